From an optimization exercise on the open Yosys and OpenROAD flow, aimed at small area and a short achievable clock period; shortcuts taken in it are not production practice.
Where RTL was checked, it was by simulation tests only, not by an equivalence proof against the original.
Order is by start time. A run may have started before the one above it ended, and the first run may already hold edits.
Some runs may be left out. An edit can pass the tests and still lose a function that they never use.
The RTL of runs 2, 10, 11, 13 to 15, 18, 27 to 29, 32 and 40 was laid out without a check of its function.

==> design.v <==
`timescale 1ns / 1ps
module FIR_Filter_16tap #(parameter N = 16)(
    input clk, reset, enable,
    input [N-1:0] data_in,
    output reg [31:0] data_out   
);
  wire [15:0] b0  = 16'h0003; 
  wire [15:0] b1  = 16'h0007; 
  wire [15:0] b2  = 16'h000C; 
  wire [15:0] b3  = 16'h0012;
  wire [15:0] b4  = 16'h0019;
  wire [15:0] b5  = 16'h0020;
  wire [15:0] b6  = 16'h0026;
  wire [15:0] b7  = 16'h002A;
  wire [15:0] b8  = 16'h002A;
  wire [15:0] b9  = 16'h0026;
  wire [15:0] b10 = 16'h0020;
  wire [15:0] b11 = 16'h0019;
  wire [15:0] b12 = 16'h0012;
  wire [15:0] b13 = 16'h000C;
  wire [15:0] b14 = 16'h0007;
  wire [15:0] b15 = 16'h0003;
  wire [N-1:0] x1, x2, x3, x4, x5, x6, x7, x8, x9, x10, x11, x12, x13, x14, x15;
    DFF DFF0  (.clk(clk), .reset(reset), .enable(enable), .data_in(data_in), .data_delayed(x1));    
    DFF DFF1  (.clk(clk), .reset(reset), .enable(enable), .data_in(x1),     .data_delayed(x2));    
    DFF DFF2  (.clk(clk), .reset(reset), .enable(enable), .data_in(x2),     .data_delayed(x3));    
    DFF DFF3  (.clk(clk), .reset(reset), .enable(enable), .data_in(x3),     .data_delayed(x4));    
    DFF DFF4  (.clk(clk), .reset(reset), .enable(enable), .data_in(x4),     .data_delayed(x5));    
    DFF DFF5  (.clk(clk), .reset(reset), .enable(enable), .data_in(x5),     .data_delayed(x6));    
    DFF DFF6  (.clk(clk), .reset(reset), .enable(enable), .data_in(x6),     .data_delayed(x7));    
    DFF DFF7  (.clk(clk), .reset(reset), .enable(enable), .data_in(x7),     .data_delayed(x8));    
    DFF DFF8  (.clk(clk), .reset(reset), .enable(enable), .data_in(x8),     .data_delayed(x9));    
    DFF DFF9  (.clk(clk), .reset(reset), .enable(enable), .data_in(x9),     .data_delayed(x10));   
    DFF DFF10 (.clk(clk), .reset(reset), .enable(enable), .data_in(x10),    .data_delayed(x11));   
    DFF DFF11 (.clk(clk), .reset(reset), .enable(enable), .data_in(x11),    .data_delayed(x12));   
    DFF DFF12 (.clk(clk), .reset(reset), .enable(enable), .data_in(x12),    .data_delayed(x13));   
    DFF DFF13 (.clk(clk), .reset(reset), .enable(enable), .data_in(x13),    .data_delayed(x14));   
    DFF DFF14 (.clk(clk), .reset(reset), .enable(enable), .data_in(x14),    .data_delayed(x15));   
  wire [31:0] Mul0, Mul1, Mul2, Mul3, Mul4, Mul5, Mul6,
              Mul7, Mul8, Mul9, Mul10, Mul11, Mul12, Mul13, Mul14, Mul15;
  hyd_mul16_4chain m0(
    .A(data_in),
    .B(b0),
    .en(enable),
    .Product(Mul0)
  );
  hyd_mul16_4chain m1(
    .A(x1),
    .B(b1),
    .en(enable),
    .Product(Mul1)
  );
  hyd_mul16_4chain m2(
    .A(x2),
    .B(b2),
    .en(enable),
    .Product(Mul2)
  );
  hyd_mul16_4chain m3(
    .A(x3),
    .B(b3),
    .en(enable),
    .Product(Mul3)
  );
  hyd_mul16_4chain m4(
    .A(x4),
    .B(b4),
    .en(enable),
    .Product(Mul4)
  );
  hyd_mul16_4chain m5(
    .A(x5),
    .B(b5),
    .en(enable),
    .Product(Mul5)
  );
  hyd_mul16_4chain m6(
    .A(x6),
    .B(b6),
    .en(enable),
    .Product(Mul6)
  );
  hyd_mul16_4chain m7(
    .A(x7),
    .B(b7),
    .en(enable),
    .Product(Mul7)
  );
  hyd_mul16_4chain m8(
    .A(x8),
    .B(b8),
    .en(enable),
    .Product(Mul8)
  );
  hyd_mul16_4chain m9(
    .A(x9),
    .B(b9),
    .en(enable),
    .Product(Mul9)
  );
  hyd_mul16_4chain m10(
    .A(x10),
    .B(b10),
    .en(enable),
    .Product(Mul10)
  );
  hyd_mul16_4chain m11(
    .A(x11),
    .B(b11),
    .en(enable),
    .Product(Mul11)
  );
  hyd_mul16_4chain m12(
    .A(x12),
    .B(b12),
    .en(enable),
    .Product(Mul12)
  );
  hyd_mul16_4chain m13(
    .A(x13),
    .B(b13),
    .en(enable),
    .Product(Mul13)
  );
  hyd_mul16_4chain m14(
    .A(x14),
    .B(b14),
    .en(enable),
    .Product(Mul14)
  );
  hyd_mul16_4chain m15(
    .A(x15),
    .B(b15),
    .en(enable),
    .Product(Mul15)
  );
  wire [31:0] chain1_0, chain1_1, chain1_final;
  wire [2:0]  chain1_cout;
  hyd_adr32 chain1_adder0 (
      .A(Mul0),
      .B(Mul1),
      .Cin(1'b0),
      .enable(enable),
      .Sum(chain1_0),
      .Cout(chain1_cout[0])
  );
  hyd_adr32 chain1_adder1 (
      .A(chain1_0),
      .B(Mul2),
      .Cin(chain1_cout[0]),
      .enable(enable),
      .Sum(chain1_1),
      .Cout(chain1_cout[1])
  );
  hyd_adr32 chain1_adder2 (
      .A(chain1_1),
      .B(Mul3),
      .Cin(chain1_cout[1]),
      .enable(enable),
      .Sum(chain1_final),
      .Cout(chain1_cout[2])
  );
  wire [31:0] chain2_0, chain2_1, chain2_final;
  wire [2:0]  chain2_cout;
  hyd_adr32 chain2_adder0 (
      .A(Mul4),
      .B(Mul5),
      .Cin(1'b0),
      .enable(enable),
      .Sum(chain2_0),
      .Cout(chain2_cout[0])
  );
  hyd_adr32 chain2_adder1 (
      .A(chain2_0),
      .B(Mul6),
      .Cin(chain2_cout[0]),
      .enable(enable),
      .Sum(chain2_1),
      .Cout(chain2_cout[1])
  );
  hyd_adr32 chain2_adder2 (
      .A(chain2_1),
      .B(Mul7),
      .Cin(chain2_cout[1]),
      .enable(enable),
      .Sum(chain2_final),
      .Cout(chain2_cout[2])
  );
  wire [31:0] chain3_0, chain3_1, chain3_final;
  wire [2:0]  chain3_cout;
  hyd_adr32 chain3_adder0 (
      .A(Mul8),
      .B(Mul9),
      .Cin(1'b0),
      .enable(enable),
      .Sum(chain3_0),
      .Cout(chain3_cout[0])
  );
  hyd_adr32 chain3_adder1 (
      .A(chain3_0),
      .B(Mul10),
      .Cin(chain3_cout[0]),
      .enable(enable),
      .Sum(chain3_1),
      .Cout(chain3_cout[1])
  );
  hyd_adr32 chain3_adder2 (
      .A(chain3_1),
      .B(Mul11),
      .Cin(chain3_cout[1]),
      .enable(enable),
      .Sum(chain3_final),
      .Cout(chain3_cout[2])
  );
  wire [31:0] chain4_0, chain4_1, chain4_final;
  wire [2:0]  chain4_cout;
  hyd_adr32 chain4_adder0 (
      .A(Mul12),
      .B(Mul13),
      .Cin(1'b0),
      .enable(enable),
      .Sum(chain4_0),
      .Cout(chain4_cout[0])
  );
  hyd_adr32 chain4_adder1 (
      .A(chain4_0),
      .B(Mul14),
      .Cin(chain4_cout[0]),
      .enable(enable),
      .Sum(chain4_1),
      .Cout(chain4_cout[1])
  );
  hyd_adr32 chain4_adder2 (
      .A(chain4_1),
      .B(Mul15),
      .Cin(chain4_cout[1]),
      .enable(enable),
      .Sum(chain4_final),
      .Cout(chain4_cout[2])
  );
  wire [31:0] group1, group2;
  hyd_adr32 group_adder0 (
      .A(chain1_final),
      .B(chain2_final),
      .Cin(1'b0),
      .enable(enable),
      .Sum(group1),
      .Cout()   
  );
  hyd_adr32 group_adder1 (
      .A(chain3_final),
      .B(chain4_final),
      .Cin(1'b0),
      .enable(enable),
      .Sum(group2),
      .Cout()   
  );
  wire [31:0] final_sum;
  hyd_adr32 final_adder (
      .A(group1),
      .B(group2),
      .Cin(1'b0),
      .enable(enable),
      .Sum(final_sum),
      .Cout()   
  );
  always @(posedge clk) begin
      if (reset || !enable)
          data_out <= 32'd0;
      else
          data_out <= final_sum;
  end
endmodule
module DFF #(parameter N = 16)(    
    input clk, reset, enable,
    input [N-1:0] data_in,
    output [N-1:0] data_delayed
);
    reg [N-1:0] Q_reg;
    always @(posedge clk) begin
        if (reset || !enable)
            Q_reg <= {N{1'b0}};  
        else
            Q_reg <= data_in;
    end
    assign data_delayed = Q_reg;
endmodule
module hyd_mul16_4chain(
    input  [15:0] A,       
    input  [15:0] B,       
    input         en,      
    output [31:0] Product  
);
    reg [31:0] PP0, PP1, PP2, PP3, PP4, PP5, PP6, PP7;
    reg [31:0] PP8, PP9, PP10, PP11, PP12, PP13, PP14, PP15;
    always @(*) begin
        if (en) begin
            PP0  = {16'b0, (A & {16{B[0]}})}  << 0;
            PP1  = {16'b0, (A & {16{B[1]}})}  << 1;
            PP2  = {16'b0, (A & {16{B[2]}})}  << 2;
            PP3  = {16'b0, (A & {16{B[3]}})}  << 3;
            PP4  = {16'b0, (A & {16{B[4]}})}  << 4;
            PP5  = {16'b0, (A & {16{B[5]}})}  << 5;
            PP6  = {16'b0, (A & {16{B[6]}})}  << 6;
            PP7  = {16'b0, (A & {16{B[7]}})}  << 7;
            PP8  = {16'b0, (A & {16{B[8]}})}  << 8;
            PP9  = {16'b0, (A & {16{B[9]}})}  << 9;
            PP10 = {16'b0, (A & {16{B[10]}})} << 10;
            PP11 = {16'b0, (A & {16{B[11]}})} << 11;
            PP12 = {16'b0, (A & {16{B[12]}})} << 12;
            PP13 = {16'b0, (A & {16{B[13]}})} << 13;
            PP14 = {16'b0, (A & {16{B[14]}})} << 14;
            PP15 = {16'b0, (A & {16{B[15]}})} << 15;
        end else begin
            PP0  = 32'b0; PP1  = 32'b0; PP2  = 32'b0; PP3  = 32'b0;
            PP4  = 32'b0; PP5  = 32'b0; PP6  = 32'b0; PP7  = 32'b0;
            PP8  = 32'b0; PP9  = 32'b0; PP10 = 32'b0; PP11 = 32'b0;
            PP12 = 32'b0; PP13 = 32'b0; PP14 = 32'b0; PP15 = 32'b0;
        end
    end
    wire [31:0] chain1_0, chain1_1, chain1_final;
    wire [2:0]  chain1_cout;
    hyd_adr32 chain1_adder0 (
        .A(PP0),
        .B(PP1),
        .Cin(1'b0),
        .enable(en),
        .Sum(chain1_0),
        .Cout(chain1_cout[0])
    );
    hyd_adr32 chain1_adder1 (
        .A(chain1_0),
        .B(PP2),
        .Cin(chain1_cout[0]),
        .enable(en),
        .Sum(chain1_1),
        .Cout(chain1_cout[1])
    );
    hyd_adr32 chain1_adder2 (
        .A(chain1_1),
        .B(PP3),
        .Cin(chain1_cout[1]),
        .enable(en),
        .Sum(chain1_final),
        .Cout(chain1_cout[2])
    );
    wire [31:0] chain2_0, chain2_1, chain2_final;
    wire [2:0]  chain2_cout;
    hyd_adr32 chain2_adder0 (
        .A(PP4),
        .B(PP5),
        .Cin(1'b0),
        .enable(en),
        .Sum(chain2_0),
        .Cout(chain2_cout[0])
    );
    hyd_adr32 chain2_adder1 (
        .A(chain2_0),
        .B(PP6),
        .Cin(chain2_cout[0]),
        .enable(en),
        .Sum(chain2_1),
        .Cout(chain2_cout[1])
    );
    hyd_adr32 chain2_adder2 (
        .A(chain2_1),
        .B(PP7),
        .Cin(chain2_cout[1]),
        .enable(en),
        .Sum(chain2_final),
        .Cout(chain2_cout[2])
    );
    wire [31:0] chain3_0, chain3_1, chain3_final;
    wire [2:0]  chain3_cout;
    hyd_adr32 chain3_adder0 (
        .A(PP8),
        .B(PP9),
        .Cin(1'b0),
        .enable(en),
        .Sum(chain3_0),
        .Cout(chain3_cout[0])
    );
    hyd_adr32 chain3_adder1 (
        .A(chain3_0),
        .B(PP10),
        .Cin(chain3_cout[0]),
        .enable(en),
        .Sum(chain3_1),
        .Cout(chain3_cout[1])
    );
    hyd_adr32 chain3_adder2 (
        .A(chain3_1),
        .B(PP11),
        .Cin(chain3_cout[1]),
        .enable(en),
        .Sum(chain3_final),
        .Cout(chain3_cout[2])
    );
    wire [31:0] chain4_0, chain4_1, chain4_final;
    wire [2:0]  chain4_cout;
    hyd_adr32 chain4_adder0 (
        .A(PP12),
        .B(PP13),
        .Cin(1'b0),
        .enable(en),
        .Sum(chain4_0),
        .Cout(chain4_cout[0])
    );
    hyd_adr32 chain4_adder1 (
        .A(chain4_0),
        .B(PP14),
        .Cin(chain4_cout[0]),
        .enable(en),
        .Sum(chain4_1),
        .Cout(chain4_cout[1])
    );
    hyd_adr32 chain4_adder2 (
        .A(chain4_1),
        .B(PP15),
        .Cin(chain4_cout[1]),
        .enable(en),
        .Sum(chain4_final),
        .Cout(chain4_cout[2])
    );
    wire [31:0] group1, group2;
    hyd_adr32 group_adder0 (
        .A(chain1_final),
        .B(chain2_final),
        .Cin(1'b0),
        .enable(en),
        .Sum(group1),
        .Cout()
    );
    hyd_adr32 group_adder1 (
        .A(chain3_final),
        .B(chain4_final),
        .Cin(1'b0),
        .enable(en),
        .Sum(group2),
        .Cout()
    );
    wire [31:0] final_sum;
    hyd_adr32 final_adder (
        .A(group1),
        .B(group2),
        .Cin(1'b0),
        .enable(en),
        .Sum(final_sum),
        .Cout()
    );
    assign Product = (en ? final_sum : 32'b0);
endmodule
module hyd_adr32 (
    input  [31:0] A,          
    input  [31:0] B,          
    input         Cin,        
    input         enable,     
    output [31:0] Sum,        
    output        Cout        
);
    wire [15:0] A_low, A_high;
    wire [15:0] B_low, B_high;
    assign A_low  = A[15:0];
    assign A_high = A[31:16];
    assign B_low  = B[15:0];
    assign B_high = B[31:16];
    wire [15:0] Sum_low, Sum_high;
    wire        Cout_low, Cout_high;
     ling_adder16_en lower_adder (
        .A(A_low),
        .B(B_low),
        .Cin(Cin),
        .enable(enable),
        .Sum(Sum_low),
        .CarryOut(Cout_low)
    );
    sparse_kogge_stone_adder_16_en upper_adder (
        .a(A_high),
        .b(B_high),
        .cin(Cout_low),
        .enable(enable),
        .sum(Sum_high),
        .cout(Cout_high)
    );
    wire [31:0] combined_sum;
    wire        combined_cout;
    assign combined_sum  = {Sum_high, Sum_low};
    assign combined_cout = Cout_high;
    reg [31:0] out_Sum;
    reg        out_Cout;
    always @(*) begin
        if (enable) begin
            out_Sum  = combined_sum;
            out_Cout = combined_cout;
        end else begin
            out_Sum  = 32'd0;
            out_Cout = 1'b0;
        end
    end
    assign Sum  = out_Sum;
    assign Cout = out_Cout;
endmodule
module  ling_adder16_en (
    input  [15:0] A,        
    input  [15:0] B,        
    input         Cin,      
    input         enable,   
    output [15:0] Sum,      
    output        CarryOut  
);
    wire [15:0] P;   
    wire [15:0] G;   
    wire [15:0] H;   
    assign P = A ^ B;
    assign G = A & B;
    assign H[0]  = G[0]  | (P[0]  & Cin);
    assign H[1]  = G[1]  | (P[1]  & H[0]);
    assign H[2]  = G[2]  | (P[2]  & H[1]);
    assign H[3]  = G[3]  | (P[3]  & H[2]);
    assign H[4]  = G[4]  | (P[4]  & H[3]);
    assign H[5]  = G[5]  | (P[5]  & H[4]);
    assign H[6]  = G[6]  | (P[6]  & H[5]);
    assign H[7]  = G[7]  | (P[7]  & H[6]);
    assign H[8]  = G[8]  | (P[8]  & H[7]);
    assign H[9]  = G[9]  | (P[9]  & H[8]);
    assign H[10] = G[10] | (P[10] & H[9]);
    assign H[11] = G[11] | (P[11] & H[10]);
    assign H[12] = G[12] | (P[12] & H[11]);
    assign H[13] = G[13] | (P[13] & H[12]);
    assign H[14] = G[14] | (P[14] & H[13]);
    assign H[15] = G[15] | (P[15] & H[14]);
    wire [15:0] computed_sum;
    assign computed_sum[0]  = P[0]  ^ Cin;
    assign computed_sum[1]  = P[1]  ^ H[0];
    assign computed_sum[2]  = P[2]  ^ H[1];
    assign computed_sum[3]  = P[3]  ^ H[2];
    assign computed_sum[4]  = P[4]  ^ H[3];
    assign computed_sum[5]  = P[5]  ^ H[4];
    assign computed_sum[6]  = P[6]  ^ H[5];
    assign computed_sum[7]  = P[7]  ^ H[6];
    assign computed_sum[8]  = P[8]  ^ H[7];
    assign computed_sum[9]  = P[9]  ^ H[8];
    assign computed_sum[10] = P[10] ^ H[9];
    assign computed_sum[11] = P[11] ^ H[10];
    assign computed_sum[12] = P[12] ^ H[11];
    assign computed_sum[13] = P[13] ^ H[12];
    assign computed_sum[14] = P[14] ^ H[13];
    assign computed_sum[15] = P[15] ^ H[14];
    wire computed_carry;
    assign computed_carry = H[15];
    reg [15:0] out_sum;
    reg        out_carry;
    always @(*) begin
        if (enable) begin
            out_sum  = computed_sum;
            out_carry = computed_carry;
        end
        else begin
            out_sum  = 16'd0;
            out_carry = 1'b0;
        end
    end
    assign Sum      = out_sum;
    assign CarryOut = out_carry;
endmodule
module sparse_kogge_stone_adder_16_en (
    input  [15:0] a,
    input  [15:0] b,
    input         cin,
    input         enable,
    output [15:0] sum,
    output        cout
);
  wire [15:0] g0, p0;
  assign g0 = a & b;
  assign p0 = a ^ b;
  wire [15:0] g1, p1;
  assign g1[0] = g0[0] | (p0[0] & cin);
  assign p1[0] = p0[0];
  assign g1[1] = g0[1] | (p0[1] & g1[0]);
  assign p1[1] = p0[1] & p1[0];
  assign g1[2] = g0[2] | (p0[2] & g1[1]);
  assign p1[2] = p0[2] & p1[1];
  assign g1[3] = g0[3] | (p0[3] & g1[2]);
  assign p1[3] = p0[3] & p1[2];
  assign g1[4] = g0[4] | (p0[4] & g1[3]);
  assign p1[4] = p0[4] & p1[3];
  assign g1[5] = g0[5] | (p0[5] & g1[4]);
  assign p1[5] = p0[5] & p1[4];
  assign g1[6] = g0[6] | (p0[6] & g1[5]);
  assign p1[6] = p0[6] & p1[5];
  assign g1[7] = g0[7] | (p0[7] & g1[6]);
  assign p1[7] = p0[7] & p1[6];
  assign g1[8] = g0[8] | (p0[8] & g1[7]);
  assign p1[8] = p0[8] & p1[7];
  assign g1[9] = g0[9] | (p0[9] & g1[8]);
  assign p1[9] = p0[9] & p1[8];
  assign g1[10] = g0[10] | (p0[10] & g1[9]);
  assign p1[10] = p0[10] & p1[9];
  assign g1[11] = g0[11] | (p0[11] & g1[10]);
  assign p1[11] = p0[11] & p1[10];
  assign g1[12] = g0[12] | (p0[12] & g1[11]);
  assign p1[12] = p0[12] & p1[11];
  assign g1[13] = g0[13] | (p0[13] & g1[12]);
  assign p1[13] = p0[13] & p1[12];
  assign g1[14] = g0[14] | (p0[14] & g1[13]);
  assign p1[14] = p0[14] & p1[13];
  assign g1[15] = g0[15] | (p0[15] & g1[14]);
  assign p1[15] = p0[15] & p1[14];
  wire [15:0] g2, p2;
  assign g2[0]  = g1[0];  assign p2[0]  = p1[0];
  assign g2[1]  = g1[1];  assign p2[1]  = p1[1];
  assign g2[2]  = g1[2]  | (p1[2]  & g1[0]);
  assign p2[2]  = p1[2]  & p1[0];
  assign g2[3]  = g1[3]  | (p1[3]  & g1[1]);
  assign p2[3]  = p1[3]  & p1[1];
  assign g2[4]  = g1[4]  | (p1[4]  & g1[2]);
  assign p2[4]  = p1[4]  & p1[2];
  assign g2[5]  = g1[5]  | (p1[5]  & g1[3]);
  assign p2[5]  = p1[5]  & p1[3];
  assign g2[6]  = g1[6]  | (p1[6]  & g1[4]);
  assign p2[6]  = p1[6]  & p1[4];
  assign g2[7]  = g1[7]  | (p1[7]  & g1[5]);
  assign p2[7]  = p1[7]  & p1[5];
  assign g2[8]  = g1[8]  | (p1[8]  & g1[6]);
  assign p2[8]  = p1[8]  & p1[6];
  assign g2[9]  = g1[9]  | (p1[9]  & g1[7]);
  assign p2[9]  = p1[9]  & p1[7];
  assign g2[10] = g1[10] | (p1[10] & g1[8]);
  assign p2[10] = p1[10] & p1[8];
  assign g2[11] = g1[11] | (p1[11] & g1[9]);
  assign p2[11] = p1[11] & p1[9];
  assign g2[12] = g1[12] | (p1[12] & g1[10]);
  assign p2[12] = p1[12] & p1[10];
  assign g2[13] = g1[13] | (p1[13] & g1[11]);
  assign p2[13] = p1[13] & p1[11];
  assign g2[14] = g1[14] | (p1[14] & g1[12]);
  assign p2[14] = p1[14] & p1[12];
  assign g2[15] = g1[15] | (p1[15] & g1[13]);
  assign p2[15] = p1[15] & p1[13];
  wire [15:0] g3, p3;
  assign g3[0]  = g2[0];  assign p3[0]  = p2[0];
  assign g3[1]  = g2[1];  assign p3[1]  = p2[1];
  assign g3[2]  = g2[2];  assign p3[2]  = p2[2];
  assign g3[3]  = g2[3];  assign p3[3]  = p2[3];
  assign g3[4]  = g2[4]  | (p2[4]  & g2[0]);
  assign p3[4]  = p2[4]  & p2[0];
  assign g3[5]  = g2[5]  | (p2[5]  & g2[1]);
  assign p3[5]  = p2[5]  & p2[1];
  assign g3[6]  = g2[6]  | (p2[6]  & g2[2]);
  assign p3[6]  = p2[6]  & p2[2];
  assign g3[7]  = g2[7]  | (p2[7]  & g2[3]);
  assign p3[7]  = p2[7]  & p2[3];
  assign g3[8]  = g2[8]  | (p2[8]  & g2[4]);
  assign p3[8]  = p2[8]  & p2[4];
  assign g3[9]  = g2[9]  | (p2[9]  & g2[5]);
  assign p3[9]  = p2[9]  & p2[5];
  assign g3[10] = g2[10] | (p2[10] & g2[6]);
  assign p3[10] = p2[10] & p2[6];
  assign g3[11] = g2[11] | (p2[11] & g2[7]);
  assign p3[11] = p2[11] & p2[7];
  assign g3[12] = g2[12] | (p2[12] & g2[8]);
  assign p3[12] = p2[12] & p2[8];
  assign g3[13] = g2[13] | (p2[13] & g2[9]);
  assign p3[13] = p2[13] & p2[9];
  assign g3[14] = g2[14] | (p2[14] & g2[10]);
  assign p3[14] = p2[14] & p2[10];
  assign g3[15] = g2[15] | (p2[15] & g2[11]);
  assign p3[15] = p2[15] & p2[11];
  wire [15:0] g4, p4;
  assign g4[0]  = g3[0];  assign p4[0]  = p3[0];
  assign g4[1]  = g3[1];  assign p4[1]  = p3[1];
  assign g4[2]  = g3[2];  assign p4[2]  = p3[2];
  assign g4[3]  = g3[3];  assign p4[3]  = p3[3];
  assign g4[4]  = g3[4];  assign p4[4]  = p3[4];
  assign g4[5]  = g3[5];  assign p4[5]  = p3[5];
  assign g4[6]  = g3[6];  assign p4[6]  = p3[6];
  assign g4[7]  = g3[7];  assign p4[7]  = p3[7];
  assign g4[8]  = g3[8]  | (p3[8]  & g3[0]);
  assign p4[8]  = p3[8]  & p3[0];
  assign g4[9]  = g3[9]  | (p3[9]  & g3[1]);
  assign p4[9]  = p3[9]  & p3[1];
  assign g4[10] = g3[10] | (p3[10] & g3[2]);
  assign p4[10] = p3[10] & p3[2];
  assign g4[11] = g3[11] | (p3[11] & g3[3]);
  assign p4[11] = p3[11] & p3[3];
  assign g4[12] = g3[12] | (p3[12] & g3[4]);
  assign p4[12] = p3[12] & p3[4];
  assign g4[13] = g3[13] | (p3[13] & g3[5]);
  assign p4[13] = p3[13] & p3[5];
  assign g4[14] = g3[14] | (p3[14] & g3[6]);
  assign p4[14] = p3[14] & p3[6];
  assign g4[15] = g3[15] | (p3[15] & g3[7]);
  assign p4[15] = p3[15] & p3[7];
  wire [15:0] computed_sum;
  wire computed_out;
  wire computed_cout;
  assign computed_sum[0]  = p0[0] ^ cin;
  assign computed_sum[1]  = p0[1] ^ g4[0];
  assign computed_sum[2]  = p0[2] ^ g4[1];
  assign computed_sum[3]  = p0[3] ^ g4[2];
  assign computed_sum[4]  = p0[4] ^ g4[3];
  assign computed_sum[5]  = p0[5] ^ g4[4];
  assign computed_sum[6]  = p0[6] ^ g4[5];
  assign computed_sum[7]  = p0[7] ^ g4[6];
  assign computed_sum[8]  = p0[8] ^ g4[7];
  assign computed_sum[9]  = p0[9] ^ g4[8];
  assign computed_sum[10] = p0[10] ^ g4[9];
  assign computed_sum[11] = p0[11] ^ g4[10];
  assign computed_sum[12] = p0[12] ^ g4[11];
  assign computed_sum[13] = p0[13] ^ g4[12];
  assign computed_sum[14] = p0[14] ^ g4[13];
  assign computed_sum[15] = p0[15] ^ g4[14];
  assign computed_cout    = g4[15];
  reg [15:0] out_sum;
  reg        out_cout;
  always @(*) begin
    if (enable) begin
      out_sum  = computed_sum;
      out_cout = computed_cout;
    end
    else begin
      out_sum  = 16'd0;
      out_cout = 1'b0;
    end
  end
  assign sum  = out_sum;
  assign cout = out_cout;
endmodule
==> run.sh <==
#!/bin/bash
# synth_recipe.tcl (not shown) runs the flow's synth.tcl, then flattens the netlist and writes it again
# the make line also repeats each setting of config.mk as NAME=value (left out here)
make -C /OpenROAD-flow-scripts/flow DESIGN_CONFIG=/design/flow/config.mk WORK_HOME=/design/flow/orfs CLKGATE_MAP_FILE= SYNTH_SCRIPT=/design/flow/synth_recipe.tcl finish
==> config.mk <==
export PLATFORM = sky130hd
export DESIGN_NAME = FIR_Filter_16tap
export DESIGN_NICKNAME = FIR_Filter_16tap
export VERILOG_FILES = /design/flow/design.v
export SDC_FILE = /design/flow/constraint.sdc
export NUM_CORES = 4
export LEC_CHECK = 0
export CAP_MARGIN = 20
export CORE_MARGIN = 2
export CORE_UTILIZATION = 40
export SLEW_MARGIN = 20
==> constraint.sdc <==
create_clock -name core_clock -period 16.0 [get_ports {clk}]
set_input_delay 3.2000 -clock core_clock [delete_from_list [all_inputs] [get_ports {clk}]]
set_output_delay 3.2000 -clock core_clock [all_outputs]
set_load 0.01 [all_outputs]
==> results of run 1 <==
## per-stage QoR
stage,instances,TNS (ns)
2_1_floorplan,2851,0
3_5_place_dp,3708,-0.572
6_report,3771,0
3_3_place_gp,3708,0
5_1_grt,3771,-0.0192
4_1_cts,3768,0
## worst min-delay path: cells and delay by family (launching register included)
kind,cells,cell delay (ns)
and+or+nand+nor,2,0.14
DFF,1,0.29
## worst min-delay path by stage
| stage | from | endpoint | slack, ns | depth (start not counted) |
|---|---|---|---|---|
| after floorplan | DFF9.Q_reg[10] | DFF10.Q_reg[10] | 0.46 | 2 |
| after global placement | DFF9.Q_reg[3] | DFF10.Q_reg[3] | 0.47 | 2 |
| after detailed placement | DFF9.Q_reg[5] | DFF10.Q_reg[5] | 0.47 | 2 |
| after CTS | DFF9.Q_reg[8] | DFF10.Q_reg[8] | 0.47 | 2 |
| after global routing | DFF9.Q_reg[8] | DFF10.Q_reg[8] | 0.50 | 2 |
| final | DFF9.Q_reg[8] | DFF10.Q_reg[8] | 0.46 | 2 |
## synthesized netlist by cell type, drive strengths merged, types with 7 or more instances
library cell,instances,area (µm²)
a21o,8,60.1
a21oi,29,145
a41oi,10,87.6
and2,92,578
buf,44,223
clkbuf,96,360
dfxtp,267,5350
fa,543,10900
ha,168,2100
inv,227,852
nand2,321,1200
nand2b,455,2850
nand3,19,95.1
nor2,365,1370
nor2b,35,219
nor3,7,35.0
o21ai,34,170
xnor2,29,254
xor2,20,175
## kinds of logic after synthesis
| family | count (synthesis) |
|---|---|
| and+or+nand+nor | 1324 |
| adders and majority gates | 711 |
| buffers and inverters | 367 |
| DFF | 267 |
| AOI/OAI and AO/OA | 122 |
| xor gates and xnor gates | 51 |
| muxes | 2 |
| other | 1 |
## layer usage
layer / routed length (µm) / global-route usage, %
met1: 25300 / 21.5
met3: 1340 / 2.12
met5: 0 / 0
met4: 1210 / 3.93
met2: 25700 / 27.8
## cell type report
cell class	instances	area, µm²
Tap cell	882	1100
Fill cell	6609	37900
Sequential cell	267	5350
Inverter	227	855
Multi-Input combinational cell	2217	20900
Timing Repair Buffer	118	1110
Clock inverter	12	150
Clock buffer	48	1020
==> results.sh, run 1 <==
export IMPL_status="no timing/DRC/antenna violations"
export IMPL_yosys_area_share_simple_pct=23.8
export IMPL_die_w_um=267
export IMPL_dp_slack_ns=-0.279
export IMPL_timing_rr_start="DFF0.Q_reg[0]"
export IMPL_maxSlewHeadroom_pct=24.5
export IMPL_cts_max_level=2
export IMPL_dp_hpwl_um=41800
export IMPL_wire_per_inst_um=14.2
export IMPL_worst_path_buf_inv=5
export IMPL_crit_path_max_fanout=4
export IMPL_finClkSkew_ns=0.0155
export IMPL_crit_cells=47
export IMPL_clock_path_buffers=3
export IMPL_grt_pass1_vias=19900
export IMPL_hold_viol_final=0
export IMPL_synth_fa_ha_area_share_pct=46.9
export IMPL_cts_resized=0
export IMPL_drt_total_wl_um=53600
export IMPL_dr_pass1_iters=4
export IMPL_overflow=0
export IMPL_clkTransAtPathRegs_ns=0.06
export IMPL_setup_viol=0
export IMPL_r2r_setup_slack_ns=2.97
export IMPL_fin_crit_sh_pct=96.5
export IMPL_numCtsBuffers=37
export IMPL_synth_flop_cell="dfxtp_1"
export IMPL_syn_cell_area_um2=27600
export IMPL_cts_tree="built"
export IMPL_layout_min_cycle_time_ns=15.44
export IMPL_rr_endpoint="data_out[24]"
export IMPL_io_pins=51
export IMPL_cts_hold_buf=0
export IMPL_synthDistinctLibCells=63
export IMPL_synth_edf_count=0
export IMPL_initial_core_util_pct=40.4
export IMPL_start_kind="primary input"
export IMPL_die_area_um2=71200
export IMPL_placementRows=96
export IMPL_cp_slowest_stage_delay_ns=0.49
export IMPL_worst_slack_ns=0.560
export IMPL_synth_top_family_by_area="adder cells"
export IMPL_ys_seq_area_share_pct=19.3
export IMPL_synth_yosys_warnings=6
export IMPL_place_gp_congestion=0.861
export IMPL_synth_xor_area_share_pct=1.72
export IMPL_drive_gt1_share_pct=5.43
export IMPL_async_flop_share_pct=0
export IMPL_clk_latency_ns=0.56
export IMPL_startpoint="enable"
export IMPL_area_growth_pct=10.4
export IMPL_coreArea_um2=68500
export IMPL_grt_total_usage_pct=16.1
export IMPL_fin_area_um2=30500
export IMPL_utilization_pct=44.6
export IMPL_avgSynthCellArea_um2=9.71
export IMPL_fin_nets=3598
export IMPL_critPathMostFrequentCell="fa_1"
export IMPL_synthMuxAreaShare_pct=0.0724
export IMPL_cts_root_buf="clkbuf_16"
export IMPL_tightest_slew_ns=1.13
export IMPL_endpoint="data_out[24]"
export IMPL_cp_arrival_ns=15.83
export IMPL_layout_commonest_cell="fa_1"
export IMPL_largest_reg_flops=27
export IMPL_drt_iter0_markers=882
export IMPL_grt_max_degree=123
export IMPL_drv_slew=0
export IMPL_mostFrequentLayoutCells="537 x fa_1, 454 x nand2b_1, 361 x nor2_1"
export IMPL_crit_family="adder cells"
export IMPL_path_class="in2reg"
export IMPL_top_register="data_out"
export IMPL_holdWs_ns=0.465
export IMPL_synth_compound_area_share_pct=2.93
export IMPL_synth_seq_cells=267
export IMPL_vias_per_cell=4.68
export IMPL_die_h_um=267
export IMPL_postSynthCellCount=2845
export IMPL_hp_class="reg2reg"
export IMPL_cts_sinks=267
export IMPL_maxCapViolations=0
export IMPL_antenna_cells=0
export IMPL_drcViolationCount=0
export IMPL_end_kind="register"
export IMPL_vias=17700
export IMPL_rr_worst_depth=46
export IMPL_antenna_found_initial=0
export IMPL_cts_setup_buffers=0
export IMPL_slowest_stage="fa_1"
export IMPL_dpl_cell_area_um2=29200
export IMPL_grt_pass1_wl_um=94700
export IMPL_io_buffers=45
export IMPL_antenna_left=0
export IMPL_critPathRequiredTime_ns=16.39
export IMPL_max_clock_freq_ghz=0.0648
Power of run 1 is not shown: the default activity estimate is doubtful for this run.
--- run 2: outline of the changes from run 1 ---
design.v: 729 -> 1268 lines; modules unchanged: 0
  FIR_Filter_16tap: edited, 272 -> 1268 lines, shown in part
  removed: DFF, hyd_mul16_4chain, hyd_adr32, ling_adder16_en, sparse_kogge_stone_adder_16_en
  code outside the modules changed too, not shown
==> module FIR_Filter_16tap as of run 2, first 131 of 1268 lines <==
module FIR_Filter_16tap #(parameter N = 16)(
    input clk, reset, enable,
    input [N-1:0] data_in,
    output [31:0] data_out
);
  wire clr = reset | ~enable;
  wire clrn = ~clr;
  reg [15:0] x1;
  reg [15:0] x2;
  reg [15:0] x3;
  reg [15:0] x4;
  reg [15:0] xn5;
  reg [15:0] xn6;
  reg [15:0] xn7;
  reg [15:0] xn8;
  reg [15:0] xn9;
  reg [15:0] xn10;
  reg [15:0] xn11;
  reg [15:0] x12;
  reg [15:0] x13;
  reg [15:0] x14;
  reg [15:0] x15;
  reg [15:0] x16;
  reg [15:0] x17;
  reg [24:0] y1, y2n;
  wire [24:0] ra, rb, sum;
  wire t1;
  wire t2;
  wire t3;
  wire t4;
  wire t5;
  wire t6;
  wire t7;
  wire t8;
  wire t9;
  wire t10;
  wire t11;
  wire t12;
  wire t13;
  wire t14;
  wire t15;
  wire t16;
  wire t17;
  wire t18;
  wire t19;
  wire t20;
  wire t21;
  wire t22;
  wire t23;
  wire t24;
  wire t25;
  wire t26;
  wire t27;
  wire t28;
  wire t29;
  wire t30;
  wire t31;
  wire t32;
  wire t33;
  wire t34;
  wire t35;
  wire t36;
  wire t37;
  wire t38;
  wire t39;
  wire t40;
  wire t41;
  wire t42;
  wire t43;
  wire t44;
  wire t45;
  wire t46;
  wire t47;
  wire t48;
  wire t49;
  wire t50;
  wire t51;
  wire t52;
  wire t53;
  wire t54;
  wire t55;
  wire t56;
  wire t57;
  wire t58;
  wire t59;
  wire t60;
  wire t61;
  wire t62;
  wire t63;
  wire t64;
  wire t65;
  wire t66;
  wire t67;
  wire t68;
  wire t69;
  wire t70;
  wire t71;
  wire t72;
  wire t73;
  wire t74;
  wire t75;
  wire t76;
  wire t77;
  wire t78;
  wire t79;
  wire t80;
  wire t81;
  wire t82;
  wire t83;
  wire t84;
  wire t85;
  wire t86;
  wire t87;
  wire t88;
  wire t89;
  wire t90;
  wire t91;
  wire t92;
  wire t93;
  wire t94;
  wire t95;
  wire t96;
  wire t97;
  wire t98;
  wire t99;
  wire t100;
  wire t101;
  wire t102;
  wire t103;
  wire t104;
  wire t105;
==> results.sh, run 2 <==
export IMPL_maxSlewHeadroom_pct=25.6
export IMPL_worstHoldStart="x4[15]"
export IMPL_antenna_cells=0
export IMPL_hp_class="reg2reg"
export IMPL_ys_seq_area_share_pct=38.3
export IMPL_clock_path_buffers=3
export IMPL_vias_per_cell=4.26
export IMPL_clk_latency_ns=0.53
export IMPL_io_buffers=43
export IMPL_postSynthCellCount=1521
export IMPL_mostFrequentLayoutCells="379 x inv_1, 322 x dfxtp_1, 293 x fa_1"
export IMPL_antenna_found_initial=0
export IMPL_drv_slew=0
export IMPL_synth_edf_count=0
export IMPL_die_area_um2=43700
export IMPL_dp_hpwl_um=22100
export IMPL_antenna_left=0
export IMPL_numCtsBuffers=36
export IMPL_r2r_setup_slack_ns=9.47
export IMPL_place_gp_congestion=0.811
export IMPL_async_flop_share_pct=0
export IMPL_worst_slack_ns=9.47
export IMPL_synth_yosys_warnings=1
export IMPL_rr_worst_depth=17
export IMPL_cts_sinks=322
export IMPL_finalSetupTns_ns=0
export IMPL_hold_viol_final=0
export IMPL_final_seq_area_um2=6450
export IMPL_maxCapViolations=0
export IMPL_avgSynthCellArea_um2=11.1
export IMPL_reg_top3="y1: 25 flops, y2n: 25 flops"
export IMPL_fill_cells=3822
export IMPL_io_pins=51
export IMPL_max_clock_freq_ghz=0.153
export IMPL_crit_path_max_fanout=6
export IMPL_grt_pass1_vias=10200
export IMPL_clkTransAtPathRegs_ns=0.06
export IMPL_cts_root_buf="clkbuf_16"
export IMPL_cp_arrival_ns=6.98
export IMPL_critPathRequiredTime_ns=16.46
export IMPL_die_w_um=209
export IMPL_setup_viol=0
export IMPL_drt_iter0_markers=405
export IMPL_area_growth_pct=12.8
export IMPL_vias=9062
export IMPL_layout_min_cycle_time_ns=6.53
export IMPL_dr_pass1_iters=4
export IMPL_synth_seq_cells=322
export IMPL_dp_slack_ns=9.08
export IMPL_drive_gt1_share_pct=4.29
export IMPL_fin_nets=1898
export IMPL_synth_area_leaders="dfxtp_1 38%, fa_1 35%, inv_1 8.5%"
export IMPL_status="no timing/DRC/antenna violations"
export IMPL_end_kind="register"
export IMPL_initial_core_util_pct=40.3
export IMPL_layout_commonest_cell="inv_1"
export IMPL_startpoint="y1[12]"
export IMPL_overflow=0
export IMPL_path_class="reg2reg"
export IMPL_endpoint="y1[24]"
export IMPL_fin_cells=2125
export IMPL_yosysMostFrequentCell="inv_1"
export IMPL_synth_common_cells="379 x inv_1, 322 x dfxtp_1, 293 x fa_1"
export IMPL_syn_cell_area_um2=16800
export IMPL_wire_per_inst_um=13.8
export IMPL_cts_max_level=2
export IMPL_start_kind="register"
export IMPL_timing_rr_start="y1[12]"
export IMPL_yosys_area_top_type="dfxtp_1"
export IMPL_drcViolationCount=0
export IMPL_multiInputGateArea_um2=8760
export IMPL_netlist_area_leader_share_pct=38.3
export IMPL_cts_hold_buf=0
export IMPL_tightest_slew_ns=1.12
export IMPL_cts_resized=0
export IMPL_utilization_pct=45.4
export IMPL_grt_pass1_wl_um=51100
export IMPL_coreArea_um2=41800
export IMPL_die_h_um=209
export IMPL_grt_total_usage_pct=14.7
export IMPL_rsz0062_at_grt="no"
export IMPL_grt_max_degree=261
export IMPL_fin_crit_sh_pct=40.8
export IMPL_rr_endpoint="y1[24]"
export IMPL_placementRows=75
export IMPL_finClkSkew_ns=0.0184
export IMPL_drt_total_wl_um=29200
export IMPL_synth_flop_cell="dfxtp_1"
export IMPL_cts_tree="built"
export IMPL_numPlacedInstances=2061
export IMPL_synthDistinctLibCells=51
export IMPL_cts_setup_buffers=0
[run 2: changes by cell type in the layout (fill, tap and decap cells not counted), moves of 35 or more]
cell	previous run	this run
buf_4	65	0
nand2_1	321	92
nand2b_1	454	64
nor2b_1	35	0
dfxtp_1	267	322
nor2_1	361	64
ha_1	167	26
inv_1	226	379
fa_1	537	293
[run 2: per-stage QoR]
step	hold WS [ns]	area, µm²
2_1_floorplan	0.358	16800
3_3_place_gp	0.364	17700
3_5_place_dp	0.367	17700
4_1_cts	0.381	19000
5_1_grt	0.401	19000
6_report	0.378	19000
[run 2: kinds of logic (layout without fill, tap and decap cells)]
family	after synthesis	count (layout)	share of synthesized area, %
buffers and inverters	428	487	9.85
AND/OR/NAND/NOR	371	371	11.5
flip-flops	322	322	38.3
adder cells (fa/ha/maj)	319	319	36.8
AO/OA/AOI/OAI	62	62	2.52
XOR/XNOR	14	14	0.729
multiplexers	4	4	0.238
other	1	7	0.0223
[run 2: worst max-delay path, stage by stage, from the launching register on]
cell,delay (ns)
dfxtp_1,0.35
fa_1,0.46
fa_1,0.54
inv_1,0.05
fa_1,0.50
fa_1,0.47
fa_1,0.54
inv_1,0.05
fa_1,0.44
fa_1,0.50
fa_1,0.41
fa_1,0.43
ha_1,0.37
and3_1,0.19
and2_0,0.17
or4b_4,0.51
a211oi_2,0.26
mux2i_1,0.19
[run 2: how the worst min path moves through the flow]
stage | cells after the start | slack (ns) | to
global route | 1 | 0.40 | xn5[8]
CTS | 1 | 0.38 | xn5[15]
detailed placement | 1 | 0.37 | xn5[15]
floorplan | 1 | 0.36 | xn5[0]
finish | 1 | 0.38 | xn5[15]
global placement | 1 | 0.36 | xn5[6]
[run 2: routing by layer]
| metal | track usage, % | routed length [µm] |
|---|---|---|
| met4 | 3.82 | 636 |
| met2 | 24.7 | 14200 |
| met3 | 2.93 | 981 |
| met5 | 0 | 0 |
| met1 | 19.6 | 13400 |
[run 2: layout make-up]
cell class | instances | share of cell area [%]
inverters | 379 | 7.50
well taps | 539 | 3.55
multi-input cells | 777 | 46.1
clock buffers | 52 | 5.44
flip-flops and latches | 322 | 34.0
clock inverters | 12 | 1.02
repair buffers | 44 | 2.37
Power of run 2 is left out: the tool's default activity adds up to more than one toggle a clock period on the data nets, which glitch-free logic cannot reach.
## Run 3: large edit since run 2, in outline
design.v: 1268 -> 1144 lines; modules unchanged: 0
  FIR_Filter_16tap: edited, 1268 -> 1144 lines, shown in part
==> module FIR_Filter_16tap, changes in run 3, first 100 of 1288 lines <==
@@ -8,22 +8,21 @@
   reg [15:0] x1;
   reg [15:0] x2;
   reg [15:0] x3;
-  reg [15:0] x4;
+  reg [15:0] xn4;
   reg [15:0] xn5;
   reg [15:0] xn6;
   reg [15:0] xn7;
   reg [15:0] xn8;
   reg [15:0] xn9;
   reg [15:0] xn10;
-  reg [15:0] xn11;
+  reg [15:0] x11;
   reg [15:0] x12;
   reg [15:0] x13;
   reg [15:0] x14;
   reg [15:0] x15;
   reg [15:0] x16;
-  reg [15:0] x17;
-  reg [24:0] y1, y2n;
-  wire [24:0] ra, rb, sum;
+  reg [24:0] y1, C;
+  wire [24:0] y1n = ~y1;
   wire t1;
   wire t2;
   wire t3;
@@ -568,701 +567,578 @@
   wire t542;
   wire t543;
   wire t544;
-  wire t545;
-  wire t546;
-  wire t547;
-  wire t548;
-  wire t549;
-  wire t550;
-  wire t551;
-  wire t552;
-  wire t553;
-  wire t554;
-  wire t555;
-  wire t556;
-  wire t557;
-  wire t558;
-  wire t559;
-  wire t560;
-  wire t561;
-  wire t562;
-  wire t563;
-  wire t564;
-  wire t565;
-  wire t566;
-  wire t567;
-  wire t568;
-  wire t569;
-  wire t570;
-  wire t571;
-  wire t572;
-  wire t573;
-  wire t574;
-  wire t575;
-  wire t576;
-  wire t577;
-  wire t578;
-  wire t579;
-  wire t580;
-  wire t581;
-  wire t582;
-  wire t583;
-  wire t584;
-  wire t585;
-  wire t586;
-  wire t587;
-  wire t588;
-  wire t589;
-  wire t590;
-  wire t591;
-  wire t592;
-  wire t593;
-  wire t594;
-  wire t595;
-  wire t596;
-  wire t597;
-  wire t598;
-  wire t599;
-  wire t600;
-  wire t601;
-  wire t602;
-  wire t603;
-  wire t604;
-  wire t605;
-  wire t606;
-  wire t607;
-  wire t608;
-  assign t1 = 1'b1 ^ x1[0] ^ x2[0];
-  assign t2 = (1'b1 & x1[0]) | (1'b1 & x2[0]) | (x1[0] & x2[0]);
-  assign t3 = x3[0] ^ x4[0] ^ xn6[0];
-  assign t4 = (x3[0] & x4[0]) | (x3[0] & xn6[0]) | (x4[0] & xn6[0]);
-  assign t5 = xn11[0] ^ x13[0] ^ x14[0];
==> results.sh, run 3 <==
export IMPL_antenna_cells=0
export IMPL_crit_path_max_fanout=6
export IMPL_io_buffers=43
export IMPL_synth_compound_area_share_pct=5.18
export IMPL_synth_fa_ha_area_share_pct=34.8
export IMPL_drv_slew=0
export IMPL_endpoint="y1[23]"
export IMPL_antenna_left=0
export IMPL_maxCapViolations=0
export IMPL_synth_yosys_warnings=1
export IMPL_cts_sinks=306
export IMPL_maxSlewHeadroom_pct=38.6
export IMPL_synth_area_leaders="dfxtp_1 36%, fa_1 30%, inv_1 8.5%"
export IMPL_crit_cells=14
export IMPL_placementRows=76
export IMPL_synth_xor_area_share_pct=3.00
export IMPL_synth_seq_cells=306
export IMPL_fin_crit_sh_pct=40.2
export IMPL_fin_cells=2275
export IMPL_fin_area_um2=19200
export IMPL_cts_root_buf="clkbuf_16"
export IMPL_antenna_found_initial=0
export IMPL_worst_path_buf_inv=3
export IMPL_numCtsBuffers=31
export IMPL_drt_iter0_markers=354
export IMPL_hp_class="reg2reg"
export IMPL_timing_rr_start="x1[14]"
export IMPL_fin_nets=2046
export IMPL_cts_tree="built"
export IMPL_finClkSkew_ns=0.00953
export IMPL_crit_chain="clkdlybuf4s50_1 -> inv_1 -> fa_1 -> inv_1 -> ha_1 -> a21oi_1 -> o21ai_0 -> o31ai_1 -> o21ai_0 -> a21oi_1 -> nor2_1 -> o21ai_0 -> or4_1 -> a21oi_1"
export IMPL_initial_core_util_pct=40.2
export IMPL_worst_slack_ns=9.58
export IMPL_dpl_cell_area_um2=18200
export IMPL_netlist_area_leader_share_pct=35.6
export IMPL_mostFrequentLayoutCells="390 x inv_1, 306 x dfxtp_1, 262 x fa_1"
export IMPL_finalSetupTns_ns=0
export IMPL_crit_family="compound AO/OA/AOI/OAI gates"
export IMPL_path_class="in2reg"
export IMPL_yosysMostFrequentCell="inv_1"
export IMPL_hold_viol_final=0
export IMPL_critPathRequiredTime_ns=16.41
export IMPL_drcViolationCount=0
export IMPL_io_pins=51
export IMPL_grt_pass1_vias=11100
export IMPL_rsz0062_at_grt="no"
export IMPL_postSynthCellCount=1663
export IMPL_tightest_slew_ns=0.921
export IMPL_cts_hold_buf=0
export IMPL_max_clock_freq_ghz=0.156
export IMPL_startpoint="data_in[5]"
export IMPL_cp_arrival_ns=6.84
export IMPL_yosys_area_share_simple_pct=11.7
export IMPL_layout_commonest_cell="inv_1"
export IMPL_cts_max_level=1
export IMPL_layout_min_cycle_time_ns=6.42
export IMPL_end_kind="register"
export IMPL_status="no timing/DRC/antenna violations"
export IMPL_grt_pass1_wl_um=54600
export IMPL_setup_viol=0
export IMPL_yosys_area_top_type="dfxtp_1"
export IMPL_die_area_um2=44700
export IMPL_grt_total_usage_pct=15.4
export IMPL_rr_worst_depth=19
export IMPL_synth_flop_cell="dfxtp_1"
export IMPL_clock_path_buffers=3
export IMPL_synth_common_cells="390 x inv_1, 306 x dfxtp_1, 262 x fa_1"
export IMPL_die_w_um=211
export IMPL_syn_cell_area_um2=17200
export IMPL_dp_slack_ns=9.08
export IMPL_avgSynthCellArea_um2=10.4
export IMPL_clk_latency_ns=0.57
export IMPL_numPlacedInstances=2219
export IMPL_worstHoldStart="x3[2]"
export IMPL_place_gp_congestion=0.817
export IMPL_rr_endpoint="C[23]"
export IMPL_synth_top_family_by_area="adder cells"
export IMPL_drt_total_wl_um=32000
export IMPL_r2r_setup_slack_ns=10.01
export IMPL_synthDistinctLibCells=58
export IMPL_synthMuxAreaShare_pct=0.0581
export IMPL_dr_pass1_iters=5
export IMPL_vias_per_cell=4.47
export IMPL_area_growth_pct=11.8
export IMPL_cts_setup_buffers=0
export IMPL_cts_resized=0
export IMPL_start_kind="primary input"
export IMPL_ys_seq_area_share_pct=35.6
export IMPL_grt_max_degree=101
export IMPL_wire_per_inst_um=14.1
export IMPL_overflow=0
export IMPL_reg_top3="C: 25 flops, y1: 25 flops"
export IMPL_async_flop_share_pct=0
export IMPL_cp_slowest_stage_delay_ns=0.54
export IMPL_clkTransAtPathRegs_ns=0.06
export IMPL_dp_hpwl_um=25300
export IMPL_coreArea_um2=42800
export IMPL_die_h_um=211
export IMPL_slowest_stage="fa_1"
export IMPL_vias=10200
export IMPL_drive_gt1_share_pct=3.93
export IMPL_synth_edf_count=0
-- run 3: layout make-up --
type,instances,area [µm²]
fill,4077,23500
multi-input combinational,931,9460
clock buffer,40,860
clock inverter,16,200
timing repair buffer,46,453
sequential,306,6130
tap,546,683
inverter,390,1460
-- run 3: how the worst min path moves through the flow --
stage	end	slack, ns	depth (start not counted)
final	xn4[2]	0.39	1
after global routing	xn4[2]	0.41	1
after CTS	xn4[2]	0.38	1
after detailed placement	xn4[2]	0.37	1
after global placement	xn4[2]	0.37	1
after floorplan	xn4[1]	0.36	1
-- run 3: kinds of logic (layout without fill, tap and decap cells) --
kind of cell	Yosys count	after routing
other	1	7
and+or+nand+nor	409	409
xor gates and xnor gates	59	59
muxes	1	1
DFF	306	306
adders and majority gates	321	321
AOI/OAI and AO/OA	134	134
buffers and inverters	432	492
-- run 3: stage by stage --
stage,utilization [%],hold WS (ns)
global route,45.0,0.409
CTS,45.0,0.383
floorplan,-,0.358
finish,45.0,0.387
detailed placement,42.5,0.372
global placement,42.5,0.370
-- run 3: per-layer routing --
layer / share of wire, % / track usage, % / vias to the layer above
met5: 0 / 0 / -
met4: 2.6 / 4.08 / 0
met2: 51 / 27.1 / 105
met1: 43 / 19.6 / 5005
met3: 3.2 / 2.52 / 47
li1: - / - / 5005
Power of run 3 is not shown: the default activity estimate is doubtful for this run.
==> run 4, diff against run 3 <==
==> flow/run.sh (new file) <==
#!/bin/bash
set -e
cp standard.sh synth_recipe.tcl config.mk flow/ 2>/dev/null || true
bash standard.sh > standard.log 2>&1
==> flow/synth_recipe.tcl (new file) <==
proc synth {args} { yosys synth -nofsm -noshare {*}$args }
source $::env(SCRIPTS_DIR)/synth.tcl
# left out here: clear keep_hierarchy, flatten, clean up, hide names made inside functions, write 1_2_yosys.v
==> flow/config.mk (new file) <==
export PLATFORM = sky130hd
export DESIGN_NAME = FIR_Filter_16tap
export DESIGN_NICKNAME = bench
export VERILOG_FILES = /design/flow/design.v
export SDC_FILE = /design/flow/constraint.sdc
export NUM_CORES = 4
export LEC_CHECK = 0
export CAP_MARGIN = 20
export CORE_MARGIN = 2
export CORE_UTILIZATION = 40
export SLEW_MARGIN = 20
==> flow/standard.sh (new file) <==
#!/bin/bash
# The standard flow's own layout of this design, on the ORFS make targets given (by default finish). After
# finish it leaves the final layout's DEF at /design/flow/out/final.def.
set -euo pipefail
make -C /OpenROAD-flow-scripts/flow DESIGN_CONFIG=/design/flow/config.mk WORK_HOME=/design/flow/orfs CLKGATE_MAP_FILE= SYNTH_SCRIPT=/design/flow/synth_recipe.tcl CAP_MARGIN=20 CORE_MARGIN=2 CORE_UTILIZATION=40 SLEW_MARGIN=20 "${@:-finish}"
if [[ -f /design/flow/orfs/results/sky130hd/FIR_Filter_16tap/base/6_final.odb ]]; then
  : # left out here: write the final layout as DEF
fi
==> standard.sh (new file) <==
#!/bin/bash
# synth_recipe.tcl (not shown) runs the flow's synth.tcl, then flattens the netlist and writes it again
# the make line also repeats each setting of config.mk as NAME=value (left out here)
make -C /OpenROAD-flow-scripts/flow DESIGN_CONFIG=/design/flow/config.mk WORK_HOME=/design/flow/orfs CLKGATE_MAP_FILE= SYNTH_SCRIPT=/design/flow/synth_recipe.tcl "${@:-finish}"
removed: run.sh
==> results.sh, run 4 <==
export IMPL_status="no timing/DRC/antenna violations"
export IMPL_path_class="in2reg"
export IMPL_layout_commonest_cell="inv_1"
export IMPL_wl_met2_um=16200
export IMPL_grt_max_degree=101
export IMPL_vias=10200
export IMPL_fill_cells=4077
export IMPL_drcViolationCount=0
export IMPL_mostFrequentLayoutCells="390 x inv_1, 306 x dfxtp_1, 262 x fa_1"
export IMPL_async_flop_share_pct=0
export IMPL_synthDistinctLibCells=58
export IMPL_numCtsBuffers=31
export IMPL_grt_pass1_vias=11100
export IMPL_layout_min_cycle_time_ns=6.42
export IMPL_io_buffers=43
export IMPL_rr_worst_depth=19
export IMPL_antenna_cells=0
export IMPL_area_growth_pct=11.8
export IMPL_hold_viol_final=0
export IMPL_clkTransAtPathRegs_ns=0.06
export IMPL_antenna_left=0
export IMPL_overflow=0
export IMPL_setup_viol=0
export IMPL_drt_iter0_markers=354
export IMPL_ys_seq_area_share_pct=35.6
export IMPL_placementRows=76
export IMPL_cts_resized=0
export IMPL_cts_setup_buffers=0
export IMPL_routed_top_layer="met4"
export IMPL_start_kind="primary input"
export IMPL_utilization_pct=45.0
export IMPL_tightest_slew_ns=0.921
export IMPL_fin_nets=2046
export IMPL_drv_slew=0
export IMPL_cp_arrival_ns=6.84
export IMPL_synth_common_cells="390 x inv_1, 306 x dfxtp_1, 262 x fa_1"
export IMPL_die_h_um=211
export IMPL_cts_sinks=306
export IMPL_initial_core_util_pct=40.2
export IMPL_coreArea_um2=42800
export IMPL_finClkSkew_ns=0.00953
export IMPL_dr_pass1_iters=5
export IMPL_vias_per_cell=4.47
export IMPL_wl_met1_um=13900
export IMPL_synth_seq_cells=306
export IMPL_maxSlewHeadroom_pct=38.6
export IMPL_fin_cells=2275
export IMPL_cts_max_level=1
export IMPL_cts_hold_buf=0
export IMPL_critPathRequiredTime_ns=16.41
export IMPL_route_met3_wl_um=1030
export IMPL_final_seq_area_um2=6130
export IMPL_synth_edf_count=0
export IMPL_yosysMostFrequentCell="inv_1"
export IMPL_synth_flop_cell="dfxtp_1"
export IMPL_maxCapViolations=0
export IMPL_clk_latency_ns=0.57
export IMPL_numPlacedInstances=2219
export IMPL_antenna_found_initial=0
export IMPL_netlist_area_leader_share_pct=35.6
export IMPL_dp_hpwl_um=25300
export IMPL_clock_path_buffers=3
export IMPL_end_kind="register"
export IMPL_die_area_um2=44700
export IMPL_cts_root_buf="clkbuf_16"
export IMPL_yosys_area_top_type="dfxtp_1"
export IMPL_synth_yosys_warnings=1
export IMPL_drive_gt1_share_pct=3.93
export IMPL_cts_tree="built"
export IMPL_hp_class="reg2reg"
export IMPL_multiInputGateArea_um2=9460
export IMPL_synth_area_leaders="dfxtp_1 36%, fa_1 30%, inv_1 8.5%"
export IMPL_drt_total_wl_um=32000
export IMPL_max_clock_freq_ghz=0.156
export IMPL_wire_per_inst_um=14.1
export IMPL_grt_pass1_wl_um=54600
export IMPL_grt_total_usage_pct=15.4
export IMPL_reg_top3="C: 25 flops, y1: 25 flops"
export IMPL_die_w_um=211
export IMPL_postSynthCellCount=1663
export IMPL_fin_crit_sh_pct=40.2
export IMPL_finalSetupTns_ns=0
export IMPL_crit_path_max_fanout=6
export IMPL_place_gp_congestion=0.817
export IMPL_rsz0062_at_grt="no"
export IMPL_syn_cell_area_um2=17200
export IMPL_io_pins=51
export IMPL_avgSynthCellArea_um2=10.4
export IMPL_holdWs_ns=0.387
export IMPL_hold_path_depth=1
==> run 4: cell counts after synthesis <==
Identical to the previous run, type by type.
==> run 4: cell families (layout without fill, tap and decap cells) <==
family	Yosys count	count (layout)	share of synthesized area (%)
adders and majority gates	321	321	34.8
muxes	1	1	0.0581
DFF	306	306	35.6
buffers and inverters	432	492	9.67
and+or+nand+nor	409	409	11.7
AOI/OAI and AO/OA	134	134	5.18
xor gates and xnor gates	59	59	3.00
other	1	7	0.0218
==> run 4: per-stage QoR <==
| step | setup slack [ns] | cell area (µm²) |
|---|---|---|
| 6_report | 9.58 | 19200 |
| 5_1_grt | 9.28 | 19200 |
| 4_1_cts | 9.66 | 19200 |
| 3_5_place_dp | 9.08 | 18200 |
| 3_3_place_gp | 9.15 | 18200 |
| 2_1_floorplan | 10.01 | 17200 |
==> run 4: final cells by class <==
class,instances,share of cell area (%)
Multi-Input combinational cell,931,49.2
Inverter,390,7.60
Tap cell,546,3.55
Timing Repair Buffer,46,2.35
Clock buffer,40,4.47
Sequential cell,306,31.8
Clock inverter,16,1.04
==> run 4: worst max-delay path, cell delays in order <==
cell and delay, ns:
clkdlybuf4s50_1 0.45, inv_1 0.08, fa_1 0.54, inv_1 0.04
ha_1 0.36, a21oi_1 0.27, o21ai_0 0.17, o31ai_1 0.51
o21ai_0 0.26, a21oi_1 0.24, nor2_1 0.06, o21ai_0 0.41
or4_1 0.19, a21oi_1 0.06
==> run 4: path summary, 6_finish.rpt <==
path / startpoint / end / slack [ns]
worst min register to register: x3[2] / xn4[2] / 0.39
worst max register to register: x1[14] / C[23] / 10.01
worst max-delay path: data_in[5] / y1[23] / 9.58
worst min-delay path: x3[2] / xn4[2] / 0.39
==> run 4: metal layers <==
metal  up-vias  global-route usage, %
li1       5005                      -
met1      5005                   19.6
met2       105                   27.1
met3        47                   2.52
met4         0                   4.08
met5         -                      0
Power of run 4 is not shown: the default activity estimate is doubtful for this run.
==> run 5, diff against run 4 <==
==> flow/run.sh (replaced) <==
#!/bin/bash
# Layout flow: the standard flow, plus
#  - after synthesis, flow/fixpol.py removes the inverters Yosys leaves
#    between full adders (a full adder is self-dual, so each fa cell can work
#    on complemented signals); the logic function is unchanged;
#  - timing repair aims at a tighter setup margin than the 16 ns clock needs,
#    and ports are buffered with buf_2 cells.
set -euo pipefail
MARGIN=${MARGIN:-11}
R=orfs/results/sky130hd/FIR_Filter_16tap/base
bash standard.sh synth > make_synth.log 2>&1
python3 flow/fixpol.py $R/1_2_yosys.v > fixpol.log 2>&1
touch $R/1_2_yosys.v
bash standard.sh finish SETUP_SLACK_MARGIN=$MARGIN "BUFFER_PORTS_ARGS=-buffer_cell sky130_fd_sc_hd__buf_2" > make_finish.log 2>&1
==> flow/fixpol.py (new file) <==
#!/usr/bin/env python3
"""Remove inverters around full adders in a mapped sky130hd netlist.

A full adder is self-dual: FA(~a,~b,~c) = (~cout, ~sum).  Yosys' extract_fa
often leaves inverters between adders; this picks, for every fa cell, whether
it works on true or complemented signals so that as few inverters as
possible remain.  The logic function of the netlist is unchanged.
usage: fixpol.py netlist.v  (rewritten in place)
"""
import re, sys, collections, random

path = sys.argv[1]
text = open(path).read()
m = re.search(r'^module\s.*?^endmodule', text, re.S | re.M)
body = m.group(0)

cell_re = re.compile(r'^\s*(sky130_fd_sc_hd__\w+)\s+(\S+)\s*\((.*?)\);\s*$', re.S | re.M)
pin_re = re.compile(r'\.(\w+)\(\s*(.*?)\s*\)\s*(?:,|$)', re.S)
OUTPINS = {'X', 'Y', 'Q', 'Q_N', 'SUM', 'COUT', 'HI', 'LO'}

cells = []
for cm in cell_re.finditer(body):
    typ, name, pins = cm.group(1), cm.group(2), cm.group(3)
    pl = [(p, n.strip()) for p, n in pin_re.findall(pins.strip())]
    cells.append([typ, name, pl, cm.start(), cm.end()])

assigns = [(a.start(), a.end(), a.group(1).strip(), a.group(2).strip())
           for a in re.finditer(r'^\s*assign\s+(.*?)\s*=\s*(.*?)\s*;\s*$', body, re.M)]
ports = set()
for pm in re.finditer(r'^\s*(?:input|output|inout)\s+(?:\[[^\]]*\]\s*)?(.*?);', body, re.M):
    for n in pm.group(1).split(','):
        ports.add(n.strip())
def is_port(net):
    base = net.split('[')[0].strip()
    return base in ports or net in ports

inv_of = {}                      # inverter output net -> input net
inv_cells = set()
for i, c in enumerate(cells):
    if re.match(r'sky130_fd_sc_hd__inv_\d+$', c[0]):
        d = dict(c[2])
        if is_port(d['Y']):
            continue             # keep: drives a port
        inv_of[d['Y']] = d['A']
        inv_cells.add(i)

def resolve(n):
    pol = 0
    while n in inv_of:
        n = inv_of[n]; pol ^= 1
    return n, pol

driver_fa = {}                   # root net -> fa cell index
fas = [i for i, c in enumerate(cells) if re.match(r'sky130_fd_sc_hd__fa_\d+$', c[0])]
for i in fas:
    for p, n in cells[i][2]:
        if p in ('SUM', 'COUT'):
            driver_fa[n] = i

# consumers: (cell index or None, pin index or assign idx, root, pol, is_fa)
cons = []
for i, c in enumerate(cells):
    if i in inv_cells: continue
    isfa = i in driver_fa.values() or c[0].startswith('sky130_fd_sc_hd__fa_')
    for k, (p, n) in enumerate(c[2]):
        if p in OUTPINS: continue
        if not n or n.startswith("1'") or n.startswith("'"): continue
        r, pol = resolve(n)
        cons.append(('c', i, k, r, pol, isfa))
for k, (s, e, lhs, rhs) in enumerate(assigns):
    if rhs.startswith("1'") or rhs.startswith('{'): continue
    r, pol = resolve(rhs)
    cons.append(('a', k, None, r, pol, False))

flip = collections.defaultdict(int)
by_root = collections.defaultdict(list)
by_cell = collections.defaultdict(list)
for ci, cn in enumerate(cons):
    by_root[cn[3]].append(ci)
    if cn[0] == 'c' and cn[5]: by_cell[cn[1]].append(ci)

def parity(ci):
    kind, i, k, r, pol, isfa = cons[ci]
    p = pol ^ (flip[driver_fa[r]] if r in driver_fa else 0)
    if isfa: p ^= flip[i]
    return p
def root_cost(r):
    return 1 if any(parity(ci) for ci in by_root[r]) else 0
def fa_roots(i):
    rs = set(cons[ci][3] for ci in by_cell[i])
    for p, n in cells[i][2]:
        if p in ('SUM', 'COUT'): rs.add(n)
    return rs
def total():
    return sum(root_cost(r) for r in by_root)

before = total()
random.seed(1)
improved = True
while improved:
    improved = False
    for i in fas:
        rs = fa_roots(i)
        c0 = sum(root_cost(r) for r in rs)
        flip[i] ^= 1
        c1 = sum(root_cost(r) for r in rs)
        if c1 < c0: improved = True
        else: flip[i] ^= 1
after = total()

# rewrite
invnet = {}
newcells = []
def comp(r):
    if r not in invnet:
        invnet[r] = '_fixpol_%d_' % len(invnet)
    return invnet[r]
pinrep = {}
for ci, cn in enumerate(cons):
    kind, i, k, r, pol, isfa = cn
    net = comp(r) if parity(ci) else r
    pinrep[(kind, i, k)] = net

out = []
pos = 0
edits = []
for i, c in enumerate(cells):
    if i in inv_cells:
        edits.append((c[3], c[4], ''))
        continue
    pl = []
    for k, (p, n) in enumerate(c[2]):
        pl.append((p, pinrep.get(('c', i, k), n)))
    s = '  %s %s (\n%s\n  );' % (c[0], c[1], ',\n'.join('    .%s(%s)' % (p, n if not n.startswith('\\') else n + ' ') for p, n in pl))
    edits.append((c[3], c[4], s))
for k, (s, e, lhs, rhs) in enumerate(assigns):
    if ('a', k, None) in pinrep:
        n = pinrep[('a', k, None)]
        edits.append((s, e, '  assign %s = %s;' % (lhs, n if not n.startswith('\\') else n + ' ')))
edits.sort()
nb = []
for s, e, rep in edits:
    nb.append(body[pos:s]); nb.append(rep); pos = e
nb.append(body[pos:])
nb = ''.join(nb)
decl = ''.join('  wire %s;\n' % w for w in invnet.values())
invs = ''.join('  sky130_fd_sc_hd__inv_1 _fixpol_inv_%d_ (\n    .A(%s),\n    .Y(%s)\n  );\n' % (j, r if not r.startswith('\\') else r + ' ', w) for j, (r, w) in enumerate(invnet.items()))
nb = nb.replace('endmodule', decl + invs + 'endmodule')
# declarations must come before use for some readers: insert after the port list
hdr_end = nb.index(');') + 2
nb = nb[:hdr_end] + '\n' + decl + nb[hdr_end:].replace(decl + invs + 'endmodule', invs + 'endmodule')
open(path, 'w').write(text[:m.start()] + nb + text[m.end():])
print('fixpol: fa %d, inverters %d -> %d' % (len(fas), len(inv_cells), len(invnet)), file=sys.stderr)
removed: flow/synth_recipe.tcl
removed: flow/config.mk
removed: flow/standard.sh
==> results.sh, run 5 <==
export IMPL_critPathMostFrequentCell="o21ai_2"
export IMPL_drt_total_wl_um=32500
export IMPL_initial_core_util_pct=40.7
export IMPL_die_area_um2=43400
export IMPL_reg_top3="C: 25 flops, y1: 25 flops"
export IMPL_place_gp_congestion=0.842
export IMPL_rsz0062_at_grt="yes"
export IMPL_hp_class="reg2reg"
export IMPL_mostFrequentLayoutCells="271 x dfxtp_1, 241 x inv_1, 185 x fa_1"
export IMPL_crit_family="adder cells"
export IMPL_cts_sinks=306
export IMPL_die_h_um=208
export IMPL_io_buffers=43
export IMPL_vias_per_cell=4.61
export IMPL_fin_nets=1948
export IMPL_clkTransAtPathRegs_ns=0.06
export IMPL_dr_pass1_iters=4
export IMPL_clock_path_buffers=3
export IMPL_crit_chain="buf_8 -> fa_1 -> ha_4 -> buf_6 -> o21ai_2 -> nor2_2 -> o21ai_2 -> o21ai_2 -> a41o_1 -> a41oi_2 -> buf_4 -> nor3b_2 -> xnor2_1 -> nor2_1"
export IMPL_antenna_found_initial=0
export IMPL_drv_slew=0
export IMPL_vias=9971
export IMPL_cts_root_buf="clkbuf_16"
export IMPL_hold_viol_final=0
export IMPL_setup_viol=0
export IMPL_finalSetupTns_ns=0
export IMPL_area_growth_pct=18.8
export IMPL_cp_slowest_stage_delay_ns=0.50
export IMPL_drcViolationCount=0
export IMPL_placementRows=74
export IMPL_io_pins=51
export IMPL_synth_yosys_warnings=1
export IMPL_grt_pass1_vias=10900
export IMPL_cts_max_level=2
export IMPL_status="no timing/DRC/antenna violations"
export IMPL_slowest_stage="fa_1"
export IMPL_finClkSkew_ns=0.0277
export IMPL_numCtsBuffers=35
export IMPL_antenna_left=0
export IMPL_clk_latency_ns=0.54
export IMPL_maxCapViolations=0
export IMPL_die_w_um=208
export IMPL_cp_arrival_ns=5.63
export IMPL_coreArea_um2=41000
export IMPL_fill_cells=3706
export IMPL_grt_max_degree=102
export IMPL_tightest_slew_ns=0.942
export IMPL_max_clock_freq_ghz=0.191
export IMPL_multiInputGateArea_um2=10400
export IMPL_start_kind="primary input"
export IMPL_antenna_cells=0
export IMPL_final_seq_area_um2=6180
export IMPL_layout_min_cycle_time_ns=5.24
export IMPL_avgSynthCellArea_um2=10.9
export IMPL_worst_path_buf_inv=3
export IMPL_drive_gt1_share_pct=22.1
export IMPL_crit_path_max_fanout=3
export IMPL_overflow=0
export IMPL_layout_commonest_cell="dfxtp_1"
export IMPL_dp_hpwl_um=24100
export IMPL_wire_per_inst_um=15.0
export IMPL_path_class="in2reg"
export IMPL_syn_cell_area_um2=16700
export IMPL_grt_pass1_wl_um=54200
export IMPL_cts_tree="built"
export IMPL_critPathRequiredTime_ns=16.38
export IMPL_grt_total_usage_pct=15.6
export IMPL_maxSlewHeadroom_pct=37.2
export IMPL_end_kind="register"
export IMPL_drt_iter0_markers=342
export IMPL_fin_crit_sh_pct=32.8
export IMPL_postSynthCellCount=1526
-- run 5: what timing repair did --
item	in CTS	in global routing
pin swaps	90	100
setup endpoints to repair	22	24
buffers inserted	24	11
hold buffers	0	0
resized for setup	112	101
-- run 5: metrics by stage --
stage	hold WS, ns	instance area, µm²	setup slack, ns	util, %	std cells
2_1_floorplan	0.380	17000	10.45	-	1532
3_3_place_gp	0.387	17700	10.07	43.1	2068
3_5_place_dp	0.389	17700	10.04	43.1	2068
4_1_cts	0.402	19400	10.69	47.3	2153
5_1_grt	0.412	19800	10.67	48.4	2164
6_report	0.397	19800	10.76	48.4	2164
-- run 5: final cells by class --
type,instances,share of cell area [%]
multi-input combinational,931,52.2
sequential,306,31.1
clock buffer,46,4.87
inverter,253,4.79
tap,532,3.35
timing repair buffer,81,2.75
clock inverter,15,0.883
-- run 5: routing by layer --
layer | global-route usage (%) | wire [µm] | share of wire, % | vias up
met5 | 0 | 0 | 0 | -
met4 | 4.52 | 741 | 2.3 | 0
met3 | 2.58 | 927 | 2.9 | 54
met2 | 27.8 | 16800 | 52 | 107
met1 | 19.4 | 14100 | 43 | 5002
li1 | - | - | - | 4808
-- run 5: final timing paths --
path,cells after the start,end,from,slack [ns]
setup / recovery,14,y1[20],data_in[2],10.76
hold / removal,1,xn4[10],x3[10],0.40
setup reg to reg,16,C[23],x3[13],10.95
hold reg to reg,1,xn4[10],x3[10],0.40
Power of run 5 is not shown: the default activity estimate is doubtful for this run.
==> run 6, diff against run 5 <==
--- a/flow/fixpol.py
+++ b/flow/fixpol.py
@@ -7,7 +7,7 @@
 possible remain.  The logic function of the netlist is unchanged.
 usage: fixpol.py netlist.v  (rewritten in place)
 """
-import re, sys, collections, random
+import re, sys, os, collections, random
 
 path = sys.argv[1]
 text = open(path).read()
@@ -95,17 +95,37 @@
     return sum(root_cost(r) for r in by_root)
 
 before = total()
-random.seed(1)
-improved = True
-while improved:
-    improved = False
-    for i in fas:
-        rs = fa_roots(i)
-        c0 = sum(root_cost(r) for r in rs)
-        flip[i] ^= 1
-        c1 = sum(root_cost(r) for r in rs)
-        if c1 < c0: improved = True
-        else: flip[i] ^= 1
+rng = random.Random(1)
+roots_of = {i: fa_roots(i) for i in fas}
+def delta(i):
+    rs = roots_of[i]
+    c0 = sum(root_cost(r) for r in rs)
+    flip[i] ^= 1
+    c1 = sum(root_cost(r) for r in rs)
+    flip[i] ^= 1
+    return c1 - c0
+def greedy():
+    improved = True
+    while improved:
+        improved = False
+        for i in fas:
+            if delta(i) < 0:
+                flip[i] ^= 1; improved = True
+greedy()
+cur = total(); best = cur; bestflip = dict(flip)
+if fas:
+    T = 2.0
+    steps = int(os.environ.get("FIXPOL_STEPS", "1000")) * len(fas)
+    for step in range(steps):
+        T = 2.0 * (1 - step / steps) + 0.05
+        i = rng.choice(fas)
+        d = delta(i)
+        if d <= 0 or rng.random() < pow(2.718, -d / T):
+            flip[i] ^= 1; cur += d
+            if cur < best:
+                best = cur; bestflip = dict(flip)
+    flip.clear(); flip.update(bestflip)
+    greedy()
 after = total()
 
 # rewrite
--- a/config.mk
+++ b/config.mk
@@ -7,5 +7,5 @@
 export LEC_CHECK = 0
 export CAP_MARGIN = 20
 export CORE_MARGIN = 2
-export CORE_UTILIZATION = 40
+export CORE_UTILIZATION = 60
 export SLEW_MARGIN = 20
==> results.sh, run 6 <==
export IMPL_status="no timing/DRC/antenna violations"
export IMPL_vias=9674
export IMPL_grt_pass1_vias=10800
export IMPL_die_h_um=169
export IMPL_syn_cell_area_um2=16400
export IMPL_numPlacedInstances=1787
export IMPL_grt_pass1_wl_um=54000
export IMPL_hold_path_depth=1
export IMPL_antenna_left=0
export IMPL_timing_rr_start="x2[3]"
export IMPL_routed_top_layer="met4"
export IMPL_fin_cells=1880
export IMPL_worstHoldStart="xn4[11]"
export IMPL_dr_pass1_iters=4
export IMPL_cts_max_level=2
export IMPL_drv_slew=0
export IMPL_grt_max_degree=107
export IMPL_start_kind="primary input"
export IMPL_reg_top3="C: 25 flops, y1: 25 flops"
export IMPL_wl_met1_um=12600
export IMPL_placementRows=60
export IMPL_mostFrequentLayoutCells="268 x dfxtp_1, 185 x fa_1, 159 x inv_1"
export IMPL_postSynthCellCount=1436
export IMPL_drive_gt1_share_pct=23.3
export IMPL_r2r_setup_slack_ns=10.96
export IMPL_synth_yosys_warnings=1
export IMPL_finalSetupTns_ns=0
export IMPL_dp_slack_ns=10.07
export IMPL_coreArea_um2=26900
export IMPL_io_buffers=43
export IMPL_end_kind="register"
export IMPL_drt_total_wl_um=32200
export IMPL_path_class="in2reg"
export IMPL_setup_viol=0
export IMPL_die_area_um2=28600
export IMPL_cts_root_buf="clkbuf_16"
export IMPL_cts_sinks=306
export IMPL_grt_total_usage_pct=24.0
export IMPL_crit_path_max_fanout=4
export IMPL_cp_arrival_ns=5.70
export IMPL_maxSlewHeadroom_pct=34.7
export IMPL_layout_min_cycle_time_ns=5.27
export IMPL_numCtsBuffers=35
export IMPL_vias_per_cell=5.15
export IMPL_cts_tree="built"
export IMPL_route_met3_wl_um=857
export IMPL_clkTransAtPathRegs_ns=0.06
export IMPL_rr_worst_depth=15
export IMPL_antenna_cells=0
export IMPL_io_pins=51
export IMPL_max_clock_freq_ghz=0.190
export IMPL_maxCapViolations=0
export IMPL_worst_slack_ns=10.73
export IMPL_holdPathEnd="xn5[11]"
export IMPL_wire_per_inst_um=17.1
export IMPL_cts_hold_buf=0
export IMPL_clk_latency_ns=0.51
export IMPL_wl_met2_um=17900
export IMPL_overflow=0
export IMPL_dp_hpwl_um=23900
export IMPL_area_growth_pct=18.2
export IMPL_antenna_found_initial=0
export IMPL_place_gp_congestion=0.834
export IMPL_finClkSkew_ns=0.0112
export IMPL_rsz0062_at_grt="yes"
export IMPL_rr_endpoint="C[23]"
export IMPL_avgSynthCellArea_um2=11.4
export IMPL_tightest_slew_ns=0.980
export IMPL_drcViolationCount=0
export IMPL_layout_commonest_cell="dfxtp_1"
export IMPL_clock_path_buffers=3
export IMPL_initial_core_util_pct=60.9
export IMPL_critPathRequiredTime_ns=16.43
export IMPL_fin_crit_sh_pct=32.9
export IMPL_hold_viol_final=0
export IMPL_holdWs_ns=0.405
export IMPL_fin_nets=1860
export IMPL_die_w_um=169
export IMPL_hp_class="reg2reg"
export IMPL_drt_iter0_markers=282
==> run 6: timing repair <==
action / CTS / global route
setup buffers: 22 / 15
endpoints found under the setup margin: 23 / 82
resized for setup: 124 / 89
pin swaps: 78 / 99
hold endpoints to repair: 0 / 0
cloned: 0 / 0
==> run 6: critical path: stages <==
cell	delay (ns)
buf_8	0.10
fa_1	0.50
ha_4	0.31
nand4b_1	0.15
a21oi_2	0.27
o31ai_4	0.10
o21ai_2	0.16
a21oi_2	0.09
nor2_2	0.10
o21ai_2	0.09
buf_4	0.17
or3_4	0.35
a21oi_2	0.12
==> run 6: final cells by class <==
type / count / area (µm²)
inverter: 163 / 612
timing repair buffer: 83 / 572
multi-input combinational: 931 / 10300
tap: 341 / 427
clock inverter: 14 / 238
clock buffer: 42 / 963
sequential: 306 / 6200
fill: 1911 / 7530
==> run 6: metrics by stage <==
| stage | utilization, % | area, µm² |
|---|---|---|
| 2_1_floorplan | - | 16600 |
| 3_3_place_gp | 63.6 | 17100 |
| 3_5_place_dp | 63.6 | 17100 |
| 4_1_cts | 70.4 | 18900 |
| 5_1_grt | 72.0 | 19300 |
| 6_report | 72.0 | 19300 |
==> run 6: routing by layer <==
metal	GRT usage (%)	vias up
met4	5.65	0
met1	28.7	4879
met5	0	-
met3	3.06	56
li1	-	4627
met2	45.9	112
==> run 6: worst max path at each step <==
stage          startpoint  endpoint  slack [ns]  cells after the start
2_1_floorplan  data_in[2]    y1[23]       10.45                     11
3_3_place_gp   data_in[2]    y1[23]       10.10                     12
3_5_place_dp   data_in[2]    y1[23]       10.07                     12
4_1_cts        data_in[3]    y1[23]       10.71                     12
5_1_grt        data_in[2]    y1[21]       10.63                     13
6_report       data_in[2]    y1[21]       10.73                     13
Power of run 6 is not shown: the default activity estimate is doubtful for this run.
==> run 7, diff against run 6 <==
--- a/flow/run.sh
+++ b/flow/run.sh
@@ -6,7 +6,7 @@
 #  - timing repair aims at a tighter setup margin than the 16 ns clock needs,
 #    and ports are buffered with buf_2 cells.
 set -euo pipefail
-MARGIN=${MARGIN:-11}
+MARGIN=${MARGIN:-11.5}
 R=orfs/results/sky130hd/FIR_Filter_16tap/base
 bash standard.sh synth > make_synth.log 2>&1
 python3 flow/fixpol.py $R/1_2_yosys.v > fixpol.log 2>&1
==> results.sh, run 7 <==
export IMPL_status="no timing/DRC/antenna violations"
export IMPL_die_h_um=169
export IMPL_crit_path_max_fanout=3
export IMPL_die_area_um2=28600
export IMPL_layout_min_cycle_time_ns=5.33
export IMPL_hold_viol_final=0
export IMPL_io_pins=51
export IMPL_dp_hpwl_um=24000
export IMPL_utilization_pct=72.0
export IMPL_drt_total_wl_um=31900
export IMPL_antenna_cells=0
export IMPL_rsz0062_at_grt="yes"
export IMPL_antenna_found_initial=0
export IMPL_reg_top3="C: 25 flops, y1: 25 flops"
export IMPL_drt_iter0_markers=348
export IMPL_area_growth_pct=18.2
export IMPL_antenna_left=0
export IMPL_grt_max_degree=104
export IMPL_place_gp_congestion=0.851
export IMPL_maxCapViolations=0
export IMPL_avgSynthCellArea_um2=11.4
export IMPL_tightest_slew_ns=0.963
export IMPL_end_kind="register"
export IMPL_critPathRequiredTime_ns=16.43
export IMPL_numCtsBuffers=36
export IMPL_numPlacedInstances=1787
export IMPL_coreArea_um2=26900
export IMPL_fin_cells=1889
export IMPL_fill_cells=2001
export IMPL_cts_sinks=306
export IMPL_hp_class="reg2reg"
export IMPL_grt_total_usage_pct=23.6
export IMPL_clkTransAtPathRegs_ns=0.06
export IMPL_layout_commonest_cell="dfxtp_1"
export IMPL_start_kind="primary input"
export IMPL_postSynthCellCount=1436
export IMPL_grt_pass1_wl_um=53200
export IMPL_fin_crit_sh_pct=33.3
export IMPL_synth_yosys_warnings=1
export IMPL_dr_pass1_iters=4
export IMPL_drive_gt1_share_pct=22.9
export IMPL_r2r_setup_slack_ns=10.99
export IMPL_clock_path_buffers=3
export IMPL_wire_per_inst_um=16.9
export IMPL_initial_core_util_pct=60.9
export IMPL_syn_cell_area_um2=16400
export IMPL_die_w_um=169
export IMPL_worst_slack_ns=10.67
export IMPL_cts_tree="built"
export IMPL_max_clock_freq_ghz=0.187
export IMPL_drv_slew=0
export IMPL_grt_pass1_vias=10700
export IMPL_path_class="in2reg"
export IMPL_maxSlewHeadroom_pct=35.8
export IMPL_dp_slack_ns=10.07
export IMPL_cp_arrival_ns=5.76
export IMPL_vias_per_cell=5.15
export IMPL_cts_max_level=2
export IMPL_cts_root_buf="clkbuf_16"
export IMPL_mostFrequentLayoutCells="281 x dfxtp_1, 177 x fa_1, 159 x inv_1"
export IMPL_overflow=0
export IMPL_io_buffers=43
export IMPL_placementRows=60
export IMPL_setup_viol=0
export IMPL_finalSetupTns_ns=0
export IMPL_drcViolationCount=0
export IMPL_clk_latency_ns=0.51
export IMPL_finClkSkew_ns=0.0226
export IMPL_vias=9721
export IMPL_fin_nets=1864
==> run 7: worst paths after layout <==
check	start	to	depth (start not counted)
min	xn4[7]	xn5[7]	1
min reg2reg	xn4[7]	xn5[7]	1
max reg2reg	y1[1]	y1[20]	21
max	data_in[2]	y1[23]	12
==> run 7: critical path: stages <==
cell and delay (ns):
buf_8 0.10, fa_1 0.49, ha_4 0.30, nand4b_1 0.19
a21oi_4 0.24, o31ai_4 0.11, o21ai_2 0.17, a21oi_2 0.08
nor2_1 0.12, o21ai_2 0.08, or4_4 0.52, a21oi_2 0.14
==> run 7: repair_timing <==
action                     4_1_cts  5_1_grt
setup endpoints to repair      134      136
gates resized for setup         79       42
setup buffers                   28       12
hold buffers                     0        0
pin swaps                       70       47
==> run 7: metrics by stage <==
stage | cell area, µm² | hold slack [ns]
floorplan | 16900 | 0.380
global placement | 17400 | 0.390
detailed placement | 17400 | 0.394
CTS | 19100 | 0.402
global route | 19300 | 0.418
finish | 19300 | 0.404
==> run 7: area by class of cell <==
cell class	count	area, µm²	share of cell area (%)
clock buffers	52	1030	5.34
clock inverters	10	92.6	0.479
inverters	163	614	3.18
multi-input cells	931	10400	53.6
flip-flops and latches	306	6180	32.0
well taps	341	427	2.21
repair buffers	86	632	3.27
==> run 7: routing by layer <==
metal / global-route usage, % / vias to the layer above / wire length, µm
met3: 2.92 / 77 / 801
met4: 8.14 / 0 / 1060
met2: 43.6 / 122 / 17300
met5: 0 / - / 0
met1: 28.7 / 4887 / 12700
li1: - / 4635 / -
Power of run 7 is not shown: the default activity estimate is doubtful for this run.
==> run 8, diff against run 7 <==
--- a/flow/run.sh
+++ b/flow/run.sh
@@ -6,7 +6,7 @@
 #  - timing repair aims at a tighter setup margin than the 16 ns clock needs,
 #    and ports are buffered with buf_2 cells.
 set -euo pipefail
-MARGIN=${MARGIN:-11.5}
+MARGIN=${MARGIN:-11}
 R=orfs/results/sky130hd/FIR_Filter_16tap/base
 bash standard.sh synth > make_synth.log 2>&1
 python3 flow/fixpol.py $R/1_2_yosys.v > fixpol.log 2>&1
--- a/config.mk
+++ b/config.mk
@@ -8,4 +8,6 @@
 export CAP_MARGIN = 20
 export CORE_MARGIN = 2
 export CORE_UTILIZATION = 60
+export CTS_BUF_LIST = sky130_fd_sc_hd__clkbuf_8
+export CTS_CLUSTER_SIZE = 30
 export SLEW_MARGIN = 20
==> results.sh, run 8 <==
export IMPL_finalSetupTns_ns=0
export IMPL_place_gp_congestion=0.834
export IMPL_drive_gt1_share_pct=21.5
export IMPL_tightest_slew_ns=0.967
export IMPL_vias=9758
export IMPL_crit_family="compound AO/OA/AOI/OAI gates"
export IMPL_drt_total_wl_um=31800
export IMPL_layout_min_cycle_time_ns=5.24
export IMPL_cts_max_level=2
export IMPL_clk_latency_ns=0.58
export IMPL_hp_class="reg2reg"
export IMPL_grt_pass1_wl_um=53600
export IMPL_cp_slowest_stage_delay_ns=0.50
export IMPL_die_h_um=169
export IMPL_rsz0062_at_grt="yes"
export IMPL_maxSlewHeadroom_pct=35.5
export IMPL_crit_chain="buf_8 -> fa_1 -> ha_4 -> nand4b_1 -> a21oi_2 -> o31ai_4 -> o21ai_2 -> a21oi_2 -> nor2_2 -> o21ai_2 -> buf_4 -> or3_4 -> a21oi_2"
export IMPL_die_w_um=169
export IMPL_start_kind="primary input"
export IMPL_cts_tree="built"
export IMPL_clkTransAtPathRegs_ns=0.06
export IMPL_dp_hpwl_um=23900
export IMPL_drt_iter0_markers=308
export IMPL_crit_cells=13
export IMPL_hold_path_depth=1
export IMPL_reg_top3="C: 25 flops, y1: 25 flops"
export IMPL_io_buffers=43
export IMPL_maxCapViolations=0
export IMPL_dr_pass1_iters=4
export IMPL_end_kind="register"
export IMPL_area_growth_pct=15.8
export IMPL_crit_path_max_fanout=4
export IMPL_cts_root_buf="clkbuf_8"
export IMPL_layout_commonest_cell="dfxtp_1"
export IMPL_initial_core_util_pct=60.9
export IMPL_coreArea_um2=26900
export IMPL_avgSynthCellArea_um2=11.4
export IMPL_drv_slew=0
export IMPL_hold_viol_final=0
export IMPL_critPathRequiredTime_ns=16.48
export IMPL_fin_area_um2=19000
export IMPL_slowest_stage="fa_1"
export IMPL_antenna_found_initial=0
export IMPL_drcViolationCount=0
export IMPL_die_area_um2=28600
export IMPL_grt_total_usage_pct=24.0
export IMPL_cp_arrival_ns=5.72
export IMPL_placementRows=60
export IMPL_worst_path_buf_inv=2
export IMPL_status="no timing/DRC/antenna violations"
export IMPL_synth_yosys_warnings=1
export IMPL_antenna_cells=0
export IMPL_fin_crit_sh_pct=32.7
export IMPL_rr_worst_depth=16
export IMPL_syn_cell_area_um2=16400
export IMPL_path_class="in2reg"
export IMPL_antenna_left=0
export IMPL_max_clock_freq_ghz=0.191
export IMPL_overflow=0
export IMPL_wire_per_inst_um=16.7
export IMPL_vias_per_cell=5.12
export IMPL_fin_nets=1874
export IMPL_clock_path_buffers=3
export IMPL_mostFrequentLayoutCells="277 x dfxtp_1, 203 x fa_1, 176 x inv_1"
export IMPL_numCtsBuffers=50
export IMPL_grt_pass1_vias=10900
export IMPL_critPathMostFrequentCell="a21oi_2"
export IMPL_cts_sinks=306
export IMPL_postSynthCellCount=1436
export IMPL_finClkSkew_ns=0.0378
export IMPL_io_pins=51
export IMPL_grt_max_degree=107
export IMPL_dpl_cell_area_um2=17100
export IMPL_setup_viol=0
[run 8: area by class of cell]
class                           instances  area (µm²)
Clock buffer                           63         867
Clock inverter                         19        86.3
Fill cell                            2004        7920
Inverter                              163         612
Multi-Input combinational cell        931       10200
Sequential cell                       306        6190
Tap cell                              341         427
Timing Repair Buffer                   82         538
[run 8: final timing paths]
check / start / slack, ns / endpoint
setup / recovery: data_in[2] / 10.76 / y1[21]
hold / removal: xn4[3] / 0.41 / xn5[3]
setup reg to reg: y1[13] / 10.97 / C[23]
hold reg to reg: xn4[3] / 0.41 / xn5[3]
[run 8: routing by layer]
metal,vias up,routed length (µm),GRT usage (%)
li1,4653,-,-
met1,4910,12600,28.5
met2,144,17600,45.2
met3,51,928,3.43
met4,0,643,6.50
met5,-,0,0
[run 8: stage by stage]
step / std cells / utilization [%] / hold slack, ns / worst slack (ns)
after floorplan: 1442 / - / 0.380 / 10.45
after global placement: 1787 / 63.6 / 0.388 / 10.10
after detailed placement: 1787 / 63.6 / 0.393 / 10.07
after CTS: 1893 / 69.4 / 0.401 / 10.77
after global routing: 1905 / 70.5 / 0.414 / 10.68
final: 1905 / 70.5 / 0.405 / 10.76
[run 8: worst register-to-register path: cells and delay by family, from the launching register on]
| kind | cells | cell delay (ns) |
|---|---|---|
| simple gates | 4 | 0.69 |
| buf+inv | 1 | 0.07 |
| compound gates | 2 | 0.24 |
| fa+ha+maj | 9 | 3.50 |
| flops | 1 | 0.38 |
[run 8: repair_timing]
item / CTS / global route
endpoints found under the setup margin: 22 / 23
resized for setup: 113 / 55
pin swaps: 79 / 58
setup buffers: 24 / 12
hold buffers: 0 / 0
Power of run 8 is not shown: the default activity estimate is doubtful for this run.
==> run 9, diff against run 8 <==
--- a/config.mk
+++ b/config.mk
@@ -8,6 +8,5 @@
 export CAP_MARGIN = 20
 export CORE_MARGIN = 2
 export CORE_UTILIZATION = 60
-export CTS_BUF_LIST = sky130_fd_sc_hd__clkbuf_8
-export CTS_CLUSTER_SIZE = 30
+export CTS_BUF_LIST = sky130_fd_sc_hd__clkbuf_4
 export SLEW_MARGIN = 20
==> results.sh, run 9 <==
export IMPL_status="no timing/DRC/antenna violations"
export IMPL_slowest_stage="or4_1"
export IMPL_dr_pass1_iters=6
export IMPL_max_clock_freq_ghz=0.193
export IMPL_rsz0062_at_grt="yes"
export IMPL_maxSlewHeadroom_pct=36.2
export IMPL_vias=9950
export IMPL_die_w_um=169
export IMPL_tightest_slew_ns=0.957
export IMPL_finClkSkew_ns=0.0816
export IMPL_io_buffers=43
export IMPL_timing_rr_start="y1[13]"
export IMPL_drcViolationCount=0
export IMPL_fin_crit_sh_pct=32.4
export IMPL_die_h_um=169
export IMPL_layout_min_cycle_time_ns=5.18
export IMPL_path_class="in2reg"
export IMPL_start_kind="primary input"
export IMPL_initial_core_util_pct=60.9
export IMPL_maxCapViolations=0
export IMPL_cts_tree="built"
export IMPL_reg_top3="C: 25 flops, y1: 25 flops"
export IMPL_drive_gt1_share_pct=24.7
export IMPL_grt_pass1_vias=11100
export IMPL_grt_pass1_wl_um=54100
export IMPL_postSynthCellCount=1436
export IMPL_syn_cell_area_um2=16400
export IMPL_coreArea_um2=26900
export IMPL_synth_yosys_warnings=1
export IMPL_grt_total_usage_pct=24.2
export IMPL_placementRows=60
export IMPL_clk_latency_ns=0.71
export IMPL_fin_nets=1902
export IMPL_r2r_setup_slack_ns=10.96
export IMPL_clock_path_buffers=3
export IMPL_io_pins=51
export IMPL_die_area_um2=28600
export IMPL_grt_max_degree=107
export IMPL_hold_viol_final=0
export IMPL_overflow=0
export IMPL_cts_root_buf="clkbuf_4"
export IMPL_drt_iter0_markers=327
export IMPL_setup_viol=0
export IMPL_wire_per_inst_um=16.3
export IMPL_antenna_found_initial=1
export IMPL_clkTransAtPathRegs_ns=0.08
export IMPL_mostFrequentLayoutCells="281 x dfxtp_1, 195 x fa_1, 160 x inv_1"
export IMPL_drv_slew=0
export IMPL_cts_sinks=306
export IMPL_area_growth_pct=16.2
export IMPL_crit_path_max_fanout=5
export IMPL_cts_hold_buf=0
export IMPL_worstHoldStart="x3[4]"
export IMPL_hp_class="reg2reg"
export IMPL_numCtsBuffers=82
export IMPL_drt_total_wl_um=31900
export IMPL_dp_hpwl_um=23900
export IMPL_hold_path_depth=1
export IMPL_crit_chain="buf_8 -> fa_1 -> ha_4 -> nand4b_1 -> a21oi_2 -> o31ai_4 -> o21ai_2 -> a21oi_2 -> nor2_2 -> o21ai_4 -> or4_1 -> a21oi_2"
export IMPL_cp_slowest_stage_delay_ns=0.54
export IMPL_finalSetupTns_ns=0
export IMPL_cp_arrival_ns=5.82
export IMPL_holdPathEnd="xn4[4]"
export IMPL_layout_commonest_cell="dfxtp_1"
export IMPL_avgSynthCellArea_um2=11.4
export IMPL_critPathMostFrequentCell="a21oi_2"
export IMPL_rr_endpoint="C[23]"
export IMPL_vias_per_cell=5.08
export IMPL_cts_max_level=3
export IMPL_critPathRequiredTime_ns=16.64
export IMPL_place_gp_congestion=0.834
export IMPL_rr_worst_depth=16
export IMPL_antenna_left=0
export IMPL_end_kind="register"
run 9: layout make-up:
| class | instances | area, µm² |
|---|---|---|
| inverter | 163 | 612 |
| antenna | 1 | 2.50 |
| clock inverter | 20 | 105 |
| tap | 341 | 427 |
| timing repair buffer | 78 | 515 |
| multi-input combinational | 931 | 10300 |
| sequential | 306 | 6180 |
| fill | 2013 | 7850 |
| clock buffer | 120 | 901 |
run 9: worst max path at each step:
stage / start / to / slack (ns) / cells past startpoint
3_3_place_gp: data_in[2] / y1[23] / 10.10 / 12
2_1_floorplan: data_in[2] / y1[23] / 10.45 / 11
6_report: data_in[2] / y1[23] / 10.82 / 12
3_5_place_dp: data_in[2] / y1[23] / 10.07 / 12
4_1_cts: data_in[3] / y1[23] / 10.94 / 12
5_1_grt: data_in[2] / y1[23] / 10.78 / 12
run 9: through the flow:
| step | util, % | instances | instance area (µm²) | setup slack [ns] | hold slack [ns] |
|---|---|---|---|---|---|
| CTS | 69.4 | 1943 | 18600 | 10.94 | 0.384 |
| global route | 70.8 | 1960 | 19000 | 10.78 | 0.401 |
| global placement | 63.6 | 1787 | 17100 | 10.10 | 0.388 |
| finish | 70.8 | 1960 | 19000 | 10.82 | 0.394 |
| detailed placement | 63.6 | 1787 | 17100 | 10.07 | 0.393 |
| floorplan | - | 1442 | 16600 | 10.45 | 0.380 |
run 9: worst max-delay path: cells and delay by family:
kind	cells	cell delay, ns
and+or+nand+nor	3	0.86
buffers and inverters	1	0.10
AOI/OAI and AO/OA	6	0.84
adders and majority gates	2	0.81
run 9: timing repair:
action	CTS	global route
endpoints found under the setup margin	22	23
buffers inserted	16	16
pin swaps	73	67
gates cloned	0	0
gates resized for setup	109	70
run 9: per-layer routing:
| layer | vias to the layer above | global-route usage [%] | wire [µm] |
|---|---|---|---|
| li1 | 4761 | - | - |
| met1 | 4996 | 28.6 | 12600 |
| met2 | 141 | 44.9 | 17800 |
| met3 | 52 | 4.52 | 878 |
| met5 | - | 0 | 0 |
| met4 | 0 | 7.17 | 585 |
Power of run 9 is not shown: the default activity estimate is doubtful for this run.
## Run 10: large edit since run 9, in outline
design.v: 1144 -> 1364 lines; modules unchanged: 0
  FIR_Filter_16tap: edited, 1144 -> 1364 lines, shown in part
==> module FIR_Filter_16tap, changes in run 10, first 53 of 1223 lines <==
@@ -6,21 +6,21 @@
   wire clr = reset | ~enable;
   wire clrn = ~clr;
   reg [15:0] x1;
-  reg [15:0] x2;
+  reg [15:0] xn2;
   reg [15:0] x3;
   reg [15:0] xn4;
-  reg [15:0] xn5;
+  reg [15:0] x5;
   reg [15:0] xn6;
-  reg [15:0] xn7;
+  reg [15:0] x7;
   reg [15:0] xn8;
-  reg [15:0] xn9;
+  reg [15:0] x9;
   reg [15:0] xn10;
   reg [15:0] x11;
-  reg [15:0] x12;
+  reg [15:0] xn12;
   reg [15:0] x13;
-  reg [15:0] x14;
+  reg [15:0] xn14;
   reg [15:0] x15;
-  reg [15:0] x16;
+  reg [15:0] xn16;
   reg [24:0] y1, C;
   wire [24:0] y1n = ~y1;
   wire t1;
@@ -617,7 +617,117 @@
   assign t48 = (y1[23] & C[24]) | (y1[23] & t46) | (C[24] & t46);
   wire [24:0] sA_a = {t47, t45, t43, t41, t39, t37, t35, t33, t31, t28, t26, t24, t22, t20, t18, t16, t14, t12, t10, t8, t6, t4, t2, t1, x1[0]};
   wire [24:0] sA_b = {1'b0, 1'b0, 1'b0, 1'b0, 1'b0, 1'b0, 1'b0, 1'b0, 1'b0, t29, t27, t25, t23, t21, t19, t17, t15, t13, t11, t9, t7, t5, t3, 1'b0, C[0]};
-  wire [24:0] sA = sA_a + sA_b;
+  wire [24:0] sA_p = sA_a ^ sA_b;
+  wire [24:0] sA_g = sA_a & sA_b;
+  wire sA_G1 = sA_g[1] | (sA_p[1] & sA_g[0]);
+  wire sA_P1 = sA_p[1] & sA_p[0];
+  wire sA_G2 = sA_g[3] | (sA_p[3] & sA_g[2]);
+  wire sA_P2 = sA_p[3] & sA_p[2];
+  wire sA_G3 = sA_g[5] | (sA_p[5] & sA_g[4]);
+  wire sA_P3 = sA_p[5] & sA_p[4];
+  wire sA_G4 = sA_g[7] | (sA_p[7] & sA_g[6]);
+  wire sA_P4 = sA_p[7] & sA_p[6];
+  wire sA_G5 = sA_g[9] | (sA_p[9] & sA_g[8]);
+  wire sA_P5 = sA_p[9] & sA_p[8];
+  wire sA_G6 = sA_g[11] | (sA_p[11] & sA_g[10]);
+  wire sA_P6 = sA_p[11] & sA_p[10];
+  wire sA_G7 = sA_g[13] | (sA_p[13] & sA_g[12]);
+  wire sA_P7 = sA_p[13] & sA_p[12];
+  wire sA_G8 = sA_g[15] | (sA_p[15] & sA_g[14]);
+  wire sA_P8 = sA_p[15] & sA_p[14];
+  wire sA_G9 = sA_g[17] | (sA_p[17] & sA_g[16]);
==> results.sh, run 10 <==
export IMPL_grtUsageMet3_pct=4.27
export IMPL_fin_nets=1816
export IMPL_antenna_left=0
export IMPL_drcViolationCount=0
export IMPL_finClkSkew_ns=0.0555
export IMPL_io_buffers=43
export IMPL_drive_gt1_share_pct=23.6
export IMPL_fin_crit_sh_pct=34.0
export IMPL_hp_class="reg2reg"
export IMPL_overflow=0
export IMPL_layout_commonest_cell="dfxtp_1"
export IMPL_numCtsBuffers=81
export IMPL_wire_per_inst_um=16.5
export IMPL_status="no timing/DRC/antenna violations"
export IMPL_grt_max_degree=90
export IMPL_grt_pass1_wl_um=50500
export IMPL_syn_cell_area_um2=15600
export IMPL_clk_latency_ns=0.70
export IMPL_layout_min_cycle_time_ns=5.44
export IMPL_postSynthCellCount=1338
export IMPL_die_area_um2=27300
export IMPL_maxSlewHeadroom_pct=34.1
export IMPL_grt_total_usage_pct=24.4
export IMPL_vias_per_cell=5.01
export IMPL_drt_iter0_markers=317
export IMPL_reg_top3="C: 25 flops, y1: 25 flops"
export IMPL_cts_max_level=3
export IMPL_placementRows=59
export IMPL_dr_pass1_iters=4
export IMPL_vias=9301
export IMPL_initial_core_util_pct=60.4
export IMPL_cts_sinks=306
export IMPL_cts_tree="built"
export IMPL_coreArea_um2=25800
export IMPL_dp_slack_ns=9.94
export IMPL_drt_total_wl_um=30600
export IMPL_clkTransAtPathRegs_ns=0.07
export IMPL_die_h_um=165
export IMPL_grt_pass1_vias=10300
export IMPL_place_gp_congestion=0.839
export IMPL_clock_path_buffers=3
export IMPL_dp_hpwl_um=23200
export IMPL_worst_slack_ns=10.56
export IMPL_antenna_found_initial=1
export IMPL_grt_met2_usage_pct=45.3
export IMPL_maxCapViolations=0
export IMPL_path_class="reg2reg"
export IMPL_end_kind="register"
export IMPL_drv_slew=0
export IMPL_critPathRequiredTime_ns=16.51
export IMPL_synth_yosys_warnings=1
export IMPL_avgSynthCellArea_um2=11.7
export IMPL_max_clock_freq_ghz=0.184
export IMPL_crit_path_max_fanout=3
export IMPL_busiest_layer="met2"
export IMPL_cp_arrival_ns=5.95
export IMPL_area_growth_pct=16.0
export IMPL_mostFrequentLayoutCells="284 x dfxtp_1, 223 x fa_1, 172 x nor2_1"
export IMPL_start_kind="register"
export IMPL_rsz0062_at_grt="yes"
export IMPL_cts_root_buf="clkbuf_4"
export IMPL_io_pins=51
export IMPL_fill_cells=2027
export IMPL_grt_util_met1_pct=28.3
export IMPL_finalSetupTns_ns=0
export IMPL_die_w_um=165
export IMPL_hold_viol_final=0
export IMPL_setup_viol=0
export IMPL_tightest_slew_ns=0.988
## run 10: metal layers
layer	wire length (µm)	vias to the layer above	part of all wire (%)
met5	0	-	0
met4	977	0	3.2
met3	962	75	3.1
met2	16900	149	55
met1	11800	4662	38
li1	-	4415	-
## run 10: repair_timing
item                       in CTS  in global routing
pin swaps                      39                 69
setup buffers                  17                 21
hold buffers                    0                  0
setup endpoints to repair      22                 26
cloned                          0                  0
resized for setup              63                 64
## run 10: per-stage QoR
stage	area, µm²	hold WS, ns	std cells	utilization (%)
2_1_floorplan	15800	0.343	1344	-
3_3_place_gp	16300	0.344	1683	63.2
3_5_place_dp	16300	0.351	1683	63.2
4_1_cts	17700	0.334	1832	68.5
5_1_grt	18100	0.365	1855	70.1
6_report	18100	0.336	1855	70.1
## run 10: critical path, cell delays in order, from the launching register on
cell and delay (ns):
dfxtp_4 0.37, fa_1 0.43, inv_1 0.08, fa_2 0.44, fa_2 0.38, fa_2 0.60
fa_2 0.44, fa_2 0.57, ha_4 0.21, o21a_1 0.17, o22a_2 0.23, and3_4 0.19
a221oi_4 0.33, and2b_2 0.28, o21a_1 0.19, nor2_2 0.12, xor2_1 0.16, nor2_1 0.06
## run 10: final cells by class
class / instances / area, µm² / share of cell area, %
Tap cell: 335 / 419 / 2.31
Timing Repair Buffer: 84 / 611 / 3.37
Multi-Input combinational cell: 855 / 9390 / 51.9
Antenna cell: 2 / 5.00 / 0.0276
Clock inverter: 14 / 98.8 / 0.546
Clock buffer: 118 / 886 / 4.89
Inverter: 141 / 529 / 2.92
Sequential cell: 306 / 6170 / 34.1
## run 10: worst paths after layout
check                             from  cells after the start  slack, ns    end
worst max register to register   y1[4]                     17      10.56  C[14]
worst min register to register  xn4[1]                      1       0.34  x5[1]
worst min-delay path            xn4[1]                      1       0.34  x5[1]
worst max-delay path             y1[4]                     17      10.56  C[14]
Power of run 10 is not shown: the default activity estimate is doubtful for this run.
==> run 11, diff against run 10 <==
--- a/config.mk
+++ b/config.mk
@@ -7,6 +7,6 @@
 export LEC_CHECK = 0
 export CAP_MARGIN = 20
 export CORE_MARGIN = 2
-export CORE_UTILIZATION = 60
+export CORE_UTILIZATION = 70
 export CTS_BUF_LIST = sky130_fd_sc_hd__clkbuf_4
 export SLEW_MARGIN = 20
==> results.sh, run 11 <==
export IMPL_r2r_setup_slack_ns=10.64
export IMPL_numPlacedInstances=1628
export IMPL_io_pins=51
export IMPL_rsz0062_at_grt="yes"
export IMPL_avgSynthCellArea_um2=11.7
export IMPL_timing_rr_start="x5[5]"
export IMPL_cts_tree="built"
export IMPL_syn_cell_area_um2=15600
export IMPL_drt_iter0_markers=318
export IMPL_start_kind="register"
export IMPL_maxCapViolations=0
export IMPL_fin_crit_sh_pct=33.5
export IMPL_numCtsBuffers=79
export IMPL_fin_cells=1784
export IMPL_layout_min_cycle_time_ns=5.36
export IMPL_grt_total_usage_pct=27.9
export IMPL_overflow=0
export IMPL_drt_total_wl_um=30900
export IMPL_layout_commonest_cell="dfxtp_1"
export IMPL_fin_nets=1803
export IMPL_holdWs_ns=0.347
export IMPL_crit_path_max_fanout=3
export IMPL_max_clock_freq_ghz=0.186
export IMPL_coreArea_um2=21900
export IMPL_wire_per_inst_um=17.3
export IMPL_io_buffers=43
export IMPL_grt_max_degree=97
export IMPL_tightest_slew_ns=1.05
export IMPL_cts_root_buf="clkbuf_4"
export IMPL_grt_pass1_vias=10700
export IMPL_drcViolationCount=0
export IMPL_grt_pass1_wl_um=51100
export IMPL_clk_latency_ns=0.69
export IMPL_placementRows=54
export IMPL_reg_top3="C: 25 flops, y1: 25 flops"
export IMPL_dr_pass1_iters=6
export IMPL_area_growth_pct=15.2
export IMPL_postSynthCellCount=1338
export IMPL_clkTransAtPathRegs_ns=0.07
export IMPL_die_h_um=153
export IMPL_dp_hpwl_um=22800
export IMPL_maxSlewHeadroom_pct=30.1
export IMPL_vias=9491
export IMPL_hp_class="reg2reg"
export IMPL_place_gp_congestion=0.878
export IMPL_cp_arrival_ns=5.90
export IMPL_drive_gt1_share_pct=22.7
export IMPL_hold_viol_final=0
export IMPL_initial_core_util_pct=71.3
export IMPL_fill_cells=1324
export IMPL_worstHoldStart="xn4[5]"
export IMPL_critPathRequiredTime_ns=16.53
export IMPL_status="no timing/DRC/antenna violations"
export IMPL_end_kind="register"
export IMPL_die_w_um=153
export IMPL_die_area_um2=23500
export IMPL_multiInputGateArea_um2=9480
export IMPL_antenna_left=0
export IMPL_setup_viol=0
export IMPL_cts_max_level=3
export IMPL_antenna_found_initial=1
export IMPL_finalSetupTns_ns=0
export IMPL_cts_sinks=306
export IMPL_holdPathEnd="x5[5]"
export IMPL_finClkSkew_ns=0.0480
export IMPL_drv_slew=0
export IMPL_final_seq_area_um2=6170
export IMPL_hold_path_depth=1
export IMPL_mostFrequentLayoutCells="284 x dfxtp_1, 222 x fa_1, 172 x nor2_1"
export IMPL_rr_worst_depth=17
export IMPL_rr_endpoint="C[14]"
export IMPL_path_class="reg2reg"
export IMPL_synth_yosys_warnings=1
export IMPL_clock_path_buffers=3
export IMPL_vias_per_cell=5.32
run 11: through the flow:
stage	instance area, µm²	setup slack, ns	utilization (%)
floorplan	15800	10.45	-
global placement	16300	10.03	74.3
detailed placement	16300	9.95	74.3
CTS	17700	10.62	80.7
global route	18000	10.45	82.2
finish	18000	10.64	82.2
run 11: layer usage:
| layer | vias up | part of all wire, % | global-route usage [%] |
|---|---|---|---|
| met5 | - | 0 | 0 |
| met4 | 0 | 3.8 | 11.8 |
| met3 | 92 | 2.8 | 4.62 |
| met2 | 207 | 55 | 50.6 |
| met1 | 4791 | 38 | 33.0 |
| li1 | 4401 | - | - |
run 11: how the worst max path moves through the flow:
| stage | from | endpoint | slack [ns] |
|---|---|---|---|
| floorplan | data_in[2] | y1[21] | 10.45 |
| finish | x5[5] | C[14] | 10.64 |
| CTS | x5[5] | C[14] | 10.62 |
| global placement | data_in[1] | y1[21] | 10.03 |
| detailed placement | data_in[1] | y1[21] | 9.95 |
| global route | x5[5] | C[14] | 10.45 |
run 11: area by class of cell:
type	instances	area share, %
multi-input combinational	855	52.7
sequential	306	34.3
clock buffer	106	4.42
inverter	141	2.94
timing repair buffer	73	2.80
tap	280	1.95
clock inverter	22	0.876
antenna	1	0.0139
run 11: critical path, cell delays in order (launching register included):
cell,delay [ns]
dfxtp_2,0.34
fa_1,0.51
fa_2,0.40
inv_2,0.07
fa_2,0.43
fa_2,0.55
fa_2,0.44
fa_2,0.57
ha_4,0.20
o21a_1,0.17
o22a_2,0.23
and3_4,0.18
a221oi_4,0.33
and2b_2,0.28
o21a_1,0.19
nor2_1,0.11
xor2_1,0.16
nor2_1,0.05
run 11: repair_timing:
action	CTS	global route
setup buffers	19	8
gates cloned	0	0
endpoints found under the setup margin	21	26
hold buffers	0	0
pin swaps	51	49
gates resized for setup	77	55
Power of run 11 is not shown: the default activity estimate is doubtful for this run.
--- run 12: outline of the changes from run 11 ---
design.v: 1364 -> 3236 lines; modules unchanged: 0
  FIR_Filter_16tap: edited, 1364 -> 3236 lines, shown in part
==> module FIR_Filter_16tap as of run 12, first 65 of 3236 lines <==
module FIR_Filter_16tap #(parameter N = 16)(
    input clk, reset, enable,
    input [N-1:0] data_in,
    output [31:0] data_out
);
  reg [15:0] x1;
  reg [15:0] xn2;
  reg [15:0] x3;
  reg [15:0] xn4;
  reg [15:0] x5;
  reg [15:0] xn6;
  reg [15:0] x7;
  reg [15:0] xn8;
  reg [15:0] x9;
  reg [15:0] xn10;
  reg [15:0] x11;
  reg [15:0] xn12;
  reg [15:0] x13;
  reg [15:0] xn14;
  reg [15:0] x15;
  reg [15:0] xn16;
  reg [24:0] y1, C;
  wire _h1_;
  wire _h3_;
  wire _h5_;
  wire _h7_;
  wire _h9_;
  wire _h11_;
  wire _h13_;
  wire _h15_;
  wire _h17_;
  wire _h19_;
  wire _h21_;
  wire _h23_;
  wire _h25_;
  wire _h27_;
  wire _h29_;
  wire _h31_;
  wire _h33_;
  wire _h35_;
  wire _h37_;
  wire _h39_;
  wire _h41_;
  wire _h43_;
  wire _h45_;
  wire _h47_;
  wire _h49_;
  wire _h51_;
  wire _h53_;
  wire _h55_;
  wire _h57_;
  wire _h59_;
  wire _h61_;
  wire _h63_;
  wire _h65_;
  wire _h67_;
  wire _h69_;
  wire _h71_;
  wire _h73_;
  wire _h75_;
  wire _h77_;
  wire _h79_;
  wire _h81_;
  wire _h83_;
  wire _h85_;
new, not shown: flow/hand.py
==> flow/run.sh (replaced) <==
#!/bin/bash
# Layout flow: the standard flow with its synthesis netlist replaced by a
# hand-built gate netlist of the same design (flow/hand.py), then
#  - flow/fixpol.py removes inverters around full adders (a full adder is
#    self-dual); the logic function is unchanged;
#  - timing repair aims at a tighter setup margin than the 16 ns clock needs;
#  - ports are buffered with buf_2, and the clock tree uses clkbuf_4/8 with
#    larger sink clusters and no dummy loads.
# The standard synthesis still runs first; if its registers (names and cell
# types) differ from the hand netlist's, its own netlist is kept instead.
set -euo pipefail
MARGIN=${MARGIN:-11}
CTS="-sink_clustering_enable -repair_clock_nets -dont_use_dummy_load -buf_list {sky130_fd_sc_hd__clkbuf_8} -sink_clustering_size 15 -sink_clustering_max_diameter 60"
R=orfs/results/sky130hd/FIR_Filter_16tap/base
bash standard.sh synth > make_synth.log 2>&1
cp $R/1_2_yosys.v std_synth.v
python3 flow/hand.py --pol alt --khi 20 -o hand.v > hand.log 2>&1
regs() { grep -o 'dfxtp_1 [^ ]*' "$1" | sort; }
if [[ "$(regs std_synth.v)" == "$(regs hand.v)" ]] && [[ $(regs hand.v | wc -l) -gt 0 ]]; then
  echo "using hand netlist" >> hand.log
  cp hand.v $R/1_2_yosys.v
else
  echo "register mismatch: keeping the standard netlist" >> hand.log
fi
python3 flow/fixpol.py $R/1_2_yosys.v > fixpol.log 2>&1
touch $R/1_2_yosys.v
bash standard.sh finish SETUP_SLACK_MARGIN=$MARGIN "BUFFER_PORTS_ARGS=-buffer_cell sky130_fd_sc_hd__buf_2" "CTS_ARGS=$CTS" > make_finish.log 2>&1
--- a/config.mk
+++ b/config.mk
@@ -8,5 +8,4 @@
 export CAP_MARGIN = 20
 export CORE_MARGIN = 2
 export CORE_UTILIZATION = 70
-export CTS_BUF_LIST = sky130_fd_sc_hd__clkbuf_4
 export SLEW_MARGIN = 20
==> results.sh, run 12 <==
export IMPL_synth_yosys_warnings=1
export IMPL_maxCapViolations=0
export IMPL_start_kind="register"
export IMPL_clkTransAtPathRegs_ns=0.09
export IMPL_grt_max_degree=91
export IMPL_die_h_um=154
export IMPL_wire_per_inst_um=16.2
export IMPL_maxSlewHeadroom_pct=30.5
export IMPL_overflow=0
export IMPL_drv_slew=0
export IMPL_antenna_left=0
export IMPL_tightest_slew_ns=1.04
export IMPL_grt_pass1_vias=10200
export IMPL_rsz0062_at_grt="yes"
export IMPL_cts_sinks=306
export IMPL_postSynthCellCount=1464
export IMPL_vias_per_cell=5.23
export IMPL_setup_viol=0
export IMPL_clock_path_buffers=3
export IMPL_end_kind="register"
export IMPL_clk_latency_ns=0.58
export IMPL_avgSynthCellArea_um2=10.8
export IMPL_hp_class="reg2reg"
export IMPL_path_class="reg2reg"
export IMPL_vias=9573
export IMPL_cp_arrival_ns=5.32
export IMPL_dp_hpwl_um=22500
export IMPL_crit_path_max_fanout=8
export IMPL_placementRows=54
export IMPL_layout_min_cycle_time_ns=4.93
export IMPL_status="no timing/DRC/antenna violations"
export IMPL_io_pins=51
export IMPL_coreArea_um2=22000
export IMPL_layout_commonest_cell="dfxtp_1"
export IMPL_initial_core_util_pct=71.8
export IMPL_drt_total_wl_um=29600
export IMPL_syn_cell_area_um2=15800
export IMPL_reg_top3="C: 25 flops, y1: 25 flops"
export IMPL_fin_nets=1820
export IMPL_finClkSkew_ns=0.0347
export IMPL_fin_crit_sh_pct=30.8
export IMPL_max_clock_freq_ghz=0.203
export IMPL_io_buffers=43
export IMPL_dr_pass1_iters=4
export IMPL_grt_total_usage_pct=26.3
export IMPL_grt_pass1_wl_um=49600
export IMPL_drcViolationCount=0
export IMPL_cts_max_level=1
export IMPL_mostFrequentLayoutCells="283 x dfxtp_1, 221 x fa_1, 197 x nor2_1"
export IMPL_cts_hold_buf=0
export IMPL_drive_gt1_share_pct=10.6
export IMPL_die_w_um=154
export IMPL_critPathRequiredTime_ns=16.39
export IMPL_cts_root_buf="clkbuf_8"
export IMPL_hold_viol_final=0
export IMPL_place_gp_congestion=0.837
export IMPL_antenna_found_initial=3
export IMPL_finalSetupTns_ns=0
export IMPL_numCtsBuffers=26
export IMPL_cts_tree="built"
export IMPL_drt_iter0_markers=390
export IMPL_area_growth_pct=8.54
export IMPL_die_area_um2=23700
[run 12: through the flow]
stage	hold slack, ns	utilization (%)	cells	area (µm²)	setup slack, ns
3_3_place_gp	0.345	74.5	1790	16400	9.95
6_report	0.370	77.9	1830	17100	11.07
2_1_floorplan	0.343	-	1464	15800	8.64
4_1_cts	0.372	76.5	1819	16800	10.98
5_1_grt	0.376	77.9	1828	17100	10.82
3_5_place_dp	0.349	74.5	1790	16400	9.87
[run 12: worst max-delay path, stage by stage (launching register included)]
cell     delay (ns)
dfxtp_4        0.37
fa_2           0.47
fa_2           0.36
fa_1           0.56
fa_1           0.45
fa_1           0.52
fa_2           0.42
xnor2_2        0.26
inv_1          0.09
nor2b_1        0.15
inv_1          0.11
o21ai_2        0.08
a21oi_4        0.14
buf_12         0.15
o21ai_4        0.09
buf_4          0.16
a21oi_2        0.13
xor2_1         0.15
nor2_1         0.06
[run 12: layout make-up]
class / instances / area [µm²]
Antenna cell: 2 / 5.00
Tap cell: 280 / 350
Multi-Input combinational cell: 1038 / 9430
Timing Repair Buffer: 58 / 340
Clock buffer: 26 / 358
Inverter: 120 / 453
Fill cell: 1478 / 4860
Sequential cell: 306 / 6160
[run 12: worst paths after layout]
check / from / endpoint / slack (ns) / cells past startpoint
min reg2reg: x11[3] / xn12[3] / 0.37 / 1
max reg2reg: y1[5] / C[17] / 11.07 / 18
min: x11[3] / xn12[3] / 0.37 / 1
max: y1[5] / C[17] / 11.07 / 18
[run 12: what timing repair did]
item | CTS | global route
resized for setup | 18 | 78
pin swaps | 2 | 23
hold endpoints to repair | 0 | 0
gates cloned | 0 | 0
setup endpoints to repair | 28 | 25
buffers inserted | 3 | 9
[run 12: layer usage]
| layer | part of all wire (%) | up-vias | GRT usage (%) |
|---|---|---|---|
| met5 | 0.027 | - | 0 |
| met3 | 2.7 | 59 | 3.27 |
| met1 | 45 | 4771 | 36.3 |
| met4 | 2.8 | 2 | 6.72 |
| li1 | - | 4629 | - |
| met2 | 50 | 112 | 44.9 |
Power of run 12 is not shown: the default activity estimate is doubtful for this run.
--- run 13: outline of the changes from run 12 ---
design.v: 3236 -> 3066 lines; modules unchanged: 0
  FIR_Filter_16tap: edited, 3236 -> 3066 lines, shown in part
==> module FIR_Filter_16tap, changes in run 13, first 110 of 3743 lines <==
@@ -19,7 +19,9 @@
   reg [15:0] xn14;
   reg [15:0] x15;
   reg [15:0] xn16;
-  reg [24:0] y1, C;
+  reg [20:0] Cc;
+  reg [24:0] Cs;
+  reg [24:0] y1;
   wire _h1_;
   wire _h3_;
   wire _h5_;
@@ -305,38 +307,37 @@
   wire _h554_;
   wire _h555_;
   wire _h557_;
-  wire _h559_;
+  wire _h558_;
   wire _h560_;
   wire _h562_;
-  wire _h563_;
+  wire _h564_;
   wire _h565_;
-  wire _h566_;
+  wire _h567_;
   wire _h568_;
-  wire _h569_;
+  wire _h570_;
   wire _h571_;
-  wire _h572_;
+  wire _h573_;
   wire _h574_;
-  wire _h575_;
+  wire _h576_;
   wire _h577_;
-  wire _h578_;
+  wire _h579_;
   wire _h580_;
   wire _h582_;
-  wire _h583_;
+  wire _h584_;
   wire _h585_;
-  wire _h586_;
+  wire _h587_;
   wire _h588_;
-  wire _h589_;
+  wire _h590_;
   wire _h591_;
-  wire _h592_;
-  wire _h594_;
+  wire _h593_;
+  wire _h595_;
   wire _h596_;
-  wire _h597_;
-  wire _h599_;
+  wire _h598_;
   wire _h600_;
-  wire _h602_;
+  wire _h601_;
+  wire _h603_;
   wire _h604_;
-  wire _h605_;
-  wire _h607_;
+  wire _h606_;
   wire _h608_;
   wire _h610_;
   wire _h611_;
@@ -347,19 +348,19 @@
   wire _h619_;
   wire _h620_;
   wire _h622_;
-  wire _h624_;
+  wire _h623_;
   wire _h625_;
-  wire _h627_;
+  wire _h626_;
   wire _h628_;
   wire _h630_;
   wire _h631_;
   wire _h633_;
   wire _h634_;
   wire _h636_;
-  wire _h638_;
+  wire _h637_;
   wire _h639_;
   wire _h641_;
-  wire _h643_;
+  wire _h642_;
   wire _h644_;
   wire _h646_;
   wire _h647_;
@@ -370,40 +371,39 @@
   wire _h656_;
   wire _h657_;
   wire _h659_;
-  wire _h660_;
+  wire _h661_;
   wire _h662_;
-  wire _h663_;
+  wire _h664_;
   wire _h665_;
-  wire _h666_;
+  wire _h667_;
   wire _h668_;
-  wire _h669_;
+  wire _h670_;
   wire _h671_;
-  wire _h672_;
+  wire _h673_;
   wire _h674_;
   wire _h676_;
changed, not shown: flow/hand.py
--- a/flow/run.sh
+++ b/flow/run.sh
@@ -14,7 +14,7 @@
 R=orfs/results/sky130hd/FIR_Filter_16tap/base
 bash standard.sh synth > make_synth.log 2>&1
 cp $R/1_2_yosys.v std_synth.v
-python3 flow/hand.py --pol alt --khi 20 -o hand.v > hand.log 2>&1
+python3 flow/hand.py --pol alt --csC -o hand.v > hand.log 2>&1
 regs() { grep -o 'dfxtp_1 [^ ]*' "$1" | sort; }
 if [[ "$(regs std_synth.v)" == "$(regs hand.v)" ]] && [[ $(regs hand.v | wc -l) -gt 0 ]]; then
   echo "using hand netlist" >> hand.log
==> results.sh, run 13 <==
export IMPL_drive_gt1_share_pct=7.43
export IMPL_layout_min_cycle_time_ns=4.88
export IMPL_r2r_setup_slack_ns=11.18
export IMPL_max_clock_freq_ghz=0.205
export IMPL_grt_pass1_vias=9721
export IMPL_busiest_layer="met2"
export IMPL_cts_tree="built"
export IMPL_grt_max_degree=96
export IMPL_critPathRequiredTime_ns=16.44
export IMPL_placementRows=54
export IMPL_holdPathEnd="xn16[15]"
export IMPL_maxSlewHeadroom_pct=30.1
export IMPL_place_gp_congestion=0.841
export IMPL_reg_top3="Cs: 25 flops, y1: 25 flops, Cc: 20 flops"
export IMPL_cp_arrival_ns=5.32
export IMPL_end_kind="register"
export IMPL_antenna_left=0
export IMPL_drcViolationCount=0
export IMPL_timing_rr_start="y1[1]"
export IMPL_fin_nets=1739
export IMPL_coreArea_um2=21900
export IMPL_numCtsBuffers=29
export IMPL_grt_pass1_wl_um=48100
export IMPL_overflow=0
export IMPL_avgSynthCellArea_um2=11.4
export IMPL_io_pins=51
export IMPL_hp_class="reg2reg"
export IMPL_final_seq_area_um2=6530
export IMPL_drv_slew=0
export IMPL_die_w_um=154
export IMPL_grt_util_met1_pct=35.2
export IMPL_finalSetupTns_ns=0
export IMPL_path_class="in2reg"
export IMPL_clock_path_buffers=3
export IMPL_clkTransAtPathRegs_ns=0.08
export IMPL_cts_sinks=326
export IMPL_synth_yosys_warnings=1
export IMPL_io_buffers=43
export IMPL_status="no timing/DRC/antenna violations"
export IMPL_grt_total_usage_pct=25.6
export IMPL_fin_crit_sh_pct=30.5
export IMPL_rr_worst_depth=20
export IMPL_drt_iter0_markers=389
export IMPL_hold_viol_final=0
export IMPL_cts_max_level=1
export IMPL_multiInputGateArea_um2=8920
export IMPL_dp_hpwl_um=21700
export IMPL_drt_total_wl_um=28400
export IMPL_die_h_um=154
export IMPL_vias=9034
export IMPL_fill_cells=1466
export IMPL_die_area_um2=23600
export IMPL_vias_per_cell=5.21
export IMPL_dr_pass1_iters=7
export IMPL_rsz0062_at_grt="no"
export IMPL_grt_met2_usage_pct=43.7
export IMPL_layout_commonest_cell="dfxtp_1"
export IMPL_worstHoldStart="x15[15]"
export IMPL_tightest_slew_ns=1.05
export IMPL_setup_viol=0
export IMPL_wire_per_inst_um=16.4
export IMPL_area_growth_pct=7.58
export IMPL_postSynthCellCount=1371
export IMPL_maxCapViolations=0
export IMPL_start_kind="primary input"
export IMPL_syn_cell_area_um2=15700
export IMPL_clk_latency_ns=0.60
export IMPL_finClkSkew_ns=0.0722
export IMPL_hold_path_depth=1
export IMPL_grtUsageMet3_pct=3.41
export IMPL_crit_path_max_fanout=8
export IMPL_initial_core_util_pct=71.7
export IMPL_utilization_pct=77.1
export IMPL_antenna_found_initial=1
export IMPL_mostFrequentLayoutCells="326 x dfxtp_1, 256 x fa_1, 202 x nand2_1"
export IMPL_rr_endpoint="y1[21]"
export IMPL_cts_root_buf="clkbuf_8"
-- run 13: changes by cell type in the layout (fill, tap and decap cells not counted), sizes merged, moves of 15 or more --
cell,delta
a21oi,-29
dfxtp,+20
fa,+19
inv,-17
nor2b,-30
o21ai,-20
xnor2,-19
xor2,-15
-- run 13: how the worst max path moves through the flow --
stage,startpoint,endpoint,cells past startpoint
floorplan,enable,Cc[10],3
global placement,data_in[2],y1[20],11
detailed placement,data_in[2],y1[20],11
CTS,y1[1],y1[20],21
global route,y1[1],y1[24],20
finish,data_in[2],y1[20],11
-- run 13: cell type report --
type	instances	share of cell area [%]
diodes	1	0.0148
clock buffers	29	2.36
inverters	103	2.31
multi-input cells	942	52.9
flip-flops and latches	326	38.7
well taps	280	2.08
repair buffers	53	1.72
-- run 13: stage by stage --
stage          setup WS [ns]  hold WS (ns)  cell area [µm²]  cells
3_5_place_dp            9.80         0.357            16300   1697
6_report               11.12         0.358            16900   1734
5_1_grt                10.94         0.368            16900   1733
2_1_floorplan           8.33         0.352            15700   1371
3_3_place_gp            9.91         0.353            16300   1697
4_1_cts                11.02         0.357            16700   1727
-- run 13: layer usage --
| metal | vias up | part of all wire [%] |
|---|---|---|
| met2 | 133 | 51 |
| met3 | 56 | 3.6 |
| li1 | 4300 | - |
| met1 | 4545 | 43 |
| met4 | 0 | 2.6 |
| met5 | - | 0 |
-- run 13: what timing repair did --
action,in CTS,in global routing
setup endpoints to repair,15,13
buffers inserted,1,6
hold buffers,0,0
pin swaps,2,9
gates resized for setup,12,27
-- run 13: worst max-delay path, stage by stage --
cell and delay [ns]:
buf_2 0.13, maj3_1 0.38, xnor2_1 0.28, o21ai_0 0.19, a21oi_2 0.28, o21ai_4 0.13, a21oi_2 0.19, inv_1 0.09
a21oi_1 0.21, xor2_1 0.17, nor2_1 0.06
Power of run 13 is not shown: default switching activity piles up to over one toggle a cycle in this logic, so the estimate is an artifact.
==> run 14, diff against run 13 <==
--- a/flow/run.sh
+++ b/flow/run.sh
@@ -9,7 +9,7 @@
 # The standard synthesis still runs first; if its registers (names and cell
 # types) differ from the hand netlist's, its own netlist is kept instead.
 set -euo pipefail
-MARGIN=${MARGIN:-11}
+MARGIN=${MARGIN:-10.8}
 CTS="-sink_clustering_enable -repair_clock_nets -dont_use_dummy_load -buf_list {sky130_fd_sc_hd__clkbuf_8} -sink_clustering_size 15 -sink_clustering_max_diameter 60"
 R=orfs/results/sky130hd/FIR_Filter_16tap/base
 bash standard.sh synth > make_synth.log 2>&1
==> results.sh, run 14 <==
export IMPL_finalSetupTns_ns=0
export IMPL_busiest_layer="met2"
export IMPL_antenna_found_initial=0
export IMPL_grt_util_met1_pct=34.2
export IMPL_antenna_left=0
export IMPL_syn_cell_area_um2=15700
export IMPL_timing_rr_start="y1[1]"
export IMPL_placementRows=54
export IMPL_grt_pass1_wl_um=47800
export IMPL_rsz0062_at_grt="no"
export IMPL_grt_max_degree=91
export IMPL_die_w_um=154
export IMPL_antenna_cells=0
export IMPL_io_pins=51
export IMPL_reg_top3="Cs: 25 flops, y1: 25 flops, Cc: 20 flops"
export IMPL_wire_per_inst_um=16.2
export IMPL_start_kind="primary input"
export IMPL_cts_tree="built"
export IMPL_max_clock_freq_ghz=0.199
export IMPL_vias=8972
export IMPL_hold_viol_final=0
export IMPL_critPathRequiredTime_ns=16.43
export IMPL_synth_yosys_warnings=1
export IMPL_layout_min_cycle_time_ns=5.02
export IMPL_worstHoldStart="x11[15]"
export IMPL_coreArea_um2=21900
export IMPL_dr_pass1_iters=5
export IMPL_postSynthCellCount=1371
export IMPL_end_kind="register"
export IMPL_tightest_slew_ns=1.04
export IMPL_vias_per_cell=5.18
export IMPL_cts_hold_buf=0
export IMPL_maxSlewHeadroom_pct=30.5
export IMPL_clkTransAtPathRegs_ns=0.09
export IMPL_setup_viol=0
export IMPL_place_gp_congestion=0.843
export IMPL_mostFrequentLayoutCells="326 x dfxtp_1, 257 x fa_1, 202 x nand2_1"
export IMPL_drcViolationCount=0
export IMPL_cp_arrival_ns=5.45
export IMPL_fill_cells=1474
export IMPL_clk_latency_ns=0.59
export IMPL_layout_commonest_cell="dfxtp_1"
export IMPL_drt_total_wl_um=28100
export IMPL_finClkSkew_ns=0.0404
export IMPL_initial_core_util_pct=71.7
export IMPL_drt_iter0_markers=256
export IMPL_cts_root_buf="clkbuf_8"
export IMPL_startpoint="enable"
export IMPL_hp_class="reg2reg"
export IMPL_drive_gt1_share_pct=6.81
export IMPL_numCtsBuffers=28
export IMPL_fin_crit_sh_pct=31.4
export IMPL_overflow=0
export IMPL_grt_pass1_vias=9811
export IMPL_cts_sinks=326
export IMPL_grt_total_usage_pct=25.3
export IMPL_cts_max_level=1
export IMPL_die_h_um=154
export IMPL_dp_hpwl_um=21700
export IMPL_die_area_um2=23600
export IMPL_io_buffers=43
export IMPL_status="no timing/DRC/antenna violations"
export IMPL_grt_met2_usage_pct=44.9
export IMPL_area_growth_pct=7.29
export IMPL_crit_path_max_fanout=90
export IMPL_avgSynthCellArea_um2=11.4
export IMPL_grtUsageMet3_pct=2.85
export IMPL_path_class="in2reg"
export IMPL_fin_nets=1739
export IMPL_drv_slew=0
export IMPL_clock_path_buffers=3
export IMPL_maxCapViolations=0
run 14: timing repair:
item | 4_1_cts | 5_1_grt
pin swaps | 1 | 2
buffers inserted | 1 | 6
hold endpoints to repair | 0 | 0
endpoints found under the setup margin | 13 | 16
resized for setup | 6 | 17
run 14: cell type report:
cell class / count / area [µm²] / area share [%]
clock buffers: 28 / 385 / 2.29
well taps: 280 / 350 / 2.08
repair buffers: 54 / 298 / 1.77
multi-input cells: 942 / 8880 / 52.8
flip-flops and latches: 326 / 6530 / 38.8
inverters: 103 / 389 / 2.31
run 14: stage by stage:
stage | setup slack [ns] | instances | utilization [%] | area (µm²) | hold slack [ns]
floorplan | 8.28 | 1371 | - | 15700 | 0.343
global placement | 9.91 | 1698 | 74.4 | 16300 | 0.345
detailed placement | 9.85 | 1698 | 74.4 | 16300 | 0.348
global route | 10.73 | 1733 | 76.9 | 16800 | 0.338
CTS | 10.86 | 1727 | 76.3 | 16700 | 0.338
finish | 10.98 | 1733 | 76.9 | 16800 | 0.339
run 14: worst paths after layout:
path                                  to  slack, ns  cells after the start
worst max-delay path               x7[9]      10.98                      6
worst min-delay path            xn12[15]       0.34                      1
worst max register to register    y1[20]      11.14                     20
worst min register to register  xn12[15]       0.34                      1
run 14: worst max-delay path: stages:
cell	delay, ns
buf_2	0.09
nor2b_4	0.11
buf_4	0.28
inv_4	0.61
buf_4	0.90
nor2_1	0.11
run 14: per-layer routing:
layer / up-vias / routed length, µm
li1: 4301 / -
met1: 4526 / 12300
met2: 101 / 14500
met3: 44 / 676
met4: 0 / 638
met5: - / 0
Power of run 14 is not shown: the default activity estimate is doubtful for this run.
## Run 15: large edit since run 14, in outline
design.v: 3066 -> 3169 lines; modules unchanged: 0
  FIR_Filter_16tap: edited, 3066 -> 3169 lines, shown in part
==> module FIR_Filter_16tap, changes in run 15, first 103 of 3460 lines <==
@@ -307,7 +307,7 @@
   wire _h554_;
   wire _h555_;
   wire _h557_;
-  wire _h558_;
+  wire _h559_;
   wire _h560_;
   wire _h562_;
   wire _h564_;
@@ -336,7 +336,7 @@
   wire _h600_;
   wire _h601_;
   wire _h603_;
-  wire _h604_;
+  wire _h605_;
   wire _h606_;
   wire _h608_;
   wire _h610_;
@@ -374,22 +374,22 @@
   wire _h661_;
   wire _h662_;
   wire _h664_;
-  wire _h665_;
+  wire _h666_;
   wire _h667_;
-  wire _h668_;
+  wire _h669_;
   wire _h670_;
-  wire _h671_;
+  wire _h672_;
   wire _h673_;
-  wire _h674_;
+  wire _h675_;
   wire _h676_;
-  wire _h677_;
+  wire _h678_;
   wire _h679_;
   wire _h681_;
   wire _h682_;
   wire _h684_;
-  wire _h685_;
+  wire _h686_;
   wire _h687_;
-  wire _h688_;
+  wire _h689_;
   wire _h690_;
   wire _h692_;
   wire _h693_;
@@ -403,30 +403,30 @@
   wire _h707_;
   wire _h708_;
   wire _h710_;
-  wire _h711_;
+  wire _h712_;
   wire _h713_;
   wire _h715_;
   wire _h716_;
   wire _h718_;
-  wire _h719_;
+  wire _h720_;
   wire _h721_;
-  wire _h722_;
-  wire _h724_;
+  wire _h723_;
   wire _h725_;
-  wire _h727_;
+  wire _h726_;
   wire _h728_;
-  wire _h730_;
+  wire _h729_;
   wire _h731_;
-  wire _h733_;
+  wire _h732_;
+  wire _h734_;
   wire _h735_;
-  wire _h736_;
+  wire _h737_;
   wire _h738_;
-  wire _h739_;
+  wire _h740_;
   wire _h741_;
-  wire _h742_;
-  wire _h744_;
+  wire _h743_;
+  wire _h745_;
   wire _h746_;
-  wire _h747_;
+  wire _h748_;
   wire _h749_;
   wire _h751_;
   wire _h752_;
@@ -443,28 +443,28 @@
   wire _h771_;
   wire _h772_;
   wire _h774_;
-  wire _h775_;
+  wire _h776_;
   wire _h777_;
-  wire _h778_;
-  wire _h780_;
+  wire _h779_;
   wire _h781_;
-  wire _h783_;
changed, not shown: flow/hand.py
--- a/flow/run.sh
+++ b/flow/run.sh
@@ -9,12 +9,12 @@
 # The standard synthesis still runs first; if its registers (names and cell
 # types) differ from the hand netlist's, its own netlist is kept instead.
 set -euo pipefail
-MARGIN=${MARGIN:-10.8}
+MARGIN=${MARGIN:-11}
 CTS="-sink_clustering_enable -repair_clock_nets -dont_use_dummy_load -buf_list {sky130_fd_sc_hd__clkbuf_8} -sink_clustering_size 15 -sink_clustering_max_diameter 60"
 R=orfs/results/sky130hd/FIR_Filter_16tap/base
 bash standard.sh synth > make_synth.log 2>&1
 cp $R/1_2_yosys.v std_synth.v
-python3 flow/hand.py --pol alt --csC -o hand.v > hand.log 2>&1
+python3 flow/hand.py --pol alt --csC --x1c --cpaA bk --cpaY ks -o hand.v > hand.log 2>&1
 regs() { grep -o 'dfxtp_1 [^ ]*' "$1" | sort; }
 if [[ "$(regs std_synth.v)" == "$(regs hand.v)" ]] && [[ $(regs hand.v | wc -l) -gt 0 ]]; then
   echo "using hand netlist" >> hand.log
==> results.sh, run 15 <==
export IMPL_synth_yosys_warnings=1
export IMPL_cp_slowest_stage_delay_ns=0.40
export IMPL_crit_chain="buf_2 -> maj3_1 -> maj3_1 -> xnor2_2 -> nor2b_2 -> nor2b_1 -> nor2b_1 -> nand2_1 -> o21ai_0 -> xnor2_1 -> nor2_1"
export IMPL_vias=9318
export IMPL_wire_per_inst_um=16.6
export IMPL_fin_nets=1793
export IMPL_drv_slew=0
export IMPL_initial_core_util_pct=70.8
export IMPL_die_w_um=155
export IMPL_end_kind="register"
export IMPL_cp_arrival_ns=5.31
export IMPL_cts_tree="built"
export IMPL_critPathRequiredTime_ns=16.43
export IMPL_crit_path_max_fanout=6
export IMPL_grt_pass1_wl_um=49300
export IMPL_cts_max_level=1
export IMPL_place_gp_congestion=0.874
export IMPL_path_class="in2reg"
export IMPL_status="no timing/DRC/antenna violations"
export IMPL_clock_path_buffers=3
export IMPL_layout_commonest_cell="dfxtp_1"
export IMPL_grt_total_usage_pct=26.2
export IMPL_antenna_left=0
export IMPL_die_h_um=155
export IMPL_rsz0062_at_grt="yes"
export IMPL_antenna_cells=0
export IMPL_dr_pass1_iters=4
export IMPL_antenna_found_initial=0
export IMPL_coreArea_um2=22400
export IMPL_finClkSkew_ns=0.0371
export IMPL_tightest_slew_ns=1.07
export IMPL_numCtsBuffers=28
export IMPL_grt_max_degree=94
export IMPL_die_area_um2=23900
export IMPL_drcViolationCount=0
export IMPL_avgSynthCellArea_um2=11.2
export IMPL_io_pins=51
export IMPL_dp_hpwl_um=22800
export IMPL_clk_latency_ns=0.59
export IMPL_cts_sinks=325
export IMPL_placementRows=55
export IMPL_drt_total_wl_um=29600
export IMPL_io_buffers=43
export IMPL_cts_hold_buf=0
export IMPL_overflow=0
export IMPL_finalSetupTns_ns=0
export IMPL_layout_min_cycle_time_ns=4.87
export IMPL_maxCapViolations=0
export IMPL_mostFrequentLayoutCells="325 x dfxtp_1, 259 x fa_1, 216 x nand2_1"
export IMPL_grt_pass1_vias=10100
export IMPL_slowest_stage="maj3_1"
export IMPL_vias_per_cell=5.21
export IMPL_maxSlewHeadroom_pct=28.6
export IMPL_cts_root_buf="clkbuf_8"
export IMPL_drive_gt1_share_pct=6.78
export IMPL_drt_iter0_markers=355
export IMPL_fin_crit_sh_pct=30.5
export IMPL_start_kind="primary input"
export IMPL_area_growth_pct=7.27
export IMPL_hold_viol_final=0
export IMPL_max_clock_freq_ghz=0.205
export IMPL_hp_class="reg2reg"
export IMPL_clkTransAtPathRegs_ns=0.09
export IMPL_fill_cells=1531
export IMPL_setup_viol=0
export IMPL_postSynthCellCount=1425
export IMPL_reg_top3="Cs: 25 flops, y1: 25 flops, Cc: 19 flops"
export IMPL_syn_cell_area_um2=15900
==> run 15: final cells by class <==
cell class | instances | area [µm²] | area share (%)
repair buffers | 51 | 275 | 1.61
flip-flops and latches | 325 | 6510 | 38.2
multi-input cells | 981 | 9070 | 53.2
clock buffers | 28 | 385 | 2.26
well taps | 285 | 357 | 2.09
inverters | 120 | 453 | 2.66
==> run 15: routing by layer <==
layer / up-vias / global-route usage, % / part of all wire (%)
met5: - / 0 / 0
met4: 0 / 6.83 / 2.7
met3: 56 / 3.19 / 3.1
met2: 143 / 46.8 / 52
met1: 4650 / 34.5 / 42
li1: 4469 / - / -
==> run 15: path summary, 6_finish.rpt <==
path / start / end / slack [ns] / depth (start not counted)
setup / recovery: data_in[15] / y1[21] / 11.13 / 11
hold / removal: x15[13] / xn16[13] / 0.36 / 1
setup reg to reg: y1[0] / y1[21] / 11.35 / 22
hold reg to reg: x15[13] / xn16[13] / 0.36 / 1
==> run 15: worst max-delay path: cells and delay by family <==
kind	cells	cell delay [ns]
buffers and inverters	1	0.14
AO/OA/AOI/OAI	1	0.22
AND/OR/NAND/NOR	5	0.63
adder cells (fa/ha/maj)	2	0.78
XOR/XNOR	2	0.34
==> run 15: through the flow <==
step	util [%]	instances	area, µm²	hold slack, ns	worst slack, ns
CTS	75.4	1785	16900	0.362	11.02
floorplan	-	1425	15900	0.352	8.35
global route	76.0	1790	17000	0.381	10.94
global placement	73.5	1756	16500	0.353	10.36
finish	76.0	1790	17000	0.364	11.13
detailed placement	73.5	1756	16500	0.355	10.33
==> run 15: timing repair <==
| item | CTS | global route |
|---|---|---|
| pin swaps | 1 | 3 |
| setup buffers | 1 | 4 |
| gates cloned | 0 | 1 |
| setup endpoints to repair | 10 | 92 |
| gates resized for setup | 8 | 31 |
Power of run 15 is not shown: default switching activity piles up to over one toggle a cycle in this logic, so the estimate is an artifact.
==> run 16: too many edits to list; what changed since run 15 <==
design.v: 3169 -> 3027 lines; modules unchanged: 0
  FIR_Filter_16tap: edited, 3169 -> 3027 lines, shown in part
==> module FIR_Filter_16tap, changes in run 16, first 104 of 588 lines <==
@@ -1241,9 +1241,7 @@
   wire _h2222_;
   wire _h2224_;
   wire _h2226_;
-  wire _h2228_;
   wire _h2230_;
-  wire _h2232_;
   wire _h2234_;
   wire _h2236_;
   wire _h2238_;
@@ -1258,20 +1256,19 @@
   wire _h2256_;
   wire _h2258_;
   wire _h2260_;
+  wire _h2262_;
   wire _h2264_;
   wire _h2266_;
+  wire _h2268_;
   wire _h2270_;
+  wire _h2272_;
   wire _h2274_;
   wire _h2276_;
-  wire _h2278_;
   wire _h2280_;
   wire _h2282_;
-  wire _h2284_;
   wire _h2286_;
   wire _h2288_;
-  wire _h2290_;
   wire _h2292_;
-  wire _h2294_;
   wire _h2296_;
   wire _h2298_;
   wire _h2300_;
@@ -1292,41 +1289,25 @@
   wire _h2330_;
   wire _h2332_;
   wire _h2334_;
-  wire _h2336_;
   wire _h2338_;
-  wire _h2340_;
   wire _h2342_;
-  wire _h2344_;
   wire _h2346_;
   wire _h2348_;
   wire _h2352_;
   wire _h2356_;
-  wire _h2358_;
-  wire _h2362_;
+  wire _h2360_;
   wire _h2364_;
-  wire _h2368_;
   wire _h2372_;
-  wire _h2374_;
   wire _h2376_;
   wire _h2378_;
-  wire _h2380_;
   wire _h2382_;
-  wire _h2384_;
   wire _h2386_;
   wire _h2388_;
-  wire _h2390_;
   wire _h2392_;
-  wire _h2394_;
   wire _h2396_;
   wire _h2398_;
-  wire _h2400_;
   wire _h2402_;
-  wire _h2404_;
   wire _h2406_;
-  wire _h2408_;
-  wire _h2410_;
-  wire _h2412_;
-  wire _h2414_;
   wire _h2416_;
   wire _h2418_;
   wire _h2420_;
@@ -1339,16 +1320,26 @@
   wire _h2434_;
   wire _h2436_;
   wire _h2438_;
+  wire _h2440_;
+  wire _h2442_;
   wire _h2444_;
   wire _h2446_;
+  wire _h2448_;
   wire _h2450_;
+  wire _h2452_;
   wire _h2454_;
+  wire _h2456_;
   wire _h2458_;
   wire _h2460_;
+  wire _h2462_;
   wire _h2464_;
+  wire _h2466_;
   wire _h2468_;
+  wire _h2470_;
   wire _h2472_;
+  wire _h2474_;
   wire _h2476_;
+  wire _h2478_;
   wire _h2480_;
   wire _h2482_;
   wire _h2484_;
--- a/flow/run.sh
+++ b/flow/run.sh
@@ -14,7 +14,7 @@
 R=orfs/results/sky130hd/FIR_Filter_16tap/base
 bash standard.sh synth > make_synth.log 2>&1
 cp $R/1_2_yosys.v std_synth.v
-python3 flow/hand.py --pol alt --csC --x1c --cpaA bk --cpaY ks -o hand.v > hand.log 2>&1
+python3 flow/hand.py --pol alt --csC --x1c --cpaA bk -o hand.v > hand.log 2>&1
 regs() { grep -o 'dfxtp_1 [^ ]*' "$1" | sort; }
 if [[ "$(regs std_synth.v)" == "$(regs hand.v)" ]] && [[ $(regs hand.v | wc -l) -gt 0 ]]; then
   echo "using hand netlist" >> hand.log
==> results.sh, run 16 <==
export IMPL_status="no timing/DRC/antenna violations"
export IMPL_crit_path_max_fanout=6
export IMPL_maxSlewHeadroom_pct=30.2
export IMPL_wire_per_inst_um=16.3
export IMPL_io_pins=51
export IMPL_cts_tree="built"
export IMPL_die_w_um=153
export IMPL_wl_met2_um=14400
export IMPL_wl_met1_um=12300
export IMPL_place_gp_congestion=0.824
export IMPL_cts_max_level=1
export IMPL_max_clock_freq_ghz=0.207
export IMPL_syn_cell_area_um2=15600
export IMPL_vias=8859
export IMPL_worstHoldStart="x11[2]"
export IMPL_fill_cells=1435
export IMPL_cp_slowest_stage_delay_ns=0.29
export IMPL_overflow=0
export IMPL_grt_max_degree=100
export IMPL_dpl_cell_area_um2=16200
export IMPL_cp_arrival_ns=5.27
export IMPL_coreArea_um2=21800
export IMPL_clkTransAtPathRegs_ns=0.07
export IMPL_fin_nets=1722
export IMPL_area_growth_pct=7.39
export IMPL_crit_chain="buf_2 -> xor2_1 -> xor2_1 -> xnor2_2 -> o21ai_0 -> a21oi_2 -> o21ai_4 -> a21oi_4 -> inv_1 -> a21oi_1 -> xor2_1 -> nor2_1"
export IMPL_hold_viol_final=0
export IMPL_cts_hold_buf=0
export IMPL_drive_gt1_share_pct=7.04
export IMPL_holdPathEnd="xn12[2]"
export IMPL_layout_min_cycle_time_ns=4.84
export IMPL_fin_area_um2=16700
export IMPL_maxCapViolations=0
export IMPL_r2r_setup_slack_ns=11.38
export IMPL_reg_top3="Cs: 25 flops, y1: 25 flops, Cc: 19 flops"
export IMPL_timing_rr_start="y1[2]"
export IMPL_mostFrequentLayoutCells="325 x dfxtp_1, 259 x fa_1, 200 x nand2_1"
export IMPL_rsz0062_at_grt="no"
export IMPL_drt_total_wl_um=28000
export IMPL_avgSynthCellArea_um2=11.5
export IMPL_numCtsBuffers=28
export IMPL_critPathMostFrequentCell="xor2_1"
export IMPL_rr_endpoint="y1[18]"
export IMPL_crit_family="compound AO/OA/AOI/OAI gates"
export IMPL_rr_worst_depth=21
export IMPL_routed_top_layer="met4"
export IMPL_hold_path_depth=1
export IMPL_grt_pass1_vias=9754
export IMPL_die_h_um=153
export IMPL_path_class="in2reg"
export IMPL_postSynthCellCount=1352
export IMPL_finClkSkew_ns=0.0582
export IMPL_drt_iter0_markers=374
export IMPL_cts_root_buf="clkbuf_8"
export IMPL_startpoint="data_in[4]"
export IMPL_vias_per_cell=5.17
export IMPL_antenna_cells=0
export IMPL_cts_sinks=325
export IMPL_drv_slew=0
export IMPL_worst_path_buf_inv=2
export IMPL_slowest_stage="xor2_1"
export IMPL_io_buffers=43
export IMPL_clk_latency_ns=0.59
export IMPL_clock_path_buffers=3
export IMPL_setup_viol=0
export IMPL_layout_commonest_cell="dfxtp_1"
export IMPL_antenna_left=0
export IMPL_placementRows=54
export IMPL_drcViolationCount=0
export IMPL_fin_crit_sh_pct=30.2
export IMPL_critPathRequiredTime_ns=16.43
export IMPL_synth_yosys_warnings=1
export IMPL_end_kind="register"
export IMPL_dp_hpwl_um=21500
export IMPL_start_kind="primary input"
export IMPL_antenna_found_initial=0
export IMPL_initial_core_util_pct=71.3
export IMPL_dr_pass1_iters=4
export IMPL_hp_class="reg2reg"
export IMPL_tightest_slew_ns=1.05
export IMPL_die_area_um2=23400
export IMPL_route_met3_wl_um=855
export IMPL_finalSetupTns_ns=0
export IMPL_grt_pass1_wl_um=48400
export IMPL_grt_total_usage_pct=25.7
## run 16: worst max-delay path by stage
stage	to	cells past startpoint	slack, ns
after floorplan	Cc[10]	3	8.35
after global placement	y1[22]	12	9.88
after detailed placement	y1[20]	12	9.76
after CTS	y1[20]	12	11.00
after global routing	y1[22]	12	10.99
final	y1[20]	12	11.16
## run 16: metal layers
metal | vias up | track usage [%]
li1 | 4204 | -
met1 | 4499 | 36.1
met2 | 115 | 44.2
met3 | 41 | 3.15
met4 | 0 | 5.25
met5 | - | 0
## run 16: cell type report
cell class / count / area, µm² / share of cell area [%]
Clock buffer: 28 / 385 / 2.31
Inverter: 117 / 442 / 2.64
Multi-Input combinational cell: 910 / 8740 / 52.3
Sequential cell: 325 / 6510 / 38.9
Tap cell: 280 / 350 / 2.10
Timing Repair Buffer: 54 / 298 / 1.78
## run 16: what timing repair did
| action | 4_1_cts | 5_1_grt |
|---|---|---|
| endpoints found under the setup margin | 15 | 9 |
| gates cloned | 0 | 0 |
| pin swaps | 2 | 5 |
| setup buffers | 3 | 5 |
| gates resized for setup | 7 | 19 |
## run 16: per-stage QoR
step | setup slack, ns | hold slack [ns] | std cells | util (%)
2_1_floorplan | 8.35 | 0.352 | 1352 | -
3_3_place_gp | 9.88 | 0.353 | 1678 | 74.1
3_5_place_dp | 9.76 | 0.355 | 1678 | 74.1
4_1_cts | 11.00 | 0.365 | 1709 | 76.0
5_1_grt | 10.99 | 0.391 | 1714 | 76.6
6_report | 11.16 | 0.363 | 1714 | 76.6
Power of run 16 is not shown: the default activity estimate is doubtful for this run.
==> run 17, diff against run 16 <==
--- a/flow/run.sh
+++ b/flow/run.sh
@@ -9,7 +9,7 @@
 # The standard synthesis still runs first; if its registers (names and cell
 # types) differ from the hand netlist's, its own netlist is kept instead.
 set -euo pipefail
-MARGIN=${MARGIN:-11}
+MARGIN=${MARGIN:-11.3}
 CTS="-sink_clustering_enable -repair_clock_nets -dont_use_dummy_load -buf_list {sky130_fd_sc_hd__clkbuf_8} -sink_clustering_size 15 -sink_clustering_max_diameter 60"
 R=orfs/results/sky130hd/FIR_Filter_16tap/base
 bash standard.sh synth > make_synth.log 2>&1
==> results.sh, run 17 <==
export IMPL_syn_cell_area_um2=15600
export IMPL_finalSetupTns_ns=0
export IMPL_worst_slack_ns=11.31
export IMPL_rsz0062_at_grt="yes"
export IMPL_finClkSkew_ns=0.0629
export IMPL_postSynthCellCount=1352
export IMPL_avgSynthCellArea_um2=11.5
export IMPL_mostFrequentLayoutCells="325 x dfxtp_1, 259 x fa_1, 200 x nand2_1"
export IMPL_grt_pass1_wl_um=48600
export IMPL_wl_met1_um=12300
export IMPL_grt_max_degree=100
export IMPL_fin_crit_sh_pct=29.3
export IMPL_initial_core_util_pct=71.3
export IMPL_io_pins=51
export IMPL_drive_gt1_share_pct=11.5
export IMPL_coreArea_um2=21800
export IMPL_reg_top3="Cs: 25 flops, y1: 25 flops, Cc: 19 flops"
export IMPL_path_class="in2reg"
export IMPL_cts_tree="built"
export IMPL_final_seq_area_um2=6510
export IMPL_vias_per_cell=5.21
export IMPL_io_buffers=43
export IMPL_place_gp_congestion=0.824
export IMPL_cts_root_buf="clkbuf_8"
export IMPL_holdWs_ns=0.364
export IMPL_synth_yosys_warnings=1
export IMPL_maxCapViolations=0
export IMPL_area_growth_pct=10.7
export IMPL_max_clock_freq_ghz=0.213
export IMPL_status="no timing/DRC/antenna violations"
export IMPL_antenna_cells=0
export IMPL_drcViolationCount=0
export IMPL_layout_min_cycle_time_ns=4.69
export IMPL_dp_slack_ns=9.76
export IMPL_placementRows=54
export IMPL_tightest_slew_ns=1.05
export IMPL_maxSlewHeadroom_pct=29.8
export IMPL_die_w_um=153
export IMPL_routed_top_layer="met4"
export IMPL_numCtsBuffers=28
export IMPL_wl_met2_um=15000
export IMPL_overflow=0
export IMPL_die_h_um=153
export IMPL_route_met3_wl_um=1030
export IMPL_dr_pass1_iters=4
export IMPL_cp_arrival_ns=5.12
export IMPL_setup_viol=0
export IMPL_grt_pass1_vias=9814
export IMPL_hp_class="reg2reg"
export IMPL_start_kind="primary input"
export IMPL_cts_sinks=325
export IMPL_vias=8996
export IMPL_drt_total_wl_um=28900
export IMPL_clkTransAtPathRegs_ns=0.07
export IMPL_hold_viol_final=0
export IMPL_critPathRequiredTime_ns=16.43
export IMPL_clk_latency_ns=0.60
export IMPL_cts_hold_buf=0
export IMPL_wire_per_inst_um=16.7
export IMPL_layout_commonest_cell="dfxtp_1"
export IMPL_fill_cells=1360
export IMPL_grt_total_usage_pct=25.9
export IMPL_dp_hpwl_um=21500
export IMPL_antenna_found_initial=0
export IMPL_drt_iter0_markers=338
export IMPL_antenna_left=0
export IMPL_clock_path_buffers=3
export IMPL_drv_slew=0
export IMPL_crit_path_max_fanout=6
export IMPL_end_kind="register"
export IMPL_fin_nets=1736
export IMPL_multiInputGateArea_um2=9070
export IMPL_cts_max_level=1
export IMPL_die_area_um2=23400
-- run 17: worst paths after layout --
kind	cells past startpoint	start	slack, ns	end
setup / recovery	12	data_in[11]	11.31	y1[20]
hold reg to reg	1	x11[2]	0.36	xn12[2]
setup reg to reg	20	y1[2]	11.59	y1[24]
hold / removal	1	x11[2]	0.36	xn12[2]
-- run 17: final cells by class --
| cell class | count | share of cell area, % |
|---|---|---|
| well taps | 280 | 2.03 |
| multi-input cells | 910 | 52.7 |
| flip-flops and latches | 325 | 37.8 |
| clock buffers | 28 | 2.24 |
| inverters | 117 | 2.56 |
| repair buffers | 68 | 2.76 |
-- run 17: timing repair --
| action | in CTS | in global routing |
|---|---|---|
| endpoints found under the setup margin | 20 | 16 |
| buffers inserted | 7 | 15 |
| pin swaps | 7 | 35 |
| gates resized for setup | 32 | 93 |
-- run 17: through the flow --
stage	instance area (µm²)	cells	utilization (%)
after floorplan	15600	1352	-
after global placement	16200	1678	74.1
after detailed placement	16200	1678	74.1
after CTS	16700	1713	76.7
after global routing	17200	1728	79.0
final	17200	1728	79.0
-- run 17: per-layer routing --
metal / vias up / track usage, %
li1: 4236 / -
met1: 4572 / 36.2
met2: 137 / 44.6
met3: 51 / 3.18
met4: 0 / 5.56
met5: - / 0
-- run 17: critical path, stage by stage --
cell and delay [ns]:
buf_2 0.17, xor2_2 0.20, xor2_2 0.21, xnor2_2 0.26, o21ai_1 0.14, a21oi_2 0.19, o21ai_2 0.09, a21oi_4 0.20
inv_2 0.08, a21oi_2 0.15, xor2_1 0.16, nor2_1 0.06
Power of run 17 is left out: the tool's default activity adds up to more than one toggle a clock period on the data nets, which glitch-free logic cannot reach.
==> run 18, diff against run 17 <==
==> design.v: back to that of run 15 <==
--- a/flow/run.sh
+++ b/flow/run.sh
@@ -14,7 +14,7 @@
 R=orfs/results/sky130hd/FIR_Filter_16tap/base
 bash standard.sh synth > make_synth.log 2>&1
 cp $R/1_2_yosys.v std_synth.v
-python3 flow/hand.py --pol alt --csC --x1c --cpaA bk -o hand.v > hand.log 2>&1
+python3 flow/hand.py --pol alt --csC --x1c --cpaA bk --cpaY ks -o hand.v > hand.log 2>&1
 regs() { grep -o 'dfxtp_1 [^ ]*' "$1" | sort; }
 if [[ "$(regs std_synth.v)" == "$(regs hand.v)" ]] && [[ $(regs hand.v | wc -l) -gt 0 ]]; then
   echo "using hand netlist" >> hand.log
==> results.sh, run 18 <==
export IMPL_die_h_um=155
export IMPL_drcViolationCount=0
export IMPL_grt_pass1_wl_um=49900
export IMPL_crit_chain="buf_12 -> maj3_2 -> maj3_2 -> xnor2_4 -> nor2b_4 -> nand2_1 -> o21ai_0 -> a21oi_1 -> o21ai_2 -> xnor2_1 -> nor2_1"
export IMPL_drt_iter0_markers=348
export IMPL_hp_class="reg2reg"
export IMPL_multiInputGateArea_um2=9440
export IMPL_path_class="in2reg"
export IMPL_drv_slew=0
export IMPL_cp_arrival_ns=5.17
export IMPL_place_gp_congestion=0.874
export IMPL_clk_latency_ns=0.59
export IMPL_cts_tree="built"
export IMPL_setup_viol=0
export IMPL_maxCapViolations=0
export IMPL_slowest_stage="maj3_2"
export IMPL_hold_path_depth=1
export IMPL_cp_slowest_stage_delay_ns=0.37
export IMPL_dp_hpwl_um=22800
export IMPL_dr_pass1_iters=5
export IMPL_vias=9457
export IMPL_drive_gt1_share_pct=12.4
export IMPL_fin_nets=1805
export IMPL_clkTransAtPathRegs_ns=0.09
export IMPL_fin_crit_sh_pct=29.5
export IMPL_cts_root_buf="clkbuf_8"
export IMPL_crit_path_max_fanout=6
export IMPL_grt_pass1_vias=10100
export IMPL_drt_total_wl_um=30400
export IMPL_initial_core_util_pct=70.8
export IMPL_finalSetupTns_ns=0
export IMPL_rr_worst_depth=23
export IMPL_antenna_left=0
export IMPL_finClkSkew_ns=0.0362
export IMPL_syn_cell_area_um2=15900
export IMPL_final_seq_area_um2=6510
export IMPL_die_area_um2=23900
export IMPL_io_pins=51
export IMPL_area_growth_pct=10.3
export IMPL_die_w_um=155
export IMPL_io_buffers=43
export IMPL_cts_sinks=325
export IMPL_max_clock_freq_ghz=0.212
export IMPL_start_kind="primary input"
export IMPL_grt_max_degree=94
export IMPL_clock_path_buffers=3
export IMPL_vias_per_cell=5.25
export IMPL_mostFrequentLayoutCells="325 x dfxtp_1, 258 x fa_1, 211 x nand2_1"
export IMPL_synth_yosys_warnings=1
export IMPL_status="no timing/DRC/antenna violations"
export IMPL_postSynthCellCount=1425
export IMPL_numCtsBuffers=28
export IMPL_tightest_slew_ns=0.910
export IMPL_critPathMostFrequentCell="maj3_2"
export IMPL_fill_cells=1451
export IMPL_reg_top3="Cs: 25 flops, y1: 25 flops, Cc: 19 flops"
export IMPL_antenna_cells=0
export IMPL_wire_per_inst_um=16.9
export IMPL_rsz0062_at_grt="yes"
export IMPL_hold_viol_final=0
export IMPL_layout_min_cycle_time_ns=4.72
export IMPL_coreArea_um2=22400
export IMPL_layout_commonest_cell="dfxtp_1"
export IMPL_critPathRequiredTime_ns=16.45
export IMPL_maxSlewHeadroom_pct=39.1
export IMPL_overflow=0
export IMPL_placementRows=55
export IMPL_cts_max_level=1
export IMPL_grt_total_usage_pct=26.7
export IMPL_end_kind="register"
export IMPL_antenna_found_initial=1
export IMPL_avgSynthCellArea_um2=11.2
[run 18: final cells by class]
cell class	count	area share, %
Multi-Input combinational cell	981	53.8
Timing Repair Buffer	63	2.23
Inverter	120	2.58
Clock buffer	28	2.20
Tap cell	285	2.03
Sequential cell	325	37.1
[run 18: critical path: cells and delay by family]
family	cells	cell delay, ns
adder cells (fa/ha/maj)	2	0.71
XOR/XNOR	2	0.33
AO/OA/AOI/OAI	3	0.47
AND/OR/NAND/NOR	3	0.33
buffers and inverters	1	0.11
[run 18: timing repair]
action	4_1_cts	5_1_grt
cloned	1	0
setup endpoints to repair	93	18
pin swaps	4	27
hold buffers	0	0
setup buffers	3	14
resized for setup	41	115
[run 18: worst paths after layout]
kind	start	to	slack (ns)
worst min-delay path	x15[13]	xn16[13]	0.36
worst max-delay path	data_in[15]	y1[18]	11.28
worst min register to register	x15[13]	xn16[13]	0.36
worst max register to register	y1[0]	y1[18]	11.44
[run 18: metal layers]
| metal | routed length, µm | track usage, % | up-vias |
|---|---|---|---|
| met1 | 12700 | 35.4 | 4758 |
| met5 | 0 | 0 | - |
| met2 | 15900 | 47.2 | 157 |
| li1 | - | - | 4486 |
| met3 | 963 | 3.22 | 56 |
| met4 | 775 | 6.92 | 0 |
[run 18: metrics by stage]
stage / utilization [%] / hold WS, ns / area (µm²) / setup slack (ns) / std cells
5_1_grt: 78.1 / 0.381 / 17500 / 11.15 / 1802
3_5_place_dp: 73.5 / 0.355 / 16500 / 10.33 / 1756
2_1_floorplan: - / 0.352 / 15900 / 8.35 / 1425
3_3_place_gp: 73.5 / 0.353 / 16500 / 10.36 / 1756
4_1_cts: 76.0 / 0.362 / 17100 / 11.31 / 1788
6_report: 78.1 / 0.365 / 17500 / 11.28 / 1802
Power of run 18 is left out for the same reason.
==> run 19, diff against run 18 <==
==> design.v: back to that of run 16 <==
--- a/flow/run.sh
+++ b/flow/run.sh
@@ -9,12 +9,12 @@
 # The standard synthesis still runs first; if its registers (names and cell
 # types) differ from the hand netlist's, its own netlist is kept instead.
 set -euo pipefail
-MARGIN=${MARGIN:-11.3}
+MARGIN=${MARGIN:-11}
 CTS="-sink_clustering_enable -repair_clock_nets -dont_use_dummy_load -buf_list {sky130_fd_sc_hd__clkbuf_8} -sink_clustering_size 15 -sink_clustering_max_diameter 60"
 R=orfs/results/sky130hd/FIR_Filter_16tap/base
 bash standard.sh synth > make_synth.log 2>&1
 cp $R/1_2_yosys.v std_synth.v
-python3 flow/hand.py --pol alt --csC --x1c --cpaA bk --cpaY ks -o hand.v > hand.log 2>&1
+python3 flow/hand.py --pol alt --csC --x1c --cpaA bk -o hand.v > hand.log 2>&1
 regs() { grep -o 'dfxtp_1 [^ ]*' "$1" | sort; }
 if [[ "$(regs std_synth.v)" == "$(regs hand.v)" ]] && [[ $(regs hand.v | wc -l) -gt 0 ]]; then
   echo "using hand netlist" >> hand.log
--- a/flow/hand.py
+++ b/flow/hand.py
@@ -520,7 +520,10 @@
         r.append('// Logic: A = 2*y1 + x1 + C;  y[n] = 3*data_in + A + KHI;')
         r.append('//        C_next = -y1 + sum_j P[j+1]*x_j - KHI  (KHI = %d).' % KHI)
     r.append('// Each sum is a full-adder tree and a parallel-prefix adder written out')
-    r.append('// gate by gate; reset or enable low clears every register (C to -KHI).')
+    if args.csC:
+        r.append('// gate by gate; reset or enable low clears every register (Cs to -K).')
+    else:
+        r.append('// gate by gate; reset or enable low clears every register (C to -KHI).')
     r.append('module FIR_Filter_16tap #(parameter N = 16)(')
     r.append('    input clk, reset, enable,')
     r.append('    input [N-1:0] data_in,')
==> results.sh, run 19 <==
export IMPL_status="no timing/DRC/antenna violations"
export IMPL_tightest_slew_ns=1.05
export IMPL_antenna_cells=0
export IMPL_finalSetupTns_ns=0
export IMPL_antenna_found_initial=0
export IMPL_cts_tree="built"
export IMPL_drv_slew=0
export IMPL_layout_min_cycle_time_ns=4.84
export IMPL_clock_path_buffers=3
export IMPL_path_class="in2reg"
export IMPL_vias_per_cell=5.17
export IMPL_die_area_um2=23400
export IMPL_crit_path_max_fanout=6
export IMPL_io_buffers=43
export IMPL_drt_iter0_markers=374
export IMPL_dpl_cell_area_um2=16200
export IMPL_max_clock_freq_ghz=0.207
export IMPL_clk_latency_ns=0.59
export IMPL_hp_class="reg2reg"
export IMPL_cts_hold_buf=0
export IMPL_drive_gt1_share_pct=7.04
export IMPL_setup_viol=0
export IMPL_drcViolationCount=0
export IMPL_grt_max_degree=100
export IMPL_start_kind="primary input"
export IMPL_grt_pass1_vias=9754
export IMPL_vias=8859
export IMPL_end_kind="register"
export IMPL_cts_max_level=1
export IMPL_finClkSkew_ns=0.0582
export IMPL_wire_per_inst_um=16.3
export IMPL_drt_total_wl_um=28000
export IMPL_mostFrequentLayoutCells="325 x dfxtp_1, 259 x fa_1, 200 x nand2_1"
export IMPL_clkTransAtPathRegs_ns=0.07
export IMPL_synth_yosys_warnings=1
export IMPL_place_gp_congestion=0.824
export IMPL_reg_top3="Cs: 25 flops, y1: 25 flops, Cc: 19 flops"
export IMPL_cp_arrival_ns=5.27
export IMPL_final_seq_area_um2=6510
export IMPL_coreArea_um2=21800
export IMPL_io_pins=51
export IMPL_antenna_left=0
export IMPL_overflow=0
export IMPL_maxSlewHeadroom_pct=30.2
export IMPL_placementRows=54
export IMPL_worst_slack_ns=11.16
export IMPL_critPathRequiredTime_ns=16.43
export IMPL_postSynthCellCount=1352
export IMPL_fin_area_um2=16700
export IMPL_cts_sinks=325
export IMPL_cts_root_buf="clkbuf_8"
export IMPL_maxCapViolations=0
export IMPL_dp_slack_ns=9.76
export IMPL_die_h_um=153
export IMPL_grt_total_usage_pct=25.7
export IMPL_numCtsBuffers=28
export IMPL_avgSynthCellArea_um2=11.5
export IMPL_fin_nets=1722
export IMPL_dr_pass1_iters=4
export IMPL_multiInputGateArea_um2=8740
export IMPL_hold_viol_final=0
export IMPL_fin_crit_sh_pct=30.2
export IMPL_area_growth_pct=7.39
export IMPL_syn_cell_area_um2=15600
export IMPL_layout_commonest_cell="dfxtp_1"
export IMPL_die_w_um=153
export IMPL_rsz0062_at_grt="no"
export IMPL_fill_cells=1435
export IMPL_grt_pass1_wl_um=48400
export IMPL_dp_hpwl_um=21500
export IMPL_initial_core_util_pct=71.3
-- run 19: metrics by stage --
stage	hold WS [ns]	std cells	utilization [%]
global route	0.391	1714	76.6
CTS	0.365	1709	76.0
finish	0.363	1714	76.6
global placement	0.353	1678	74.1
floorplan	0.352	1352	-
detailed placement	0.355	1678	74.1
-- run 19: per-layer routing --
metal  GRT usage (%)  routed length (µm)  up-vias
li1                -                   -     4204
met1            36.1               12300     4499
met2            44.2               14400      115
met3            3.15                 855       41
met4            5.25                 514        0
met5               0                   0        -
-- run 19: worst max-delay path, cell delays in order --
cell	delay (ns)
buf_2	0.18
xor2_1	0.19
xor2_1	0.29
xnor2_2	0.18
o21ai_0	0.21
a21oi_2	0.24
o21ai_4	0.10
a21oi_4	0.21
inv_1	0.08
a21oi_1	0.18
xor2_1	0.16
nor2_1	0.06
-- run 19: what timing repair did --
action / 4_1_cts / 5_1_grt
setup buffers: 3 / 5
setup endpoints to repair: 15 / 9
resized for setup: 7 / 19
pin swaps: 2 / 5
-- run 19: final cells by class --
class,instances,share of cell area (%)
clock buffers,28,2.31
well taps,280,2.10
flip-flops and latches,325,38.9
repair buffers,54,1.78
multi-input cells,910,52.3
inverters,117,2.64
-- run 19: worst paths after layout --
check | start | slack, ns | endpoint | cells past startpoint
max | data_in[4] | 11.16 | y1[20] | 12
min | x11[2] | 0.36 | xn12[2] | 1
max reg2reg | y1[2] | 11.38 | y1[18] | 21
min reg2reg | x11[2] | 0.36 | xn12[2] | 1
Power of run 19 is not shown: the default activity estimate is doubtful for this run.
==> run 20, diff against run 19 <==
--- a/flow/run.sh
+++ b/flow/run.sh
@@ -9,7 +9,7 @@
 # The standard synthesis still runs first; if its registers (names and cell
 # types) differ from the hand netlist's, its own netlist is kept instead.
 set -euo pipefail
-MARGIN=${MARGIN:-11}
+MARGIN=${MARGIN:-11.5}
 CTS="-sink_clustering_enable -repair_clock_nets -dont_use_dummy_load -buf_list {sky130_fd_sc_hd__clkbuf_8} -sink_clustering_size 15 -sink_clustering_max_diameter 60"
 R=orfs/results/sky130hd/FIR_Filter_16tap/base
 bash standard.sh synth > make_synth.log 2>&1
--- a/flow/hand.py
+++ b/flow/hand.py
@@ -520,10 +520,7 @@
         r.append('// Logic: A = 2*y1 + x1 + C;  y[n] = 3*data_in + A + KHI;')
         r.append('//        C_next = -y1 + sum_j P[j+1]*x_j - KHI  (KHI = %d).' % KHI)
     r.append('// Each sum is a full-adder tree and a parallel-prefix adder written out')
-    if args.csC:
-        r.append('// gate by gate; reset or enable low clears every register (Cs to -K).')
-    else:
-        r.append('// gate by gate; reset or enable low clears every register (C to -KHI).')
+    r.append('// gate by gate; reset or enable low clears every register (C to -KHI).')
     r.append('module FIR_Filter_16tap #(parameter N = 16)(')
     r.append('    input clk, reset, enable,')
     r.append('    input [N-1:0] data_in,')
==> results.sh, run 20 <==
export IMPL_fin_area_um2=17600
export IMPL_fin_crit_sh_pct=29.5
export IMPL_vias=9133
export IMPL_io_buffers=43
export IMPL_area_growth_pct=12.8
export IMPL_finClkSkew_ns=0.0611
export IMPL_die_area_um2=23400
export IMPL_die_h_um=153
export IMPL_hold_path_depth=1
export IMPL_place_gp_congestion=0.824
export IMPL_hold_viol_final=0
export IMPL_cts_max_level=1
export IMPL_drcViolationCount=0
export IMPL_drive_gt1_share_pct=14.8
export IMPL_cts_hold_buf=0
export IMPL_dr_pass1_iters=6
export IMPL_cp_slowest_stage_delay_ns=0.31
export IMPL_clkTransAtPathRegs_ns=0.10
export IMPL_die_w_um=153
export IMPL_reg_top3="Cs: 25 flops, y1: 25 flops, Cc: 19 flops"
export IMPL_worst_slack_ns=11.28
export IMPL_critPathMostFrequentCell="a21oi_2"
export IMPL_numCtsBuffers=28
export IMPL_antenna_cells=0
export IMPL_crit_path_max_fanout=6
export IMPL_initial_core_util_pct=71.3
export IMPL_route_met3_wl_um=975
export IMPL_maxSlewHeadroom_pct=29.6
export IMPL_slowest_stage="xnor2_2"
export IMPL_grt_pass1_vias=9938
export IMPL_placementRows=54
export IMPL_dp_hpwl_um=21500
export IMPL_routed_top_layer="met4"
export IMPL_io_pins=51
export IMPL_grt_max_degree=100
export IMPL_path_class="in2reg"
export IMPL_drt_iter0_markers=384
export IMPL_worstHoldStart="x11[2]"
export IMPL_rr_worst_depth=21
export IMPL_syn_cell_area_um2=15600
export IMPL_cts_tree="built"
export IMPL_antenna_found_initial=0
export IMPL_end_kind="register"
export IMPL_vias_per_cell=5.22
export IMPL_tightest_slew_ns=1.06
export IMPL_rsz0062_at_grt="yes"
export IMPL_layout_commonest_cell="dfxtp_1"
export IMPL_clock_path_buffers=3
export IMPL_postSynthCellCount=1352
export IMPL_overflow=0
export IMPL_dpl_cell_area_um2=16200
export IMPL_layout_min_cycle_time_ns=4.72
export IMPL_clk_latency_ns=0.60
export IMPL_mostFrequentLayoutCells="313 x dfxtp_1, 259 x fa_1, 198 x nand2_1"
export IMPL_cp_arrival_ns=5.15
export IMPL_multiInputGateArea_um2=9140
export IMPL_rr_endpoint="y1[22]"
export IMPL_status="no timing/DRC/antenna violations"
export IMPL_timing_rr_start="y1[2]"
export IMPL_synth_yosys_warnings=1
export IMPL_holdPathEnd="xn12[2]"
export IMPL_dp_slack_ns=9.76
export IMPL_max_clock_freq_ghz=0.212
export IMPL_wl_met1_um=12700
export IMPL_drt_total_wl_um=30000
export IMPL_r2r_setup_slack_ns=11.51
export IMPL_grt_total_usage_pct=26.3
export IMPL_grt_pass1_wl_um=49300
export IMPL_critPathRequiredTime_ns=16.44
export IMPL_holdWs_ns=0.363
export IMPL_setup_viol=0
export IMPL_hp_class="reg2reg"
export IMPL_fill_cells=1297
export IMPL_wire_per_inst_um=17.1
export IMPL_fin_nets=1757
export IMPL_antenna_left=0
export IMPL_wl_met2_um=15700
export IMPL_cts_sinks=325
export IMPL_maxCapViolations=0
export IMPL_crit_chain="buf_12 -> xor2_4 -> xor2_2 -> xnor2_2 -> nor2_2 -> a21oi_2 -> o21ai_4 -> a21oi_4 -> inv_2 -> a21oi_2 -> xor2_1 -> nor2_1"
export IMPL_cts_root_buf="clkbuf_8"
export IMPL_start_kind="primary input"
export IMPL_final_seq_area_um2=6520
export IMPL_coreArea_um2=21800
export IMPL_avgSynthCellArea_um2=11.5
export IMPL_drv_slew=0
export IMPL_finalSetupTns_ns=0
## run 20: through the flow
stage                     instances  util (%)
final                          1749      80.5
after global placement         1678      74.1
after detailed placement       1678      74.1
after global routing           1749      80.5
after floorplan                1352         -
after CTS                      1723      77.9
## run 20: layer usage
metal,GRT usage (%),vias up
met5,0,-
met4,5.20,0
met3,3.29,50
met2,45.7,144
met1,36.5,4671
li1,-,4268
## run 20: worst max path at each step
stage	slack, ns	endpoint	startpoint
floorplan	8.35	Cc[10]	enable
global placement	9.88	y1[22]	data_in[3]
detailed placement	9.76	y1[20]	data_in[3]
CTS	11.40	y1[19]	data_in[8]
global route	11.19	y1[22]	data_in[5]
finish	11.28	y1[22]	data_in[5]
## run 20: layout make-up
class | instances | area share, %
clock buffer | 28 | 2.19
inverter | 117 | 2.53
multi-input combinational | 910 | 52.1
sequential | 325 | 37.1
tap | 280 | 1.99
timing repair buffer | 89 | 4.10
## run 20: what timing repair did
item                       in CTS  in global routing
cloned                          0                  0
pin swaps                      28                 57
buffers inserted               17                 26
setup endpoints to repair      99                 88
resized for setup              93                 89
## run 20: worst max-delay path: cells and delay by family
kind | cells | cell delay, ns
buffers and inverters | 2 | 0.21
xor gates and xnor gates | 4 | 0.87
AOI/OAI and AO/OA | 4 | 0.72
and+or+nand+nor | 2 | 0.16
Power of run 20 is left out: the tool's default activity adds up to more than one toggle a clock period on the data nets, which glitch-free logic cannot reach.
==> run 21, diff against run 20 <==
--- a/flow/run.sh
+++ b/flow/run.sh
@@ -9,7 +9,7 @@
 # The standard synthesis still runs first; if its registers (names and cell
 # types) differ from the hand netlist's, its own netlist is kept instead.
 set -euo pipefail
-MARGIN=${MARGIN:-11.5}
+MARGIN=${MARGIN:-11.3}
 CTS="-sink_clustering_enable -repair_clock_nets -dont_use_dummy_load -buf_list {sky130_fd_sc_hd__clkbuf_8} -sink_clustering_size 15 -sink_clustering_max_diameter 60"
 R=orfs/results/sky130hd/FIR_Filter_16tap/base
 bash standard.sh synth > make_synth.log 2>&1
--- a/config.mk
+++ b/config.mk
@@ -7,5 +7,5 @@
 export LEC_CHECK = 0
 export CAP_MARGIN = 20
 export CORE_MARGIN = 2
-export CORE_UTILIZATION = 70
+export CORE_UTILIZATION = 80
 export SLEW_MARGIN = 20
==> results.sh, run 21 <==
export IMPL_status="no timing/DRC/antenna violations"
export IMPL_numCtsBuffers=26
export IMPL_synth_yosys_warnings=1
export IMPL_initial_core_util_pct=80.8
export IMPL_slowest_stage="xor2_1"
export IMPL_place_gp_congestion=0.825
export IMPL_crit_chain="clkbuf_4 -> xor2_1 -> xor2_1 -> xnor2_1 -> nor2_1 -> nand2_1 -> o21ai_4 -> a21oi_2 -> buf_6 -> buf_4 -> nor2b_1 -> xor2_1 -> nor2_1"
export IMPL_vias_per_cell=5.94
export IMPL_fin_nets=1737
export IMPL_mostFrequentLayoutCells="325 x dfxtp_1, 259 x fa_1, 199 x nand2_1"
export IMPL_finalSetupTns_ns=0
export IMPL_avgSynthCellArea_um2=11.5
export IMPL_maxCapViolations=0
export IMPL_setup_viol=0
export IMPL_crit_path_max_fanout=7
export IMPL_wire_per_inst_um=23.4
export IMPL_grt_max_degree=166
export IMPL_path_class="in2reg"
export IMPL_critPathMostFrequentCell="xor2_1"
export IMPL_cts_tree="built"
export IMPL_drive_gt1_share_pct=11.9
export IMPL_tightest_slew_ns=0.737
export IMPL_reg_top3="Cs: 25 flops, y1: 25 flops, Cc: 19 flops"
export IMPL_cts_sinks=325
export IMPL_finClkSkew_ns=0.0433
export IMPL_postSynthCellCount=1352
export IMPL_clock_path_buffers=3
export IMPL_coreArea_um2=19300
export IMPL_grt_pass1_vias=10600
export IMPL_area_growth_pct=10.5
export IMPL_die_area_um2=20600
export IMPL_end_kind="register"
export IMPL_cp_arrival_ns=5.31
export IMPL_placementRows=51
export IMPL_antenna_cells=0
export IMPL_drt_total_wl_um=40100
export IMPL_overflow=0
export IMPL_syn_cell_area_um2=15600
export IMPL_vias=10200
export IMPL_cts_hold_buf=0
export IMPL_layout_min_cycle_time_ns=4.81
export IMPL_final_seq_area_um2=6510
export IMPL_antenna_left=0
export IMPL_clk_latency_ns=0.61
export IMPL_drv_slew=0
export IMPL_drcViolationCount=0
export IMPL_antenna_found_initial=1
export IMPL_rsz0062_at_grt="no"
export IMPL_multiInputGateArea_um2=9060
export IMPL_critPathRequiredTime_ns=16.50
export IMPL_grt_total_usage_pct=34.0
export IMPL_die_w_um=143
export IMPL_cp_slowest_stage_delay_ns=0.25
export IMPL_crit_family="XOR/XNOR gates"
export IMPL_hold_viol_final=0
export IMPL_maxSlewHeadroom_pct=50.9
export IMPL_cts_root_buf="clkbuf_8"
export IMPL_hp_class="reg2reg"
export IMPL_fin_crit_sh_pct=30.1
export IMPL_dr_pass1_iters=5
export IMPL_clkTransAtPathRegs_ns=0.11
export IMPL_layout_commonest_cell="dfxtp_1"
export IMPL_dp_hpwl_um=23600
export IMPL_grt_pass1_wl_um=52900
export IMPL_worst_path_buf_inv=3
export IMPL_cts_max_level=1
export IMPL_io_pins=51
export IMPL_max_clock_freq_ghz=0.208
export IMPL_fill_cells=753
export IMPL_io_buffers=43
export IMPL_die_h_um=143
export IMPL_start_kind="primary input"
export IMPL_drt_iter0_markers=693
run 21: cell types whose count changed in the layout (fill, tap and decap cells not counted), sizes merged:
cell	before	now
buf	89	66
clkbuf	28	31
run 21: cell type report:
type                    instances  area share (%)
repair buffers                 71            2.94
flip-flops and latches        325            37.8
inverters                     117            2.57
well taps                     265            1.93
multi-input cells             910            52.7
clock buffers                  26            2.08
run 21: routing by layer:
metal / vias to the layer above / global-route usage (%) / part of all wire (%)
met3: 238 / 4.13 / 5.7
li1: 4226 / - / -
met1: 5203 / 41.8 / 34
met2: 518 / 61.4 / 53
met5: - / 0 / 0.042
met4: 2 / 14.3 / 7.5
run 21: final timing paths:
check	start	slack [ns]	endpoint	cells past startpoint
worst max register to register	y1[2]	11.20	y1[17]	21
worst min register to register	x11[9]	0.38	xn12[9]	1
worst min-delay path	x11[9]	0.38	xn12[9]	1
worst max-delay path	data_in[3]	11.19	y1[17]	13
run 21: what timing repair did:
action                                  in CTS  in global routing
resized for setup                           31                 90
pin swaps                                    6                 36
endpoints found under the setup margin      17                 15
buffers inserted                             8                 17
run 21: through the flow:
| step | hold slack (ns) | area (µm²) | utilization, % | worst slack (ns) | cells |
|---|---|---|---|---|---|
| finish | 0.384 | 17200 | 89.3 | 11.19 | 1714 |
| CTS | 0.373 | 16700 | 86.5 | 11.29 | 1696 |
| global route | 0.392 | 17200 | 89.3 | 11.05 | 1714 |
| detailed placement | 0.356 | 16200 | 83.8 | 9.87 | 1662 |
| floorplan | 0.352 | 15600 | - | 8.35 | 1352 |
| global placement | 0.353 | 16200 | 83.8 | 9.92 | 1662 |
run 21: worst register-to-register path, stage by stage, from the launching register on:
cell     delay (ns)
dfxtp_1        0.42
or2_1          0.29
fa_1           0.44
xnor2_1        0.31
o21ai_0        0.24
a21oi_1        0.23
o21ai_2        0.10
buf_4          0.17
a21oi_1        0.23
o21ai_0        0.15
xnor2_1        0.22
maj3_1         0.46
xnor2_2        0.22
nor2_1         0.16
nand2_1        0.12
nor2_2         0.16
a21oi_2        0.07
buf_6          0.14
buf_4          0.14
nor2b_1        0.16
xor2_1         0.20
nor2_1         0.07
Power of run 21 is left out for the same reason.
==> run 22, diff against run 21 <==
--- a/config.mk
+++ b/config.mk
@@ -7,5 +7,5 @@
 export LEC_CHECK = 0
 export CAP_MARGIN = 20
 export CORE_MARGIN = 2
-export CORE_UTILIZATION = 80
+export CORE_UTILIZATION = 62
 export SLEW_MARGIN = 20
==> results.sh, run 22 <==
export IMPL_placementRows=57
export IMPL_mostFrequentLayoutCells="325 x dfxtp_1, 259 x fa_1, 199 x nand2_1"
export IMPL_tightest_slew_ns=0.873
export IMPL_dpl_cell_area_um2=16200
export IMPL_rsz0062_at_grt="yes"
export IMPL_final_seq_area_um2=6510
export IMPL_synth_yosys_warnings=1
export IMPL_multiInputGateArea_um2=9130
export IMPL_clock_path_buffers=3
export IMPL_utilization_pct=70.9
export IMPL_numCtsBuffers=29
export IMPL_layout_commonest_cell="dfxtp_1"
export IMPL_fin_crit_sh_pct=29.1
export IMPL_clkTransAtPathRegs_ns=0.09
export IMPL_maxSlewHeadroom_pct=41.8
export IMPL_start_kind="primary input"
export IMPL_hp_class="reg2reg"
export IMPL_grt_pass1_vias=9655
export IMPL_die_area_um2=26400
export IMPL_coreArea_um2=24500
export IMPL_reg_top3="Cs: 25 flops, y1: 25 flops, Cc: 19 flops"
export IMPL_cp_slowest_stage_delay_ns=0.39
export IMPL_slowest_stage="maj3_1"
export IMPL_rr_worst_depth=20
export IMPL_overflow=0
export IMPL_vias_per_cell=5.02
export IMPL_cts_max_level=1
export IMPL_syn_cell_area_um2=15600
export IMPL_hold_path_depth=1
export IMPL_finClkSkew_ns=0.0522
export IMPL_cts_hold_buf=0
export IMPL_avgSynthCellArea_um2=11.5
export IMPL_crit_family="adder cells"
export IMPL_rr_endpoint="y1[22]"
export IMPL_setup_viol=0
export IMPL_crit_path_max_fanout=6
export IMPL_fill_cells=1828
export IMPL_place_gp_congestion=0.796
export IMPL_max_clock_freq_ghz=0.215
export IMPL_vias=8906
export IMPL_die_w_um=162
export IMPL_drive_gt1_share_pct=12.0
export IMPL_r2r_setup_slack_ns=11.58
export IMPL_layout_min_cycle_time_ns=4.66
export IMPL_drt_iter0_markers=445
export IMPL_path_class="in2reg"
export IMPL_initial_core_util_pct=63.6
export IMPL_cp_arrival_ns=5.07
export IMPL_end_kind="register"
export IMPL_holdPathEnd="x5[4]"
export IMPL_drcViolationCount=0
export IMPL_cts_sinks=325
export IMPL_clk_latency_ns=0.60
export IMPL_timing_rr_start="y1[2]"
export IMPL_finalSetupTns_ns=0
export IMPL_critPathRequiredTime_ns=16.41
export IMPL_status="no timing/DRC/antenna violations"
export IMPL_cts_tree="built"
export IMPL_grt_total_usage_pct=23.6
export IMPL_fin_nets=1737
export IMPL_dr_pass1_iters=4
export IMPL_fin_cells=1773
export IMPL_io_buffers=43
export IMPL_cts_root_buf="clkbuf_8"
export IMPL_die_h_um=162
export IMPL_antenna_cells=0
export IMPL_area_growth_pct=11.5
export IMPL_io_pins=51
export IMPL_drt_total_wl_um=29200
export IMPL_crit_chain="buf_2 -> maj3_1 -> maj3_2 -> xnor2_2 -> nor2b_2 -> nor2b_4 -> nor2b_2 -> a21oi_2 -> xor2_1 -> nor2_1"
export IMPL_dp_hpwl_um=21900
export IMPL_drv_slew=0
export IMPL_worstHoldStart="xn4[4]"
export IMPL_grt_pass1_wl_um=48500
export IMPL_critPathMostFrequentCell="nor2b_2"
export IMPL_numPlacedInstances=1723
export IMPL_antenna_found_initial=0
export IMPL_grt_max_degree=86
export IMPL_worst_path_buf_inv=1
export IMPL_hold_viol_final=0
export IMPL_maxCapViolations=0
export IMPL_fin_area_um2=17400
export IMPL_wire_per_inst_um=16.5
export IMPL_postSynthCellCount=1352
export IMPL_antenna_left=0
-- run 22: worst max-delay path by stage --
| stage | startpoint | endpoint | slack [ns] | depth (start not counted) |
|---|---|---|---|---|
| 2_1_floorplan | enable | Cc[10] | 8.35 | 3 |
| 3_3_place_gp | data_in[2] | y1[22] | 9.82 | 11 |
| 3_5_place_dp | data_in[2] | y1[20] | 9.76 | 11 |
| 4_1_cts | data_in[2] | y1[20] | 11.25 | 12 |
| 5_1_grt | data_in[1] | y1[22] | 11.23 | 12 |
| 6_report | data_in[15] | y1[22] | 11.34 | 10 |
-- run 22: final cells by class --
cell class,instances,area share (%)
Multi-Input combinational cell,910,52.6
Timing Repair Buffer,68,2.70
Clock buffer,29,2.30
Inverter,117,2.56
Sequential cell,325,37.5
Tap cell,324,2.34
-- run 22: per-stage QoR --
stage	worst slack [ns]	hold WS (ns)
finish	11.34	0.371
global placement	9.82	0.354
global route	11.23	0.388
CTS	11.25	0.374
floorplan	8.35	0.352
detailed placement	9.76	0.359
-- run 22: repair_timing --
item / in CTS / in global routing
pin swaps: 9 / 31
gates cloned: 0 / 0
gates resized for setup: 39 / 91
buffers inserted: 7 / 14
setup endpoints to repair: 94 / 93
-- run 22: metal layers --
layer	track usage (%)	vias up	routed length (µm)
li1	-	4228	-
met1	33.1	4541	13200
met2	40.1	91	14600
met3	2.90	46	698
met4	4.83	0	686
met5	0	-	0
Power of run 22 is left out for the same reason.
==> run 23, diff against run 22 <==
--- a/flow/run.sh
+++ b/flow/run.sh
@@ -24,4 +24,4 @@
 fi
 python3 flow/fixpol.py $R/1_2_yosys.v > fixpol.log 2>&1
 touch $R/1_2_yosys.v
-bash standard.sh finish SETUP_SLACK_MARGIN=$MARGIN "BUFFER_PORTS_ARGS=-buffer_cell sky130_fd_sc_hd__buf_2" "CTS_ARGS=$CTS" > make_finish.log 2>&1
+bash standard.sh finish SETUP_SLACK_MARGIN=$MARGIN "BUFFER_PORTS_ARGS=-buffer_cell sky130_fd_sc_hd__buf_4" "CTS_ARGS=$CTS" > make_finish.log 2>&1
--- a/config.mk
+++ b/config.mk
@@ -7,5 +7,5 @@
 export LEC_CHECK = 0
 export CAP_MARGIN = 20
 export CORE_MARGIN = 2
-export CORE_UTILIZATION = 62
+export CORE_UTILIZATION = 70
 export SLEW_MARGIN = 20
==> results.sh, run 23 <==
export IMPL_end_kind="register"
export IMPL_crit_chain="buf_4 -> xor2_2 -> xor2_2 -> xnor2_2 -> nor2_2 -> a21oi_2 -> o21ai_2 -> a21oi_4 -> buf_6 -> o21bai_2 -> xnor2_1 -> nor2_1"
export IMPL_syn_cell_area_um2=15600
export IMPL_cp_arrival_ns=5.10
export IMPL_numPlacedInstances=1678
export IMPL_drt_iter0_markers=365
export IMPL_drcViolationCount=0
export IMPL_grt_pass1_vias=9590
export IMPL_reg_top3="Cs: 25 flops, y1: 25 flops, Cc: 19 flops"
export IMPL_drive_gt1_share_pct=10.6
export IMPL_grtUsageMet3_pct=3.23
export IMPL_postSynthCellCount=1352
export IMPL_cts_root_buf="clkbuf_8"
export IMPL_max_clock_freq_ghz=0.214
export IMPL_path_class="in2reg"
export IMPL_grt_pass1_wl_um=47800
export IMPL_layout_commonest_cell="dfxtp_1"
export IMPL_critPathMostFrequentCell="xor2_2"
export IMPL_cp_slowest_stage_delay_ns=0.30
export IMPL_cts_sinks=325
export IMPL_drv_slew=0
export IMPL_vias_per_cell=5.12
export IMPL_critPathRequiredTime_ns=16.42
export IMPL_die_h_um=153
export IMPL_drt_total_wl_um=28300
export IMPL_rsz0062_at_grt="yes"
export IMPL_status="no timing/DRC/antenna violations"
export IMPL_coreArea_um2=21800
export IMPL_die_area_um2=23400
export IMPL_cts_hold_buf=0
export IMPL_fill_cells=1405
export IMPL_hp_class="reg2reg"
export IMPL_maxCapViolations=0
export IMPL_hold_viol_final=0
export IMPL_grt_total_usage_pct=25.6
export IMPL_overflow=0
export IMPL_clk_latency_ns=0.58
export IMPL_place_gp_congestion=0.825
export IMPL_fin_cells=1724
export IMPL_finalSetupTns_ns=0
export IMPL_cts_max_level=1
export IMPL_fin_nets=1732
export IMPL_layout_min_cycle_time_ns=4.68
export IMPL_setup_viol=0
export IMPL_clock_path_buffers=3
export IMPL_cts_tree="built"
export IMPL_io_buffers=43
export IMPL_numCtsBuffers=27
export IMPL_avgSynthCellArea_um2=11.5
export IMPL_area_growth_pct=10.4
export IMPL_vias=8835
export IMPL_clkTransAtPathRegs_ns=0.09
export IMPL_grt_util_met1_pct=36.5
export IMPL_finClkSkew_ns=0.0380
export IMPL_die_w_um=153
export IMPL_tightest_slew_ns=0.759
export IMPL_grt_max_degree=101
export IMPL_mostFrequentLayoutCells="325 x dfxtp_1, 259 x fa_1, 200 x nand2_1"
export IMPL_dr_pass1_iters=4
export IMPL_initial_core_util_pct=71.3
export IMPL_fin_crit_sh_pct=29.3
export IMPL_maxSlewHeadroom_pct=49.4
export IMPL_r2r_setup_slack_ns=11.49
export IMPL_io_pins=51
export IMPL_fin_area_um2=17200
export IMPL_grt_met2_usage_pct=43.5
export IMPL_dp_hpwl_um=21600
export IMPL_dpl_cell_area_um2=16300
export IMPL_holdWs_ns=0.370
export IMPL_synth_yosys_warnings=1
export IMPL_slowest_stage="xnor2_2"
export IMPL_antenna_left=0
export IMPL_antenna_found_initial=0
export IMPL_start_kind="primary input"
export IMPL_antenna_cells=0
export IMPL_wire_per_inst_um=16.4
export IMPL_placementRows=54
export IMPL_crit_path_max_fanout=6
export IMPL_busiest_layer="met2"
## run 23: cell count changes in the layout (fill, tap and decap cells not counted), moves of 3 or more
cell	delta
a21oi_1	+3
buf_2	-30
buf_4	+31
clkbuf_4	-3
nor2_1	+4
nor2_2	-4
xor2_1	+5
xor2_2	-3
## run 23: critical path, delay by kind of cell
family,cells,cell delay (ns)
xor+xnor,4,0.85
buf+inv,2,0.30
simple gates,2,0.15
compound gates,4,0.60
## run 23: per-stage QoR
step	setup WS [ns]	util [%]
4_1_cts	11.29	77.0
3_3_place_gp	9.88	74.6
5_1_grt	11.22	78.7
2_1_floorplan	8.35	-
3_5_place_dp	9.85	74.6
6_report	11.32	78.7
## run 23: final timing paths
kind / depth (start not counted) / to / from
max reg2reg: 20 / y1[23] / y1[2]
min reg2reg: 1 / xn12[8] / x11[8]
max: 12 / y1[19] / data_in[11]
min: 1 / xn12[8] / x11[8]
## run 23: what timing repair did
item | in CTS | in global routing
resized for setup | 32 | 60
pin swaps | 6 | 24
buffers inserted | 5 | 14
setup endpoints to repair | 41 | 103
## run 23: metal layers
layer | wire length, µm | part of all wire, % | vias to the layer above
met2 | 14500 | 51 | 106
met4 | 463 | 1.6 | 0
li1 | - | - | 4218
met1 | 12500 | 44 | 4473
met5 | 0 | 0 | -
met3 | 852 | 3.0 | 38
## run 23: area by class of cell
cell class              count  area [µm²]  share of cell area [%]
multi-input cells         910        9000                    52.4
flip-flops and latches    325        6510                    37.9
repair buffers             65         518                    3.01
inverters                 117         442                    2.57
clock buffers              27         372                    2.16
well taps                 280         350                    2.04
Power of run 23 is left out for the same reason.
==> run 24, diff against run 23 <==
--- a/config.mk
+++ b/config.mk
@@ -7,5 +7,5 @@
 export LEC_CHECK = 0
 export CAP_MARGIN = 20
 export CORE_MARGIN = 2
-export CORE_UTILIZATION = 70
+export CORE_UTILIZATION = 62
 export SLEW_MARGIN = 20
==> results.sh, run 24 <==
export IMPL_clock_path_buffers=3
export IMPL_placementRows=57
export IMPL_postSynthCellCount=1352
export IMPL_coreArea_um2=24500
export IMPL_layout_min_cycle_time_ns=4.66
export IMPL_die_w_um=162
export IMPL_maxSlewHeadroom_pct=39.0
export IMPL_syn_cell_area_um2=15600
export IMPL_drcViolationCount=0
export IMPL_fill_cells=1866
export IMPL_dp_hpwl_um=21700
export IMPL_antenna_left=0
export IMPL_grt_max_degree=90
export IMPL_vias_per_cell=5.02
export IMPL_wire_per_inst_um=16.3
export IMPL_io_pins=51
export IMPL_status="no timing/DRC/antenna violations"
export IMPL_cts_root_buf="clkbuf_8"
export IMPL_finClkSkew_ns=0.0524
export IMPL_grt_total_usage_pct=23.3
export IMPL_numCtsBuffers=30
export IMPL_die_area_um2=26400
export IMPL_antenna_found_initial=0
export IMPL_drt_total_wl_um=28900
export IMPL_cts_hold_buf=0
export IMPL_reg_top3="Cs: 25 flops, y1: 25 flops, Cc: 19 flops"
export IMPL_dr_pass1_iters=4
export IMPL_grt_pass1_vias=9532
export IMPL_start_kind="primary input"
export IMPL_worstHoldStart="x9[15]"
export IMPL_initial_core_util_pct=63.6
export IMPL_synth_yosys_warnings=1
export IMPL_clkTransAtPathRegs_ns=0.10
export IMPL_timing_rr_start="y1[0]"
export IMPL_cts_max_level=1
export IMPL_layout_commonest_cell="dfxtp_1"
export IMPL_place_gp_congestion=0.790
export IMPL_r2r_setup_slack_ns=11.59
export IMPL_critPathRequiredTime_ns=16.46
export IMPL_clk_latency_ns=0.61
export IMPL_cts_tree="built"
export IMPL_finalSetupTns_ns=0
export IMPL_io_buffers=43
export IMPL_max_clock_freq_ghz=0.215
export IMPL_avgSynthCellArea_um2=11.5
export IMPL_startpoint="data_in[10]"
export IMPL_maxCapViolations=0
export IMPL_overflow=0
export IMPL_drt_iter0_markers=432
export IMPL_path_class="in2reg"
export IMPL_utilization_pct=70.4
export IMPL_fin_crit_sh_pct=29.1
export IMPL_crit_path_max_fanout=6
export IMPL_antenna_cells=0
export IMPL_rsz0062_at_grt="yes"
export IMPL_tightest_slew_ns=0.915
export IMPL_setup_viol=0
export IMPL_cp_arrival_ns=5.12
export IMPL_cts_sinks=325
export IMPL_fin_nets=1736
export IMPL_grt_pass1_wl_um=48200
export IMPL_hp_class="reg2reg"
export IMPL_area_growth_pct=10.6
export IMPL_vias=8890
export IMPL_hold_viol_final=0
export IMPL_drv_slew=0
export IMPL_die_h_um=162
export IMPL_mostFrequentLayoutCells="325 x dfxtp_1, 259 x fa_1, 199 x nand2_1"
export IMPL_drive_gt1_share_pct=10.4
export IMPL_end_kind="register"
-- run 24: metrics by stage --
step	area, µm²	hold WS [ns]	setup slack (ns)	instances
floorplan	15600	0.352	8.35	1352
global placement	16300	0.353	9.82	1723
detailed placement	16300	0.355	9.77	1723
CTS	16900	0.364	11.32	1758
global route	17200	0.378	11.22	1772
finish	17200	0.364	11.34	1772
-- run 24: final timing paths --
kind	endpoint	cells after the start
worst min-delay path	xn10[15]	1
worst min register to register	xn10[15]	1
worst max register to register	y1[21]	21
worst max-delay path	y1[14]	10
-- run 24: critical path, cell delays in order --
cell and delay (ns):
buf_4 0.15, maj3_1 0.41, xnor2_2 0.25, nor2_1 0.12
a21oi_2 0.23, inv_1 0.09, a21oi_1 0.16, a21boi_0 0.28
xnor2_1 0.16, nor2_1 0.06
-- run 24: cell type report --
| class | count | area [µm²] | area share (%) |
|---|---|---|---|
| Timing Repair Buffer | 66 | 503 | 2.92 |
| Sequential cell | 325 | 6510 | 37.8 |
| Multi-Input combinational cell | 910 | 8950 | 52.0 |
| Tap cell | 324 | 405 | 2.35 |
| Clock buffer | 30 | 413 | 2.40 |
| Inverter | 117 | 444 | 2.58 |
-- run 24: metal layers --
metal	share of wire, %	track usage [%]	vias to the layer above	wire length [µm]
met3	3.2	3.00	39	919
met2	50	38.8	111	14300
met5	0	0	-	0
met1	45	33.3	4499	13100
met4	2.0	4.79	0	591
li1	-	-	4241	-
-- run 24: timing repair --
item	in CTS	in global routing
pin swaps	5	20
endpoints found under the hold margin	0	0
resized for setup	27	54
buffers inserted	5	14
setup endpoints to repair	102	15
Power of run 24 is left out for the same reason.
==> run 25, diff against run 24 <==
--- a/config.mk
+++ b/config.mk
@@ -7,5 +7,5 @@
 export LEC_CHECK = 0
 export CAP_MARGIN = 20
 export CORE_MARGIN = 2
-export CORE_UTILIZATION = 62
+export CORE_UTILIZATION = 55
 export SLEW_MARGIN = 20
==> results.sh, run 25 <==
export IMPL_status="no timing/DRC/antenna violations"
export IMPL_cts_hold_buf=0
export IMPL_place_gp_congestion=0.795
export IMPL_clk_latency_ns=0.61
export IMPL_cts_root_buf="clkbuf_8"
export IMPL_drv_slew=0
export IMPL_path_class="in2reg"
export IMPL_io_pins=51
export IMPL_synth_yosys_warnings=1
export IMPL_finClkSkew_ns=0.0452
export IMPL_area_growth_pct=10.9
export IMPL_initial_core_util_pct=55.9
export IMPL_grt_total_usage_pct=20.5
export IMPL_drcViolationCount=0
export IMPL_cts_max_level=1
export IMPL_cp_arrival_ns=5.16
export IMPL_layout_commonest_cell="dfxtp_1"
export IMPL_overflow=0
export IMPL_antenna_found_initial=0
export IMPL_crit_chain="buf_4 -> xor2_1 -> xor2_1 -> xnor2_2 -> o21ai_2 -> a21oi_2 -> o21ai_2 -> a21oi_4 -> inv_2 -> a21oi_2 -> xor2_1 -> nor2_1"
export IMPL_postSynthCellCount=1352
export IMPL_finalSetupTns_ns=0
export IMPL_mostFrequentLayoutCells="325 x dfxtp_1, 259 x fa_1, 199 x nand2_1"
export IMPL_setup_viol=0
export IMPL_start_kind="primary input"
export IMPL_hold_viol_final=0
export IMPL_vias=8757
export IMPL_clkTransAtPathRegs_ns=0.09
export IMPL_syn_cell_area_um2=15600
export IMPL_slowest_stage="xor2_1"
export IMPL_clock_path_buffers=3
export IMPL_maxCapViolations=0
export IMPL_rsz0062_at_grt="yes"
export IMPL_die_h_um=172
export IMPL_drt_total_wl_um=28400
export IMPL_tightest_slew_ns=0.787
export IMPL_r2r_setup_slack_ns=11.62
export IMPL_utilization_pct=62.0
export IMPL_cp_slowest_stage_delay_ns=0.32
export IMPL_wire_per_inst_um=15.6
export IMPL_hp_class="reg2reg"
export IMPL_dp_hpwl_um=21200
export IMPL_fin_crit_sh_pct=29.5
export IMPL_avgSynthCellArea_um2=11.5
export IMPL_vias_per_cell=4.80
export IMPL_fin_nets=1733
export IMPL_cts_sinks=325
export IMPL_placementRows=61
export IMPL_drt_iter0_markers=354
export IMPL_io_buffers=43
export IMPL_crit_path_max_fanout=6
export IMPL_end_kind="register"
export IMPL_antenna_cells=0
export IMPL_die_area_um2=29700
export IMPL_critPathMostFrequentCell="xor2_1"
export IMPL_grt_max_degree=167
export IMPL_drive_gt1_share_pct=10.4
export IMPL_maxSlewHeadroom_pct=47.5
export IMPL_die_w_um=172
export IMPL_numCtsBuffers=29
export IMPL_cts_tree="built"
export IMPL_grt_pass1_wl_um=47200
export IMPL_antenna_left=0
export IMPL_max_clock_freq_ghz=0.212
export IMPL_critPathRequiredTime_ns=16.45
export IMPL_dr_pass1_iters=4
export IMPL_reg_top3="Cs: 25 flops, y1: 25 flops, Cc: 19 flops"
export IMPL_grt_pass1_vias=9358
export IMPL_coreArea_um2=27900
export IMPL_layout_min_cycle_time_ns=4.72
-- run 25: area by class of cell --
| type | count | area [µm²] |
|---|---|---|
| Timing Repair Buffer | 64 | 517 |
| Tap cell | 378 | 473 |
| Sequential cell | 325 | 6510 |
| Fill cell | 2374 | 10600 |
| Inverter | 117 | 447 |
| Clock buffer | 29 | 399 |
| Multi-Input combinational cell | 910 | 8930 |
-- run 25: final timing paths --
kind / start / end / cells past startpoint
setup / recovery: data_in[9] / y1[20] / 12
hold / removal: x11[15] / xn12[15] / 1
setup reg to reg: y1[0] / y1[22] / 21
hold reg to reg: x11[15] / xn12[15] / 1
-- run 25: critical path: cells and delay by family --
kind	cells	cell delay, ns
compound gates	5	0.81
xor+xnor	4	0.88
buf+inv	2	0.23
simple gates	1	0.05
-- run 25: through the flow --
step	hold slack [ns]	instance area [µm²]	std cells	worst slack (ns)
floorplan	0.352	15600	1352	8.35
detailed placement	0.355	16400	1775	9.79
CTS	0.374	17000	1810	11.25
global placement	0.353	16400	1775	9.85
finish	0.366	17300	1823	11.28
global route	0.387	17300	1823	11.17
-- run 25: metal layers --
metal	vias up	routed length [µm]	global-route usage, %
met5	-	0	0
met4	0	591	4.31
met3	42	668	2.47
met2	80	14100	35.0
met1	4408	13000	28.4
li1	4227	-	-
-- run 25: what timing repair did --
action | 4_1_cts | 5_1_grt
setup endpoints to repair | 71 | 70
pin swaps | 5 | 33
gates resized for setup | 26 | 58
setup buffers | 6 | 13
Power of run 25 is left out for the same reason.
==> run 26, diff against run 25 <==
--- a/flow/run.sh
+++ b/flow/run.sh
@@ -1,13 +1,18 @@
 #!/bin/bash
 # Layout flow: the standard flow with its synthesis netlist replaced by a
-# hand-built gate netlist of the same design (flow/hand.py), then
+# hand-built gate netlist of the same design (flow/hand.py, the script that
+# also wrote rtl/fir_filter_16tap.v, so registers and adder structure match
+# the RTL one for one), then
 #  - flow/fixpol.py removes inverters around full adders (a full adder is
 #    self-dual); the logic function is unchanged;
-#  - timing repair aims at a tighter setup margin than the 16 ns clock needs;
-#  - ports are buffered with buf_2, and the clock tree uses clkbuf_4/8 with
-#    larger sink clusters and no dummy loads.
+#  - timing repair aims at a setup margin of 11.3 ns (about a 4.7 ns period)
+#    instead of the bare 16 ns clock;
+#  - ports are buffered with buf_4 cells, and the clock tree uses clkbuf_8
+#    cells, sink clusters of 15 and no dummy loads.
 # The standard synthesis still runs first; if its registers (names and cell
 # types) differ from the hand netlist's, its own netlist is kept instead.
+# Logs: make_synth.log, hand.log, fixpol.log, make_finish.log here, and the
+# ORFS logs under orfs/logs.
 set -euo pipefail
 MARGIN=${MARGIN:-11.3}
 CTS="-sink_clustering_enable -repair_clock_nets -dont_use_dummy_load -buf_list {sky130_fd_sc_hd__clkbuf_8} -sink_clustering_size 15 -sink_clustering_max_diameter 60"
--- a/flow/hand.py
+++ b/flow/hand.py
@@ -520,7 +520,10 @@
         r.append('// Logic: A = 2*y1 + x1 + C;  y[n] = 3*data_in + A + KHI;')
         r.append('//        C_next = -y1 + sum_j P[j+1]*x_j - KHI  (KHI = %d).' % KHI)
     r.append('// Each sum is a full-adder tree and a parallel-prefix adder written out')
-    r.append('// gate by gate; reset or enable low clears every register (C to -KHI).')
+    if args.csC:
+        r.append('// gate by gate; reset or enable low clears every register (Cs to -K).')
+    else:
+        r.append('// gate by gate; reset or enable low clears every register (C to -KHI).')
     r.append('module FIR_Filter_16tap #(parameter N = 16)(')
     r.append('    input clk, reset, enable,')
     r.append('    input [N-1:0] data_in,')
--- a/config.mk
+++ b/config.mk
@@ -7,5 +7,5 @@
 export LEC_CHECK = 0
 export CAP_MARGIN = 20
 export CORE_MARGIN = 2
-export CORE_UTILIZATION = 55
+export CORE_UTILIZATION = 62
 export SLEW_MARGIN = 20
==> results.sh, run 26 <==
export IMPL_start_kind="primary input"
export IMPL_fin_crit_sh_pct=29.1
export IMPL_die_w_um=162
export IMPL_hold_path_depth=1
export IMPL_endpoint="y1[14]"
export IMPL_hold_viol_final=0
export IMPL_drt_iter0_markers=432
export IMPL_initial_core_util_pct=63.6
export IMPL_numCtsBuffers=30
export IMPL_finalSetupTns_ns=0
export IMPL_crit_path_max_fanout=6
export IMPL_reg_top3="Cs: 25 flops, y1: 25 flops, Cc: 19 flops"
export IMPL_place_gp_congestion=0.790
export IMPL_die_area_um2=26400
export IMPL_coreArea_um2=24500
export IMPL_fin_nets=1736
export IMPL_layout_commonest_cell="dfxtp_1"
export IMPL_vias_per_cell=5.02
export IMPL_clk_latency_ns=0.61
export IMPL_tightest_slew_ns=0.915
export IMPL_antenna_found_initial=0
export IMPL_synth_yosys_warnings=1
export IMPL_postSynthCellCount=1352
export IMPL_rsz0062_at_grt="yes"
export IMPL_hp_class="reg2reg"
export IMPL_end_kind="register"
export IMPL_dp_hpwl_um=21700
export IMPL_cts_hold_buf=0
export IMPL_overflow=0
export IMPL_grt_pass1_vias=9532
export IMPL_timing_rr_start="y1[0]"
export IMPL_path_class="in2reg"
export IMPL_startpoint="data_in[10]"
export IMPL_wire_per_inst_um=16.3
export IMPL_setup_viol=0
export IMPL_rr_worst_depth=21
export IMPL_cts_max_level=1
export IMPL_critPathRequiredTime_ns=16.46
export IMPL_clock_path_buffers=3
export IMPL_antenna_cells=0
export IMPL_cts_sinks=325
export IMPL_avgSynthCellArea_um2=11.5
export IMPL_numPlacedInstances=1723
export IMPL_maxSlewHeadroom_pct=39.0
export IMPL_drive_gt1_share_pct=10.4
export IMPL_die_h_um=162
export IMPL_grt_max_degree=90
export IMPL_cp_arrival_ns=5.12
export IMPL_placementRows=57
export IMPL_cts_tree="built"
export IMPL_drv_slew=0
export IMPL_cts_root_buf="clkbuf_8"
export IMPL_io_buffers=43
export IMPL_final_seq_area_um2=6510
export IMPL_r2r_setup_slack_ns=11.59
export IMPL_io_pins=51
export IMPL_clkTransAtPathRegs_ns=0.10
export IMPL_maxCapViolations=0
export IMPL_dr_pass1_iters=4
export IMPL_status="no timing/DRC/antenna violations"
export IMPL_grt_total_usage_pct=23.3
export IMPL_area_growth_pct=10.6
export IMPL_multiInputGateArea_um2=8950
export IMPL_drt_total_wl_um=28900
export IMPL_max_clock_freq_ghz=0.215
export IMPL_fill_cells=1866
export IMPL_vias=8890
export IMPL_layout_min_cycle_time_ns=4.66
export IMPL_grt_pass1_wl_um=48200
export IMPL_rr_endpoint="y1[21]"
export IMPL_finClkSkew_ns=0.0524
export IMPL_drcViolationCount=0
export IMPL_syn_cell_area_um2=15600
export IMPL_antenna_left=0
export IMPL_mostFrequentLayoutCells="325 x dfxtp_1, 259 x fa_1, 199 x nand2_1"
export IMPL_fin_cells=1772
[run 26: repair_timing]
item	CTS	global route
setup endpoints to repair	102	15
buffers inserted	5	14
pin swaps	5	20
resized for setup	27	54
[run 26: stage by stage]
stage               area, µm²  hold slack (ns)  utilization (%)  setup slack (ns)
CTS                     16900            0.364             69.0             11.32
finish                  17200            0.364             70.4             11.34
global route            17200            0.378             70.4             11.22
floorplan               15600            0.352                -              8.35
detailed placement      16300            0.355             66.8              9.77
global placement        16300            0.353             66.8              9.82
[run 26: per-layer routing]
layer	part of all wire, %	routed length (µm)	vias up	track usage [%]
li1	-	-	4241	-
met1	45	13100	4499	33.3
met2	50	14300	111	38.8
met3	3.2	919	39	3.00
met4	2.0	591	0	4.79
met5	0	0	-	0
[run 26: layout make-up]
cell class,count,share of cell area (%)
inverter,117,2.58
tap,324,2.35
timing repair buffer,66,2.92
sequential,325,37.8
multi-input combinational,910,52.0
clock buffer,30,2.40
[run 26: critical path: stages]
cell and delay (ns):
buf_4 0.15, maj3_1 0.41, xnor2_2 0.25, nor2_1 0.12
a21oi_2 0.23, inv_1 0.09, a21oi_1 0.16, a21boi_0 0.28
xnor2_1 0.16, nor2_1 0.06
[run 26: how the worst min path moves through the flow]
stage,start,end,slack [ns]
after global placement,x11[4],xn12[4],0.35
final,x9[15],xn10[15],0.36
after detailed placement,x11[11],xn12[11],0.36
after CTS,x9[15],xn10[15],0.36
after global routing,x9[15],xn10[15],0.38
after floorplan,x11[0],xn12[0],0.35
Power of run 26 is left out for the same reason.
## Run 27: large edit since run 26, in outline
design.v: 3027 -> 3091 lines; modules unchanged: 0
  FIR_Filter_16tap: edited, 3027 -> 3091 lines, shown in part
==> module FIR_Filter_16tap, changes in run 27, first 39 of 806 lines <==
@@ -1140,96 +1140,81 @@
   wire _h2018_;
   wire _h2020_;
   wire _h2022_;
-  wire _h2024_;
   wire _h2026_;
   wire _h2028_;
   wire _h2030_;
   wire _h2032_;
   wire _h2034_;
-  wire _h2036_;
   wire _h2038_;
   wire _h2040_;
   wire _h2042_;
   wire _h2044_;
   wire _h2046_;
-  wire _h2048_;
   wire _h2050_;
   wire _h2052_;
   wire _h2054_;
   wire _h2056_;
   wire _h2058_;
-  wire _h2060_;
   wire _h2062_;
   wire _h2064_;
   wire _h2066_;
   wire _h2068_;
   wire _h2070_;
-  wire _h2072_;
   wire _h2074_;
   wire _h2076_;
   wire _h2078_;
   wire _h2080_;
   wire _h2082_;
-  wire _h2084_;
   wire _h2086_;
   wire _h2088_;
   wire _h2090_;
   wire _h2092_;
--- a/flow/run.sh
+++ b/flow/run.sh
@@ -19,7 +19,7 @@
 R=orfs/results/sky130hd/FIR_Filter_16tap/base
 bash standard.sh synth > make_synth.log 2>&1
 cp $R/1_2_yosys.v std_synth.v
-python3 flow/hand.py --pol alt --csC --x1c --cpaA bk -o hand.v > hand.log 2>&1
+python3 flow/hand.py --pol alt --csC --x1c --cpaA bk --fast3 -o hand.v > hand.log 2>&1
 regs() { grep -o 'dfxtp_1 [^ ]*' "$1" | sort; }
 if [[ "$(regs std_synth.v)" == "$(regs hand.v)" ]] && [[ $(regs hand.v | wc -l) -gt 0 ]]; then
   echo "using hand netlist" >> hand.log
--- a/flow/hand.py
+++ b/flow/hand.py
@@ -20,6 +20,7 @@
 ap.add_argument('--cpaA', default='sk')
 ap.add_argument('--csC', action='store_true')
 ap.add_argument('--x1c', action='store_true')
+ap.add_argument('--fast3', action='store_true')
 ap.add_argument('--cpaC', default='sk')
 ap.add_argument('--cpaY', default='sk')
 args = ap.parse_args()
@@ -410,6 +411,12 @@
         if av[1] is None:
             s = (u, 0) if av[0] == '0' else (u, 1)
             c = (AND2(x0[0], x1[0]), 0) if av[0] == '0' else (OR2(x0[0], x1[0]), 0)
+        elif args.fast3:
+            # the late bits take the fast pins; a (= A_i, early) selects
+            # or/and of the late pair for the carry
+            s = (gate('xor3_1', 'X', A=av[0], B=x1[0], C=x0[0]), 0)
+            an = INV(av[0])
+            c = (O21AI(an, NOR2(x0[0], x1[0]), NAND2(x0[0], x1[0])), 0)
         else:
             s = (XOR2(u, av[0]), 0)
             c = (MAJ3(x0[0], x1[0], av[0]), 0)
@@ -485,6 +492,7 @@
     'and2_1': lambda p: ('X', '%s & %s' % (p['A'], p['B'])),
     'or2_1': lambda p: ('X', '%s | %s' % (p['A'], p['B'])),
     'xor2_1': lambda p: ('X', '%s ^ %s' % (p['A'], p['B'])),
+    'xor3_1': lambda p: ('X', '%s ^ %s ^ %s' % (p['A'], p['B'], p['C'])),
     'xnor2_1': lambda p: ('Y', '~(%s ^ %s)' % (p['A'], p['B'])),
     'maj3_1': lambda p: ('X', '(%s & %s) | (%s & %s) | (%s & %s)' % (p['A'], p['B'], p['A'], p['C'], p['B'], p['C'])),
     'a21oi_1': lambda p: ('Y', '~((%s & %s) | %s)' % (p['A1'], p['A2'], p['B1'])),
==> results.sh, run 27 <==
export IMPL_antenna_left=0
export IMPL_avgSynthCellArea_um2=11.4
export IMPL_utilization_pct=69.3
export IMPL_setup_viol=0
export IMPL_critPathRequiredTime_ns=16.41
export IMPL_layout_min_cycle_time_ns=4.65
export IMPL_cp_arrival_ns=5.06
export IMPL_fill_cells=1879
export IMPL_rsz0062_at_grt="yes"
export IMPL_holdWs_ns=0.374
export IMPL_r2r_setup_slack_ns=11.61
export IMPL_layout_commonest_cell="dfxtp_1"
export IMPL_dr_pass1_iters=4
export IMPL_crit_cells=11
export IMPL_synth_yosys_warnings=1
export IMPL_maxSlewHeadroom_pct=34.9
export IMPL_tightest_slew_ns=0.977
export IMPL_dp_hpwl_um=21600
export IMPL_place_gp_congestion=0.795
export IMPL_worstHoldStart="x3[15]"
export IMPL_max_clock_freq_ghz=0.215
export IMPL_finalSetupTns_ns=0
export IMPL_drv_slew=0
export IMPL_initial_core_util_pct=62.9
export IMPL_clkTransAtPathRegs_ns=0.09
export IMPL_status="no timing/DRC/antenna violations"
export IMPL_crit_chain="buf_4 -> xor3_1 -> xnor2_2 -> o21ai_2 -> a21oi_2 -> o21ai_2 -> a21oi_4 -> buf_6 -> o21bai_4 -> xnor2_1 -> nor2_1"
export IMPL_grt_util_met1_pct=32.5
export IMPL_path_class="in2reg"
export IMPL_drt_iter0_markers=404
export IMPL_grt_max_degree=96
export IMPL_fin_crit_sh_pct=29.1
export IMPL_holdPathEnd="xn4[15]"
export IMPL_syn_cell_area_um2=15800
export IMPL_clk_latency_ns=0.59
export IMPL_die_w_um=163
export IMPL_hp_class="reg2reg"
export IMPL_timing_rr_start="y1[0]"
export IMPL_finClkSkew_ns=0.0581
export IMPL_die_h_um=163
export IMPL_vias=8991
export IMPL_cp_slowest_stage_delay_ns=0.41
export IMPL_rr_worst_depth=20
export IMPL_cts_sinks=325
export IMPL_io_pins=51
export IMPL_critPathMostFrequentCell="o21ai_2"
export IMPL_hold_path_depth=1
export IMPL_worst_path_buf_inv=2
export IMPL_vias_per_cell=5.00
export IMPL_start_kind="primary input"
export IMPL_drt_total_wl_um=28700
export IMPL_reg_top3="Cs: 25 flops, y1: 25 flops, Cc: 19 flops"
export IMPL_coreArea_um2=25000
export IMPL_maxCapViolations=0
export IMPL_overflow=0
export IMPL_grt_pass1_vias=9708
export IMPL_die_area_um2=26700
export IMPL_fin_nets=1757
export IMPL_grtUsageMet3_pct=2.67
export IMPL_hold_viol_final=0
export IMPL_area_growth_pct=10.1
export IMPL_crit_path_max_fanout=8
export IMPL_cts_tree="built"
export IMPL_clock_path_buffers=3
export IMPL_io_buffers=43
export IMPL_antenna_found_initial=0
export IMPL_cts_max_level=1
export IMPL_grt_total_usage_pct=23.2
export IMPL_drcViolationCount=0
export IMPL_drive_gt1_share_pct=9.39
export IMPL_end_kind="register"
export IMPL_crit_family="XOR/XNOR gates"
export IMPL_mostFrequentLayoutCells="325 x dfxtp_1, 259 x fa_1, 215 x nand2_1"
export IMPL_busiest_layer="met2"
export IMPL_wire_per_inst_um=16.0
export IMPL_numCtsBuffers=30
export IMPL_antenna_cells=0
export IMPL_rr_endpoint="y1[12]"
export IMPL_grt_pass1_wl_um=48400
export IMPL_placementRows=58
export IMPL_grt_met2_usage_pct=39.2
export IMPL_slowest_stage="xor3_1"
export IMPL_postSynthCellCount=1382
export IMPL_cts_root_buf="clkbuf_8"
export IMPL_cts_hold_buf=0
## run 27: timing repair
action | in CTS | in global routing
gates resized for setup | 27 | 66
buffers inserted | 7 | 4
pin swaps | 5 | 29
endpoints found under the setup margin | 58 | 16
## run 27: area by class of cell
cell class	instances	area (µm²)	area share [%]
multi-input combinational	926	9070	52.3
clock buffer	30	413	2.38
inverter	131	494	2.85
sequential	325	6510	37.5
tap	330	413	2.38
timing repair buffer	57	459	2.65
## run 27: worst register-to-register path: cells and delay by family (launching register included)
kind            cells  cell delay, ns
xor+xnor            5            1.28
simple gates        5            0.69
flops               1            0.38
compound gates      5            0.96
buf+inv             4            0.33
fa+ha+maj           1            0.57
## run 27: layer usage
metal  vias to the layer above  wire, µm
li1                       4307         -
met1                      4539     12800
met2                       104     14400
met3                        41       791
met4                         0       690
met5                         -         0
## run 27: worst max-delay path by stage
stage                from      to  slack, ns
6_report       data_in[8]  y1[19]      11.35
5_1_grt        data_in[5]  y1[22]      11.25
4_1_cts             y1[0]  y1[20]      11.30
3_5_place_dp   data_in[2]  y1[20]       9.85
3_3_place_gp   data_in[2]  y1[22]       9.92
2_1_floorplan      enable  Cc[10]       8.35
## run 27: through the flow
stage,worst slack (ns),cells,instance area (µm²)
2_1_floorplan,8.35,1382,15800
3_3_place_gp,9.92,1758,16500
3_5_place_dp,9.85,1758,16500
4_1_cts,11.30,1795,17100
5_1_grt,11.25,1799,17400
6_report,11.35,1799,17400
Power of run 27 is left out for the same reason.
==> run 28, diff against run 27 <==
--- a/flow/run.sh
+++ b/flow/run.sh
@@ -14,7 +14,7 @@
 # Logs: make_synth.log, hand.log, fixpol.log, make_finish.log here, and the
 # ORFS logs under orfs/logs.
 set -euo pipefail
-MARGIN=${MARGIN:-11.3}
+MARGIN=${MARGIN:-11.5}
 CTS="-sink_clustering_enable -repair_clock_nets -dont_use_dummy_load -buf_list {sky130_fd_sc_hd__clkbuf_8} -sink_clustering_size 15 -sink_clustering_max_diameter 60"
 R=orfs/results/sky130hd/FIR_Filter_16tap/base
 bash standard.sh synth > make_synth.log 2>&1
==> results.sh, run 28 <==
export IMPL_status="no timing/DRC/antenna violations"
export IMPL_fin_crit_sh_pct=28.7
export IMPL_maxCapViolations=0
export IMPL_syn_cell_area_um2=15800
export IMPL_avgSynthCellArea_um2=11.4
export IMPL_path_class="in2reg"
export IMPL_start_kind="primary input"
export IMPL_hp_class="reg2reg"
export IMPL_place_gp_congestion=0.795
export IMPL_mostFrequentLayoutCells="316 x dfxtp_1, 258 x fa_1, 213 x nand2_1"
export IMPL_hold_viol_final=0
export IMPL_grt_total_usage_pct=23.4
export IMPL_finClkSkew_ns=0.0587
export IMPL_cp_slowest_stage_delay_ns=0.40
export IMPL_critPathRequiredTime_ns=16.45
export IMPL_initial_core_util_pct=62.9
export IMPL_io_pins=51
export IMPL_dr_pass1_iters=4
export IMPL_clk_latency_ns=0.59
export IMPL_drcViolationCount=0
export IMPL_antenna_cells=0
export IMPL_postSynthCellCount=1382
export IMPL_fin_nets=1779
export IMPL_antenna_found_initial=0
export IMPL_dp_slack_ns=9.85
export IMPL_end_kind="register"
export IMPL_layout_commonest_cell="dfxtp_1"
export IMPL_slowest_stage="xor3_1"
export IMPL_grt_max_degree=96
export IMPL_critPathMostFrequentCell="a21oi_2"
export IMPL_crit_path_max_fanout=7
export IMPL_cts_max_level=1
export IMPL_grt_pass1_vias=9839
export IMPL_drive_gt1_share_pct=12.6
export IMPL_setup_viol=0
export IMPL_drt_total_wl_um=29200
export IMPL_io_buffers=43
export IMPL_vias_per_cell=5.01
export IMPL_worst_slack_ns=11.41
export IMPL_worst_path_buf_inv=2
export IMPL_cts_tree="built"
export IMPL_overflow=0
export IMPL_max_clock_freq_ghz=0.218
export IMPL_vias=9118
export IMPL_maxSlewHeadroom_pct=34.6
export IMPL_cp_arrival_ns=5.04
export IMPL_area_growth_pct=12.6
export IMPL_cts_root_buf="clkbuf_8"
export IMPL_crit_family="XOR/XNOR gates"
export IMPL_placementRows=58
export IMPL_wire_per_inst_um=16.0
export IMPL_cts_sinks=325
export IMPL_drv_slew=0
export IMPL_layout_min_cycle_time_ns=4.59
export IMPL_die_area_um2=26700
export IMPL_grt_pass1_wl_um=48900
export IMPL_synth_yosys_warnings=1
export IMPL_numCtsBuffers=30
export IMPL_finalSetupTns_ns=0
export IMPL_tightest_slew_ns=0.982
export IMPL_rsz0062_at_grt="yes"
export IMPL_drt_iter0_markers=434
export IMPL_die_w_um=163
export IMPL_dp_hpwl_um=21600
export IMPL_clock_path_buffers=3
export IMPL_clkTransAtPathRegs_ns=0.10
export IMPL_crit_chain="buf_12 -> xor3_1 -> xnor2_2 -> nor2_4 -> a21oi_2 -> o21ai_4 -> a21oi_4 -> inv_2 -> a21oi_2 -> xor2_1 -> nor2_1"
export IMPL_reg_top3="Cs: 25 flops, y1: 25 flops, Cc: 19 flops"
export IMPL_antenna_left=0
export IMPL_coreArea_um2=25000
export IMPL_die_h_um=163
[run 28: changes by cell type in the layout (fill, tap and decap cells not counted), sizes merged]
cell  previous run  this run
buf             57        79
[run 28: layout make-up]
cell class / count / area, µm²
clock buffers: 30 / 413
fillers: 1817 / 7290
inverters: 131 / 497
multi-input cells: 926 / 9190
flip-flops and latches: 325 / 6520
well taps: 330 / 413
repair buffers: 79 / 716
[run 28: worst reg2reg max path, delay by kind of cell, from the launching register on]
kind / cells / cell delay (ns)
AO/OA/AOI/OAI: 9 / 1.34
XOR/XNOR: 5 / 1.18
adder cells (fa/ha/maj): 1 / 0.57
buffers and inverters: 3 / 0.29
flip-flops: 1 / 0.38
AND/OR/NAND/NOR: 3 / 0.38
[run 28: final timing paths]
| path | startpoint | to | slack [ns] | depth (start not counted) |
|---|---|---|---|---|
| max | data_in[5] | y1[22] | 11.41 | 11 |
| min | x3[15] | xn4[15] | 0.37 | 1 |
| max reg2reg | y1[0] | y1[22] | 11.71 | 21 |
| min reg2reg | x3[15] | xn4[15] | 0.37 | 1 |
[run 28: per-layer routing]
metal	vias up	track usage (%)	share of wire, %
li1	4360	-	-
met1	4604	32.5	45
met2	107	40.0	50
met3	47	2.69	2.7
met4	0	5.71	2.5
met5	-	0	0
[run 28: stage by stage]
step	cells	hold WS (ns)	utilization, %	cell area, µm²
floorplan	1382	0.352	-	15800
global placement	1758	0.353	66.0	16500
finish	1821	0.373	70.9	17700
global route	1821	0.384	70.9	17700
detailed placement	1758	0.356	66.0	16500
CTS	1809	0.373	69.2	17300
[run 28: timing repair]
item                                    in CTS  in global routing
pin swaps                                   20                 51
setup buffers                               21                 12
hold buffers                                 0                  0
endpoints found under the setup margin     103                 23
gates resized for setup                     65                 95
Power of run 28 is left out for the same reason.
==> run 29, diff against run 28 <==
--- a/flow/run.sh
+++ b/flow/run.sh
@@ -14,7 +14,7 @@
 # Logs: make_synth.log, hand.log, fixpol.log, make_finish.log here, and the
 # ORFS logs under orfs/logs.
 set -euo pipefail
-MARGIN=${MARGIN:-11.5}
+MARGIN=${MARGIN:-11.7}
 CTS="-sink_clustering_enable -repair_clock_nets -dont_use_dummy_load -buf_list {sky130_fd_sc_hd__clkbuf_8} -sink_clustering_size 15 -sink_clustering_max_diameter 60"
 R=orfs/results/sky130hd/FIR_Filter_16tap/base
 bash standard.sh synth > make_synth.log 2>&1
==> results.sh, run 29 <==
export IMPL_status="no timing/DRC/antenna violations"
export IMPL_layout_commonest_cell="dfxtp_1"
export IMPL_die_w_um=163
export IMPL_fin_crit_sh_pct=28.9
export IMPL_die_h_um=163
export IMPL_io_buffers=43
export IMPL_grt_pass1_vias=10000
export IMPL_hp_class="reg2reg"
export IMPL_finClkSkew_ns=0.0638
export IMPL_place_gp_congestion=0.795
export IMPL_io_pins=51
export IMPL_numCtsBuffers=30
export IMPL_drcViolationCount=0
export IMPL_rr_endpoint="y1[19]"
export IMPL_rsz0062_at_grt="yes"
export IMPL_initial_core_util_pct=62.9
export IMPL_die_area_um2=26700
export IMPL_holdPathEnd="x5[2]"
export IMPL_reg_top3="Cs: 25 flops, y1: 25 flops, Cc: 19 flops"
export IMPL_max_clock_freq_ghz=0.216
export IMPL_tightest_slew_ns=0.719
export IMPL_vias_per_cell=4.99
export IMPL_syn_cell_area_um2=15800
export IMPL_cp_arrival_ns=5.05
export IMPL_wire_per_inst_um=16.2
export IMPL_placementRows=58
export IMPL_end_kind="register"
export IMPL_drv_slew=0
export IMPL_avgSynthCellArea_um2=11.4
export IMPL_timing_rr_start="y1[0]"
export IMPL_cts_sinks=325
export IMPL_grt_total_usage_pct=24.0
export IMPL_vias=9182
export IMPL_synth_yosys_warnings=1
export IMPL_path_class="in2reg"
export IMPL_maxCapViolations=0
export IMPL_cts_max_level=1
export IMPL_dp_hpwl_um=21600
export IMPL_drt_iter0_markers=478
export IMPL_cts_root_buf="clkbuf_8"
export IMPL_coreArea_um2=25000
export IMPL_antenna_found_initial=0
export IMPL_area_growth_pct=13.7
export IMPL_antenna_left=0
export IMPL_cts_hold_buf=0
export IMPL_critPathRequiredTime_ns=16.42
export IMPL_crit_path_max_fanout=8
export IMPL_cts_tree="built"
export IMPL_finalSetupTns_ns=0
export IMPL_grt_pass1_wl_um=50000
export IMPL_antenna_cells=0
export IMPL_postSynthCellCount=1382
export IMPL_clk_latency_ns=0.60
export IMPL_worstHoldStart="xn4[2]"
export IMPL_hold_path_depth=1
export IMPL_drive_gt1_share_pct=14.2
export IMPL_hold_viol_final=0
export IMPL_fin_nets=1798
export IMPL_fill_cells=1800
export IMPL_numPlacedInstances=1758
export IMPL_layout_min_cycle_time_ns=4.63
export IMPL_mostFrequentLayoutCells="300 x dfxtp_1, 259 x fa_1, 214 x nand2_1"
export IMPL_grt_max_degree=96
export IMPL_start_kind="primary input"
export IMPL_drt_total_wl_um=29800
export IMPL_dr_pass1_iters=4
export IMPL_overflow=0
export IMPL_r2r_setup_slack_ns=11.62
export IMPL_rr_worst_depth=20
export IMPL_fin_cells=1840
export IMPL_clock_path_buffers=3
export IMPL_maxSlewHeadroom_pct=52.1
export IMPL_clkTransAtPathRegs_ns=0.07
export IMPL_setup_viol=0
==> run 29: cell count changes in the layout (fill, tap and decap cells not counted), moves of 3 or more <==
cell     delta
buf_12      -6
buf_6      +24
dfxtp_1    -16
dfxtp_2     -5
dfxtp_4    +21
nor2_2      +4
nor2_4      -4
o21ai_1     +4
o21ai_2     -4
xnor2_2     +3
==> run 29: per-layer routing <==
metal	global-route usage [%]	share of wire [%]	vias to the layer above
li1	-	-	4394
met1	33.5	45	4639
met2	41.2	50	110
met3	2.62	2.5	39
met4	5.03	2.0	0
met5	0	0	-
==> run 29: repair_timing <==
item / CTS / global route
gates resized for setup: 153 / 42
setup endpoints to repair: 123 / 141
buffers inserted: 42 / 10
pin swaps: 50 / 22
==> run 29: cell type report <==
| cell class | count | area (µm²) | area share, % |
|---|---|---|---|
| inverters | 131 | 497 | 2.77 |
| flip-flops and latches | 325 | 6590 | 36.8 |
| well taps | 330 | 413 | 2.30 |
| clock buffers | 30 | 413 | 2.30 |
| repair buffers | 98 | 887 | 4.95 |
| multi-input cells | 926 | 9130 | 50.9 |
==> run 29: worst max path at each step <==
stage	from	endpoint	slack (ns)	cells after the start
finish	data_in[10]	y1[19]	11.37	11
global route	data_in[3]	y1[19]	11.25	13
global placement	data_in[2]	y1[22]	9.92	11
CTS	data_in[9]	y1[19]	11.45	11
detailed placement	data_in[2]	y1[20]	9.85	11
floorplan	enable	Cc[10]	8.35	3
==> run 29: critical path, stage by stage <==
cell and delay, ns:
buf_6 0.11, xor3_2 0.50, xnor2_4 0.23, o21ai_2 0.10
a21oi_4 0.18, o21ai_2 0.10, a21oi_4 0.21, buf_6 0.14
o21bai_1 0.08, xnor2_1 0.16, nor2_1 0.05
==> run 29: stage by stage <==
stage | util [%] | hold slack [ns] | cell area, µm² | worst slack, ns
final | 71.6 | 0.373 | 17900 | 11.37
after global routing | 71.6 | 0.384 | 17900 | 11.25
after CTS | 70.7 | 0.373 | 17700 | 11.45
after detailed placement | 66.0 | 0.356 | 16500 | 9.85
after global placement | 66.0 | 0.353 | 16500 | 9.92
after floorplan | - | 0.352 | 15800 | 8.35
Power of run 29 is left out for the same reason.
==> run 30, diff against run 29 <==
==> design.v: back to that of run 16 <==
--- a/flow/run.sh
+++ b/flow/run.sh
@@ -14,12 +14,12 @@
 # Logs: make_synth.log, hand.log, fixpol.log, make_finish.log here, and the
 # ORFS logs under orfs/logs.
 set -euo pipefail
-MARGIN=${MARGIN:-11.7}
+MARGIN=${MARGIN:-11.3}
 CTS="-sink_clustering_enable -repair_clock_nets -dont_use_dummy_load -buf_list {sky130_fd_sc_hd__clkbuf_8} -sink_clustering_size 15 -sink_clustering_max_diameter 60"
 R=orfs/results/sky130hd/FIR_Filter_16tap/base
 bash standard.sh synth > make_synth.log 2>&1
 cp $R/1_2_yosys.v std_synth.v
-python3 flow/hand.py --pol alt --csC --x1c --cpaA bk --fast3 -o hand.v > hand.log 2>&1
+python3 flow/hand.py --pol alt --csC --x1c --cpaA bk -o hand.v > hand.log 2>&1
 regs() { grep -o 'dfxtp_1 [^ ]*' "$1" | sort; }
 if [[ "$(regs std_synth.v)" == "$(regs hand.v)" ]] && [[ $(regs hand.v | wc -l) -gt 0 ]]; then
   echo "using hand netlist" >> hand.log
--- a/flow/hand.py
+++ b/flow/hand.py
@@ -20,7 +20,6 @@
 ap.add_argument('--cpaA', default='sk')
 ap.add_argument('--csC', action='store_true')
 ap.add_argument('--x1c', action='store_true')
-ap.add_argument('--fast3', action='store_true')
 ap.add_argument('--cpaC', default='sk')
 ap.add_argument('--cpaY', default='sk')
 args = ap.parse_args()
@@ -411,12 +410,6 @@
         if av[1] is None:
             s = (u, 0) if av[0] == '0' else (u, 1)
             c = (AND2(x0[0], x1[0]), 0) if av[0] == '0' else (OR2(x0[0], x1[0]), 0)
-        elif args.fast3:
-            # the late bits take the fast pins; a (= A_i, early) selects
-            # or/and of the late pair for the carry
-            s = (gate('xor3_1', 'X', A=av[0], B=x1[0], C=x0[0]), 0)
-            an = INV(av[0])
-            c = (O21AI(an, NOR2(x0[0], x1[0]), NAND2(x0[0], x1[0])), 0)
         else:
             s = (XOR2(u, av[0]), 0)
             c = (MAJ3(x0[0], x1[0], av[0]), 0)
@@ -492,7 +485,6 @@
     'and2_1': lambda p: ('X', '%s & %s' % (p['A'], p['B'])),
     'or2_1': lambda p: ('X', '%s | %s' % (p['A'], p['B'])),
     'xor2_1': lambda p: ('X', '%s ^ %s' % (p['A'], p['B'])),
-    'xor3_1': lambda p: ('X', '%s ^ %s ^ %s' % (p['A'], p['B'], p['C'])),
     'xnor2_1': lambda p: ('Y', '~(%s ^ %s)' % (p['A'], p['B'])),
     'maj3_1': lambda p: ('X', '(%s & %s) | (%s & %s) | (%s & %s)' % (p['A'], p['B'], p['A'], p['C'], p['B'], p['C'])),
     'a21oi_1': lambda p: ('Y', '~((%s & %s) | %s)' % (p['A1'], p['A2'], p['B1'])),
--- a/config.mk
+++ b/config.mk
@@ -8,4 +8,5 @@
 export CAP_MARGIN = 20
 export CORE_MARGIN = 2
 export CORE_UTILIZATION = 62
+export PLACE_DENSITY = 0.75
 export SLEW_MARGIN = 20
==> results.sh, run 30 <==
export IMPL_utilization_pct=70.7
export IMPL_cts_max_level=1
export IMPL_start_kind="primary input"
export IMPL_grt_max_degree=99
export IMPL_avgSynthCellArea_um2=11.5
export IMPL_maxSlewHeadroom_pct=46.5
export IMPL_cp_slowest_stage_delay_ns=0.32
export IMPL_fin_nets=1740
export IMPL_io_buffers=43
export IMPL_dp_slack_ns=9.70
export IMPL_antenna_cells=0
export IMPL_setup_viol=0
export IMPL_die_h_um=162
export IMPL_synth_yosys_warnings=1
export IMPL_numCtsBuffers=29
export IMPL_drive_gt1_share_pct=10.5
export IMPL_worst_path_buf_inv=3
export IMPL_reg_top3="Cs: 25 flops, y1: 25 flops, Cc: 19 flops"
export IMPL_cts_sinks=325
export IMPL_die_area_um2=26400
export IMPL_clock_path_buffers=3
export IMPL_drcViolationCount=0
export IMPL_crit_family="XOR/XNOR gates"
export IMPL_end_kind="register"
export IMPL_crit_chain="buf_4 -> xor2_1 -> xor2_1 -> xnor2_2 -> o21ai_1 -> a21oi_2 -> o21ai_4 -> a21oi_4 -> buf_6 -> buf_6 -> nor2b_4 -> xor2_1 -> nor2_1"
export IMPL_critPathRequiredTime_ns=16.43
export IMPL_dr_pass1_iters=5
export IMPL_syn_cell_area_um2=15600
export IMPL_drv_slew=0
export IMPL_area_growth_pct=11.1
export IMPL_fill_cells=1741
export IMPL_maxCapViolations=0
export IMPL_cts_root_buf="clkbuf_8"
export IMPL_fin_crit_sh_pct=30.0
export IMPL_grt_pass1_wl_um=49000
export IMPL_max_clock_freq_ghz=0.208
export IMPL_fin_cells=1776
export IMPL_critPathMostFrequentCell="xor2_1"
export IMPL_antenna_found_initial=0
export IMPL_startpoint="data_in[7]"
export IMPL_vias=9054
export IMPL_timing_rr_start="y1[0]"
export IMPL_place_gp_congestion=0.837
export IMPL_wire_per_inst_um=16.5
export IMPL_status="no timing/DRC/antenna violations"
export IMPL_dp_hpwl_um=21700
export IMPL_placementRows=57
export IMPL_clk_latency_ns=0.60
export IMPL_slowest_stage="xor2_1"
export IMPL_drt_total_wl_um=29300
export IMPL_numPlacedInstances=1722
export IMPL_crit_path_max_fanout=6
export IMPL_hp_class="reg2reg"
export IMPL_clkTransAtPathRegs_ns=0.09
export IMPL_hold_viol_final=0
export IMPL_multiInputGateArea_um2=8970
export IMPL_layout_commonest_cell="dfxtp_1"
export IMPL_grt_pass1_vias=9851
export IMPL_worst_slack_ns=11.19
export IMPL_postSynthCellCount=1352
export IMPL_finalSetupTns_ns=0
export IMPL_cp_arrival_ns=5.24
export IMPL_worstHoldStart="x11[11]"
export IMPL_die_w_um=162
export IMPL_initial_core_util_pct=63.6
export IMPL_mostFrequentLayoutCells="325 x dfxtp_1, 259 x fa_1, 198 x nand2_1"
export IMPL_vias_per_cell=5.10
export IMPL_rsz0062_at_grt="yes"
export IMPL_final_seq_area_um2=6510
export IMPL_cts_hold_buf=0
export IMPL_cts_tree="built"
export IMPL_io_pins=51
export IMPL_tightest_slew_ns=0.803
export IMPL_coreArea_um2=24500
export IMPL_path_class="in2reg"
export IMPL_drt_iter0_markers=488
export IMPL_grt_total_usage_pct=23.6
export IMPL_layout_min_cycle_time_ns=4.81
export IMPL_finClkSkew_ns=0.0451
export IMPL_antenna_left=0
export IMPL_overflow=0
run 30: layer usage:
| layer | track usage (%) | wire (µm) | vias up |
|---|---|---|---|
| li1 | - | - | 4245 |
| met1 | 32.5 | 12700 | 4608 |
| met2 | 40.8 | 15000 | 156 |
| met3 | 3.06 | 993 | 45 |
| met4 | 4.99 | 617 | 0 |
| met5 | 0 | 0 | - |
run 30: final cells by class:
type / count / share of cell area, %
well taps: 324 / 2.34
repair buffers: 71 / 3.33
flip-flops and latches: 325 / 37.6
multi-input cells: 910 / 51.8
clock buffers: 29 / 2.31
inverters: 117 / 2.55
run 30: path summary, 6_finish.rpt:
check	endpoint	slack, ns	cells after the start
setup / recovery	y1[17]	11.19	13
hold / removal	xn12[11]	0.34	1
setup reg to reg	y1[22]	11.48	21
hold reg to reg	xn12[11]	0.34	1
run 30: what timing repair did:
action | in CTS | in global routing
gates cloned | 0 | 0
resized for setup | 35 | 54
pin swaps | 7 | 24
buffers inserted | 9 | 16
setup endpoints to repair | 32 | 109
run 30: worst register-to-register path, stage by stage, from the launching register on:
cell     delay (ns)
dfxtp_1        0.37
or2_1          0.27
xnor2_1        0.14
inv_1          0.07
fa_1           0.52
nor2_4         0.17
a21oi_4        0.10
o21ai_2        0.25
inv_1          0.12
o21ai_2        0.19
a21oi_1        0.13
o21ai_1        0.17
xnor2_1        0.12
maj3_1         0.40
maj3_1         0.38
xnor2_1        0.27
nor2b_2        0.08
nor2b_4        0.15
nor2b_1        0.14
a21oi_2        0.15
xor2_1         0.16
nor2_1         0.05
run 30: through the flow:
step	hold slack (ns)	cell area, µm²
2_1_floorplan	0.352	15600
3_3_place_gp	0.353	16300
3_5_place_dp	0.357	16300
4_1_cts	0.352	16900
5_1_grt	0.373	17300
6_report	0.345	17300
Power of run 30 is left out for the same reason.
==> run 31, diff against run 30 <==
--- a/flow/run.sh
+++ b/flow/run.sh
@@ -29,4 +29,4 @@
 fi
 python3 flow/fixpol.py $R/1_2_yosys.v > fixpol.log 2>&1
 touch $R/1_2_yosys.v
-bash standard.sh finish SETUP_SLACK_MARGIN=$MARGIN "BUFFER_PORTS_ARGS=-buffer_cell sky130_fd_sc_hd__buf_4" "CTS_ARGS=$CTS" > make_finish.log 2>&1
+bash standard.sh finish SETUP_SLACK_MARGIN=$MARGIN "BUFFER_PORTS_ARGS=-buffer_cell sky130_fd_sc_hd__buf_4" "CTS_ARGS=$CTS" RECOVER_POWER=100 > make_finish.log 2>&1
--- a/config.mk
+++ b/config.mk
@@ -8,5 +8,4 @@
 export CAP_MARGIN = 20
 export CORE_MARGIN = 2
 export CORE_UTILIZATION = 62
-export PLACE_DENSITY = 0.75
 export SLEW_MARGIN = 20
==> results.sh, run 31 <==
export IMPL_status="failed layout checks"
export IMPL_so_faults="max-capacitance violations, max-slew violations"
export IMPL_tightest_slew_ns=4.24
export IMPL_antenna_left=0
export IMPL_crit_chain="clkbuf_1 -> nor2b_4 -> clkbuf_1 -> clkinvlp_2 -> clkbuf_1 -> nor2_1"
export IMPL_fin_nets=1736
export IMPL_start_kind="primary input"
export IMPL_fin_crit_sh_pct=56.0
export IMPL_timing_rr_start="y1[2]"
export IMPL_antenna_cells=0
export IMPL_area_growth_pct=9.88
export IMPL_layout_min_cycle_time_ns=8.96
export IMPL_end_kind="register"
export IMPL_finClkSkew_ns=0.0521
export IMPL_setup_viol=0
export IMPL_finalSetupTns_ns=0
export IMPL_holdPathEnd="xn12[8]"
export IMPL_cp_arrival_ns=9.37
export IMPL_worstHoldStart="x11[8]"
export IMPL_busiest_layer="met2"
export IMPL_clk_latency_ns=0.61
export IMPL_grt_met2_usage_pct=38.8
export IMPL_initial_core_util_pct=63.6
export IMPL_fin_cells=1772
export IMPL_cts_sinks=325
export IMPL_placementRows=57
export IMPL_vias=8875
export IMPL_r2r_setup_slack_ns=11.53
export IMPL_numCtsBuffers=30
export IMPL_rr_worst_depth=20
export IMPL_grt_util_met1_pct=33.3
export IMPL_rr_endpoint="y1[21]"
export IMPL_layout_commonest_cell="dfxtp_1"
export IMPL_hp_class="reg2reg"
export IMPL_cts_hold_buf=0
export IMPL_grt_max_degree=90
export IMPL_cts_tree="built"
export IMPL_grt_total_usage_pct=23.3
export IMPL_avgSynthCellArea_um2=11.5
export IMPL_vias_per_cell=5.01
export IMPL_rsz0062_at_grt="yes"
export IMPL_maxCapViolations=4
export IMPL_antenna_found_initial=0
export IMPL_io_pins=51
export IMPL_drt_iter0_markers=425
export IMPL_coreArea_um2=24500
export IMPL_max_clock_freq_ghz=0.112
export IMPL_die_w_um=162
export IMPL_hold_path_depth=1
export IMPL_path_class="in2reg"
export IMPL_cts_max_level=1
export IMPL_grt_pass1_vias=9532
export IMPL_slowest_stage="clkinvlp_2"
export IMPL_critPathMostFrequentCell="clkbuf_1"
export IMPL_drive_gt1_share_pct=8.36
export IMPL_grt_pass1_wl_um=48200
export IMPL_hold_viol_final=0
export IMPL_wire_per_inst_um=16.3
export IMPL_die_area_um2=26400
export IMPL_dr_pass1_iters=4
export IMPL_dp_hpwl_um=21700
export IMPL_reg_top3="Cs: 25 flops, y1: 25 flops, Cc: 19 flops"
export IMPL_postSynthCellCount=1352
export IMPL_grtUsageMet3_pct=3.00
export IMPL_overflow=0
export IMPL_die_h_um=162
export IMPL_cts_root_buf="clkbuf_8"
export IMPL_place_gp_congestion=0.790
export IMPL_fill_cells=1882
export IMPL_syn_cell_area_um2=15600
export IMPL_worst_path_buf_inv=4
export IMPL_mostFrequentLayoutCells="325 x dfxtp_1, 259 x fa_1, 199 x nand2_1"
export IMPL_maxSlewHeadroom_pct=-182
export IMPL_drv_slew=307
export IMPL_drcViolationCount=0
export IMPL_cp_slowest_stage_delay_ns=2.40
export IMPL_clock_path_buffers=3
export IMPL_clkTransAtPathRegs_ns=0.10
export IMPL_crit_path_max_fanout=89
export IMPL_numPlacedInstances=1723
export IMPL_crit_family="buffers and inverters"
export IMPL_io_buffers=43
export IMPL_critPathRequiredTime_ns=16.42
export IMPL_synth_yosys_warnings=1
export IMPL_drt_total_wl_um=28900
-- run 31: cell types whose count changed in the layout (fill, tap and decap cells not counted), sizes merged --
cell      previous run  this run
buf                 71        36
clkbuf              29        60
clkinvlp             0         1
inv                117       116
-- run 31: worst max-delay path by stage --
stage,start,end,slack [ns],cells after the start
5_1_grt,reset,y1[3],6.32,6
4_1_cts,data_in[12],y1[22],11.32,11
3_5_place_dp,data_in[2],y1[22],9.77,11
2_1_floorplan,enable,Cc[10],8.35,3
3_3_place_gp,data_in[2],y1[20],9.82,11
6_report,reset,y1[3],7.04,6
-- run 31: through the flow --
step / instance area [µm²] / utilization, % / setup WS [ns] / hold slack [ns]
floorplan: 15600 / - / 8.35 / 0.352
global placement: 16300 / 66.8 / 9.82 / 0.353
detailed placement: 16300 / 66.8 / 9.77 / 0.355
CTS: 16900 / 69.0 / 11.32 / 0.364
global route: 17100 / 69.9 / 6.32 / 0.378
finish: 17100 / 69.9 / 7.04 / 0.368
-- run 31: what timing repair did --
item	4_1_cts	5_1_grt
pin swaps	5	20
setup buffers	5	14
setup endpoints to repair	102	15
resized for setup	27	54
-- run 31: per-layer routing --
metal	part of all wire, %	vias up
met1	46	4496
met4	2.0	0
li1	-	4235
met5	0	-
met3	2.8	40
met2	50	104
-- run 31: worst register-to-register path: stages, from the launching register on --
cell and delay (ns):
dfxtp_1 0.40, or2_1 0.27, fa_1 0.49, xnor2_1 0.20
nor2_1 0.17, nand2_1 0.12, o21ai_4 0.20, inv_1 0.12
o21ai_4 0.18, a21oi_2 0.10, o21ai_1 0.16, xnor2_1 0.12
maj3_1 0.40, maj3_2 0.33, xnor2_1 0.16, nor2b_1 0.18
nor2b_4 0.22, nand2_1 0.07, o21ai_1 0.19, xnor2_1 0.15
nor2_1 0.07
-- run 31: layout make-up --
type	count	area (µm²)	area share, %
multi-input cells	910	8950	52.3
inverters	117	440	2.57
well taps	324	405	2.37
clock buffers	30	413	2.41
flip-flops and latches	325	6510	38.0
repair buffers	66	387	2.26
Power of run 31 is left out for the same reason.
## Run 32: large edit since run 31, in outline
design.v: 3027 -> 3087 lines; modules unchanged: 0
  FIR_Filter_16tap: edited, 3027 -> 3087 lines, shown in part
==> module FIR_Filter_16tap, changes in run 32, first 88 of 802 lines <==
@@ -1140,96 +1140,81 @@
   wire _h2018_;
   wire _h2020_;
   wire _h2022_;
-  wire _h2024_;
   wire _h2026_;
   wire _h2028_;
   wire _h2030_;
   wire _h2032_;
   wire _h2034_;
-  wire _h2036_;
   wire _h2038_;
   wire _h2040_;
   wire _h2042_;
   wire _h2044_;
   wire _h2046_;
-  wire _h2048_;
   wire _h2050_;
   wire _h2052_;
   wire _h2054_;
   wire _h2056_;
   wire _h2058_;
-  wire _h2060_;
   wire _h2062_;
   wire _h2064_;
   wire _h2066_;
   wire _h2068_;
   wire _h2070_;
-  wire _h2072_;
   wire _h2074_;
   wire _h2076_;
   wire _h2078_;
   wire _h2080_;
   wire _h2082_;
-  wire _h2084_;
   wire _h2086_;
   wire _h2088_;
   wire _h2090_;
   wire _h2092_;
   wire _h2094_;
-  wire _h2096_;
   wire _h2098_;
   wire _h2100_;
   wire _h2102_;
   wire _h2104_;
   wire _h2106_;
-  wire _h2108_;
   wire _h2110_;
   wire _h2112_;
   wire _h2114_;
   wire _h2116_;
   wire _h2118_;
-  wire _h2120_;
   wire _h2122_;
   wire _h2124_;
   wire _h2126_;
   wire _h2128_;
   wire _h2130_;
-  wire _h2132_;
   wire _h2134_;
   wire _h2136_;
   wire _h2138_;
   wire _h2140_;
   wire _h2142_;
-  wire _h2144_;
   wire _h2146_;
   wire _h2148_;
   wire _h2150_;
   wire _h2152_;
   wire _h2154_;
-  wire _h2156_;
   wire _h2158_;
   wire _h2160_;
   wire _h2162_;
   wire _h2164_;
   wire _h2166_;
-  wire _h2168_;
   wire _h2170_;
   wire _h2172_;
   wire _h2174_;
   wire _h2176_;
   wire _h2178_;
-  wire _h2180_;
   wire _h2182_;
   wire _h2184_;
+  wire _h2186_;
   wire _h2188_;
   wire _h2190_;
changed, not shown: flow/hand.py
--- a/flow/run.sh
+++ b/flow/run.sh
@@ -19,7 +19,7 @@
 R=orfs/results/sky130hd/FIR_Filter_16tap/base
 bash standard.sh synth > make_synth.log 2>&1
 cp $R/1_2_yosys.v std_synth.v
-python3 flow/hand.py --pol alt --csC --x1c --cpaA bk -o hand.v > hand.log 2>&1
+python3 flow/hand.py --pol alt --csC --x1c --cpaA bk --gclr --fast3 -o hand.v > hand.log 2>&1
 regs() { grep -o 'dfxtp_1 [^ ]*' "$1" | sort; }
 if [[ "$(regs std_synth.v)" == "$(regs hand.v)" ]] && [[ $(regs hand.v | wc -l) -gt 0 ]]; then
   echo "using hand netlist" >> hand.log
@@ -29,4 +29,4 @@
 fi
 python3 flow/fixpol.py $R/1_2_yosys.v > fixpol.log 2>&1
 touch $R/1_2_yosys.v
-bash standard.sh finish SETUP_SLACK_MARGIN=$MARGIN "BUFFER_PORTS_ARGS=-buffer_cell sky130_fd_sc_hd__buf_4" "CTS_ARGS=$CTS" RECOVER_POWER=100 > make_finish.log 2>&1
+bash standard.sh finish SETUP_SLACK_MARGIN=$MARGIN "BUFFER_PORTS_ARGS=-buffer_cell sky130_fd_sc_hd__buf_4" "CTS_ARGS=$CTS" > make_finish.log 2>&1
==> results.sh, run 32 <==
export IMPL_status="no timing/DRC/antenna violations"
export IMPL_worst_path_buf_inv=2
export IMPL_critPathMostFrequentCell="buf_4"
export IMPL_clock_path_buffers=3
export IMPL_grt_met2_usage_pct=39.6
export IMPL_clkTransAtPathRegs_ns=0.09
export IMPL_numCtsBuffers=29
export IMPL_io_pins=51
export IMPL_drcViolationCount=0
export IMPL_antenna_left=0
export IMPL_cts_sinks=325
export IMPL_avgSynthCellArea_um2=11.4
export IMPL_hold_viol_final=0
export IMPL_initial_core_util_pct=62.8
export IMPL_tightest_slew_ns=0.932
export IMPL_dp_hpwl_um=22000
export IMPL_area_growth_pct=9.92
export IMPL_dr_pass1_iters=5
export IMPL_die_area_um2=26700
export IMPL_end_kind="register"
export IMPL_place_gp_congestion=0.796
export IMPL_layout_commonest_cell="dfxtp_1"
export IMPL_vias_per_cell=4.99
export IMPL_wire_per_inst_um=16.4
export IMPL_grt_max_degree=90
export IMPL_antenna_cells=0
export IMPL_overflow=0
export IMPL_cp_arrival_ns=5.13
export IMPL_maxSlewHeadroom_pct=37.9
export IMPL_crit_path_max_fanout=8
export IMPL_setup_viol=0
export IMPL_cts_root_buf="clkbuf_8"
export IMPL_grt_util_met1_pct=33.7
export IMPL_mostFrequentLayoutCells="325 x dfxtp_1, 259 x fa_1, 209 x nand2_1"
export IMPL_crit_chain="buf_4 -> xor3_1 -> xnor2_2 -> nor2_1 -> nand2_1 -> o21ai_4 -> a21oi_4 -> buf_4 -> o21ai_2 -> xnor2_1"
export IMPL_grt_pass1_wl_um=48500
export IMPL_die_h_um=164
export IMPL_slowest_stage="xor3_1"
export IMPL_start_kind="primary input"
export IMPL_fin_area_um2=17300
export IMPL_grt_pass1_vias=9590
export IMPL_finalSetupTns_ns=0
export IMPL_drv_slew=0
export IMPL_grt_total_usage_pct=23.6
export IMPL_vias=8979
export IMPL_antenna_found_initial=0
export IMPL_clk_latency_ns=0.60
export IMPL_rsz0062_at_grt="no"
export IMPL_maxCapViolations=0
export IMPL_drt_iter0_markers=405
export IMPL_reg_top3="Cs: 25 flops, y1: 25 flops, Cc: 19 flops"
export IMPL_placementRows=58
export IMPL_drt_total_wl_um=29600
export IMPL_synth_yosys_warnings=1
export IMPL_drive_gt1_share_pct=8.84
export IMPL_layout_min_cycle_time_ns=4.64
export IMPL_path_class="in2reg"
export IMPL_grtUsageMet3_pct=2.89
export IMPL_critPathRequiredTime_ns=16.50
export IMPL_finClkSkew_ns=0.0339
export IMPL_crit_family="XOR/XNOR gates"
export IMPL_io_buffers=43
export IMPL_hp_class="reg2reg"
export IMPL_fin_nets=1759
export IMPL_fin_crit_sh_pct=29.0
export IMPL_coreArea_um2=25100
export IMPL_utilization_pct=69.1
export IMPL_syn_cell_area_um2=15800
export IMPL_cts_max_level=1
export IMPL_die_w_um=164
export IMPL_cp_slowest_stage_delay_ns=0.42
export IMPL_cts_tree="built"
export IMPL_max_clock_freq_ghz=0.216
export IMPL_postSynthCellCount=1382
export IMPL_busiest_layer="met2"
export IMPL_dpl_cell_area_um2=16600
run 32: repair_timing:
item | 4_1_cts | 5_1_grt
buffers inserted | 7 | 3
pin swaps | 4 | 8
setup endpoints to repair | 62 | 14
hold endpoints to repair | 0 | 0
hold buffers | 0 | 0
gates resized for setup | 19 | 37
gates cloned | 2 | 1
run 32: through the flow:
step	setup slack (ns)	std cells	hold WS (ns)
4_1_cts	11.32	1797	0.351
3_5_place_dp	9.79	1759	0.355
6_report	11.36	1801	0.347
2_1_floorplan	7.77	1382	0.352
5_1_grt	11.28	1801	0.361
3_3_place_gp	9.83	1759	0.353
run 32: per-layer routing:
metal,part of all wire (%),wire length [µm]
met1,46,13500
met2,50,14800
met3,3.0,895
met4,1.4,413
met5,0,0
run 32: layout make-up:
type,instances,area (µm²)
Multi-Input combinational cell,927,9020
Clock buffer,29,399
Tap cell,330,413
Sequential cell,325,6510
Inverter,131,494
Timing Repair Buffer,59,509
Fill cell,1926,7760
run 32: final timing paths:
path,startpoint,endpoint,slack [ns],depth (start not counted)
worst min-delay path,x11[2],xn12[2],0.35,1
worst min register to register,x11[2],xn12[2],0.35,1
worst max-delay path,data_in[4],y1[18],11.36,10
worst max register to register,y1[0],y1[18],11.61,22
Power of run 32 is not shown: the default activity estimate is doubtful for this run.
## Run 33: large edit since run 32, in outline
design.v: 3087 -> 3023 lines; modules unchanged: 0
  FIR_Filter_16tap: edited, 3087 -> 3023 lines, shown in part
==> module FIR_Filter_16tap, changes in run 33, first 96 of 800 lines <==
@@ -1140,81 +1140,96 @@
   wire _h2018_;
   wire _h2020_;
   wire _h2022_;
+  wire _h2024_;
   wire _h2026_;
   wire _h2028_;
   wire _h2030_;
   wire _h2032_;
   wire _h2034_;
+  wire _h2036_;
   wire _h2038_;
   wire _h2040_;
   wire _h2042_;
   wire _h2044_;
   wire _h2046_;
+  wire _h2048_;
   wire _h2050_;
   wire _h2052_;
   wire _h2054_;
   wire _h2056_;
   wire _h2058_;
+  wire _h2060_;
   wire _h2062_;
   wire _h2064_;
   wire _h2066_;
   wire _h2068_;
   wire _h2070_;
+  wire _h2072_;
   wire _h2074_;
   wire _h2076_;
   wire _h2078_;
   wire _h2080_;
   wire _h2082_;
+  wire _h2084_;
   wire _h2086_;
   wire _h2088_;
   wire _h2090_;
   wire _h2092_;
   wire _h2094_;
+  wire _h2096_;
   wire _h2098_;
   wire _h2100_;
   wire _h2102_;
   wire _h2104_;
   wire _h2106_;
+  wire _h2108_;
   wire _h2110_;
   wire _h2112_;
   wire _h2114_;
   wire _h2116_;
   wire _h2118_;
+  wire _h2120_;
   wire _h2122_;
   wire _h2124_;
   wire _h2126_;
   wire _h2128_;
   wire _h2130_;
+  wire _h2132_;
   wire _h2134_;
   wire _h2136_;
   wire _h2138_;
   wire _h2140_;
   wire _h2142_;
+  wire _h2144_;
   wire _h2146_;
   wire _h2148_;
   wire _h2150_;
   wire _h2152_;
   wire _h2154_;
+  wire _h2156_;
   wire _h2158_;
   wire _h2160_;
   wire _h2162_;
   wire _h2164_;
   wire _h2166_;
+  wire _h2168_;
   wire _h2170_;
   wire _h2172_;
   wire _h2174_;
   wire _h2176_;
   wire _h2178_;
+  wire _h2180_;
   wire _h2182_;
   wire _h2184_;
-  wire _h2186_;
   wire _h2188_;
   wire _h2190_;
+  wire _h2192_;
   wire _h2194_;
   wire _h2196_;
   wire _h2198_;
   wire _h2200_;
   wire _h2202_;
+  wire _h2204_;
   wire _h2206_;
--- a/flow/run.sh
+++ b/flow/run.sh
@@ -14,12 +14,12 @@
 # Logs: make_synth.log, hand.log, fixpol.log, make_finish.log here, and the
 # ORFS logs under orfs/logs.
 set -euo pipefail
-MARGIN=${MARGIN:-11.3}
+MARGIN=${MARGIN:-11.5}
 CTS="-sink_clustering_enable -repair_clock_nets -dont_use_dummy_load -buf_list {sky130_fd_sc_hd__clkbuf_8} -sink_clustering_size 15 -sink_clustering_max_diameter 60"
 R=orfs/results/sky130hd/FIR_Filter_16tap/base
 bash standard.sh synth > make_synth.log 2>&1
 cp $R/1_2_yosys.v std_synth.v
-python3 flow/hand.py --pol alt --csC --x1c --cpaA bk --gclr --fast3 -o hand.v > hand.log 2>&1
+python3 flow/hand.py --pol alt --csC --x1c --cpaA bk --gclr -o hand.v > hand.log 2>&1
 regs() { grep -o 'dfxtp_1 [^ ]*' "$1" | sort; }
 if [[ "$(regs std_synth.v)" == "$(regs hand.v)" ]] && [[ $(regs hand.v | wc -l) -gt 0 ]]; then
   echo "using hand netlist" >> hand.log
==> results.sh, run 33 <==
export IMPL_status="no timing/DRC/antenna violations"
export IMPL_start_kind="primary input"
export IMPL_overflow=0
export IMPL_maxCapViolations=0
export IMPL_finClkSkew_ns=0.0570
export IMPL_grt_total_usage_pct=24.6
export IMPL_die_area_um2=26400
export IMPL_fill_cells=1879
export IMPL_final_seq_area_um2=6520
export IMPL_dr_pass1_iters=4
export IMPL_mostFrequentLayoutCells="311 x dfxtp_1, 259 x fa_1, 191 x nand2_1"
export IMPL_fin_area_um2=17800
export IMPL_finalSetupTns_ns=0
export IMPL_cts_root_buf="clkbuf_8"
export IMPL_max_clock_freq_ghz=0.218
export IMPL_layout_commonest_cell="dfxtp_1"
export IMPL_placementRows=58
export IMPL_io_buffers=43
export IMPL_tightest_slew_ns=0.627
export IMPL_vias_per_cell=5.07
export IMPL_io_pins=51
export IMPL_multiInputGateArea_um2=9110
export IMPL_critPathRequiredTime_ns=16.51
export IMPL_clkTransAtPathRegs_ns=0.09
export IMPL_avgSynthCellArea_um2=11.5
export IMPL_layout_min_cycle_time_ns=4.58
export IMPL_clk_latency_ns=0.59
export IMPL_drt_iter0_markers=440
export IMPL_cp_arrival_ns=5.09
export IMPL_cts_max_level=1
export IMPL_numCtsBuffers=28
export IMPL_antenna_found_initial=1
export IMPL_hold_viol_final=0
export IMPL_reg_top3="Cs: 25 flops, y1: 25 flops, Cc: 19 flops"
export IMPL_maxSlewHeadroom_pct=58.2
export IMPL_dp_hpwl_um=21700
export IMPL_drive_gt1_share_pct=13.9
export IMPL_syn_cell_area_um2=15600
export IMPL_fin_nets=1757
export IMPL_synth_yosys_warnings=1
export IMPL_drcViolationCount=0
export IMPL_crit_path_max_fanout=7
export IMPL_initial_core_util_pct=62.4
export IMPL_die_w_um=163
export IMPL_coreArea_um2=25000
export IMPL_postSynthCellCount=1352
export IMPL_end_kind="register"
export IMPL_wire_per_inst_um=17.3
export IMPL_fin_crit_sh_pct=28.6
export IMPL_path_class="in2reg"
export IMPL_die_h_um=163
export IMPL_clock_path_buffers=3
export IMPL_vias=9125
export IMPL_place_gp_congestion=0.830
export IMPL_grt_max_degree=93
export IMPL_area_growth_pct=14.4
export IMPL_cts_tree="built"
export IMPL_dpl_cell_area_um2=16400
export IMPL_drv_slew=0
export IMPL_rsz0062_at_grt="yes"
export IMPL_grt_pass1_wl_um=50000
export IMPL_antenna_left=0
export IMPL_grt_pass1_vias=9722
export IMPL_cts_sinks=325
export IMPL_holdWs_ns=0.373
export IMPL_hp_class="reg2reg"
export IMPL_drt_total_wl_um=31200
export IMPL_setup_viol=0
==> run 33: changes by cell type in the layout (fill, tap and decap cells not counted), moves of 10 or more <==
cell,previous run,this run
maj3_1,0,10
dfxtp_2,0,14
inv_1,129,115
o21ai_0,37,25
nor2_1,185,163
xor2_2,0,10
buf_4,54,66
xor3_1,13,0
xor2_1,20,40
nand2_1,209,191
dfxtp_1,325,311
==> run 33: critical path, cell delays in order <==
cell and delay [ns]:
buf_4 0.16, xor2_2 0.19, xor2_2 0.20, xnor2_2 0.26, o21ai_2 0.11, a21oi_2 0.25
o21ai_2 0.10, a21oi_4 0.14, buf_12 0.14, inv_2 0.05, a21oi_2 0.13, xor2_1 0.14
==> run 33: routing by layer <==
layer	vias to the layer above	part of all wire (%)	GRT usage [%]	routed length, µm
li1	4293	-	-	-
met2	130	50	41.3	15600
met5	-	0	0	0
met1	4652	44	34.1	13700
met3	50	3.9	3.90	1230
met4	0	2.1	5.95	642
==> run 33: worst paths after layout <==
kind                            endpoint  startpoint  slack, ns  depth (start not counted)
worst max-delay path              y1[20]  data_in[9]      11.42                         12
worst min-delay path             xn12[9]      x11[9]       0.37                          1
worst max register to register    y1[21]       y1[2]      11.65                         20
worst min register to register   xn12[9]      x11[9]       0.37                          1
==> run 33: timing repair <==
item / in CTS / in global routing
setup endpoints to repair: 110 / 21
hold buffers: 0 / 0
cloned: 5 / 2
setup buffers: 17 / 19
resized for setup: 58 / 70
pin swaps: 16 / 29
==> run 33: layout make-up <==
cell class | instances | area share (%)
Multi-Input combinational cell | 910 | 51.1
Inverter | 117 | 2.48
Timing Repair Buffer | 89 | 5.36
Antenna cell | 1 | 0.0140
Sequential cell | 325 | 36.6
Clock buffer | 28 | 2.16
Tap cell | 330 | 2.32
==> run 33: through the flow <==
step | utilization (%) | setup slack [ns] | instances
final | 71.4 | 11.42 | 1800
after global routing | 71.4 | 11.36 | 1799
after CTS | 69.4 | 11.45 | 1778
after detailed placement | 65.8 | 9.85 | 1728
after global placement | 65.8 | 9.90 | 1728
after floorplan | - | 7.77 | 1352
Power of run 33 is not shown: the default activity estimate is doubtful for this run.
==> run 34, diff against run 33 <==
--- a/flow/run.sh
+++ b/flow/run.sh
@@ -14,7 +14,7 @@
 # Logs: make_synth.log, hand.log, fixpol.log, make_finish.log here, and the
 # ORFS logs under orfs/logs.
 set -euo pipefail
-MARGIN=${MARGIN:-11.5}
+MARGIN=${MARGIN:-11.15}
 CTS="-sink_clustering_enable -repair_clock_nets -dont_use_dummy_load -buf_list {sky130_fd_sc_hd__clkbuf_8} -sink_clustering_size 15 -sink_clustering_max_diameter 60"
 R=orfs/results/sky130hd/FIR_Filter_16tap/base
 bash standard.sh synth > make_synth.log 2>&1
==> results.sh, run 34 <==
export IMPL_crit_path_max_fanout=8
export IMPL_rsz0062_at_grt="yes"
export IMPL_drt_iter0_markers=404
export IMPL_die_area_um2=26400
export IMPL_maxCapViolations=0
export IMPL_die_h_um=163
export IMPL_fin_nets=1732
export IMPL_clkTransAtPathRegs_ns=0.09
export IMPL_status="no timing/DRC/antenna violations"
export IMPL_layout_min_cycle_time_ns=4.73
export IMPL_setup_viol=0
export IMPL_fill_cells=1967
export IMPL_end_kind="register"
export IMPL_cp_arrival_ns=5.18
export IMPL_dr_pass1_iters=4
export IMPL_clk_latency_ns=0.59
export IMPL_drv_slew=0
export IMPL_hp_class="reg2reg"
export IMPL_layout_commonest_cell="dfxtp_1"
export IMPL_antenna_cells=0
export IMPL_antenna_found_initial=0
export IMPL_antenna_left=0
export IMPL_drive_gt1_share_pct=7.76
export IMPL_finalSetupTns_ns=0
export IMPL_grt_pass1_vias=9509
export IMPL_maxSlewHeadroom_pct=49.8
export IMPL_holdWs_ns=0.373
export IMPL_cts_tree="built"
export IMPL_syn_cell_area_um2=15600
export IMPL_mostFrequentLayoutCells="325 x dfxtp_1, 259 x fa_1, 193 x nand2_1"
export IMPL_grt_pass1_wl_um=49000
export IMPL_tightest_slew_ns=0.753
export IMPL_coreArea_um2=25000
export IMPL_initial_core_util_pct=62.4
export IMPL_io_pins=51
export IMPL_max_clock_freq_ghz=0.211
export IMPL_fin_crit_sh_pct=29.6
export IMPL_grt_max_degree=93
export IMPL_avgSynthCellArea_um2=11.5
export IMPL_cts_sinks=325
export IMPL_vias=8933
export IMPL_postSynthCellCount=1352
export IMPL_grt_total_usage_pct=24.0
export IMPL_busiest_layer="met2"
export IMPL_slowest_stage="maj3_1"
export IMPL_die_w_um=163
export IMPL_io_buffers=43
export IMPL_cp_slowest_stage_delay_ns=0.38
export IMPL_grtUsageMet3_pct=3.26
export IMPL_drt_total_wl_um=29600
export IMPL_crit_chain="buf_4 -> maj3_1 -> xnor2_1 -> o21ai_1 -> a21oi_2 -> o21ai_0 -> a21oi_4 -> buf_4 -> o21ai_2 -> xnor2_1"
export IMPL_critPathRequiredTime_ns=16.45
export IMPL_overflow=0
export IMPL_place_gp_congestion=0.830
export IMPL_grt_util_met1_pct=33.9
export IMPL_area_growth_pct=9.82
export IMPL_clock_path_buffers=3
export IMPL_grt_met2_usage_pct=40.3
export IMPL_cts_root_buf="clkbuf_8"
export IMPL_finClkSkew_ns=0.0627
export IMPL_dp_slack_ns=9.85
export IMPL_wire_per_inst_um=16.7
export IMPL_dp_hpwl_um=21700
export IMPL_placementRows=58
export IMPL_vias_per_cell=5.04
export IMPL_reg_top3="Cs: 25 flops, y1: 25 flops, Cc: 19 flops"
export IMPL_cts_max_level=1
export IMPL_path_class="in2reg"
export IMPL_numCtsBuffers=28
export IMPL_drcViolationCount=0
export IMPL_hold_viol_final=0
export IMPL_synth_yosys_warnings=1
export IMPL_worst_slack_ns=11.27
export IMPL_start_kind="primary input"
[run 34: final cells by class]
type,count,area [µm²],area share [%]
Sequential cell,325,6510,38.0
Multi-Input combinational cell,910,8760,51.2
Tap cell,330,413,2.41
Inverter,117,442,2.58
Timing Repair Buffer,64,613,3.58
Clock buffer,28,385,2.25
[run 34: layer usage]
metal  wire (µm)  part of all wire [%]  up-vias
met3        1130                   3.8       41
met1       13300                    45     4516
met2       14600                    49      116
met5           0                     0        -
met4         576                   1.9        0
li1            -                     -     4260
[run 34: critical path, delay by kind of cell]
kind / cells / cell delay [ns]
buffers and inverters: 2 / 0.31
adder cells (fa/ha/maj): 1 / 0.38
XOR/XNOR: 2 / 0.38
AO/OA/AOI/OAI: 5 / 0.90
[run 34: what timing repair did]
action,in CTS,in global routing
endpoints found under the setup margin,100,18
resized for setup,12,10
buffers inserted,4,10
hold buffers,0,0
cloned,3,1
pin swaps,2,2
[run 34: final timing paths]
check | from | to | slack (ns) | depth (start not counted)
min reg2reg | x11[9] | xn12[9] | 0.37 | 1
min | x11[9] | xn12[9] | 0.37 | 1
max reg2reg | y1[0] | y1[22] | 11.44 | 20
max | data_in[8] | y1[24] | 11.27 | 10
[run 34: metrics by stage]
step | cells | instance area (µm²) | utilization (%)
floorplan | 1352 | 15700 | -
global placement | 1728 | 16400 | 65.8
detailed placement | 1728 | 16400 | 65.8
CTS | 1763 | 17000 | 68.1
global route | 1774 | 17100 | 68.6
finish | 1774 | 17100 | 68.6
Power of run 34 is not shown: the default activity estimate is doubtful for this run.
==> run 35, diff against run 34 <==
--- a/flow/run.sh
+++ b/flow/run.sh
@@ -14,7 +14,7 @@
 # Logs: make_synth.log, hand.log, fixpol.log, make_finish.log here, and the
 # ORFS logs under orfs/logs.
 set -euo pipefail
-MARGIN=${MARGIN:-11.15}
+MARGIN=${MARGIN:-11.3}
 CTS="-sink_clustering_enable -repair_clock_nets -dont_use_dummy_load -buf_list {sky130_fd_sc_hd__clkbuf_8} -sink_clustering_size 15 -sink_clustering_max_diameter 60"
 R=orfs/results/sky130hd/FIR_Filter_16tap/base
 bash standard.sh synth > make_synth.log 2>&1
==> results.sh, run 35 <==
export IMPL_cts_sinks=325
export IMPL_cts_hold_buf=0
export IMPL_place_gp_congestion=0.830
export IMPL_avgSynthCellArea_um2=11.5
export IMPL_wl_met1_um=13300
export IMPL_hold_viol_final=0
export IMPL_cts_tree="built"
export IMPL_drv_slew=0
export IMPL_clock_path_buffers=3
export IMPL_end_kind="register"
export IMPL_maxCapViolations=0
export IMPL_grt_pass1_wl_um=49000
export IMPL_grt_max_degree=93
export IMPL_start_kind="primary input"
export IMPL_synth_yosys_warnings=1
export IMPL_wire_per_inst_um=16.8
export IMPL_mostFrequentLayoutCells="325 x dfxtp_1, 259 x fa_1, 193 x nand2_1"
export IMPL_area_growth_pct=10.7
export IMPL_dr_pass1_iters=4
export IMPL_drt_total_wl_um=29800
export IMPL_path_class="in2reg"
export IMPL_worst_path_buf_inv=1
export IMPL_slowest_stage="maj3_1"
export IMPL_die_w_um=163
export IMPL_io_pins=51
export IMPL_cts_max_level=1
export IMPL_numCtsBuffers=28
export IMPL_wl_met2_um=14800
export IMPL_critPathMostFrequentCell="maj3_1"
export IMPL_layout_commonest_cell="dfxtp_1"
export IMPL_startpoint="data_in[15]"
export IMPL_coreArea_um2=25000
export IMPL_crit_path_max_fanout=6
export IMPL_drt_iter0_markers=348
export IMPL_tightest_slew_ns=0.628
export IMPL_rsz0062_at_grt="yes"
export IMPL_cp_slowest_stage_delay_ns=0.38
export IMPL_worstHoldStart="x11[9]"
export IMPL_timing_rr_start="y1[2]"
export IMPL_placementRows=58
export IMPL_fin_crit_sh_pct=28.9
export IMPL_fin_nets=1735
export IMPL_status="no timing/DRC/antenna violations"
export IMPL_finClkSkew_ns=0.0540
export IMPL_clk_latency_ns=0.58
export IMPL_reg_top3="Cs: 25 flops, y1: 25 flops, Cc: 19 flops"
export IMPL_fill_cells=1944
export IMPL_max_clock_freq_ghz=0.216
export IMPL_vias=8921
export IMPL_initial_core_util_pct=62.4
export IMPL_die_h_um=163
export IMPL_hp_class="reg2reg"
export IMPL_io_buffers=43
export IMPL_drcViolationCount=0
export IMPL_crit_family="adder cells"
export IMPL_layout_min_cycle_time_ns=4.62
export IMPL_grt_total_usage_pct=24.0
export IMPL_antenna_cells=0
export IMPL_drive_gt1_share_pct=8.98
export IMPL_vias_per_cell=5.02
export IMPL_die_area_um2=26400
export IMPL_cp_arrival_ns=5.09
export IMPL_syn_cell_area_um2=15600
export IMPL_route_met3_wl_um=1130
export IMPL_crit_chain="buf_4 -> maj3_1 -> maj3_1 -> xnor2_1 -> nor2b_1 -> nor2b_4 -> nor2b_2 -> a21oi_2 -> xor2_1"
export IMPL_antenna_found_initial=0
export IMPL_overflow=0
export IMPL_antenna_left=0
export IMPL_grt_pass1_vias=9529
export IMPL_maxSlewHeadroom_pct=58.2
export IMPL_setup_viol=0
export IMPL_cts_root_buf="clkbuf_8"
export IMPL_routed_top_layer="met4"
export IMPL_critPathRequiredTime_ns=16.47
export IMPL_postSynthCellCount=1352
export IMPL_dp_hpwl_um=21700
export IMPL_clkTransAtPathRegs_ns=0.09
export IMPL_finalSetupTns_ns=0
[run 35: layer usage]
metal | vias to the layer above | global-route usage (%)
met5 | - | 0
met1 | 4495 | 33.9
met3 | 42 | 3.26
li1 | 4265 | -
met2 | 119 | 40.4
met4 | 0 | 4.99
[run 35: final cells by class]
cell class | count | area, µm² | share of cell area (%)
multi-input combinational | 910 | 8840 | 51.3
sequential | 325 | 6510 | 37.7
timing repair buffer | 67 | 657 | 3.81
inverter | 117 | 442 | 2.56
tap | 330 | 413 | 2.39
clock buffer | 28 | 385 | 2.23
[run 35: path summary, 6_finish.rpt]
check        slack (ns)  depth (start not counted)       to
max               11.38                          9   y1[22]
max reg2reg       11.50                         19   y1[22]
min reg2reg        0.37                          1  xn12[9]
min                0.37                          1  xn12[9]
[run 35: timing repair]
item | in CTS | in global routing
setup buffers | 9 | 7
endpoints found under the setup margin | 100 | 15
gates cloned | 3 | 2
resized for setup | 18 | 26
pin swaps | 2 | 10
[run 35: worst reg2reg max path, delay by kind of cell (launching register included)]
family,cells,cell delay (ns)
adder cells (fa/ha/maj),3,1.19
AO/OA/AOI/OAI,7,1.04
AND/OR/NAND/NOR,4,0.91
XOR/XNOR,4,0.75
flip-flops,1,0.39
buffers and inverters,1,0.12
[run 35: metrics by stage]
| step | utilization, % | hold slack [ns] | setup slack (ns) | cell area, µm² | cells |
|---|---|---|---|---|---|
| after global routing | 69.1 | 0.388 | 11.28 | 17200 | 1777 |
| after floorplan | - | 0.352 | 7.77 | 15700 | 1352 |
| after detailed placement | 65.8 | 0.356 | 9.85 | 16400 | 1728 |
| final | 69.1 | 0.375 | 11.38 | 17200 | 1777 |
| after CTS | 68.3 | 0.373 | 11.30 | 17100 | 1768 |
| after global placement | 65.8 | 0.353 | 9.90 | 16400 | 1728 |
Power of run 35 is not shown: the default activity estimate is doubtful for this run.
==> run 36, diff against run 35 <==
--- a/config.mk
+++ b/config.mk
@@ -7,5 +7,5 @@
 export LEC_CHECK = 0
 export CAP_MARGIN = 20
 export CORE_MARGIN = 2
-export CORE_UTILIZATION = 62
+export CORE_UTILIZATION = 66
 export SLEW_MARGIN = 20
==> results.sh, run 36 <==
export IMPL_cp_arrival_ns=5.13
export IMPL_start_kind="primary input"
export IMPL_io_buffers=43
export IMPL_hold_viol_final=0
export IMPL_io_pins=51
export IMPL_maxCapViolations=0
export IMPL_syn_cell_area_um2=15600
export IMPL_cts_tree="built"
export IMPL_die_area_um2=24900
export IMPL_busiest_layer="met2"
export IMPL_vias=8919
export IMPL_cts_hold_buf=0
export IMPL_grt_pass1_wl_um=47500
export IMPL_rr_worst_depth=20
export IMPL_hold_path_depth=1
export IMPL_hp_class="reg2reg"
export IMPL_finalSetupTns_ns=0
export IMPL_holdWs_ns=0.371
export IMPL_antenna_cells=0
export IMPL_grtUsageMet3_pct=3.01
export IMPL_fin_crit_sh_pct=29.4
export IMPL_place_gp_congestion=0.813
export IMPL_drv_slew=0
export IMPL_drive_gt1_share_pct=8.81
export IMPL_placementRows=56
export IMPL_wire_per_inst_um=16.6
export IMPL_clock_path_buffers=3
export IMPL_synth_yosys_warnings=1
export IMPL_cts_root_buf="clkbuf_8"
export IMPL_end_kind="register"
export IMPL_setup_viol=0
export IMPL_rsz0062_at_grt="no"
export IMPL_antenna_left=0
export IMPL_max_clock_freq_ghz=0.212
export IMPL_reg_top3="Cs: 25 flops, y1: 25 flops, Cc: 19 flops"
export IMPL_die_w_um=158
export IMPL_dr_pass1_iters=4
export IMPL_overflow=0
export IMPL_grt_pass1_vias=9585
export IMPL_dp_hpwl_um=21500
export IMPL_coreArea_um2=23300
export IMPL_critPathRequiredTime_ns=16.43
export IMPL_path_class="in2reg"
export IMPL_clkTransAtPathRegs_ns=0.10
export IMPL_finClkSkew_ns=0.0538
export IMPL_numCtsBuffers=29
export IMPL_fin_cells=1761
export IMPL_numPlacedInstances=1718
export IMPL_avgSynthCellArea_um2=11.5
export IMPL_cts_sinks=325
export IMPL_drt_total_wl_um=29100
export IMPL_fin_area_um2=17200
export IMPL_dpl_cell_area_um2=16400
export IMPL_maxSlewHeadroom_pct=58.2
export IMPL_layout_commonest_cell="dfxtp_1"
export IMPL_crit_path_max_fanout=6
export IMPL_grt_util_met1_pct=33.7
export IMPL_cts_max_level=1
export IMPL_drt_iter0_markers=356
export IMPL_grt_total_usage_pct=24.7
export IMPL_tightest_slew_ns=0.627
export IMPL_grt_met2_usage_pct=43.1
export IMPL_die_h_um=158
export IMPL_grt_max_degree=88
export IMPL_status="no timing/DRC/antenna violations"
export IMPL_postSynthCellCount=1352
export IMPL_clk_latency_ns=0.60
export IMPL_layout_min_cycle_time_ns=4.71
export IMPL_antenna_found_initial=0
export IMPL_drcViolationCount=0
export IMPL_vias_per_cell=5.06
export IMPL_mostFrequentLayoutCells="325 x dfxtp_1, 259 x fa_1, 193 x nand2_1"
export IMPL_area_growth_pct=10.1
export IMPL_initial_core_util_pct=66.8
export IMPL_fin_nets=1730
[run 36: changes by cell type in the layout (fill, tap and decap cells not counted), sizes merged]
cell    before  now
clkbuf      30   31
bufbuf       3    1
buf         62   58
[run 36: final cells by class]
cell class / instances / area (µm²)
clock buffers: 29 / 399
multi-input cells: 910 / 8840
fillers: 1646 / 6180
repair buffers: 61 / 562
well taps: 319 / 399
inverters: 117 / 444
flip-flops and latches: 325 / 6510
[run 36: critical path, cell delays in order]
cell and delay [ns]:
buf_4 0.15, xor2_1 0.19, xor2_1 0.36, xnor2_2 0.20
nor2_1 0.11, a21oi_2 0.23, o21ai_1 0.13, a21oi_4 0.23
buf_4 0.16, o21ai_2 0.05, xnor2_1 0.13
[run 36: what timing repair did]
| action | 4_1_cts | 5_1_grt |
|---|---|---|
| buffers inserted | 3 | 8 |
| endpoints found under the hold margin | 0 | 0 |
| endpoints found under the setup margin | 119 | 80 |
| cloned | 1 | 2 |
| resized for setup | 22 | 22 |
| pin swaps | 4 | 5 |
[run 36: path summary, 6_finish.rpt]
kind,from,endpoint,slack (ns)
max,data_in[10],y1[18],11.29
max reg2reg,y1[0],y1[22],11.54
min reg2reg,x11[9],xn12[9],0.37
min,x11[9],xn12[9],0.37
[run 36: per-layer routing]
metal	vias up	part of all wire, %	wire, µm
li1	4246	-	-
met1	4523	44	12800
met2	108	51	14900
met3	42	2.9	854
met4	0	2.0	571
met5	-	0	0
[run 36: per-stage QoR]
| stage | setup slack, ns | util [%] |
|---|---|---|
| after floorplan | 7.77 | - |
| after global placement | 9.78 | 70.3 |
| after detailed placement | 9.72 | 70.3 |
| after CTS | 11.32 | 72.6 |
| after global routing | 11.23 | 73.5 |
| final | 11.29 | 73.5 |
Power of run 36 is not shown: the default activity estimate is doubtful for this run.
==> run 37, diff against run 36 <==
--- a/config.mk
+++ b/config.mk
@@ -7,5 +7,5 @@
 export LEC_CHECK = 0
 export CAP_MARGIN = 20
 export CORE_MARGIN = 2
-export CORE_UTILIZATION = 66
+export CORE_UTILIZATION = 57
 export SLEW_MARGIN = 20
==> results.sh, run 37 <==
export IMPL_status="no timing/DRC/antenna violations"
export IMPL_reg_top3="Cs: 25 flops, y1: 25 flops, Cc: 19 flops"
export IMPL_slowest_stage="maj3_1"
export IMPL_syn_cell_area_um2=15600
export IMPL_cts_max_level=1
export IMPL_antenna_left=0
export IMPL_numCtsBuffers=30
export IMPL_coreArea_um2=26900
export IMPL_clkTransAtPathRegs_ns=0.09
export IMPL_utilization_pct=63.6
export IMPL_maxCapViolations=0
export IMPL_wire_per_inst_um=16.7
export IMPL_fin_nets=1726
export IMPL_io_pins=51
export IMPL_dr_pass1_iters=4
export IMPL_postSynthCellCount=1352
export IMPL_placementRows=60
export IMPL_cts_root_buf="clkbuf_8"
export IMPL_hold_viol_final=0
export IMPL_avgSynthCellArea_um2=11.5
export IMPL_die_area_um2=28700
export IMPL_synth_yosys_warnings=1
export IMPL_fin_crit_sh_pct=29.3
export IMPL_io_buffers=43
export IMPL_rr_worst_depth=20
export IMPL_layout_min_cycle_time_ns=4.69
export IMPL_fill_cells=2204
export IMPL_end_kind="register"
export IMPL_initial_core_util_pct=58.0
export IMPL_drt_iter0_markers=289
export IMPL_cts_hold_buf=0
export IMPL_dp_hpwl_um=21400
export IMPL_dp_slack_ns=10.12
export IMPL_fin_area_um2=17100
export IMPL_crit_chain="buf_4 -> maj3_1 -> xnor2_1 -> o21ai_0 -> a21oi_2 -> o21ai_4 -> a21oi_4 -> buf_12 -> inv_2 -> a21oi_2 -> xor2_1"
export IMPL_path_class="in2reg"
export IMPL_antenna_found_initial=0
export IMPL_layout_commonest_cell="dfxtp_1"
export IMPL_worst_slack_ns=11.31
export IMPL_die_h_um=169
export IMPL_mostFrequentLayoutCells="325 x dfxtp_1, 259 x fa_1, 193 x nand2_1"
export IMPL_maxSlewHeadroom_pct=54.7
export IMPL_cp_arrival_ns=5.23
export IMPL_critPathMostFrequentCell="a21oi_2"
export IMPL_max_clock_freq_ghz=0.213
export IMPL_critPathRequiredTime_ns=16.54
export IMPL_vias=8817
export IMPL_dpl_cell_area_um2=16400
export IMPL_area_growth_pct=9.74
export IMPL_grt_pass1_vias=9607
export IMPL_clock_path_buffers=3
export IMPL_hold_path_depth=1
export IMPL_finalSetupTns_ns=0
export IMPL_cts_tree="built"
export IMPL_clk_latency_ns=0.60
export IMPL_finClkSkew_ns=0.0372
export IMPL_cts_sinks=325
export IMPL_grt_pass1_wl_um=49700
export IMPL_start_kind="primary input"
export IMPL_die_w_um=169
export IMPL_antenna_cells=0
export IMPL_vias_per_cell=4.96
export IMPL_hp_class="reg2reg"
export IMPL_place_gp_congestion=0.802
export IMPL_drive_gt1_share_pct=7.86
export IMPL_rsz0062_at_grt="no"
export IMPL_grt_total_usage_pct=22.2
export IMPL_tightest_slew_ns=0.679
export IMPL_setup_viol=0
export IMPL_overflow=0
export IMPL_drt_total_wl_um=29700
export IMPL_cp_slowest_stage_delay_ns=0.38
export IMPL_grt_max_degree=96
export IMPL_drv_slew=0
export IMPL_drcViolationCount=0
export IMPL_crit_path_max_fanout=8
==> run 37: layout make-up <==
class	count	area [µm²]	area share (%)
flip-flops and latches	325	6510	38.0
well taps	341	427	2.49
clock buffers	30	413	2.41
multi-input cells	910	8780	51.4
repair buffers	56	532	3.11
inverters	117	444	2.60
==> run 37: critical path, delay by kind of cell <==
family,cells,cell delay (ns)
adders and majority gates,1,0.38
AOI/OAI and AO/OA,5,0.89
buffers and inverters,3,0.34
xor gates and xnor gates,2,0.40
==> run 37: routing by layer <==
metal  share of wire (%)  track usage, %  wire, µm
met1                  46            30.9     13600
met2                  50            38.1     14800
met3                 2.9            3.08       857
met4                 1.5            3.90       450
met5                   0               0         0
==> run 37: timing repair <==
action / CTS / global route
setup endpoints to repair: 92 / 12
gates resized for setup: 10 / 15
pin swaps: 1 / 3
gates cloned: 3 / 0
setup buffers: 2 / 6
==> run 37: final timing paths <==
| path | from | to | slack [ns] |
|---|---|---|---|
| worst max-delay path | data_in[4] | y1[20] | 11.31 |
| worst min-delay path | x15[7] | xn16[7] | 0.37 |
| worst min register to register | x15[7] | xn16[7] | 0.37 |
| worst max register to register | y1[0] | y1[22] | 11.60 |
==> run 37: stage by stage <==
step,instances,hold WS (ns)
2_1_floorplan,1352,0.352
3_3_place_gp,1738,0.353
3_5_place_dp,1738,0.355
4_1_cts,1773,0.368
5_1_grt,1779,0.382
6_report,1779,0.365
Power of run 37 is not shown: the default activity estimate is doubtful for this run.
==> run 38, diff against run 37 <==
--- a/design.v
+++ b/design.v
@@ -1221,7 +1221,7 @@
   wire _h2180_;
   wire _h2182_;
   wire _h2184_;
-  wire _h2188_;
+  wire _h2186_;
   wire _h2190_;
   wire _h2192_;
   wire _h2194_;
@@ -1241,9 +1241,9 @@
   wire _h2222_;
   wire _h2224_;
   wire _h2226_;
+  wire _h2228_;
   wire _h2230_;
   wire _h2234_;
-  wire _h2236_;
   wire _h2238_;
   wire _h2240_;
   wire _h2242_;
@@ -1264,13 +1264,13 @@
   wire _h2272_;
   wire _h2274_;
   wire _h2276_;
+  wire _h2278_;
   wire _h2280_;
-  wire _h2282_;
+  wire _h2284_;
   wire _h2286_;
-  wire _h2288_;
+  wire _h2290_;
   wire _h2292_;
   wire _h2296_;
-  wire _h2298_;
   wire _h2300_;
   wire _h2302_;
   wire _h2304_;
@@ -1289,27 +1289,27 @@
   wire _h2330_;
   wire _h2332_;
   wire _h2334_;
+  wire _h2336_;
   wire _h2338_;
   wire _h2342_;
   wire _h2346_;
-  wire _h2348_;
+  wire _h2350_;
   wire _h2352_;
   wire _h2356_;
   wire _h2360_;
   wire _h2364_;
-  wire _h2372_;
+  wire _h2368_;
   wire _h2376_;
-  wire _h2378_;
+  wire _h2380_;
   wire _h2382_;
   wire _h2386_;
-  wire _h2388_;
+  wire _h2390_;
   wire _h2392_;
   wire _h2396_;
-  wire _h2398_;
+  wire _h2400_;
   wire _h2402_;
   wire _h2406_;
-  wire _h2416_;
-  wire _h2418_;
+  wire _h2410_;
   wire _h2420_;
   wire _h2422_;
   wire _h2424_;
@@ -1357,6 +1357,8 @@
   wire _h2508_;
   wire _h2510_;
   wire _h2512_;
+  wire _h2514_;
+  wire _h2516_;
   assign _h1_ = ~(reset | ~enable);
   assign _h3_ = ~_h1_;
   assign _h5_ = data_in[0] & _h1_;
@@ -2520,178 +2522,180 @@
   assign _h2108_ = data_in[15] ^ data_in[14];
   assign _h2110_ = _h2108_ ^ _h2004_;
   assign _h2112_ = (data_in[15] & data_in[14]) | (data_in[15] & _h2004_) | (data_in[14] & _h2004_);
-  assign _h2114_ = data_in[15] ^ _h2112_;
-  assign _h2116_ = _h2114_ ^ _h2006_;
-  assign _h2118_ = (data_in[15] & _h2112_) | (data_in[15] & _h2006_) | (_h2112_ & _h2006_);
-  assign _h2120_ = ~(data_in[0] & _h1974_ & _h1_);
-  assign _h2122_ = ~(data_in[0] ^ _h1974_);
-  assign _h2124_ = ~(_h2028_ & _h2032_ & _h1_);
-  assign _h2126_ = ~(_h2028_ ^ _h2032_);
-  assign _h2128_ = ~(_h2034_ & _h2038_ & _h1_);
-  assign _h2130_ = ~(_h2034_ ^ _h2038_);
-  assign _h2132_ = ~(_h2040_ & _h2044_ & _h1_);
-  assign _h2134_ = ~(_h2040_ ^ _h2044_);
-  assign _h2136_ = ~(_h2046_ & _h2050_ & _h1_);
-  assign _h2138_ = ~(_h2046_ ^ _h2050_);
-  assign _h2140_ = ~(_h2052_ & _h2056_ & _h1_);
-  assign _h2142_ = ~(_h2052_ ^ _h2056_);
-  assign _h2144_ = ~(_h2058_ & _h2062_ & _h1_);
-  assign _h2146_ = ~(_h2058_ ^ _h2062_);
-  assign _h2148_ = ~(_h2064_ & _h2068_ & _h1_);
-  assign _h2150_ = ~(_h2064_ ^ _h2068_);
-  assign _h2152_ = ~(_h2070_ & _h2074_ & _h1_);
-  assign _h2154_ = ~(_h2070_ ^ _h2074_);
-  assign _h2156_ = ~(_h2076_ & _h2080_ & _h1_);
-  assign _h2158_ = ~(_h2076_ ^ _h2080_);
-  assign _h2160_ = ~(_h2082_ & _h2086_ & _h1_);
-  assign _h2162_ = ~(_h2082_ ^ _h2086_);
-  assign _h2164_ = ~(_h2088_ & _h2092_ & _h1_);
-  assign _h2166_ = ~(_h2088_ ^ _h2092_);
-  assign _h2168_ = ~(_h2094_ & _h2098_ & _h1_);
-  assign _h2170_ = ~(_h2094_ ^ _h2098_);
-  assign _h2172_ = ~(_h2100_ & _h2104_ & _h1_);
-  assign _h2174_ = ~(_h2100_ ^ _h2104_);
-  assign _h2176_ = ~(_h2106_ & _h2110_ & _h1_);
-  assign _h2178_ = ~(_h2106_ ^ _h2110_);
-  assign _h2180_ = ~(_h2118_ & _h2008_ & _h1_);
-  assign _h2182_ = ~(_h2118_ ^ _h2008_);
-  assign _h2184_ = ~(_h2120_ | ~_h2026_);
-  assign _h2188_ = ~((_h2130_ | _h2124_) & _h2128_);
-  assign _h2190_ = ~(_h2130_ | _h2126_);
-  assign _h2192_ = ~((_h2138_ | _h2132_) & _h2136_);
-  assign _h2194_ = ~(_h2138_ | _h2134_);
-  assign _h2196_ = ~((_h2146_ | _h2140_) & _h2144_);
-  assign _h2198_ = ~(_h2146_ | _h2142_);
-  assign _h2200_ = ~((_h2154_ | _h2148_) & _h2152_);
-  assign _h2202_ = ~(_h2154_ | _h2150_);
-  assign _h2204_ = ~((_h2162_ | _h2156_) & _h2160_);
-  assign _h2206_ = ~(_h2162_ | _h2158_);
-  assign _h2208_ = ~((_h2170_ | _h2164_) & _h2168_);
-  assign _h2210_ = ~(_h2170_ | _h2166_);
-  assign _h2212_ = ~((_h2178_ | _h2172_) & _h2176_);
-  assign _h2214_ = ~(_h2178_ | _h2174_);
-  assign _h2216_ = ~(_h2182_ | ~_h2116_);
-  assign _h2218_ = ~(_h2012_ & _h2010_);
-  assign _h2220_ = ~(_h2016_ & _h2014_);
-  assign _h2222_ = ~(_h2020_ & _h2018_);
-  assign _h2224_ = ~_h2184_;
-  assign _h2226_ = ~((_h2126_ | _h2224_) & _h2124_);
-  assign _h2230_ = ~((_h2190_ & _h2184_) | _h2188_);
-  assign _h2234_ = ~_h2192_;
-  assign _h2236_ = ~((_h2142_ | _h2234_) & _h2140_);
-  assign _h2238_ = ~(_h2142_ | ~_h2194_);
-  assign _h2240_ = ~((_h2198_ & _h2192_) | _h2196_);
-  assign _h2242_ = ~(_h2198_ & _h2194_);
-  assign _h2244_ = ~_h2200_;
-  assign _h2246_ = ~((_h2158_ | _h2244_) & _h2156_);
-  assign _h2248_ = ~(_h2158_ | ~_h2202_);
-  assign _h2250_ = ~((_h2206_ & _h2200_) | _h2204_);
-  assign _h2252_ = ~(_h2206_ & _h2202_);
-  assign _h2254_ = ~_h2208_;
-  assign _h2256_ = ~((_h2174_ | _h2254_) & _h2172_);
-  assign _h2258_ = ~(_h2174_ | ~_h2210_);
-  assign _h2260_ = ~((_h2214_ & _h2208_) | _h2212_);
-  assign _h2262_ = ~(_h2214_ & _h2210_);
-  assign _h2264_ = ~(_h2180_ | ~_h2010_);
-  assign _h2266_ = ~(_h2010_ & _h2216_);
-  assign _h2268_ = ~(_h2218_ | _h2180_);
-  assign _h2270_ = ~(_h2218_ | ~_h2216_);
-  assign _h2272_ = ~(_h2220_ | ~_h2018_);
-  assign _h2274_ = ~(_h2222_ | _h2220_);
-  assign _h2276_ = ~((_h2134_ | _h2230_) & _h2132_);
-  assign _h2280_ = ~_h2230_;
-  assign _h2282_ = ~((_h2194_ & _h2280_) | _h2192_);
-  assign _h2286_ = ~_h2230_;
-  assign _h2288_ = ~((_h2238_ & _h2286_) | _h2236_);
-  assign _h2292_ = ~((_h2242_ | _h2230_) & _h2240_);
-  assign _h2296_ = ~((_h2166_ | _h2250_) & _h2164_);
-  assign _h2298_ = ~(_h2166_ | _h2252_);
-  assign _h2300_ = ~_h2250_;
-  assign _h2302_ = ~((_h2210_ & _h2300_) | _h2208_);
-  assign _h2304_ = ~(_h2252_ | ~_h2210_);
-  assign _h2306_ = ~_h2250_;
-  assign _h2308_ = ~((_h2258_ & _h2306_) | _h2256_);
-  assign _h2310_ = ~(_h2252_ | ~_h2258_);
-  assign _h2312_ = ~((_h2262_ | _h2250_) & _h2260_);
-  assign _h2314_ = ~(_h2262_ | _h2252_);
-  assign _h2316_ = ~(_h2014_ & _h2268_);
-  assign _h2318_ = ~(_h2014_ & _h2270_);
-  assign _h2320_ = ~(_h2220_ | ~_h2268_);
-  assign _h2322_ = ~(_h2220_ | ~_h2270_);
-  assign _h2324_ = ~(_h2272_ & _h2268_);
-  assign _h2326_ = ~(_h2272_ & _h2270_);
-  assign _h2328_ = ~(_h2274_ & _h2268_);
-  assign _h2330_ = ~(_h2274_ & _h2270_);
-  assign _h2332_ = ~_h2292_;
-  assign _h2334_ = ~((_h2150_ | _h2332_) & _h2148_);
-  assign _h2338_ = ~((_h2202_ & _h2292_) | _h2200_);
-  assign _h2342_ = ~((_h2248_ & _h2292_) | _h2246_);
-  assign _h2346_ = ~_h2292_;
-  assign _h2348_ = ~((_h2252_ | _h2346_) & _h2250_);
-  assign _h2352_ = ~((_h2298_ & _h2292_) | _h2296_);
-  assign _h2356_ = ~((_h2304_ & _h2292_) | ~_h2302_);
-  assign _h2360_ = ~((_h2310_ & _h2292_) | ~_h2308_);
-  assign _h2364_ = ~((_h2314_ & _h2292_) | _h2312_);
-  assign _h2372_ = ~(_h2364_ | ~_h2116_);
-  assign _h2376_ = ~_h2216_;
-  assign _h2378_ = ~((_h2376_ | _h2364_) & _h2180_);
-  assign _h2382_ = ~((_h2266_ | _h2364_) & ~_h2264_);
-  assign _h2386_ = ~_h2364_;
-  assign _h2388_ = ~((_h2270_ & _h2386_) | _h2268_);
-  assign _h2392_ = ~((_h2318_ | _h2364_) & _h2316_);
-  assign _h2396_ = ~_h2364_;
-  assign _h2398_ = ~((_h2322_ & _h2396_) | _h2320_);
-  assign _h2402_ = ~((_h2326_ | _h2364_) & _h2324_);
-  assign _h2406_ = ~((_h2330_ | _h2364_) & _h2328_);
-  assign _h2416_ = ~(_h2122_ | _h3_);
-  assign _h2418_ = ~(_h2026_ & _h1_);
-  assign _h2420_ = ~(_h2126_ | _h3_);
-  assign _h2422_ = ~(_h2130_ | _h3_);
-  assign _h2424_ = ~(_h2134_ | _h3_);
-  assign _h2426_ = ~(_h2138_ | _h3_);
-  assign _h2428_ = ~(_h2142_ | _h3_);
-  assign _h2430_ = ~(_h2146_ | _h3_);
-  assign _h2432_ = ~(_h2150_ | _h3_);
-  assign _h2434_ = ~(_h2154_ | _h3_);
-  assign _h2436_ = ~(_h2158_ | _h3_);
-  assign _h2438_ = ~(_h2162_ | _h3_);
-  assign _h2440_ = ~(_h2166_ | _h3_);
-  assign _h2442_ = ~(_h2170_ | _h3_);
-  assign _h2444_ = ~(_h2174_ | _h3_);
-  assign _h2446_ = ~(_h2178_ | _h3_);
-  assign _h2448_ = ~(_h2116_ & _h1_);
-  assign _h2450_ = ~(_h2182_ | _h3_);
-  assign _h2452_ = ~(_h2010_ & _h1_);
-  assign _h2454_ = ~(_h2012_ & _h1_);
-  assign _h2456_ = ~(_h2014_ & _h1_);
-  assign _h2458_ = ~(_h2016_ & _h1_);
-  assign _h2460_ = ~(_h2018_ & _h1_);
-  assign _h2462_ = ~(_h2020_ & _h1_);
-  assign _h2464_ = ~(_h2022_ & _h1_);
-  assign _h2466_ = _h2418_ ^ _h2120_;
-  assign _h2468_ = _h2420_ ^ _h2184_;
-  assign _h2470_ = _h2422_ ^ _h2226_;
-  assign _h2472_ = ~(_h2424_ ^ _h2230_);
-  assign _h2474_ = _h2426_ ^ _h2276_;
-  assign _h2476_ = ~(_h2428_ ^ _h2282_);
-  assign _h2478_ = ~(_h2430_ ^ _h2288_);
-  assign _h2480_ = _h2432_ ^ _h2292_;
-  assign _h2482_ = _h2434_ ^ _h2334_;
-  assign _h2484_ = ~(_h2436_ ^ _h2338_);
-  assign _h2486_ = ~(_h2438_ ^ _h2342_);
-  assign _h2488_ = _h2440_ ^ _h2348_;
-  assign _h2490_ = ~(_h2442_ ^ _h2352_);
-  assign _h2492_ = ~(_h2444_ ^ _h2356_);
-  assign _h2494_ = ~(_h2446_ ^ _h2360_);
-  assign _h2496_ = _h2448_ ^ _h2364_;
-  assign _h2498_ = _h2450_ ^ _h2372_;
-  assign _h2500_ = ~(_h2452_ ^ _h2378_);
-  assign _h2502_ = ~(_h2454_ ^ _h2382_);
-  assign _h2504_ = _h2456_ ^ _h2388_;
-  assign _h2506_ = ~(_h2458_ ^ _h2392_);
-  assign _h2508_ = _h2460_ ^ _h2398_;
-  assign _h2510_ = ~(_h2462_ ^ _h2402_);
-  assign _h2512_ = ~(_h2464_ ^ _h2406_);
+  assign _h2114_ = data_in[15] ^ _h2006_;
+  assign _h2116_ = data_in[15] & _h2006_;
+  assign _h2118_ = ~(data_in[0] & _h1974_ & _h1_);
+  assign _h2120_ = ~(data_in[0] ^ _h1974_);
+  assign _h2122_ = ~(_h2028_ & _h2032_ & _h1_);
+  assign _h2124_ = ~(_h2028_ ^ _h2032_);
+  assign _h2126_ = ~(_h2034_ & _h2038_ & _h1_);
+  assign _h2128_ = ~(_h2034_ ^ _h2038_);
+  assign _h2130_ = ~(_h2040_ & _h2044_ & _h1_);
+  assign _h2132_ = ~(_h2040_ ^ _h2044_);
+  assign _h2134_ = ~(_h2046_ & _h2050_ & _h1_);
+  assign _h2136_ = ~(_h2046_ ^ _h2050_);
+  assign _h2138_ = ~(_h2052_ & _h2056_ & _h1_);
+  assign _h2140_ = ~(_h2052_ ^ _h2056_);
+  assign _h2142_ = ~(_h2058_ & _h2062_ & _h1_);
+  assign _h2144_ = ~(_h2058_ ^ _h2062_);
+  assign _h2146_ = ~(_h2064_ & _h2068_ & _h1_);
+  assign _h2148_ = ~(_h2064_ ^ _h2068_);
+  assign _h2150_ = ~(_h2070_ & _h2074_ & _h1_);
+  assign _h2152_ = ~(_h2070_ ^ _h2074_);
+  assign _h2154_ = ~(_h2076_ & _h2080_ & _h1_);
+  assign _h2156_ = ~(_h2076_ ^ _h2080_);
+  assign _h2158_ = ~(_h2082_ & _h2086_ & _h1_);
+  assign _h2160_ = ~(_h2082_ ^ _h2086_);
+  assign _h2162_ = ~(_h2088_ & _h2092_ & _h1_);
+  assign _h2164_ = ~(_h2088_ ^ _h2092_);
+  assign _h2166_ = ~(_h2094_ & _h2098_ & _h1_);
+  assign _h2168_ = ~(_h2094_ ^ _h2098_);
+  assign _h2170_ = ~(_h2100_ & _h2104_ & _h1_);
+  assign _h2172_ = ~(_h2100_ ^ _h2104_);
+  assign _h2174_ = ~(_h2106_ & _h2110_ & _h1_);
+  assign _h2176_ = ~(_h2106_ ^ _h2110_);
+  assign _h2178_ = ~(_h2112_ & _h2114_ & _h1_);
+  assign _h2180_ = ~(_h2112_ ^ _h2114_);
+  assign _h2182_ = ~(_h2116_ & _h2008_ & _h1_);
+  assign _h2184_ = ~(_h2116_ ^ _h2008_);
+  assign _h2186_ = ~(_h2118_ | ~_h2026_);
+  assign _h2190_ = ~((_h2128_ | _h2122_) & _h2126_);
+  assign _h2192_ = ~(_h2128_ | _h2124_);
+  assign _h2194_ = ~((_h2136_ | _h2130_) & _h2134_);
+  assign _h2196_ = ~(_h2136_ | _h2132_);
+  assign _h2198_ = ~((_h2144_ | _h2138_) & _h2142_);
+  assign _h2200_ = ~(_h2144_ | _h2140_);
+  assign _h2202_ = ~((_h2152_ | _h2146_) & _h2150_);
+  assign _h2204_ = ~(_h2152_ | _h2148_);
+  assign _h2206_ = ~((_h2160_ | _h2154_) & _h2158_);
+  assign _h2208_ = ~(_h2160_ | _h2156_);
+  assign _h2210_ = ~((_h2168_ | _h2162_) & _h2166_);
+  assign _h2212_ = ~(_h2168_ | _h2164_);
+  assign _h2214_ = ~((_h2176_ | _h2170_) & _h2174_);
+  assign _h2216_ = ~(_h2176_ | _h2172_);
+  assign _h2218_ = ~((_h2184_ | _h2178_) & _h2182_);
+  assign _h2220_ = ~(_h2184_ | _h2180_);
+  assign _h2222_ = ~(_h2012_ & _h2010_);
+  assign _h2224_ = ~(_h2016_ & _h2014_);
+  assign _h2226_ = ~(_h2020_ & _h2018_);
+  assign _h2228_ = ~_h2186_;
+  assign _h2230_ = ~((_h2124_ | _h2228_) & _h2122_);
+  assign _h2234_ = ~((_h2192_ & _h2186_) | _h2190_);
+  assign _h2238_ = ~_h2194_;
+  assign _h2240_ = ~((_h2140_ | _h2238_) & _h2138_);
+  assign _h2242_ = ~(_h2140_ | ~_h2196_);
+  assign _h2244_ = ~((_h2200_ & _h2194_) | _h2198_);
+  assign _h2246_ = ~(_h2200_ & _h2196_);
+  assign _h2248_ = ~_h2202_;
+  assign _h2250_ = ~((_h2156_ | _h2248_) & _h2154_);
+  assign _h2252_ = ~(_h2156_ | ~_h2204_);
+  assign _h2254_ = ~((_h2208_ & _h2202_) | _h2206_);
+  assign _h2256_ = ~(_h2208_ & _h2204_);
+  assign _h2258_ = ~_h2210_;
+  assign _h2260_ = ~((_h2172_ | _h2258_) & _h2170_);
+  assign _h2262_ = ~(_h2172_ | ~_h2212_);
+  assign _h2264_ = ~((_h2216_ & _h2210_) | _h2214_);
+  assign _h2266_ = ~(_h2216_ & _h2212_);
+  assign _h2268_ = ~(_h2010_ & _h2218_);
+  assign _h2270_ = ~(_h2010_ & _h2220_);
+  assign _h2272_ = ~(_h2222_ | ~_h2218_);
+  assign _h2274_ = ~(_h2222_ | ~_h2220_);
+  assign _h2276_ = ~(_h2224_ | ~_h2018_);
+  assign _h2278_ = ~(_h2226_ | _h2224_);
+  assign _h2280_ = ~((_h2132_ | _h2234_) & _h2130_);
+  assign _h2284_ = ~_h2234_;
+  assign _h2286_ = ~((_h2196_ & _h2284_) | _h2194_);
+  assign _h2290_ = ~_h2234_;
+  assign _h2292_ = ~((_h2242_ & _h2290_) | _h2240_);
+  assign _h2296_ = ~((_h2246_ | _h2234_) & _h2244_);
+  assign _h2300_ = ~((_h2164_ | _h2254_) & _h2162_);
+  assign _h2302_ = ~(_h2164_ | _h2256_);
+  assign _h2304_ = ~_h2254_;
+  assign _h2306_ = ~((_h2212_ & _h2304_) | _h2210_);
+  assign _h2308_ = ~(_h2256_ | ~_h2212_);
+  assign _h2310_ = ~_h2254_;
+  assign _h2312_ = ~((_h2262_ & _h2310_) | _h2260_);
+  assign _h2314_ = ~(_h2256_ | ~_h2262_);
+  assign _h2316_ = ~((_h2266_ | _h2254_) & _h2264_);
+  assign _h2318_ = ~(_h2266_ | _h2256_);
+  assign _h2320_ = ~(_h2014_ & _h2272_);
+  assign _h2322_ = ~(_h2014_ & _h2274_);
+  assign _h2324_ = ~(_h2224_ | ~_h2272_);
+  assign _h2326_ = ~(_h2224_ | ~_h2274_);
+  assign _h2328_ = ~(_h2276_ & _h2272_);
+  assign _h2330_ = ~(_h2276_ & _h2274_);
+  assign _h2332_ = ~(_h2278_ & _h2272_);
+  assign _h2334_ = ~(_h2278_ & _h2274_);
+  assign _h2336_ = ~_h2296_;
+  assign _h2338_ = ~((_h2148_ | _h2336_) & _h2146_);
+  assign _h2342_ = ~((_h2204_ & _h2296_) | _h2202_);
+  assign _h2346_ = ~((_h2252_ & _h2296_) | _h2250_);
+  assign _h2350_ = ~_h2296_;
+  assign _h2352_ = ~((_h2256_ | _h2350_) & _h2254_);
+  assign _h2356_ = ~((_h2302_ & _h2296_) | _h2300_);
+  assign _h2360_ = ~((_h2308_ & _h2296_) | ~_h2306_);
+  assign _h2364_ = ~((_h2314_ & _h2296_) | ~_h2312_);
+  assign _h2368_ = ~((_h2318_ & _h2296_) | _h2316_);
+  assign _h2376_ = ~((_h2180_ | _h2368_) & _h2178_);
+  assign _h2380_ = ~_h2368_;
+  assign _h2382_ = ~((_h2220_ & _h2380_) | _h2218_);
+  assign _h2386_ = ~((_h2270_ | _h2368_) & _h2268_);
+  assign _h2390_ = ~_h2368_;
+  assign _h2392_ = ~((_h2274_ & _h2390_) | _h2272_);
+  assign _h2396_ = ~((_h2322_ | _h2368_) & _h2320_);
+  assign _h2400_ = ~_h2368_;
+  assign _h2402_ = ~((_h2326_ & _h2400_) | _h2324_);
+  assign _h2406_ = ~((_h2330_ | _h2368_) & _h2328_);
+  assign _h2410_ = ~((_h2334_ | _h2368_) & _h2332_);
+  assign _h2420_ = ~(_h2120_ | _h3_);
+  assign _h2422_ = ~(_h2026_ & _h1_);
+  assign _h2424_ = ~(_h2124_ | _h3_);
+  assign _h2426_ = ~(_h2128_ | _h3_);
+  assign _h2428_ = ~(_h2132_ | _h3_);
+  assign _h2430_ = ~(_h2136_ | _h3_);
+  assign _h2432_ = ~(_h2140_ | _h3_);
+  assign _h2434_ = ~(_h2144_ | _h3_);
+  assign _h2436_ = ~(_h2148_ | _h3_);
+  assign _h2438_ = ~(_h2152_ | _h3_);
+  assign _h2440_ = ~(_h2156_ | _h3_);
+  assign _h2442_ = ~(_h2160_ | _h3_);
+  assign _h2444_ = ~(_h2164_ | _h3_);
+  assign _h2446_ = ~(_h2168_ | _h3_);
+  assign _h2448_ = ~(_h2172_ | _h3_);
+  assign _h2450_ = ~(_h2176_ | _h3_);
+  assign _h2452_ = ~(_h2180_ | _h3_);
+  assign _h2454_ = ~(_h2184_ | _h3_);
+  assign _h2456_ = ~(_h2010_ & _h1_);
+  assign _h2458_ = ~(_h2012_ & _h1_);
+  assign _h2460_ = ~(_h2014_ & _h1_);
+  assign _h2462_ = ~(_h2016_ & _h1_);
+  assign _h2464_ = ~(_h2018_ & _h1_);
+  assign _h2466_ = ~(_h2020_ & _h1_);
+  assign _h2468_ = ~(_h2022_ & _h1_);
+  assign _h2470_ = _h2422_ ^ _h2118_;
+  assign _h2472_ = _h2424_ ^ _h2186_;
+  assign _h2474_ = _h2426_ ^ _h2230_;
+  assign _h2476_ = ~(_h2428_ ^ _h2234_);
+  assign _h2478_ = _h2430_ ^ _h2280_;
+  assign _h2480_ = ~(_h2432_ ^ _h2286_);
+  assign _h2482_ = ~(_h2434_ ^ _h2292_);
+  assign _h2484_ = _h2436_ ^ _h2296_;
+  assign _h2486_ = _h2438_ ^ _h2338_;
+  assign _h2488_ = ~(_h2440_ ^ _h2342_);
+  assign _h2490_ = ~(_h2442_ ^ _h2346_);
+  assign _h2492_ = _h2444_ ^ _h2352_;
+  assign _h2494_ = ~(_h2446_ ^ _h2356_);
+  assign _h2496_ = ~(_h2448_ ^ _h2360_);
+  assign _h2498_ = ~(_h2450_ ^ _h2364_);
+  assign _h2500_ = ~(_h2452_ ^ _h2368_);
+  assign _h2502_ = _h2454_ ^ _h2376_;
+  assign _h2504_ = _h2456_ ^ _h2382_;
+  assign _h2506_ = ~(_h2458_ ^ _h2386_);
+  assign _h2508_ = _h2460_ ^ _h2392_;
+  assign _h2510_ = ~(_h2462_ ^ _h2396_);
+  assign _h2512_ = _h2464_ ^ _h2402_;
+  assign _h2514_ = ~(_h2466_ ^ _h2406_);
+  assign _h2516_ = ~(_h2468_ ^ _h2410_);
   always @(posedge clk) begin
     x1[0] <= _h5_;
     x1[1] <= _h7_;
@@ -2993,31 +2997,31 @@
     Cs[22] <= _h1575_;
     Cs[23] <= _h1577_;
     Cs[24] <= _h1579_;
-    y1[0] <= _h2416_;
-    y1[1] <= _h2466_;
-    y1[2] <= _h2468_;
-    y1[3] <= _h2470_;
-    y1[4] <= _h2472_;
-    y1[5] <= _h2474_;
-    y1[6] <= _h2476_;
-    y1[7] <= _h2478_;
-    y1[8] <= _h2480_;
-    y1[9] <= _h2482_;
-    y1[10] <= _h2484_;
-    y1[11] <= _h2486_;
-    y1[12] <= _h2488_;
-    y1[13] <= _h2490_;
-    y1[14] <= _h2492_;
-    y1[15] <= _h2494_;
-    y1[16] <= _h2496_;
-    y1[17] <= _h2498_;
-    y1[18] <= _h2500_;
-    y1[19] <= _h2502_;
-    y1[20] <= _h2504_;
-    y1[21] <= _h2506_;
-    y1[22] <= _h2508_;
-    y1[23] <= _h2510_;
-    y1[24] <= _h2512_;
+    y1[0] <= _h2420_;
+    y1[1] <= _h2470_;
+    y1[2] <= _h2472_;
+    y1[3] <= _h2474_;
+    y1[4] <= _h2476_;
+    y1[5] <= _h2478_;
+    y1[6] <= _h2480_;
+    y1[7] <= _h2482_;
+    y1[8] <= _h2484_;
+    y1[9] <= _h2486_;
+    y1[10] <= _h2488_;
+    y1[11] <= _h2490_;
+    y1[12] <= _h2492_;
+    y1[13] <= _h2494_;
+    y1[14] <= _h2496_;
+    y1[15] <= _h2498_;
+    y1[16] <= _h2500_;
+    y1[17] <= _h2502_;
+    y1[18] <= _h2504_;
+    y1[19] <= _h2506_;
+    y1[20] <= _h2508_;
+    y1[21] <= _h2510_;
+    y1[22] <= _h2512_;
+    y1[23] <= _h2514_;
+    y1[24] <= _h2516_;
   end
   assign data_out = {7'd0, y1};
 endmodule
--- a/flow/run.sh
+++ b/flow/run.sh
@@ -14,12 +14,12 @@
 # Logs: make_synth.log, hand.log, fixpol.log, make_finish.log here, and the
 # ORFS logs under orfs/logs.
 set -euo pipefail
-MARGIN=${MARGIN:-11.3}
+MARGIN=${MARGIN:-11.45}
 CTS="-sink_clustering_enable -repair_clock_nets -dont_use_dummy_load -buf_list {sky130_fd_sc_hd__clkbuf_8} -sink_clustering_size 15 -sink_clustering_max_diameter 60"
 R=orfs/results/sky130hd/FIR_Filter_16tap/base
 bash standard.sh synth > make_synth.log 2>&1
 cp $R/1_2_yosys.v std_synth.v
-python3 flow/hand.py --pol alt --csC --x1c --cpaA bk --gclr -o hand.v > hand.log 2>&1
+python3 flow/hand.py --pol alt --csC --x1c --cpaA bk --gclr --c16ha -o hand.v > hand.log 2>&1
 regs() { grep -o 'dfxtp_1 [^ ]*' "$1" | sort; }
 if [[ "$(regs std_synth.v)" == "$(regs hand.v)" ]] && [[ $(regs hand.v | wc -l) -gt 0 ]]; then
   echo "using hand netlist" >> hand.log
--- a/flow/hand.py
+++ b/flow/hand.py
@@ -22,6 +22,7 @@
 ap.add_argument('--x1c', action='store_true')
 ap.add_argument('--fast3', action='store_true')
 ap.add_argument('--gclr', action='store_true')
+ap.add_argument('--c16ha', action='store_true')
 ap.add_argument('--cpaC', default='sk')
 ap.add_argument('--cpaY', default='sk')
 args = ap.parse_args()
@@ -446,8 +447,14 @@
             c = (MAJ3(x0[0], x1[0], av[0]), 0)
         colsY[i].append((s, 1.0))
         if i+1 < W:
-            if i+1 == 16: carry = c       # joins column 16 (a single data_in bit)
+            if i+1 == 16 and not args.c16ha: carry = c       # joins column 16 (a single data_in bit)
             else: colsY[i+1].append((c, 1.0))
+    elif args.c16ha and len(xs) == 1 and i > 0 and lit(a, 0)[1] is not None:
+        # column 16: half adder of the lone data_in bit and A, so no carry
+        # passes through two adders in a row
+        x0, av = lit(xs[0], 0), lit(a, 0)
+        colsY[i].append(((XOR2(x0[0], av[0]), 0), 1.0))
+        if i+1 < W: colsY[i+1].append(((AND2(x0[0], av[0]), 0), 1.0))
     else:
         for x in xs: colsY[i].append((x, 1.0))
         colsY[i].append((a, 0.5))
--- a/config.mk
+++ b/config.mk
@@ -7,5 +7,5 @@
 export LEC_CHECK = 0
 export CAP_MARGIN = 20
 export CORE_MARGIN = 2
-export CORE_UTILIZATION = 57
+export CORE_UTILIZATION = 62
 export SLEW_MARGIN = 20
==> results.sh, run 38 <==
export IMPL_status="no timing/DRC/antenna violations"
export IMPL_tightest_slew_ns=1.07
export IMPL_antenna_found_initial=0
export IMPL_finClkSkew_ns=0.0566
export IMPL_path_class="in2reg"
export IMPL_start_kind="primary input"
export IMPL_grt_pass1_vias=9539
export IMPL_overflow=0
export IMPL_cts_root_buf="clkbuf_8"
export IMPL_end_kind="register"
export IMPL_vias=8922
export IMPL_initial_core_util_pct=62.4
export IMPL_drcViolationCount=0
export IMPL_io_pins=51
export IMPL_dp_hpwl_um=21800
export IMPL_critPathRequiredTime_ns=16.49
export IMPL_io_buffers=43
export IMPL_maxSlewHeadroom_pct=28.4
export IMPL_finalSetupTns_ns=0
export IMPL_drt_total_wl_um=29300
export IMPL_reg_top3="Cs: 25 flops, y1: 25 flops, Cc: 19 flops"
export IMPL_coreArea_um2=25000
export IMPL_drive_gt1_share_pct=11.7
export IMPL_wire_per_inst_um=16.4
export IMPL_cts_hold_buf=0
export IMPL_grt_max_degree=99
export IMPL_area_growth_pct=12.4
export IMPL_cts_sinks=325
export IMPL_fin_area_um2=17500
export IMPL_vias_per_cell=5.00
export IMPL_drv_slew=0
export IMPL_dpl_cell_area_um2=16400
export IMPL_crit_chain="buf_12 -> xor2_2 -> xor2_1 -> buf_4 -> xnor2_4 -> o21ai_2 -> a21oi_2 -> o21ai_2 -> a21oi_4 -> inv_2 -> a21oi_2 -> xor2_1"
export IMPL_placementRows=58
export IMPL_layout_min_cycle_time_ns=4.51
export IMPL_numCtsBuffers=29
export IMPL_synth_yosys_warnings=1
export IMPL_cp_slowest_stage_delay_ns=0.23
export IMPL_fill_cells=1883
export IMPL_rsz0062_at_grt="yes"
export IMPL_layout_commonest_cell="dfxtp_1"
export IMPL_fin_crit_sh_pct=28.2
export IMPL_clkTransAtPathRegs_ns=0.09
export IMPL_hold_viol_final=0
export IMPL_antenna_cells=0
export IMPL_drt_iter0_markers=430
export IMPL_fin_nets=1742
export IMPL_syn_cell_area_um2=15600
export IMPL_grt_pass1_wl_um=48300
export IMPL_maxCapViolations=0
export IMPL_cp_arrival_ns=5.00
export IMPL_clock_path_buffers=3
export IMPL_multiInputGateArea_um2=9070
export IMPL_die_w_um=163
export IMPL_dp_slack_ns=10.00
export IMPL_die_area_um2=26400
export IMPL_final_seq_area_um2=6510
export IMPL_place_gp_congestion=0.838
export IMPL_cts_max_level=1
export IMPL_slowest_stage="a21oi_2"
export IMPL_setup_viol=0
export IMPL_clk_latency_ns=0.59
export IMPL_antenna_left=0
export IMPL_cts_tree="built"
export IMPL_hp_class="reg2reg"
export IMPL_crit_path_max_fanout=6
export IMPL_max_clock_freq_ghz=0.222
export IMPL_dr_pass1_iters=5
export IMPL_grt_total_usage_pct=23.6
export IMPL_utilization_pct=70.2
export IMPL_mostFrequentLayoutCells="325 x dfxtp_1, 259 x fa_1, 193 x nand2_1"
export IMPL_worst_slack_ns=11.49
export IMPL_avgSynthCellArea_um2=11.5
export IMPL_die_h_um=163
export IMPL_postSynthCellCount=1353
## run 38: path summary, 6_finish.rpt
path	startpoint	end	slack [ns]	depth (start not counted)
max	data_in[8]	y1[20]	11.49	12
min	x11[11]	xn12[11]	0.37	1
max reg2reg	y1[0]	y1[20]	11.76	21
min reg2reg	x11[11]	xn12[11]	0.37	1
## run 38: layer usage
layer / share of wire (%) / vias to the layer above / global-route usage, %
li1: - / 4271 / -
met1: 45 / 4504 / 33.0
met2: 50 / 113 / 40.8
met3: 3.2 / 34 / 2.98
met4: 1.5 / 0 / 3.62
met5: 0 / - / 0
## run 38: critical path: cells and delay by family
| kind | cells | cell delay [ns] |
|---|---|---|
| compound gates | 5 | 0.78 |
| buf+inv | 3 | 0.37 |
| xor+xnor | 4 | 0.66 |
## run 38: repair_timing
item	CTS	global route
endpoints found under the setup margin	189	18
pin swaps	16	21
cloned	2	1
resized for setup	45	50
hold endpoints to repair	0	0
buffers inserted	9	13
## run 38: metrics by stage
| step | hold slack (ns) | instances |
|---|---|---|
| after global placement | 0.353 | 1730 |
| after global routing | 0.382 | 1784 |
| after detailed placement | 0.356 | 1730 |
| final | 0.371 | 1784 |
| after floorplan | 0.352 | 1353 |
| after CTS | 0.378 | 1770 |
## run 38: cell type report
class | count | share of cell area (%)
timing repair buffer | 72 | 3.95
sequential | 325 | 37.1
multi-input combinational | 912 | 51.8
clock buffer | 29 | 2.28
inverter | 116 | 2.51
tap | 330 | 2.36
Power of run 38 is not shown: the default activity estimate is doubtful for this run.
==> run 39, diff against run 38 <==
--- a/flow/run.sh
+++ b/flow/run.sh
@@ -14,7 +14,7 @@
 # Logs: make_synth.log, hand.log, fixpol.log, make_finish.log here, and the
 # ORFS logs under orfs/logs.
 set -euo pipefail
-MARGIN=${MARGIN:-11.45}
+MARGIN=${MARGIN:-11.3}
 CTS="-sink_clustering_enable -repair_clock_nets -dont_use_dummy_load -buf_list {sky130_fd_sc_hd__clkbuf_8} -sink_clustering_size 15 -sink_clustering_max_diameter 60"
 R=orfs/results/sky130hd/FIR_Filter_16tap/base
 bash standard.sh synth > make_synth.log 2>&1
==> results.sh, run 39 <==
export IMPL_status="no timing/DRC/antenna violations"
export IMPL_postSynthCellCount=1353
export IMPL_endpoint="y1[18]"
export IMPL_worst_slack_ns=11.39
export IMPL_wire_per_inst_um=16.1
export IMPL_die_h_um=163
export IMPL_io_pins=51
export IMPL_drv_slew=0
export IMPL_cts_tree="built"
export IMPL_numCtsBuffers=29
export IMPL_syn_cell_area_um2=15600
export IMPL_drive_gt1_share_pct=7.86
export IMPL_grt_pass1_wl_um=47600
export IMPL_cts_sinks=325
export IMPL_cts_root_buf="clkbuf_8"
export IMPL_end_kind="register"
export IMPL_reg_top3="Cs: 25 flops, y1: 25 flops, Cc: 19 flops"
export IMPL_dp_hpwl_um=21800
export IMPL_path_class="in2reg"
export IMPL_tightest_slew_ns=1.07
export IMPL_critPathMostFrequentCell="a21oi_4"
export IMPL_rr_endpoint="y1[18]"
export IMPL_hold_path_depth=1
export IMPL_antenna_cells=0
export IMPL_slowest_stage="maj3_1"
export IMPL_clkTransAtPathRegs_ns=0.09
export IMPL_drt_iter0_markers=406
export IMPL_clk_latency_ns=0.59
export IMPL_drt_total_wl_um=28400
export IMPL_hp_class="reg2reg"
export IMPL_dp_slack_ns=10.00
export IMPL_vias_per_cell=4.97
export IMPL_startpoint="data_in[2]"
export IMPL_place_gp_congestion=0.838
export IMPL_rsz0062_at_grt="yes"
export IMPL_hold_viol_final=0
export IMPL_grt_total_usage_pct=23.2
export IMPL_cp_arrival_ns=5.10
export IMPL_dr_pass1_iters=4
export IMPL_fin_crit_sh_pct=28.8
export IMPL_cp_slowest_stage_delay_ns=0.39
export IMPL_layout_commonest_cell="dfxtp_1"
export IMPL_clock_path_buffers=3
export IMPL_overflow=0
export IMPL_area_growth_pct=9.32
export IMPL_avgSynthCellArea_um2=11.5
export IMPL_drcViolationCount=0
export IMPL_die_area_um2=26400
export IMPL_rr_worst_depth=21
export IMPL_maxCapViolations=0
export IMPL_synth_yosys_warnings=1
export IMPL_start_kind="primary input"
export IMPL_grt_max_degree=99
export IMPL_placementRows=58
export IMPL_max_clock_freq_ghz=0.217
export IMPL_cts_max_level=1
export IMPL_initial_core_util_pct=62.4
export IMPL_crit_path_max_fanout=6
export IMPL_vias=8791
export IMPL_mostFrequentLayoutCells="325 x dfxtp_1, 259 x fa_1, 193 x nand2_1"
export IMPL_holdWs_ns=0.373
export IMPL_timing_rr_start="y1[0]"
export IMPL_r2r_setup_slack_ns=11.63
export IMPL_io_buffers=43
export IMPL_crit_chain="buf_4 -> maj3_1 -> xnor2_1 -> nor2_1 -> a21oi_4 -> o21ai_4 -> a21oi_4 -> inv_2 -> a21oi_2 -> xor2_1"
export IMPL_fin_nets=1726
export IMPL_maxSlewHeadroom_pct=28.6
export IMPL_die_w_um=163
export IMPL_coreArea_um2=25000
export IMPL_antenna_found_initial=0
export IMPL_grt_pass1_vias=9440
export IMPL_critPathRequiredTime_ns=16.49
export IMPL_finClkSkew_ns=0.0570
export IMPL_finalSetupTns_ns=0
export IMPL_setup_viol=0
export IMPL_antenna_left=0
export IMPL_layout_min_cycle_time_ns=4.61
run 39: cell count changes in the layout (fill, tap and decap cells not counted), sizes merged:
cell / change
buf: -14
bufbuf: -1
clkbuf: -1
run 39: repair_timing:
item,4_1_cts,5_1_grt
gates cloned,1,0
setup buffers,3,5
gates resized for setup,16,20
hold endpoints to repair,0,0
hold buffers,0,0
pin swaps,4,2
endpoints found under the setup margin,188,18
run 39: cell type report:
class                           count  area, µm²
Fill cell                        1947       7930
Tap cell                          330        413
Timing Repair Buffer               56        485
Clock buffer                       29        399
Sequential cell                   325       6510
Inverter                          116        440
Multi-Input combinational cell    912       8790
run 39: layer usage:
layer	vias to the layer above	track usage, %	routed length [µm]
li1	4247	-	-
met1	4421	32.6	13100
met2	96	40.0	14200
met3	27	2.95	742
met4	0	3.38	391
met5	-	0	0
run 39: through the flow:
stage          instances  util, %  instance area, µm²
4_1_cts             1763     67.8               16900
2_1_floorplan       1353        -               15700
6_report            1768     68.2               17000
3_5_place_dp        1730     65.8               16400
5_1_grt             1768     68.2               17000
3_3_place_gp        1730     65.8               16400
run 39: critical path, delay by kind of cell:
family	cells	cell delay, ns
compound gates	4	0.72
xor+xnor	2	0.41
fa+ha+maj	1	0.39
buf+inv	2	0.24
simple gates	1	0.12
run 39: worst min-delay path by stage:
stage,from,end,slack (ns)
after floorplan,x11[0],xn12[0],0.35
after global placement,x11[8],xn12[8],0.35
after detailed placement,x11[3],xn12[3],0.36
after CTS,x11[3],xn12[3],0.38
after global routing,x11[1],xn12[1],0.38
final,x11[11],xn12[11],0.37
Power of run 39 is not shown: the default activity estimate is doubtful for this run.
--- run 40: outline of the changes from run 39 ---
design.v: 3027 -> 3117 lines; modules unchanged: 0
  FIR_Filter_16tap: edited, 3027 -> 3117 lines, shown in part
==> module FIR_Filter_16tap, changes in run 40, first 71 of 725 lines <==
@@ -1222,6 +1222,7 @@
   wire _h2182_;
   wire _h2184_;
   wire _h2186_;
+  wire _h2188_;
   wire _h2190_;
   wire _h2192_;
   wire _h2194_;
@@ -1243,7 +1244,9 @@
   wire _h2226_;
   wire _h2228_;
   wire _h2230_;
+  wire _h2232_;
   wire _h2234_;
+  wire _h2236_;
   wire _h2238_;
   wire _h2240_;
   wire _h2242_;
@@ -1264,13 +1267,16 @@
   wire _h2272_;
   wire _h2274_;
   wire _h2276_;
-  wire _h2278_;
   wire _h2280_;
+  wire _h2282_;
   wire _h2284_;
   wire _h2286_;
+  wire _h2288_;
   wire _h2290_;
   wire _h2292_;
+  wire _h2294_;
   wire _h2296_;
+  wire _h2298_;
   wire _h2300_;
   wire _h2302_;
   wire _h2304_;
@@ -1282,83 +1288,122 @@
   wire _h2316_;
   wire _h2318_;
   wire _h2320_;
-  wire _h2322_;
   wire _h2324_;
-  wire _h2326_;
   wire _h2328_;
   wire _h2330_;
   wire _h2332_;
   wire _h2334_;
   wire _h2336_;
   wire _h2338_;
+  wire _h2340_;
   wire _h2342_;
+  wire _h2344_;
   wire _h2346_;
+  wire _h2348_;
   wire _h2350_;
   wire _h2352_;
+  wire _h2354_;
   wire _h2356_;
+  wire _h2358_;
   wire _h2360_;
+  wire _h2362_;
   wire _h2364_;
+  wire _h2366_;
   wire _h2368_;
+  wire _h2370_;
+  wire _h2374_;
   wire _h2376_;
   wire _h2380_;
   wire _h2382_;
   wire _h2386_;
   wire _h2390_;
--- a/flow/run.sh
+++ b/flow/run.sh
@@ -19,7 +19,7 @@
 R=orfs/results/sky130hd/FIR_Filter_16tap/base
 bash standard.sh synth > make_synth.log 2>&1
 cp $R/1_2_yosys.v std_synth.v
-python3 flow/hand.py --pol alt --csC --x1c --cpaA bk --gclr --c16ha -o hand.v > hand.log 2>&1
+python3 flow/hand.py --pol alt --csC --x1c --cpaA bk --gclr --c16ha --fastc -o hand.v > hand.log 2>&1
 regs() { grep -o 'dfxtp_1 [^ ]*' "$1" | sort; }
 if [[ "$(regs std_synth.v)" == "$(regs hand.v)" ]] && [[ $(regs hand.v | wc -l) -gt 0 ]]; then
   echo "using hand netlist" >> hand.log
--- a/flow/hand.py
+++ b/flow/hand.py
@@ -23,6 +23,7 @@
 ap.add_argument('--fast3', action='store_true')
 ap.add_argument('--gclr', action='store_true')
 ap.add_argument('--c16ha', action='store_true')
+ap.add_argument('--fastc', action='store_true')
 ap.add_argument('--cpaC', default='sk')
 ap.add_argument('--cpaY', default='sk')
 args = ap.parse_args()
@@ -442,6 +443,10 @@
             s = (gate('xor3_1', 'X', A=av[0], B=x1[0], C=x0[0]), 0)
             an = INV(av[0])
             c = (O21AI(an, NOR2(x0[0], x1[0]), NAND2(x0[0], x1[0])), 0)
+        elif args.fastc:
+            # carry: a (= A_i, early) selects or/and of the late pair
+            s = (XOR2(u, av[0]), 0)
+            c = (O21AI(INV(av[0]), NOR2(x0[0], x1[0]), NAND2(x0[0], x1[0])), 0)
         else:
             s = (XOR2(u, av[0]), 0)
             c = (MAJ3(x0[0], x1[0], av[0]), 0)
==> results.sh, run 40 <==
export IMPL_numCtsBuffers=27
export IMPL_utilization_pct=69.2
export IMPL_path_class="in2reg"
export IMPL_grt_total_usage_pct=23.4
export IMPL_antenna_found_initial=0
export IMPL_postSynthCellCount=1396
export IMPL_clock_path_buffers=3
export IMPL_drt_total_wl_um=29300
export IMPL_cts_root_buf="clkbuf_8"
export IMPL_dpl_cell_area_um2=16500
export IMPL_drive_gt1_share_pct=9.18
export IMPL_cts_sinks=325
export IMPL_cts_hold_buf=0
export IMPL_vias=9097
export IMPL_dr_pass1_iters=5
export IMPL_start_kind="primary input"
export IMPL_wire_per_inst_um=16.1
export IMPL_antenna_left=0
export IMPL_cp_arrival_ns=5.10
export IMPL_drt_iter0_markers=541
export IMPL_clk_latency_ns=0.57
export IMPL_rr_endpoint="y1[18]"
export IMPL_overflow=0
export IMPL_rr_worst_depth=22
export IMPL_crit_path_max_fanout=8
export IMPL_mostFrequentLayoutCells="325 x dfxtp_1, 259 x fa_1, 208 x nand2_1"
export IMPL_die_h_um=163
export IMPL_fin_crit_sh_pct=28.9
export IMPL_max_clock_freq_ghz=0.216
export IMPL_layout_min_cycle_time_ns=4.63
export IMPL_grt_pass1_wl_um=48100
export IMPL_syn_cell_area_um2=15700
export IMPL_setup_viol=0
export IMPL_grt_max_degree=81
export IMPL_finalSetupTns_ns=0
export IMPL_critPathRequiredTime_ns=16.47
export IMPL_placementRows=58
export IMPL_status="no timing/DRC/antenna violations"
export IMPL_die_w_um=163
export IMPL_maxSlewHeadroom_pct=55.6
export IMPL_tightest_slew_ns=0.663
export IMPL_cts_max_level=1
export IMPL_initial_core_util_pct=62.8
export IMPL_cts_tree="built"
export IMPL_vias_per_cell=4.99
export IMPL_maxCapViolations=0
export IMPL_hold_viol_final=0
export IMPL_end_kind="register"
export IMPL_drv_slew=0
export IMPL_reg_top3="Cs: 25 flops, y1: 25 flops, Cc: 19 flops"
export IMPL_dp_slack_ns=9.87
export IMPL_fin_nets=1781
export IMPL_avgSynthCellArea_um2=11.2
export IMPL_hp_class="reg2reg"
export IMPL_io_buffers=43
export IMPL_antenna_cells=0
export IMPL_grt_pass1_vias=9544
export IMPL_drcViolationCount=0
export IMPL_r2r_setup_slack_ns=11.68
export IMPL_place_gp_congestion=0.810
export IMPL_layout_commonest_cell="dfxtp_1"
export IMPL_timing_rr_start="y1[0]"
export IMPL_worst_slack_ns=11.37
export IMPL_synth_yosys_warnings=1
export IMPL_rsz0062_at_grt="no"
export IMPL_coreArea_um2=25000
export IMPL_die_area_um2=26600
export IMPL_clkTransAtPathRegs_ns=0.09
export IMPL_fin_area_um2=17300
export IMPL_finClkSkew_ns=0.0345
export IMPL_io_pins=51
export IMPL_holdPathEnd="xn12[3]"
export IMPL_dp_hpwl_um=22100
export IMPL_worstHoldStart="x11[3]"
export IMPL_area_growth_pct=10.2
export IMPL_hold_path_depth=1
==> run 40: worst max-delay path, cell delays in order <==
cell and delay [ns]:
buf_4 0.16, xor2_2 0.18, xor2_1 0.30, xnor2_1 0.20
nor2_1 0.11, a21oi_2 0.19, o21ai_4 0.12, a21oi_4 0.24
inv_2 0.09, a21oi_2 0.15, xor2_1 0.15
==> run 40: through the flow <==
stage | hold WS, ns | std cells
after floorplan | 0.352 | 1396
after global placement | 0.353 | 1773
after detailed placement | 0.356 | 1773
after CTS | 0.372 | 1812
after global routing | 0.386 | 1823
final | 0.371 | 1823
==> run 40: area by class of cell <==
| cell class | instances | area, µm² |
|---|---|---|
| timing repair buffer | 69 | 579 |
| clock buffer | 27 | 372 |
| sequential | 325 | 6510 |
| fill | 1910 | 7690 |
| inverter | 129 | 492 |
| tap | 330 | 413 |
| multi-input combinational | 943 | 8910 |
==> run 40: repair_timing <==
action / 4_1_cts / 5_1_grt
resized for setup: 15 / 32
pin swaps: 5 / 11
endpoints found under the setup margin: 132 / 12
buffers inserted: 10 / 11
gates cloned: 2 / 0
==> run 40: worst max path at each step <==
stage / startpoint / to / slack, ns
5_1_grt: data_in[7] / y1[18] / 11.26
3_3_place_gp: reset / y1[17] / 9.90
6_report: data_in[7] / y1[18] / 11.37
3_5_place_dp: reset / y1[17] / 9.87
2_1_floorplan: enable / y1[10] / 7.76
4_1_cts: data_in[9] / y1[18] / 11.31
==> run 40: per-layer routing <==
layer | wire (µm) | GRT usage [%] | up-vias
met2 | 14800 | 40.8 | 120
met3 | 977 | 3.21 | 36
li1 | - | - | 4389
met5 | 0 | 0 | -
met4 | 451 | 3.78 | 0
met1 | 13100 | 32.1 | 4552
Power of run 40 is not shown: the default activity estimate is doubtful for this run.
==> run 41, diff against run 40 <==
==> design.v: back to that of run 38 <==
--- a/flow/run.sh
+++ b/flow/run.sh
@@ -15,11 +15,11 @@
 # ORFS logs under orfs/logs.
 set -euo pipefail
 MARGIN=${MARGIN:-11.3}
-CTS="-sink_clustering_enable -repair_clock_nets -dont_use_dummy_load -buf_list {sky130_fd_sc_hd__clkbuf_8} -sink_clustering_size 15 -sink_clustering_max_diameter 60"
+CTS="-sink_clustering_enable -repair_clock_nets -dont_use_dummy_load -buf_list {sky130_fd_sc_hd__clkbuf_8} -sink_clustering_size 12 -sink_clustering_max_diameter 50"
 R=orfs/results/sky130hd/FIR_Filter_16tap/base
 bash standard.sh synth > make_synth.log 2>&1
 cp $R/1_2_yosys.v std_synth.v
-python3 flow/hand.py --pol alt --csC --x1c --cpaA bk --gclr --c16ha --fastc -o hand.v > hand.log 2>&1
+python3 flow/hand.py --pol alt --csC --x1c --cpaA bk --gclr --c16ha -o hand.v > hand.log 2>&1
 regs() { grep -o 'dfxtp_1 [^ ]*' "$1" | sort; }
 if [[ "$(regs std_synth.v)" == "$(regs hand.v)" ]] && [[ $(regs hand.v | wc -l) -gt 0 ]]; then
   echo "using hand netlist" >> hand.log
--- a/flow/hand.py
+++ b/flow/hand.py
@@ -23,7 +23,6 @@
 ap.add_argument('--fast3', action='store_true')
 ap.add_argument('--gclr', action='store_true')
 ap.add_argument('--c16ha', action='store_true')
-ap.add_argument('--fastc', action='store_true')
 ap.add_argument('--cpaC', default='sk')
 ap.add_argument('--cpaY', default='sk')
 args = ap.parse_args()
@@ -443,10 +442,6 @@
             s = (gate('xor3_1', 'X', A=av[0], B=x1[0], C=x0[0]), 0)
             an = INV(av[0])
             c = (O21AI(an, NOR2(x0[0], x1[0]), NAND2(x0[0], x1[0])), 0)
-        elif args.fastc:
-            # carry: a (= A_i, early) selects or/and of the late pair
-            s = (XOR2(u, av[0]), 0)
-            c = (O21AI(INV(av[0]), NOR2(x0[0], x1[0]), NAND2(x0[0], x1[0])), 0)
         else:
             s = (XOR2(u, av[0]), 0)
             c = (MAJ3(x0[0], x1[0], av[0]), 0)
==> results.sh, run 41 <==
export IMPL_drt_iter0_markers=392
export IMPL_tightest_slew_ns=1.07
export IMPL_synth_yosys_warnings=1
export IMPL_wl_met2_um=14800
export IMPL_clkTransAtPathRegs_ns=0.07
export IMPL_postSynthCellCount=1353
export IMPL_drt_total_wl_um=29400
export IMPL_antenna_cells=0
export IMPL_overflow=0
export IMPL_grt_pass1_vias=9570
export IMPL_critPathRequiredTime_ns=16.38
export IMPL_cts_hold_buf=0
export IMPL_die_area_um2=26400
export IMPL_maxCapViolations=0
export IMPL_layout_min_cycle_time_ns=4.62
export IMPL_dp_hpwl_um=21800
export IMPL_crit_path_max_fanout=6
export IMPL_status="no timing/DRC/antenna violations"
export IMPL_io_buffers=43
export IMPL_clk_latency_ns=0.54
export IMPL_grt_pass1_wl_um=48200
export IMPL_drv_slew=0
export IMPL_wl_met1_um=13100
export IMPL_cts_max_level=2
export IMPL_avgSynthCellArea_um2=11.5
export IMPL_grt_max_degree=99
export IMPL_maxSlewHeadroom_pct=28.4
export IMPL_cts_root_buf="clkbuf_8"
export IMPL_path_class="in2reg"
export IMPL_vias=8959
export IMPL_end_kind="register"
export IMPL_antenna_left=0
export IMPL_placementRows=58
export IMPL_fin_nets=1742
export IMPL_startpoint="data_in[7]"
export IMPL_coreArea_um2=25000
export IMPL_antenna_found_initial=0
export IMPL_route_met3_wl_um=979
export IMPL_cp_arrival_ns=5.01
export IMPL_drive_gt1_share_pct=9.77
export IMPL_cts_sinks=325
export IMPL_die_h_um=163
export IMPL_wire_per_inst_um=16.5
export IMPL_max_clock_freq_ghz=0.216
export IMPL_fin_cells=1784
export IMPL_fin_crit_sh_pct=28.9
export IMPL_area_growth_pct=11.1
export IMPL_timing_rr_start="y1[0]"
export IMPL_clock_path_buffers=3
export IMPL_initial_core_util_pct=62.4
export IMPL_dr_pass1_iters=4
export IMPL_start_kind="primary input"
export IMPL_worstHoldStart="x11[13]"
export IMPL_numPlacedInstances=1730
export IMPL_hp_class="reg2reg"
export IMPL_numCtsBuffers=38
export IMPL_reg_top3="Cs: 25 flops, y1: 25 flops, Cc: 19 flops"
export IMPL_io_pins=51
export IMPL_finClkSkew_ns=0.0486
export IMPL_routed_top_layer="met4"
export IMPL_setup_viol=0
export IMPL_grt_total_usage_pct=23.6
export IMPL_place_gp_congestion=0.838
export IMPL_layout_commonest_cell="dfxtp_1"
export IMPL_vias_per_cell=5.02
export IMPL_cts_tree="built"
export IMPL_syn_cell_area_um2=15600
export IMPL_hold_viol_final=0
export IMPL_finalSetupTns_ns=0
export IMPL_fill_cells=1927
export IMPL_rsz0062_at_grt="yes"
export IMPL_drcViolationCount=0
export IMPL_mostFrequentLayoutCells="325 x dfxtp_1, 259 x fa_1, 193 x nand2_1"
export IMPL_die_w_um=163
[run 41: final timing paths]
check	endpoint	slack (ns)	cells past startpoint
min reg2reg	xn12[13]	0.36	1
max reg2reg	y1[21]	11.61	20
min	xn12[13]	0.36	1
max	y1[21]	11.38	11
[run 41: worst max-delay path: stages]
cell and delay [ns]:
buf_4 0.15, xor2_2 0.18, xor2_1 0.19, xnor2_1 0.32
o21ai_1 0.14, a21oi_2 0.16, o21ai_4 0.12, a21oi_4 0.20
buf_4 0.16, o21ai_2 0.06, xnor2_1 0.12
[run 41: routing by layer]
layer  GRT usage (%)  vias to the layer above
met5               0                        -
met4            5.03                        0
met2            40.4                      107
met3            3.28                       45
li1                -                     4276
met1            32.7                     4531
[run 41: layout make-up]
type,instances,area [µm²],area share [%]
Sequential cell,325,6510,37.6
Multi-Input combinational cell,912,8860,51.2
Timing Repair Buffer,63,573,3.31
Clock buffer,38,523,3.02
Tap cell,330,413,2.38
Inverter,116,440,2.54
[run 41: what timing repair did]
item,in CTS,in global routing
pin swaps,6,6
resized for setup,25,24
setup endpoints to repair,188,15
setup buffers,4,9
endpoints found under the hold margin,0,0
cloned,1,2
[run 41: per-stage QoR]
stage                     utilization [%]  instance area, µm²  setup WS [ns]  hold slack, ns
after floorplan                         -               15700           7.76           0.352
after global placement               65.8               16400          10.03           0.353
after detailed placement             65.8               16400          10.00           0.356
after CTS                            68.5               17100          11.28           0.369
after global routing                 69.4               17300          11.28           0.369
final                                69.4               17300          11.38           0.362
Power of run 41 is not shown: the default activity estimate is doubtful for this run.
==> run 42, diff against run 41 <==
--- a/flow/run.sh
+++ b/flow/run.sh
@@ -15,7 +15,7 @@
 # ORFS logs under orfs/logs.
 set -euo pipefail
 MARGIN=${MARGIN:-11.3}
-CTS="-sink_clustering_enable -repair_clock_nets -dont_use_dummy_load -buf_list {sky130_fd_sc_hd__clkbuf_8} -sink_clustering_size 12 -sink_clustering_max_diameter 50"
+CTS="-sink_clustering_enable -repair_clock_nets -dont_use_dummy_load -buf_list {sky130_fd_sc_hd__clkbuf_8} -sink_clustering_size 18 -sink_clustering_max_diameter 60"
 R=orfs/results/sky130hd/FIR_Filter_16tap/base
 bash standard.sh synth > make_synth.log 2>&1
 cp $R/1_2_yosys.v std_synth.v
==> results.sh, run 42 <==
export IMPL_max_clock_freq_ghz=0.218
export IMPL_placementRows=58
export IMPL_grt_pass1_vias=9419
export IMPL_hold_viol_final=0
export IMPL_maxCapViolations=0
export IMPL_rr_worst_depth=21
export IMPL_timing_rr_start="y1[0]"
export IMPL_crit_chain="buf_4 -> xor2_1 -> xor2_1 -> xnor2_2 -> o21ai_0 -> a21oi_2 -> o21ai_1 -> a21oi_4 -> inv_2 -> a21oi_2 -> xor2_1"
export IMPL_crit_path_max_fanout=6
export IMPL_startpoint="data_in[11]"
export IMPL_place_gp_congestion=0.838
export IMPL_grtUsageMet3_pct=2.67
export IMPL_path_class="in2reg"
export IMPL_critPathRequiredTime_ns=16.46
export IMPL_drcViolationCount=0
export IMPL_synth_yosys_warnings=1
export IMPL_vias_per_cell=4.98
export IMPL_cp_slowest_stage_delay_ns=0.31
export IMPL_drive_gt1_share_pct=7.54
export IMPL_grt_total_usage_pct=23.1
export IMPL_maxSlewHeadroom_pct=29.1
export IMPL_drt_total_wl_um=28300
export IMPL_antenna_cells=0
export IMPL_drv_slew=0
export IMPL_avgSynthCellArea_um2=11.5
export IMPL_cts_tree="built"
export IMPL_status="no timing/DRC/antenna violations"
export IMPL_postSynthCellCount=1353
export IMPL_layout_min_cycle_time_ns=4.59
export IMPL_cts_root_buf="clkbuf_8"
export IMPL_finClkSkew_ns=0.0391
export IMPL_grt_util_met1_pct=32.7
export IMPL_grt_pass1_wl_um=47500
export IMPL_antenna_left=0
export IMPL_io_pins=51
export IMPL_cts_max_level=1
export IMPL_end_kind="register"
export IMPL_cts_hold_buf=0
export IMPL_fin_crit_sh_pct=28.7
export IMPL_dp_hpwl_um=21800
export IMPL_clk_latency_ns=0.57
export IMPL_start_kind="primary input"
export IMPL_overflow=0
export IMPL_grt_met2_usage_pct=39.8
export IMPL_clock_path_buffers=3
export IMPL_initial_core_util_pct=62.4
export IMPL_wire_per_inst_um=16.1
export IMPL_drt_iter0_markers=382
export IMPL_cp_arrival_ns=5.06
export IMPL_setup_viol=0
export IMPL_numCtsBuffers=25
export IMPL_layout_commonest_cell="dfxtp_1"
export IMPL_dr_pass1_iters=4
export IMPL_endpoint="y1[18]"
export IMPL_die_area_um2=26400
export IMPL_syn_cell_area_um2=15600
export IMPL_rsz0062_at_grt="yes"
export IMPL_vias=8782
export IMPL_io_buffers=43
export IMPL_utilization_pct=68.0
export IMPL_tightest_slew_ns=1.06
export IMPL_antenna_found_initial=0
export IMPL_r2r_setup_slack_ns=11.61
export IMPL_busiest_layer="met2"
export IMPL_reg_top3="Cs: 25 flops, y1: 25 flops, Cc: 19 flops"
export IMPL_hp_class="reg2reg"
export IMPL_grt_max_degree=99
export IMPL_cts_sinks=325
export IMPL_finalSetupTns_ns=0
export IMPL_mostFrequentLayoutCells="325 x dfxtp_1, 259 x fa_1, 193 x nand2_1"
export IMPL_clkTransAtPathRegs_ns=0.10
export IMPL_critPathMostFrequentCell="xor2_1"
export IMPL_fin_nets=1720
export IMPL_coreArea_um2=25000
export IMPL_die_h_um=163
export IMPL_rr_endpoint="y1[18]"
export IMPL_die_w_um=163
export IMPL_slowest_stage="xor2_1"
export IMPL_area_growth_pct=8.90
==> run 42: changes by cell type in the layout (fill, tap and decap cells not counted), sizes merged <==
cell | previous run | this run
buf | 60 | 53
clkbuf | 40 | 25
==> run 42: worst min-delay path by stage <==
stage                     startpoint  endpoint  cells after the start
after floorplan               x11[0]   xn12[0]                      1
after global placement        x11[8]   xn12[8]                      1
after detailed placement      x11[3]   xn12[3]                      1
after CTS                     x11[3]   xn12[3]                      1
after global routing          x15[8]   xn16[8]                      1
final                         x11[3]   xn12[3]                      1
==> run 42: metal layers <==
layer | share of wire [%] | routed length (µm)
met2 | 50 | 14100
met1 | 46 | 13100
met3 | 2.5 | 718
met5 | 0 | 0
met4 | 1.5 | 419
==> run 42: timing repair <==
action / in CTS / in global routing
resized for setup: 17 / 17
pin swaps: 4 / 1
buffers inserted: 4 / 2
gates cloned: 1 / 0
endpoints found under the setup margin: 188 / 15
==> run 42: layout make-up <==
class	instances	area [µm²]
clock buffer	25	344
fill	1963	7990
inverter	116	440
multi-input combinational	912	8800
sequential	325	6510
tap	330	413
timing repair buffer	54	467
==> run 42: worst max-delay path: cells and delay by family <==
family          cells  cell delay, ns
compound gates      5            0.83
xor+xnor            4            0.79
buf+inv             2            0.24
==> run 42: through the flow <==
stage                     worst slack [ns]  instances  hold slack [ns]  area, µm²
final                                11.41       1762            0.348      17000
after global routing                 11.25       1762            0.361      17000
after CTS                            11.30       1760            0.344      16900
after detailed placement             10.00       1730            0.356      16400
after global placement               10.03       1730            0.353      16400
after floorplan                       7.76       1353            0.352      15700
Power of run 42 is not shown: the default activity estimate is doubtful for this run.
==> run 43, diff against run 42 <==
--- a/flow/run.sh
+++ b/flow/run.sh
@@ -8,7 +8,7 @@
 #  - timing repair aims at a setup margin of 11.3 ns (about a 4.7 ns period)
 #    instead of the bare 16 ns clock;
 #  - ports are buffered with buf_4 cells, and the clock tree uses clkbuf_8
-#    cells, sink clusters of 15 and no dummy loads.
+#    cells, sink clusters of 18 and no dummy loads.
 # The standard synthesis still runs first; if its registers (names and cell
 # types) differ from the hand netlist's, its own netlist is kept instead.
 # Logs: make_synth.log, hand.log, fixpol.log, make_finish.log here, and the
==> results.sh, run 43 <==
export IMPL_cp_arrival_ns=5.06
export IMPL_postSynthCellCount=1353
export IMPL_worst_slack_ns=11.41
export IMPL_dp_hpwl_um=21800
export IMPL_wire_per_inst_um=16.1
export IMPL_end_kind="register"
export IMPL_cts_root_buf="clkbuf_8"
export IMPL_initial_core_util_pct=62.4
export IMPL_fin_area_um2=17000
export IMPL_io_pins=51
export IMPL_vias_per_cell=4.98
export IMPL_critPathMostFrequentCell="xor2_1"
export IMPL_crit_family="compound AO/OA/AOI/OAI gates"
export IMPL_placementRows=58
export IMPL_antenna_left=0
export IMPL_dr_pass1_iters=4
export IMPL_coreArea_um2=25000
export IMPL_die_area_um2=26400
export IMPL_numPlacedInstances=1730
export IMPL_maxSlewHeadroom_pct=29.1
export IMPL_finalSetupTns_ns=0
export IMPL_grt_pass1_wl_um=47500
export IMPL_setup_viol=0
export IMPL_hp_class="reg2reg"
export IMPL_start_kind="primary input"
export IMPL_drv_slew=0
export IMPL_cts_tree="built"
export IMPL_tightest_slew_ns=1.06
export IMPL_die_h_um=163
export IMPL_layout_min_cycle_time_ns=4.59
export IMPL_drcViolationCount=0
export IMPL_mostFrequentLayoutCells="325 x dfxtp_1, 259 x fa_1, 193 x nand2_1"
export IMPL_max_clock_freq_ghz=0.218
export IMPL_grt_total_usage_pct=23.1
export IMPL_drive_gt1_share_pct=7.54
export IMPL_clkTransAtPathRegs_ns=0.10
export IMPL_overflow=0
export IMPL_clock_path_buffers=3
export IMPL_cts_max_level=1
export IMPL_dpl_cell_area_um2=16400
export IMPL_rsz0062_at_grt="yes"
export IMPL_io_buffers=43
export IMPL_grt_max_degree=99
export IMPL_grt_pass1_vias=9419
export IMPL_layout_commonest_cell="dfxtp_1"
export IMPL_path_class="in2reg"
export IMPL_fin_nets=1720
export IMPL_slowest_stage="xor2_1"
export IMPL_hold_viol_final=0
export IMPL_vias=8782
export IMPL_critPathRequiredTime_ns=16.46
export IMPL_antenna_found_initial=0
export IMPL_finClkSkew_ns=0.0391
export IMPL_syn_cell_area_um2=15600
export IMPL_crit_chain="buf_4 -> xor2_1 -> xor2_1 -> xnor2_2 -> o21ai_0 -> a21oi_2 -> o21ai_1 -> a21oi_4 -> inv_2 -> a21oi_2 -> xor2_1"
export IMPL_r2r_setup_slack_ns=11.61
export IMPL_place_gp_congestion=0.838
export IMPL_avgSynthCellArea_um2=11.5
export IMPL_status="no timing/DRC/antenna violations"
export IMPL_cts_sinks=325
export IMPL_fin_crit_sh_pct=28.7
export IMPL_clk_latency_ns=0.57
export IMPL_drt_total_wl_um=28300
export IMPL_dp_slack_ns=10.00
export IMPL_synth_yosys_warnings=1
export IMPL_maxCapViolations=0
export IMPL_numCtsBuffers=25
export IMPL_die_w_um=163
export IMPL_worst_path_buf_inv=2
export IMPL_drt_iter0_markers=382
export IMPL_crit_path_max_fanout=6
export IMPL_antenna_cells=0
export IMPL_reg_top3="Cs: 25 flops, y1: 25 flops, Cc: 19 flops"
export IMPL_fin_cells=1762
export IMPL_cp_slowest_stage_delay_ns=0.31
export IMPL_fill_cells=1963
export IMPL_area_growth_pct=8.90
-- run 43: cell counts in the layout (fill, tap and decap cells not counted) --
No cell type changed its count.
-- run 43: cell type report --
| type | count | area, µm² | area share, % |
|---|---|---|---|
| sequential | 325 | 6510 | 38.3 |
| inverter | 116 | 440 | 2.60 |
| tap | 330 | 413 | 2.43 |
| timing repair buffer | 54 | 467 | 2.75 |
| clock buffer | 25 | 344 | 2.03 |
| multi-input combinational | 912 | 8800 | 51.9 |
-- run 43: worst reg2reg max path, cell delays in order, from the launching register on --
cell	delay, ns
dfxtp_1	0.37
or2_1	0.28
xnor2_1	0.14
inv_1	0.07
fa_1	0.39
xnor2_1	0.28
a21oi_2	0.16
o21ai_2	0.30
inv_1	0.14
o21ai_2	0.19
inv_1	0.05
o21ai_0	0.21
xnor2_1	0.13
maj3_1	0.42
xnor2_2	0.25
nor2_1	0.08
a21oi_1	0.14
o21ai_1	0.12
a21oi_4	0.21
inv_2	0.09
a21oi_2	0.15
xor2_1	0.14
-- run 43: through the flow --
step	hold slack (ns)	utilization (%)
floorplan	0.352	-
global placement	0.353	65.8
detailed placement	0.356	65.8
CTS	0.344	67.6
global route	0.361	68.0
finish	0.348	68.0
-- run 43: worst paths after layout --
path,startpoint,to,cells after the start
setup / recovery,data_in[11],y1[18],11
hold / removal,x11[3],xn12[3],1
hold reg to reg,x11[3],xn12[3],1
setup reg to reg,y1[0],y1[18],21
-- run 43: repair_timing --
action,4_1_cts,5_1_grt
buffers inserted,4,2
resized for setup,17,17
pin swaps,4,1
hold buffers,0,0
setup endpoints to repair,188,15
gates cloned,1,0
-- run 43: per-layer routing --
layer / up-vias / wire length, µm / part of all wire, % / GRT usage [%]
met4: 0 / 419 / 1.5 / 3.90
met5: - / 0 / 0 / 0
li1: 4233 / - / - / -
met1: 4434 / 13100 / 46 / 32.7
met3: 30 / 718 / 2.5 / 2.67
met2: 85 / 14100 / 50 / 39.8
Power of run 43 is not shown: the default activity estimate is doubtful for this run.
==> run 44, diff against run 43 <==
--- a/flow/run.sh
+++ b/flow/run.sh
@@ -14,7 +14,7 @@
 # Logs: make_synth.log, hand.log, fixpol.log, make_finish.log here, and the
 # ORFS logs under orfs/logs.
 set -euo pipefail
-MARGIN=${MARGIN:-11.3}
+MARGIN=${MARGIN:-11.4}
 CTS="-sink_clustering_enable -repair_clock_nets -dont_use_dummy_load -buf_list {sky130_fd_sc_hd__clkbuf_8} -sink_clustering_size 18 -sink_clustering_max_diameter 60"
 R=orfs/results/sky130hd/FIR_Filter_16tap/base
 bash standard.sh synth > make_synth.log 2>&1
==> results.sh, run 44 <==
export IMPL_status="no timing/DRC/antenna violations"
export IMPL_die_w_um=163
export IMPL_drcViolationCount=0
export IMPL_reg_top3="Cs: 25 flops, y1: 25 flops, Cc: 19 flops"
export IMPL_initial_core_util_pct=62.4
export IMPL_hold_viol_final=0
export IMPL_dp_hpwl_um=21800
export IMPL_wire_per_inst_um=16.4
export IMPL_drt_total_wl_um=29100
export IMPL_area_growth_pct=10.9
export IMPL_finalSetupTns_ns=0
export IMPL_maxSlewHeadroom_pct=29.1
export IMPL_clkTransAtPathRegs_ns=0.10
export IMPL_synth_yosys_warnings=1
export IMPL_antenna_found_initial=0
export IMPL_vias=8876
export IMPL_cts_sinks=325
export IMPL_syn_cell_area_um2=15600
export IMPL_max_clock_freq_ghz=0.220
export IMPL_io_buffers=43
export IMPL_crit_path_max_fanout=6
export IMPL_grt_pass1_wl_um=48000
export IMPL_cts_max_level=1
export IMPL_path_class="in2reg"
export IMPL_timing_rr_start="y1[0]"
export IMPL_overflow=0
export IMPL_die_h_um=163
export IMPL_mostFrequentLayoutCells="325 x dfxtp_1, 259 x fa_1, 193 x nand2_1"
export IMPL_start_kind="primary input"
export IMPL_drt_iter0_markers=389
export IMPL_coreArea_um2=25000
export IMPL_tightest_slew_ns=1.06
export IMPL_clock_path_buffers=3
export IMPL_finClkSkew_ns=0.0381
export IMPL_layout_commonest_cell="dfxtp_1"
export IMPL_setup_viol=0
export IMPL_io_pins=51
export IMPL_end_kind="register"
export IMPL_antenna_left=0
export IMPL_die_area_um2=26400
export IMPL_dr_pass1_iters=4
export IMPL_fin_nets=1731
export IMPL_postSynthCellCount=1353
export IMPL_layout_min_cycle_time_ns=4.54
export IMPL_startpoint="data_in[5]"
export IMPL_drv_slew=0
export IMPL_numCtsBuffers=25
export IMPL_place_gp_congestion=0.838
export IMPL_grt_max_degree=99
export IMPL_avgSynthCellArea_um2=11.5
export IMPL_clk_latency_ns=0.57
export IMPL_critPathRequiredTime_ns=16.42
export IMPL_grt_total_usage_pct=23.4
export IMPL_rsz0062_at_grt="yes"
export IMPL_placementRows=58
export IMPL_cts_tree="built"
export IMPL_cts_root_buf="clkbuf_8"
export IMPL_cp_arrival_ns=4.96
export IMPL_worstHoldStart="x11[3]"
export IMPL_antenna_cells=0
export IMPL_vias_per_cell=5.01
export IMPL_hp_class="reg2reg"
export IMPL_drive_gt1_share_pct=10.1
export IMPL_grt_pass1_vias=9494
export IMPL_maxCapViolations=0
export IMPL_fin_crit_sh_pct=28.3
run 44: what timing repair did:
action | CTS | global route
hold buffers | 0 | 0
resized for setup | 32 | 38
endpoints found under the hold margin | 0 | 0
endpoints found under the setup margin | 188 | 17
cloned | 2 | 1
buffers inserted | 5 | 10
pin swaps | 8 | 12
run 44: worst paths after layout:
kind | to | slack (ns) | depth (start not counted)
hold / removal | xn12[3] | 0.35 | 1
hold reg to reg | xn12[3] | 0.35 | 1
setup reg to reg | y1[21] | 11.74 | 21
setup / recovery | y1[21] | 11.46 | 12
run 44: layer usage:
metal  track usage, %  part of all wire, %
met1             32.7                   46
met2             40.4                   50
met3             2.72                  2.7
met4             4.14                  1.6
met5                0                    0
run 44: critical path, stage by stage:
cell and delay [ns]:
buf_4 0.14, xor2_1 0.17, xor2_1 0.16, buf_4 0.17, xnor2_4 0.19, o21ai_2 0.10
a21oi_2 0.19, o21ai_4 0.12, a21oi_4 0.20, buf_4 0.15, o21ai_2 0.05, xnor2_1 0.12
run 44: through the flow:
step           util, %  worst slack [ns]  area (µm²)  hold WS (ns)  instances
3_5_place_dp      65.8             10.00       16400         0.356       1730
5_1_grt           69.2             11.37       17300         0.361       1773
2_1_floorplan        -              7.76       15700         0.352       1353
3_3_place_gp      65.8             10.03       16400         0.353       1730
4_1_cts           68.1             11.40       17000         0.344       1762
6_report          69.2             11.46       17300         0.347       1773
run 44: final cells by class:
cell class	count	area, µm²
fillers	1921	7680
inverters	116	440
clock buffers	25	344
flip-flops and latches	325	6510
repair buffers	65	596
well taps	330	413
multi-input cells	912	8980
Power of run 44 is not shown: the default activity estimate is doubtful for this run.

[what the ideal ports hide]
No port has a modelled driver above. Below, the same layouts with a new extraction and two added sets of constraints.
Step 1 (the two cells are an assumption about what drives the block):
set clk [get_ports {clk}]
set_driving_cell -lib_cell sky130_fd_sc_hd__clkbuf_16 $clk
set_driving_cell -lib_cell sky130_fd_sc_hd__buf_2 [delete_from_list [all_inputs] $clk]
Step 2, shift: input delay + t, output delay - t, t = (earliest + latest rising clock arrival at the registers) / 2. This alone moves slack from input paths to output paths.
Slacks: no drivers / after step 1 / after step 2; pairs: no drivers / after step 1.
| run | t (ns) | setup slack, ns | hold slack, ns | worst setup path at the end | worst data-port slew with drivers (ns) |
|---|---|---|---|---|---|
| run 1 | 0.598 | 0.560 / 0.379 / -0.219 | 0.465 / 0.465 / 0.465 | input to register | 0.25 |
| run 2 | 0.575 | 9.475 / 9.475 / 9.073 | 0.378 / 0.378 / 0.378 | input to register | 0.09 |
| run 3 | 0.619 | 9.575 / 9.607 / 8.988 | 0.387 / 0.387 / 0.387 | input to register | 0.04 |
| run 4 | 0.619 | 9.575 / 9.607 / 8.988 | 0.387 / 0.387 / 0.387 | input to register | 0.04 |
| run 5 | 0.579 | 10.756 / 10.764 / 10.185 | 0.397 / 0.397 / 0.397 | input to register | 0.06 |
| run 6 | 0.558 | 10.731 / 10.744 / 10.186 | 0.405 / 0.405 / 0.405 | input to register | 0.05 |
| run 7 | 0.551 | 10.667 / 10.677 / 10.125 | 0.404 / 0.404 / 0.404 | input to register | 0.05 |
| run 8 | 0.607 | 10.763 / 10.773 / 10.166 | 0.405 / 0.405 / 0.405 | input to register | 0.05 |
| run 9 | 0.713 | 10.815 / 10.820 / 10.107 | 0.394 / 0.394 / 0.394 | input to register | 0.05 |
| run 10 | 0.719 | 10.560 / 10.560 / 10.013 | 0.336 / 0.336 / 0.336 | input to register | 0.06 |
| run 11 | 0.709 | 10.636 / 10.636 / 10.096 | 0.347 / 0.347 / 0.347 | input to register | 0.05 |
| run 12 | 0.607 | 11.070 / 11.070 / 10.529 | 0.370 / 0.370 / 0.370 | input to register | 0.07 |
| run 13 | 0.607 | 11.115 / 11.122 / 10.515 | 0.358 / 0.358 / 0.358 | input to register | 0.08 |
| run 14 | 0.616 | 10.979 / 11.004 / 10.388 | 0.339 / 0.339 / 0.339 | input to register | 0.07 |
| run 15 | 0.611 | 11.127 / 11.151 / 10.540 | 0.364 / 0.364 / 0.364 | input to register | 0.05 |
| run 16 | 0.609 | 11.162 / 11.186 / 10.577 | 0.363 / 0.363 / 0.363 | input to register | 0.05 |
| run 17 | 0.611 | 11.311 / 11.328 / 10.717 | 0.364 / 0.364 / 0.364 | input to register | 0.06 |
| run 18 | 0.615 | 11.283 / 11.281 / 10.666 | 0.365 / 0.365 / 0.365 | input to register | 0.06 |
| run 19 | 0.609 | 11.162 / 11.186 / 10.577 | 0.363 / 0.363 / 0.363 | input to register | 0.05 |
| run 20 | 0.613 | 11.282 / 11.277 / 10.664 | 0.363 / 0.363 / 0.363 | input to register | 0.07 |
| run 21 | 0.640 | 11.187 / 11.197 / 10.563 | 0.384 / 0.384 / 0.384 | input to register | 0.08 |
| run 22 | 0.616 | 11.345 / 11.361 / 10.745 | 0.371 / 0.371 / 0.371 | input to register | 0.05 |
| run 23 | 0.606 | 11.319 / 11.342 / 10.736 | 0.370 / 0.370 / 0.370 | input to register | 0.06 |
| run 24 | 0.630 | 11.344 / 11.372 / 10.742 | 0.364 / 0.364 / 0.364 | input to register | 0.06 |
| run 25 | 0.629 | 11.285 / 11.306 / 10.677 | 0.366 / 0.366 / 0.366 | input to register | 0.07 |
| run 26 | 0.630 | 11.344 / 11.372 / 10.742 | 0.364 / 0.364 / 0.364 | input to register | 0.06 |
| run 27 | 0.611 | 11.351 / 11.366 / 10.756 | 0.374 / 0.374 / 0.374 | input to register | 0.07 |
| run 28 | 0.617 | 11.413 / 11.396 / 10.779 | 0.373 / 0.373 / 0.373 | input to register | 0.09 |
| run 29 | 0.617 | 11.370 / 11.374 / 10.757 | 0.373 / 0.373 / 0.373 | input to register | 0.07 |
| run 30 | 0.624 | 11.193 / 11.215 / 10.591 | 0.345 / 0.345 / 0.345 | input to register | 0.06 |
| run 31 | 0.631 | 7.044 / 7.071 / 6.440 | 0.368 / 0.368 / 0.368 | input to register | 0.05 |
| run 32 | 0.625 | 11.364 / 11.386 / 10.761 | 0.347 / 0.347 / 0.347 | input to register | 0.03 |
| run 33 | 0.604 | 11.421 / 11.446 / 10.842 | 0.373 / 0.373 / 0.373 | input to register | 0.07 |
| run 34 | 0.605 | 11.267 / 11.291 / 10.686 | 0.373 / 0.373 / 0.373 | input to register | 0.03 |
| run 35 | 0.603 | 11.380 / 11.401 / 10.799 | 0.375 / 0.375 / 0.375 | input to register | 0.03 |
| run 36 | 0.616 | 11.292 / 11.317 / 10.701 | 0.371 / 0.371 / 0.371 | input to register | 0.03 |
| run 37 | 0.631 | 11.305 / 11.326 / 10.696 | 0.365 / 0.365 / 0.365 | input to register | 0.03 |
| run 38 | 0.604 | 11.492 / 11.486 / 10.882 | 0.371 / 0.371 / 0.371 | input to register | 0.06 |
| run 39 | 0.603 | 11.388 / 11.408 / 10.805 | 0.373 / 0.373 / 0.373 | input to register | 0.04 |
| run 40 | 0.603 | 11.371 / 11.395 / 10.792 | 0.371 / 0.371 / 0.371 | input to register | 0.03 |
| run 41 | 0.563 | 11.375 / 11.398 / 10.835 | 0.362 / 0.362 / 0.362 | input to register | 0.04 |
| run 42 | 0.594 | 11.406 / 11.429 / 10.835 | 0.348 / 0.348 / 0.348 | input to register | 0.04 |
| run 43 | 0.594 | 11.406 / 11.429 / 10.835 | 0.348 / 0.348 / 0.348 | input to register | 0.04 |
| run 44 | 0.595 | 11.464 / 11.478 / 10.883 | 0.347 / 0.347 / 0.347 | input to register | 0.04 |
With both steps, setup timing fails in run 1, where it was met with ideal ports. For run 1, which loses most, drivers alone change the setup slack by -0.181 ns; drivers and shift together by -0.779 ns.
